From an optimization exercise on the open Yosys and OpenROAD flow, aimed at small area, a short achievable clock period and few clock cycles per item; shortcuts taken in it are not production practice.
Only simulation tests tie the RTL to the original design; equivalence was not proved.
The runs stand in the order in which they began. Some may have run side by side, so a run need not build on the results above it, and the first need not be the original design.
Not every run is shown, and edits may drop behaviour that the tests do not exercise.
Power figures rest on the tool's default switching activity, not on a simulated workload.

## run.sh

```bash
#!/bin/bash
# synth_recipe.tcl (not shown) runs the flow's synth.tcl, then flattens the netlist and writes it again
# the make line also repeats each setting of config.mk as NAME=value (left out here)
make -C /OpenROAD-flow-scripts/flow DESIGN_CONFIG=/design/flow/config.mk WORK_HOME=/design/flow/orfs CLKGATE_MAP_FILE= SYNTH_SCRIPT=/design/flow/synth_recipe.tcl finish
```

## config.mk

```make
export PLATFORM = sky130hd
export DESIGN_NAME = rram_ternary_cim
export DESIGN_NICKNAME = rram_ternary_cim
export VERILOG_FILES = /design/flow/design.v
export SDC_FILE = /design/flow/constraint.sdc
export NUM_CORES = 4
export LEC_CHECK = 0
export CAP_MARGIN = 20
export CORE_MARGIN = 2
export CORE_UTILIZATION = 40
export SLEW_MARGIN = 20
```

## constraint.sdc

```tcl
create_clock -name core_clock -period 10.0 [get_ports {clk}]
set_input_delay 2.0000 -clock core_clock [delete_from_list [all_inputs] [get_ports {clk}]]
set_output_delay 2.0000 -clock core_clock [all_outputs]
set_load 0.01 [all_outputs]
```

## design.v

```verilog
`timescale 1ns / 1ps
module rram_ternary_cim #(
    parameter ROWS = 16,
    parameter COLS = 16,
    parameter TRIT_WIDTH = 2     
)(
    input  wire                        clk,
    input  wire                        rst_n,
    input  wire [$clog2(ROWS)-1:0]     wr_row,
    input  wire [$clog2(COLS)-1:0]     wr_col,
    input  wire [TRIT_WIDTH-1:0]       wr_data,    
    input  wire                        wr_en,
    input  wire [ROWS*TRIT_WIDTH-1:0]  input_vector,   
    input  wire                        mac_start,
    output reg  [COLS*8-1:0]           mac_result,     
    output reg                         mac_done,
    input  wire [$clog2(ROWS)-1:0]     rd_row,
    input  wire [$clog2(COLS)-1:0]     rd_col,
    output wire [TRIT_WIDTH-1:0]       rd_data
);
    reg [TRIT_WIDTH-1:0] xbar_cell [0:ROWS-1][0:COLS-1];
    always @(posedge clk or negedge rst_n) begin
        if (!rst_n) begin
            integer r, c;
            for (r = 0; r < ROWS; r = r + 1)
                for (c = 0; c < COLS; c = c + 1)
                    xbar_cell[r][c] <= 2'b00;  
        end else if (wr_en) begin
            xbar_cell[wr_row][wr_col] <= wr_data;
        end
    end
    assign rd_data = xbar_cell[rd_row][rd_col];
    function signed [1:0] trit_decode;
        input [1:0] encoded;
        begin
            case (encoded)
                2'b10:   trit_decode = -1;
                2'b00:   trit_decode = 0;
                2'b01:   trit_decode = 1;
                default: trit_decode = 0;  
            endcase
        end
    endfunction
    integer ri, ci;
    reg signed [7:0] col_sum [0:COLS-1];
    reg mac_computing;
    always @(posedge clk or negedge rst_n) begin
        if (!rst_n) begin
            mac_done <= 1'b0;
            mac_computing <= 1'b0;
            mac_result <= {COLS*8{1'b0}};
        end else if (mac_start && !mac_computing) begin
            mac_computing <= 1'b1;
            mac_done <= 1'b0;
            for (ci = 0; ci < COLS; ci = ci + 1) begin
                col_sum[ci] = 0;
                for (ri = 0; ri < ROWS; ri = ri + 1) begin
                    col_sum[ci] = col_sum[ci] +
                        trit_decode(input_vector[ri*TRIT_WIDTH +: TRIT_WIDTH]) *
                        trit_decode(xbar_cell[ri][ci]);
                end
                mac_result[ci*8 +: 8] <= col_sum[ci];
            end
        end else if (mac_computing) begin
            mac_done <= 1'b1;
            mac_computing <= 1'b0;
        end else begin
            mac_done <= 1'b0;
        end
    end
endmodule
```

==> flow_summary.ini, run 1 <==
[run_status]
status = timing/DRC/antenna clean

[critical_path]
cp_slowest_cell = a222oi_1
crit_buf_inv = 3
crit_required_ps = 8000
crit_cells = 11
critical_path_class = in -> out
cp-end-kind = output pin
cp.arrival_ps = 7030
crit_family = simple AND/OR/NAND/NOR gates
rr_worst_depth = 24
slowest_delay_ps = 730
worstPathMaxFanout = 32
cp-start-kind = input port
worstPathCellList = buf_2, and4b_1, buf_4, a222oi_1, nor2_1, a221oi_1, nand4_1, nor4b_1, and4_1, o21ai_1, clkdlybuf4s50_1

[hold_path]
min_path_cells = 0
hp-class = reg -> reg

[synth]
ys_top_cells_by_area = fa_1, dfrtp_1, inv_1, ha_1, mux2_2
async_flop_share_pct = 100
synth.avg_cell_area_um2 = 10.0
synth_top_area_share_pct = 39.9
synth_edf_count = 0
syn_inst = 9187
synthFlopType = dfrtp_1
yosysMostFrequentCell = inv_1
synth.ff_latch_count = 642
syn_area_um2 = 92300
synthDistinctLibCells = 70
synth_common_cells = inv_1, fa_1, nand2_1
synth_top_area_cell = fa_1
seq_area_frac_synth_pct = 17.4
yosysWarnings = 3

[route]
via_count = 66900
wl_per_cell_um = 29.1
detail-route-antenna-nets = 0
vias_per_cell = 5.38
drc = 0
dr.pass1.iters = 6
drt_iter0_markers = 6141
routed_wl_um = 361000

[die]
die-area_um2 = 235000
die_height_um = 484
die-width_um = 484
start_util_pct = 40.2
core-area_um2 = 230000
num_io_pins = 185
rows = 176

[layout]
fin_util_pct = 44.3
fin_area_um2 = 102000
drive_gt1_share_pct = 10.1
layout.nets = 11800
area_delta_synth_final_pct = 10.2

[timing]
worst_slack_ps = 973
min_period_ps = 9030
slew_violations = 0
report.final.setup_viol = 0
rsz0062_at_grt = false
setup_tns_ps = 0
hold_viol_final = 0
fmax_mhz = 111
period_share_pct = 90.3
slew_headroom_pct = 13.9
worstMarginPinSlew_ps = 1280
finClkSkew_ps = 49.0

[global_route]
grt_pass1_wl_um = 525000
grt_antenna_before_repair = 44
first_global_vias = 73200
grt_max_degree = 150
grt_usage_pct = 31.4
grt_overflow = 0

[cts]
clockRootBuffer = clkbuf_16
clkSlewWorstSetupHoldPaths_ps = 60
cts_made_buffers = 83
post-cts-setup-buffer-count = 0
cts_buffer_depth = 3
h-tree-depth = 3
worstSkewPairLatency_ps = 780
cts_resized = 0
clock_sinks = 642
cts_tree = yes
cts_hold_buffers = 0

[placement]
post-place-ws_ps = 560
gp_congestion = 1.09
place_area_um2 = 98700
place_hpwl_um = 298000
port_buffers = 184

[flow_run]
cap_violations = 0

[pwr]
vdd.ir_drop.worst_uv = 292
finalPower_mw = 23.6
p_per_area_nw_per_um2 = 232
leakage_nw = 50.1
metal layers:
| metal | GRT usage, % | wire length (um) | up-vias |
|---|---|---|---|
| met1 | 42.5 | 150000 | 35400 |
| met2 | 48.9 | 165000 | 2859 |
| met3 | 5.66 | 27100 | 669 |
| li1 | - | - | 28000 |
| met5 | 0 | 132 | - |
| met4 | 14.4 | 19500 | 20 |
final timing paths:
check                                             startpoint                           to  slack, ps
worst max-delay path                               rd_row[0]                   rd_data[0]        970
worst min-delay path                 mac_computing$_DFF_PN0_           mac_done$_DFF_PN0_        390
worst max register to register  xbar_cell[33][0]$_DFFE_PN0P_   mac_result[15]$_DFFE_PN0P_       2820
worst min register to register       mac_computing$_DFF_PN0_           mac_done$_DFF_PN0_        390
max in group asynchronous                              rst_n    mac_result[5]$_DFFE_PN0P_       6540
min in group asynchronous                              rst_n  mac_result[109]$_DFFE_PN0P_       1240
placed cells by master, fill, tap and decap left out, types with 171 or more instances in the layout:
| cell | n |
|---|---|
| o21ai_0 | 223 |
| mux2_2 | 483 |
| nor2_1 | 331 |
| inv_1 | 2383 |
| clkdlybuf4s50_1 | 173 |
| fa_1 | 1840 |
| nand2b_1 | 347 |
| nand3_1 | 184 |
| nand2_1 | 719 |
| ha_1 | 603 |
| buf_4 | 171 |
| dfrtp_1 | 642 |
worst reg2reg max path, cell delays in order (launching register included):
cell	delay, ps
dfrtp_1	380
inv_1	60
ha_1	320
nand2b_1	310
inv_1	110
fa_1	600
inv_1	90
fa_1	580
inv_1	60
fa_1	470
fa_1	550
fa_1	530
fa_1	520
fa_1	550
inv_1	50
fa_1	520
inv_1	40
ha_1	320
nor2b_1	140
o21ai_0	160
nand2b_1	110
a21o_1	190
a21oi_1	170
xnor2_1	140
o21ai_0	90
state kept, by name, summed over array words and instances (netlist names):
name,cells
mac_computing,1
xbar_cell,512
mac_result,128
mac_done,1
layout make-up:
type / count / area [um^2]
Antenna cell: 20 / 50.0
Sequential cell: 642 / 16100
Tap cell: 3026 / 3790
Timing Repair Buffer: 387 / 3720
Clock inverter: 38 / 573
Fill cell: 22200 / 128000
Clock buffer: 113 / 2400
Inverter: 2385 / 8950
Multi-Input combinational cell: 5808 / 66200
through the flow:
stage               hold WS [ps]  cells
finish                       386  12400
global route                 402  12400
CTS                          386  12400
detailed placement           367  12200
global placement             381  12200
floorplan                    421   9217
kinds of logic after synthesis:
| family | count (synthesis) | share of synthesized area [%] |
|---|---|---|
| mux | 486 | 5.93 |
| simple gates | 1959 | 10.3 |
| flops | 642 | 17.4 |
| xor+xnor | 198 | 1.88 |
| other cells | 2 | 0.00814 |
| buf+inv | 2767 | 11.4 |
| fa+ha+maj | 2459 | 48.3 |
| compound gates | 674 | 4.78 |
power breakdown:
part / leakage, nW / internal, mW / switching, mW
registers: 8.53 / 3.02 / 0.314
logic: 40.1 / 7.94 / 8.93
clock network: 1.45 / 2.00 / 1.38
total: 50.1 / 13.0 / 10.6
Testbench counts, summed over its fixed seeds: cycles 3,104, macs 1,536.
==> run 2: changes to the inputs <==
==> design.v (replaced) <==
`timescale 1ns / 1ps
module rram_ternary_cim #(
    parameter ROWS = 16,
    parameter COLS = 16,
    parameter TRIT_WIDTH = 2     
)(
    input  wire                        clk,
    input  wire                        rst_n,
    input  wire [$clog2(ROWS)-1:0]     wr_row,
    input  wire [$clog2(COLS)-1:0]     wr_col,
    input  wire [TRIT_WIDTH-1:0]       wr_data,    
    input  wire                        wr_en,
    input  wire [ROWS*TRIT_WIDTH-1:0]  input_vector,   
    input  wire                        mac_start,
    output wire [COLS*8-1:0]           mac_result,     
    output reg                         mac_done,
    input  wire [$clog2(ROWS)-1:0]     rd_row,
    input  wire [$clog2(COLS)-1:0]     rd_col,
    output wire [TRIT_WIDTH-1:0]       rd_data
);
    reg [TRIT_WIDTH-1:0] xbar_cell [0:ROWS-1][0:COLS-1];
    always @(posedge clk or negedge rst_n) begin
        if (!rst_n) begin
            integer r, c;
            for (r = 0; r < ROWS; r = r + 1)
                for (c = 0; c < COLS; c = c + 1)
                    xbar_cell[r][c] <= 2'b00;
        end else if (wr_en) begin
            xbar_cell[wr_row][wr_col] <= wr_data;
        end
    end
    assign rd_data = xbar_cell[rd_row][rd_col];
    wire [ROWS*COLS-1:0] pa, pb;    
    genvar gr, gc;
    generate
        for (gr = 0; gr < ROWS; gr = gr + 1) begin : g_row
            wire xp = input_vector[2*gr] & ~input_vector[2*gr+1];
            wire xn = input_vector[2*gr+1] & ~input_vector[2*gr];
            for (gc = 0; gc < COLS; gc = gc + 1) begin : g_col
                wire c0 = xbar_cell[gr][gc][0];
                wire c1 = xbar_cell[gr][gc][1];
                assign pa[gr*COLS+gc] = (xp & c0) | (xn & c1);
                assign pb[gr*COLS+gc] = ~((xp & c1) | (xn & c0));
            end
        end
    endgenerate
    wire [COLS*6-1:0] pc;           
    generate
        for (gc = 0; gc < COLS; gc = gc + 1) begin : g_res
            reg [5:0] res;          
            always @(posedge clk)
                res <= {pc[gc*6+4 +: 2] - 2'd1, pc[gc*6 +: 4]};
            assign mac_result[gc*8 +: 8] = {{2{res[5]}}, res};
        end
    endgenerate
    always @(posedge clk or negedge rst_n) begin
        if (!rst_n)
            mac_done <= 1'b0;
        else
            mac_done <= mac_start;
    end
    wire c0_s0 = pa[0] ^ pb[0] ^ pa[16];
    wire c0_k0 = (pa[0] & pb[0]) | (pa[0] & pa[16]) | (pb[0] & pa[16]);
    wire c0_s1 = pb[16] ^ pa[32] ^ pb[32];
    wire c0_k1 = (pb[16] & pa[32]) | (pb[16] & pb[32]) | (pa[32] & pb[32]);
    wire c0_s2 = pa[48] ^ pb[48] ^ pa[64];
    wire c0_k2 = (pa[48] & pb[48]) | (pa[48] & pa[64]) | (pb[48] & pa[64]);
    wire c0_s3 = pb[64] ^ pa[80] ^ pb[80];
    wire c0_k3 = (pb[64] & pa[80]) | (pb[64] & pb[80]) | (pa[80] & pb[80]);
    wire c0_s4 = pa[96] ^ pb[96] ^ pa[112];
    wire c0_k4 = (pa[96] & pb[96]) | (pa[96] & pa[112]) | (pb[96] & pa[112]);
    wire c0_s5 = pb[112] ^ pa[128] ^ pb[128];
    wire c0_k5 = (pb[112] & pa[128]) | (pb[112] & pb[128]) | (pa[128] & pb[128]);
    wire c0_s6 = pa[144] ^ pb[144] ^ pa[160];
    wire c0_k6 = (pa[144] & pb[144]) | (pa[144] & pa[160]) | (pb[144] & pa[160]);
    wire c0_s7 = pb[160] ^ pa[176] ^ pb[176];
    wire c0_k7 = (pb[160] & pa[176]) | (pb[160] & pb[176]) | (pa[176] & pb[176]);
    wire c0_s8 = pa[192] ^ pb[192] ^ pa[208];
    wire c0_k8 = (pa[192] & pb[192]) | (pa[192] & pa[208]) | (pb[192] & pa[208]);
    wire c0_s9 = pb[208] ^ pa[224] ^ pb[224];
    wire c0_k9 = (pb[208] & pa[224]) | (pb[208] & pb[224]) | (pa[224] & pb[224]);
    wire c0_s10 = pa[240] ^ pb[240] ^ c0_s0;
    wire c0_k10 = (pa[240] & pb[240]) | (pa[240] & c0_s0) | (pb[240] & c0_s0);
    wire c0_s11 = c0_s1 ^ c0_s2 ^ c0_s3;
    wire c0_k11 = (c0_s1 & c0_s2) | (c0_s1 & c0_s3) | (c0_s2 & c0_s3);
    wire c0_s12 = c0_s4 ^ c0_s5 ^ c0_s6;
    wire c0_k12 = (c0_s4 & c0_s5) | (c0_s4 & c0_s6) | (c0_s5 & c0_s6);
    wire c0_s13 = c0_s7 ^ c0_s8 ^ c0_s9;
    wire c0_k13 = (c0_s7 & c0_s8) | (c0_s7 & c0_s9) | (c0_s8 & c0_s9);
    wire c0_s14 = c0_s10 ^ c0_s11 ^ c0_s12;
    wire c0_k14 = (c0_s10 & c0_s11) | (c0_s10 & c0_s12) | (c0_s11 & c0_s12);
    wire c0_s15 = c0_s13 ^ c0_s14;
    wire c0_k15 = c0_s13 & c0_s14;
    wire c0_s16 = c0_k0 ^ c0_k1 ^ c0_k2;
    wire c0_k16 = (c0_k0 & c0_k1) | (c0_k0 & c0_k2) | (c0_k1 & c0_k2);
    wire c0_s17 = c0_k3 ^ c0_k4 ^ c0_k5;
    wire c0_k17 = (c0_k3 & c0_k4) | (c0_k3 & c0_k5) | (c0_k4 & c0_k5);
    wire c0_s18 = c0_k6 ^ c0_k7 ^ c0_k8;
    wire c0_k18 = (c0_k6 & c0_k7) | (c0_k6 & c0_k8) | (c0_k7 & c0_k8);
    wire c0_s19 = c0_k9 ^ c0_k10 ^ c0_k11;
    wire c0_k19 = (c0_k9 & c0_k10) | (c0_k9 & c0_k11) | (c0_k10 & c0_k11);
    wire c0_s20 = c0_k12 ^ c0_k13 ^ c0_s16;
    wire c0_k20 = (c0_k12 & c0_k13) | (c0_k12 & c0_s16) | (c0_k13 & c0_s16);
    wire c0_s21 = c0_s17 ^ c0_s18 ^ c0_k14;
    wire c0_k21 = (c0_s17 & c0_s18) | (c0_s17 & c0_k14) | (c0_s18 & c0_k14);
    wire c0_s22 = c0_s19 ^ c0_s20 ^ c0_k15;
    wire c0_k22 = (c0_s19 & c0_s20) | (c0_s19 & c0_k15) | (c0_s20 & c0_k15);
    wire c0_s23 = c0_s21 ^ c0_s22;
    wire c0_k23 = c0_s21 & c0_s22;
    wire c0_s24 = c0_k16 ^ c0_k17 ^ c0_k18;
    wire c0_k24 = (c0_k16 & c0_k17) | (c0_k16 & c0_k18) | (c0_k17 & c0_k18);
    wire c0_s25 = c0_k19 ^ c0_k20 ^ c0_s24;
    wire c0_k25 = (c0_k19 & c0_k20) | (c0_k19 & c0_s24) | (c0_k20 & c0_s24);
    wire c0_s26 = c0_k21 ^ c0_s25 ^ c0_k22;
    wire c0_k26 = (c0_k21 & c0_s25) | (c0_k21 & c0_k22) | (c0_s25 & c0_k22);
    wire c0_s27 = c0_k23 ^ c0_s26;
    wire c0_k27 = c0_k23 & c0_s26;
    wire c0_s28 = c0_k24 ^ c0_k25 ^ c0_k26;
    wire c0_k28 = (c0_k24 & c0_k25) | (c0_k24 & c0_k26) | (c0_k25 & c0_k26);
    wire c0_s29 = c0_k27 ^ c0_s28;
    wire c0_k29 = c0_k27 & c0_s28;
    wire c0_s30 = c0_k28 ^ c0_k29;
    wire c0_k30 = c0_k28 & c0_k29;
    assign pc[5:0] = {c0_k30, c0_s30, c0_s29, c0_s27, c0_s23, c0_s15};
    wire c1_s0 = pa[1] ^ pb[1] ^ pa[17];
    wire c1_k0 = (pa[1] & pb[1]) | (pa[1] & pa[17]) | (pb[1] & pa[17]);
    wire c1_s1 = pb[17] ^ pa[33] ^ pb[33];
    wire c1_k1 = (pb[17] & pa[33]) | (pb[17] & pb[33]) | (pa[33] & pb[33]);
    wire c1_s2 = pa[49] ^ pb[49] ^ pa[65];
    wire c1_k2 = (pa[49] & pb[49]) | (pa[49] & pa[65]) | (pb[49] & pa[65]);
    wire c1_s3 = pb[65] ^ pa[81] ^ pb[81];
    wire c1_k3 = (pb[65] & pa[81]) | (pb[65] & pb[81]) | (pa[81] & pb[81]);
    wire c1_s4 = pa[97] ^ pb[97] ^ pa[113];
    wire c1_k4 = (pa[97] & pb[97]) | (pa[97] & pa[113]) | (pb[97] & pa[113]);
    wire c1_s5 = pb[113] ^ pa[129] ^ pb[129];
    wire c1_k5 = (pb[113] & pa[129]) | (pb[113] & pb[129]) | (pa[129] & pb[129]);
    wire c1_s6 = pa[145] ^ pb[145] ^ pa[161];
    wire c1_k6 = (pa[145] & pb[145]) | (pa[145] & pa[161]) | (pb[145] & pa[161]);
    wire c1_s7 = pb[161] ^ pa[177] ^ pb[177];
    wire c1_k7 = (pb[161] & pa[177]) | (pb[161] & pb[177]) | (pa[177] & pb[177]);
    wire c1_s8 = pa[193] ^ pb[193] ^ pa[209];
    wire c1_k8 = (pa[193] & pb[193]) | (pa[193] & pa[209]) | (pb[193] & pa[209]);
    wire c1_s9 = pb[209] ^ pa[225] ^ pb[225];
    wire c1_k9 = (pb[209] & pa[225]) | (pb[209] & pb[225]) | (pa[225] & pb[225]);
    wire c1_s10 = pa[241] ^ pb[241] ^ c1_s0;
    wire c1_k10 = (pa[241] & pb[241]) | (pa[241] & c1_s0) | (pb[241] & c1_s0);
    wire c1_s11 = c1_s1 ^ c1_s2 ^ c1_s3;
    wire c1_k11 = (c1_s1 & c1_s2) | (c1_s1 & c1_s3) | (c1_s2 & c1_s3);
    wire c1_s12 = c1_s4 ^ c1_s5 ^ c1_s6;
    wire c1_k12 = (c1_s4 & c1_s5) | (c1_s4 & c1_s6) | (c1_s5 & c1_s6);
    wire c1_s13 = c1_s7 ^ c1_s8 ^ c1_s9;
    wire c1_k13 = (c1_s7 & c1_s8) | (c1_s7 & c1_s9) | (c1_s8 & c1_s9);
    wire c1_s14 = c1_s10 ^ c1_s11 ^ c1_s12;
    wire c1_k14 = (c1_s10 & c1_s11) | (c1_s10 & c1_s12) | (c1_s11 & c1_s12);
    wire c1_s15 = c1_s13 ^ c1_s14;
    wire c1_k15 = c1_s13 & c1_s14;
    wire c1_s16 = c1_k0 ^ c1_k1 ^ c1_k2;
    wire c1_k16 = (c1_k0 & c1_k1) | (c1_k0 & c1_k2) | (c1_k1 & c1_k2);
    wire c1_s17 = c1_k3 ^ c1_k4 ^ c1_k5;
    wire c1_k17 = (c1_k3 & c1_k4) | (c1_k3 & c1_k5) | (c1_k4 & c1_k5);
    wire c1_s18 = c1_k6 ^ c1_k7 ^ c1_k8;
    wire c1_k18 = (c1_k6 & c1_k7) | (c1_k6 & c1_k8) | (c1_k7 & c1_k8);
    wire c1_s19 = c1_k9 ^ c1_k10 ^ c1_k11;
    wire c1_k19 = (c1_k9 & c1_k10) | (c1_k9 & c1_k11) | (c1_k10 & c1_k11);
    wire c1_s20 = c1_k12 ^ c1_k13 ^ c1_s16;
    wire c1_k20 = (c1_k12 & c1_k13) | (c1_k12 & c1_s16) | (c1_k13 & c1_s16);
    wire c1_s21 = c1_s17 ^ c1_s18 ^ c1_k14;
    wire c1_k21 = (c1_s17 & c1_s18) | (c1_s17 & c1_k14) | (c1_s18 & c1_k14);
    wire c1_s22 = c1_s19 ^ c1_s20 ^ c1_k15;
    wire c1_k22 = (c1_s19 & c1_s20) | (c1_s19 & c1_k15) | (c1_s20 & c1_k15);
    wire c1_s23 = c1_s21 ^ c1_s22;
    wire c1_k23 = c1_s21 & c1_s22;
    wire c1_s24 = c1_k16 ^ c1_k17 ^ c1_k18;
    wire c1_k24 = (c1_k16 & c1_k17) | (c1_k16 & c1_k18) | (c1_k17 & c1_k18);
    wire c1_s25 = c1_k19 ^ c1_k20 ^ c1_s24;
    wire c1_k25 = (c1_k19 & c1_k20) | (c1_k19 & c1_s24) | (c1_k20 & c1_s24);
    wire c1_s26 = c1_k21 ^ c1_s25 ^ c1_k22;
    wire c1_k26 = (c1_k21 & c1_s25) | (c1_k21 & c1_k22) | (c1_s25 & c1_k22);
    wire c1_s27 = c1_k23 ^ c1_s26;
    wire c1_k27 = c1_k23 & c1_s26;
    wire c1_s28 = c1_k24 ^ c1_k25 ^ c1_k26;
    wire c1_k28 = (c1_k24 & c1_k25) | (c1_k24 & c1_k26) | (c1_k25 & c1_k26);
    wire c1_s29 = c1_k27 ^ c1_s28;
    wire c1_k29 = c1_k27 & c1_s28;
    wire c1_s30 = c1_k28 ^ c1_k29;
    wire c1_k30 = c1_k28 & c1_k29;
    assign pc[11:6] = {c1_k30, c1_s30, c1_s29, c1_s27, c1_s23, c1_s15};
    wire c2_s0 = pa[2] ^ pb[2] ^ pa[18];
    wire c2_k0 = (pa[2] & pb[2]) | (pa[2] & pa[18]) | (pb[2] & pa[18]);
    wire c2_s1 = pb[18] ^ pa[34] ^ pb[34];
    wire c2_k1 = (pb[18] & pa[34]) | (pb[18] & pb[34]) | (pa[34] & pb[34]);
    wire c2_s2 = pa[50] ^ pb[50] ^ pa[66];
    wire c2_k2 = (pa[50] & pb[50]) | (pa[50] & pa[66]) | (pb[50] & pa[66]);
    wire c2_s3 = pb[66] ^ pa[82] ^ pb[82];
    wire c2_k3 = (pb[66] & pa[82]) | (pb[66] & pb[82]) | (pa[82] & pb[82]);
    wire c2_s4 = pa[98] ^ pb[98] ^ pa[114];
    wire c2_k4 = (pa[98] & pb[98]) | (pa[98] & pa[114]) | (pb[98] & pa[114]);
    wire c2_s5 = pb[114] ^ pa[130] ^ pb[130];
    wire c2_k5 = (pb[114] & pa[130]) | (pb[114] & pb[130]) | (pa[130] & pb[130]);
    wire c2_s6 = pa[146] ^ pb[146] ^ pa[162];
    wire c2_k6 = (pa[146] & pb[146]) | (pa[146] & pa[162]) | (pb[146] & pa[162]);
    wire c2_s7 = pb[162] ^ pa[178] ^ pb[178];
    wire c2_k7 = (pb[162] & pa[178]) | (pb[162] & pb[178]) | (pa[178] & pb[178]);
    wire c2_s8 = pa[194] ^ pb[194] ^ pa[210];
    wire c2_k8 = (pa[194] & pb[194]) | (pa[194] & pa[210]) | (pb[194] & pa[210]);
    wire c2_s9 = pb[210] ^ pa[226] ^ pb[226];
    wire c2_k9 = (pb[210] & pa[226]) | (pb[210] & pb[226]) | (pa[226] & pb[226]);
    wire c2_s10 = pa[242] ^ pb[242] ^ c2_s0;
    wire c2_k10 = (pa[242] & pb[242]) | (pa[242] & c2_s0) | (pb[242] & c2_s0);
    wire c2_s11 = c2_s1 ^ c2_s2 ^ c2_s3;
    wire c2_k11 = (c2_s1 & c2_s2) | (c2_s1 & c2_s3) | (c2_s2 & c2_s3);
    wire c2_s12 = c2_s4 ^ c2_s5 ^ c2_s6;
    wire c2_k12 = (c2_s4 & c2_s5) | (c2_s4 & c2_s6) | (c2_s5 & c2_s6);
    wire c2_s13 = c2_s7 ^ c2_s8 ^ c2_s9;
    wire c2_k13 = (c2_s7 & c2_s8) | (c2_s7 & c2_s9) | (c2_s8 & c2_s9);
    wire c2_s14 = c2_s10 ^ c2_s11 ^ c2_s12;
    wire c2_k14 = (c2_s10 & c2_s11) | (c2_s10 & c2_s12) | (c2_s11 & c2_s12);
    wire c2_s15 = c2_s13 ^ c2_s14;
    wire c2_k15 = c2_s13 & c2_s14;
    wire c2_s16 = c2_k0 ^ c2_k1 ^ c2_k2;
    wire c2_k16 = (c2_k0 & c2_k1) | (c2_k0 & c2_k2) | (c2_k1 & c2_k2);
    wire c2_s17 = c2_k3 ^ c2_k4 ^ c2_k5;
    wire c2_k17 = (c2_k3 & c2_k4) | (c2_k3 & c2_k5) | (c2_k4 & c2_k5);
    wire c2_s18 = c2_k6 ^ c2_k7 ^ c2_k8;
    wire c2_k18 = (c2_k6 & c2_k7) | (c2_k6 & c2_k8) | (c2_k7 & c2_k8);
    wire c2_s19 = c2_k9 ^ c2_k10 ^ c2_k11;
    wire c2_k19 = (c2_k9 & c2_k10) | (c2_k9 & c2_k11) | (c2_k10 & c2_k11);
    wire c2_s20 = c2_k12 ^ c2_k13 ^ c2_s16;
    wire c2_k20 = (c2_k12 & c2_k13) | (c2_k12 & c2_s16) | (c2_k13 & c2_s16);
    wire c2_s21 = c2_s17 ^ c2_s18 ^ c2_k14;
    wire c2_k21 = (c2_s17 & c2_s18) | (c2_s17 & c2_k14) | (c2_s18 & c2_k14);
    wire c2_s22 = c2_s19 ^ c2_s20 ^ c2_k15;
    wire c2_k22 = (c2_s19 & c2_s20) | (c2_s19 & c2_k15) | (c2_s20 & c2_k15);
    wire c2_s23 = c2_s21 ^ c2_s22;
    wire c2_k23 = c2_s21 & c2_s22;
    wire c2_s24 = c2_k16 ^ c2_k17 ^ c2_k18;
    wire c2_k24 = (c2_k16 & c2_k17) | (c2_k16 & c2_k18) | (c2_k17 & c2_k18);
    wire c2_s25 = c2_k19 ^ c2_k20 ^ c2_s24;
    wire c2_k25 = (c2_k19 & c2_k20) | (c2_k19 & c2_s24) | (c2_k20 & c2_s24);
    wire c2_s26 = c2_k21 ^ c2_s25 ^ c2_k22;
    wire c2_k26 = (c2_k21 & c2_s25) | (c2_k21 & c2_k22) | (c2_s25 & c2_k22);
    wire c2_s27 = c2_k23 ^ c2_s26;
    wire c2_k27 = c2_k23 & c2_s26;
    wire c2_s28 = c2_k24 ^ c2_k25 ^ c2_k26;
    wire c2_k28 = (c2_k24 & c2_k25) | (c2_k24 & c2_k26) | (c2_k25 & c2_k26);
    wire c2_s29 = c2_k27 ^ c2_s28;
    wire c2_k29 = c2_k27 & c2_s28;
    wire c2_s30 = c2_k28 ^ c2_k29;
    wire c2_k30 = c2_k28 & c2_k29;
    assign pc[17:12] = {c2_k30, c2_s30, c2_s29, c2_s27, c2_s23, c2_s15};
    wire c3_s0 = pa[3] ^ pb[3] ^ pa[19];
    wire c3_k0 = (pa[3] & pb[3]) | (pa[3] & pa[19]) | (pb[3] & pa[19]);
    wire c3_s1 = pb[19] ^ pa[35] ^ pb[35];
    wire c3_k1 = (pb[19] & pa[35]) | (pb[19] & pb[35]) | (pa[35] & pb[35]);
    wire c3_s2 = pa[51] ^ pb[51] ^ pa[67];
    wire c3_k2 = (pa[51] & pb[51]) | (pa[51] & pa[67]) | (pb[51] & pa[67]);
    wire c3_s3 = pb[67] ^ pa[83] ^ pb[83];
    wire c3_k3 = (pb[67] & pa[83]) | (pb[67] & pb[83]) | (pa[83] & pb[83]);
    wire c3_s4 = pa[99] ^ pb[99] ^ pa[115];
    wire c3_k4 = (pa[99] & pb[99]) | (pa[99] & pa[115]) | (pb[99] & pa[115]);
    wire c3_s5 = pb[115] ^ pa[131] ^ pb[131];
    wire c3_k5 = (pb[115] & pa[131]) | (pb[115] & pb[131]) | (pa[131] & pb[131]);
    wire c3_s6 = pa[147] ^ pb[147] ^ pa[163];
    wire c3_k6 = (pa[147] & pb[147]) | (pa[147] & pa[163]) | (pb[147] & pa[163]);
    wire c3_s7 = pb[163] ^ pa[179] ^ pb[179];
    wire c3_k7 = (pb[163] & pa[179]) | (pb[163] & pb[179]) | (pa[179] & pb[179]);
    wire c3_s8 = pa[195] ^ pb[195] ^ pa[211];
    wire c3_k8 = (pa[195] & pb[195]) | (pa[195] & pa[211]) | (pb[195] & pa[211]);
    wire c3_s9 = pb[211] ^ pa[227] ^ pb[227];
    wire c3_k9 = (pb[211] & pa[227]) | (pb[211] & pb[227]) | (pa[227] & pb[227]);
    wire c3_s10 = pa[243] ^ pb[243] ^ c3_s0;
    wire c3_k10 = (pa[243] & pb[243]) | (pa[243] & c3_s0) | (pb[243] & c3_s0);
    wire c3_s11 = c3_s1 ^ c3_s2 ^ c3_s3;
    wire c3_k11 = (c3_s1 & c3_s2) | (c3_s1 & c3_s3) | (c3_s2 & c3_s3);
    wire c3_s12 = c3_s4 ^ c3_s5 ^ c3_s6;
    wire c3_k12 = (c3_s4 & c3_s5) | (c3_s4 & c3_s6) | (c3_s5 & c3_s6);
    wire c3_s13 = c3_s7 ^ c3_s8 ^ c3_s9;
    wire c3_k13 = (c3_s7 & c3_s8) | (c3_s7 & c3_s9) | (c3_s8 & c3_s9);
    wire c3_s14 = c3_s10 ^ c3_s11 ^ c3_s12;
    wire c3_k14 = (c3_s10 & c3_s11) | (c3_s10 & c3_s12) | (c3_s11 & c3_s12);
    wire c3_s15 = c3_s13 ^ c3_s14;
    wire c3_k15 = c3_s13 & c3_s14;
    wire c3_s16 = c3_k0 ^ c3_k1 ^ c3_k2;
    wire c3_k16 = (c3_k0 & c3_k1) | (c3_k0 & c3_k2) | (c3_k1 & c3_k2);
    wire c3_s17 = c3_k3 ^ c3_k4 ^ c3_k5;
    wire c3_k17 = (c3_k3 & c3_k4) | (c3_k3 & c3_k5) | (c3_k4 & c3_k5);
    wire c3_s18 = c3_k6 ^ c3_k7 ^ c3_k8;
    wire c3_k18 = (c3_k6 & c3_k7) | (c3_k6 & c3_k8) | (c3_k7 & c3_k8);
    wire c3_s19 = c3_k9 ^ c3_k10 ^ c3_k11;
    wire c3_k19 = (c3_k9 & c3_k10) | (c3_k9 & c3_k11) | (c3_k10 & c3_k11);
    wire c3_s20 = c3_k12 ^ c3_k13 ^ c3_s16;
    wire c3_k20 = (c3_k12 & c3_k13) | (c3_k12 & c3_s16) | (c3_k13 & c3_s16);
    wire c3_s21 = c3_s17 ^ c3_s18 ^ c3_k14;
    wire c3_k21 = (c3_s17 & c3_s18) | (c3_s17 & c3_k14) | (c3_s18 & c3_k14);
    wire c3_s22 = c3_s19 ^ c3_s20 ^ c3_k15;
    wire c3_k22 = (c3_s19 & c3_s20) | (c3_s19 & c3_k15) | (c3_s20 & c3_k15);
    wire c3_s23 = c3_s21 ^ c3_s22;
    wire c3_k23 = c3_s21 & c3_s22;
    wire c3_s24 = c3_k16 ^ c3_k17 ^ c3_k18;
    wire c3_k24 = (c3_k16 & c3_k17) | (c3_k16 & c3_k18) | (c3_k17 & c3_k18);
    wire c3_s25 = c3_k19 ^ c3_k20 ^ c3_s24;
    wire c3_k25 = (c3_k19 & c3_k20) | (c3_k19 & c3_s24) | (c3_k20 & c3_s24);
    wire c3_s26 = c3_k21 ^ c3_s25 ^ c3_k22;
    wire c3_k26 = (c3_k21 & c3_s25) | (c3_k21 & c3_k22) | (c3_s25 & c3_k22);
    wire c3_s27 = c3_k23 ^ c3_s26;
    wire c3_k27 = c3_k23 & c3_s26;
    wire c3_s28 = c3_k24 ^ c3_k25 ^ c3_k26;
    wire c3_k28 = (c3_k24 & c3_k25) | (c3_k24 & c3_k26) | (c3_k25 & c3_k26);
    wire c3_s29 = c3_k27 ^ c3_s28;
    wire c3_k29 = c3_k27 & c3_s28;
    wire c3_s30 = c3_k28 ^ c3_k29;
    wire c3_k30 = c3_k28 & c3_k29;
    assign pc[23:18] = {c3_k30, c3_s30, c3_s29, c3_s27, c3_s23, c3_s15};
    wire c4_s0 = pa[4] ^ pb[4] ^ pa[20];
    wire c4_k0 = (pa[4] & pb[4]) | (pa[4] & pa[20]) | (pb[4] & pa[20]);
    wire c4_s1 = pb[20] ^ pa[36] ^ pb[36];
    wire c4_k1 = (pb[20] & pa[36]) | (pb[20] & pb[36]) | (pa[36] & pb[36]);
    wire c4_s2 = pa[52] ^ pb[52] ^ pa[68];
    wire c4_k2 = (pa[52] & pb[52]) | (pa[52] & pa[68]) | (pb[52] & pa[68]);
    wire c4_s3 = pb[68] ^ pa[84] ^ pb[84];
    wire c4_k3 = (pb[68] & pa[84]) | (pb[68] & pb[84]) | (pa[84] & pb[84]);
    wire c4_s4 = pa[100] ^ pb[100] ^ pa[116];
    wire c4_k4 = (pa[100] & pb[100]) | (pa[100] & pa[116]) | (pb[100] & pa[116]);
    wire c4_s5 = pb[116] ^ pa[132] ^ pb[132];
    wire c4_k5 = (pb[116] & pa[132]) | (pb[116] & pb[132]) | (pa[132] & pb[132]);
    wire c4_s6 = pa[148] ^ pb[148] ^ pa[164];
    wire c4_k6 = (pa[148] & pb[148]) | (pa[148] & pa[164]) | (pb[148] & pa[164]);
    wire c4_s7 = pb[164] ^ pa[180] ^ pb[180];
    wire c4_k7 = (pb[164] & pa[180]) | (pb[164] & pb[180]) | (pa[180] & pb[180]);
    wire c4_s8 = pa[196] ^ pb[196] ^ pa[212];
    wire c4_k8 = (pa[196] & pb[196]) | (pa[196] & pa[212]) | (pb[196] & pa[212]);
    wire c4_s9 = pb[212] ^ pa[228] ^ pb[228];
    wire c4_k9 = (pb[212] & pa[228]) | (pb[212] & pb[228]) | (pa[228] & pb[228]);
    wire c4_s10 = pa[244] ^ pb[244] ^ c4_s0;
    wire c4_k10 = (pa[244] & pb[244]) | (pa[244] & c4_s0) | (pb[244] & c4_s0);
    wire c4_s11 = c4_s1 ^ c4_s2 ^ c4_s3;
    wire c4_k11 = (c4_s1 & c4_s2) | (c4_s1 & c4_s3) | (c4_s2 & c4_s3);
    wire c4_s12 = c4_s4 ^ c4_s5 ^ c4_s6;
    wire c4_k12 = (c4_s4 & c4_s5) | (c4_s4 & c4_s6) | (c4_s5 & c4_s6);
    wire c4_s13 = c4_s7 ^ c4_s8 ^ c4_s9;
    wire c4_k13 = (c4_s7 & c4_s8) | (c4_s7 & c4_s9) | (c4_s8 & c4_s9);
    wire c4_s14 = c4_s10 ^ c4_s11 ^ c4_s12;
    wire c4_k14 = (c4_s10 & c4_s11) | (c4_s10 & c4_s12) | (c4_s11 & c4_s12);
    wire c4_s15 = c4_s13 ^ c4_s14;
    wire c4_k15 = c4_s13 & c4_s14;
    wire c4_s16 = c4_k0 ^ c4_k1 ^ c4_k2;
    wire c4_k16 = (c4_k0 & c4_k1) | (c4_k0 & c4_k2) | (c4_k1 & c4_k2);
    wire c4_s17 = c4_k3 ^ c4_k4 ^ c4_k5;
    wire c4_k17 = (c4_k3 & c4_k4) | (c4_k3 & c4_k5) | (c4_k4 & c4_k5);
    wire c4_s18 = c4_k6 ^ c4_k7 ^ c4_k8;
    wire c4_k18 = (c4_k6 & c4_k7) | (c4_k6 & c4_k8) | (c4_k7 & c4_k8);
    wire c4_s19 = c4_k9 ^ c4_k10 ^ c4_k11;
    wire c4_k19 = (c4_k9 & c4_k10) | (c4_k9 & c4_k11) | (c4_k10 & c4_k11);
    wire c4_s20 = c4_k12 ^ c4_k13 ^ c4_s16;
    wire c4_k20 = (c4_k12 & c4_k13) | (c4_k12 & c4_s16) | (c4_k13 & c4_s16);
    wire c4_s21 = c4_s17 ^ c4_s18 ^ c4_k14;
    wire c4_k21 = (c4_s17 & c4_s18) | (c4_s17 & c4_k14) | (c4_s18 & c4_k14);
    wire c4_s22 = c4_s19 ^ c4_s20 ^ c4_k15;
    wire c4_k22 = (c4_s19 & c4_s20) | (c4_s19 & c4_k15) | (c4_s20 & c4_k15);
    wire c4_s23 = c4_s21 ^ c4_s22;
    wire c4_k23 = c4_s21 & c4_s22;
    wire c4_s24 = c4_k16 ^ c4_k17 ^ c4_k18;
    wire c4_k24 = (c4_k16 & c4_k17) | (c4_k16 & c4_k18) | (c4_k17 & c4_k18);
    wire c4_s25 = c4_k19 ^ c4_k20 ^ c4_s24;
    wire c4_k25 = (c4_k19 & c4_k20) | (c4_k19 & c4_s24) | (c4_k20 & c4_s24);
    wire c4_s26 = c4_k21 ^ c4_s25 ^ c4_k22;
    wire c4_k26 = (c4_k21 & c4_s25) | (c4_k21 & c4_k22) | (c4_s25 & c4_k22);
    wire c4_s27 = c4_k23 ^ c4_s26;
    wire c4_k27 = c4_k23 & c4_s26;
    wire c4_s28 = c4_k24 ^ c4_k25 ^ c4_k26;
    wire c4_k28 = (c4_k24 & c4_k25) | (c4_k24 & c4_k26) | (c4_k25 & c4_k26);
    wire c4_s29 = c4_k27 ^ c4_s28;
    wire c4_k29 = c4_k27 & c4_s28;
    wire c4_s30 = c4_k28 ^ c4_k29;
    wire c4_k30 = c4_k28 & c4_k29;
    assign pc[29:24] = {c4_k30, c4_s30, c4_s29, c4_s27, c4_s23, c4_s15};
    wire c5_s0 = pa[5] ^ pb[5] ^ pa[21];
    wire c5_k0 = (pa[5] & pb[5]) | (pa[5] & pa[21]) | (pb[5] & pa[21]);
    wire c5_s1 = pb[21] ^ pa[37] ^ pb[37];
    wire c5_k1 = (pb[21] & pa[37]) | (pb[21] & pb[37]) | (pa[37] & pb[37]);
    wire c5_s2 = pa[53] ^ pb[53] ^ pa[69];
    wire c5_k2 = (pa[53] & pb[53]) | (pa[53] & pa[69]) | (pb[53] & pa[69]);
    wire c5_s3 = pb[69] ^ pa[85] ^ pb[85];
    wire c5_k3 = (pb[69] & pa[85]) | (pb[69] & pb[85]) | (pa[85] & pb[85]);
    wire c5_s4 = pa[101] ^ pb[101] ^ pa[117];
    wire c5_k4 = (pa[101] & pb[101]) | (pa[101] & pa[117]) | (pb[101] & pa[117]);
    wire c5_s5 = pb[117] ^ pa[133] ^ pb[133];
    wire c5_k5 = (pb[117] & pa[133]) | (pb[117] & pb[133]) | (pa[133] & pb[133]);
    wire c5_s6 = pa[149] ^ pb[149] ^ pa[165];
    wire c5_k6 = (pa[149] & pb[149]) | (pa[149] & pa[165]) | (pb[149] & pa[165]);
    wire c5_s7 = pb[165] ^ pa[181] ^ pb[181];
    wire c5_k7 = (pb[165] & pa[181]) | (pb[165] & pb[181]) | (pa[181] & pb[181]);
    wire c5_s8 = pa[197] ^ pb[197] ^ pa[213];
    wire c5_k8 = (pa[197] & pb[197]) | (pa[197] & pa[213]) | (pb[197] & pa[213]);
    wire c5_s9 = pb[213] ^ pa[229] ^ pb[229];
    wire c5_k9 = (pb[213] & pa[229]) | (pb[213] & pb[229]) | (pa[229] & pb[229]);
    wire c5_s10 = pa[245] ^ pb[245] ^ c5_s0;
    wire c5_k10 = (pa[245] & pb[245]) | (pa[245] & c5_s0) | (pb[245] & c5_s0);
    wire c5_s11 = c5_s1 ^ c5_s2 ^ c5_s3;
    wire c5_k11 = (c5_s1 & c5_s2) | (c5_s1 & c5_s3) | (c5_s2 & c5_s3);
    wire c5_s12 = c5_s4 ^ c5_s5 ^ c5_s6;
    wire c5_k12 = (c5_s4 & c5_s5) | (c5_s4 & c5_s6) | (c5_s5 & c5_s6);
    wire c5_s13 = c5_s7 ^ c5_s8 ^ c5_s9;
    wire c5_k13 = (c5_s7 & c5_s8) | (c5_s7 & c5_s9) | (c5_s8 & c5_s9);
    wire c5_s14 = c5_s10 ^ c5_s11 ^ c5_s12;
    wire c5_k14 = (c5_s10 & c5_s11) | (c5_s10 & c5_s12) | (c5_s11 & c5_s12);
    wire c5_s15 = c5_s13 ^ c5_s14;
    wire c5_k15 = c5_s13 & c5_s14;
    wire c5_s16 = c5_k0 ^ c5_k1 ^ c5_k2;
    wire c5_k16 = (c5_k0 & c5_k1) | (c5_k0 & c5_k2) | (c5_k1 & c5_k2);
    wire c5_s17 = c5_k3 ^ c5_k4 ^ c5_k5;
    wire c5_k17 = (c5_k3 & c5_k4) | (c5_k3 & c5_k5) | (c5_k4 & c5_k5);
    wire c5_s18 = c5_k6 ^ c5_k7 ^ c5_k8;
    wire c5_k18 = (c5_k6 & c5_k7) | (c5_k6 & c5_k8) | (c5_k7 & c5_k8);
    wire c5_s19 = c5_k9 ^ c5_k10 ^ c5_k11;
    wire c5_k19 = (c5_k9 & c5_k10) | (c5_k9 & c5_k11) | (c5_k10 & c5_k11);
    wire c5_s20 = c5_k12 ^ c5_k13 ^ c5_s16;
    wire c5_k20 = (c5_k12 & c5_k13) | (c5_k12 & c5_s16) | (c5_k13 & c5_s16);
    wire c5_s21 = c5_s17 ^ c5_s18 ^ c5_k14;
    wire c5_k21 = (c5_s17 & c5_s18) | (c5_s17 & c5_k14) | (c5_s18 & c5_k14);
    wire c5_s22 = c5_s19 ^ c5_s20 ^ c5_k15;
    wire c5_k22 = (c5_s19 & c5_s20) | (c5_s19 & c5_k15) | (c5_s20 & c5_k15);
    wire c5_s23 = c5_s21 ^ c5_s22;
    wire c5_k23 = c5_s21 & c5_s22;
    wire c5_s24 = c5_k16 ^ c5_k17 ^ c5_k18;
    wire c5_k24 = (c5_k16 & c5_k17) | (c5_k16 & c5_k18) | (c5_k17 & c5_k18);
    wire c5_s25 = c5_k19 ^ c5_k20 ^ c5_s24;
    wire c5_k25 = (c5_k19 & c5_k20) | (c5_k19 & c5_s24) | (c5_k20 & c5_s24);
    wire c5_s26 = c5_k21 ^ c5_s25 ^ c5_k22;
    wire c5_k26 = (c5_k21 & c5_s25) | (c5_k21 & c5_k22) | (c5_s25 & c5_k22);
    wire c5_s27 = c5_k23 ^ c5_s26;
    wire c5_k27 = c5_k23 & c5_s26;
    wire c5_s28 = c5_k24 ^ c5_k25 ^ c5_k26;
    wire c5_k28 = (c5_k24 & c5_k25) | (c5_k24 & c5_k26) | (c5_k25 & c5_k26);
    wire c5_s29 = c5_k27 ^ c5_s28;
    wire c5_k29 = c5_k27 & c5_s28;
    wire c5_s30 = c5_k28 ^ c5_k29;
    wire c5_k30 = c5_k28 & c5_k29;
    assign pc[35:30] = {c5_k30, c5_s30, c5_s29, c5_s27, c5_s23, c5_s15};
    wire c6_s0 = pa[6] ^ pb[6] ^ pa[22];
    wire c6_k0 = (pa[6] & pb[6]) | (pa[6] & pa[22]) | (pb[6] & pa[22]);
    wire c6_s1 = pb[22] ^ pa[38] ^ pb[38];
    wire c6_k1 = (pb[22] & pa[38]) | (pb[22] & pb[38]) | (pa[38] & pb[38]);
    wire c6_s2 = pa[54] ^ pb[54] ^ pa[70];
    wire c6_k2 = (pa[54] & pb[54]) | (pa[54] & pa[70]) | (pb[54] & pa[70]);
    wire c6_s3 = pb[70] ^ pa[86] ^ pb[86];
    wire c6_k3 = (pb[70] & pa[86]) | (pb[70] & pb[86]) | (pa[86] & pb[86]);
    wire c6_s4 = pa[102] ^ pb[102] ^ pa[118];
    wire c6_k4 = (pa[102] & pb[102]) | (pa[102] & pa[118]) | (pb[102] & pa[118]);
    wire c6_s5 = pb[118] ^ pa[134] ^ pb[134];
    wire c6_k5 = (pb[118] & pa[134]) | (pb[118] & pb[134]) | (pa[134] & pb[134]);
    wire c6_s6 = pa[150] ^ pb[150] ^ pa[166];
    wire c6_k6 = (pa[150] & pb[150]) | (pa[150] & pa[166]) | (pb[150] & pa[166]);
    wire c6_s7 = pb[166] ^ pa[182] ^ pb[182];
    wire c6_k7 = (pb[166] & pa[182]) | (pb[166] & pb[182]) | (pa[182] & pb[182]);
    wire c6_s8 = pa[198] ^ pb[198] ^ pa[214];
    wire c6_k8 = (pa[198] & pb[198]) | (pa[198] & pa[214]) | (pb[198] & pa[214]);
    wire c6_s9 = pb[214] ^ pa[230] ^ pb[230];
    wire c6_k9 = (pb[214] & pa[230]) | (pb[214] & pb[230]) | (pa[230] & pb[230]);
    wire c6_s10 = pa[246] ^ pb[246] ^ c6_s0;
    wire c6_k10 = (pa[246] & pb[246]) | (pa[246] & c6_s0) | (pb[246] & c6_s0);
    wire c6_s11 = c6_s1 ^ c6_s2 ^ c6_s3;
    wire c6_k11 = (c6_s1 & c6_s2) | (c6_s1 & c6_s3) | (c6_s2 & c6_s3);
    wire c6_s12 = c6_s4 ^ c6_s5 ^ c6_s6;
    wire c6_k12 = (c6_s4 & c6_s5) | (c6_s4 & c6_s6) | (c6_s5 & c6_s6);
    wire c6_s13 = c6_s7 ^ c6_s8 ^ c6_s9;
    wire c6_k13 = (c6_s7 & c6_s8) | (c6_s7 & c6_s9) | (c6_s8 & c6_s9);
    wire c6_s14 = c6_s10 ^ c6_s11 ^ c6_s12;
    wire c6_k14 = (c6_s10 & c6_s11) | (c6_s10 & c6_s12) | (c6_s11 & c6_s12);
    wire c6_s15 = c6_s13 ^ c6_s14;
    wire c6_k15 = c6_s13 & c6_s14;
    wire c6_s16 = c6_k0 ^ c6_k1 ^ c6_k2;
    wire c6_k16 = (c6_k0 & c6_k1) | (c6_k0 & c6_k2) | (c6_k1 & c6_k2);
    wire c6_s17 = c6_k3 ^ c6_k4 ^ c6_k5;
    wire c6_k17 = (c6_k3 & c6_k4) | (c6_k3 & c6_k5) | (c6_k4 & c6_k5);
    wire c6_s18 = c6_k6 ^ c6_k7 ^ c6_k8;
    wire c6_k18 = (c6_k6 & c6_k7) | (c6_k6 & c6_k8) | (c6_k7 & c6_k8);
    wire c6_s19 = c6_k9 ^ c6_k10 ^ c6_k11;
    wire c6_k19 = (c6_k9 & c6_k10) | (c6_k9 & c6_k11) | (c6_k10 & c6_k11);
    wire c6_s20 = c6_k12 ^ c6_k13 ^ c6_s16;
    wire c6_k20 = (c6_k12 & c6_k13) | (c6_k12 & c6_s16) | (c6_k13 & c6_s16);
    wire c6_s21 = c6_s17 ^ c6_s18 ^ c6_k14;
    wire c6_k21 = (c6_s17 & c6_s18) | (c6_s17 & c6_k14) | (c6_s18 & c6_k14);
    wire c6_s22 = c6_s19 ^ c6_s20 ^ c6_k15;
    wire c6_k22 = (c6_s19 & c6_s20) | (c6_s19 & c6_k15) | (c6_s20 & c6_k15);
    wire c6_s23 = c6_s21 ^ c6_s22;
    wire c6_k23 = c6_s21 & c6_s22;
    wire c6_s24 = c6_k16 ^ c6_k17 ^ c6_k18;
    wire c6_k24 = (c6_k16 & c6_k17) | (c6_k16 & c6_k18) | (c6_k17 & c6_k18);
    wire c6_s25 = c6_k19 ^ c6_k20 ^ c6_s24;
    wire c6_k25 = (c6_k19 & c6_k20) | (c6_k19 & c6_s24) | (c6_k20 & c6_s24);
    wire c6_s26 = c6_k21 ^ c6_s25 ^ c6_k22;
    wire c6_k26 = (c6_k21 & c6_s25) | (c6_k21 & c6_k22) | (c6_s25 & c6_k22);
    wire c6_s27 = c6_k23 ^ c6_s26;
    wire c6_k27 = c6_k23 & c6_s26;
    wire c6_s28 = c6_k24 ^ c6_k25 ^ c6_k26;
    wire c6_k28 = (c6_k24 & c6_k25) | (c6_k24 & c6_k26) | (c6_k25 & c6_k26);
    wire c6_s29 = c6_k27 ^ c6_s28;
    wire c6_k29 = c6_k27 & c6_s28;
    wire c6_s30 = c6_k28 ^ c6_k29;
    wire c6_k30 = c6_k28 & c6_k29;
    assign pc[41:36] = {c6_k30, c6_s30, c6_s29, c6_s27, c6_s23, c6_s15};
    wire c7_s0 = pa[7] ^ pb[7] ^ pa[23];
    wire c7_k0 = (pa[7] & pb[7]) | (pa[7] & pa[23]) | (pb[7] & pa[23]);
    wire c7_s1 = pb[23] ^ pa[39] ^ pb[39];
    wire c7_k1 = (pb[23] & pa[39]) | (pb[23] & pb[39]) | (pa[39] & pb[39]);
    wire c7_s2 = pa[55] ^ pb[55] ^ pa[71];
    wire c7_k2 = (pa[55] & pb[55]) | (pa[55] & pa[71]) | (pb[55] & pa[71]);
    wire c7_s3 = pb[71] ^ pa[87] ^ pb[87];
    wire c7_k3 = (pb[71] & pa[87]) | (pb[71] & pb[87]) | (pa[87] & pb[87]);
    wire c7_s4 = pa[103] ^ pb[103] ^ pa[119];
    wire c7_k4 = (pa[103] & pb[103]) | (pa[103] & pa[119]) | (pb[103] & pa[119]);
    wire c7_s5 = pb[119] ^ pa[135] ^ pb[135];
    wire c7_k5 = (pb[119] & pa[135]) | (pb[119] & pb[135]) | (pa[135] & pb[135]);
    wire c7_s6 = pa[151] ^ pb[151] ^ pa[167];
    wire c7_k6 = (pa[151] & pb[151]) | (pa[151] & pa[167]) | (pb[151] & pa[167]);
    wire c7_s7 = pb[167] ^ pa[183] ^ pb[183];
    wire c7_k7 = (pb[167] & pa[183]) | (pb[167] & pb[183]) | (pa[183] & pb[183]);
    wire c7_s8 = pa[199] ^ pb[199] ^ pa[215];
    wire c7_k8 = (pa[199] & pb[199]) | (pa[199] & pa[215]) | (pb[199] & pa[215]);
    wire c7_s9 = pb[215] ^ pa[231] ^ pb[231];
    wire c7_k9 = (pb[215] & pa[231]) | (pb[215] & pb[231]) | (pa[231] & pb[231]);
    wire c7_s10 = pa[247] ^ pb[247] ^ c7_s0;
    wire c7_k10 = (pa[247] & pb[247]) | (pa[247] & c7_s0) | (pb[247] & c7_s0);
    wire c7_s11 = c7_s1 ^ c7_s2 ^ c7_s3;
    wire c7_k11 = (c7_s1 & c7_s2) | (c7_s1 & c7_s3) | (c7_s2 & c7_s3);
    wire c7_s12 = c7_s4 ^ c7_s5 ^ c7_s6;
    wire c7_k12 = (c7_s4 & c7_s5) | (c7_s4 & c7_s6) | (c7_s5 & c7_s6);
    wire c7_s13 = c7_s7 ^ c7_s8 ^ c7_s9;
    wire c7_k13 = (c7_s7 & c7_s8) | (c7_s7 & c7_s9) | (c7_s8 & c7_s9);
    wire c7_s14 = c7_s10 ^ c7_s11 ^ c7_s12;
    wire c7_k14 = (c7_s10 & c7_s11) | (c7_s10 & c7_s12) | (c7_s11 & c7_s12);
    wire c7_s15 = c7_s13 ^ c7_s14;
    wire c7_k15 = c7_s13 & c7_s14;
    wire c7_s16 = c7_k0 ^ c7_k1 ^ c7_k2;
    wire c7_k16 = (c7_k0 & c7_k1) | (c7_k0 & c7_k2) | (c7_k1 & c7_k2);
    wire c7_s17 = c7_k3 ^ c7_k4 ^ c7_k5;
    wire c7_k17 = (c7_k3 & c7_k4) | (c7_k3 & c7_k5) | (c7_k4 & c7_k5);
    wire c7_s18 = c7_k6 ^ c7_k7 ^ c7_k8;
    wire c7_k18 = (c7_k6 & c7_k7) | (c7_k6 & c7_k8) | (c7_k7 & c7_k8);
    wire c7_s19 = c7_k9 ^ c7_k10 ^ c7_k11;
    wire c7_k19 = (c7_k9 & c7_k10) | (c7_k9 & c7_k11) | (c7_k10 & c7_k11);
    wire c7_s20 = c7_k12 ^ c7_k13 ^ c7_s16;
    wire c7_k20 = (c7_k12 & c7_k13) | (c7_k12 & c7_s16) | (c7_k13 & c7_s16);
    wire c7_s21 = c7_s17 ^ c7_s18 ^ c7_k14;
    wire c7_k21 = (c7_s17 & c7_s18) | (c7_s17 & c7_k14) | (c7_s18 & c7_k14);
    wire c7_s22 = c7_s19 ^ c7_s20 ^ c7_k15;
    wire c7_k22 = (c7_s19 & c7_s20) | (c7_s19 & c7_k15) | (c7_s20 & c7_k15);
    wire c7_s23 = c7_s21 ^ c7_s22;
    wire c7_k23 = c7_s21 & c7_s22;
    wire c7_s24 = c7_k16 ^ c7_k17 ^ c7_k18;
    wire c7_k24 = (c7_k16 & c7_k17) | (c7_k16 & c7_k18) | (c7_k17 & c7_k18);
    wire c7_s25 = c7_k19 ^ c7_k20 ^ c7_s24;
    wire c7_k25 = (c7_k19 & c7_k20) | (c7_k19 & c7_s24) | (c7_k20 & c7_s24);
    wire c7_s26 = c7_k21 ^ c7_s25 ^ c7_k22;
    wire c7_k26 = (c7_k21 & c7_s25) | (c7_k21 & c7_k22) | (c7_s25 & c7_k22);
    wire c7_s27 = c7_k23 ^ c7_s26;
    wire c7_k27 = c7_k23 & c7_s26;
    wire c7_s28 = c7_k24 ^ c7_k25 ^ c7_k26;
    wire c7_k28 = (c7_k24 & c7_k25) | (c7_k24 & c7_k26) | (c7_k25 & c7_k26);
    wire c7_s29 = c7_k27 ^ c7_s28;
    wire c7_k29 = c7_k27 & c7_s28;
    wire c7_s30 = c7_k28 ^ c7_k29;
    wire c7_k30 = c7_k28 & c7_k29;
    assign pc[47:42] = {c7_k30, c7_s30, c7_s29, c7_s27, c7_s23, c7_s15};
    wire c8_s0 = pa[8] ^ pb[8] ^ pa[24];
    wire c8_k0 = (pa[8] & pb[8]) | (pa[8] & pa[24]) | (pb[8] & pa[24]);
    wire c8_s1 = pb[24] ^ pa[40] ^ pb[40];
    wire c8_k1 = (pb[24] & pa[40]) | (pb[24] & pb[40]) | (pa[40] & pb[40]);
    wire c8_s2 = pa[56] ^ pb[56] ^ pa[72];
    wire c8_k2 = (pa[56] & pb[56]) | (pa[56] & pa[72]) | (pb[56] & pa[72]);
    wire c8_s3 = pb[72] ^ pa[88] ^ pb[88];
    wire c8_k3 = (pb[72] & pa[88]) | (pb[72] & pb[88]) | (pa[88] & pb[88]);
    wire c8_s4 = pa[104] ^ pb[104] ^ pa[120];
    wire c8_k4 = (pa[104] & pb[104]) | (pa[104] & pa[120]) | (pb[104] & pa[120]);
    wire c8_s5 = pb[120] ^ pa[136] ^ pb[136];
    wire c8_k5 = (pb[120] & pa[136]) | (pb[120] & pb[136]) | (pa[136] & pb[136]);
    wire c8_s6 = pa[152] ^ pb[152] ^ pa[168];
    wire c8_k6 = (pa[152] & pb[152]) | (pa[152] & pa[168]) | (pb[152] & pa[168]);
    wire c8_s7 = pb[168] ^ pa[184] ^ pb[184];
    wire c8_k7 = (pb[168] & pa[184]) | (pb[168] & pb[184]) | (pa[184] & pb[184]);
    wire c8_s8 = pa[200] ^ pb[200] ^ pa[216];
    wire c8_k8 = (pa[200] & pb[200]) | (pa[200] & pa[216]) | (pb[200] & pa[216]);
    wire c8_s9 = pb[216] ^ pa[232] ^ pb[232];
    wire c8_k9 = (pb[216] & pa[232]) | (pb[216] & pb[232]) | (pa[232] & pb[232]);
    wire c8_s10 = pa[248] ^ pb[248] ^ c8_s0;
    wire c8_k10 = (pa[248] & pb[248]) | (pa[248] & c8_s0) | (pb[248] & c8_s0);
    wire c8_s11 = c8_s1 ^ c8_s2 ^ c8_s3;
    wire c8_k11 = (c8_s1 & c8_s2) | (c8_s1 & c8_s3) | (c8_s2 & c8_s3);
    wire c8_s12 = c8_s4 ^ c8_s5 ^ c8_s6;
    wire c8_k12 = (c8_s4 & c8_s5) | (c8_s4 & c8_s6) | (c8_s5 & c8_s6);
    wire c8_s13 = c8_s7 ^ c8_s8 ^ c8_s9;
    wire c8_k13 = (c8_s7 & c8_s8) | (c8_s7 & c8_s9) | (c8_s8 & c8_s9);
    wire c8_s14 = c8_s10 ^ c8_s11 ^ c8_s12;
    wire c8_k14 = (c8_s10 & c8_s11) | (c8_s10 & c8_s12) | (c8_s11 & c8_s12);
    wire c8_s15 = c8_s13 ^ c8_s14;
    wire c8_k15 = c8_s13 & c8_s14;
    wire c8_s16 = c8_k0 ^ c8_k1 ^ c8_k2;
    wire c8_k16 = (c8_k0 & c8_k1) | (c8_k0 & c8_k2) | (c8_k1 & c8_k2);
    wire c8_s17 = c8_k3 ^ c8_k4 ^ c8_k5;
    wire c8_k17 = (c8_k3 & c8_k4) | (c8_k3 & c8_k5) | (c8_k4 & c8_k5);
    wire c8_s18 = c8_k6 ^ c8_k7 ^ c8_k8;
    wire c8_k18 = (c8_k6 & c8_k7) | (c8_k6 & c8_k8) | (c8_k7 & c8_k8);
    wire c8_s19 = c8_k9 ^ c8_k10 ^ c8_k11;
    wire c8_k19 = (c8_k9 & c8_k10) | (c8_k9 & c8_k11) | (c8_k10 & c8_k11);
    wire c8_s20 = c8_k12 ^ c8_k13 ^ c8_s16;
    wire c8_k20 = (c8_k12 & c8_k13) | (c8_k12 & c8_s16) | (c8_k13 & c8_s16);
    wire c8_s21 = c8_s17 ^ c8_s18 ^ c8_k14;
    wire c8_k21 = (c8_s17 & c8_s18) | (c8_s17 & c8_k14) | (c8_s18 & c8_k14);
    wire c8_s22 = c8_s19 ^ c8_s20 ^ c8_k15;
    wire c8_k22 = (c8_s19 & c8_s20) | (c8_s19 & c8_k15) | (c8_s20 & c8_k15);
    wire c8_s23 = c8_s21 ^ c8_s22;
    wire c8_k23 = c8_s21 & c8_s22;
    wire c8_s24 = c8_k16 ^ c8_k17 ^ c8_k18;
    wire c8_k24 = (c8_k16 & c8_k17) | (c8_k16 & c8_k18) | (c8_k17 & c8_k18);
    wire c8_s25 = c8_k19 ^ c8_k20 ^ c8_s24;
    wire c8_k25 = (c8_k19 & c8_k20) | (c8_k19 & c8_s24) | (c8_k20 & c8_s24);
    wire c8_s26 = c8_k21 ^ c8_s25 ^ c8_k22;
    wire c8_k26 = (c8_k21 & c8_s25) | (c8_k21 & c8_k22) | (c8_s25 & c8_k22);
    wire c8_s27 = c8_k23 ^ c8_s26;
    wire c8_k27 = c8_k23 & c8_s26;
    wire c8_s28 = c8_k24 ^ c8_k25 ^ c8_k26;
    wire c8_k28 = (c8_k24 & c8_k25) | (c8_k24 & c8_k26) | (c8_k25 & c8_k26);
    wire c8_s29 = c8_k27 ^ c8_s28;
    wire c8_k29 = c8_k27 & c8_s28;
    wire c8_s30 = c8_k28 ^ c8_k29;
    wire c8_k30 = c8_k28 & c8_k29;
    assign pc[53:48] = {c8_k30, c8_s30, c8_s29, c8_s27, c8_s23, c8_s15};
    wire c9_s0 = pa[9] ^ pb[9] ^ pa[25];
    wire c9_k0 = (pa[9] & pb[9]) | (pa[9] & pa[25]) | (pb[9] & pa[25]);
    wire c9_s1 = pb[25] ^ pa[41] ^ pb[41];
    wire c9_k1 = (pb[25] & pa[41]) | (pb[25] & pb[41]) | (pa[41] & pb[41]);
    wire c9_s2 = pa[57] ^ pb[57] ^ pa[73];
    wire c9_k2 = (pa[57] & pb[57]) | (pa[57] & pa[73]) | (pb[57] & pa[73]);
    wire c9_s3 = pb[73] ^ pa[89] ^ pb[89];
    wire c9_k3 = (pb[73] & pa[89]) | (pb[73] & pb[89]) | (pa[89] & pb[89]);
    wire c9_s4 = pa[105] ^ pb[105] ^ pa[121];
    wire c9_k4 = (pa[105] & pb[105]) | (pa[105] & pa[121]) | (pb[105] & pa[121]);
    wire c9_s5 = pb[121] ^ pa[137] ^ pb[137];
    wire c9_k5 = (pb[121] & pa[137]) | (pb[121] & pb[137]) | (pa[137] & pb[137]);
    wire c9_s6 = pa[153] ^ pb[153] ^ pa[169];
    wire c9_k6 = (pa[153] & pb[153]) | (pa[153] & pa[169]) | (pb[153] & pa[169]);
    wire c9_s7 = pb[169] ^ pa[185] ^ pb[185];
    wire c9_k7 = (pb[169] & pa[185]) | (pb[169] & pb[185]) | (pa[185] & pb[185]);
    wire c9_s8 = pa[201] ^ pb[201] ^ pa[217];
    wire c9_k8 = (pa[201] & pb[201]) | (pa[201] & pa[217]) | (pb[201] & pa[217]);
    wire c9_s9 = pb[217] ^ pa[233] ^ pb[233];
    wire c9_k9 = (pb[217] & pa[233]) | (pb[217] & pb[233]) | (pa[233] & pb[233]);
    wire c9_s10 = pa[249] ^ pb[249] ^ c9_s0;
    wire c9_k10 = (pa[249] & pb[249]) | (pa[249] & c9_s0) | (pb[249] & c9_s0);
    wire c9_s11 = c9_s1 ^ c9_s2 ^ c9_s3;
    wire c9_k11 = (c9_s1 & c9_s2) | (c9_s1 & c9_s3) | (c9_s2 & c9_s3);
    wire c9_s12 = c9_s4 ^ c9_s5 ^ c9_s6;
    wire c9_k12 = (c9_s4 & c9_s5) | (c9_s4 & c9_s6) | (c9_s5 & c9_s6);
    wire c9_s13 = c9_s7 ^ c9_s8 ^ c9_s9;
    wire c9_k13 = (c9_s7 & c9_s8) | (c9_s7 & c9_s9) | (c9_s8 & c9_s9);
    wire c9_s14 = c9_s10 ^ c9_s11 ^ c9_s12;
    wire c9_k14 = (c9_s10 & c9_s11) | (c9_s10 & c9_s12) | (c9_s11 & c9_s12);
    wire c9_s15 = c9_s13 ^ c9_s14;
    wire c9_k15 = c9_s13 & c9_s14;
    wire c9_s16 = c9_k0 ^ c9_k1 ^ c9_k2;
    wire c9_k16 = (c9_k0 & c9_k1) | (c9_k0 & c9_k2) | (c9_k1 & c9_k2);
    wire c9_s17 = c9_k3 ^ c9_k4 ^ c9_k5;
    wire c9_k17 = (c9_k3 & c9_k4) | (c9_k3 & c9_k5) | (c9_k4 & c9_k5);
    wire c9_s18 = c9_k6 ^ c9_k7 ^ c9_k8;
    wire c9_k18 = (c9_k6 & c9_k7) | (c9_k6 & c9_k8) | (c9_k7 & c9_k8);
    wire c9_s19 = c9_k9 ^ c9_k10 ^ c9_k11;
    wire c9_k19 = (c9_k9 & c9_k10) | (c9_k9 & c9_k11) | (c9_k10 & c9_k11);
    wire c9_s20 = c9_k12 ^ c9_k13 ^ c9_s16;
    wire c9_k20 = (c9_k12 & c9_k13) | (c9_k12 & c9_s16) | (c9_k13 & c9_s16);
    wire c9_s21 = c9_s17 ^ c9_s18 ^ c9_k14;
    wire c9_k21 = (c9_s17 & c9_s18) | (c9_s17 & c9_k14) | (c9_s18 & c9_k14);
    wire c9_s22 = c9_s19 ^ c9_s20 ^ c9_k15;
    wire c9_k22 = (c9_s19 & c9_s20) | (c9_s19 & c9_k15) | (c9_s20 & c9_k15);
    wire c9_s23 = c9_s21 ^ c9_s22;
    wire c9_k23 = c9_s21 & c9_s22;
    wire c9_s24 = c9_k16 ^ c9_k17 ^ c9_k18;
    wire c9_k24 = (c9_k16 & c9_k17) | (c9_k16 & c9_k18) | (c9_k17 & c9_k18);
    wire c9_s25 = c9_k19 ^ c9_k20 ^ c9_s24;
    wire c9_k25 = (c9_k19 & c9_k20) | (c9_k19 & c9_s24) | (c9_k20 & c9_s24);
    wire c9_s26 = c9_k21 ^ c9_s25 ^ c9_k22;
    wire c9_k26 = (c9_k21 & c9_s25) | (c9_k21 & c9_k22) | (c9_s25 & c9_k22);
    wire c9_s27 = c9_k23 ^ c9_s26;
    wire c9_k27 = c9_k23 & c9_s26;
    wire c9_s28 = c9_k24 ^ c9_k25 ^ c9_k26;
    wire c9_k28 = (c9_k24 & c9_k25) | (c9_k24 & c9_k26) | (c9_k25 & c9_k26);
    wire c9_s29 = c9_k27 ^ c9_s28;
    wire c9_k29 = c9_k27 & c9_s28;
    wire c9_s30 = c9_k28 ^ c9_k29;
    wire c9_k30 = c9_k28 & c9_k29;
    assign pc[59:54] = {c9_k30, c9_s30, c9_s29, c9_s27, c9_s23, c9_s15};
    wire c10_s0 = pa[10] ^ pb[10] ^ pa[26];
    wire c10_k0 = (pa[10] & pb[10]) | (pa[10] & pa[26]) | (pb[10] & pa[26]);
    wire c10_s1 = pb[26] ^ pa[42] ^ pb[42];
    wire c10_k1 = (pb[26] & pa[42]) | (pb[26] & pb[42]) | (pa[42] & pb[42]);
    wire c10_s2 = pa[58] ^ pb[58] ^ pa[74];
    wire c10_k2 = (pa[58] & pb[58]) | (pa[58] & pa[74]) | (pb[58] & pa[74]);
    wire c10_s3 = pb[74] ^ pa[90] ^ pb[90];
    wire c10_k3 = (pb[74] & pa[90]) | (pb[74] & pb[90]) | (pa[90] & pb[90]);
    wire c10_s4 = pa[106] ^ pb[106] ^ pa[122];
    wire c10_k4 = (pa[106] & pb[106]) | (pa[106] & pa[122]) | (pb[106] & pa[122]);
    wire c10_s5 = pb[122] ^ pa[138] ^ pb[138];
    wire c10_k5 = (pb[122] & pa[138]) | (pb[122] & pb[138]) | (pa[138] & pb[138]);
    wire c10_s6 = pa[154] ^ pb[154] ^ pa[170];
    wire c10_k6 = (pa[154] & pb[154]) | (pa[154] & pa[170]) | (pb[154] & pa[170]);
    wire c10_s7 = pb[170] ^ pa[186] ^ pb[186];
    wire c10_k7 = (pb[170] & pa[186]) | (pb[170] & pb[186]) | (pa[186] & pb[186]);
    wire c10_s8 = pa[202] ^ pb[202] ^ pa[218];
    wire c10_k8 = (pa[202] & pb[202]) | (pa[202] & pa[218]) | (pb[202] & pa[218]);
    wire c10_s9 = pb[218] ^ pa[234] ^ pb[234];
    wire c10_k9 = (pb[218] & pa[234]) | (pb[218] & pb[234]) | (pa[234] & pb[234]);
    wire c10_s10 = pa[250] ^ pb[250] ^ c10_s0;
    wire c10_k10 = (pa[250] & pb[250]) | (pa[250] & c10_s0) | (pb[250] & c10_s0);
    wire c10_s11 = c10_s1 ^ c10_s2 ^ c10_s3;
    wire c10_k11 = (c10_s1 & c10_s2) | (c10_s1 & c10_s3) | (c10_s2 & c10_s3);
    wire c10_s12 = c10_s4 ^ c10_s5 ^ c10_s6;
    wire c10_k12 = (c10_s4 & c10_s5) | (c10_s4 & c10_s6) | (c10_s5 & c10_s6);
    wire c10_s13 = c10_s7 ^ c10_s8 ^ c10_s9;
    wire c10_k13 = (c10_s7 & c10_s8) | (c10_s7 & c10_s9) | (c10_s8 & c10_s9);
    wire c10_s14 = c10_s10 ^ c10_s11 ^ c10_s12;
    wire c10_k14 = (c10_s10 & c10_s11) | (c10_s10 & c10_s12) | (c10_s11 & c10_s12);
    wire c10_s15 = c10_s13 ^ c10_s14;
    wire c10_k15 = c10_s13 & c10_s14;
    wire c10_s16 = c10_k0 ^ c10_k1 ^ c10_k2;
    wire c10_k16 = (c10_k0 & c10_k1) | (c10_k0 & c10_k2) | (c10_k1 & c10_k2);
    wire c10_s17 = c10_k3 ^ c10_k4 ^ c10_k5;
    wire c10_k17 = (c10_k3 & c10_k4) | (c10_k3 & c10_k5) | (c10_k4 & c10_k5);
    wire c10_s18 = c10_k6 ^ c10_k7 ^ c10_k8;
    wire c10_k18 = (c10_k6 & c10_k7) | (c10_k6 & c10_k8) | (c10_k7 & c10_k8);
    wire c10_s19 = c10_k9 ^ c10_k10 ^ c10_k11;
    wire c10_k19 = (c10_k9 & c10_k10) | (c10_k9 & c10_k11) | (c10_k10 & c10_k11);
    wire c10_s20 = c10_k12 ^ c10_k13 ^ c10_s16;
    wire c10_k20 = (c10_k12 & c10_k13) | (c10_k12 & c10_s16) | (c10_k13 & c10_s16);
    wire c10_s21 = c10_s17 ^ c10_s18 ^ c10_k14;
    wire c10_k21 = (c10_s17 & c10_s18) | (c10_s17 & c10_k14) | (c10_s18 & c10_k14);
    wire c10_s22 = c10_s19 ^ c10_s20 ^ c10_k15;
    wire c10_k22 = (c10_s19 & c10_s20) | (c10_s19 & c10_k15) | (c10_s20 & c10_k15);
    wire c10_s23 = c10_s21 ^ c10_s22;
    wire c10_k23 = c10_s21 & c10_s22;
    wire c10_s24 = c10_k16 ^ c10_k17 ^ c10_k18;
    wire c10_k24 = (c10_k16 & c10_k17) | (c10_k16 & c10_k18) | (c10_k17 & c10_k18);
    wire c10_s25 = c10_k19 ^ c10_k20 ^ c10_s24;
    wire c10_k25 = (c10_k19 & c10_k20) | (c10_k19 & c10_s24) | (c10_k20 & c10_s24);
    wire c10_s26 = c10_k21 ^ c10_s25 ^ c10_k22;
    wire c10_k26 = (c10_k21 & c10_s25) | (c10_k21 & c10_k22) | (c10_s25 & c10_k22);
    wire c10_s27 = c10_k23 ^ c10_s26;
    wire c10_k27 = c10_k23 & c10_s26;
    wire c10_s28 = c10_k24 ^ c10_k25 ^ c10_k26;
    wire c10_k28 = (c10_k24 & c10_k25) | (c10_k24 & c10_k26) | (c10_k25 & c10_k26);
    wire c10_s29 = c10_k27 ^ c10_s28;
    wire c10_k29 = c10_k27 & c10_s28;
    wire c10_s30 = c10_k28 ^ c10_k29;
    wire c10_k30 = c10_k28 & c10_k29;
    assign pc[65:60] = {c10_k30, c10_s30, c10_s29, c10_s27, c10_s23, c10_s15};
    wire c11_s0 = pa[11] ^ pb[11] ^ pa[27];
    wire c11_k0 = (pa[11] & pb[11]) | (pa[11] & pa[27]) | (pb[11] & pa[27]);
    wire c11_s1 = pb[27] ^ pa[43] ^ pb[43];
    wire c11_k1 = (pb[27] & pa[43]) | (pb[27] & pb[43]) | (pa[43] & pb[43]);
    wire c11_s2 = pa[59] ^ pb[59] ^ pa[75];
    wire c11_k2 = (pa[59] & pb[59]) | (pa[59] & pa[75]) | (pb[59] & pa[75]);
    wire c11_s3 = pb[75] ^ pa[91] ^ pb[91];
    wire c11_k3 = (pb[75] & pa[91]) | (pb[75] & pb[91]) | (pa[91] & pb[91]);
    wire c11_s4 = pa[107] ^ pb[107] ^ pa[123];
    wire c11_k4 = (pa[107] & pb[107]) | (pa[107] & pa[123]) | (pb[107] & pa[123]);
    wire c11_s5 = pb[123] ^ pa[139] ^ pb[139];
    wire c11_k5 = (pb[123] & pa[139]) | (pb[123] & pb[139]) | (pa[139] & pb[139]);
    wire c11_s6 = pa[155] ^ pb[155] ^ pa[171];
    wire c11_k6 = (pa[155] & pb[155]) | (pa[155] & pa[171]) | (pb[155] & pa[171]);
    wire c11_s7 = pb[171] ^ pa[187] ^ pb[187];
    wire c11_k7 = (pb[171] & pa[187]) | (pb[171] & pb[187]) | (pa[187] & pb[187]);
    wire c11_s8 = pa[203] ^ pb[203] ^ pa[219];
    wire c11_k8 = (pa[203] & pb[203]) | (pa[203] & pa[219]) | (pb[203] & pa[219]);
    wire c11_s9 = pb[219] ^ pa[235] ^ pb[235];
    wire c11_k9 = (pb[219] & pa[235]) | (pb[219] & pb[235]) | (pa[235] & pb[235]);
    wire c11_s10 = pa[251] ^ pb[251] ^ c11_s0;
    wire c11_k10 = (pa[251] & pb[251]) | (pa[251] & c11_s0) | (pb[251] & c11_s0);
    wire c11_s11 = c11_s1 ^ c11_s2 ^ c11_s3;
    wire c11_k11 = (c11_s1 & c11_s2) | (c11_s1 & c11_s3) | (c11_s2 & c11_s3);
    wire c11_s12 = c11_s4 ^ c11_s5 ^ c11_s6;
    wire c11_k12 = (c11_s4 & c11_s5) | (c11_s4 & c11_s6) | (c11_s5 & c11_s6);
    wire c11_s13 = c11_s7 ^ c11_s8 ^ c11_s9;
    wire c11_k13 = (c11_s7 & c11_s8) | (c11_s7 & c11_s9) | (c11_s8 & c11_s9);
    wire c11_s14 = c11_s10 ^ c11_s11 ^ c11_s12;
    wire c11_k14 = (c11_s10 & c11_s11) | (c11_s10 & c11_s12) | (c11_s11 & c11_s12);
    wire c11_s15 = c11_s13 ^ c11_s14;
    wire c11_k15 = c11_s13 & c11_s14;
    wire c11_s16 = c11_k0 ^ c11_k1 ^ c11_k2;
    wire c11_k16 = (c11_k0 & c11_k1) | (c11_k0 & c11_k2) | (c11_k1 & c11_k2);
    wire c11_s17 = c11_k3 ^ c11_k4 ^ c11_k5;
    wire c11_k17 = (c11_k3 & c11_k4) | (c11_k3 & c11_k5) | (c11_k4 & c11_k5);
    wire c11_s18 = c11_k6 ^ c11_k7 ^ c11_k8;
    wire c11_k18 = (c11_k6 & c11_k7) | (c11_k6 & c11_k8) | (c11_k7 & c11_k8);
    wire c11_s19 = c11_k9 ^ c11_k10 ^ c11_k11;
    wire c11_k19 = (c11_k9 & c11_k10) | (c11_k9 & c11_k11) | (c11_k10 & c11_k11);
    wire c11_s20 = c11_k12 ^ c11_k13 ^ c11_s16;
    wire c11_k20 = (c11_k12 & c11_k13) | (c11_k12 & c11_s16) | (c11_k13 & c11_s16);
    wire c11_s21 = c11_s17 ^ c11_s18 ^ c11_k14;
    wire c11_k21 = (c11_s17 & c11_s18) | (c11_s17 & c11_k14) | (c11_s18 & c11_k14);
    wire c11_s22 = c11_s19 ^ c11_s20 ^ c11_k15;
    wire c11_k22 = (c11_s19 & c11_s20) | (c11_s19 & c11_k15) | (c11_s20 & c11_k15);
    wire c11_s23 = c11_s21 ^ c11_s22;
    wire c11_k23 = c11_s21 & c11_s22;
    wire c11_s24 = c11_k16 ^ c11_k17 ^ c11_k18;
    wire c11_k24 = (c11_k16 & c11_k17) | (c11_k16 & c11_k18) | (c11_k17 & c11_k18);
    wire c11_s25 = c11_k19 ^ c11_k20 ^ c11_s24;
    wire c11_k25 = (c11_k19 & c11_k20) | (c11_k19 & c11_s24) | (c11_k20 & c11_s24);
    wire c11_s26 = c11_k21 ^ c11_s25 ^ c11_k22;
    wire c11_k26 = (c11_k21 & c11_s25) | (c11_k21 & c11_k22) | (c11_s25 & c11_k22);
    wire c11_s27 = c11_k23 ^ c11_s26;
    wire c11_k27 = c11_k23 & c11_s26;
    wire c11_s28 = c11_k24 ^ c11_k25 ^ c11_k26;
    wire c11_k28 = (c11_k24 & c11_k25) | (c11_k24 & c11_k26) | (c11_k25 & c11_k26);
    wire c11_s29 = c11_k27 ^ c11_s28;
    wire c11_k29 = c11_k27 & c11_s28;
    wire c11_s30 = c11_k28 ^ c11_k29;
    wire c11_k30 = c11_k28 & c11_k29;
    assign pc[71:66] = {c11_k30, c11_s30, c11_s29, c11_s27, c11_s23, c11_s15};
    wire c12_s0 = pa[12] ^ pb[12] ^ pa[28];
    wire c12_k0 = (pa[12] & pb[12]) | (pa[12] & pa[28]) | (pb[12] & pa[28]);
    wire c12_s1 = pb[28] ^ pa[44] ^ pb[44];
    wire c12_k1 = (pb[28] & pa[44]) | (pb[28] & pb[44]) | (pa[44] & pb[44]);
    wire c12_s2 = pa[60] ^ pb[60] ^ pa[76];
    wire c12_k2 = (pa[60] & pb[60]) | (pa[60] & pa[76]) | (pb[60] & pa[76]);
    wire c12_s3 = pb[76] ^ pa[92] ^ pb[92];
    wire c12_k3 = (pb[76] & pa[92]) | (pb[76] & pb[92]) | (pa[92] & pb[92]);
    wire c12_s4 = pa[108] ^ pb[108] ^ pa[124];
    wire c12_k4 = (pa[108] & pb[108]) | (pa[108] & pa[124]) | (pb[108] & pa[124]);
    wire c12_s5 = pb[124] ^ pa[140] ^ pb[140];
    wire c12_k5 = (pb[124] & pa[140]) | (pb[124] & pb[140]) | (pa[140] & pb[140]);
    wire c12_s6 = pa[156] ^ pb[156] ^ pa[172];
    wire c12_k6 = (pa[156] & pb[156]) | (pa[156] & pa[172]) | (pb[156] & pa[172]);
    wire c12_s7 = pb[172] ^ pa[188] ^ pb[188];
    wire c12_k7 = (pb[172] & pa[188]) | (pb[172] & pb[188]) | (pa[188] & pb[188]);
    wire c12_s8 = pa[204] ^ pb[204] ^ pa[220];
    wire c12_k8 = (pa[204] & pb[204]) | (pa[204] & pa[220]) | (pb[204] & pa[220]);
    wire c12_s9 = pb[220] ^ pa[236] ^ pb[236];
    wire c12_k9 = (pb[220] & pa[236]) | (pb[220] & pb[236]) | (pa[236] & pb[236]);
    wire c12_s10 = pa[252] ^ pb[252] ^ c12_s0;
    wire c12_k10 = (pa[252] & pb[252]) | (pa[252] & c12_s0) | (pb[252] & c12_s0);
    wire c12_s11 = c12_s1 ^ c12_s2 ^ c12_s3;
    wire c12_k11 = (c12_s1 & c12_s2) | (c12_s1 & c12_s3) | (c12_s2 & c12_s3);
    wire c12_s12 = c12_s4 ^ c12_s5 ^ c12_s6;
    wire c12_k12 = (c12_s4 & c12_s5) | (c12_s4 & c12_s6) | (c12_s5 & c12_s6);
    wire c12_s13 = c12_s7 ^ c12_s8 ^ c12_s9;
    wire c12_k13 = (c12_s7 & c12_s8) | (c12_s7 & c12_s9) | (c12_s8 & c12_s9);
    wire c12_s14 = c12_s10 ^ c12_s11 ^ c12_s12;
    wire c12_k14 = (c12_s10 & c12_s11) | (c12_s10 & c12_s12) | (c12_s11 & c12_s12);
    wire c12_s15 = c12_s13 ^ c12_s14;
    wire c12_k15 = c12_s13 & c12_s14;
    wire c12_s16 = c12_k0 ^ c12_k1 ^ c12_k2;
    wire c12_k16 = (c12_k0 & c12_k1) | (c12_k0 & c12_k2) | (c12_k1 & c12_k2);
    wire c12_s17 = c12_k3 ^ c12_k4 ^ c12_k5;
    wire c12_k17 = (c12_k3 & c12_k4) | (c12_k3 & c12_k5) | (c12_k4 & c12_k5);
    wire c12_s18 = c12_k6 ^ c12_k7 ^ c12_k8;
    wire c12_k18 = (c12_k6 & c12_k7) | (c12_k6 & c12_k8) | (c12_k7 & c12_k8);
    wire c12_s19 = c12_k9 ^ c12_k10 ^ c12_k11;
    wire c12_k19 = (c12_k9 & c12_k10) | (c12_k9 & c12_k11) | (c12_k10 & c12_k11);
    wire c12_s20 = c12_k12 ^ c12_k13 ^ c12_s16;
    wire c12_k20 = (c12_k12 & c12_k13) | (c12_k12 & c12_s16) | (c12_k13 & c12_s16);
    wire c12_s21 = c12_s17 ^ c12_s18 ^ c12_k14;
    wire c12_k21 = (c12_s17 & c12_s18) | (c12_s17 & c12_k14) | (c12_s18 & c12_k14);
    wire c12_s22 = c12_s19 ^ c12_s20 ^ c12_k15;
    wire c12_k22 = (c12_s19 & c12_s20) | (c12_s19 & c12_k15) | (c12_s20 & c12_k15);
    wire c12_s23 = c12_s21 ^ c12_s22;
    wire c12_k23 = c12_s21 & c12_s22;
    wire c12_s24 = c12_k16 ^ c12_k17 ^ c12_k18;
    wire c12_k24 = (c12_k16 & c12_k17) | (c12_k16 & c12_k18) | (c12_k17 & c12_k18);
    wire c12_s25 = c12_k19 ^ c12_k20 ^ c12_s24;
    wire c12_k25 = (c12_k19 & c12_k20) | (c12_k19 & c12_s24) | (c12_k20 & c12_s24);
    wire c12_s26 = c12_k21 ^ c12_s25 ^ c12_k22;
    wire c12_k26 = (c12_k21 & c12_s25) | (c12_k21 & c12_k22) | (c12_s25 & c12_k22);
    wire c12_s27 = c12_k23 ^ c12_s26;
    wire c12_k27 = c12_k23 & c12_s26;
    wire c12_s28 = c12_k24 ^ c12_k25 ^ c12_k26;
    wire c12_k28 = (c12_k24 & c12_k25) | (c12_k24 & c12_k26) | (c12_k25 & c12_k26);
    wire c12_s29 = c12_k27 ^ c12_s28;
    wire c12_k29 = c12_k27 & c12_s28;
    wire c12_s30 = c12_k28 ^ c12_k29;
    wire c12_k30 = c12_k28 & c12_k29;
    assign pc[77:72] = {c12_k30, c12_s30, c12_s29, c12_s27, c12_s23, c12_s15};
    wire c13_s0 = pa[13] ^ pb[13] ^ pa[29];
    wire c13_k0 = (pa[13] & pb[13]) | (pa[13] & pa[29]) | (pb[13] & pa[29]);
    wire c13_s1 = pb[29] ^ pa[45] ^ pb[45];
    wire c13_k1 = (pb[29] & pa[45]) | (pb[29] & pb[45]) | (pa[45] & pb[45]);
    wire c13_s2 = pa[61] ^ pb[61] ^ pa[77];
    wire c13_k2 = (pa[61] & pb[61]) | (pa[61] & pa[77]) | (pb[61] & pa[77]);
    wire c13_s3 = pb[77] ^ pa[93] ^ pb[93];
    wire c13_k3 = (pb[77] & pa[93]) | (pb[77] & pb[93]) | (pa[93] & pb[93]);
    wire c13_s4 = pa[109] ^ pb[109] ^ pa[125];
    wire c13_k4 = (pa[109] & pb[109]) | (pa[109] & pa[125]) | (pb[109] & pa[125]);
    wire c13_s5 = pb[125] ^ pa[141] ^ pb[141];
    wire c13_k5 = (pb[125] & pa[141]) | (pb[125] & pb[141]) | (pa[141] & pb[141]);
    wire c13_s6 = pa[157] ^ pb[157] ^ pa[173];
    wire c13_k6 = (pa[157] & pb[157]) | (pa[157] & pa[173]) | (pb[157] & pa[173]);
    wire c13_s7 = pb[173] ^ pa[189] ^ pb[189];
    wire c13_k7 = (pb[173] & pa[189]) | (pb[173] & pb[189]) | (pa[189] & pb[189]);
    wire c13_s8 = pa[205] ^ pb[205] ^ pa[221];
    wire c13_k8 = (pa[205] & pb[205]) | (pa[205] & pa[221]) | (pb[205] & pa[221]);
    wire c13_s9 = pb[221] ^ pa[237] ^ pb[237];
    wire c13_k9 = (pb[221] & pa[237]) | (pb[221] & pb[237]) | (pa[237] & pb[237]);
    wire c13_s10 = pa[253] ^ pb[253] ^ c13_s0;
    wire c13_k10 = (pa[253] & pb[253]) | (pa[253] & c13_s0) | (pb[253] & c13_s0);
    wire c13_s11 = c13_s1 ^ c13_s2 ^ c13_s3;
    wire c13_k11 = (c13_s1 & c13_s2) | (c13_s1 & c13_s3) | (c13_s2 & c13_s3);
    wire c13_s12 = c13_s4 ^ c13_s5 ^ c13_s6;
    wire c13_k12 = (c13_s4 & c13_s5) | (c13_s4 & c13_s6) | (c13_s5 & c13_s6);
    wire c13_s13 = c13_s7 ^ c13_s8 ^ c13_s9;
    wire c13_k13 = (c13_s7 & c13_s8) | (c13_s7 & c13_s9) | (c13_s8 & c13_s9);
    wire c13_s14 = c13_s10 ^ c13_s11 ^ c13_s12;
    wire c13_k14 = (c13_s10 & c13_s11) | (c13_s10 & c13_s12) | (c13_s11 & c13_s12);
    wire c13_s15 = c13_s13 ^ c13_s14;
    wire c13_k15 = c13_s13 & c13_s14;
    wire c13_s16 = c13_k0 ^ c13_k1 ^ c13_k2;
    wire c13_k16 = (c13_k0 & c13_k1) | (c13_k0 & c13_k2) | (c13_k1 & c13_k2);
    wire c13_s17 = c13_k3 ^ c13_k4 ^ c13_k5;
    wire c13_k17 = (c13_k3 & c13_k4) | (c13_k3 & c13_k5) | (c13_k4 & c13_k5);
    wire c13_s18 = c13_k6 ^ c13_k7 ^ c13_k8;
    wire c13_k18 = (c13_k6 & c13_k7) | (c13_k6 & c13_k8) | (c13_k7 & c13_k8);
    wire c13_s19 = c13_k9 ^ c13_k10 ^ c13_k11;
    wire c13_k19 = (c13_k9 & c13_k10) | (c13_k9 & c13_k11) | (c13_k10 & c13_k11);
    wire c13_s20 = c13_k12 ^ c13_k13 ^ c13_s16;
    wire c13_k20 = (c13_k12 & c13_k13) | (c13_k12 & c13_s16) | (c13_k13 & c13_s16);
    wire c13_s21 = c13_s17 ^ c13_s18 ^ c13_k14;
    wire c13_k21 = (c13_s17 & c13_s18) | (c13_s17 & c13_k14) | (c13_s18 & c13_k14);
    wire c13_s22 = c13_s19 ^ c13_s20 ^ c13_k15;
    wire c13_k22 = (c13_s19 & c13_s20) | (c13_s19 & c13_k15) | (c13_s20 & c13_k15);
    wire c13_s23 = c13_s21 ^ c13_s22;
    wire c13_k23 = c13_s21 & c13_s22;
    wire c13_s24 = c13_k16 ^ c13_k17 ^ c13_k18;
    wire c13_k24 = (c13_k16 & c13_k17) | (c13_k16 & c13_k18) | (c13_k17 & c13_k18);
    wire c13_s25 = c13_k19 ^ c13_k20 ^ c13_s24;
    wire c13_k25 = (c13_k19 & c13_k20) | (c13_k19 & c13_s24) | (c13_k20 & c13_s24);
    wire c13_s26 = c13_k21 ^ c13_s25 ^ c13_k22;
    wire c13_k26 = (c13_k21 & c13_s25) | (c13_k21 & c13_k22) | (c13_s25 & c13_k22);
    wire c13_s27 = c13_k23 ^ c13_s26;
    wire c13_k27 = c13_k23 & c13_s26;
    wire c13_s28 = c13_k24 ^ c13_k25 ^ c13_k26;
    wire c13_k28 = (c13_k24 & c13_k25) | (c13_k24 & c13_k26) | (c13_k25 & c13_k26);
    wire c13_s29 = c13_k27 ^ c13_s28;
    wire c13_k29 = c13_k27 & c13_s28;
    wire c13_s30 = c13_k28 ^ c13_k29;
    wire c13_k30 = c13_k28 & c13_k29;
    assign pc[83:78] = {c13_k30, c13_s30, c13_s29, c13_s27, c13_s23, c13_s15};
    wire c14_s0 = pa[14] ^ pb[14] ^ pa[30];
    wire c14_k0 = (pa[14] & pb[14]) | (pa[14] & pa[30]) | (pb[14] & pa[30]);
    wire c14_s1 = pb[30] ^ pa[46] ^ pb[46];
    wire c14_k1 = (pb[30] & pa[46]) | (pb[30] & pb[46]) | (pa[46] & pb[46]);
    wire c14_s2 = pa[62] ^ pb[62] ^ pa[78];
    wire c14_k2 = (pa[62] & pb[62]) | (pa[62] & pa[78]) | (pb[62] & pa[78]);
    wire c14_s3 = pb[78] ^ pa[94] ^ pb[94];
    wire c14_k3 = (pb[78] & pa[94]) | (pb[78] & pb[94]) | (pa[94] & pb[94]);
    wire c14_s4 = pa[110] ^ pb[110] ^ pa[126];
    wire c14_k4 = (pa[110] & pb[110]) | (pa[110] & pa[126]) | (pb[110] & pa[126]);
    wire c14_s5 = pb[126] ^ pa[142] ^ pb[142];
    wire c14_k5 = (pb[126] & pa[142]) | (pb[126] & pb[142]) | (pa[142] & pb[142]);
    wire c14_s6 = pa[158] ^ pb[158] ^ pa[174];
    wire c14_k6 = (pa[158] & pb[158]) | (pa[158] & pa[174]) | (pb[158] & pa[174]);
    wire c14_s7 = pb[174] ^ pa[190] ^ pb[190];
    wire c14_k7 = (pb[174] & pa[190]) | (pb[174] & pb[190]) | (pa[190] & pb[190]);
    wire c14_s8 = pa[206] ^ pb[206] ^ pa[222];
    wire c14_k8 = (pa[206] & pb[206]) | (pa[206] & pa[222]) | (pb[206] & pa[222]);
    wire c14_s9 = pb[222] ^ pa[238] ^ pb[238];
    wire c14_k9 = (pb[222] & pa[238]) | (pb[222] & pb[238]) | (pa[238] & pb[238]);
    wire c14_s10 = pa[254] ^ pb[254] ^ c14_s0;
    wire c14_k10 = (pa[254] & pb[254]) | (pa[254] & c14_s0) | (pb[254] & c14_s0);
    wire c14_s11 = c14_s1 ^ c14_s2 ^ c14_s3;
    wire c14_k11 = (c14_s1 & c14_s2) | (c14_s1 & c14_s3) | (c14_s2 & c14_s3);
    wire c14_s12 = c14_s4 ^ c14_s5 ^ c14_s6;
    wire c14_k12 = (c14_s4 & c14_s5) | (c14_s4 & c14_s6) | (c14_s5 & c14_s6);
    wire c14_s13 = c14_s7 ^ c14_s8 ^ c14_s9;
    wire c14_k13 = (c14_s7 & c14_s8) | (c14_s7 & c14_s9) | (c14_s8 & c14_s9);
    wire c14_s14 = c14_s10 ^ c14_s11 ^ c14_s12;
    wire c14_k14 = (c14_s10 & c14_s11) | (c14_s10 & c14_s12) | (c14_s11 & c14_s12);
    wire c14_s15 = c14_s13 ^ c14_s14;
    wire c14_k15 = c14_s13 & c14_s14;
    wire c14_s16 = c14_k0 ^ c14_k1 ^ c14_k2;
    wire c14_k16 = (c14_k0 & c14_k1) | (c14_k0 & c14_k2) | (c14_k1 & c14_k2);
    wire c14_s17 = c14_k3 ^ c14_k4 ^ c14_k5;
    wire c14_k17 = (c14_k3 & c14_k4) | (c14_k3 & c14_k5) | (c14_k4 & c14_k5);
    wire c14_s18 = c14_k6 ^ c14_k7 ^ c14_k8;
    wire c14_k18 = (c14_k6 & c14_k7) | (c14_k6 & c14_k8) | (c14_k7 & c14_k8);
    wire c14_s19 = c14_k9 ^ c14_k10 ^ c14_k11;
    wire c14_k19 = (c14_k9 & c14_k10) | (c14_k9 & c14_k11) | (c14_k10 & c14_k11);
    wire c14_s20 = c14_k12 ^ c14_k13 ^ c14_s16;
    wire c14_k20 = (c14_k12 & c14_k13) | (c14_k12 & c14_s16) | (c14_k13 & c14_s16);
    wire c14_s21 = c14_s17 ^ c14_s18 ^ c14_k14;
    wire c14_k21 = (c14_s17 & c14_s18) | (c14_s17 & c14_k14) | (c14_s18 & c14_k14);
    wire c14_s22 = c14_s19 ^ c14_s20 ^ c14_k15;
    wire c14_k22 = (c14_s19 & c14_s20) | (c14_s19 & c14_k15) | (c14_s20 & c14_k15);
    wire c14_s23 = c14_s21 ^ c14_s22;
    wire c14_k23 = c14_s21 & c14_s22;
    wire c14_s24 = c14_k16 ^ c14_k17 ^ c14_k18;
    wire c14_k24 = (c14_k16 & c14_k17) | (c14_k16 & c14_k18) | (c14_k17 & c14_k18);
    wire c14_s25 = c14_k19 ^ c14_k20 ^ c14_s24;
    wire c14_k25 = (c14_k19 & c14_k20) | (c14_k19 & c14_s24) | (c14_k20 & c14_s24);
    wire c14_s26 = c14_k21 ^ c14_s25 ^ c14_k22;
    wire c14_k26 = (c14_k21 & c14_s25) | (c14_k21 & c14_k22) | (c14_s25 & c14_k22);
    wire c14_s27 = c14_k23 ^ c14_s26;
    wire c14_k27 = c14_k23 & c14_s26;
    wire c14_s28 = c14_k24 ^ c14_k25 ^ c14_k26;
    wire c14_k28 = (c14_k24 & c14_k25) | (c14_k24 & c14_k26) | (c14_k25 & c14_k26);
    wire c14_s29 = c14_k27 ^ c14_s28;
    wire c14_k29 = c14_k27 & c14_s28;
    wire c14_s30 = c14_k28 ^ c14_k29;
    wire c14_k30 = c14_k28 & c14_k29;
    assign pc[89:84] = {c14_k30, c14_s30, c14_s29, c14_s27, c14_s23, c14_s15};
    wire c15_s0 = pa[15] ^ pb[15] ^ pa[31];
    wire c15_k0 = (pa[15] & pb[15]) | (pa[15] & pa[31]) | (pb[15] & pa[31]);
    wire c15_s1 = pb[31] ^ pa[47] ^ pb[47];
    wire c15_k1 = (pb[31] & pa[47]) | (pb[31] & pb[47]) | (pa[47] & pb[47]);
    wire c15_s2 = pa[63] ^ pb[63] ^ pa[79];
    wire c15_k2 = (pa[63] & pb[63]) | (pa[63] & pa[79]) | (pb[63] & pa[79]);
    wire c15_s3 = pb[79] ^ pa[95] ^ pb[95];
    wire c15_k3 = (pb[79] & pa[95]) | (pb[79] & pb[95]) | (pa[95] & pb[95]);
    wire c15_s4 = pa[111] ^ pb[111] ^ pa[127];
    wire c15_k4 = (pa[111] & pb[111]) | (pa[111] & pa[127]) | (pb[111] & pa[127]);
    wire c15_s5 = pb[127] ^ pa[143] ^ pb[143];
    wire c15_k5 = (pb[127] & pa[143]) | (pb[127] & pb[143]) | (pa[143] & pb[143]);
    wire c15_s6 = pa[159] ^ pb[159] ^ pa[175];
    wire c15_k6 = (pa[159] & pb[159]) | (pa[159] & pa[175]) | (pb[159] & pa[175]);
    wire c15_s7 = pb[175] ^ pa[191] ^ pb[191];
    wire c15_k7 = (pb[175] & pa[191]) | (pb[175] & pb[191]) | (pa[191] & pb[191]);
    wire c15_s8 = pa[207] ^ pb[207] ^ pa[223];
    wire c15_k8 = (pa[207] & pb[207]) | (pa[207] & pa[223]) | (pb[207] & pa[223]);
    wire c15_s9 = pb[223] ^ pa[239] ^ pb[239];
    wire c15_k9 = (pb[223] & pa[239]) | (pb[223] & pb[239]) | (pa[239] & pb[239]);
    wire c15_s10 = pa[255] ^ pb[255] ^ c15_s0;
    wire c15_k10 = (pa[255] & pb[255]) | (pa[255] & c15_s0) | (pb[255] & c15_s0);
    wire c15_s11 = c15_s1 ^ c15_s2 ^ c15_s3;
    wire c15_k11 = (c15_s1 & c15_s2) | (c15_s1 & c15_s3) | (c15_s2 & c15_s3);
    wire c15_s12 = c15_s4 ^ c15_s5 ^ c15_s6;
    wire c15_k12 = (c15_s4 & c15_s5) | (c15_s4 & c15_s6) | (c15_s5 & c15_s6);
    wire c15_s13 = c15_s7 ^ c15_s8 ^ c15_s9;
    wire c15_k13 = (c15_s7 & c15_s8) | (c15_s7 & c15_s9) | (c15_s8 & c15_s9);
    wire c15_s14 = c15_s10 ^ c15_s11 ^ c15_s12;
    wire c15_k14 = (c15_s10 & c15_s11) | (c15_s10 & c15_s12) | (c15_s11 & c15_s12);
    wire c15_s15 = c15_s13 ^ c15_s14;
    wire c15_k15 = c15_s13 & c15_s14;
    wire c15_s16 = c15_k0 ^ c15_k1 ^ c15_k2;
    wire c15_k16 = (c15_k0 & c15_k1) | (c15_k0 & c15_k2) | (c15_k1 & c15_k2);
    wire c15_s17 = c15_k3 ^ c15_k4 ^ c15_k5;
    wire c15_k17 = (c15_k3 & c15_k4) | (c15_k3 & c15_k5) | (c15_k4 & c15_k5);
    wire c15_s18 = c15_k6 ^ c15_k7 ^ c15_k8;
    wire c15_k18 = (c15_k6 & c15_k7) | (c15_k6 & c15_k8) | (c15_k7 & c15_k8);
    wire c15_s19 = c15_k9 ^ c15_k10 ^ c15_k11;
    wire c15_k19 = (c15_k9 & c15_k10) | (c15_k9 & c15_k11) | (c15_k10 & c15_k11);
    wire c15_s20 = c15_k12 ^ c15_k13 ^ c15_s16;
    wire c15_k20 = (c15_k12 & c15_k13) | (c15_k12 & c15_s16) | (c15_k13 & c15_s16);
    wire c15_s21 = c15_s17 ^ c15_s18 ^ c15_k14;
    wire c15_k21 = (c15_s17 & c15_s18) | (c15_s17 & c15_k14) | (c15_s18 & c15_k14);
    wire c15_s22 = c15_s19 ^ c15_s20 ^ c15_k15;
    wire c15_k22 = (c15_s19 & c15_s20) | (c15_s19 & c15_k15) | (c15_s20 & c15_k15);
    wire c15_s23 = c15_s21 ^ c15_s22;
    wire c15_k23 = c15_s21 & c15_s22;
    wire c15_s24 = c15_k16 ^ c15_k17 ^ c15_k18;
    wire c15_k24 = (c15_k16 & c15_k17) | (c15_k16 & c15_k18) | (c15_k17 & c15_k18);
    wire c15_s25 = c15_k19 ^ c15_k20 ^ c15_s24;
    wire c15_k25 = (c15_k19 & c15_k20) | (c15_k19 & c15_s24) | (c15_k20 & c15_s24);
    wire c15_s26 = c15_k21 ^ c15_s25 ^ c15_k22;
    wire c15_k26 = (c15_k21 & c15_s25) | (c15_k21 & c15_k22) | (c15_s25 & c15_k22);
    wire c15_s27 = c15_k23 ^ c15_s26;
    wire c15_k27 = c15_k23 & c15_s26;
    wire c15_s28 = c15_k24 ^ c15_k25 ^ c15_k26;
    wire c15_k28 = (c15_k24 & c15_k25) | (c15_k24 & c15_k26) | (c15_k25 & c15_k26);
    wire c15_s29 = c15_k27 ^ c15_s28;
    wire c15_k29 = c15_k27 & c15_s28;
    wire c15_s30 = c15_k28 ^ c15_k29;
    wire c15_k30 = c15_k28 & c15_k29;
    assign pc[95:90] = {c15_k30, c15_s30, c15_s29, c15_s27, c15_s23, c15_s15};
endmodule
==> run 2 against run 1 <==
Compared with the run above: hold slack improved by 180 ps; critical path depth unchanged; setup slack better by 240 ps; critical path type unchanged; clock skew is 18 ps lower; largest power group is now registers; sequential cell count shrank 33; die area down 53%; synthesized cell count down 57%.
==> flow_summary.ini, run 2 <==
[route]
drc = 0
detail-route-antenna-nets = 0
routed_wl_um = 205000
top_layer_used = met5
dr_wl_met3_um = 24700
vias_per_cell = 6.64
wl_met1_um = 78700
met2WireLength_um = 86200
dr.pass1.iters = 7
wl_per_cell_um = 37.4
via_count = 36500
drt_iter0_markers = 5336

[critical_path]
worstPathMaxFanout = 18
r2r_start = xbar_cell[95][0]$_DFFE_PN0P_
rr_worst_depth = 17
critical_path_class = in -> out
crit_required_ps = 8000
cp-start-kind = input port
r2r_setup_slack_ps = 5310
r2r-end = g_res[15].res[4]$_DFF_P_
cp-end-kind = output pin
cp.arrival_ps = 6790

[cts]
worstSkewPairLatency_ps = 690
cts_buffer_depth = 3
post-cts-setup-buffer-count = 0
clockRootBuffer = clkbuf_16
cts_made_buffers = 76
cts_resized = 0
cts_tree = yes
h-tree-depth = 3
clkSlewWorstSetupHoldPaths_ps = 50
clock_sinks = 609
cts_hold_buffers = 0

[placement]
place_area_um2 = 47100
dp.cells = 5350
port_buffers = 184
gp_congestion = 1.18
place_hpwl_um = 153000
post-place-ws_ps = 1420

[synth]
ys_top_cells_by_area = dfrtp_1, fa_1, mux2_2, a22oi_1, a22o_1
syn_inst = 3982
syn_area_um2 = 43300
synth_top_area_cell = dfrtp_1
yosysWarnings = 2
synth.ff_latch_count = 609
yosysMostFrequentCell = mux2_2
synth_top_area_share_pct = 29.6
synth_common_cells = mux2_2, dfrtp_1, inv_1
async_flop_share_pct = 84.2
synthDistinctLibCells = 65
synth_edf_count = 0
seq_area_frac_synth_pct = 34.1
synthFlopType = dfrtp_1
synth.avg_cell_area_um2 = 10.9

[die]
core-area_um2 = 107000
die-width_um = 333
die-area_um2 = 111000
die_height_um = 333
num_io_pins = 185
start_util_pct = 40.4
rows = 120

[timing]
slew_headroom_pct = 16.7
period_share_pct = 87.9
hold_viol_final = 0
slew_violations = 0
finClkSkew_ps = 30.7
fin_hold_ws_ps = 562
rsz0062_at_grt = false
fmax_mhz = 114
setup_tns_ps = 0
worst_slack_ps = 1210
report.final.setup_viol = 0
min_period_ps = 8790
worstMarginPinSlew_ps = 1250

[global_route]
grt_overflow = 0
grt_usage_pct = 36.8
grt_antenna_before_repair = 16
grt_max_degree = 173
grt_pass1_wl_um = 285000
first_global_vias = 35900

[layout]
seq_area_um2 = 14800
fillCellCount = 10000
fin_util_pct = 46.4
largest_reg_flops = 512
layout.nets = 4576
fin_area_um2 = 49800
regMostFlops = xbar_cell
multiInputGateArea_um2 = 25900
area_delta_synth_final_pct = 14.9
instances_no_fill = 5498
final_common_cell = mux2_2
reg_top3 = xbar_cell (512), g_res.res (96), mac_done (1)
mostFrequentLayoutCells = mux2_2, dfrtp_1, inv_1, fa_1, a22oi_1
drive_gt1_share_pct = 21.6

[pwr]
clkPwrFrac_pct = 32.0
leakage_nw = 21.8
p_seq_share_pct = 34.1
finalPower_mw = 9.09
p_int_mw = 5.96
p_per_area_nw_per_um2 = 183
p_sw_share_pct = 34.5
vdd.ir_drop.worst_uv = 182
switchingPower_mw = 3.13
power_frac_comb_pct = 33.9

[flow_run]
cap_violations = 0

[hold_path]
hp-class = reg -> reg
hold_start = xbar_cell[193][1]$_DFFE_PN0P_
min_path_cells = 1
min_to = xbar_cell[193][1]$_DFFE_PN0P_

[run_status]
status = timing/DRC/antenna clean
run 2: cell types whose count changed in the layout (fill, tap and decap cells not counted), sizes merged, moves of 141 or more:
cell	before	now
a22o	16	280
a22oi	119	394
fa	1840	416
ha	619	80
inv	2391	457
nand2	719	293
nand2b	348	13
nor2	332	47
o21ai	225	22
xnor2	145	4
run 2: logic make-up after synthesis:
group / share of synthesized area, %
muxes: 13.5
buffers and inverters: 7.47
xor gates and xnor gates: 0.121
AOI/OAI and AO/OA: 15.9
adders and majority gates: 21.5
DFF: 34.1
and+or+nand+nor: 7.42
run 2: final cells by class:
class                   instances  share of cell area, %
diodes                          7                 0.0352
clock buffers                 108                   4.47
clock inverters                32                  0.747
inverters                     452                   3.41
multi-input cells            2557                   52.1
flip-flops and latches        609                   29.7
well taps                    1403                   3.53
repair buffers                330                   6.02
run 2: worst max path at each step:
stage	from	endpoint	slack [ps]
CTS	rd_col[0]	rd_data[1]	1360
finish	rd_col[0]	rd_data[1]	1210
floorplan	rd_row[1]	rd_data[1]	3620
global route	rd_col[0]	rd_data[1]	1140
detailed placement	rd_col[0]	rd_data[1]	1420
global placement	rd_col[0]	rd_data[1]	1440
run 2: layer usage:
metal,track usage [%],up-vias
met5,0,-
met4,22.7,16
met3,11.0,683
met2,53.1,2675
met1,48.5,18900
li1,-,14300
run 2: power by group through the flow:
stage                     registers (mW)  clock network, mW  logic (mW)
final                               3.10               2.91        3.08
after global routing                3.12               3.04        3.59
after CTS                           3.09               2.94        3.17
after detailed placement            3.13                  0        3.12
after global placement              3.13                  0        3.10
after floorplan                     3.12                  0        1.79
run 2: critical path, cell delays in order:
cell and delay, ps:
clkdlybuf4s50_1 860, buf_4 440, and4b_1 510, a22oi_1 400
o22ai_1 140, or4_1 550, nor4_1 300, nand4_1 130
or4_1 570, mux2_2 350, clkdlybuf4s50_1 500
Testbench counts for the RTL of run 2, summed over its fixed seeds: cycles 1,568, macs 1,536.
==> run 3: changes to the inputs <==
==> design.v (replaced) <==
`timescale 1ns / 1ps
module rram_ternary_cim #(
    parameter ROWS = 16,
    parameter COLS = 16,
    parameter TRIT_WIDTH = 2     
)(
    input  wire                        clk,
    input  wire                        rst_n,
    input  wire [$clog2(ROWS)-1:0]     wr_row,
    input  wire [$clog2(COLS)-1:0]     wr_col,
    input  wire [TRIT_WIDTH-1:0]       wr_data,    
    input  wire                        wr_en,
    input  wire [ROWS*TRIT_WIDTH-1:0]  input_vector,   
    input  wire                        mac_start,
    output wire [COLS*8-1:0]           mac_result,     
    output reg                         mac_done,
    input  wire [$clog2(ROWS)-1:0]     rd_row,
    input  wire [$clog2(COLS)-1:0]     rd_col,
    output wire [TRIT_WIDTH-1:0]       rd_data
);
    reg [TRIT_WIDTH-1:0] xbar_cell [0:ROWS-1][0:COLS-1];
    reg [ROWS-1:0] row_vld;
    wire wr_row_inv = ~row_vld[wr_row];      
    wire [COLS-1:0] col_sel, col_en;
    wire [ROWS-1:0] row_sel;
    genvar gr, gc;
    generate
        for (gc = 0; gc < COLS; gc = gc + 1) begin : g_wcol
            assign col_sel[gc] = wr_en & (wr_col == gc);
            assign col_en[gc]  = col_sel[gc] | (wr_en & wr_row_inv);
        end
        for (gr = 0; gr < ROWS; gr = gr + 1) begin : g_wrow
            assign row_sel[gr] = (wr_row == gr);
            for (gc = 0; gc < COLS; gc = gc + 1) begin : g_wcell
                always @(posedge clk)
                    if (row_sel[gr] & col_en[gc])
                        xbar_cell[gr][gc] <= col_sel[gc] ? wr_data : 2'b00;
            end
        end
    endgenerate
    always @(posedge clk or negedge rst_n) begin
        if (!rst_n)
            row_vld <= {ROWS{1'b0}};
        else if (wr_en)
            row_vld[wr_row] <= 1'b1;
    end
    assign rd_data = xbar_cell[rd_row][rd_col] & {TRIT_WIDTH{row_vld[rd_row]}};
    wire [ROWS*COLS-1:0] pa, pb;    
    generate
        for (gr = 0; gr < ROWS; gr = gr + 1) begin : g_row
            wire xp = input_vector[2*gr] & ~input_vector[2*gr+1] & row_vld[gr];
            wire xn = input_vector[2*gr+1] & ~input_vector[2*gr] & row_vld[gr];
            for (gc = 0; gc < COLS; gc = gc + 1) begin : g_col
                wire c0 = xbar_cell[gr][gc][0];
                wire c1 = xbar_cell[gr][gc][1];
                assign pa[gr*COLS+gc] = (xp & c0) | (xn & c1);
                assign pb[gr*COLS+gc] = ~((xp & c1) | (xn & c0));
            end
        end
    endgenerate
    wire [COLS*6-1:0] pc;           
    generate
        for (gc = 0; gc < COLS; gc = gc + 1) begin : g_res
            reg [5:0] res;          
            always @(posedge clk)
                res <= {pc[gc*6+4 +: 2] - 2'd1, pc[gc*6 +: 4]};
            assign mac_result[gc*8 +: 8] = {{2{res[5]}}, res};
        end
    endgenerate
    always @(posedge clk or negedge rst_n) begin
        if (!rst_n)
            mac_done <= 1'b0;
        else
            mac_done <= mac_start;
    end
    wire c0_s0, c0_k0;
    cim_fa u_c0_s0 (.a(pa[0]), .b(pb[0]), .c(pa[16]), .s(c0_s0), .co(c0_k0));
    wire c0_s1, c0_k1;
    cim_fa u_c0_s1 (.a(pb[16]), .b(pa[32]), .c(pb[32]), .s(c0_s1), .co(c0_k1));
    wire c0_s2, c0_k2;
    cim_fa u_c0_s2 (.a(pa[48]), .b(pb[48]), .c(pa[64]), .s(c0_s2), .co(c0_k2));
    wire c0_s3, c0_k3;
    cim_fa u_c0_s3 (.a(pb[64]), .b(pa[80]), .c(pb[80]), .s(c0_s3), .co(c0_k3));
    wire c0_s4, c0_k4;
    cim_fa u_c0_s4 (.a(pa[96]), .b(pb[96]), .c(pa[112]), .s(c0_s4), .co(c0_k4));
    wire c0_s5, c0_k5;
    cim_fa u_c0_s5 (.a(pb[112]), .b(pa[128]), .c(pb[128]), .s(c0_s5), .co(c0_k5));
    wire c0_s6, c0_k6;
    cim_fa u_c0_s6 (.a(pa[144]), .b(pb[144]), .c(pa[160]), .s(c0_s6), .co(c0_k6));
    wire c0_s7, c0_k7;
    cim_fa u_c0_s7 (.a(pb[160]), .b(pa[176]), .c(pb[176]), .s(c0_s7), .co(c0_k7));
    wire c0_s8, c0_k8;
    cim_fa u_c0_s8 (.a(pa[192]), .b(pb[192]), .c(pa[208]), .s(c0_s8), .co(c0_k8));
    wire c0_s9, c0_k9;
    cim_fa u_c0_s9 (.a(pb[208]), .b(pa[224]), .c(pb[224]), .s(c0_s9), .co(c0_k9));
    wire c0_s10, c0_k10;
    cim_fa u_c0_s10 (.a(pa[240]), .b(pb[240]), .c(c0_s0), .s(c0_s10), .co(c0_k10));
    wire c0_s11, c0_k11;
    cim_fa u_c0_s11 (.a(c0_s1), .b(c0_s2), .c(c0_s3), .s(c0_s11), .co(c0_k11));
    wire c0_s12, c0_k12;
    cim_fa u_c0_s12 (.a(c0_s4), .b(c0_s5), .c(c0_s6), .s(c0_s12), .co(c0_k12));
    wire c0_s13, c0_k13;
    cim_fa u_c0_s13 (.a(c0_s7), .b(c0_s8), .c(c0_s9), .s(c0_s13), .co(c0_k13));
    wire c0_s14, c0_k14;
    cim_fa u_c0_s14 (.a(c0_s10), .b(c0_s11), .c(c0_s12), .s(c0_s14), .co(c0_k14));
    wire c0_s15 = c0_s13 ^ c0_s14;
    wire c0_k15 = c0_s13 & c0_s14;
    wire c0_s16, c0_k16;
    cim_fa u_c0_s16 (.a(c0_k0), .b(c0_k1), .c(c0_k2), .s(c0_s16), .co(c0_k16));
    wire c0_s17, c0_k17;
    cim_fa u_c0_s17 (.a(c0_k3), .b(c0_k4), .c(c0_k5), .s(c0_s17), .co(c0_k17));
    wire c0_s18, c0_k18;
    cim_fa u_c0_s18 (.a(c0_k6), .b(c0_k7), .c(c0_k8), .s(c0_s18), .co(c0_k18));
    wire c0_s19, c0_k19;
    cim_fa u_c0_s19 (.a(c0_k9), .b(c0_k10), .c(c0_k11), .s(c0_s19), .co(c0_k19));
    wire c0_s20, c0_k20;
    cim_fa u_c0_s20 (.a(c0_k12), .b(c0_k13), .c(c0_s16), .s(c0_s20), .co(c0_k20));
    wire c0_s21, c0_k21;
    cim_fa u_c0_s21 (.a(c0_s17), .b(c0_s18), .c(c0_k14), .s(c0_s21), .co(c0_k21));
    wire c0_s22, c0_k22;
    cim_fa u_c0_s22 (.a(c0_s19), .b(c0_s20), .c(c0_k15), .s(c0_s22), .co(c0_k22));
    wire c0_s23 = c0_s21 ^ c0_s22;
    wire c0_k23 = c0_s21 & c0_s22;
    wire c0_s24, c0_k24;
    cim_fa u_c0_s24 (.a(c0_k16), .b(c0_k17), .c(c0_k18), .s(c0_s24), .co(c0_k24));
    wire c0_s25, c0_k25;
    cim_fa u_c0_s25 (.a(c0_k19), .b(c0_k20), .c(c0_s24), .s(c0_s25), .co(c0_k25));
    wire c0_s26, c0_k26;
    cim_fa u_c0_s26 (.a(c0_k21), .b(c0_s25), .c(c0_k22), .s(c0_s26), .co(c0_k26));
    wire c0_s27 = c0_k23 ^ c0_s26;
    wire c0_k27 = c0_k23 & c0_s26;
    wire c0_s28, c0_k28;
    cim_fa u_c0_s28 (.a(c0_k24), .b(c0_k25), .c(c0_k26), .s(c0_s28), .co(c0_k28));
    wire c0_s29 = c0_k27 ^ c0_s28;
    wire c0_k29 = c0_k27 & c0_s28;
    wire c0_s30 = c0_k28 ^ c0_k29;
    wire c0_k30 = c0_k28 & c0_k29;
    assign pc[5:0] = {c0_k30, c0_s30, c0_s29, c0_s27, c0_s23, c0_s15};
    wire c1_s0, c1_k0;
    cim_fa u_c1_s0 (.a(pa[1]), .b(pb[1]), .c(pa[17]), .s(c1_s0), .co(c1_k0));
    wire c1_s1, c1_k1;
    cim_fa u_c1_s1 (.a(pb[17]), .b(pa[33]), .c(pb[33]), .s(c1_s1), .co(c1_k1));
    wire c1_s2, c1_k2;
    cim_fa u_c1_s2 (.a(pa[49]), .b(pb[49]), .c(pa[65]), .s(c1_s2), .co(c1_k2));
    wire c1_s3, c1_k3;
    cim_fa u_c1_s3 (.a(pb[65]), .b(pa[81]), .c(pb[81]), .s(c1_s3), .co(c1_k3));
    wire c1_s4, c1_k4;
    cim_fa u_c1_s4 (.a(pa[97]), .b(pb[97]), .c(pa[113]), .s(c1_s4), .co(c1_k4));
    wire c1_s5, c1_k5;
    cim_fa u_c1_s5 (.a(pb[113]), .b(pa[129]), .c(pb[129]), .s(c1_s5), .co(c1_k5));
    wire c1_s6, c1_k6;
    cim_fa u_c1_s6 (.a(pa[145]), .b(pb[145]), .c(pa[161]), .s(c1_s6), .co(c1_k6));
    wire c1_s7, c1_k7;
    cim_fa u_c1_s7 (.a(pb[161]), .b(pa[177]), .c(pb[177]), .s(c1_s7), .co(c1_k7));
    wire c1_s8, c1_k8;
    cim_fa u_c1_s8 (.a(pa[193]), .b(pb[193]), .c(pa[209]), .s(c1_s8), .co(c1_k8));
    wire c1_s9, c1_k9;
    cim_fa u_c1_s9 (.a(pb[209]), .b(pa[225]), .c(pb[225]), .s(c1_s9), .co(c1_k9));
    wire c1_s10, c1_k10;
    cim_fa u_c1_s10 (.a(pa[241]), .b(pb[241]), .c(c1_s0), .s(c1_s10), .co(c1_k10));
    wire c1_s11, c1_k11;
    cim_fa u_c1_s11 (.a(c1_s1), .b(c1_s2), .c(c1_s3), .s(c1_s11), .co(c1_k11));
    wire c1_s12, c1_k12;
    cim_fa u_c1_s12 (.a(c1_s4), .b(c1_s5), .c(c1_s6), .s(c1_s12), .co(c1_k12));
    wire c1_s13, c1_k13;
    cim_fa u_c1_s13 (.a(c1_s7), .b(c1_s8), .c(c1_s9), .s(c1_s13), .co(c1_k13));
    wire c1_s14, c1_k14;
    cim_fa u_c1_s14 (.a(c1_s10), .b(c1_s11), .c(c1_s12), .s(c1_s14), .co(c1_k14));
    wire c1_s15 = c1_s13 ^ c1_s14;
    wire c1_k15 = c1_s13 & c1_s14;
    wire c1_s16, c1_k16;
    cim_fa u_c1_s16 (.a(c1_k0), .b(c1_k1), .c(c1_k2), .s(c1_s16), .co(c1_k16));
    wire c1_s17, c1_k17;
    cim_fa u_c1_s17 (.a(c1_k3), .b(c1_k4), .c(c1_k5), .s(c1_s17), .co(c1_k17));
    wire c1_s18, c1_k18;
    cim_fa u_c1_s18 (.a(c1_k6), .b(c1_k7), .c(c1_k8), .s(c1_s18), .co(c1_k18));
    wire c1_s19, c1_k19;
    cim_fa u_c1_s19 (.a(c1_k9), .b(c1_k10), .c(c1_k11), .s(c1_s19), .co(c1_k19));
    wire c1_s20, c1_k20;
    cim_fa u_c1_s20 (.a(c1_k12), .b(c1_k13), .c(c1_s16), .s(c1_s20), .co(c1_k20));
    wire c1_s21, c1_k21;
    cim_fa u_c1_s21 (.a(c1_s17), .b(c1_s18), .c(c1_k14), .s(c1_s21), .co(c1_k21));
    wire c1_s22, c1_k22;
    cim_fa u_c1_s22 (.a(c1_s19), .b(c1_s20), .c(c1_k15), .s(c1_s22), .co(c1_k22));
    wire c1_s23 = c1_s21 ^ c1_s22;
    wire c1_k23 = c1_s21 & c1_s22;
    wire c1_s24, c1_k24;
    cim_fa u_c1_s24 (.a(c1_k16), .b(c1_k17), .c(c1_k18), .s(c1_s24), .co(c1_k24));
    wire c1_s25, c1_k25;
    cim_fa u_c1_s25 (.a(c1_k19), .b(c1_k20), .c(c1_s24), .s(c1_s25), .co(c1_k25));
    wire c1_s26, c1_k26;
    cim_fa u_c1_s26 (.a(c1_k21), .b(c1_s25), .c(c1_k22), .s(c1_s26), .co(c1_k26));
    wire c1_s27 = c1_k23 ^ c1_s26;
    wire c1_k27 = c1_k23 & c1_s26;
    wire c1_s28, c1_k28;
    cim_fa u_c1_s28 (.a(c1_k24), .b(c1_k25), .c(c1_k26), .s(c1_s28), .co(c1_k28));
    wire c1_s29 = c1_k27 ^ c1_s28;
    wire c1_k29 = c1_k27 & c1_s28;
    wire c1_s30 = c1_k28 ^ c1_k29;
    wire c1_k30 = c1_k28 & c1_k29;
    assign pc[11:6] = {c1_k30, c1_s30, c1_s29, c1_s27, c1_s23, c1_s15};
    wire c2_s0, c2_k0;
    cim_fa u_c2_s0 (.a(pa[2]), .b(pb[2]), .c(pa[18]), .s(c2_s0), .co(c2_k0));
    wire c2_s1, c2_k1;
    cim_fa u_c2_s1 (.a(pb[18]), .b(pa[34]), .c(pb[34]), .s(c2_s1), .co(c2_k1));
    wire c2_s2, c2_k2;
    cim_fa u_c2_s2 (.a(pa[50]), .b(pb[50]), .c(pa[66]), .s(c2_s2), .co(c2_k2));
    wire c2_s3, c2_k3;
    cim_fa u_c2_s3 (.a(pb[66]), .b(pa[82]), .c(pb[82]), .s(c2_s3), .co(c2_k3));
    wire c2_s4, c2_k4;
    cim_fa u_c2_s4 (.a(pa[98]), .b(pb[98]), .c(pa[114]), .s(c2_s4), .co(c2_k4));
    wire c2_s5, c2_k5;
    cim_fa u_c2_s5 (.a(pb[114]), .b(pa[130]), .c(pb[130]), .s(c2_s5), .co(c2_k5));
    wire c2_s6, c2_k6;
    cim_fa u_c2_s6 (.a(pa[146]), .b(pb[146]), .c(pa[162]), .s(c2_s6), .co(c2_k6));
    wire c2_s7, c2_k7;
    cim_fa u_c2_s7 (.a(pb[162]), .b(pa[178]), .c(pb[178]), .s(c2_s7), .co(c2_k7));
    wire c2_s8, c2_k8;
    cim_fa u_c2_s8 (.a(pa[194]), .b(pb[194]), .c(pa[210]), .s(c2_s8), .co(c2_k8));
    wire c2_s9, c2_k9;
    cim_fa u_c2_s9 (.a(pb[210]), .b(pa[226]), .c(pb[226]), .s(c2_s9), .co(c2_k9));
    wire c2_s10, c2_k10;
    cim_fa u_c2_s10 (.a(pa[242]), .b(pb[242]), .c(c2_s0), .s(c2_s10), .co(c2_k10));
    wire c2_s11, c2_k11;
    cim_fa u_c2_s11 (.a(c2_s1), .b(c2_s2), .c(c2_s3), .s(c2_s11), .co(c2_k11));
    wire c2_s12, c2_k12;
    cim_fa u_c2_s12 (.a(c2_s4), .b(c2_s5), .c(c2_s6), .s(c2_s12), .co(c2_k12));
    wire c2_s13, c2_k13;
    cim_fa u_c2_s13 (.a(c2_s7), .b(c2_s8), .c(c2_s9), .s(c2_s13), .co(c2_k13));
    wire c2_s14, c2_k14;
    cim_fa u_c2_s14 (.a(c2_s10), .b(c2_s11), .c(c2_s12), .s(c2_s14), .co(c2_k14));
    wire c2_s15 = c2_s13 ^ c2_s14;
    wire c2_k15 = c2_s13 & c2_s14;
    wire c2_s16, c2_k16;
    cim_fa u_c2_s16 (.a(c2_k0), .b(c2_k1), .c(c2_k2), .s(c2_s16), .co(c2_k16));
    wire c2_s17, c2_k17;
    cim_fa u_c2_s17 (.a(c2_k3), .b(c2_k4), .c(c2_k5), .s(c2_s17), .co(c2_k17));
    wire c2_s18, c2_k18;
    cim_fa u_c2_s18 (.a(c2_k6), .b(c2_k7), .c(c2_k8), .s(c2_s18), .co(c2_k18));
    wire c2_s19, c2_k19;
    cim_fa u_c2_s19 (.a(c2_k9), .b(c2_k10), .c(c2_k11), .s(c2_s19), .co(c2_k19));
    wire c2_s20, c2_k20;
    cim_fa u_c2_s20 (.a(c2_k12), .b(c2_k13), .c(c2_s16), .s(c2_s20), .co(c2_k20));
    wire c2_s21, c2_k21;
    cim_fa u_c2_s21 (.a(c2_s17), .b(c2_s18), .c(c2_k14), .s(c2_s21), .co(c2_k21));
    wire c2_s22, c2_k22;
    cim_fa u_c2_s22 (.a(c2_s19), .b(c2_s20), .c(c2_k15), .s(c2_s22), .co(c2_k22));
    wire c2_s23 = c2_s21 ^ c2_s22;
    wire c2_k23 = c2_s21 & c2_s22;
    wire c2_s24, c2_k24;
    cim_fa u_c2_s24 (.a(c2_k16), .b(c2_k17), .c(c2_k18), .s(c2_s24), .co(c2_k24));
    wire c2_s25, c2_k25;
    cim_fa u_c2_s25 (.a(c2_k19), .b(c2_k20), .c(c2_s24), .s(c2_s25), .co(c2_k25));
    wire c2_s26, c2_k26;
    cim_fa u_c2_s26 (.a(c2_k21), .b(c2_s25), .c(c2_k22), .s(c2_s26), .co(c2_k26));
    wire c2_s27 = c2_k23 ^ c2_s26;
    wire c2_k27 = c2_k23 & c2_s26;
    wire c2_s28, c2_k28;
    cim_fa u_c2_s28 (.a(c2_k24), .b(c2_k25), .c(c2_k26), .s(c2_s28), .co(c2_k28));
    wire c2_s29 = c2_k27 ^ c2_s28;
    wire c2_k29 = c2_k27 & c2_s28;
    wire c2_s30 = c2_k28 ^ c2_k29;
    wire c2_k30 = c2_k28 & c2_k29;
    assign pc[17:12] = {c2_k30, c2_s30, c2_s29, c2_s27, c2_s23, c2_s15};
    wire c3_s0, c3_k0;
    cim_fa u_c3_s0 (.a(pa[3]), .b(pb[3]), .c(pa[19]), .s(c3_s0), .co(c3_k0));
    wire c3_s1, c3_k1;
    cim_fa u_c3_s1 (.a(pb[19]), .b(pa[35]), .c(pb[35]), .s(c3_s1), .co(c3_k1));
    wire c3_s2, c3_k2;
    cim_fa u_c3_s2 (.a(pa[51]), .b(pb[51]), .c(pa[67]), .s(c3_s2), .co(c3_k2));
    wire c3_s3, c3_k3;
    cim_fa u_c3_s3 (.a(pb[67]), .b(pa[83]), .c(pb[83]), .s(c3_s3), .co(c3_k3));
    wire c3_s4, c3_k4;
    cim_fa u_c3_s4 (.a(pa[99]), .b(pb[99]), .c(pa[115]), .s(c3_s4), .co(c3_k4));
    wire c3_s5, c3_k5;
    cim_fa u_c3_s5 (.a(pb[115]), .b(pa[131]), .c(pb[131]), .s(c3_s5), .co(c3_k5));
    wire c3_s6, c3_k6;
    cim_fa u_c3_s6 (.a(pa[147]), .b(pb[147]), .c(pa[163]), .s(c3_s6), .co(c3_k6));
    wire c3_s7, c3_k7;
    cim_fa u_c3_s7 (.a(pb[163]), .b(pa[179]), .c(pb[179]), .s(c3_s7), .co(c3_k7));
    wire c3_s8, c3_k8;
    cim_fa u_c3_s8 (.a(pa[195]), .b(pb[195]), .c(pa[211]), .s(c3_s8), .co(c3_k8));
    wire c3_s9, c3_k9;
    cim_fa u_c3_s9 (.a(pb[211]), .b(pa[227]), .c(pb[227]), .s(c3_s9), .co(c3_k9));
    wire c3_s10, c3_k10;
    cim_fa u_c3_s10 (.a(pa[243]), .b(pb[243]), .c(c3_s0), .s(c3_s10), .co(c3_k10));
    wire c3_s11, c3_k11;
    cim_fa u_c3_s11 (.a(c3_s1), .b(c3_s2), .c(c3_s3), .s(c3_s11), .co(c3_k11));
    wire c3_s12, c3_k12;
    cim_fa u_c3_s12 (.a(c3_s4), .b(c3_s5), .c(c3_s6), .s(c3_s12), .co(c3_k12));
    wire c3_s13, c3_k13;
    cim_fa u_c3_s13 (.a(c3_s7), .b(c3_s8), .c(c3_s9), .s(c3_s13), .co(c3_k13));
    wire c3_s14, c3_k14;
    cim_fa u_c3_s14 (.a(c3_s10), .b(c3_s11), .c(c3_s12), .s(c3_s14), .co(c3_k14));
    wire c3_s15 = c3_s13 ^ c3_s14;
    wire c3_k15 = c3_s13 & c3_s14;
    wire c3_s16, c3_k16;
    cim_fa u_c3_s16 (.a(c3_k0), .b(c3_k1), .c(c3_k2), .s(c3_s16), .co(c3_k16));
    wire c3_s17, c3_k17;
    cim_fa u_c3_s17 (.a(c3_k3), .b(c3_k4), .c(c3_k5), .s(c3_s17), .co(c3_k17));
    wire c3_s18, c3_k18;
    cim_fa u_c3_s18 (.a(c3_k6), .b(c3_k7), .c(c3_k8), .s(c3_s18), .co(c3_k18));
    wire c3_s19, c3_k19;
    cim_fa u_c3_s19 (.a(c3_k9), .b(c3_k10), .c(c3_k11), .s(c3_s19), .co(c3_k19));
    wire c3_s20, c3_k20;
    cim_fa u_c3_s20 (.a(c3_k12), .b(c3_k13), .c(c3_s16), .s(c3_s20), .co(c3_k20));
    wire c3_s21, c3_k21;
    cim_fa u_c3_s21 (.a(c3_s17), .b(c3_s18), .c(c3_k14), .s(c3_s21), .co(c3_k21));
    wire c3_s22, c3_k22;
    cim_fa u_c3_s22 (.a(c3_s19), .b(c3_s20), .c(c3_k15), .s(c3_s22), .co(c3_k22));
    wire c3_s23 = c3_s21 ^ c3_s22;
    wire c3_k23 = c3_s21 & c3_s22;
    wire c3_s24, c3_k24;
    cim_fa u_c3_s24 (.a(c3_k16), .b(c3_k17), .c(c3_k18), .s(c3_s24), .co(c3_k24));
    wire c3_s25, c3_k25;
    cim_fa u_c3_s25 (.a(c3_k19), .b(c3_k20), .c(c3_s24), .s(c3_s25), .co(c3_k25));
    wire c3_s26, c3_k26;
    cim_fa u_c3_s26 (.a(c3_k21), .b(c3_s25), .c(c3_k22), .s(c3_s26), .co(c3_k26));
    wire c3_s27 = c3_k23 ^ c3_s26;
    wire c3_k27 = c3_k23 & c3_s26;
    wire c3_s28, c3_k28;
    cim_fa u_c3_s28 (.a(c3_k24), .b(c3_k25), .c(c3_k26), .s(c3_s28), .co(c3_k28));
    wire c3_s29 = c3_k27 ^ c3_s28;
    wire c3_k29 = c3_k27 & c3_s28;
    wire c3_s30 = c3_k28 ^ c3_k29;
    wire c3_k30 = c3_k28 & c3_k29;
    assign pc[23:18] = {c3_k30, c3_s30, c3_s29, c3_s27, c3_s23, c3_s15};
    wire c4_s0, c4_k0;
    cim_fa u_c4_s0 (.a(pa[4]), .b(pb[4]), .c(pa[20]), .s(c4_s0), .co(c4_k0));
    wire c4_s1, c4_k1;
    cim_fa u_c4_s1 (.a(pb[20]), .b(pa[36]), .c(pb[36]), .s(c4_s1), .co(c4_k1));
    wire c4_s2, c4_k2;
    cim_fa u_c4_s2 (.a(pa[52]), .b(pb[52]), .c(pa[68]), .s(c4_s2), .co(c4_k2));
    wire c4_s3, c4_k3;
    cim_fa u_c4_s3 (.a(pb[68]), .b(pa[84]), .c(pb[84]), .s(c4_s3), .co(c4_k3));
    wire c4_s4, c4_k4;
    cim_fa u_c4_s4 (.a(pa[100]), .b(pb[100]), .c(pa[116]), .s(c4_s4), .co(c4_k4));
    wire c4_s5, c4_k5;
    cim_fa u_c4_s5 (.a(pb[116]), .b(pa[132]), .c(pb[132]), .s(c4_s5), .co(c4_k5));
    wire c4_s6, c4_k6;
    cim_fa u_c4_s6 (.a(pa[148]), .b(pb[148]), .c(pa[164]), .s(c4_s6), .co(c4_k6));
    wire c4_s7, c4_k7;
    cim_fa u_c4_s7 (.a(pb[164]), .b(pa[180]), .c(pb[180]), .s(c4_s7), .co(c4_k7));
    wire c4_s8, c4_k8;
    cim_fa u_c4_s8 (.a(pa[196]), .b(pb[196]), .c(pa[212]), .s(c4_s8), .co(c4_k8));
    wire c4_s9, c4_k9;
    cim_fa u_c4_s9 (.a(pb[212]), .b(pa[228]), .c(pb[228]), .s(c4_s9), .co(c4_k9));
    wire c4_s10, c4_k10;
    cim_fa u_c4_s10 (.a(pa[244]), .b(pb[244]), .c(c4_s0), .s(c4_s10), .co(c4_k10));
    wire c4_s11, c4_k11;
    cim_fa u_c4_s11 (.a(c4_s1), .b(c4_s2), .c(c4_s3), .s(c4_s11), .co(c4_k11));
    wire c4_s12, c4_k12;
    cim_fa u_c4_s12 (.a(c4_s4), .b(c4_s5), .c(c4_s6), .s(c4_s12), .co(c4_k12));
    wire c4_s13, c4_k13;
    cim_fa u_c4_s13 (.a(c4_s7), .b(c4_s8), .c(c4_s9), .s(c4_s13), .co(c4_k13));
    wire c4_s14, c4_k14;
    cim_fa u_c4_s14 (.a(c4_s10), .b(c4_s11), .c(c4_s12), .s(c4_s14), .co(c4_k14));
    wire c4_s15 = c4_s13 ^ c4_s14;
    wire c4_k15 = c4_s13 & c4_s14;
    wire c4_s16, c4_k16;
    cim_fa u_c4_s16 (.a(c4_k0), .b(c4_k1), .c(c4_k2), .s(c4_s16), .co(c4_k16));
    wire c4_s17, c4_k17;
    cim_fa u_c4_s17 (.a(c4_k3), .b(c4_k4), .c(c4_k5), .s(c4_s17), .co(c4_k17));
    wire c4_s18, c4_k18;
    cim_fa u_c4_s18 (.a(c4_k6), .b(c4_k7), .c(c4_k8), .s(c4_s18), .co(c4_k18));
    wire c4_s19, c4_k19;
    cim_fa u_c4_s19 (.a(c4_k9), .b(c4_k10), .c(c4_k11), .s(c4_s19), .co(c4_k19));
    wire c4_s20, c4_k20;
    cim_fa u_c4_s20 (.a(c4_k12), .b(c4_k13), .c(c4_s16), .s(c4_s20), .co(c4_k20));
    wire c4_s21, c4_k21;
    cim_fa u_c4_s21 (.a(c4_s17), .b(c4_s18), .c(c4_k14), .s(c4_s21), .co(c4_k21));
    wire c4_s22, c4_k22;
    cim_fa u_c4_s22 (.a(c4_s19), .b(c4_s20), .c(c4_k15), .s(c4_s22), .co(c4_k22));
    wire c4_s23 = c4_s21 ^ c4_s22;
    wire c4_k23 = c4_s21 & c4_s22;
    wire c4_s24, c4_k24;
    cim_fa u_c4_s24 (.a(c4_k16), .b(c4_k17), .c(c4_k18), .s(c4_s24), .co(c4_k24));
    wire c4_s25, c4_k25;
    cim_fa u_c4_s25 (.a(c4_k19), .b(c4_k20), .c(c4_s24), .s(c4_s25), .co(c4_k25));
    wire c4_s26, c4_k26;
    cim_fa u_c4_s26 (.a(c4_k21), .b(c4_s25), .c(c4_k22), .s(c4_s26), .co(c4_k26));
    wire c4_s27 = c4_k23 ^ c4_s26;
    wire c4_k27 = c4_k23 & c4_s26;
    wire c4_s28, c4_k28;
    cim_fa u_c4_s28 (.a(c4_k24), .b(c4_k25), .c(c4_k26), .s(c4_s28), .co(c4_k28));
    wire c4_s29 = c4_k27 ^ c4_s28;
    wire c4_k29 = c4_k27 & c4_s28;
    wire c4_s30 = c4_k28 ^ c4_k29;
    wire c4_k30 = c4_k28 & c4_k29;
    assign pc[29:24] = {c4_k30, c4_s30, c4_s29, c4_s27, c4_s23, c4_s15};
    wire c5_s0, c5_k0;
    cim_fa u_c5_s0 (.a(pa[5]), .b(pb[5]), .c(pa[21]), .s(c5_s0), .co(c5_k0));
    wire c5_s1, c5_k1;
    cim_fa u_c5_s1 (.a(pb[21]), .b(pa[37]), .c(pb[37]), .s(c5_s1), .co(c5_k1));
    wire c5_s2, c5_k2;
    cim_fa u_c5_s2 (.a(pa[53]), .b(pb[53]), .c(pa[69]), .s(c5_s2), .co(c5_k2));
    wire c5_s3, c5_k3;
    cim_fa u_c5_s3 (.a(pb[69]), .b(pa[85]), .c(pb[85]), .s(c5_s3), .co(c5_k3));
    wire c5_s4, c5_k4;
    cim_fa u_c5_s4 (.a(pa[101]), .b(pb[101]), .c(pa[117]), .s(c5_s4), .co(c5_k4));
    wire c5_s5, c5_k5;
    cim_fa u_c5_s5 (.a(pb[117]), .b(pa[133]), .c(pb[133]), .s(c5_s5), .co(c5_k5));
    wire c5_s6, c5_k6;
    cim_fa u_c5_s6 (.a(pa[149]), .b(pb[149]), .c(pa[165]), .s(c5_s6), .co(c5_k6));
    wire c5_s7, c5_k7;
    cim_fa u_c5_s7 (.a(pb[165]), .b(pa[181]), .c(pb[181]), .s(c5_s7), .co(c5_k7));
    wire c5_s8, c5_k8;
    cim_fa u_c5_s8 (.a(pa[197]), .b(pb[197]), .c(pa[213]), .s(c5_s8), .co(c5_k8));
    wire c5_s9, c5_k9;
    cim_fa u_c5_s9 (.a(pb[213]), .b(pa[229]), .c(pb[229]), .s(c5_s9), .co(c5_k9));
    wire c5_s10, c5_k10;
    cim_fa u_c5_s10 (.a(pa[245]), .b(pb[245]), .c(c5_s0), .s(c5_s10), .co(c5_k10));
    wire c5_s11, c5_k11;
    cim_fa u_c5_s11 (.a(c5_s1), .b(c5_s2), .c(c5_s3), .s(c5_s11), .co(c5_k11));
    wire c5_s12, c5_k12;
    cim_fa u_c5_s12 (.a(c5_s4), .b(c5_s5), .c(c5_s6), .s(c5_s12), .co(c5_k12));
    wire c5_s13, c5_k13;
    cim_fa u_c5_s13 (.a(c5_s7), .b(c5_s8), .c(c5_s9), .s(c5_s13), .co(c5_k13));
    wire c5_s14, c5_k14;
    cim_fa u_c5_s14 (.a(c5_s10), .b(c5_s11), .c(c5_s12), .s(c5_s14), .co(c5_k14));
    wire c5_s15 = c5_s13 ^ c5_s14;
    wire c5_k15 = c5_s13 & c5_s14;
    wire c5_s16, c5_k16;
    cim_fa u_c5_s16 (.a(c5_k0), .b(c5_k1), .c(c5_k2), .s(c5_s16), .co(c5_k16));
    wire c5_s17, c5_k17;
    cim_fa u_c5_s17 (.a(c5_k3), .b(c5_k4), .c(c5_k5), .s(c5_s17), .co(c5_k17));
    wire c5_s18, c5_k18;
    cim_fa u_c5_s18 (.a(c5_k6), .b(c5_k7), .c(c5_k8), .s(c5_s18), .co(c5_k18));
    wire c5_s19, c5_k19;
    cim_fa u_c5_s19 (.a(c5_k9), .b(c5_k10), .c(c5_k11), .s(c5_s19), .co(c5_k19));
    wire c5_s20, c5_k20;
    cim_fa u_c5_s20 (.a(c5_k12), .b(c5_k13), .c(c5_s16), .s(c5_s20), .co(c5_k20));
    wire c5_s21, c5_k21;
    cim_fa u_c5_s21 (.a(c5_s17), .b(c5_s18), .c(c5_k14), .s(c5_s21), .co(c5_k21));
    wire c5_s22, c5_k22;
    cim_fa u_c5_s22 (.a(c5_s19), .b(c5_s20), .c(c5_k15), .s(c5_s22), .co(c5_k22));
    wire c5_s23 = c5_s21 ^ c5_s22;
    wire c5_k23 = c5_s21 & c5_s22;
    wire c5_s24, c5_k24;
    cim_fa u_c5_s24 (.a(c5_k16), .b(c5_k17), .c(c5_k18), .s(c5_s24), .co(c5_k24));
    wire c5_s25, c5_k25;
    cim_fa u_c5_s25 (.a(c5_k19), .b(c5_k20), .c(c5_s24), .s(c5_s25), .co(c5_k25));
    wire c5_s26, c5_k26;
    cim_fa u_c5_s26 (.a(c5_k21), .b(c5_s25), .c(c5_k22), .s(c5_s26), .co(c5_k26));
    wire c5_s27 = c5_k23 ^ c5_s26;
    wire c5_k27 = c5_k23 & c5_s26;
    wire c5_s28, c5_k28;
    cim_fa u_c5_s28 (.a(c5_k24), .b(c5_k25), .c(c5_k26), .s(c5_s28), .co(c5_k28));
    wire c5_s29 = c5_k27 ^ c5_s28;
    wire c5_k29 = c5_k27 & c5_s28;
    wire c5_s30 = c5_k28 ^ c5_k29;
    wire c5_k30 = c5_k28 & c5_k29;
    assign pc[35:30] = {c5_k30, c5_s30, c5_s29, c5_s27, c5_s23, c5_s15};
    wire c6_s0, c6_k0;
    cim_fa u_c6_s0 (.a(pa[6]), .b(pb[6]), .c(pa[22]), .s(c6_s0), .co(c6_k0));
    wire c6_s1, c6_k1;
    cim_fa u_c6_s1 (.a(pb[22]), .b(pa[38]), .c(pb[38]), .s(c6_s1), .co(c6_k1));
    wire c6_s2, c6_k2;
    cim_fa u_c6_s2 (.a(pa[54]), .b(pb[54]), .c(pa[70]), .s(c6_s2), .co(c6_k2));
    wire c6_s3, c6_k3;
    cim_fa u_c6_s3 (.a(pb[70]), .b(pa[86]), .c(pb[86]), .s(c6_s3), .co(c6_k3));
    wire c6_s4, c6_k4;
    cim_fa u_c6_s4 (.a(pa[102]), .b(pb[102]), .c(pa[118]), .s(c6_s4), .co(c6_k4));
    wire c6_s5, c6_k5;
    cim_fa u_c6_s5 (.a(pb[118]), .b(pa[134]), .c(pb[134]), .s(c6_s5), .co(c6_k5));
    wire c6_s6, c6_k6;
    cim_fa u_c6_s6 (.a(pa[150]), .b(pb[150]), .c(pa[166]), .s(c6_s6), .co(c6_k6));
    wire c6_s7, c6_k7;
    cim_fa u_c6_s7 (.a(pb[166]), .b(pa[182]), .c(pb[182]), .s(c6_s7), .co(c6_k7));
    wire c6_s8, c6_k8;
    cim_fa u_c6_s8 (.a(pa[198]), .b(pb[198]), .c(pa[214]), .s(c6_s8), .co(c6_k8));
    wire c6_s9, c6_k9;
    cim_fa u_c6_s9 (.a(pb[214]), .b(pa[230]), .c(pb[230]), .s(c6_s9), .co(c6_k9));
    wire c6_s10, c6_k10;
    cim_fa u_c6_s10 (.a(pa[246]), .b(pb[246]), .c(c6_s0), .s(c6_s10), .co(c6_k10));
    wire c6_s11, c6_k11;
    cim_fa u_c6_s11 (.a(c6_s1), .b(c6_s2), .c(c6_s3), .s(c6_s11), .co(c6_k11));
    wire c6_s12, c6_k12;
    cim_fa u_c6_s12 (.a(c6_s4), .b(c6_s5), .c(c6_s6), .s(c6_s12), .co(c6_k12));
    wire c6_s13, c6_k13;
    cim_fa u_c6_s13 (.a(c6_s7), .b(c6_s8), .c(c6_s9), .s(c6_s13), .co(c6_k13));
    wire c6_s14, c6_k14;
    cim_fa u_c6_s14 (.a(c6_s10), .b(c6_s11), .c(c6_s12), .s(c6_s14), .co(c6_k14));
    wire c6_s15 = c6_s13 ^ c6_s14;
    wire c6_k15 = c6_s13 & c6_s14;
    wire c6_s16, c6_k16;
    cim_fa u_c6_s16 (.a(c6_k0), .b(c6_k1), .c(c6_k2), .s(c6_s16), .co(c6_k16));
    wire c6_s17, c6_k17;
    cim_fa u_c6_s17 (.a(c6_k3), .b(c6_k4), .c(c6_k5), .s(c6_s17), .co(c6_k17));
    wire c6_s18, c6_k18;
    cim_fa u_c6_s18 (.a(c6_k6), .b(c6_k7), .c(c6_k8), .s(c6_s18), .co(c6_k18));
    wire c6_s19, c6_k19;
    cim_fa u_c6_s19 (.a(c6_k9), .b(c6_k10), .c(c6_k11), .s(c6_s19), .co(c6_k19));
    wire c6_s20, c6_k20;
    cim_fa u_c6_s20 (.a(c6_k12), .b(c6_k13), .c(c6_s16), .s(c6_s20), .co(c6_k20));
    wire c6_s21, c6_k21;
    cim_fa u_c6_s21 (.a(c6_s17), .b(c6_s18), .c(c6_k14), .s(c6_s21), .co(c6_k21));
    wire c6_s22, c6_k22;
    cim_fa u_c6_s22 (.a(c6_s19), .b(c6_s20), .c(c6_k15), .s(c6_s22), .co(c6_k22));
    wire c6_s23 = c6_s21 ^ c6_s22;
    wire c6_k23 = c6_s21 & c6_s22;
    wire c6_s24, c6_k24;
    cim_fa u_c6_s24 (.a(c6_k16), .b(c6_k17), .c(c6_k18), .s(c6_s24), .co(c6_k24));
    wire c6_s25, c6_k25;
    cim_fa u_c6_s25 (.a(c6_k19), .b(c6_k20), .c(c6_s24), .s(c6_s25), .co(c6_k25));
    wire c6_s26, c6_k26;
    cim_fa u_c6_s26 (.a(c6_k21), .b(c6_s25), .c(c6_k22), .s(c6_s26), .co(c6_k26));
    wire c6_s27 = c6_k23 ^ c6_s26;
    wire c6_k27 = c6_k23 & c6_s26;
    wire c6_s28, c6_k28;
    cim_fa u_c6_s28 (.a(c6_k24), .b(c6_k25), .c(c6_k26), .s(c6_s28), .co(c6_k28));
    wire c6_s29 = c6_k27 ^ c6_s28;
    wire c6_k29 = c6_k27 & c6_s28;
    wire c6_s30 = c6_k28 ^ c6_k29;
    wire c6_k30 = c6_k28 & c6_k29;
    assign pc[41:36] = {c6_k30, c6_s30, c6_s29, c6_s27, c6_s23, c6_s15};
    wire c7_s0, c7_k0;
    cim_fa u_c7_s0 (.a(pa[7]), .b(pb[7]), .c(pa[23]), .s(c7_s0), .co(c7_k0));
    wire c7_s1, c7_k1;
    cim_fa u_c7_s1 (.a(pb[23]), .b(pa[39]), .c(pb[39]), .s(c7_s1), .co(c7_k1));
    wire c7_s2, c7_k2;
    cim_fa u_c7_s2 (.a(pa[55]), .b(pb[55]), .c(pa[71]), .s(c7_s2), .co(c7_k2));
    wire c7_s3, c7_k3;
    cim_fa u_c7_s3 (.a(pb[71]), .b(pa[87]), .c(pb[87]), .s(c7_s3), .co(c7_k3));
    wire c7_s4, c7_k4;
    cim_fa u_c7_s4 (.a(pa[103]), .b(pb[103]), .c(pa[119]), .s(c7_s4), .co(c7_k4));
    wire c7_s5, c7_k5;
    cim_fa u_c7_s5 (.a(pb[119]), .b(pa[135]), .c(pb[135]), .s(c7_s5), .co(c7_k5));
    wire c7_s6, c7_k6;
    cim_fa u_c7_s6 (.a(pa[151]), .b(pb[151]), .c(pa[167]), .s(c7_s6), .co(c7_k6));
    wire c7_s7, c7_k7;
    cim_fa u_c7_s7 (.a(pb[167]), .b(pa[183]), .c(pb[183]), .s(c7_s7), .co(c7_k7));
    wire c7_s8, c7_k8;
    cim_fa u_c7_s8 (.a(pa[199]), .b(pb[199]), .c(pa[215]), .s(c7_s8), .co(c7_k8));
    wire c7_s9, c7_k9;
    cim_fa u_c7_s9 (.a(pb[215]), .b(pa[231]), .c(pb[231]), .s(c7_s9), .co(c7_k9));
    wire c7_s10, c7_k10;
    cim_fa u_c7_s10 (.a(pa[247]), .b(pb[247]), .c(c7_s0), .s(c7_s10), .co(c7_k10));
    wire c7_s11, c7_k11;
    cim_fa u_c7_s11 (.a(c7_s1), .b(c7_s2), .c(c7_s3), .s(c7_s11), .co(c7_k11));
    wire c7_s12, c7_k12;
    cim_fa u_c7_s12 (.a(c7_s4), .b(c7_s5), .c(c7_s6), .s(c7_s12), .co(c7_k12));
    wire c7_s13, c7_k13;
    cim_fa u_c7_s13 (.a(c7_s7), .b(c7_s8), .c(c7_s9), .s(c7_s13), .co(c7_k13));
    wire c7_s14, c7_k14;
    cim_fa u_c7_s14 (.a(c7_s10), .b(c7_s11), .c(c7_s12), .s(c7_s14), .co(c7_k14));
    wire c7_s15 = c7_s13 ^ c7_s14;
    wire c7_k15 = c7_s13 & c7_s14;
    wire c7_s16, c7_k16;
    cim_fa u_c7_s16 (.a(c7_k0), .b(c7_k1), .c(c7_k2), .s(c7_s16), .co(c7_k16));
    wire c7_s17, c7_k17;
    cim_fa u_c7_s17 (.a(c7_k3), .b(c7_k4), .c(c7_k5), .s(c7_s17), .co(c7_k17));
    wire c7_s18, c7_k18;
    cim_fa u_c7_s18 (.a(c7_k6), .b(c7_k7), .c(c7_k8), .s(c7_s18), .co(c7_k18));
    wire c7_s19, c7_k19;
    cim_fa u_c7_s19 (.a(c7_k9), .b(c7_k10), .c(c7_k11), .s(c7_s19), .co(c7_k19));
    wire c7_s20, c7_k20;
    cim_fa u_c7_s20 (.a(c7_k12), .b(c7_k13), .c(c7_s16), .s(c7_s20), .co(c7_k20));
    wire c7_s21, c7_k21;
    cim_fa u_c7_s21 (.a(c7_s17), .b(c7_s18), .c(c7_k14), .s(c7_s21), .co(c7_k21));
    wire c7_s22, c7_k22;
    cim_fa u_c7_s22 (.a(c7_s19), .b(c7_s20), .c(c7_k15), .s(c7_s22), .co(c7_k22));
    wire c7_s23 = c7_s21 ^ c7_s22;
    wire c7_k23 = c7_s21 & c7_s22;
    wire c7_s24, c7_k24;
    cim_fa u_c7_s24 (.a(c7_k16), .b(c7_k17), .c(c7_k18), .s(c7_s24), .co(c7_k24));
    wire c7_s25, c7_k25;
    cim_fa u_c7_s25 (.a(c7_k19), .b(c7_k20), .c(c7_s24), .s(c7_s25), .co(c7_k25));
    wire c7_s26, c7_k26;
    cim_fa u_c7_s26 (.a(c7_k21), .b(c7_s25), .c(c7_k22), .s(c7_s26), .co(c7_k26));
    wire c7_s27 = c7_k23 ^ c7_s26;
    wire c7_k27 = c7_k23 & c7_s26;
    wire c7_s28, c7_k28;
    cim_fa u_c7_s28 (.a(c7_k24), .b(c7_k25), .c(c7_k26), .s(c7_s28), .co(c7_k28));
    wire c7_s29 = c7_k27 ^ c7_s28;
    wire c7_k29 = c7_k27 & c7_s28;
    wire c7_s30 = c7_k28 ^ c7_k29;
    wire c7_k30 = c7_k28 & c7_k29;
    assign pc[47:42] = {c7_k30, c7_s30, c7_s29, c7_s27, c7_s23, c7_s15};
    wire c8_s0, c8_k0;
    cim_fa u_c8_s0 (.a(pa[8]), .b(pb[8]), .c(pa[24]), .s(c8_s0), .co(c8_k0));
    wire c8_s1, c8_k1;
    cim_fa u_c8_s1 (.a(pb[24]), .b(pa[40]), .c(pb[40]), .s(c8_s1), .co(c8_k1));
    wire c8_s2, c8_k2;
    cim_fa u_c8_s2 (.a(pa[56]), .b(pb[56]), .c(pa[72]), .s(c8_s2), .co(c8_k2));
    wire c8_s3, c8_k3;
    cim_fa u_c8_s3 (.a(pb[72]), .b(pa[88]), .c(pb[88]), .s(c8_s3), .co(c8_k3));
    wire c8_s4, c8_k4;
    cim_fa u_c8_s4 (.a(pa[104]), .b(pb[104]), .c(pa[120]), .s(c8_s4), .co(c8_k4));
    wire c8_s5, c8_k5;
    cim_fa u_c8_s5 (.a(pb[120]), .b(pa[136]), .c(pb[136]), .s(c8_s5), .co(c8_k5));
    wire c8_s6, c8_k6;
    cim_fa u_c8_s6 (.a(pa[152]), .b(pb[152]), .c(pa[168]), .s(c8_s6), .co(c8_k6));
    wire c8_s7, c8_k7;
    cim_fa u_c8_s7 (.a(pb[168]), .b(pa[184]), .c(pb[184]), .s(c8_s7), .co(c8_k7));
    wire c8_s8, c8_k8;
    cim_fa u_c8_s8 (.a(pa[200]), .b(pb[200]), .c(pa[216]), .s(c8_s8), .co(c8_k8));
    wire c8_s9, c8_k9;
    cim_fa u_c8_s9 (.a(pb[216]), .b(pa[232]), .c(pb[232]), .s(c8_s9), .co(c8_k9));
    wire c8_s10, c8_k10;
    cim_fa u_c8_s10 (.a(pa[248]), .b(pb[248]), .c(c8_s0), .s(c8_s10), .co(c8_k10));
    wire c8_s11, c8_k11;
    cim_fa u_c8_s11 (.a(c8_s1), .b(c8_s2), .c(c8_s3), .s(c8_s11), .co(c8_k11));
    wire c8_s12, c8_k12;
    cim_fa u_c8_s12 (.a(c8_s4), .b(c8_s5), .c(c8_s6), .s(c8_s12), .co(c8_k12));
    wire c8_s13, c8_k13;
    cim_fa u_c8_s13 (.a(c8_s7), .b(c8_s8), .c(c8_s9), .s(c8_s13), .co(c8_k13));
    wire c8_s14, c8_k14;
    cim_fa u_c8_s14 (.a(c8_s10), .b(c8_s11), .c(c8_s12), .s(c8_s14), .co(c8_k14));
    wire c8_s15 = c8_s13 ^ c8_s14;
    wire c8_k15 = c8_s13 & c8_s14;
    wire c8_s16, c8_k16;
    cim_fa u_c8_s16 (.a(c8_k0), .b(c8_k1), .c(c8_k2), .s(c8_s16), .co(c8_k16));
    wire c8_s17, c8_k17;
    cim_fa u_c8_s17 (.a(c8_k3), .b(c8_k4), .c(c8_k5), .s(c8_s17), .co(c8_k17));
    wire c8_s18, c8_k18;
    cim_fa u_c8_s18 (.a(c8_k6), .b(c8_k7), .c(c8_k8), .s(c8_s18), .co(c8_k18));
    wire c8_s19, c8_k19;
    cim_fa u_c8_s19 (.a(c8_k9), .b(c8_k10), .c(c8_k11), .s(c8_s19), .co(c8_k19));
    wire c8_s20, c8_k20;
    cim_fa u_c8_s20 (.a(c8_k12), .b(c8_k13), .c(c8_s16), .s(c8_s20), .co(c8_k20));
    wire c8_s21, c8_k21;
    cim_fa u_c8_s21 (.a(c8_s17), .b(c8_s18), .c(c8_k14), .s(c8_s21), .co(c8_k21));
    wire c8_s22, c8_k22;
    cim_fa u_c8_s22 (.a(c8_s19), .b(c8_s20), .c(c8_k15), .s(c8_s22), .co(c8_k22));
    wire c8_s23 = c8_s21 ^ c8_s22;
    wire c8_k23 = c8_s21 & c8_s22;
    wire c8_s24, c8_k24;
    cim_fa u_c8_s24 (.a(c8_k16), .b(c8_k17), .c(c8_k18), .s(c8_s24), .co(c8_k24));
    wire c8_s25, c8_k25;
    cim_fa u_c8_s25 (.a(c8_k19), .b(c8_k20), .c(c8_s24), .s(c8_s25), .co(c8_k25));
    wire c8_s26, c8_k26;
    cim_fa u_c8_s26 (.a(c8_k21), .b(c8_s25), .c(c8_k22), .s(c8_s26), .co(c8_k26));
    wire c8_s27 = c8_k23 ^ c8_s26;
    wire c8_k27 = c8_k23 & c8_s26;
    wire c8_s28, c8_k28;
    cim_fa u_c8_s28 (.a(c8_k24), .b(c8_k25), .c(c8_k26), .s(c8_s28), .co(c8_k28));
    wire c8_s29 = c8_k27 ^ c8_s28;
    wire c8_k29 = c8_k27 & c8_s28;
    wire c8_s30 = c8_k28 ^ c8_k29;
    wire c8_k30 = c8_k28 & c8_k29;
    assign pc[53:48] = {c8_k30, c8_s30, c8_s29, c8_s27, c8_s23, c8_s15};
    wire c9_s0, c9_k0;
    cim_fa u_c9_s0 (.a(pa[9]), .b(pb[9]), .c(pa[25]), .s(c9_s0), .co(c9_k0));
    wire c9_s1, c9_k1;
    cim_fa u_c9_s1 (.a(pb[25]), .b(pa[41]), .c(pb[41]), .s(c9_s1), .co(c9_k1));
    wire c9_s2, c9_k2;
    cim_fa u_c9_s2 (.a(pa[57]), .b(pb[57]), .c(pa[73]), .s(c9_s2), .co(c9_k2));
    wire c9_s3, c9_k3;
    cim_fa u_c9_s3 (.a(pb[73]), .b(pa[89]), .c(pb[89]), .s(c9_s3), .co(c9_k3));
    wire c9_s4, c9_k4;
    cim_fa u_c9_s4 (.a(pa[105]), .b(pb[105]), .c(pa[121]), .s(c9_s4), .co(c9_k4));
    wire c9_s5, c9_k5;
    cim_fa u_c9_s5 (.a(pb[121]), .b(pa[137]), .c(pb[137]), .s(c9_s5), .co(c9_k5));
    wire c9_s6, c9_k6;
    cim_fa u_c9_s6 (.a(pa[153]), .b(pb[153]), .c(pa[169]), .s(c9_s6), .co(c9_k6));
    wire c9_s7, c9_k7;
    cim_fa u_c9_s7 (.a(pb[169]), .b(pa[185]), .c(pb[185]), .s(c9_s7), .co(c9_k7));
    wire c9_s8, c9_k8;
    cim_fa u_c9_s8 (.a(pa[201]), .b(pb[201]), .c(pa[217]), .s(c9_s8), .co(c9_k8));
    wire c9_s9, c9_k9;
    cim_fa u_c9_s9 (.a(pb[217]), .b(pa[233]), .c(pb[233]), .s(c9_s9), .co(c9_k9));
    wire c9_s10, c9_k10;
    cim_fa u_c9_s10 (.a(pa[249]), .b(pb[249]), .c(c9_s0), .s(c9_s10), .co(c9_k10));
    wire c9_s11, c9_k11;
    cim_fa u_c9_s11 (.a(c9_s1), .b(c9_s2), .c(c9_s3), .s(c9_s11), .co(c9_k11));
    wire c9_s12, c9_k12;
    cim_fa u_c9_s12 (.a(c9_s4), .b(c9_s5), .c(c9_s6), .s(c9_s12), .co(c9_k12));
    wire c9_s13, c9_k13;
    cim_fa u_c9_s13 (.a(c9_s7), .b(c9_s8), .c(c9_s9), .s(c9_s13), .co(c9_k13));
    wire c9_s14, c9_k14;
    cim_fa u_c9_s14 (.a(c9_s10), .b(c9_s11), .c(c9_s12), .s(c9_s14), .co(c9_k14));
    wire c9_s15 = c9_s13 ^ c9_s14;
    wire c9_k15 = c9_s13 & c9_s14;
    wire c9_s16, c9_k16;
    cim_fa u_c9_s16 (.a(c9_k0), .b(c9_k1), .c(c9_k2), .s(c9_s16), .co(c9_k16));
    wire c9_s17, c9_k17;
    cim_fa u_c9_s17 (.a(c9_k3), .b(c9_k4), .c(c9_k5), .s(c9_s17), .co(c9_k17));
    wire c9_s18, c9_k18;
    cim_fa u_c9_s18 (.a(c9_k6), .b(c9_k7), .c(c9_k8), .s(c9_s18), .co(c9_k18));
    wire c9_s19, c9_k19;
    cim_fa u_c9_s19 (.a(c9_k9), .b(c9_k10), .c(c9_k11), .s(c9_s19), .co(c9_k19));
    wire c9_s20, c9_k20;
    cim_fa u_c9_s20 (.a(c9_k12), .b(c9_k13), .c(c9_s16), .s(c9_s20), .co(c9_k20));
    wire c9_s21, c9_k21;
    cim_fa u_c9_s21 (.a(c9_s17), .b(c9_s18), .c(c9_k14), .s(c9_s21), .co(c9_k21));
    wire c9_s22, c9_k22;
    cim_fa u_c9_s22 (.a(c9_s19), .b(c9_s20), .c(c9_k15), .s(c9_s22), .co(c9_k22));
    wire c9_s23 = c9_s21 ^ c9_s22;
    wire c9_k23 = c9_s21 & c9_s22;
    wire c9_s24, c9_k24;
    cim_fa u_c9_s24 (.a(c9_k16), .b(c9_k17), .c(c9_k18), .s(c9_s24), .co(c9_k24));
    wire c9_s25, c9_k25;
    cim_fa u_c9_s25 (.a(c9_k19), .b(c9_k20), .c(c9_s24), .s(c9_s25), .co(c9_k25));
    wire c9_s26, c9_k26;
    cim_fa u_c9_s26 (.a(c9_k21), .b(c9_s25), .c(c9_k22), .s(c9_s26), .co(c9_k26));
    wire c9_s27 = c9_k23 ^ c9_s26;
    wire c9_k27 = c9_k23 & c9_s26;
    wire c9_s28, c9_k28;
    cim_fa u_c9_s28 (.a(c9_k24), .b(c9_k25), .c(c9_k26), .s(c9_s28), .co(c9_k28));
    wire c9_s29 = c9_k27 ^ c9_s28;
    wire c9_k29 = c9_k27 & c9_s28;
    wire c9_s30 = c9_k28 ^ c9_k29;
    wire c9_k30 = c9_k28 & c9_k29;
    assign pc[59:54] = {c9_k30, c9_s30, c9_s29, c9_s27, c9_s23, c9_s15};
    wire c10_s0, c10_k0;
    cim_fa u_c10_s0 (.a(pa[10]), .b(pb[10]), .c(pa[26]), .s(c10_s0), .co(c10_k0));
    wire c10_s1, c10_k1;
    cim_fa u_c10_s1 (.a(pb[26]), .b(pa[42]), .c(pb[42]), .s(c10_s1), .co(c10_k1));
    wire c10_s2, c10_k2;
    cim_fa u_c10_s2 (.a(pa[58]), .b(pb[58]), .c(pa[74]), .s(c10_s2), .co(c10_k2));
    wire c10_s3, c10_k3;
    cim_fa u_c10_s3 (.a(pb[74]), .b(pa[90]), .c(pb[90]), .s(c10_s3), .co(c10_k3));
    wire c10_s4, c10_k4;
    cim_fa u_c10_s4 (.a(pa[106]), .b(pb[106]), .c(pa[122]), .s(c10_s4), .co(c10_k4));
    wire c10_s5, c10_k5;
    cim_fa u_c10_s5 (.a(pb[122]), .b(pa[138]), .c(pb[138]), .s(c10_s5), .co(c10_k5));
    wire c10_s6, c10_k6;
    cim_fa u_c10_s6 (.a(pa[154]), .b(pb[154]), .c(pa[170]), .s(c10_s6), .co(c10_k6));
    wire c10_s7, c10_k7;
    cim_fa u_c10_s7 (.a(pb[170]), .b(pa[186]), .c(pb[186]), .s(c10_s7), .co(c10_k7));
    wire c10_s8, c10_k8;
    cim_fa u_c10_s8 (.a(pa[202]), .b(pb[202]), .c(pa[218]), .s(c10_s8), .co(c10_k8));
    wire c10_s9, c10_k9;
    cim_fa u_c10_s9 (.a(pb[218]), .b(pa[234]), .c(pb[234]), .s(c10_s9), .co(c10_k9));
    wire c10_s10, c10_k10;
    cim_fa u_c10_s10 (.a(pa[250]), .b(pb[250]), .c(c10_s0), .s(c10_s10), .co(c10_k10));
    wire c10_s11, c10_k11;
    cim_fa u_c10_s11 (.a(c10_s1), .b(c10_s2), .c(c10_s3), .s(c10_s11), .co(c10_k11));
    wire c10_s12, c10_k12;
    cim_fa u_c10_s12 (.a(c10_s4), .b(c10_s5), .c(c10_s6), .s(c10_s12), .co(c10_k12));
    wire c10_s13, c10_k13;
    cim_fa u_c10_s13 (.a(c10_s7), .b(c10_s8), .c(c10_s9), .s(c10_s13), .co(c10_k13));
    wire c10_s14, c10_k14;
    cim_fa u_c10_s14 (.a(c10_s10), .b(c10_s11), .c(c10_s12), .s(c10_s14), .co(c10_k14));
    wire c10_s15 = c10_s13 ^ c10_s14;
    wire c10_k15 = c10_s13 & c10_s14;
    wire c10_s16, c10_k16;
    cim_fa u_c10_s16 (.a(c10_k0), .b(c10_k1), .c(c10_k2), .s(c10_s16), .co(c10_k16));
    wire c10_s17, c10_k17;
    cim_fa u_c10_s17 (.a(c10_k3), .b(c10_k4), .c(c10_k5), .s(c10_s17), .co(c10_k17));
    wire c10_s18, c10_k18;
    cim_fa u_c10_s18 (.a(c10_k6), .b(c10_k7), .c(c10_k8), .s(c10_s18), .co(c10_k18));
    wire c10_s19, c10_k19;
    cim_fa u_c10_s19 (.a(c10_k9), .b(c10_k10), .c(c10_k11), .s(c10_s19), .co(c10_k19));
    wire c10_s20, c10_k20;
    cim_fa u_c10_s20 (.a(c10_k12), .b(c10_k13), .c(c10_s16), .s(c10_s20), .co(c10_k20));
    wire c10_s21, c10_k21;
    cim_fa u_c10_s21 (.a(c10_s17), .b(c10_s18), .c(c10_k14), .s(c10_s21), .co(c10_k21));
    wire c10_s22, c10_k22;
    cim_fa u_c10_s22 (.a(c10_s19), .b(c10_s20), .c(c10_k15), .s(c10_s22), .co(c10_k22));
    wire c10_s23 = c10_s21 ^ c10_s22;
    wire c10_k23 = c10_s21 & c10_s22;
    wire c10_s24, c10_k24;
    cim_fa u_c10_s24 (.a(c10_k16), .b(c10_k17), .c(c10_k18), .s(c10_s24), .co(c10_k24));
    wire c10_s25, c10_k25;
    cim_fa u_c10_s25 (.a(c10_k19), .b(c10_k20), .c(c10_s24), .s(c10_s25), .co(c10_k25));
    wire c10_s26, c10_k26;
    cim_fa u_c10_s26 (.a(c10_k21), .b(c10_s25), .c(c10_k22), .s(c10_s26), .co(c10_k26));
    wire c10_s27 = c10_k23 ^ c10_s26;
    wire c10_k27 = c10_k23 & c10_s26;
    wire c10_s28, c10_k28;
    cim_fa u_c10_s28 (.a(c10_k24), .b(c10_k25), .c(c10_k26), .s(c10_s28), .co(c10_k28));
    wire c10_s29 = c10_k27 ^ c10_s28;
    wire c10_k29 = c10_k27 & c10_s28;
    wire c10_s30 = c10_k28 ^ c10_k29;
    wire c10_k30 = c10_k28 & c10_k29;
    assign pc[65:60] = {c10_k30, c10_s30, c10_s29, c10_s27, c10_s23, c10_s15};
    wire c11_s0, c11_k0;
    cim_fa u_c11_s0 (.a(pa[11]), .b(pb[11]), .c(pa[27]), .s(c11_s0), .co(c11_k0));
    wire c11_s1, c11_k1;
    cim_fa u_c11_s1 (.a(pb[27]), .b(pa[43]), .c(pb[43]), .s(c11_s1), .co(c11_k1));
    wire c11_s2, c11_k2;
    cim_fa u_c11_s2 (.a(pa[59]), .b(pb[59]), .c(pa[75]), .s(c11_s2), .co(c11_k2));
    wire c11_s3, c11_k3;
    cim_fa u_c11_s3 (.a(pb[75]), .b(pa[91]), .c(pb[91]), .s(c11_s3), .co(c11_k3));
    wire c11_s4, c11_k4;
    cim_fa u_c11_s4 (.a(pa[107]), .b(pb[107]), .c(pa[123]), .s(c11_s4), .co(c11_k4));
    wire c11_s5, c11_k5;
    cim_fa u_c11_s5 (.a(pb[123]), .b(pa[139]), .c(pb[139]), .s(c11_s5), .co(c11_k5));
    wire c11_s6, c11_k6;
    cim_fa u_c11_s6 (.a(pa[155]), .b(pb[155]), .c(pa[171]), .s(c11_s6), .co(c11_k6));
    wire c11_s7, c11_k7;
    cim_fa u_c11_s7 (.a(pb[171]), .b(pa[187]), .c(pb[187]), .s(c11_s7), .co(c11_k7));
    wire c11_s8, c11_k8;
    cim_fa u_c11_s8 (.a(pa[203]), .b(pb[203]), .c(pa[219]), .s(c11_s8), .co(c11_k8));
    wire c11_s9, c11_k9;
    cim_fa u_c11_s9 (.a(pb[219]), .b(pa[235]), .c(pb[235]), .s(c11_s9), .co(c11_k9));
    wire c11_s10, c11_k10;
    cim_fa u_c11_s10 (.a(pa[251]), .b(pb[251]), .c(c11_s0), .s(c11_s10), .co(c11_k10));
    wire c11_s11, c11_k11;
    cim_fa u_c11_s11 (.a(c11_s1), .b(c11_s2), .c(c11_s3), .s(c11_s11), .co(c11_k11));
    wire c11_s12, c11_k12;
    cim_fa u_c11_s12 (.a(c11_s4), .b(c11_s5), .c(c11_s6), .s(c11_s12), .co(c11_k12));
    wire c11_s13, c11_k13;
    cim_fa u_c11_s13 (.a(c11_s7), .b(c11_s8), .c(c11_s9), .s(c11_s13), .co(c11_k13));
    wire c11_s14, c11_k14;
    cim_fa u_c11_s14 (.a(c11_s10), .b(c11_s11), .c(c11_s12), .s(c11_s14), .co(c11_k14));
    wire c11_s15 = c11_s13 ^ c11_s14;
    wire c11_k15 = c11_s13 & c11_s14;
    wire c11_s16, c11_k16;
    cim_fa u_c11_s16 (.a(c11_k0), .b(c11_k1), .c(c11_k2), .s(c11_s16), .co(c11_k16));
    wire c11_s17, c11_k17;
    cim_fa u_c11_s17 (.a(c11_k3), .b(c11_k4), .c(c11_k5), .s(c11_s17), .co(c11_k17));
    wire c11_s18, c11_k18;
    cim_fa u_c11_s18 (.a(c11_k6), .b(c11_k7), .c(c11_k8), .s(c11_s18), .co(c11_k18));
    wire c11_s19, c11_k19;
    cim_fa u_c11_s19 (.a(c11_k9), .b(c11_k10), .c(c11_k11), .s(c11_s19), .co(c11_k19));
    wire c11_s20, c11_k20;
    cim_fa u_c11_s20 (.a(c11_k12), .b(c11_k13), .c(c11_s16), .s(c11_s20), .co(c11_k20));
    wire c11_s21, c11_k21;
    cim_fa u_c11_s21 (.a(c11_s17), .b(c11_s18), .c(c11_k14), .s(c11_s21), .co(c11_k21));
    wire c11_s22, c11_k22;
    cim_fa u_c11_s22 (.a(c11_s19), .b(c11_s20), .c(c11_k15), .s(c11_s22), .co(c11_k22));
    wire c11_s23 = c11_s21 ^ c11_s22;
    wire c11_k23 = c11_s21 & c11_s22;
    wire c11_s24, c11_k24;
    cim_fa u_c11_s24 (.a(c11_k16), .b(c11_k17), .c(c11_k18), .s(c11_s24), .co(c11_k24));
    wire c11_s25, c11_k25;
    cim_fa u_c11_s25 (.a(c11_k19), .b(c11_k20), .c(c11_s24), .s(c11_s25), .co(c11_k25));
    wire c11_s26, c11_k26;
    cim_fa u_c11_s26 (.a(c11_k21), .b(c11_s25), .c(c11_k22), .s(c11_s26), .co(c11_k26));
    wire c11_s27 = c11_k23 ^ c11_s26;
    wire c11_k27 = c11_k23 & c11_s26;
    wire c11_s28, c11_k28;
    cim_fa u_c11_s28 (.a(c11_k24), .b(c11_k25), .c(c11_k26), .s(c11_s28), .co(c11_k28));
    wire c11_s29 = c11_k27 ^ c11_s28;
    wire c11_k29 = c11_k27 & c11_s28;
    wire c11_s30 = c11_k28 ^ c11_k29;
    wire c11_k30 = c11_k28 & c11_k29;
    assign pc[71:66] = {c11_k30, c11_s30, c11_s29, c11_s27, c11_s23, c11_s15};
    wire c12_s0, c12_k0;
    cim_fa u_c12_s0 (.a(pa[12]), .b(pb[12]), .c(pa[28]), .s(c12_s0), .co(c12_k0));
    wire c12_s1, c12_k1;
    cim_fa u_c12_s1 (.a(pb[28]), .b(pa[44]), .c(pb[44]), .s(c12_s1), .co(c12_k1));
    wire c12_s2, c12_k2;
    cim_fa u_c12_s2 (.a(pa[60]), .b(pb[60]), .c(pa[76]), .s(c12_s2), .co(c12_k2));
    wire c12_s3, c12_k3;
    cim_fa u_c12_s3 (.a(pb[76]), .b(pa[92]), .c(pb[92]), .s(c12_s3), .co(c12_k3));
    wire c12_s4, c12_k4;
    cim_fa u_c12_s4 (.a(pa[108]), .b(pb[108]), .c(pa[124]), .s(c12_s4), .co(c12_k4));
    wire c12_s5, c12_k5;
    cim_fa u_c12_s5 (.a(pb[124]), .b(pa[140]), .c(pb[140]), .s(c12_s5), .co(c12_k5));
    wire c12_s6, c12_k6;
    cim_fa u_c12_s6 (.a(pa[156]), .b(pb[156]), .c(pa[172]), .s(c12_s6), .co(c12_k6));
    wire c12_s7, c12_k7;
    cim_fa u_c12_s7 (.a(pb[172]), .b(pa[188]), .c(pb[188]), .s(c12_s7), .co(c12_k7));
    wire c12_s8, c12_k8;
    cim_fa u_c12_s8 (.a(pa[204]), .b(pb[204]), .c(pa[220]), .s(c12_s8), .co(c12_k8));
    wire c12_s9, c12_k9;
    cim_fa u_c12_s9 (.a(pb[220]), .b(pa[236]), .c(pb[236]), .s(c12_s9), .co(c12_k9));
    wire c12_s10, c12_k10;
    cim_fa u_c12_s10 (.a(pa[252]), .b(pb[252]), .c(c12_s0), .s(c12_s10), .co(c12_k10));
    wire c12_s11, c12_k11;
    cim_fa u_c12_s11 (.a(c12_s1), .b(c12_s2), .c(c12_s3), .s(c12_s11), .co(c12_k11));
    wire c12_s12, c12_k12;
    cim_fa u_c12_s12 (.a(c12_s4), .b(c12_s5), .c(c12_s6), .s(c12_s12), .co(c12_k12));
    wire c12_s13, c12_k13;
    cim_fa u_c12_s13 (.a(c12_s7), .b(c12_s8), .c(c12_s9), .s(c12_s13), .co(c12_k13));
    wire c12_s14, c12_k14;
    cim_fa u_c12_s14 (.a(c12_s10), .b(c12_s11), .c(c12_s12), .s(c12_s14), .co(c12_k14));
    wire c12_s15 = c12_s13 ^ c12_s14;
    wire c12_k15 = c12_s13 & c12_s14;
    wire c12_s16, c12_k16;
    cim_fa u_c12_s16 (.a(c12_k0), .b(c12_k1), .c(c12_k2), .s(c12_s16), .co(c12_k16));
    wire c12_s17, c12_k17;
    cim_fa u_c12_s17 (.a(c12_k3), .b(c12_k4), .c(c12_k5), .s(c12_s17), .co(c12_k17));
    wire c12_s18, c12_k18;
    cim_fa u_c12_s18 (.a(c12_k6), .b(c12_k7), .c(c12_k8), .s(c12_s18), .co(c12_k18));
    wire c12_s19, c12_k19;
    cim_fa u_c12_s19 (.a(c12_k9), .b(c12_k10), .c(c12_k11), .s(c12_s19), .co(c12_k19));
    wire c12_s20, c12_k20;
    cim_fa u_c12_s20 (.a(c12_k12), .b(c12_k13), .c(c12_s16), .s(c12_s20), .co(c12_k20));
    wire c12_s21, c12_k21;
    cim_fa u_c12_s21 (.a(c12_s17), .b(c12_s18), .c(c12_k14), .s(c12_s21), .co(c12_k21));
    wire c12_s22, c12_k22;
    cim_fa u_c12_s22 (.a(c12_s19), .b(c12_s20), .c(c12_k15), .s(c12_s22), .co(c12_k22));
    wire c12_s23 = c12_s21 ^ c12_s22;
    wire c12_k23 = c12_s21 & c12_s22;
    wire c12_s24, c12_k24;
    cim_fa u_c12_s24 (.a(c12_k16), .b(c12_k17), .c(c12_k18), .s(c12_s24), .co(c12_k24));
    wire c12_s25, c12_k25;
    cim_fa u_c12_s25 (.a(c12_k19), .b(c12_k20), .c(c12_s24), .s(c12_s25), .co(c12_k25));
    wire c12_s26, c12_k26;
    cim_fa u_c12_s26 (.a(c12_k21), .b(c12_s25), .c(c12_k22), .s(c12_s26), .co(c12_k26));
    wire c12_s27 = c12_k23 ^ c12_s26;
    wire c12_k27 = c12_k23 & c12_s26;
    wire c12_s28, c12_k28;
    cim_fa u_c12_s28 (.a(c12_k24), .b(c12_k25), .c(c12_k26), .s(c12_s28), .co(c12_k28));
    wire c12_s29 = c12_k27 ^ c12_s28;
    wire c12_k29 = c12_k27 & c12_s28;
    wire c12_s30 = c12_k28 ^ c12_k29;
    wire c12_k30 = c12_k28 & c12_k29;
    assign pc[77:72] = {c12_k30, c12_s30, c12_s29, c12_s27, c12_s23, c12_s15};
    wire c13_s0, c13_k0;
    cim_fa u_c13_s0 (.a(pa[13]), .b(pb[13]), .c(pa[29]), .s(c13_s0), .co(c13_k0));
    wire c13_s1, c13_k1;
    cim_fa u_c13_s1 (.a(pb[29]), .b(pa[45]), .c(pb[45]), .s(c13_s1), .co(c13_k1));
    wire c13_s2, c13_k2;
    cim_fa u_c13_s2 (.a(pa[61]), .b(pb[61]), .c(pa[77]), .s(c13_s2), .co(c13_k2));
    wire c13_s3, c13_k3;
    cim_fa u_c13_s3 (.a(pb[77]), .b(pa[93]), .c(pb[93]), .s(c13_s3), .co(c13_k3));
    wire c13_s4, c13_k4;
    cim_fa u_c13_s4 (.a(pa[109]), .b(pb[109]), .c(pa[125]), .s(c13_s4), .co(c13_k4));
    wire c13_s5, c13_k5;
    cim_fa u_c13_s5 (.a(pb[125]), .b(pa[141]), .c(pb[141]), .s(c13_s5), .co(c13_k5));
    wire c13_s6, c13_k6;
    cim_fa u_c13_s6 (.a(pa[157]), .b(pb[157]), .c(pa[173]), .s(c13_s6), .co(c13_k6));
    wire c13_s7, c13_k7;
    cim_fa u_c13_s7 (.a(pb[173]), .b(pa[189]), .c(pb[189]), .s(c13_s7), .co(c13_k7));
    wire c13_s8, c13_k8;
    cim_fa u_c13_s8 (.a(pa[205]), .b(pb[205]), .c(pa[221]), .s(c13_s8), .co(c13_k8));
    wire c13_s9, c13_k9;
    cim_fa u_c13_s9 (.a(pb[221]), .b(pa[237]), .c(pb[237]), .s(c13_s9), .co(c13_k9));
    wire c13_s10, c13_k10;
    cim_fa u_c13_s10 (.a(pa[253]), .b(pb[253]), .c(c13_s0), .s(c13_s10), .co(c13_k10));
    wire c13_s11, c13_k11;
    cim_fa u_c13_s11 (.a(c13_s1), .b(c13_s2), .c(c13_s3), .s(c13_s11), .co(c13_k11));
    wire c13_s12, c13_k12;
    cim_fa u_c13_s12 (.a(c13_s4), .b(c13_s5), .c(c13_s6), .s(c13_s12), .co(c13_k12));
    wire c13_s13, c13_k13;
    cim_fa u_c13_s13 (.a(c13_s7), .b(c13_s8), .c(c13_s9), .s(c13_s13), .co(c13_k13));
    wire c13_s14, c13_k14;
    cim_fa u_c13_s14 (.a(c13_s10), .b(c13_s11), .c(c13_s12), .s(c13_s14), .co(c13_k14));
    wire c13_s15 = c13_s13 ^ c13_s14;
    wire c13_k15 = c13_s13 & c13_s14;
    wire c13_s16, c13_k16;
    cim_fa u_c13_s16 (.a(c13_k0), .b(c13_k1), .c(c13_k2), .s(c13_s16), .co(c13_k16));
    wire c13_s17, c13_k17;
    cim_fa u_c13_s17 (.a(c13_k3), .b(c13_k4), .c(c13_k5), .s(c13_s17), .co(c13_k17));
    wire c13_s18, c13_k18;
    cim_fa u_c13_s18 (.a(c13_k6), .b(c13_k7), .c(c13_k8), .s(c13_s18), .co(c13_k18));
    wire c13_s19, c13_k19;
    cim_fa u_c13_s19 (.a(c13_k9), .b(c13_k10), .c(c13_k11), .s(c13_s19), .co(c13_k19));
    wire c13_s20, c13_k20;
    cim_fa u_c13_s20 (.a(c13_k12), .b(c13_k13), .c(c13_s16), .s(c13_s20), .co(c13_k20));
    wire c13_s21, c13_k21;
    cim_fa u_c13_s21 (.a(c13_s17), .b(c13_s18), .c(c13_k14), .s(c13_s21), .co(c13_k21));
    wire c13_s22, c13_k22;
    cim_fa u_c13_s22 (.a(c13_s19), .b(c13_s20), .c(c13_k15), .s(c13_s22), .co(c13_k22));
    wire c13_s23 = c13_s21 ^ c13_s22;
    wire c13_k23 = c13_s21 & c13_s22;
    wire c13_s24, c13_k24;
    cim_fa u_c13_s24 (.a(c13_k16), .b(c13_k17), .c(c13_k18), .s(c13_s24), .co(c13_k24));
    wire c13_s25, c13_k25;
    cim_fa u_c13_s25 (.a(c13_k19), .b(c13_k20), .c(c13_s24), .s(c13_s25), .co(c13_k25));
    wire c13_s26, c13_k26;
    cim_fa u_c13_s26 (.a(c13_k21), .b(c13_s25), .c(c13_k22), .s(c13_s26), .co(c13_k26));
    wire c13_s27 = c13_k23 ^ c13_s26;
    wire c13_k27 = c13_k23 & c13_s26;
    wire c13_s28, c13_k28;
    cim_fa u_c13_s28 (.a(c13_k24), .b(c13_k25), .c(c13_k26), .s(c13_s28), .co(c13_k28));
    wire c13_s29 = c13_k27 ^ c13_s28;
    wire c13_k29 = c13_k27 & c13_s28;
    wire c13_s30 = c13_k28 ^ c13_k29;
    wire c13_k30 = c13_k28 & c13_k29;
    assign pc[83:78] = {c13_k30, c13_s30, c13_s29, c13_s27, c13_s23, c13_s15};
    wire c14_s0, c14_k0;
    cim_fa u_c14_s0 (.a(pa[14]), .b(pb[14]), .c(pa[30]), .s(c14_s0), .co(c14_k0));
    wire c14_s1, c14_k1;
    cim_fa u_c14_s1 (.a(pb[30]), .b(pa[46]), .c(pb[46]), .s(c14_s1), .co(c14_k1));
    wire c14_s2, c14_k2;
    cim_fa u_c14_s2 (.a(pa[62]), .b(pb[62]), .c(pa[78]), .s(c14_s2), .co(c14_k2));
    wire c14_s3, c14_k3;
    cim_fa u_c14_s3 (.a(pb[78]), .b(pa[94]), .c(pb[94]), .s(c14_s3), .co(c14_k3));
    wire c14_s4, c14_k4;
    cim_fa u_c14_s4 (.a(pa[110]), .b(pb[110]), .c(pa[126]), .s(c14_s4), .co(c14_k4));
    wire c14_s5, c14_k5;
    cim_fa u_c14_s5 (.a(pb[126]), .b(pa[142]), .c(pb[142]), .s(c14_s5), .co(c14_k5));
    wire c14_s6, c14_k6;
    cim_fa u_c14_s6 (.a(pa[158]), .b(pb[158]), .c(pa[174]), .s(c14_s6), .co(c14_k6));
    wire c14_s7, c14_k7;
    cim_fa u_c14_s7 (.a(pb[174]), .b(pa[190]), .c(pb[190]), .s(c14_s7), .co(c14_k7));
    wire c14_s8, c14_k8;
    cim_fa u_c14_s8 (.a(pa[206]), .b(pb[206]), .c(pa[222]), .s(c14_s8), .co(c14_k8));
    wire c14_s9, c14_k9;
    cim_fa u_c14_s9 (.a(pb[222]), .b(pa[238]), .c(pb[238]), .s(c14_s9), .co(c14_k9));
    wire c14_s10, c14_k10;
    cim_fa u_c14_s10 (.a(pa[254]), .b(pb[254]), .c(c14_s0), .s(c14_s10), .co(c14_k10));
    wire c14_s11, c14_k11;
    cim_fa u_c14_s11 (.a(c14_s1), .b(c14_s2), .c(c14_s3), .s(c14_s11), .co(c14_k11));
    wire c14_s12, c14_k12;
    cim_fa u_c14_s12 (.a(c14_s4), .b(c14_s5), .c(c14_s6), .s(c14_s12), .co(c14_k12));
    wire c14_s13, c14_k13;
    cim_fa u_c14_s13 (.a(c14_s7), .b(c14_s8), .c(c14_s9), .s(c14_s13), .co(c14_k13));
    wire c14_s14, c14_k14;
    cim_fa u_c14_s14 (.a(c14_s10), .b(c14_s11), .c(c14_s12), .s(c14_s14), .co(c14_k14));
    wire c14_s15 = c14_s13 ^ c14_s14;
    wire c14_k15 = c14_s13 & c14_s14;
    wire c14_s16, c14_k16;
    cim_fa u_c14_s16 (.a(c14_k0), .b(c14_k1), .c(c14_k2), .s(c14_s16), .co(c14_k16));
    wire c14_s17, c14_k17;
    cim_fa u_c14_s17 (.a(c14_k3), .b(c14_k4), .c(c14_k5), .s(c14_s17), .co(c14_k17));
    wire c14_s18, c14_k18;
    cim_fa u_c14_s18 (.a(c14_k6), .b(c14_k7), .c(c14_k8), .s(c14_s18), .co(c14_k18));
    wire c14_s19, c14_k19;
    cim_fa u_c14_s19 (.a(c14_k9), .b(c14_k10), .c(c14_k11), .s(c14_s19), .co(c14_k19));
    wire c14_s20, c14_k20;
    cim_fa u_c14_s20 (.a(c14_k12), .b(c14_k13), .c(c14_s16), .s(c14_s20), .co(c14_k20));
    wire c14_s21, c14_k21;
    cim_fa u_c14_s21 (.a(c14_s17), .b(c14_s18), .c(c14_k14), .s(c14_s21), .co(c14_k21));
    wire c14_s22, c14_k22;
    cim_fa u_c14_s22 (.a(c14_s19), .b(c14_s20), .c(c14_k15), .s(c14_s22), .co(c14_k22));
    wire c14_s23 = c14_s21 ^ c14_s22;
    wire c14_k23 = c14_s21 & c14_s22;
    wire c14_s24, c14_k24;
    cim_fa u_c14_s24 (.a(c14_k16), .b(c14_k17), .c(c14_k18), .s(c14_s24), .co(c14_k24));
    wire c14_s25, c14_k25;
    cim_fa u_c14_s25 (.a(c14_k19), .b(c14_k20), .c(c14_s24), .s(c14_s25), .co(c14_k25));
    wire c14_s26, c14_k26;
    cim_fa u_c14_s26 (.a(c14_k21), .b(c14_s25), .c(c14_k22), .s(c14_s26), .co(c14_k26));
    wire c14_s27 = c14_k23 ^ c14_s26;
    wire c14_k27 = c14_k23 & c14_s26;
    wire c14_s28, c14_k28;
    cim_fa u_c14_s28 (.a(c14_k24), .b(c14_k25), .c(c14_k26), .s(c14_s28), .co(c14_k28));
    wire c14_s29 = c14_k27 ^ c14_s28;
    wire c14_k29 = c14_k27 & c14_s28;
    wire c14_s30 = c14_k28 ^ c14_k29;
    wire c14_k30 = c14_k28 & c14_k29;
    assign pc[89:84] = {c14_k30, c14_s30, c14_s29, c14_s27, c14_s23, c14_s15};
    wire c15_s0, c15_k0;
    cim_fa u_c15_s0 (.a(pa[15]), .b(pb[15]), .c(pa[31]), .s(c15_s0), .co(c15_k0));
    wire c15_s1, c15_k1;
    cim_fa u_c15_s1 (.a(pb[31]), .b(pa[47]), .c(pb[47]), .s(c15_s1), .co(c15_k1));
    wire c15_s2, c15_k2;
    cim_fa u_c15_s2 (.a(pa[63]), .b(pb[63]), .c(pa[79]), .s(c15_s2), .co(c15_k2));
    wire c15_s3, c15_k3;
    cim_fa u_c15_s3 (.a(pb[79]), .b(pa[95]), .c(pb[95]), .s(c15_s3), .co(c15_k3));
    wire c15_s4, c15_k4;
    cim_fa u_c15_s4 (.a(pa[111]), .b(pb[111]), .c(pa[127]), .s(c15_s4), .co(c15_k4));
    wire c15_s5, c15_k5;
    cim_fa u_c15_s5 (.a(pb[127]), .b(pa[143]), .c(pb[143]), .s(c15_s5), .co(c15_k5));
    wire c15_s6, c15_k6;
    cim_fa u_c15_s6 (.a(pa[159]), .b(pb[159]), .c(pa[175]), .s(c15_s6), .co(c15_k6));
    wire c15_s7, c15_k7;
    cim_fa u_c15_s7 (.a(pb[175]), .b(pa[191]), .c(pb[191]), .s(c15_s7), .co(c15_k7));
    wire c15_s8, c15_k8;
    cim_fa u_c15_s8 (.a(pa[207]), .b(pb[207]), .c(pa[223]), .s(c15_s8), .co(c15_k8));
    wire c15_s9, c15_k9;
    cim_fa u_c15_s9 (.a(pb[223]), .b(pa[239]), .c(pb[239]), .s(c15_s9), .co(c15_k9));
    wire c15_s10, c15_k10;
    cim_fa u_c15_s10 (.a(pa[255]), .b(pb[255]), .c(c15_s0), .s(c15_s10), .co(c15_k10));
    wire c15_s11, c15_k11;
    cim_fa u_c15_s11 (.a(c15_s1), .b(c15_s2), .c(c15_s3), .s(c15_s11), .co(c15_k11));
    wire c15_s12, c15_k12;
    cim_fa u_c15_s12 (.a(c15_s4), .b(c15_s5), .c(c15_s6), .s(c15_s12), .co(c15_k12));
    wire c15_s13, c15_k13;
    cim_fa u_c15_s13 (.a(c15_s7), .b(c15_s8), .c(c15_s9), .s(c15_s13), .co(c15_k13));
    wire c15_s14, c15_k14;
    cim_fa u_c15_s14 (.a(c15_s10), .b(c15_s11), .c(c15_s12), .s(c15_s14), .co(c15_k14));
    wire c15_s15 = c15_s13 ^ c15_s14;
    wire c15_k15 = c15_s13 & c15_s14;
    wire c15_s16, c15_k16;
    cim_fa u_c15_s16 (.a(c15_k0), .b(c15_k1), .c(c15_k2), .s(c15_s16), .co(c15_k16));
    wire c15_s17, c15_k17;
    cim_fa u_c15_s17 (.a(c15_k3), .b(c15_k4), .c(c15_k5), .s(c15_s17), .co(c15_k17));
    wire c15_s18, c15_k18;
    cim_fa u_c15_s18 (.a(c15_k6), .b(c15_k7), .c(c15_k8), .s(c15_s18), .co(c15_k18));
    wire c15_s19, c15_k19;
    cim_fa u_c15_s19 (.a(c15_k9), .b(c15_k10), .c(c15_k11), .s(c15_s19), .co(c15_k19));
    wire c15_s20, c15_k20;
    cim_fa u_c15_s20 (.a(c15_k12), .b(c15_k13), .c(c15_s16), .s(c15_s20), .co(c15_k20));
    wire c15_s21, c15_k21;
    cim_fa u_c15_s21 (.a(c15_s17), .b(c15_s18), .c(c15_k14), .s(c15_s21), .co(c15_k21));
    wire c15_s22, c15_k22;
    cim_fa u_c15_s22 (.a(c15_s19), .b(c15_s20), .c(c15_k15), .s(c15_s22), .co(c15_k22));
    wire c15_s23 = c15_s21 ^ c15_s22;
    wire c15_k23 = c15_s21 & c15_s22;
    wire c15_s24, c15_k24;
    cim_fa u_c15_s24 (.a(c15_k16), .b(c15_k17), .c(c15_k18), .s(c15_s24), .co(c15_k24));
    wire c15_s25, c15_k25;
    cim_fa u_c15_s25 (.a(c15_k19), .b(c15_k20), .c(c15_s24), .s(c15_s25), .co(c15_k25));
    wire c15_s26, c15_k26;
    cim_fa u_c15_s26 (.a(c15_k21), .b(c15_s25), .c(c15_k22), .s(c15_s26), .co(c15_k26));
    wire c15_s27 = c15_k23 ^ c15_s26;
    wire c15_k27 = c15_k23 & c15_s26;
    wire c15_s28, c15_k28;
    cim_fa u_c15_s28 (.a(c15_k24), .b(c15_k25), .c(c15_k26), .s(c15_s28), .co(c15_k28));
    wire c15_s29 = c15_k27 ^ c15_s28;
    wire c15_k29 = c15_k27 & c15_s28;
    wire c15_s30 = c15_k28 ^ c15_k29;
    wire c15_k30 = c15_k28 & c15_k29;
    assign pc[95:90] = {c15_k30, c15_s30, c15_s29, c15_s27, c15_s23, c15_s15};
endmodule
module cim_fa (input wire a, input wire b, input wire c, output wire s, output wire co);
    assign s = a ^ b ^ c;
    assign co = (a & b) | (a & c) | (b & c);
endmodule
--- a/config.mk
+++ b/config.mk
@@ -10,2 +10,5 @@
 export CORE_UTILIZATION = 40
+export SETUP_SLACK_MARGIN = 4
 export SLEW_MARGIN = 20
+export SYNTH_HIERARCHICAL = 1
+export SYNTH_MINIMUM_KEEP_SIZE = 0
==> run 3 against run 2 <==
Compared with the run above: sequential power increased by about 10%; total power increased by 48%; via count decreased by 3.2%; clock power increased by 4%; area after synthesis decreased by 7.7%; fmax increased by 24%; critical path depth unchanged; clock-buffer cell count decreased by 7; non-clock buffer count increased by 141; still clean; combinational power increased by 130%; final cell count decreased by 13%; global-route usage increased by 6.3 points.
==> flow_summary.ini, run 3 <==
[route]
detail-route-antenna-nets = 0
drt_iter0_markers = 6768
via_count = 35300
routed_wl_um = 232000
dr.pass1.iters = 9
wl_met1_um = 81300
top_layer_used = met5
dr_wl_met3_um = 36600
vias_per_cell = 7.37
drc = 0
wl_per_cell_um = 48.3
met2WireLength_um = 91300

[synth]
yosysWarnings = 8
syn_inst = 3186
syn_area_um2 = 40000
synth_edf_count = 512
yosys.area_share.adder_pct = 23.5
synthFlopType = edfxtp_1
synth.avg_cell_area_um2 = 12.6
synthSimpleGateAreaFrac_pct = 9.29
async_flop_share_pct = 2.72
synth-xor-area-share_pct = 0.153
ys_top_cells_by_area = edfxtp_1, fa_1, a22oi_1, a22o_1, dfxtp_1
synth_top_family_by_area = adder cells
synth_common_cells = edfxtp_1, fa_1, a22oi_1
seq_area_frac_synth_pct = 44.3
yosysMostFrequentCell = edfxtp_1
synth_top_area_cell = edfxtp_1
synth.ff_latch_count = 625
synthDistinctLibCells = 80
synth_mux_area_share_pct = 0.560
synth_compound_area_share_pct = 18.0
synth_top_area_share_pct = 38.4

[die]
die-area_um2 = 103000
num_io_pins = 185
start_util_pct = 40.5
die_height_um = 320
rows = 115
die-width_um = 320
core-area_um2 = 98700

[layout]
fin_area_um2 = 50400
regMostFlops = xbar_cell
area_delta_synth_final_pct = 26.0
drive_gt1_share_pct = 20.6
mostFrequentLayoutCells = edfxtp_1, a22oi_1, fa_1, nor2_1, a22o_1
reg_top3 = xbar_cell (512), g_res.res (96), row_vld (16)
final_common_cell = edfxtp_1
layout.nets = 3978
largest_reg_flops = 512
fillCellCount = 8520

[timing]
min_period_ps = 7110
worst_slack_ps = 2890
hold_viol_final = 0
fmax_mhz = 141
rsz0062_at_grt = true
slew_headroom_pct = 20.1
report.final.setup_viol = 0
finClkSkew_ps = 24.8
period_share_pct = 71.1
worstMarginPinSlew_ps = 1200
slew_violations = 0
setup_tns_ps = 0

[flow_run]
cap_violations = 0

[pwr]
p_per_area_nw_per_um2 = 266
leakage_nw = 17.1
finalPower_mw = 13.4
vdd.ir_drop.worst_uv = 323

[placement]
port_buffers = 184
post-place-ws_ps = 1380
place_area_um2 = 43300
gp_congestion = 1.12
place_hpwl_um = 149000

[global_route]
first_global_vias = 32600
grt_usage_pct = 43.1
grt_pass1_wl_um = 293000
grt_overflow = 0
grt_max_degree = 52
grt_antenna_before_repair = 33

[critical_path]
critical_path_class = in -> out
worstPathMaxFanout = 17
crit_required_ps = 8000
cp-end-kind = output pin
cp.arrival_ps = 5110
rr_worst_depth = 16
cp-start-kind = input port

[cts]
h-tree-depth = 3
clockRootBuffer = clkbuf_16
worstSkewPairLatency_ps = 680
clkSlewWorstSetupHoldPaths_ps = 60
cts_made_buffers = 75
cts_tree = yes
cts_buffer_depth = 3
clock_sinks = 625

[hold_path]
min_path_cells = 1
hp-class = reg -> reg

[run_status]
status = timing/DRC/antenna clean
-- run 3: cell types whose count changed after synthesis, moves of 15 or more --
cell and change:
a21o_1 +16, a22oi_1 +19, and2_1 +34, and3b_1 +15
buf_2 +26, clkbuf_1 -85, dfrtp_1 -496, edfxtp_1 +512
inv_1 -397, mux2_2 -514, nand2_1 -216, nor2_1 +279
nor2b_1 -28, o22ai_1 +21
-- run 3: final timing paths --
kind | startpoint | to | slack [ps]
worst max-delay path | rd_row[0] | rd_data[0] | 2890
worst min-delay path | row_vld[2]$_DFFE_PN0P_ | row_vld[2]$_DFFE_PN0P_ | 590
worst max register to register | row_vld[3]$_DFFE_PN0P_ | g_res[9].res[4]$_DFF_P_ | 4840
worst min register to register | row_vld[2]$_DFFE_PN0P_ | row_vld[2]$_DFFE_PN0P_ | 590
max in group asynchronous | rst_n | row_vld[8]$_DFFE_PN0P_ | 7730
min in group asynchronous | rst_n | row_vld[11]$_DFFE_PN0P_ | 1780
-- run 3: critical path: stages --
cell,delay (ps)
buf_16,130
buf_12,140
nor4bb_4,170
buf_6,190
a222oi_1,480
o22ai_1,220
or4_1,590
or4_4,450
nor4_4,310
a311oi_2,180
buf_2,210
-- run 3: cell type report --
class,instances,area (um^2),area share (%)
Clock buffer,101,2190,4.35
Sequential cell,625,17700,35.2
Antenna cell,22,55.1,0.109
Tap cell,1287,1610,3.19
Timing Repair Buffer,471,6200,12.3
Inverter,55,210,0.417
Clock inverter,38,537,1.06
Multi-Input combinational cell,2195,21900,43.4
-- run 3: cell families after synthesis --
kind of cell               after synthesis
DFF                                    625
buffers and inverters                  370
muxes                                   11
xor gates and xnor gates                 7
adders and majority gates              502
AOI/OAI and AO/OA                      934
and+or+nand+nor                        737
-- run 3: power breakdown --
part,total (mW),internal [mW],leakage (nW),switching [mW]
Combinational,6.96,3.35,10.4,3.61
Clock,3.04,1.84,1.32,1.20
Sequential,3.42,3.25,5.41,0.164
-- run 3: routing by layer --
metal / track usage, % / vias up
met1: 55.2 / 17800
met3: 17.1 / 1019
met5: 0 / -
li1: - / 12800
met2: 58.8 / 3691
met4: 31.6 / 28
-- run 3: what timing repair did --
action,in CTS,in global routing
endpoints found under the setup margin,71,33
gates cloned,36,15
resized for setup,286,194
pin swaps,86,130
hold buffers,0,0
setup buffers,80,59
-- run 3: per-stage QoR --
| step | std cells | hold slack, ps | util (%) |
|---|---|---|---|
| after floorplan | 3186 | 474 | - |
| after global placement | 4440 | 563 | 43.8 |
| after detailed placement | 4443 | 563 | 43.8 |
| after CTS | 4698 | 580 | 49.5 |
| after global routing | 4774 | 613 | 51.0 |
| final | 4794 | 588 | 51.1 |
-- run 3: Yosys stat by module (local to each module, per instance) --
| module | flip-flops and latches | copies in the design |
|---|---|---|
| rram_ternary_cim | 625 | 1 |
| cim_fa | 0 | 416 |
Testbench counts for the RTL of run 3, summed over its fixed seeds: cycles 1,568, macs 1,536.
==> run 4: changes to the inputs <==
--- a/design.v
+++ b/design.v
@@ -46,3 +46,18 @@
     end
-    assign rd_data = xbar_cell[rd_row][rd_col] & {TRIT_WIDTH{row_vld[rd_row]}};
+    wire [ROWS-1:0] rd_rh = ({{(ROWS-1){1'b0}}, 1'b1} << rd_row) & row_vld;
+    wire [COLS-1:0] rd_ch = {{(COLS-1){1'b0}}, 1'b1} << rd_col;
+    reg [TRIT_WIDTH*COLS-1:0] rd_colv;
+    reg [TRIT_WIDTH-1:0] rd_v;
+    integer rr, rc;
+    always @* begin
+        rd_colv = {TRIT_WIDTH*COLS{1'b0}};
+        for (rc = 0; rc < COLS; rc = rc + 1)
+            for (rr = 0; rr < ROWS; rr = rr + 1)
+                rd_colv[rc*TRIT_WIDTH +: TRIT_WIDTH] = rd_colv[rc*TRIT_WIDTH +: TRIT_WIDTH]
+                    | (xbar_cell[rr][rc] & {TRIT_WIDTH{rd_rh[rr]}});
+        rd_v = {TRIT_WIDTH{1'b0}};
+        for (rc = 0; rc < COLS; rc = rc + 1)
+            rd_v = rd_v | (rd_colv[rc*TRIT_WIDTH +: TRIT_WIDTH] & {TRIT_WIDTH{rd_ch[rc]}});
+    end
+    assign rd_data = rd_v;
     wire [ROWS*COLS-1:0] pa, pb;    
@@ -65,3 +80,3 @@
             always @(posedge clk)
-                res <= {pc[gc*6+4 +: 2] - 2'd1, pc[gc*6 +: 4]};
+                res <= {~(pc[gc*6+5] | pc[gc*6+4]), ~pc[gc*6+4], pc[gc*6 +: 4]};
             assign mac_result[gc*8 +: 8] = {{2{res[5]}}, res};
==> run 4 against run 3 <==
Compared with the run above: still clean; wire length decreased by 27%; sequential share of layout area increased by 1.8 points; hold slack improved by 50 ps; clock-buffer cell count decreased by 13; highest routed layer unchanged.
==> flow_summary.ini, run 4 <==
[run_status]
status = timing/DRC/antenna clean

[route]
vias_per_cell = 6.93
wl_per_cell_um = 38.6
via_count = 30400
detail-route-antenna-nets = 0
drc = 0
drt_iter0_markers = 5574
dr.pass1.iters = 7
routed_wl_um = 169000

[timing]
setup_tns_ps = 0
min_period_ps = 6670
report.final.setup_viol = 0
fmax_mhz = 150
rsz0062_at_grt = true
finClkSkew_ps = 43.9
fin_hold_ws_ps = 639
worstMarginPinSlew_ps = 1330
hold_viol_final = 0
period_share_pct = 66.7
slew_headroom_pct = 10.9
slew_violations = 0

[cts]
cts_tree = yes
clkSlewWorstSetupHoldPaths_ps = 60
cts_made_buffers = 74
clock_sinks = 625
h-tree-depth = 3
worstSkewPairLatency_ps = 670
cts_buffer_depth = 3
clockRootBuffer = clkbuf_16

[critical_path]
crit_required_ps = 8000
r2r_start = row_vld[4]$_DFFE_PN0P_
cp.arrival_ps = 4670
cp-end-kind = output pin
rr_worst_depth = 16
worstPathMaxFanout = 9
r2r-end = g_res[15].res[4]$_DFF_P_
critical_path_class = in -> out
r2r_setup_slack_ps = 4840
cp-start-kind = input port

[die]
die-area_um2 = 96700
start_util_pct = 40.4
rows = 112
num_io_pins = 185
die_height_um = 311
die-width_um = 311
core-area_um2 = 93300

[synth]
ys_top_cells_by_area = edfxtp_1, fa_1, a22o_1, a22oi_1, dfxtp_1
synth_common_cells = edfxtp_1, fa_1, a22o_1, a22oi_1, nor2_1
synth_edf_count = 512
syn_inst = 2775
seq_area_frac_synth_pct = 47.0
yosysMostFrequentCell = edfxtp_1
synthFlopType = edfxtp_1
synthDistinctLibCells = 53
async_flop_share_pct = 2.72
synth_top_area_share_pct = 40.8
yosysWarnings = 8
synth.avg_cell_area_um2 = 13.6
synth.ff_latch_count = 625
synth_top_area_cell = edfxtp_1
syn_area_um2 = 37700

[pwr]
vdd.ir_drop.worst_uv = 290
p_sw_share_pct = 37.9
p_per_area_nw_per_um2 = 285
switchingPower_mw = 5.18
leakage_nw = 16.6
p_int_mw = 8.49
power_frac_comb_pct = 53.9
p_seq_share_pct = 25.0
clkPwrFrac_pct = 21.1

[layout]
largest_reg_flops = 512
reg_top3 = xbar_cell (512), g_res.res (96), row_vld (16)
fillCellCount = 7807
area_delta_synth_final_pct = 27.4
mostFrequentLayoutCells = edfxtp_1, fa_1, a22o_1, nor2_1, a22oi_1
final_common_cell = edfxtp_1
layout.nets = 3616
drive_gt1_share_pct = 22.8
regMostFlops = xbar_cell
instances_no_fill = 4381

[flow_run]
cap_violations = 0

[hold_path]
min_to = row_vld[12]$_DFFE_PN0P_
hp-class = reg -> reg
min_path_cells = 1
hold_start = row_vld[12]$_DFFE_PN0P_

[placement]
gp_congestion = 0.958
dp.cells = 4037
place_hpwl_um = 97800
port_buffers = 184

[global_route]
grt_pass1_wl_um = 228000
first_global_vias = 30100
grt_usage_pct = 33.7
grt_max_degree = 33
grt_overflow = 0
grt_antenna_before_repair = 9
==> run 4: cell count changes after synthesis, moves of 22 or more <==
| cell | before | now |
|---|---|---|
| o21ai_0 | 24 | 0 |
| clkbuf_1 | 211 | 175 |
| and3_1 | 5 | 37 |
| nand3_1 | 97 | 23 |
| a22oi_1 | 413 | 338 |
| a21oi_1 | 40 | 3 |
| o22ai_1 | 79 | 2 |
| nand2_1 | 77 | 50 |
| a221oi_1 | 9 | 81 |
| buf_2 | 50 | 23 |
| nor4_1 | 30 | 4 |
| nor2_1 | 326 | 304 |
| a22o_1 | 269 | 338 |
==> run 4: worst max-delay path, stage by stage <==
cell and delay [ps]:
clkdlybuf4s50_1 770, nand4_1 700, a31oi_2 700, nor4b_2 110
nand4_1 180, buf_2 190
==> run 4: worst max path at each step <==
| stage | start | to | slack (ps) |
|---|---|---|---|
| 2_1_floorplan | input_vector[21] | g_res[10].res[4]$_DFF_P_ | 3960 |
| 3_3_place_gp | rd_row[1] | rd_data[1] | 1930 |
| 3_5_place_dp | rd_row[0] | rd_data[1] | 1880 |
| 4_1_cts | rd_row[2] | rd_data[0] | 3520 |
| 5_1_grt | rd_row[3] | rd_data[0] | 3400 |
| 6_report | rd_col[0] | rd_data[0] | 3330 |
==> run 4: area by class of cell <==
cell class / instances / area [um^2] / area share (%)
multi-input cells: 1855 / 20000 / 41.6
inverters: 51 / 191 / 0.399
well taps: 1254 / 1570 / 3.27
diodes: 6 / 15.0 / 0.0313
clock buffers: 88 / 1980 / 4.14
flip-flops and latches: 625 / 17700 / 36.9
repair buffers: 454 / 5950 / 12.4
clock inverters: 48 / 572 / 1.19
==> run 4: repair_timing <==
| action | 4_1_cts | 5_1_grt |
|---|---|---|
| cloned | 31 | 8 |
| hold buffers | 0 | 0 |
| resized for setup | 371 | 168 |
| pin swaps | 142 | 137 |
| endpoints found under the setup margin | 74 | 35 |
| buffers inserted | 126 | 37 |
==> run 4: stage by stage <==
step | total power, mW | area (um^2) | utilization, % | worst slack [ps]
final | 13.7 | 48000 | 51.4 | 3330
after global routing | 14.8 | 48000 | 51.4 | 3400
after CTS | 13.6 | 46800 | 50.2 | 3520
after detailed placement | 10.2 | 40900 | 43.8 | 1880
after global placement | 10.1 | 40800 | 43.8 | 1930
after floorplan | 7.62 | 38100 | - | 3960
==> run 4: power by group through the flow <==
stage,sequential (mW),combinational [mW],clock [mW]
6_report,3.41,7.37,2.89
5_1_grt,3.43,8.36,3.01
4_1_cts,3.40,7.31,2.89
3_5_place_dp,3.45,6.80,0
3_3_place_gp,3.45,6.68,0
2_1_floorplan,3.51,4.11,0
==> run 4: routing by layer <==
| layer | global-route usage, % | vias to the layer above | wire length [um] |
|---|---|---|---|
| met5 | 0.395 | - | 320 |
| met3 | 14.1 | 789 | 28300 |
| met4 | 21.0 | 18 | 13700 |
| met2 | 48.1 | 3003 | 69200 |
| li1 | - | 11200 | - |
| met1 | 42.2 | 15300 | 57400 |
==> run 4: Yosys stat by module, one instance, submodules excluded <==
module            cells inside  times used
rram_ternary_cim          2359           1
cim_fa                       1         416
==> run 4: kinds of logic after synthesis <==
group                    Yosys count  synth area share [%]
AO/OA/AOI/OAI                    809                  17.6
flip-flops                       625                  47.0
AND/OR/NAND/NOR                  535                  6.64
adder cells (fa/ha/maj)          501                  24.9
buffers and inverters            298                  3.42
multiplexers                       5                 0.299
XOR/XNOR                           2                0.0465
Testbench counts for the RTL of run 4, summed over its fixed seeds: cycles 1,568, macs 1,536.
==> run 5: changes to the inputs <==
==> design.v (replaced) <==
`timescale 1ns / 1ps
module rram_ternary_cim #(
    parameter ROWS = 16,
    parameter COLS = 16,
    parameter TRIT_WIDTH = 2     
)(
    input  wire                        clk,
    input  wire                        rst_n,
    input  wire [$clog2(ROWS)-1:0]     wr_row,
    input  wire [$clog2(COLS)-1:0]     wr_col,
    input  wire [TRIT_WIDTH-1:0]       wr_data,    
    input  wire                        wr_en,
    input  wire [ROWS*TRIT_WIDTH-1:0]  input_vector,   
    input  wire                        mac_start,
    output wire [COLS*8-1:0]           mac_result,     
    output reg                         mac_done,
    input  wire [$clog2(ROWS)-1:0]     rd_row,
    input  wire [$clog2(COLS)-1:0]     rd_col,
    output wire [TRIT_WIDTH-1:0]       rd_data
);
    reg  [ROWS*COLS*TRIT_WIDTH-1:0] xbar;
    reg  [ROWS-1:0] row_vld;
    wire [ROWS-1:0] row_n;      
    wire [COLS-1:0] col_n;      
    wire [COLS*TRIT_WIDTH-1:0] col_wd;
    cim_wdec u_wdec (.wr_en(wr_en), .wr_row(wr_row), .wr_col(wr_col), .wr_data(wr_data),
                     .row_vld(row_vld), .row_n(row_n), .col_n(col_n), .col_wd(col_wd));
    genvar gr, gc;
    generate
        for (gr = 0; gr < ROWS; gr = gr + 1) begin : g_wrow
            for (gc = 0; gc < COLS; gc = gc + 1) begin : g_wcell
                always @(posedge clk)
                    if (~(row_n[gr] | col_n[gc]))
                        xbar[(gr*COLS+gc)*2 +: 2] <= col_wd[gc*2 +: 2];
            end
        end
    endgenerate
    always @(posedge clk or negedge rst_n) begin
        if (!rst_n)
            row_vld <= {ROWS{1'b0}};
        else if (wr_en)
            row_vld[wr_row] <= 1'b1;
    end
    cim_rmux u_rmux (.xbar(xbar), .row_vld(row_vld), .rd_row(rd_row), .rd_col(rd_col),
                     .rd_data(rd_data));
    wire [ROWS-1:0] xp, xn;
    generate
        for (gr = 0; gr < ROWS; gr = gr + 1) begin : g_x
            assign xp[gr] = input_vector[2*gr] & ~input_vector[2*gr+1] & row_vld[gr];
            assign xn[gr] = input_vector[2*gr+1] & ~input_vector[2*gr] & row_vld[gr];
        end
        for (gc = 0; gc < COLS; gc = gc + 1) begin : g_res
            wire [ROWS*2-1:0] cv;
            wire [5:0] sum;
            for (gr = 0; gr < ROWS; gr = gr + 1) begin : g_cv
                assign cv[gr*2 +: 2] = xbar[(gr*COLS+gc)*2 +: 2];
            end
            cim_col u_col (.xp(xp), .xn(xn), .cv(cv), .sum(sum));
            reg [5:0] res;
            always @(posedge clk)
                res <= sum;
            assign mac_result[gc*8 +: 8] = {{2{res[5]}}, res};
        end
    endgenerate
    always @(posedge clk or negedge rst_n) begin
        if (!rst_n)
            mac_done <= 1'b0;
        else
            mac_done <= mac_start;
    end
endmodule
module cim_wdec (
    input  wire         wr_en,
    input  wire [3:0]   wr_row,
    input  wire [3:0]   wr_col,
    input  wire [1:0]   wr_data,
    input  wire [15:0]  row_vld,
    output wire [15:0]  row_n,
    output wire [15:0]  col_n,
    output wire [31:0]  col_wd
);
    wire row_first = ~row_vld[wr_row];
    wire [15:0] col_sel, col_en, row_sel;
    genvar i;
    generate
        for (i = 0; i < 16; i = i + 1) begin : g_dec
            assign col_sel[i] = wr_en & (wr_col == i);
            assign col_en[i]  = col_sel[i] | (wr_en & row_first);
            assign row_sel[i] = (wr_row == i);
            assign col_wd[i*2 +: 2] = wr_data & {2{col_sel[i]}};
            assign row_n[i] = ~row_sel[i];
            assign col_n[i] = ~col_en[i];
        end
    endgenerate
endmodule
module cim_rmux (
    input  wire [511:0] xbar,
    input  wire [15:0]  row_vld,
    input  wire [3:0]   rd_row,
    input  wire [3:0]   rd_col,
    output wire [1:0]   rd_data
);
    wire [15:0] rh = (16'd1 << rd_row) & row_vld;
    wire [15:0] ch = 16'd1 << rd_col;
    reg [31:0] colv;
    reg [1:0]  v;
    integer r, c;
    always @* begin
        colv = 32'd0;
        for (c = 0; c < 16; c = c + 1)
            for (r = 0; r < 16; r = r + 1)
                colv[c*2 +: 2] = colv[c*2 +: 2] | (xbar[(r*16+c)*2 +: 2] & {2{rh[r]}});
        v = 2'd0;
        for (c = 0; c < 16; c = c + 1)
            v = v | (colv[c*2 +: 2] & {2{ch[c]}});
    end
    assign rd_data = v;
endmodule
module cim_col (
    input  wire [15:0] xp,
    input  wire [15:0] xn,
    input  wire [31:0] cv,
    output wire [5:0]  sum
);
    wire [15:0] pa, pb;    
    genvar r;
    generate
        for (r = 0; r < 16; r = r + 1) begin : g_p
            assign pa[r] = (xp[r] & cv[2*r]) | (xn[r] & cv[2*r+1]);
            assign pb[r] = ~((xp[r] & cv[2*r+1]) | (xn[r] & cv[2*r]));
        end
    endgenerate
    wire [5:0] pc;
    assign sum = {~(pc[5] | pc[4]), ~pc[4], pc[3:0]};
    wire s0 = pa[0] ^ pb[0];
    wire k0 = pa[0] & pb[0];
    wire s1, k1;
    cim_fa u_s1 (.a(pa[1]), .b(pb[1]), .c(pa[2]), .s(s1), .co(k1));
    wire s2, k2;
    cim_fa u_s2 (.a(pb[2]), .b(pa[3]), .c(pb[3]), .s(s2), .co(k2));
    wire s3, k3;
    cim_fa u_s3 (.a(pa[4]), .b(pb[4]), .c(pa[5]), .s(s3), .co(k3));
    wire s4, k4;
    cim_fa u_s4 (.a(pb[5]), .b(pa[6]), .c(pb[6]), .s(s4), .co(k4));
    wire s5, k5;
    cim_fa u_s5 (.a(pa[7]), .b(pb[7]), .c(pa[8]), .s(s5), .co(k5));
    wire s6, k6;
    cim_fa u_s6 (.a(pb[8]), .b(pa[9]), .c(pb[9]), .s(s6), .co(k6));
    wire s7, k7;
    cim_fa u_s7 (.a(pa[10]), .b(pb[10]), .c(pa[11]), .s(s7), .co(k7));
    wire s8, k8;
    cim_fa u_s8 (.a(pb[11]), .b(pa[12]), .c(pb[12]), .s(s8), .co(k8));
    wire s9, k9;
    cim_fa u_s9 (.a(pa[13]), .b(pb[13]), .c(pa[14]), .s(s9), .co(k9));
    wire s10, k10;
    cim_fa u_s10 (.a(pb[14]), .b(pa[15]), .c(pb[15]), .s(s10), .co(k10));
    wire s11, k11;
    cim_fa u_s11 (.a(s0), .b(s1), .c(s2), .s(s11), .co(k11));
    wire s12, k12;
    cim_fa u_s12 (.a(s3), .b(s4), .c(s5), .s(s12), .co(k12));
    wire s13, k13;
    cim_fa u_s13 (.a(s6), .b(s7), .c(s8), .s(s13), .co(k13));
    wire s14, k14;
    cim_fa u_s14 (.a(s9), .b(s10), .c(s11), .s(s14), .co(k14));
    wire s15, k15;
    cim_fa u_s15 (.a(s12), .b(s13), .c(s14), .s(s15), .co(k15));
    wire s16 = k0 ^ k1;
    wire k16 = k0 & k1;
    wire s17, k17;
    cim_fa u_s17 (.a(k2), .b(k3), .c(k4), .s(s17), .co(k17));
    wire s18, k18;
    cim_fa u_s18 (.a(k5), .b(k6), .c(k7), .s(s18), .co(k18));
    wire s19, k19;
    cim_fa u_s19 (.a(k8), .b(k9), .c(k10), .s(s19), .co(k19));
    wire s20, k20;
    cim_fa u_s20 (.a(s16), .b(k11), .c(k12), .s(s20), .co(k20));
    wire s21, k21;
    cim_fa u_s21 (.a(k13), .b(s17), .c(s18), .s(s21), .co(k21));
    wire s22, k22;
    cim_fa u_s22 (.a(s19), .b(k14), .c(s20), .s(s22), .co(k22));
    wire s23, k23;
    cim_fa u_s23 (.a(s21), .b(k15), .c(s22), .s(s23), .co(k23));
    wire s24 = k16 ^ k17;
    wire k24 = k16 & k17;
    wire s25, k25;
    cim_fa u_s25 (.a(k18), .b(k19), .c(s24), .s(s25), .co(k25));
    wire s26, k26;
    cim_fa u_s26 (.a(k20), .b(k21), .c(s25), .s(s26), .co(k26));
    wire s27, k27;
    cim_fa u_s27 (.a(k22), .b(s26), .c(k23), .s(s27), .co(k27));
    wire s28, k28;
    cim_fa u_s28 (.a(k24), .b(k25), .c(k26), .s(s28), .co(k28));
    wire s29 = s28 ^ k27;
    wire k29 = s28 & k27;
    wire s30 = k28 ^ k29;
    wire k30 = k28 & k29;
    assign pc = {k30, s30, s29, s27, s23, s15};
endmodule
module cim_fa (input wire a, input wire b, input wire c, output wire s, output wire co);
    assign s = a ^ b ^ c;
    assign co = (a & b) | (a & c) | (b & c);
endmodule
==> run 5 against run 4 <==
Compared with the run above: first-iteration DRC count decreased by 26%; wire length is 5.9% lower; global-route usage down 2.0 points.
==> flow_summary.ini, run 5 <==
[cts]
cts_made_buffers = 76
h-tree-depth = 3
clock_sinks = 625
worstSkewPairLatency_ps = 660
clockRootBuffer = clkbuf_16
clkSlewWorstSetupHoldPaths_ps = 60
cts_tree = yes
cts_hold_buffers = 0
cts_buffer_depth = 3

[die]
die-area_um2 = 97600
num_io_pins = 185
die_height_um = 312
die-width_um = 312
start_util_pct = 40.2
rows = 113
core-area_um2 = 94600

[hold_path]
hp-class = reg -> reg

[timing]
hold_viol_final = 0
rsz0062_at_grt = true
period_share_pct = 65.9
slew_violations = 0
fmax_mhz = 152
worstMarginPinSlew_ps = 1240
slew_headroom_pct = 17.5
report.final.setup_viol = 0
min_period_ps = 6590
finClkSkew_ps = 37.2
setup_tns_ps = 0

[pwr]
vdd.ir_drop.worst_uv = 190
leakage_nw = 15.6
finalPower_mw = 11.7
p_per_area_nw_per_um2 = 255

[layout]
final_common_cell = edfxtp_1
regMostFlops = xbar
layout.nets = 3524
drive_gt1_share_pct = 16.3
reg_top3 = xbar (512), g_res.res (96), row_vld (16)
mostFrequentLayoutCells = edfxtp_1, fa_1, a22o_1, a22oi_1, nor2_1
largest_reg_flops = 512
area_delta_synth_final_pct = 20.4

[route]
dr.pass1.iters = 9
drt_iter0_markers = 4101
drc = 0
wl_per_cell_um = 37.0
via_count = 29200
vias_per_cell = 6.79
detail-route-antenna-nets = 0
routed_wl_um = 159000

[critical_path]
r2r_setup_slack_ps = 4970
cp-end-kind = output pin
cp_slowest_cell = or4_4
critical_path_class = in -> out
crit_required_ps = 8000
worstPathCellList = buf_8, and2_4, and3_4, buf_12, buf_16, a22o_1, a221oi_2, nand4_1, a22oi_2, o211ai_1, or4_4, buf_6
worstPathMaxFanout = 5
slowest_delay_ps = 490
cp.arrival_ps = 4590
cp-start-kind = input port

[synth]
synthFlopType = edfxtp_1
synth_top_area_share_pct = 40.4
async_flop_share_pct = 2.72
seq_area_frac_synth_pct = 46.6
synth_edf_count = 512
synth_common_cells = edfxtp_1, fa_1, a22o_1
ys_top_cells_by_area = edfxtp_1, fa_1, a22o_1, a22oi_1, dfxtp_1
yosysMostFrequentCell = edfxtp_1
syn_area_um2 = 38000
synth_top_area_cell = edfxtp_1
synthDistinctLibCells = 58
synth.avg_cell_area_um2 = 13.7
syn_inst = 2773
yosysWarnings = 8
synth.ff_latch_count = 625

[global_route]
first_global_vias = 29200
grt_overflow = 0
grt_pass1_wl_um = 217000
grt_antenna_before_repair = 12
grt_max_degree = 33
grt_usage_pct = 31.7

[placement]
port_buffers = 184
place_hpwl_um = 93200
gp_congestion = 0.944

[run_status]
status = timing/DRC/antenna clean

[flow_run]
cap_violations = 0
==> run 5: final timing paths <==
| path | from | end | cells after the start |
|---|---|---|---|
| min in group asynchronous | rst_n | row_vld[10]$_DFFE_PN0P_ | 1 |
| max in group asynchronous | rst_n | row_vld[7]$_DFFE_PN0P_ | 1 |
| setup reg to reg | row_vld[6]$_DFFE_PN0P_ | g_res[10].res[4]$_DFF_P_ | 14 |
| hold / removal | row_vld[5]$_DFFE_PN0P_ | row_vld[5]$_DFFE_PN0P_ | 2 |
| hold reg to reg | row_vld[5]$_DFFE_PN0P_ | row_vld[5]$_DFFE_PN0P_ | 2 |
| setup / recovery | rd_row[3] | rd_data[1] | 12 |
==> run 5: stage by stage <==
step,hold WS (ps),std cells,setup WS [ps],instance area [um^2],util [%]
floorplan,485,2773,3900,38100,-
global placement,588,4055,2030,40900,43.2
detailed placement,583,4057,1990,40900,43.3
CTS,608,4281,3490,45100,47.7
global route,631,4297,3370,45800,48.4
finish,614,4302,3410,45800,48.4
==> run 5: kinds of logic after synthesis <==
family                     share of synthesized area, %
AOI/OAI and AO/OA                                  18.0
DFF                                                46.6
and+or+nand+nor                                    6.39
adders and majority gates                          24.7
buffers and inverters                              4.09
muxes                                             0.240
==> run 5: modules after synthesis (local to each module, per instance) <==
module | copies in the design | cells inside
cim_col | 16 | 44
cim_fa | 416 | 1
cim_rmux | 1 | 448
cim_wdec | 1 | 112
rram_ternary_cim | 1 | 1093
==> run 5: cell type report <==
type	count	area, um^2
well taps	1265	1580
diodes	5	12.5
clock inverters	43	432
fillers	8131	48800
repair buffers	344	4050
multi-input cells	1866	19700
inverters	57	214
clock buffers	97	2040
flip-flops and latches	625	17700
==> run 5: power by group <==
group	internal [mW]	total (mW)	switching, mW	leakage [nW]
Clock	1.63	2.80	1.17	1.20
Combinational	2.59	5.57	2.98	9.11
Sequential	3.18	3.31	0.131	5.25
==> run 5: critical path, delay by kind of cell <==
kind / cells / cell delay [ps]
and+or+nand+nor: 4 / 1230
AOI/OAI and AO/OA: 4 / 800
buffers and inverters: 4 / 550
==> run 5: repair_timing <==
item                                    CTS  global route
pin swaps                                42            52
setup buffers                            69            10
gates resized for setup                 197           114
cloned                                   15             6
endpoints found under the setup margin   75            27
==> run 5: metal layers <==
layer | GRT usage (%) | wire length, um | vias to the layer above
met5 | 0 | 117 | -
met4 | 18.4 | 11300 | 16
met3 | 9.86 | 22100 | 639
met2 | 48.2 | 69800 | 2592
met1 | 40.0 | 55700 | 14900
li1 | - | - | 11100
Testbench counts for the RTL of run 5, summed over its fixed seeds: cycles 1,568, macs 1,536.
==> run 6: changes to the inputs <==
--- a/design.v
+++ b/design.v
@@ -104,15 +104,38 @@
     wire [15:0] ch = 16'd1 << rd_col;
-    reg [31:0] colv;
-    reg [1:0]  v;
-    integer r, c;
-    always @* begin
-        colv = 32'd0;
-        for (c = 0; c < 16; c = c + 1)
-            for (r = 0; r < 16; r = r + 1)
-                colv[c*2 +: 2] = colv[c*2 +: 2] | (xbar[(r*16+c)*2 +: 2] & {2{rh[r]}});
-        v = 2'd0;
-        for (c = 0; c < 16; c = c + 1)
-            v = v | (colv[c*2 +: 2] & {2{ch[c]}});
-    end
-    assign rd_data = v;
+    genvar c, b, r, h;
+    generate
+        for (b = 0; b < 2; b = b + 1) begin : g_b
+            wire [31:0] hv;                  
+            for (c = 0; c < 16; c = c + 1) begin : g_c
+                wire [15:0] d;
+                for (r = 0; r < 16; r = r + 1) begin : g_r
+                    assign d[r] = xbar[(r*16+c)*2+b];
+                end
+                cim_ao8 u_lo (.s(rh[7:0]), .d(d[7:0]), .y(hv[2*c]));
+                cim_ao8 u_hi (.s(rh[15:8]), .d(d[15:8]), .y(hv[2*c+1]));
+            end
+            wire [3:0] qv;                   
+            for (h = 0; h < 4; h = h + 1) begin : g_q
+                cim_ao8 u_q (.s({ch[4*h+3], ch[4*h+3], ch[4*h+2], ch[4*h+2],
+                                 ch[4*h+1], ch[4*h+1], ch[4*h], ch[4*h]}),
+                             .d(hv[8*h +: 8]), .y(qv[h]));
+            end
+            cim_or4 u_o (.a(qv), .y(rd_data[b]));
+        end
+    endgenerate
+endmodule
+module cim_ao8 (input wire [7:0] s, input wire [7:0] d, output wire y);
+    assign y = |(s & d);
+endmodule
+module cim_or4 (input wire [3:0] a, output wire y);
+    wire n0, n1;
+    cim_nor2 u_n0 (.a(a[0]), .b(a[1]), .y(n0));
+    cim_nor2 u_n1 (.a(a[2]), .b(a[3]), .y(n1));
+    cim_nand2 u_y (.a(n0), .b(n1), .y(y));
+endmodule
+module cim_nor2 (input wire a, input wire b, output wire y);
+    assign y = ~(a | b);
+endmodule
+module cim_nand2 (input wire a, input wire b, output wire y);
+    assign y = ~(a & b);
 endmodule
@@ -132,4 +155,2 @@
     endgenerate
-    wire [5:0] pc;
-    assign sum = {~(pc[5] | pc[4]), ~pc[4], pc[3:0]};
     wire s0 = pa[0] ^ pb[0];
@@ -194,5 +215,5 @@
     wire k29 = s28 & k27;
-    wire s30 = k28 ^ k29;
-    wire k30 = k28 & k29;
-    assign pc = {k30, s30, s29, s27, s23, s15};
+    assign sum[3:0] = {s29, s27, s23, s15};
+    assign sum[4] = ~(k28 ^ k29);
+    assign sum[5] = ~(k28 | k29);
 endmodule
--- a/config.mk
+++ b/config.mk
@@ -10,3 +10,3 @@
 export CORE_UTILIZATION = 40
-export SETUP_SLACK_MARGIN = 4
+export SETUP_SLACK_MARGIN = 3.8
 export SLEW_MARGIN = 20
==> run 6 against run 5 <==
Compared with the run above: wire length decreased by 9.5%; via count decreased by 3.7%; still clean; total power decreased by 3.3%; sequential power about the same; fmax increased by 4.7%; global-route usage decreased by 2.5 points; utilization decreased by 0.77 points; largest power group unchanged; final cell count decreased by 1.2%; area after synthesis decreased by 1.0%; highest routed layer is now met4; clock-buffer cell count decreased by 5; hold slack got worse by 16 ps; setup slack improved by 300 ps.
==> flow_summary.ini, run 6 <==
[critical_path]
crit_cells = 11
endpoint = rd_data[1]
r2r_start = row_vld[13]$_DFFE_PN0P_
crit_family = simple AND/OR/NAND/NOR gates
cp-start-kind = input port
r2r_setup_slack_ps = 5060
worstPathMaxFanout = 7
worstPathCellList = buf_8, and2b_4, and3_4, buf_12, a22oi_2, nand4_1, a22oi_2, nand4_1, nor2_4, nand2_4, buf_6
slowest_delay_ps = 440
cp.arrival_ps = 4290
crit_buf_inv = 3
critical_path_class = in -> out
cp_slowest_cell = a22oi_2
cp-end-kind = output pin
r2r-end = g_res[0].res[4]$_DFF_P_
crit_required_ps = 8000
cp-startpoint = rd_row[3]
rr_worst_depth = 13

[global_route]
grt_overflow = 0
grt_max_degree = 33
first_global_vias = 28700
grt_usage_pct = 29.2
grt_antenna_before_repair = 1
grt_pass1_wl_um = 202000

[layout]
drive_gt1_share_pct = 11.6
area_delta_synth_final_pct = 18.2
fin_area_um2 = 44500
largest_reg_flops = 512
regMostFlops = xbar
mostFrequentLayoutCells = a22oi_1, edfxtp_1, fa_1, nor2_1, a22o_1
multiInputGateArea_um2 = 19300
layout.nets = 3491
reg_top3 = xbar (512), g_res.res (96), row_vld (16)
fillCellCount = 8108
seq_area_um2 = 17700

[placement]
place_hpwl_um = 89300
place_area_um2 = 40800
gp_congestion = 0.937
port_buffers = 184

[synth]
async_flop_share_pct = 2.72
seq_area_frac_synth_pct = 47.1
synth_common_cells = a22oi_1, edfxtp_1, fa_1
synth_top_area_cell = edfxtp_1
syn_inst = 2737
yosysWarnings = 7
synthDistinctLibCells = 47
synth.ff_latch_count = 625
ys_top_cells_by_area = edfxtp_1, fa_1, a22oi_1, a22o_1, dfxtp_1
syn_area_um2 = 37600
synth_top_area_share_pct = 40.8
synth.avg_cell_area_um2 = 13.8
yosysMostFrequentCell = a22oi_1
synthFlopType = edfxtp_1
synth_edf_count = 512

[cts]
cts_tree = yes
h-tree-depth = 3
clkSlewWorstSetupHoldPaths_ps = 60
cts_buffer_depth = 3
worstSkewPairLatency_ps = 650
clock_sinks = 625
clockRootBuffer = clkbuf_16
cts_made_buffers = 75
cts_hold_buffers = 0

[die]
die-area_um2 = 96600
num_io_pins = 185
start_util_pct = 40.3
die-width_um = 311
core-area_um2 = 93300
die_height_um = 311
rows = 112

[pwr]
vdd.ir_drop.worst_uv = 186
p_per_area_nw_per_um2 = 254
leakage_nw = 14.8
finalPower_mw = 11.3

[route]
via_count = 28100
vias_per_cell = 6.62
detail-route-antenna-nets = 0
drt_iter0_markers = 4336
wl_per_cell_um = 33.8
drc = 0
dr.pass1.iters = 7
routed_wl_um = 144000

[timing]
worstMarginPinSlew_ps = 1190
rsz0062_at_grt = true
fmax_mhz = 159
finClkSkew_ps = 31.4
min_period_ps = 6290
setup_tns_ps = 0
period_share_pct = 62.9
report.final.setup_viol = 0
hold_viol_final = 0
slew_headroom_pct = 20.2
slew_violations = 0

[flow_run]
cap_violations = 0

[hold_path]
hp-class = reg -> reg

[run_status]
status = timing/DRC/antenna clean
[run 6: Yosys stat by module, one instance, submodules excluded, excerpt]
| module | cells | area (um^2) | times used | flops+latches |
|---|---|---|---|---|
| cim_ao8 | 5 | 36.3 | 72 | 0 |
| cim_wdec | 112 | 723 | 1 | 0 |
| cim_fa | 1 | 20.0 | 416 | 0 |
| rram_ternary_cim | 1093 | 19900 | 1 | 625 |
| cim_col | 44 | 364 | 16 | 0 |
| cim_nor2 | 1 | 3.75 | 4 | 0 |
| cim_nand2 | 1 | 3.75 | 2 | 0 |
| cim_rmux | 46 | 273 | 1 | 0 |
[run 6: cells by family (layout without fill, tap and decap cells)]
family / count (synthesis) / in the layout / share of synthesized area [%]
AOI/OAI and AO/OA: 846 / 846 / 17.7
DFF: 625 / 625 / 47.1
and+or+nand+nor: 536 / 543 / 6.81
adders and majority gates: 500 / 500 / 24.9
buffers and inverters: 225 / 477 / 3.25
muxes: 5 / 5 / 0.243
other: 0 / 2 / 0
[run 6: worst min path at each step]
stage,from,endpoint,slack [ps],cells after the start
global placement,row_vld[0]$_DFFE_PN0P_,row_vld[0]$_DFFE_PN0P_,560,1
floorplan,row_vld[0]$_DFFE_PN0P_,row_vld[0]$_DFFE_PN0P_,490,1
CTS,row_vld[0]$_DFFE_PN0P_,row_vld[0]$_DFFE_PN0P_,600,1
global route,row_vld[0]$_DFFE_PN0P_,row_vld[0]$_DFFE_PN0P_,610,1
finish,row_vld[0]$_DFFE_PN0P_,row_vld[0]$_DFFE_PN0P_,600,1
detailed placement,row_vld[0]$_DFFE_PN0P_,row_vld[0]$_DFFE_PN0P_,570,1
[run 6: report_power, final]
| part | switching [mW] | total (mW) | internal (mW) |
|---|---|---|---|
| registers | 0.127 | 3.31 | 3.18 |
| logic | 2.73 | 5.17 | 2.43 |
| clock network | 1.13 | 2.81 | 1.68 |
[run 6: repair_timing]
action,CTS,global route
pin swaps,45,15
setup buffers,23,4
endpoints found under the setup margin,63,17
cloned,12,1
resized for setup,147,34
[run 6: metal layers]
metal	vias up	global-route usage [%]	part of all wire [%]	wire length, um
met4	0	17.6	7.3	10500
met1	14400	35.7	35	50900
met5	-	0	0	0
li1	11000	-	-	-
met2	2154	46.3	46	65600
met3	547	7.92	12	16900
[run 6: cell type report]
| type | instances | area share (%) |
|---|---|---|
| tap | 1254 | 3.53 |
| antenna | 2 | 0.0113 |
| sequential | 625 | 39.8 |
| clock buffer | 92 | 4.58 |
| clock inverter | 44 | 1.05 |
| timing repair buffer | 285 | 7.06 |
| inverter | 56 | 0.473 |
| multi-input combinational | 1894 | 43.5 |
[run 6: per-stage QoR]
step	hold WS [ps]	std cells	setup WS, ps	utilization [%]
final	599	4252	3710	47.7
after floorplan	487	2737	3840	-
after global placement	563	4070	2480	43.7
after CTS	595	4244	3810	47.4
after detailed placement	570	4073	2420	43.7
after global routing	605	4250	3790	47.7
Testbench counts for the RTL of run 6, summed over its fixed seeds: cycles 1,568, macs 1,536.
==> run 7: changes to the inputs <==
==> flow/run.sh (new file) <==
#!/bin/bash
# Layout flow: the standard ORFS flow (standard.sh, all steps), except
# that the port buffers are sky130_fd_sc_hd__buf_2 instead of the buffer
# that buffer_ports picks on its own (a slow delay buffer).
set -e
cp standard.sh standard.sh.txt
export BUFFER_PORTS_ARGS="-buffer_cell sky130_fd_sc_hd__buf_2"
bash standard.sh > standard.log 2>&1
==> standard.sh (new file) <==
#!/bin/bash
# synth_recipe.tcl (not shown) runs the flow's synth.tcl, then flattens the netlist and writes it again
# the make line also repeats each setting of config.mk as NAME=value (left out here)
make -C /OpenROAD-flow-scripts/flow DESIGN_CONFIG=/design/flow/config.mk WORK_HOME=/design/flow/orfs CLKGATE_MAP_FILE= SYNTH_SCRIPT=/design/flow/synth_recipe.tcl "${@:-finish}"
removed: run.sh
==> run 7 against run 6 <==
Compared with the run above: design area is 3.1% lower; non-clock buffer count is 10 lower; sequential share of layout area is 1.3 points higher; fmax is 0.63% lower; critical path type unchanged; register-to-register slack hardly changed; setup slack worse by 40 ps; combinational power is 2% lower.
==> flow_summary.ini, run 7 <==
[run_status]
status = timing/DRC/antenna clean

[synth]
syn_area_um2 = 37600
synthDistinctLibCells = 47
synth_top_family_by_area = adder cells
synth_common_cells = a22oi_1, edfxtp_1, fa_1
yosysMostFrequentCell = a22oi_1
synthSimpleGateAreaFrac_pct = 6.81
synthFlopType = edfxtp_1
syn_inst = 2737
synth.avg_cell_area_um2 = 13.8
synth-xor-area-share_pct = 0
synth_mux_area_share_pct = 0.243
yosysWarnings = 7
synth.ff_latch_count = 625
synth_compound_area_share_pct = 17.7
synth_edf_count = 512
synth_top_area_cell = edfxtp_1
yosys.area_share.adder_pct = 24.9
ys_top_cells_by_area = edfxtp_1, fa_1, a22oi_1, a22o_1, dfxtp_1
async_flop_share_pct = 2.72
synth_top_area_share_pct = 40.8
seq_area_frac_synth_pct = 47.1

[placement]
port_buffers = 184
place_hpwl_um = 85400
gp_congestion = 0.914

[die]
core-area_um2 = 93300
start_util_pct = 40.3
num_io_pins = 185
die-width_um = 311
die-area_um2 = 96600
die_height_um = 311
rows = 112

[timing]
report.final.setup_viol = 0
fmax_mhz = 158
setup_tns_ps = 0
fin_hold_ws_ps = 590
slew_headroom_pct = 18.1
worstMarginPinSlew_ps = 1230
rsz0062_at_grt = true
period_share_pct = 63.3
hold_viol_final = 0
slew_violations = 0
finClkSkew_ps = 19.0
min_period_ps = 6330

[global_route]
grt_usage_pct = 27.7
grt_pass1_wl_um = 194000
grt_max_degree = 33
first_global_vias = 28700
grt_antenna_before_repair = 9
grt_overflow = 0

[route]
vias_per_cell = 6.52
detail-route-antenna-nets = 0
drt_iter0_markers = 3923
routed_wl_um = 136000
dr.pass1.iters = 9
wl_per_cell_um = 32.1
drc = 0
via_count = 27600

[cts]
clockRootBuffer = clkbuf_16
clock_sinks = 625
worstSkewPairLatency_ps = 640
cts_tree = yes
cts_buffer_depth = 3
clkSlewWorstSetupHoldPaths_ps = 60
h-tree-depth = 3
cts_made_buffers = 74
cts_hold_buffers = 0

[critical_path]
critical_path_class = in -> out
worstPathMaxFanout = 7
crit_buf_inv = 4
cp_slowest_cell = a22oi_2
cp-start-kind = input port
worstPathCellList = buf_8, and2b_2, and3_4, buf_12, buf_16, a22oi_2, nand4_1, a22oi_2, nand4_1, nor2_2, nand2_4, buf_6
slowest_delay_ps = 410
crit_required_ps = 8000
cp-end-kind = output pin
cp.arrival_ps = 4330
crit_family = simple AND/OR/NAND/NOR gates

[layout]
mostFrequentLayoutCells = a22oi_1, edfxtp_1, fa_1, nor2_1, a22o_1
layout.nets = 3473
largest_reg_flops = 512
regMostFlops = xbar
area_delta_synth_final_pct = 14.5
fillCellCount = 8346
drive_gt1_share_pct = 16.2
final_common_cell = a22oi_1
reg_top3 = xbar (512), g_res.res (96), row_vld (16)

[pwr]
p_seq_share_pct = 29.6
power_frac_comb_pct = 45.6
vdd.ir_drop.worst_uv = 194
clkPwrFrac_pct = 24.8
switchingPower_mw = 4.08
p_per_area_nw_per_um2 = 258
leakage_nw = 14.7
p_sw_share_pct = 36.7
p_int_mw = 7.05

[flow_run]
cap_violations = 0

[hold_path]
hp-class = reg -> reg
-- run 7: cell counts after synthesis --
No cell type changed its count.
-- run 7: routing by layer --
layer	wire length, um	GRT usage, %
met1	48500	34.7
met2	61800	43.8
met3	16600	6.82
met4	8930	16.1
met5	13	0
-- run 7: metrics by stage --
step / utilization (%) / instance area (um^2) / power, mW / setup WS, ps / cells
finish: 46.2 / 43100 / 11.1 / 3670 / 4235
floorplan: - / 37700 / 8.11 / 3840 / 2737
global placement: 42.7 / 39900 / 8.36 / 3120 / 4075
global route: 46.2 / 43100 / 12.0 / 3680 / 4235
detailed placement: 42.7 / 39900 / 8.43 / 3120 / 4076
CTS: 46.0 / 42900 / 11.3 / 3810 / 4224
-- run 7: timing repair --
action / 4_1_cts / 5_1_grt
cloned: 6 / 0
gates resized for setup: 74 / 12
setup endpoints to repair: 2 / 3
pin swaps: 27 / 10
buffers inserted: 6 / 9
-- run 7: final timing paths --
| kind | from | end | cells past startpoint | slack (ps) |
|---|---|---|---|---|
| setup / recovery | rd_row[2] | rd_data[0] | 12 | 3670 |
| hold / removal | row_vld[0]$_DFFE_PN0P_ | row_vld[0]$_DFFE_PN0P_ | 1 | 590 |
| setup reg to reg | row_vld[4]$_DFFE_PN0P_ | g_res[0].res[4]$_DFF_P_ | 14 | 5060 |
| hold reg to reg | row_vld[0]$_DFFE_PN0P_ | row_vld[0]$_DFFE_PN0P_ | 1 | 590 |
| max in group asynchronous | rst_n | row_vld[2]$_DFFE_PN0P_ | 1 | 8440 |
| min in group asynchronous | rst_n | row_vld[1]$_DFFE_PN0P_ | 1 | 1280 |
-- run 7: modules after synthesis, one instance, submodules excluded, excerpt --
module            cell area (um^2)  times used
cim_col                        364          16
cim_nand2                     3.75           2
cim_ao8                       36.3          72
rram_ternary_cim             19900           1
cim_fa                        20.0         416
cim_wdec                       723           1
cim_rmux                       273           1
cim_nor2                      3.75           4
-- run 7: layout make-up --
class,count,area [um^2],area share [%]
Clock buffer,108,2160,5.02
Clock inverter,28,330,0.766
Tap cell,1254,1570,3.64
Antenna cell,2,5.00,0.0116
Multi-Input combinational cell,1887,19100,44.4
Inverter,56,210,0.488
Timing Repair Buffer,275,1960,4.55
Sequential cell,625,17700,41.1
-- run 7: cells by family (layout without fill, tap and decap cells) --
family                   Yosys count  count (layout)
AO/OA/AOI/OAI                    846             846
adder cells (fa/ha/maj)          500             500
buffers and inverters            225             467
flip-flops                       625             625
multiplexers                       5               5
other                              0               2
AND/OR/NAND/NOR                  536             536
-- run 7: power by group through the flow --
| stage | clock network, mW | registers (mW) | logic (mW) |
|---|---|---|---|
| CTS | 2.80 | 3.29 | 5.17 |
| finish | 2.76 | 3.29 | 5.07 |
| global placement | 0 | 3.34 | 5.02 |
| detailed placement | 0 | 3.34 | 5.09 |
| global route | 2.90 | 3.32 | 5.78 |
| floorplan | 0 | 3.43 | 4.67 |
==> run 8: changes to the inputs <==
--- a/design.v
+++ b/design.v
@@ -102,4 +102,5 @@
 );
-    wire [15:0] rh = (16'd1 << rd_row) & row_vld;
-    wire [15:0] ch = 16'd1 << rd_col;
+    wire [15:0] rh = 16'd1 << rd_row;
+    wire vsel = |(rh & row_vld);
+    wire [15:0] ch = (16'd1 << rd_col) & {16{vsel}};
     genvar c, b, r, h;
@@ -158,3 +159,4 @@
     wire s1, k1;
-    cim_fa u_s1 (.a(pa[1]), .b(pb[1]), .c(pa[2]), .s(s1), .co(k1));
+    cim_fsum u_s1 (.a(pa[1]), .b(pb[1]), .c(pa[2]), .s(s1));
+    cim_maj u_k1 (.a(pa[1]), .b(pb[1]), .c(pa[2]), .y(k1));
     wire s2, k2;
@@ -178,3 +180,4 @@
     wire s11, k11;
-    cim_fa u_s11 (.a(s0), .b(s1), .c(s2), .s(s11), .co(k11));
+    cim_fsum u_s11 (.a(s0), .b(s1), .c(s2), .s(s11));
+    cim_maj u_k11 (.a(s0), .b(s1), .c(s2), .y(k11));
     wire s12, k12;
@@ -200,3 +203,4 @@
     wire s22, k22;
-    cim_fa u_s22 (.a(s19), .b(k14), .c(s20), .s(s22), .co(k22));
+    cim_fsum u_s22 (.a(s19), .b(k14), .c(s20), .s(s22));
+    cim_maj u_k22 (.a(s19), .b(k14), .c(s20), .y(k22));
     wire s23, k23;
@@ -206,5 +210,6 @@
     wire s25, k25;
-    cim_fa u_s25 (.a(k18), .b(k19), .c(s24), .s(s25), .co(k25));
+    cim_fsum u_s25 (.a(k18), .b(k19), .c(s24), .s(s25));
+    cim_maj u_k25 (.a(k18), .b(k19), .c(s24), .y(k25));
     wire s26, k26;
-    cim_fa u_s26 (.a(k20), .b(k21), .c(s25), .s(s26), .co(k26));
+    cim_fa u_s26 (.a(s25), .b(k20), .c(k21), .s(s26), .co(k26));
     wire s27, k27;
@@ -219,2 +224,9 @@
 endmodule
+module cim_fsum (input wire a, input wire b, input wire c, output wire s);
+    wire p = a ^ b;
+    assign s = p ^ c;
+endmodule
+module cim_maj (input wire a, input wire b, input wire c, output wire y);
+    assign y = (a & b) | (a & c) | (b & c);
+endmodule
 module cim_fa (input wire a, input wire b, input wire c, output wire s, output wire co);
--- a/flow/run.sh
+++ b/flow/run.sh
@@ -5,3 +5,2 @@
 set -e
-cp standard.sh standard.sh.txt
 export BUFFER_PORTS_ARGS="-buffer_cell sky130_fd_sc_hd__buf_2"
==> run 8 against run 7 <==
Compared with the run above: clock power about the same; critical path depth unchanged; utilization down 0.28 points; final cell count up 3.2%; total power is 4.3% higher; die area increased by 3.2%; combinational power up 9.3%; first-iteration DRC count grew 1.4%; register-to-register slack improved by 60 ps; wire length grew 2.5%; critical path type unchanged.
==> flow_summary.ini, run 8 <==
[cts]
cts_tree = yes
h-tree-depth = 3
cts_made_buffers = 75
clock_sinks = 625
clockRootBuffer = clkbuf_16
cts_buffer_depth = 3
clkSlewWorstSetupHoldPaths_ps = 50
worstSkewPairLatency_ps = 640
cts_hold_buffers = 0

[critical_path]
cp-start-kind = input port
r2r_start = row_vld[1]$_DFFE_PN0P_
worstPathMaxFanout = 8
cp-startpoint = rd_row[3]
critical_path_class = in -> out
cp-end-kind = output pin
crit_required_ps = 8000
cp.arrival_ps = 4390

[route]
dr.pass1.iters = 7
wl_per_cell_um = 31.9
routed_wl_um = 139000
detail-route-antenna-nets = 0
drc = 0
via_count = 29000
drt_iter0_markers = 3976
vias_per_cell = 6.63

[timing]
fmax_mhz = 157
slew_violations = 0
rsz0062_at_grt = true
worstMarginPinSlew_ps = 1130
period_share_pct = 63.9
report.final.setup_viol = 0
hold_viol_final = 0
slew_headroom_pct = 24.7
min_period_ps = 6390
setup_tns_ps = 0
finClkSkew_ps = 45.4

[placement]
port_buffers = 184
place_hpwl_um = 91500
gp_congestion = 0.972

[die]
die-width_um = 316
num_io_pins = 185
core-area_um2 = 96400
rows = 114
die-area_um2 = 99700
die_height_um = 316
start_util_pct = 40.3

[layout]
largest_reg_flops = 512
area_delta_synth_final_pct = 13.9
fin_util_pct = 45.9
final_common_cell = a22oi_1
mostFrequentLayoutCells = a22oi_1, edfxtp_1, fa_1, nor2_1, a22o_1
reg_top3 = xbar (512), g_res.res (96), row_vld (16)
drive_gt1_share_pct = 18.1
layout.nets = 3513
regMostFlops = xbar

[global_route]
first_global_vias = 29300
grt_antenna_before_repair = 12
grt_usage_pct = 27.8
grt_max_degree = 33
grt_pass1_wl_um = 200000
grt_overflow = 0

[hold_path]
hold_start = row_vld[8]$_DFFE_PN0P_
hp-class = reg -> reg

[synth]
yosysWarnings = 7
synth_top_area_share_pct = 39.6
synthFlopType = edfxtp_1
async_flop_share_pct = 2.72
synth_common_cells = a22oi_1, edfxtp_1, fa_1
yosysMostFrequentCell = a22oi_1
synth_top_area_cell = edfxtp_1
syn_area_um2 = 38900
ys_top_cells_by_area = edfxtp_1, fa_1, a22oi_1, a22o_1, dfxtp_1
syn_inst = 2844
synth.ff_latch_count = 625
synth.avg_cell_area_um2 = 13.7
seq_area_frac_synth_pct = 45.6
synthDistinctLibCells = 56
synth_edf_count = 512

[run_status]
status = timing/DRC/antenna clean

[flow_run]
cap_violations = 0

[pwr]
p_per_area_nw_per_um2 = 262
vdd.ir_drop.worst_uv = 236
leakage_nw = 15.4
-- run 8: area by class of cell --
type / count / area, um^2
flip-flops and latches: 625 / 17700
multi-input cells: 1986 / 20400
inverters: 57 / 214
well taps: 1276 / 1600
clock inverters: 38 / 372
diodes: 9 / 22.5
clock buffers: 100 / 2110
fillers: 8619 / 52200
repair buffers: 278 / 1820
-- run 8: final timing paths --
check                                          end  slack [ps]  depth (start not counted)
min in group asynchronous   row_vld[9]$_DFFE_PN0P_        1280                          1
hold / removal              row_vld[8]$_DFFE_PN0P_         600                          1
setup / recovery                        rd_data[1]        3610                         12
max in group asynchronous   row_vld[2]$_DFFE_PN0P_        8410                          1
setup reg to reg           g_res[1].res[4]$_DFF_P_        5120                         14
hold reg to reg             row_vld[8]$_DFFE_PN0P_         600                          1
-- run 8: power breakdown --
| group | switching [mW] | leakage [nW] | internal [mW] |
|---|---|---|---|
| registers | 0.111 | 5.25 | 3.18 |
| logic | 2.98 | 8.95 | 2.56 |
| clock network | 1.13 | 1.21 | 1.64 |
| total | 4.22 | 15.4 | 7.38 |
-- run 8: metrics by stage --
stage | hold slack [ps] | instances | total power, mW | setup WS, ps | area [um^2]
after global routing | 635 | 4361 | 12.4 | 3630 | 44200
after CTS | 597 | 4360 | 11.8 | 3750 | 44200
after detailed placement | 581 | 4202 | 8.92 | 2780 | 41200
after global placement | 591 | 4200 | 8.83 | 2460 | 41200
after floorplan | 491 | 2844 | 8.48 | 3810 | 39000
final | 603 | 4369 | 11.6 | 3610 | 44300
-- run 8: cell families (layout without fill, tap and decap cells) --
family	Yosys count	in the layout	share of synthesized area, %
buffers and inverters	233	473	3.28
adders and majority gates	500	500	22.7
DFF	625	625	45.6
muxes	8	8	0.325
and+or+nand+nor	543	543	6.66
xor gates and xnor gates	64	64	3.91
other	0	9	0
AOI/OAI and AO/OA	871	871	17.5
-- run 8: Yosys stat by module (local to each module, per instance), excerpt --
module,cells,copies in the design,area [um^2],flip-flops and latches
cim_col,44,16,364,0
cim_fa,1,352,20.0,0
cim_fsum,1,64,23.8,0
cim_nor2,1,4,3.75,0
cim_wdec,112,1,723,0
rram_ternary_cim,1093,1,19900,625
-- run 8: timing repair --
action                                 in CTS  in global routing
pin swaps                                  45                  5
setup buffers                              18                  0
resized for setup                          68                  5
setup endpoints to repair                   2                  2
endpoints found under the hold margin       0                  0
cloned                                      2                  0
-- run 8: routing by layer --
layer  vias to the layer above  GRT usage [%]  part of all wire, %
met2                      2309           43.0                   44
li1                      11500              -                    -
met3                       453           6.93                   13
met1                     14700           37.2                   37
met4                         2           12.3                  5.1
met5                         -          0.426                0.042
-- run 8: worst max-delay path, stage by stage --
cell and delay, ps:
buf_16 110, mux2_4 290, a32o_2 280, nor4b_4 250
buf_6 270, buf_16 160, a21oi_2 90, a22oi_1 230
nand4_1 180, nor2_2 200, nand2_2 150, buf_6 150
Testbench counts for the RTL of run 8, summed over its fixed seeds: cycles 1,568, macs 1,536.
==> run 9: changes to the inputs <==
--- a/config.mk
+++ b/config.mk
@@ -10,2 +10,3 @@
 export CORE_UTILIZATION = 40
+export CTS_BUF_LIST = sky130_fd_sc_hd__clkbuf_8
 export SETUP_SLACK_MARGIN = 3.8
==> run 9 against run 8 <==
Compared with the run above: largest cell class unchanged; critical endpoint unchanged; design area stayed put; critical path depth is 1 lower; non-clock buffer count stayed put; register-to-register slack hardly changed; die area stayed put; largest power group unchanged; hold slack better by 4.2 ps; sequential share of layout area stayed put.
==> flow_summary.ini, run 9 <==
[synth]
ys_top_cells_by_area = edfxtp_1, fa_1, a22oi_1, a22o_1, dfxtp_1
yosysWarnings = 7
syn_area_um2 = 38900
seq_area_frac_synth_pct = 45.6
synth.ff_latch_count = 625
synth.avg_cell_area_um2 = 13.7
yosysMostFrequentCell = a22oi_1
async_flop_share_pct = 2.72
synth_common_cells = a22oi_1, edfxtp_1, fa_1
synth_top_area_cell = edfxtp_1
synth_edf_count = 512
syn_inst = 2844
synthDistinctLibCells = 56
synthFlopType = edfxtp_1
synth_top_area_share_pct = 39.6

[layout]
fin_util_pct = 45.9
layout.nets = 3545
mostFrequentLayoutCells = a22oi_1, edfxtp_1, fa_1, nor2_1, a22o_1
largest_reg_flops = 512
drive_gt1_share_pct = 19.5
regMostFlops = xbar
instances_no_fill = 4433
reg_top3 = xbar (512), g_res.res (96), row_vld (16)
area_delta_synth_final_pct = 13.9
final_common_cell = a22oi_1

[global_route]
grt_max_degree = 33
first_global_vias = 29700
grt_antenna_before_repair = 13
grt_overflow = 0
grt_usage_pct = 27.8
grt_pass1_wl_um = 200000

[cts]
cts_tree = yes
clkSlewWorstSetupHoldPaths_ps = 60
clockRootBuffer = clkbuf_8
clock_sinks = 625
worstSkewPairLatency_ps = 790
cts_buffer_depth = 3
h-tree-depth = 3
cts_made_buffers = 107

[route]
dr.pass1.iters = 6
routed_wl_um = 140000
detail-route-antenna-nets = 0
wl_per_cell_um = 31.5
drc = 0
drt_iter0_markers = 4181
vias_per_cell = 6.54
via_count = 29000

[placement]
post-place-ws_ps = 2780
place_hpwl_um = 91500
gp_congestion = 0.972
dp.cells = 4202
port_buffers = 184

[timing]
fmax_mhz = 158
worst_slack_ps = 3680
setup_tns_ps = 0
report.final.setup_viol = 0
rsz0062_at_grt = true
period_share_pct = 63.2
hold_viol_final = 0
min_period_ps = 6320
slew_violations = 0
finClkSkew_ps = 71.7
worstMarginPinSlew_ps = 1090
slew_headroom_pct = 27.1

[die]
start_util_pct = 40.3
core-area_um2 = 96400
num_io_pins = 185
rows = 114
die-area_um2 = 99700
die_height_um = 316
die-width_um = 316

[critical_path]
crit_required_ps = 8000
cp-end-kind = output pin
cp-start-kind = input port
r2r-end = g_res[1].res[4]$_DFF_P_
cp.arrival_ps = 4320
r2r_setup_slack_ps = 5110
worstPathMaxFanout = 8
cp_slowest_cell = mux2_4
rr_worst_depth = 13
r2r_start = row_vld[5]$_DFFE_PN0P_
slowest_delay_ps = 290
critical_path.most_common_cell = buf_6
worstPathCellList = buf_16, mux2_4, a32o_2, nor4b_4, buf_6, a21oi_4, a22oi_2, nand4_1, nor2_2, nand2_4, buf_6
critical_path_class = in -> out

[pwr]
switchingPower_mw = 4.22
finalPower_mw = 11.5
power_frac_comb_pct = 48.3
p_per_area_nw_per_um2 = 259
p_seq_share_pct = 28.7
leakage_nw = 15.5
p_sw_share_pct = 36.9
vdd.ir_drop.worst_uv = 238
clkPwrFrac_pct = 22.9
p_int_mw = 7.23

[hold_path]
hold_start = row_vld[8]$_DFFE_PN0P_
min_path_cells = 1
hp-class = reg -> reg
min_to = row_vld[8]$_DFFE_PN0P_

[flow_run]
cap_violations = 0

[run_status]
status = timing/DRC/antenna clean
run 9: cell count changes in the layout (fill, tap and decap cells not counted), moves of 5 or more:
cell        change
clkinv_1        +9
inv_1          +19
a22oi_1         -5
bufinv_16       +9
clkinvlp_4      +8
clkbuf_16      -80
clkbuf_1       -17
inv_6           -6
clkbuf_8      +116
a22oi_2         +5
run 9: critical path, delay by kind of cell:
family | cells | cell delay (ps)
muxes | 1 | 290
AOI/OAI and AO/OA | 3 | 590
buffers and inverters | 3 | 500
and+or+nand+nor | 4 | 910
run 9: Yosys stat by module, one instance, submodules excluded, excerpt:
module | cells inside | flops+latches | copies in the design | cell area [um^2]
cim_ao8 | 5 | 0 | 72 | 36.3
cim_nor2 | 1 | 0 | 4 | 3.75
rram_ternary_cim | 1093 | 625 | 1 | 19900
cim_fsum | 1 | 0 | 64 | 23.8
cim_fa | 1 | 0 | 352 | 20.0
cim_rmux | 89 | 0 | 1 | 533
cim_wdec | 112 | 0 | 1 | 723
cim_col | 44 | 0 | 16 | 364
run 9: kinds of logic (layout without fill, tap and decap cells):
family,after synthesis,in the layout,share of synthesized area (%)
AOI/OAI and AO/OA,871,871,17.5
xor gates and xnor gates,64,64,3.91
adders and majority gates,500,500,22.7
buffers and inverters,233,534,3.28
DFF,625,625,45.6
muxes,8,8,0.325
other,0,12,0
and+or+nand+nor,543,543,6.66
run 9: layout make-up:
| cell class | count | area (um^2) |
|---|---|---|
| multi-input cells | 1986 | 20400 |
| fillers | 8659 | 52200 |
| clock buffers | 119 | 1640 |
| repair buffers | 278 | 1840 |
| inverters | 57 | 214 |
| diodes | 12 | 30.0 |
| well taps | 1276 | 1600 |
| clock inverters | 80 | 773 |
| flip-flops and latches | 625 | 17700 |
run 9: metal layers:
metal,track usage (%),up-vias,wire [um]
met5,0.616,-,92
met4,14.0,2,7250
met3,7.34,464,18700
met1,36.6,14600,51800
met2,42.6,2339,62000
li1,-,11600,-
run 9: worst max-delay path by stage:
stage / start / end / slack [ps] / cells past startpoint
6_report: rd_row[3] / rd_data[1] / 3680 / 11
4_1_cts: rd_row[3] / rd_data[1] / 3750 / 11
3_3_place_gp: rd_row[3] / rd_data[0] / 2460 / 10
2_1_floorplan: rd_row[3] / rd_data[0] / 3810 / 10
5_1_grt: rd_row[3] / rd_data[1] / 3620 / 12
3_5_place_dp: rd_row[3] / rd_data[0] / 2780 / 11
run 9: per-stage QoR:
stage	hold WS (ps)	area (um^2)
after floorplan	491	39000
after global placement	591	41200
after detailed placement	581	41200
after CTS	598	44100
after global routing	631	44200
final	607	44300
run 9: repair_timing:
action                     in CTS  in global routing
resized for setup              68                 15
setup endpoints to repair       2                  2
cloned                          2                  0
pin swaps                      46                 15
hold buffers                    0                  0
buffers inserted               16                  2
run 9: power by group through the flow:
stage	Combinational (mW)	Sequential, mW	Clock, mW
after global routing	6.22	3.32	2.77
after global placement	5.49	3.34	0
after detailed placement	5.57	3.35	0
final	5.54	3.29	2.63
after floorplan	5.05	3.43	0
after CTS	5.66	3.30	2.67
==> run 10: changes to the inputs <==
--- a/design.v
+++ b/design.v
@@ -103,4 +103,8 @@
     wire [15:0] rh = 16'd1 << rd_row;
-    wire vsel = |(rh & row_vld);
-    wire [15:0] ch = (16'd1 << rd_col) & {16{vsel}};
+    wire [15:0] ch = 16'd1 << rd_col;
+    wire [1:0] vh;
+    wire vsel_n;
+    cim_ao8 u_v0 (.s(rh[7:0]), .d(row_vld[7:0]), .y(vh[0]));
+    cim_ao8 u_v1 (.s(rh[15:8]), .d(row_vld[15:8]), .y(vh[1]));
+    cim_nor2 u_vn (.a(vh[0]), .b(vh[1]), .y(vsel_n));
     genvar c, b, r, h;
@@ -123,3 +127,6 @@
             end
-            cim_or4 u_o (.a(qv), .y(rd_data[b]));
+            wire [1:0] on;
+            cim_nor2 u_n0 (.a(qv[0]), .b(qv[1]), .y(on[0]));
+            cim_nor2 u_n1 (.a(qv[2]), .b(qv[3]), .y(on[1]));
+            cim_a21oi u_o (.a1(on[0]), .a2(on[1]), .b1(vsel_n), .y(rd_data[b]));
         end
@@ -130,7 +137,4 @@
 endmodule
-module cim_or4 (input wire [3:0] a, output wire y);
-    wire n0, n1;
-    cim_nor2 u_n0 (.a(a[0]), .b(a[1]), .y(n0));
-    cim_nor2 u_n1 (.a(a[2]), .b(a[3]), .y(n1));
-    cim_nand2 u_y (.a(n0), .b(n1), .y(y));
+module cim_a21oi (input wire a1, input wire a2, input wire b1, output wire y);
+    assign y = ~((a1 & a2) | b1);
 endmodule
@@ -138,5 +142,2 @@
     assign y = ~(a | b);
-endmodule
-module cim_nand2 (input wire a, input wire b, output wire y);
-    assign y = ~(a & b);
 endmodule
--- a/config.mk
+++ b/config.mk
@@ -9,3 +9,3 @@
 export CORE_MARGIN = 2
-export CORE_UTILIZATION = 40
+export CORE_UTILIZATION = 55
 export CTS_BUF_LIST = sky130_fd_sc_hd__clkbuf_8
==> run 10 against run 9 <==
Compared with the run above: sequential share of layout area grew 1.1 points; wire length down 1.8%; total power is 5.2% lower; design area down 2.6%; global-route usage rose by 9.7 points; critical path depth down 1; die area decreased by 27%; combinational power is 4.5% lower; area after synthesis hardly changed; clock power decreased by 13%; utilization up 16 points; sequential cell count is the same; largest cell class unchanged.
==> flow_summary.ini, run 10 <==
[die]
die_height_um = 270
die-width_um = 270
num_io_pins = 185
die-area_um2 = 72800
rows = 97
start_util_pct = 55.5
core-area_um2 = 70000

[critical_path]
worstPathMaxFanout = 19
crit_buf_inv = 3
cp-end-kind = output pin
crit_required_ps = 8000
slowest_delay_ps = 430
critical_path_class = in -> out
crit_family = simple AND/OR/NAND/NOR gates
cp.arrival_ps = 4250
cp-start-kind = input port
worstPathCellList = buf_8, and4bb_4, buf_6, a22oi_1, nand4_1, a22oi_1, nand4_1, nor2_2, a21oi_2, buf_2
cp_slowest_cell = and4bb_4

[layout]
final_common_cell = a22oi_1
regMostFlops = xbar
mostFrequentLayoutCells = a22oi_1, edfxtp_1, fa_1, nor2_1, a22o_1
largest_reg_flops = 512
instances_no_fill = 4019
multiInputGateArea_um2 = 20400
fillCellCount = 5477
fin_area_um2 = 43100
layout.nets = 3474
fin_util_pct = 61.6
reg_top3 = xbar (512), g_res.res (96), row_vld (16)
drive_gt1_share_pct = 18.5
seq_area_um2 = 17700
area_delta_synth_final_pct = 10.9

[global_route]
grt_pass1_wl_um = 196000
grt_antenna_before_repair = 5
grt_usage_pct = 37.5
grt_max_degree = 34
first_global_vias = 28900
grt_overflow = 0

[synth]
syn_inst = 2806
yosysWarnings = 7
synth.ff_latch_count = 625
synth_edf_count = 512
synth_common_cells = a22oi_1, edfxtp_1, fa_1
syn_area_um2 = 38900
synth_top_area_share_pct = 39.6
synthDistinctLibCells = 50
seq_area_frac_synth_pct = 45.6
synth_top_area_cell = edfxtp_1
async_flop_share_pct = 2.72
synthFlopType = edfxtp_1
ys_top_cells_by_area = edfxtp_1, fa_1, a22oi_1, a22o_1, dfxtp_1
synth.avg_cell_area_um2 = 13.9
yosysMostFrequentCell = a22oi_1

[route]
wl_per_cell_um = 34.2
detail-route-antenna-nets = 0
dr.pass1.iters = 10
via_count = 28700
routed_wl_um = 137000
drt_iter0_markers = 3786
vias_per_cell = 7.15
drc = 0

[timing]
fin_hold_ws_ps = 613
worstMarginPinSlew_ps = 1260
rsz0062_at_grt = true
finClkSkew_ps = 34.0
report.final.setup_viol = 0
hold_viol_final = 0
period_share_pct = 62.5
min_period_ps = 6250
fmax_mhz = 160
worst_slack_ps = 3750
slew_violations = 0
slew_headroom_pct = 15.7
setup_tns_ps = 0

[cts]
cts_tree = yes
cts_made_buffers = 107
h-tree-depth = 3
cts_buffer_depth = 3
worstSkewPairLatency_ps = 740
clock_sinks = 625
clockRootBuffer = clkbuf_8
clkSlewWorstSetupHoldPaths_ps = 60

[placement]
place_area_um2 = 40600
post-place-ws_ps = 3280
port_buffers = 184
place_hpwl_um = 86100
gp_congestion = 0.943
dp.cells = 3807

[pwr]
finalPower_mw = 10.9
vdd.ir_drop.worst_uv = 265
p_per_area_nw_per_um2 = 252
leakage_nw = 15.1

[run_status]
status = timing/DRC/antenna clean

[hold_path]
hp-class = reg -> reg

[flow_run]
cap_violations = 0
==> run 10: cell count changes after synthesis, sizes merged, moves of 6 or more <==
cell / delta
nand2: -14
nor2: -10
nor3: -6
and4bb: +12
a21oi: -16
nor4b: +7
nand3: -6
and4b: +7
a22oi: +8
==> run 10: cells by family after synthesis <==
kind of cell | synth area share, %
AND/OR/NAND/NOR | 6.92
AO/OA/AOI/OAI | 17.3
XOR/XNOR | 3.91
multiplexers | 0.235
buffers and inverters | 3.30
flip-flops | 45.6
adder cells (fa/ha/maj) | 22.7
==> run 10: worst paths after layout <==
check                                  startpoint  depth (start not counted)                      end  slack (ps)
max                                     rd_row[2]                         10               rd_data[1]        3750
min                        row_vld[5]$_DFFE_PN0P_                          2   row_vld[5]$_DFFE_PN0P_         610
max reg2reg                row_vld[1]$_DFFE_PN0P_                         12  g_res[8].res[4]$_DFF_P_        4880
min reg2reg                row_vld[5]$_DFFE_PN0P_                          2   row_vld[5]$_DFFE_PN0P_         610
max in group asynchronous                   rst_n                          1  row_vld[15]$_DFFE_PN0P_        8510
min in group asynchronous                   rst_n                          1       mac_done$_DFF_PN0_        1190
==> run 10: what timing repair did <==
action / in CTS / in global routing
cloned: 2 / 1
setup buffers: 3 / 2
setup endpoints to repair: 2 / 2
gates resized for setup: 39 / 32
hold buffers: 0 / 0
pin swaps: 7 / 22
hold endpoints to repair: 0 / 0
==> run 10: layout make-up <==
class,count,area share [%]
Sequential cell,625,41.1
Timing Repair Buffer,243,3.51
Inverter,56,0.488
Antenna cell,3,0.0174
Tap cell,940,2.73
Clock buffer,115,3.67
Clock inverter,86,1.20
Multi-Input combinational cell,1951,47.3
==> run 10: power breakdown <==
| group | total [mW] | switching, mW | leakage (nW) | internal, mW |
|---|---|---|---|---|
| Sequential | 3.28 | 0.100 | 5.25 | 3.18 |
| Clock | 2.29 | 1.09 | 1.18 | 1.19 |
| Combinational | 5.29 | 2.83 | 8.70 | 2.46 |
==> run 10: Yosys stat by module, one instance, submodules excluded <==
module / copies in the design / cells / flops+latches / cell area (um^2)
rram_ternary_cim: 1 / 1093 / 625 / 19900
cim_wdec: 1 / 112 / 0 / 723
cim_rmux: 1 / 40 / 0 / 453
cim_col: 16 / 44 / 0 / 364
cim_ao8: 74 / 5 / 0 / 36.3
cim_fsum: 64 / 1 / 0 / 23.8
cim_fa: 352 / 1 / 0 / 20.0
cim_maj: 64 / 1 / 0 / 11.3
cim_a21oi: 2 / 1 / 0 / 8.76
cim_nor2: 5 / 1 / 0 / 3.75
==> run 10: layer usage <==
| metal | global-route usage, % | wire [um] | vias up |
|---|---|---|---|
| met5 | 0 | 35 | - |
| met4 | 17.8 | 7370 | 6 |
| met3 | 11.2 | 19700 | 463 |
| met2 | 55.5 | 59700 | 2353 |
| met1 | 51.1 | 50500 | 14500 |
| li1 | - | - | 11400 |
==> run 10: tightest hold or removal path: cells and delay by family, from the launching register on <==
| family | cells | cell delay (ps) |
|---|---|---|
| AO/OA/AOI/OAI | 2 | 140 |
| flip-flops | 1 | 430 |
Testbench counts for the RTL of run 10, summed over its fixed seeds: cycles 1,568, macs 1,536.
==> run 11: changes to the inputs <==
--- a/config.mk
+++ b/config.mk
@@ -9,3 +9,3 @@
 export CORE_MARGIN = 2
-export CORE_UTILIZATION = 55
+export CORE_UTILIZATION = 40
 export CTS_BUF_LIST = sky130_fd_sc_hd__clkbuf_8
==> run 11 against run 10 <==
Compared with the run above: sequential power hardly changed; non-clock buffer count is 16 higher; still clean on timing, DRC and antenna; hold slack worse by 1.0 ps; largest cell class unchanged; sequential cell count stayed put; utilization is 16 points lower; area after synthesis stayed put.
==> flow_summary.ini, run 11 <==
[synth]
syn_inst = 2806
seq_area_frac_synth_pct = 45.6
synth_top_area_cell = edfxtp_1
syn_area_um2 = 38900
synth_edf_count = 512
synth_common_cells = a22oi_1, edfxtp_1, fa_1
synthFlopType = edfxtp_1
synthDistinctLibCells = 50
async_flop_share_pct = 2.72
synth.avg_cell_area_um2 = 13.9
yosysMostFrequentCell = a22oi_1
yosysWarnings = 7
synth_top_area_share_pct = 39.6
ys_top_cells_by_area = edfxtp_1, fa_1, a22oi_1, a22o_1, dfxtp_1
synth.ff_latch_count = 625

[critical_path]
crit_required_ps = 8000
rr_worst_depth = 14
r2r-end = g_res[10].res[4]$_DFF_P_
r2r_setup_slack_ps = 5110
cp-end-kind = output pin
worstPathMaxFanout = 33
worstPathCellList = buf_12, and4_1, buf_12, a22oi_2, nand4_1, a22oi_2, nand4_1, nor2_4, a21oi_4, buf_6
r2r_start = row_vld[4]$_DFFE_PN0P_
slowest_delay_ps = 300
cp-start-kind = input port
cp_slowest_cell = a22oi_2
critical_path_class = in -> out
cp.arrival_ps = 4290

[layout]
largest_reg_flops = 512
area_delta_synth_final_pct = 12.9
final_common_cell = a22oi_1
fillCellCount = 8524
mostFrequentLayoutCells = a22oi_1, edfxtp_1, fa_1, nor2_1, a22o_1
layout.nets = 3490
reg_top3 = xbar (512), g_res.res (96), row_vld (16)
regMostFlops = xbar
drive_gt1_share_pct = 19.2

[route]
dr.pass1.iters = 7
drt_iter0_markers = 4072
wl_per_cell_um = 32.5
vias_per_cell = 6.53
detail-route-antenna-nets = 0
drc = 0
via_count = 28600
routed_wl_um = 142000

[timing]
finClkSkew_ps = 30.8
slew_violations = 0
rsz0062_at_grt = false
slew_headroom_pct = 20.9
report.final.setup_viol = 0
period_share_pct = 62.9
min_period_ps = 6290
worstMarginPinSlew_ps = 1180
fmax_mhz = 159
hold_viol_final = 0
setup_tns_ps = 0

[cts]
clockRootBuffer = clkbuf_8
clock_sinks = 625
h-tree-depth = 3
cts_hold_buffers = 0
clkSlewWorstSetupHoldPaths_ps = 60
cts_made_buffers = 107
cts_buffer_depth = 3
worstSkewPairLatency_ps = 750
cts_tree = yes

[placement]
gp_congestion = 0.938
port_buffers = 184
place_hpwl_um = 87800

[global_route]
grt_max_degree = 34
grt_pass1_wl_um = 198000
grt_usage_pct = 27.9
first_global_vias = 29000
grt_overflow = 0
grt_antenna_before_repair = 10

[pwr]
vdd.ir_drop.worst_uv = 175
leakage_nw = 15.3
p_per_area_nw_per_um2 = 254
finalPower_mw = 11.1

[hold_path]
min_path_cells = 2
hold_start = row_vld[3]$_DFFE_PN0P_
min_to = row_vld[3]$_DFFE_PN0P_
hp-class = reg -> reg

[die]
die-area_um2 = 99700
rows = 114
num_io_pins = 185
start_util_pct = 40.3
core-area_um2 = 96600
die-width_um = 316
die_height_um = 316

[run_status]
status = timing/DRC/antenna clean

[flow_run]
cap_violations = 0
-- run 11: where the power goes --
part / switching [mW] / internal [mW]
clock: 1.10 / 1.21
sequential: 0.109 / 3.18
combinational: 2.98 / 2.56
-- run 11: logic make-up after synthesis --
kind of cell / Yosys count / synth area share (%)
fa+ha+maj: 500 / 22.7
xor+xnor: 64 / 3.91
flops: 625 / 45.6
mux: 5 / 0.235
simple gates: 523 / 6.92
buf+inv: 233 / 3.30
compound gates: 856 / 17.3
-- run 11: worst max path at each step --
stage,start,endpoint,slack (ps),cells after the start
after CTS,rd_row[3],rd_data[1],3790,9
after global placement,rd_row[1],rd_data[1],3170,10
after global routing,rd_row[2],rd_data[0],3750,8
after floorplan,input_vector[1],g_res[0].res[4]$_DFF_P_,3850,13
final,rd_row[3],rd_data[1],3710,10
after detailed placement,rd_row[3],rd_data[0],3130,10
-- run 11: metrics by stage --
step	hold slack [ps]	area (um^2)	cells	worst slack (ps)	utilization (%)
after floorplan	496	39000	2806	3850	-
after global placement	580	41100	4154	3170	42.5
after detailed placement	577	41100	4156	3130	42.6
after CTS	593	43500	4357	3790	45.0
after global routing	646	43900	4367	3750	45.4
final	612	43900	4371	3710	45.4
-- run 11: cell type report --
cell class              count  area, um^2  share of cell area, %
diodes                      5        12.5                 0.0285
clock inverters            85         531                   1.21
clock buffers             114        1570                   3.58
repair buffers            259        1790                   4.08
well taps                1276        1600                   3.64
inverters                  56         210                  0.479
multi-input cells        1951       20400                   46.6
flip-flops and latches    625       17700                   40.4
-- run 11: per-layer routing --
metal	GRT usage [%]	share of wire (%)	vias up
met5	0	0.034	-
met4	13.4	5.4	8
met3	7.68	14	451
met2	41.5	43	2207
met1	37.8	37	14500
li1	-	-	11400
-- run 11: per-module statistics from Yosys (local to each module, per instance) --
module / times used / flip-flops and latches
cim_rmux: 1 / 0
cim_nor2: 5 / 0
cim_col: 16 / 0
rram_ternary_cim: 1 / 625
cim_fa: 352 / 0
cim_maj: 64 / 0
cim_wdec: 1 / 0
cim_ao8: 74 / 0
cim_fsum: 64 / 0
cim_a21oi: 2 / 0
-- run 11: what timing repair did --
item                       CTS  global route
gates cloned                 1             6
setup buffers                1             1
setup endpoints to repair    2             2
resized for setup           56            60
pin swaps                   11            23
-- run 11: critical path, delay by kind of cell --
family	cells	cell delay (ps)
AND/OR/NAND/NOR	4	980
buffers and inverters	3	510
AO/OA/AOI/OAI	3	650
==> run 12: changes to the inputs <==
--- a/design.v
+++ b/design.v
@@ -105,6 +105,4 @@
     wire [1:0] vh;
-    wire vsel_n;
     cim_ao8 u_v0 (.s(rh[7:0]), .d(row_vld[7:0]), .y(vh[0]));
     cim_ao8 u_v1 (.s(rh[15:8]), .d(row_vld[15:8]), .y(vh[1]));
-    cim_nor2 u_vn (.a(vh[0]), .b(vh[1]), .y(vsel_n));
     genvar c, b, r, h;
@@ -127,2 +125,4 @@
             end
+            wire vsel_n;                     
+            cim_nor2 u_vn (.a(vh[0]), .b(vh[1]), .y(vsel_n));
             wire [1:0] on;
@@ -160,4 +160,3 @@
     wire s1, k1;
-    cim_fsum u_s1 (.a(pa[1]), .b(pb[1]), .c(pa[2]), .s(s1));
-    cim_maj u_k1 (.a(pa[1]), .b(pb[1]), .c(pa[2]), .y(k1));
+    cim_fa u_s1 (.a(pa[1]), .b(pb[1]), .c(pa[2]), .s(s1), .co(k1));
     wire s2, k2;
@@ -181,4 +180,3 @@
     wire s11, k11;
-    cim_fsum u_s11 (.a(s0), .b(s1), .c(s2), .s(s11));
-    cim_maj u_k11 (.a(s0), .b(s1), .c(s2), .y(k11));
+    cim_fa u_s11 (.a(s0), .b(s1), .c(s2), .s(s11), .co(k11));
     wire s12, k12;
@@ -204,4 +202,3 @@
     wire s22, k22;
-    cim_fsum u_s22 (.a(s19), .b(k14), .c(s20), .s(s22));
-    cim_maj u_k22 (.a(s19), .b(k14), .c(s20), .y(k22));
+    cim_fa u_s22 (.a(s19), .b(k14), .c(s20), .s(s22), .co(k22));
     wire s23, k23;
@@ -211,6 +208,5 @@
     wire s25, k25;
-    cim_fsum u_s25 (.a(k18), .b(k19), .c(s24), .s(s25));
-    cim_maj u_k25 (.a(k18), .b(k19), .c(s24), .y(k25));
+    cim_fa u_s25 (.a(k18), .b(k19), .c(s24), .s(s25), .co(k25));
     wire s26, k26;
-    cim_fa u_s26 (.a(s25), .b(k20), .c(k21), .s(s26), .co(k26));
+    cim_fa u_s26 (.a(k20), .b(k21), .c(s25), .s(s26), .co(k26));
     wire s27, k27;
--- a/config.mk
+++ b/config.mk
@@ -9,3 +9,3 @@
 export CORE_MARGIN = 2
-export CORE_UTILIZATION = 40
+export CORE_UTILIZATION = 55
 export CTS_BUF_LIST = sky130_fd_sc_hd__clkbuf_8
@@ -15 +15,2 @@
 export SYNTH_MINIMUM_KEEP_SIZE = 0
+export TNS_END_PERCENT = 0
==> run 12 against run 11 <==
Compared with the run above: still clean on timing, DRC and antenna; sequential power about the same; clock power is 2% higher; wire length is 8.5% lower; setup slack improved by 110 ps; register-to-register slack got worse by 340 ps; design area decreased by 4.0%; sequential share of layout area increased by 1.7 points; via count is 4.6% lower; largest cell class unchanged; largest power group unchanged.
==> flow_summary.ini, run 12 <==
[synth]
synthDistinctLibCells = 48
synth.ff_latch_count = 625
syn_inst = 2743
syn_area_um2 = 37900
synth.avg_cell_area_um2 = 13.8
synth_edf_count = 512
seq_area_frac_synth_pct = 46.7
async_flop_share_pct = 2.72
yosysMostFrequentCell = a22oi_1
ys_top_cells_by_area = edfxtp_1, fa_1, a22oi_1, a22o_1, dfxtp_1
yosysWarnings = 7
synthFlopType = edfxtp_1
synth_top_area_share_pct = 40.6
synth_top_area_cell = edfxtp_1
synth_common_cells = a22oi_1, edfxtp_1, fa_1

[cts]
clock_sinks = 625
clockRootBuffer = clkbuf_8
h-tree-depth = 3
cts_buffer_depth = 3
post-cts-setup-buffer-count = 0
worstSkewPairLatency_ps = 720
clkSlewWorstSetupHoldPaths_ps = 60
cts_tree = yes
cts_made_buffers = 106

[timing]
setup_tns_ps = 0
fmax_mhz = 162
rsz0062_at_grt = false
report.final.setup_viol = 0
worstMarginPinSlew_ps = 1250
finClkSkew_ps = 30.3
slew_violations = 0
hold_viol_final = 0
slew_headroom_pct = 16.8
min_period_ps = 6180
period_share_pct = 61.8

[layout]
drive_gt1_share_pct = 16.6
reg_top3 = xbar (512), g_res.res (96), row_vld (16)
largest_reg_flops = 512
mostFrequentLayoutCells = a22oi_1, edfxtp_1, fa_1, nor2_1, a22o_1
fillCellCount = 5345
area_delta_synth_final_pct = 11.0
final_common_cell = a22oi_1
fin_util_pct = 61.5
regMostFlops = xbar
layout.nets = 3465

[pwr]
p_sw_share_pct = 37.5
clkPwrFrac_pct = 22.1
power_frac_comb_pct = 47.0
p_seq_share_pct = 30.9
switchingPower_mw = 3.98
vdd.ir_drop.worst_uv = 174
p_per_area_nw_per_um2 = 252
leakage_nw = 14.5
p_int_mw = 6.65

[route]
drt_iter0_markers = 3207
via_count = 27200
drc = 0
wl_per_cell_um = 33.4
routed_wl_um = 130000
detail-route-antenna-nets = 0
vias_per_cell = 7.00
dr.pass1.iters = 6

[die]
num_io_pins = 185
rows = 96
die-area_um2 = 71100
die-width_um = 267
die_height_um = 267
core-area_um2 = 68500
start_util_pct = 55.4

[run_status]
status = timing/DRC/antenna clean

[flow_run]
cap_violations = 0

[placement]
place_hpwl_um = 80800
gp_congestion = 0.895
port_buffers = 184

[critical_path]
cp.arrival_ps = 4180
crit_required_ps = 8000
r2r_setup_slack_ps = 4770
cp-end-kind = output pin
critical_path_class = in -> out
worstPathMaxFanout = 33
cp-startpoint = rd_row[0]
cp-start-kind = input port
r2r-end = g_res[11].res[4]$_DFF_P_
r2r_start = row_vld[2]$_DFFE_PN0P_
rr_worst_depth = 13

[global_route]
top_usage_layer = met2
grt_antenna_before_repair = 5
grt_util_met1_pct = 48.4
grt_usage_pct = 36.7
first_global_vias = 27900
grt_overflow = 0
grt_max_degree = 34
grt_pass1_wl_um = 184000
grtUsageMet2_pct = 57.5
grt_util_met3_pct = 9.66

[hold_path]
min_to = row_vld[0]$_DFFE_PN0P_
min_path_cells = 1
hp-class = reg -> reg
hold_start = row_vld[0]$_DFFE_PN0P_
==> run 12: what timing repair did <==
action,CTS,global route
gates resized for setup,29,36
pin swaps,6,11
setup endpoints to repair,2,2
hold buffers,0,0
endpoints found under the hold margin,0,0
gates cloned,0,1
==> run 12: per-layer routing <==
metal / up-vias / share of wire [%]
met1: 13900 / 37
li1: 11000 / -
met3: 419 / 12
met2: 1848 / 45
met4: 4 / 5.2
met5: - / 0.015
==> run 12: worst max path at each step <==
stage	end	slack (ps)
finish	rd_data[0]	3820
detailed placement	g_res[11].res[4]$_DFF_P_	3240
CTS	rd_data[1]	3800
global route	rd_data[1]	3800
floorplan	g_res[0].res[4]$_DFF_P_	3630
global placement	g_res[14].res[4]$_DFF_P_	3340
==> run 12: power by group through the flow <==
stage / Combinational, mW / Clock, mW / Sequential (mW)
after detailed placement: 5.03 / 0 / 3.33
final: 4.99 / 2.35 / 3.28
after CTS: 5.07 / 2.38 / 3.28
after global placement: 4.87 / 0 / 3.33
after floorplan: 4.68 / 0 / 3.43
after global routing: 5.60 / 2.50 / 3.31
==> run 12: layout make-up <==
| type | count | area (um^2) | area share (%) |
|---|---|---|---|
| antenna | 4 | 10.0 | 0.0238 |
| clock buffer | 127 | 1750 | 4.15 |
| clock inverter | 73 | 434 | 1.03 |
| inverter | 56 | 210 | 0.499 |
| multi-input combinational | 1885 | 19400 | 46.0 |
| sequential | 625 | 17700 | 42.1 |
| tap | 882 | 1100 | 2.62 |
| timing repair buffer | 237 | 1520 | 3.61 |
==> run 12: cell families after synthesis <==
family / synth area share [%]
buf+inv: 3.39
flops: 46.7
fa+ha+maj: 24.7
mux: 0.241
compound gates: 17.8
simple gates: 7.11
==> run 12: per-module statistics from Yosys (local to each module, per instance) <==
module            times used  cells inside
cim_rmux                   1            40
cim_a21oi                  2             1
cim_ao8                   74             5
cim_nor2                   6             1
cim_wdec                   1           112
cim_fa                   416             1
rram_ternary_cim           1          1093
cim_col                   16            44
==> run 12: critical path: stages <==
cell      delay [ps]
buf_6            160
and4bb_2         280
buf_12           210
a22oi_1          220
nand4_1          310
a22oi_1          250
nand4_1          230
nor2_4           250
a21oi_2          100
buf_2            140
==> run 12: metrics by stage <==
stage	power (mW)	setup slack (ps)	instance area [um^2]	hold slack, ps	cells
5_1_grt	11.4	3800	42100	608	3887
3_3_place_gp	8.20	3340	39500	570	3680
6_report	10.6	3820	42100	584	3889
3_5_place_dp	8.36	3240	39600	561	3682
4_1_cts	10.7	3800	41900	577	3882
2_1_floorplan	8.11	3630	38000	496	2743
Testbench counts for the RTL of run 12, summed over its fixed seeds: cycles 1,568, macs 1,536.
==> run 13: changes to the inputs <==
--- a/config.mk
+++ b/config.mk
@@ -15,2 +15 @@
 export SYNTH_MINIMUM_KEEP_SIZE = 0
-export TNS_END_PERCENT = 0
==> run 13 against run 12 <==
Compared with the run above: fmax down 1.8%; global-route usage rose by 1.6 points; sequential cell count did not move; register-to-register slack worse by 70 ps; total power decreased by 2.8%; still clean on timing, DRC and antenna; largest cell class unchanged.
==> flow_summary.ini, run 13 <==
[timing]
hold_viol_final = 0
min_period_ps = 6290
report.final.setup_viol = 0
finClkSkew_ps = 45.1
slew_headroom_pct = 15.0
worstMarginPinSlew_ps = 1270
rsz0062_at_grt = true
setup_tns_ps = 0
slew_violations = 0
fmax_mhz = 159
period_share_pct = 62.9

[pwr]
finalPower_mw = 10.3
vdd.ir_drop.worst_uv = 251
leakage_nw = 14.7
p_per_area_nw_per_um2 = 243

[route]
dr.pass1.iters = 8
via_count = 28100
detail-route-antenna-nets = 0
vias_per_cell = 7.19
drc = 0
drt_iter0_markers = 3966
routed_wl_um = 137000
wl_per_cell_um = 35.0

[layout]
reg_top3 = xbar (512), g_res.res (96), row_vld (16)
mostFrequentLayoutCells = a22oi_1, edfxtp_1, fa_1, nor2_1, a22o_1
area_delta_synth_final_pct = 12.2
regMostFlops = xbar
final_common_cell = a22oi_1
largest_reg_flops = 512
drive_gt1_share_pct = 17.2
layout.nets = 3488
fin_util_pct = 62.1

[die]
die_height_um = 267
rows = 96
die-area_um2 = 71100
num_io_pins = 185
start_util_pct = 55.4
core-area_um2 = 68500
die-width_um = 267

[synth]
seq_area_frac_synth_pct = 46.7
synth_common_cells = a22oi_1, edfxtp_1, fa_1
synthDistinctLibCells = 48
synth_edf_count = 512
synth_top_area_share_pct = 40.6
synth.ff_latch_count = 625
syn_area_um2 = 37900
synth.avg_cell_area_um2 = 13.8
async_flop_share_pct = 2.72
synthFlopType = edfxtp_1
yosysMostFrequentCell = a22oi_1
syn_inst = 2743
ys_top_cells_by_area = edfxtp_1, fa_1, a22oi_1, a22o_1, dfxtp_1
yosysWarnings = 7
synth_top_area_cell = edfxtp_1

[critical_path]
r2r_setup_slack_ps = 4700
r2r_start = row_vld[5]$_DFFE_PN0P_
cp-end-kind = output pin
crit_required_ps = 8000
worstPathCellList = buf_12, nor4b_4, buf_4, buf_6, a22oi_1, nand4_1, a22oi_2, nand4_1, nor2_4, a21oi_4, buf_2
r2r-end = g_res[1].res[4]$_DFF_P_
critical_path_class = in -> out
slowest_delay_ps = 410
endpoint = rd_data[0]
cp.arrival_ps = 4290
cp-startpoint = rd_row[3]
cp-start-kind = input port
worstPathMaxFanout = 19
critical_path.most_common_cell = nand4_1
rr_worst_depth = 13
cp_slowest_cell = a22oi_2

[cts]
cts_buffer_depth = 3
clock_sinks = 625
clkSlewWorstSetupHoldPaths_ps = 60
h-tree-depth = 3
cts_tree = yes
cts_made_buffers = 111
clockRootBuffer = clkbuf_8
cts_hold_buffers = 0
worstSkewPairLatency_ps = 750

[hold_path]
hp-class = reg -> reg

[global_route]
grt_overflow = 0
grt_pass1_wl_um = 191000
grt_antenna_before_repair = 4
grt_usage_pct = 38.2
first_global_vias = 28300
grt_max_degree = 34

[flow_run]
cap_violations = 0

[placement]
gp_congestion = 0.915
port_buffers = 184
place_hpwl_um = 82200

[run_status]
status = timing/DRC/antenna clean
==> run 13: cell counts after synthesis <==
Identical to the previous run, type by type.
==> run 13: layout make-up <==
cell class	count	area [um^2]
sequential	625	17700
clock inverter	79	393
timing repair buffer	252	1940
tap	882	1100
antenna	7	17.5
clock buffer	125	1720
inverter	56	210
fill	5274	25900
multi-input combinational	1888	19400
==> run 13: power by group <==
group          internal, mW  switching (mW)  total (mW)
sequential             3.18           0.109        3.29
combinational          2.12            2.65        4.77
clock                  1.19            1.09        2.28
==> run 13: worst max-delay path, delay by kind of cell <==
kind | cells | cell delay (ps)
buffers and inverters | 4 | 640
and+or+nand+nor | 4 | 900
AOI/OAI and AO/OA | 3 | 720
==> run 13: what timing repair did <==
action                                  in CTS  in global routing
pin swaps                                    9                 24
cloned                                       7                  4
setup buffers                                6                  3
resized for setup                           52                 35
endpoints found under the setup margin       2                  2
==> run 13: metrics by stage <==
| stage | cell area [um^2] | setup WS, ps | hold WS, ps | instances |
|---|---|---|---|---|
| floorplan | 38000 | 3840 | 496 | 2743 |
| CTS | 42100 | 3770 | 583 | 3895 |
| detailed placement | 39500 | 3170 | 569 | 3678 |
| finish | 42500 | 3710 | 584 | 3914 |
| global route | 42500 | 3790 | 619 | 3909 |
| global placement | 39500 | 3040 | 562 | 3677 |
==> run 13: cell families (layout without fill, tap and decap cells) <==
group | count (synthesis) | in the layout | synth area share (%)
buf+inv | 233 | 512 | 3.39
fa+ha+maj | 500 | 500 | 24.7
other cells | 0 | 7 | 0
simple gates | 524 | 527 | 7.11
mux | 5 | 5 | 0.241
compound gates | 856 | 856 | 17.8
flops | 625 | 625 | 46.7
==> run 13: worst min path at each step <==
| stage | start | end | slack [ps] | depth (start not counted) |
|---|---|---|---|---|
| 5_1_grt | row_vld[11]$_DFFE_PN0P_ | row_vld[11]$_DFFE_PN0P_ | 620 | 2 |
| 6_report | row_vld[11]$_DFFE_PN0P_ | row_vld[11]$_DFFE_PN0P_ | 580 | 2 |
| 3_3_place_gp | row_vld[5]$_DFFE_PN0P_ | row_vld[5]$_DFFE_PN0P_ | 560 | 2 |
| 2_1_floorplan | row_vld[0]$_DFFE_PN0P_ | row_vld[0]$_DFFE_PN0P_ | 500 | 1 |
| 4_1_cts | row_vld[1]$_DFFE_PN0P_ | row_vld[1]$_DFFE_PN0P_ | 580 | 2 |
| 3_5_place_dp | row_vld[1]$_DFFE_PN0P_ | row_vld[1]$_DFFE_PN0P_ | 570 | 2 |
==> run 13: modules after synthesis (local to each module, per instance), a selection <==
module            area [um^2]  flip-flops and latches
cim_a21oi                8.76                       0
cim_fa                   20.0                       0
cim_wdec                  723                       0
rram_ternary_cim        19900                     625
cim_rmux                  453                       0
cim_col                   364                       0
==> run 13: metal layers <==
layer / wire (um) / GRT usage, %
met1: 49800 / 52.1
met5: 94 / 0
met3: 20700 / 12.8
met4: 5890 / 14.9
met2: 60400 / 57.0
==> run 14: changes to the inputs <==
--- a/design.v
+++ b/design.v
@@ -218,4 +218,7 @@
     assign sum[3:0] = {s29, s27, s23, s15};
-    assign sum[4] = ~(k28 ^ k29);
-    assign sum[5] = ~(k28 | k29);
+    cim_xnor2 u_top4 (.a(k28), .b(k29), .y(sum[4]));
+    cim_nor2 u_top5 (.a(k28), .b(k29), .y(sum[5]));
+endmodule
+module cim_xnor2 (input wire a, input wire b, output wire y);
+    assign y = ~(a ^ b);
 endmodule
--- a/config.mk
+++ b/config.mk
@@ -15 +15,2 @@
 export SYNTH_MINIMUM_KEEP_SIZE = 0
+export TNS_END_PERCENT = 0
==> run 14 against run 13 <==
Compared with the run above: synthesized cell count is 1.2% lower; fmax hardly changed; first-iteration DRC count up 0.68%; clock skew down 9.3 ps; combinational power grew 3%; die area shrank 0.47%; sequential share of layout area grew 0.51 points; design area fell by 1.2%; via count fell by 2.5%; register-to-register slack better by 80 ps; wire length shrank 5.3%; sequential cell count did not move; critical endpoint is now rd_data[1]; largest power group unchanged.
==> flow_summary.ini, run 14 <==
[synth]
yosysMostFrequentCell = a22oi_1
synth_edf_count = 512
synthFlopType = edfxtp_1
seq_area_frac_synth_pct = 47.0
synth.ff_latch_count = 625
async_flop_share_pct = 2.72
yosysWarnings = 7
synth_common_cells = a22oi_1, edfxtp_1, fa_1
syn_inst = 2711
synth.avg_cell_area_um2 = 13.9
synth_top_area_cell = edfxtp_1
synth_top_area_share_pct = 40.7
syn_area_um2 = 37700
ys_top_cells_by_area = edfxtp_1, fa_1, a22oi_1, a22o_1, dfxtp_1
synthDistinctLibCells = 49

[layout]
fin_area_um2 = 42000
mostFrequentLayoutCells = a22oi_1, edfxtp_1, fa_1, nor2_1, a22o_1
reg_top3 = xbar (512), g_res.res (96), row_vld (16)
largest_reg_flops = 512
drive_gt1_share_pct = 17.3
multiInputGateArea_um2 = 19300
fin_util_pct = 61.6
area_delta_synth_final_pct = 11.4
instances_no_fill = 3860
final_common_cell = a22oi_1
seq_area_um2 = 17700
regMostFlops = xbar
fillCellCount = 5293
layout.nets = 3417

[placement]
place_hpwl_um = 80800
gp_congestion = 0.927
port_buffers = 184
dp.cells = 3645
place_area_um2 = 39400
post-place-ws_ps = 3200

[timing]
min_period_ps = 6290
worst_slack_ps = 3710
period_share_pct = 62.9
finClkSkew_ps = 35.9
fmax_mhz = 159
worstMarginPinSlew_ps = 1290
slew_headroom_pct = 14.1
report.final.setup_viol = 0
rsz0062_at_grt = true
hold_viol_final = 0
slew_violations = 0
setup_tns_ps = 0

[die]
start_util_pct = 55.3
rows = 96
die_height_um = 266
die-area_um2 = 70700
die-width_um = 266
core-area_um2 = 68200
num_io_pins = 185

[route]
via_count = 27500
drc = 0
vias_per_cell = 7.11
routed_wl_um = 130000
drt_iter0_markers = 3993
wl_per_cell_um = 33.6
detail-route-antenna-nets = 0
dr.pass1.iters = 6

[critical_path]
cp-end-kind = output pin
crit_required_ps = 8000
worstPathCellList = buf_4, and4bb_4, a22oi_1, nand4_1, a22oi_1, nand4_1, nor2_4, a21oi_2, buf_2
crit_family = simple AND/OR/NAND/NOR gates
crit_buf_inv = 2
critical_path_class = in -> out
cp.arrival_ps = 4290
cp_slowest_cell = and4bb_4
worstPathMaxFanout = 33
slowest_delay_ps = 820
cp-start-kind = input port

[cts]
cts_buffer_depth = 3
cts_hold_buffers = 0
h-tree-depth = 3
clockRootBuffer = clkbuf_8
cts_made_buffers = 110
cts_tree = yes
clkSlewWorstSetupHoldPaths_ps = 60
clock_sinks = 625
worstSkewPairLatency_ps = 740

[global_route]
first_global_vias = 27800
grt_usage_pct = 36.9
grt_antenna_before_repair = 3
grt_max_degree = 34
grt_pass1_wl_um = 185000
grt_overflow = 0

[run_status]
status = timing/DRC/antenna clean

[pwr]
p_per_area_nw_per_um2 = 256
leakage_nw = 14.3
vdd.ir_drop.worst_uv = 261

[flow_run]
cap_violations = 0

[hold_path]
hp-class = reg -> reg
==> run 14: changes by cell type in the layout (fill, tap and decap cells not counted), sizes merged, moves of 8 or more <==
cell | previous run | this run
xnor2 | 0 | 16
clkinv | 29 | 37
ha | 84 | 68
inv | 97 | 30
nor2 | 296 | 312
buf | 243 | 232
clkbuf | 129 | 140
==> run 14: timing repair <==
| action | CTS | global route |
|---|---|---|
| cloned | 1 | 0 |
| pin swaps | 6 | 6 |
| buffers inserted | 1 | 0 |
| setup endpoints to repair | 2 | 3 |
| gates resized for setup | 30 | 6 |
==> run 14: tightest hold or removal path: cells and delay by family (launching register included) <==
kind            cells  cell delay (ps)
flops               1              420
compound gates      2              130
==> run 14: routing by layer <==
metal	routed length [um]	part of all wire (%)	vias up	global-route usage [%]
li1	-	-	11000	-
met1	47000	36	14000	49.3
met2	59200	46	2077	57.0
met3	17300	13	402	9.43
met4	6220	4.8	2	17.0
met5	14	0.011	-	0
==> run 14: final timing paths <==
check                                        from                       to  slack, ps  cells past startpoint
max in group asynchronous                   rst_n   row_vld[8]$_DFFE_PN0P_       8500                      1
min                        row_vld[2]$_DFFE_PN0P_   row_vld[2]$_DFFE_PN0P_        590                      2
max reg2reg                row_vld[5]$_DFFE_PN0P_  g_res[8].res[5]$_DFF_P_       4780                     11
min reg2reg                row_vld[2]$_DFFE_PN0P_   row_vld[2]$_DFFE_PN0P_        590                      2
min in group asynchronous                   rst_n   row_vld[7]$_DFFE_PN0P_       1200                      1
max                                     rd_row[3]               rd_data[1]       3710                      9
==> run 14: layout make-up <==
| cell class | count | share of cell area [%] |
|---|---|---|
| Multi-Input combinational cell | 1902 | 46.0 |
| Sequential cell | 625 | 42.2 |
| Clock buffer | 140 | 4.59 |
| Clock inverter | 69 | 1.19 |
| Inverter | 8 | 0.0715 |
| Timing Repair Buffer | 232 | 3.36 |
| Antenna cell | 2 | 0.0119 |
| Tap cell | 882 | 2.63 |
==> run 14: cell families after synthesis <==
family,count (synthesis),share of synthesized area [%]
and+or+nand+nor,540,7.30
AOI/OAI and AO/OA,856,17.9
buffers and inverters,185,2.92
DFF,625,47.0
muxes,5,0.242
xor gates and xnor gates,16,0.371
adders and majority gates,484,24.3
==> run 14: stage by stage <==
stage | power, mW | hold slack, ps
3_5_place_dp | 8.22 | 560
2_1_floorplan | 8.18 | 496
3_3_place_gp | 8.11 | 532
5_1_grt | 11.6 | 594
6_report | 10.7 | 588
4_1_cts | 10.8 | 575
==> run 14: Yosys stat by module (local to each module, per instance), excerpt <==
module / area, um^2 / copies in the design
cim_a21oi: 8.76 / 2
cim_ao8: 36.3 / 74
cim_fa: 20.0 / 416
cim_nor2: 3.75 / 22
cim_rmux: 453 / 1
cim_wdec: 723 / 1
cim_xnor2: 8.76 / 16
==> run 14: report_power, final <==
part / leakage (nW) / total [mW] / internal [mW] / switching, mW
logic: 7.71 / 4.89 / 2.19 / 2.70
registers: 5.25 / 3.28 / 3.18 / 0.0977
clock network: 1.35 / 2.57 / 1.44 / 1.13
Testbench counts for the RTL of run 14, summed over its fixed seeds: cycles 1,568, macs 1,536.
==> run 15: changes to the inputs <==
--- a/design.v
+++ b/design.v
@@ -45,9 +45,13 @@
                      .rd_data(rd_data));
-    wire [ROWS-1:0] xp, xn;
-    generate
-        for (gr = 0; gr < ROWS; gr = gr + 1) begin : g_x
-            assign xp[gr] = input_vector[2*gr] & ~input_vector[2*gr+1] & row_vld[gr];
-            assign xn[gr] = input_vector[2*gr+1] & ~input_vector[2*gr] & row_vld[gr];
-        end
+    generate
         for (gc = 0; gc < COLS; gc = gc + 1) begin : g_res
+            wire [ROWS-1:0] xp, xn;
+            if (gc % (COLS/2) == 0) begin : g_x
+                for (gr = 0; gr < ROWS; gr = gr + 1) begin : g_xr
+                    cim_xdec u_xd (.x(input_vector[2*gr +: 2]), .v(row_vld[gr]), .p(xp[gr]), .n(xn[gr]));
+                end
+            end else begin : g_xc
+                assign xp = g_res[gc - gc % (COLS/2)].xp;
+                assign xn = g_res[gc - gc % (COLS/2)].xn;
+            end
             wire [ROWS*2-1:0] cv;
@@ -70,2 +74,6 @@
     end
+endmodule
+module cim_xdec (input wire [1:0] x, input wire v, output wire p, output wire n);
+    assign p = x[0] & ~x[1] & v;
+    assign n = x[1] & ~x[0] & v;
 endmodule
@@ -102,3 +110,5 @@
 );
-    wire [15:0] rh = 16'd1 << rd_row;
+    wire [15:0] rh, rh1;
+    cim_dec16 u_rh0 (.a(rd_row), .y(rh));
+    cim_dec16 u_rh1 (.a(rd_row), .y(rh1));
     wire [15:0] ch = 16'd1 << rd_col;
@@ -116,4 +126,5 @@
                 end
-                cim_ao8 u_lo (.s(rh[7:0]), .d(d[7:0]), .y(hv[2*c]));
-                cim_ao8 u_hi (.s(rh[15:8]), .d(d[15:8]), .y(hv[2*c+1]));
+                wire [15:0] rs = (c < 8) ? rh : rh1;
+                cim_ao8 u_lo (.s(rs[7:0]), .d(d[7:0]), .y(hv[2*c]));
+                cim_ao8 u_hi (.s(rs[15:8]), .d(d[15:8]), .y(hv[2*c+1]));
             end
@@ -133,2 +144,5 @@
     endgenerate
+endmodule
+module cim_dec16 (input wire [3:0] a, output wire [15:0] y);
+    assign y = 16'd1 << a;
 endmodule
==> run 15 against run 14 <==
Compared with the run above: total power down 3.3%; global-route usage is 0.39 points higher; setup slack improved by 41 ps; utilization is 0.22 points lower; design area increased by 0.51%; critical path depth grew 1; synthesized cell count grew 1.3%; area after synthesis is 1.8% higher; clock power decreased by 8.2%; largest power group unchanged.
==> flow_summary.ini, run 15 <==
[cts]
clkSlewWorstSetupHoldPaths_ps = 60
clockRootBuffer = clkbuf_8
h-tree-depth = 3
cts_made_buffers = 105
clock_sinks = 625
worstSkewPairLatency_ps = 740
cts_buffer_depth = 3
cts_tree = yes

[layout]
mostFrequentLayoutCells = a22oi_1, edfxtp_1, fa_1, nor2_1, a22o_1
largest_reg_flops = 512
area_delta_synth_final_pct = 9.94
layout.nets = 3438
reg_top3 = xbar (512), g_res.res (96), row_vld (16)
final_common_cell = a22oi_1
drive_gt1_share_pct = 15.7
regMostFlops = xbar
fillCellCount = 5421

[synth]
synthDistinctLibCells = 51
ys_top_cells_by_area = edfxtp_1, fa_1, a22oi_1, a22o_1, dfxtp_1
synth_top_area_share_pct = 40.0
async_flop_share_pct = 2.72
syn_area_um2 = 38400
synth.ff_latch_count = 625
synth_common_cells = a22oi_1, edfxtp_1, fa_1
synth_top_area_cell = edfxtp_1
yosysMostFrequentCell = a22oi_1
seq_area_frac_synth_pct = 46.1
synth_edf_count = 512
syn_inst = 2747
synth.avg_cell_area_um2 = 14.0
synthFlopType = edfxtp_1
yosysWarnings = 7

[critical_path]
cp.arrival_ps = 4250
worstPathMaxFanout = 32
rr_worst_depth = 10
crit_required_ps = 8000
cp-end-kind = output pin
cp-start-kind = input port
critical_path_class = in -> out

[flow_run]
cap_violations = 0

[route]
met2WireLength_um = 60100
drt_iter0_markers = 3591
wl_per_cell_um = 33.8
vias_per_cell = 7.06
top_layer_used = met4
via_count = 27800
wl_met1_um = 46800
drc = 0
routed_wl_um = 133000
detail-route-antenna-nets = 0
dr_wl_met3_um = 16700
dr.pass1.iters = 7

[global_route]
grt_overflow = 0
grt_max_degree = 33
first_global_vias = 28200
grt_pass1_wl_um = 188000
grt_usage_pct = 37.2
grt_antenna_before_repair = 5

[timing]
fin_hold_ws_ps = 609
slew_headroom_pct = 16.2
report.final.setup_viol = 0
min_period_ps = 6250
finClkSkew_ps = 34.8
fmax_mhz = 160
period_share_pct = 62.5
worst_slack_ps = 3750
rsz0062_at_grt = false
worstMarginPinSlew_ps = 1260
hold_viol_final = 0
slew_violations = 0
setup_tns_ps = 0

[die]
die_height_um = 268
rows = 96
start_util_pct = 55.8
die-area_um2 = 72000
num_io_pins = 185
core-area_um2 = 68800
die-width_um = 268

[placement]
place_hpwl_um = 91400
port_buffers = 184
gp_congestion = 0.957
post-place-ws_ps = 3050

[pwr]
finalPower_mw = 10.4
p_per_area_nw_per_um2 = 246
leakage_nw = 14.6
vdd.ir_drop.worst_uv = 264

[hold_path]
hp-class = reg -> reg
min_path_cells = 1

[run_status]
status = timing/DRC/antenna clean
run 15: changes by cell type after synthesis, moves of 9 or more:
cell      previous run  this run
and3b_1             12        65
nand2_1             36        20
nor2_1             312       296
and4bb_1             0        15
buf_6                1        13
nor4b_4              0        12
and4bb_2            12         3
buf_1                0         9
clkbuf_1            67        58
run 15: metal layers:
metal	track usage, %	vias to the layer above
li1	-	11100
met5	0.608	-
met1	47.1	14100
met4	23.5	0
met2	57.3	2045
met3	9.87	455
run 15: per-stage QoR:
stage | utilization, % | instances | cell area, um^2
2_1_floorplan | - | 2747 | 38400
6_report | 61.4 | 3931 | 42200
5_1_grt | 61.3 | 3925 | 42200
3_3_place_gp | 57.7 | 3712 | 39700
4_1_cts | 61.2 | 3920 | 42100
3_5_place_dp | 57.8 | 3716 | 39800
run 15: path summary, 6_finish.rpt:
kind                                         from                       to  slack (ps)
max                                     rd_row[0]               rd_data[1]        3750
min                        row_vld[8]$_DFFE_PN0P_   row_vld[8]$_DFFE_PN0P_         610
max reg2reg                row_vld[1]$_DFFE_PN0P_  g_res[9].res[4]$_DFF_P_        4940
min reg2reg                row_vld[8]$_DFFE_PN0P_   row_vld[8]$_DFFE_PN0P_         610
max in group asynchronous                   rst_n   row_vld[3]$_DFFE_PN0P_        8490
min in group asynchronous                   rst_n  row_vld[13]$_DFFE_PN0P_        1210
run 15: worst max-delay path, cell delays in order:
cell and delay, ps:
buf_12 180, and4bb_1 240, buf_4 260, a22oi_1 330
nand4_1 210, a22oi_1 290, nand4_1 200, nor2_2 200
a21oi_2 120, buf_2 160
run 15: final cells by class:
class                   instances  area [um^2]  area share (%)
multi-input cells            1933        19800            46.8
inverters                       8         30.0          0.0711
flip-flops and latches        625        17700            42.0
diodes                          8         20.0          0.0474
clock buffers                 125         1720            4.07
clock inverters                74          474            1.12
well taps                     931         1160            2.76
repair buffers                227         1340            3.16
run 15: power breakdown:
part | switching (mW) | total, mW | leakage [nW] | internal [mW]
sequential | 0.0955 | 3.27 | 5.25 | 3.18
combinational | 2.60 | 4.76 | 8.06 | 2.16
clock | 1.08 | 2.36 | 1.28 | 1.27
run 15: cells by family after synthesis:
| family | share of synthesized area (%) |
|---|---|
| and+or+nand+nor | 8.75 |
| AOI/OAI and AO/OA | 17.6 |
| xor gates and xnor gates | 0.365 |
| DFF | 46.1 |
| muxes | 0.238 |
| buffers and inverters | 3.07 |
| adders and majority gates | 23.9 |
run 15: modules after synthesis, one instance, submodules excluded:
| module | flops+latches | cells | area, um^2 |
|---|---|---|---|
| cim_a21oi | 0 | 1 | 8.76 |
| cim_ao8 | 0 | 5 | 36.3 |
| cim_col | 0 | 40 | 340 |
| cim_dec16 | 0 | 20 | 277 |
| cim_fa | 0 | 1 | 20.0 |
| cim_nor2 | 0 | 1 | 3.75 |
| cim_rmux | 0 | 20 | 277 |
| cim_wdec | 0 | 112 | 723 |
| cim_xdec | 0 | 2 | 17.5 |
| cim_xnor2 | 0 | 1 | 8.76 |
| rram_ternary_cim | 625 | 1045 | 19600 |
run 15: repair_timing:
| item | 4_1_cts | 5_1_grt |
|---|---|---|
| buffers inserted | 5 | 2 |
| setup endpoints to repair | 2 | 2 |
| pin swaps | 2 | 3 |
| hold buffers | 0 | 0 |
| resized for setup | 46 | 18 |
Testbench counts for the RTL of run 15, summed over its fixed seeds: cycles 1,568, macs 1,536.
==> run 16: changes to the inputs <==
--- a/config.mk
+++ b/config.mk
@@ -9,3 +9,3 @@
 export CORE_MARGIN = 2
-export CORE_UTILIZATION = 55
+export CORE_UTILIZATION = 70
 export CTS_BUF_LIST = sky130_fd_sc_hd__clkbuf_8
==> run 16 against run 15 <==
Compared with the run above: critical path type unchanged; largest cell class unchanged; sequential share of layout area grew 0.69 points; synthesized cell count is the same; combinational power is essentially flat; critical endpoint unchanged; total power shrank 1.5%; still clean on timing, DRC and antenna; design area shrank 1.6%.
==> flow_summary.ini, run 16 <==
[run_status]
status = timing/DRC/antenna clean

[synth]
synth.avg_cell_area_um2 = 14.0
synthDistinctLibCells = 51
synthFlopType = edfxtp_1
yosysMostFrequentCell = a22oi_1
synth_common_cells = a22oi_1, edfxtp_1, fa_1
syn_inst = 2747
synth.ff_latch_count = 625
syn_area_um2 = 38400
seq_area_frac_synth_pct = 46.1
synth_top_area_cell = edfxtp_1
yosysWarnings = 7
ys_top_cells_by_area = edfxtp_1, fa_1, a22oi_1, a22o_1, dfxtp_1
synth_edf_count = 512
synth_top_area_share_pct = 40.0
async_flop_share_pct = 2.72

[route]
via_count = 28500
detail-route-antenna-nets = 0
dr.pass1.iters = 7
routed_wl_um = 129000
wl_per_cell_um = 35.1
vias_per_cell = 7.76
drt_iter0_markers = 4855
drc = 0

[global_route]
grt_antenna_before_repair = 6
grt_max_degree = 33
grt_usage_pct = 45.5
first_global_vias = 28800
grt_overflow = 0
grt_pass1_wl_um = 182000

[cts]
cts_buffer_depth = 3
clockRootBuffer = clkbuf_8
worstSkewPairLatency_ps = 720
cts_tree = yes
h-tree-depth = 3
cts_made_buffers = 99
clkSlewWorstSetupHoldPaths_ps = 60
clock_sinks = 625

[timing]
slew_headroom_pct = 12.4
setup_tns_ps = 0
worst_slack_ps = 3730
period_share_pct = 62.7
min_period_ps = 6270
report.final.setup_viol = 0
worstMarginPinSlew_ps = 1310
hold_viol_final = 0
fmax_mhz = 160
slew_violations = 0
finClkSkew_ps = 30.1
rsz0062_at_grt = true

[layout]
fin_util_pct = 76.9
mostFrequentLayoutCells = a22oi_1, edfxtp_1, fa_1, nor2_1, a22o_1
area_delta_synth_final_pct = 8.17
reg_top3 = xbar (512), g_res.res (96), row_vld (16)
multiInputGateArea_um2 = 19700
seq_area_um2 = 17700
layout.nets = 3422
final_common_cell = a22oi_1
largest_reg_flops = 512
instances_no_fill = 3668
drive_gt1_share_pct = 14.7
regMostFlops = xbar
fillCellCount = 3374

[critical_path]
cp-startpoint = rd_row[1]
critical_path_class = in -> out
worstPathMaxFanout = 32
r2r_start = row_vld[1]$_DFFE_PN0P_
cp_slowest_cell = and4bb_4
cp.arrival_ps = 4270
crit_required_ps = 8000
slowest_delay_ps = 420
endpoint = rd_data[1]
r2r_setup_slack_ps = 4860
worstPathCellList = buf_8, and4bb_4, a22oi_1, nand4_1, a22oi_1, nand4_1, nor2_2, a21oi_2, buf_2
rr_worst_depth = 10
cp-start-kind = input port
cp-end-kind = output pin
r2r-end = g_res[5].res[4]$_DFF_P_

[die]
core-area_um2 = 54000
num_io_pins = 185
die_height_um = 238
die-width_um = 238
start_util_pct = 71.1
die-area_um2 = 56800
rows = 85

[pwr]
finalPower_mw = 10.2
leakage_nw = 14.4
vdd.ir_drop.worst_uv = 305
p_per_area_nw_per_um2 = 246

[hold_path]
hp-class = reg -> reg

[placement]
port_buffers = 184
dp.cells = 3476
post-place-ws_ps = 3010
place_hpwl_um = 85500
gp_congestion = 0.999

[flow_run]
cap_violations = 0
run 16: cell counts after synthesis:
No cell type changed its count.
run 16: timing repair:
item	4_1_cts	5_1_grt
endpoints found under the hold margin	0	0
pin swaps	0	3
buffers inserted	2	0
hold buffers	0	0
gates resized for setup	46	16
setup endpoints to repair	2	2
run 16: worst min-delay path by stage:
| stage | from | end | cells after the start |
|---|---|---|---|
| floorplan | row_vld[13]$_DFFE_PN0P_ | row_vld[13]$_DFFE_PN0P_ | 2 |
| detailed placement | row_vld[9]$_DFFE_PN0P_ | row_vld[9]$_DFFE_PN0P_ | 2 |
| global placement | row_vld[9]$_DFFE_PN0P_ | row_vld[9]$_DFFE_PN0P_ | 2 |
| finish | row_vld[9]$_DFFE_PN0P_ | row_vld[9]$_DFFE_PN0P_ | 2 |
| global route | row_vld[2]$_DFFE_PN0P_ | row_vld[2]$_DFFE_PN0P_ | 2 |
| CTS | row_vld[9]$_DFFE_PN0P_ | row_vld[9]$_DFFE_PN0P_ | 2 |
run 16: per-module statistics from Yosys, one instance, submodules excluded:
module            flip-flops and latches  cell area, um^2  copies in the design
cim_a21oi                              0             8.76                     2
cim_ao8                                0             36.3                    74
cim_col                                0              340                    16
cim_dec16                              0              277                     2
cim_fa                                 0             20.0                   416
cim_nor2                               0             3.75                    22
cim_rmux                               0              277                     1
cim_wdec                               0              723                     1
cim_xdec                               0             17.5                    32
cim_xnor2                              0             8.76                    16
rram_ternary_cim                     625            19600                     1
run 16: cells by family (layout without fill, tap and decap cells):
group                    after synthesis  in the layout  share of synthesized area, %
AO/OA/AOI/OAI                        856            856                          17.6
adder cells (fa/ha/maj)              484            484                          23.9
multiplexers                           5              5                         0.238
AND/OR/NAND/NOR                      572            572                          8.75
flip-flops                           625            625                          46.1
buffers and inverters                189            408                          3.07
other                                  0              6                             0
XOR/XNOR                              16             16                         0.365
run 16: worst max-delay path, delay by kind of cell:
family / cells / cell delay (ps)
AND/OR/NAND/NOR: 4 / 1070
buffers and inverters: 2 / 410
AO/OA/AOI/OAI: 3 / 770
run 16: final cells by class:
type	instances	share of cell area, %
timing repair buffer	217	2.97
antenna	6	0.0361
tap	696	2.10
inverter	8	0.0723
sequential	625	42.6
clock buffer	112	3.71
clock inverter	71	1.02
multi-input combinational	1933	47.5
run 16: routing by layer:
metal / routed length [um] / vias to the layer above / GRT usage [%]
li1: - / 11100 / -
met1: 40100 / 13900 / 57.3
met2: 55300 / 2775 / 67.0
met3: 21500 / 713 / 15.2
met4: 11700 / 6 / 32.3
met5: 41 / - / 0
run 16: where the power goes:
group	switching [mW]	internal [mW]	leakage, nW	total (mW)
Sequential	0.109	3.18	5.25	3.29
Combinational	2.61	2.16	7.99	4.77
Clock	1.04	1.13	1.14	2.17
run 16: metrics by stage:
step           instance area (um^2)  hold slack, ps
2_1_floorplan                 38400             514
3_3_place_gp                  39400             585
3_5_place_dp                  39400             588
4_1_cts                       41500             600
5_1_grt                       41500             640
6_report                      41600             612
==> run 17: changes to the inputs <==
==> flow/run.sh (replaced) <==
#!/bin/bash
# Layout flow: the standard ORFS flow (standard.sh, all steps), except
# that the port buffers are sky130_fd_sc_hd__buf_1 (the repair steps upsize those on critical paths) instead of the buffer
# that buffer_ports picks on its own (a slow delay buffer).
set -e
export BUFFER_PORTS_ARGS="-buffer_cell sky130_fd_sc_hd__buf_1"
bash standard.sh > standard.log 2>&1
--- a/config.mk
+++ b/config.mk
@@ -9,3 +9,3 @@
 export CORE_MARGIN = 2
-export CORE_UTILIZATION = 70
+export CORE_UTILIZATION = 55
 export CTS_BUF_LIST = sky130_fd_sc_hd__clkbuf_8
==> run 17 against run 16 <==
Compared with the run above: largest power group unchanged; sequential cell count is the same; first-iteration DRC count is 27% lower; critical endpoint is now rd_data[0]; fmax shrank 0.40%.
==> flow_summary.ini, run 17 <==
[route]
routed_wl_um = 130000
dr.pass1.iters = 6
drt_iter0_markers = 3538
vias_per_cell = 6.98
drc = 0
detail-route-antenna-nets = 0
via_count = 27600
wl_per_cell_um = 32.9

[synth]
synth_top_area_share_pct = 40.0
synth.avg_cell_area_um2 = 14.0
ys_top_cells_by_area = edfxtp_1, fa_1, a22oi_1, a22o_1, dfxtp_1
synth_top_area_cell = edfxtp_1
syn_inst = 2747
synth_common_cells = a22oi_1, edfxtp_1, fa_1
seq_area_frac_synth_pct = 46.1
synth_edf_count = 512
yosysMostFrequentCell = a22oi_1
synthFlopType = edfxtp_1
syn_area_um2 = 38400
async_flop_share_pct = 2.72
synthDistinctLibCells = 51
yosysWarnings = 7
synth.ff_latch_count = 625

[critical_path]
worstPathMaxFanout = 32
critical_path_class = in -> out
slowest_delay_ps = 330
cp.arrival_ps = 4290
cp-start-kind = input port
critical_path.most_common_cell = nand4_1
crit_required_ps = 8000
worstPathCellList = clkbuf_8, and4bb_1, buf_4, a22oi_2, nand4_1, a22oi_1, nand4_1, nor2_4, a21oi_2, buf_1
cp_slowest_cell = nand4_1
cp-end-kind = output pin

[pwr]
vdd.ir_drop.worst_uv = 250
leakage_nw = 14.1
p_per_area_nw_per_um2 = 242

[hold_path]
hp-class = reg -> reg

[layout]
instances_no_fill = 3949
regMostFlops = xbar
largest_reg_flops = 512
area_delta_synth_final_pct = 9.27
drive_gt1_share_pct = 9.46
final_common_cell = a22oi_1
mostFrequentLayoutCells = a22oi_1, edfxtp_1, fa_1, nor2_1, a22o_1
layout.nets = 3446
reg_top3 = xbar (512), g_res.res (96), row_vld (16)
fin_util_pct = 61.0

[global_route]
grt_max_degree = 33
grt_pass1_wl_um = 185000
grt_usage_pct = 36.4
grt_antenna_before_repair = 15
first_global_vias = 28100
grt_overflow = 0

[timing]
fin_hold_ws_ps = 613
slew_headroom_pct = 15.8
slew_violations = 0
worstMarginPinSlew_ps = 1260
period_share_pct = 62.9
setup_tns_ps = 0
report.final.setup_viol = 0
fmax_mhz = 159
worst_slack_ps = 3710
min_period_ps = 6290
hold_viol_final = 0
finClkSkew_ps = 24.4
rsz0062_at_grt = true

[die]
die-width_um = 268
die-area_um2 = 72000
core-area_um2 = 68800
num_io_pins = 185
die_height_um = 268
start_util_pct = 55.8
rows = 96

[cts]
h-tree-depth = 3
cts_buffer_depth = 3
cts_made_buffers = 109
clock_sinks = 625
cts_hold_buffers = 0
cts_tree = yes
clockRootBuffer = clkbuf_8
clkSlewWorstSetupHoldPaths_ps = 60
worstSkewPairLatency_ps = 740

[placement]
post-place-ws_ps = 3020
dp.cells = 3713
place_hpwl_um = 91300
port_buffers = 184
gp_congestion = 0.982

[run_status]
status = timing/DRC/antenna clean

[flow_run]
cap_violations = 0
run 17: cell counts after synthesis:
No cell type changed its count.
run 17: routing by layer:
layer / share of wire, % / GRT usage, % / up-vias
met1: 36 / 45.7 / 14200
met2: 47 / 58.9 / 1854
met3: 11 / 6.80 / 397
met5: 0.011 / 0.338 / -
li1: - / - / 11200
met4: 6.2 / 22.0 / 4
run 17: path summary, 6_finish.rpt:
path	to	start	slack [ps]	cells after the start
setup reg to reg	g_res[6].res[4]$_DFF_P_	row_vld[4]$_DFFE_PN0P_	4960	10
hold / removal	row_vld[4]$_DFFE_PN0P_	row_vld[4]$_DFFE_PN0P_	610	2
hold reg to reg	row_vld[4]$_DFFE_PN0P_	row_vld[4]$_DFFE_PN0P_	610	2
min in group asynchronous	row_vld[15]$_DFFE_PN0P_	rst_n	1220	1
setup / recovery	rd_data[0]	rd_row[3]	3710	10
max in group asynchronous	row_vld[7]$_DFFE_PN0P_	rst_n	8470	1
run 17: area by class of cell:
class                           count  area (um^2)
Timing Repair Buffer              231         1180
Multi-Input combinational cell   1933        19800
Fill cell                        5461        26800
Inverter                            8         30.0
Clock inverter                     83          385
Sequential cell                   625        17700
Tap cell                          931         1160
Clock buffer                      123         1690
Antenna cell                       15         37.5
run 17: timing repair:
item                                    4_1_cts  5_1_grt
gates resized for setup                      44       19
endpoints found under the setup margin        2        2
setup buffers                                11        3
pin swaps                                     3        8
cloned                                        0        0
run 17: worst max-delay path, delay by kind of cell:
| kind | cells | cell delay, ps |
|---|---|---|
| AOI/OAI and AO/OA | 3 | 610 |
| buffers and inverters | 3 | 610 |
| and+or+nand+nor | 4 | 1030 |
run 17: cells by family (layout without fill, tap and decap cells):
logic type / after synthesis / count (layout) / share of synthesized area, %
AND/OR/NAND/NOR: 572 / 572 / 8.75
XOR/XNOR: 16 / 16 / 0.365
flip-flops: 625 / 625 / 46.1
other: 0 / 15 / 0
AO/OA/AOI/OAI: 856 / 856 / 17.6
adder cells (fa/ha/maj): 484 / 484 / 23.9
multiplexers: 5 / 5 / 0.238
buffers and inverters: 189 / 445 / 3.07
run 17: per-module statistics from Yosys (local to each module, per instance), a selection:
module | cells | flops+latches | times used | area, um^2
cim_xnor2 | 1 | 0 | 16 | 8.76
cim_dec16 | 20 | 0 | 2 | 277
cim_col | 40 | 0 | 16 | 340
cim_fa | 1 | 0 | 416 | 20.0
rram_ternary_cim | 1045 | 625 | 1 | 19600
cim_wdec | 112 | 0 | 1 | 723
cim_ao8 | 5 | 0 | 74 | 36.3
cim_rmux | 20 | 0 | 1 | 277
cim_xdec | 2 | 0 | 32 | 17.5
cim_nor2 | 1 | 0 | 22 | 3.75
run 17: stage by stage:
stage	total power, mW	cell area [um^2]
4_1_cts	10.3	41800
6_report	10.2	42000
3_5_place_dp	8.06	39500
5_1_grt	11.0	42000
3_3_place_gp	7.87	39400
2_1_floorplan	8.25	38400
run 17: power by group:
group | switching, mW | total [mW] | internal, mW
Clock | 1.08 | 2.23 | 1.15
Sequential | 0.102 | 3.28 | 3.18
Combinational | 2.57 | 4.64 | 2.07
==> run 18: changes to the inputs <==
==> flow/run.sh (replaced) <==
#!/bin/bash
# Layout flow: the standard ORFS flow (standard.sh, all steps), except
# that the port buffers are sky130_fd_sc_hd__buf_2 instead of the buffer
# that buffer_ports picks on its own (a slow delay buffer).
set -e
export BUFFER_PORTS_ARGS="-buffer_cell sky130_fd_sc_hd__buf_2"
bash standard.sh > standard.log 2>&1
--- a/config.mk
+++ b/config.mk
@@ -9,5 +9,5 @@
 export CORE_MARGIN = 2
-export CORE_UTILIZATION = 55
+export CORE_UTILIZATION = 70
 export CTS_BUF_LIST = sky130_fd_sc_hd__clkbuf_8
-export SETUP_SLACK_MARGIN = 3.8
+export SETUP_SLACK_MARGIN = 4.1
 export SLEW_MARGIN = 20
==> run 18 against run 17 <==
Compared with the run above: sequential share of layout area shrank 0.51 points; critical path depth is the same; wire length grew 3.6%; non-clock buffer count increased by 29; fmax up 3.3%; hold slack better by 8.0 ps; global-route usage is 9.4 points higher; critical endpoint unchanged.
==> flow_summary.ini, run 18 <==
[cts]
cts_tree = yes
cts_buffer_depth = 3
cts_hold_buffers = 0
clock_sinks = 625
clkSlewWorstSetupHoldPaths_ps = 60
worstSkewPairLatency_ps = 720
h-tree-depth = 3
clockRootBuffer = clkbuf_8
cts_made_buffers = 99

[pwr]
p_per_area_nw_per_um2 = 243
finalPower_mw = 10.3
leakage_nw = 14.7
vdd.ir_drop.worst_uv = 306

[route]
routed_wl_um = 135000
detail-route-antenna-nets = 0
via_count = 29400
vias_per_cell = 7.92
dr.pass1.iters = 10
drt_iter0_markers = 5352
drc = 0
wl_per_cell_um = 36.2

[die]
start_util_pct = 71.1
die-width_um = 238
die-area_um2 = 56800
die_height_um = 238
num_io_pins = 185
rows = 85
core-area_um2 = 54000

[timing]
min_period_ps = 6090
finClkSkew_ps = 32.7
hold_viol_final = 0
fmax_mhz = 164
report.final.setup_viol = 0
slew_headroom_pct = 13.9
period_share_pct = 60.9
setup_tns_ps = 0
worstMarginPinSlew_ps = 1290
rsz0062_at_grt = true
slew_violations = 0

[layout]
area_delta_synth_final_pct = 10.6
largest_reg_flops = 512
mostFrequentLayoutCells = a22oi_1, edfxtp_1, fa_1, nor2_1, a22o_1
regMostFlops = xbar
fin_util_pct = 78.6
layout.nets = 3473
final_common_cell = a22oi_1
reg_top3 = xbar (512), g_res.res (96), row_vld (16)
drive_gt1_share_pct = 17.2

[synth]
async_flop_share_pct = 2.72
syn_inst = 2747
synthDistinctLibCells = 51
seq_area_frac_synth_pct = 46.1
synth_common_cells = a22oi_1, edfxtp_1, fa_1
synth_top_area_share_pct = 40.0
yosysMostFrequentCell = a22oi_1
synth.ff_latch_count = 625
synth_edf_count = 512
yosysWarnings = 7
synth.avg_cell_area_um2 = 14.0
synth_top_area_cell = edfxtp_1
synthFlopType = edfxtp_1
ys_top_cells_by_area = edfxtp_1, fa_1, a22oi_1, a22o_1, dfxtp_1
syn_area_um2 = 38400

[critical_path]
cp.arrival_ps = 4090
slowest_delay_ps = 320
critical_path_class = in -> out
crit_required_ps = 8000
cp_slowest_cell = a22oi_1
worstPathMaxFanout = 11
worstPathCellList = clkbuf_16, buf_12, and4bb_4, a22oi_1, nand4_1, a22oi_1, nand4_1, nor2_4, a21oi_4, buf_2
cp-end-kind = output pin
cp-start-kind = input port

[global_route]
grt_max_degree = 35
grt_antenna_before_repair = 6
grt_pass1_wl_um = 184000
first_global_vias = 29000
grt_overflow = 0
grt_usage_pct = 45.8

[run_status]
status = timing/DRC/antenna clean

[placement]
gp_congestion = 0.999
place_hpwl_um = 85500
port_buffers = 184

[hold_path]
hp-class = reg -> reg

[flow_run]
cap_violations = 0
run 18: cell counts after synthesis:
No cell type changed its count.
run 18: worst paths after layout:
check,start,to,cells after the start,slack [ps]
setup reg to reg,row_vld[5]$_DFFE_PN0P_,g_res[8].res[4]$_DFF_P_,10,4870
hold / removal,row_vld[9]$_DFFE_PN0P_,row_vld[9]$_DFFE_PN0P_,2,620
max in group asynchronous,rst_n,row_vld[9]$_DFFE_PN0P_,1,8530
hold reg to reg,row_vld[9]$_DFFE_PN0P_,row_vld[9]$_DFFE_PN0P_,2,620
setup / recovery,rd_row[2],rd_data[0],10,3910
min in group asynchronous,rst_n,row_vld[0]$_DFFE_PN0P_,1,1190
run 18: per-layer routing:
metal | track usage (%) | routed length [um]
met1 | 56.8 | 41500
met2 | 67.2 | 57000
met3 | 16.1 | 22600
met4 | 33.2 | 13600
met5 | 0 | 34
run 18: worst max-delay path: cells and delay by family:
kind / cells / cell delay [ps]
and+or+nand+nor: 4 / 950
AOI/OAI and AO/OA: 3 / 670
buffers and inverters: 3 / 470
run 18: cell type report:
cell class / instances / area (um^2)
flip-flops and latches: 625 / 17700
fillers: 3238 / 11500
inverters: 8 / 30.0
well taps: 696 / 871
clock inverters: 71 / 424
repair buffers: 260 / 1880
clock buffers: 112 / 1540
diodes: 4 / 10.0
multi-input cells: 1941 / 20000
run 18: logic make-up after synthesis:
group	Yosys count	share of synthesized area, %
AO/OA/AOI/OAI	856	17.6
adder cells (fa/ha/maj)	484	23.9
flip-flops	625	46.1
AND/OR/NAND/NOR	572	8.75
XOR/XNOR	16	0.365
multiplexers	5	0.238
buffers and inverters	189	3.07
run 18: modules after synthesis, one instance, submodules excluded, a selection:
module / flip-flops and latches / copies in the design / cells inside
cim_col: 0 / 16 / 40
cim_fa: 0 / 416 / 1
cim_wdec: 0 / 1 / 112
cim_ao8: 0 / 74 / 5
cim_a21oi: 0 / 2 / 1
rram_ternary_cim: 625 / 1 / 1045
cim_nor2: 0 / 22 / 1
cim_rmux: 0 / 1 / 20
cim_xnor2: 0 / 16 / 1
cim_xdec: 0 / 32 / 2
run 18: metrics by stage:
stage	hold slack [ps]	area, um^2	setup WS, ps	instances
2_1_floorplan	514	38400	4260	2747
3_3_place_gp	585	39400	3090	3476
3_5_place_dp	588	39400	3010	3476
4_1_cts	600	41600	4030	3668
5_1_grt	636	42500	3940	3715
6_report	621	42500	3910	3717
run 18: repair_timing:
item,in CTS,in global routing
cloned,2,14
endpoints found under the hold margin,0,0
gates resized for setup,77,56
setup endpoints to repair,5,48
buffers inserted,7,31
pin swaps,15,38
run 18: power by group:
| group | leakage [nW] | switching [mW] | total [mW] | internal (mW) |
|---|---|---|---|---|
| clock | 1.14 | 1.04 | 2.18 | 1.13 |
| sequential | 5.25 | 0.110 | 3.29 | 3.18 |
| combinational | 8.36 | 2.65 | 4.85 | 2.20 |
==> run 19: changes to the inputs <==
--- a/config.mk
+++ b/config.mk
@@ -9,5 +9,7 @@
 export CORE_MARGIN = 2
-export CORE_UTILIZATION = 70
+export CORE_UTILIZATION = 55
 export CTS_BUF_LIST = sky130_fd_sc_hd__clkbuf_8
-export SETUP_SLACK_MARGIN = 4.1
+export CTS_CLUSTER_DIAMETER = 80
+export CTS_CLUSTER_SIZE = 16
+export SETUP_SLACK_MARGIN = 3.8
 export SLEW_MARGIN = 20
==> run 19 against run 18 <==
Compared with the run above: still clean; total power shrank 8.6%; clock-buffer cell count shrank 62; utilization shrank 19 points; register-to-register slack gained 50 ps; area after synthesis is the same; critical path type unchanged; largest cell class unchanged.
==> flow_summary.ini, run 19 <==
[run_status]
status = timing/DRC/antenna clean

[layout]
drive_gt1_share_pct = 13.2
regMostFlops = xbar
fin_util_pct = 59.6
area_delta_synth_final_pct = 6.73
instances_no_fill = 3818
fin_area_um2 = 41000
mostFrequentLayoutCells = a22oi_1, edfxtp_1, fa_1, nor2_1, a22o_1
final_common_cell = a22oi_1
layout.nets = 3381
fillCellCount = 5504
reg_top3 = xbar (512), g_res.res (96), row_vld (16)
largest_reg_flops = 512

[critical_path]
cp-start-kind = input port
critical_path_class = in -> out
cp-end-kind = output pin
crit_required_ps = 8000
worstPathMaxFanout = 32
cp.arrival_ps = 4240

[pwr]
leakage_nw = 13.9
p_int_mw = 5.86
p_per_area_nw_per_um2 = 230
p_sw_share_pct = 37.9
clkPwrFrac_pct = 14.8
finalPower_mw = 9.43
p_seq_share_pct = 34.7
switchingPower_mw = 3.57
vdd.ir_drop.worst_uv = 262
power_frac_comb_pct = 50.5

[placement]
place_hpwl_um = 91400
gp_congestion = 0.957
dp.cells = 3716
place_area_um2 = 39800
port_buffers = 184

[die]
num_io_pins = 185
start_util_pct = 55.8
die-area_um2 = 72000
core-area_um2 = 68800
rows = 96
die_height_um = 268
die-width_um = 268

[synth]
synth_top_area_cell = edfxtp_1
yosysWarnings = 7
ys_top_cells_by_area = edfxtp_1, fa_1, a22oi_1, a22o_1, dfxtp_1
synth_edf_count = 512
synth.ff_latch_count = 625
syn_area_um2 = 38400
synthFlopType = edfxtp_1
synth_top_area_share_pct = 40.0
synth_common_cells = a22oi_1, edfxtp_1, fa_1
synthDistinctLibCells = 51
async_flop_share_pct = 2.72
syn_inst = 2747
synth.avg_cell_area_um2 = 14.0
seq_area_frac_synth_pct = 46.1
yosysMostFrequentCell = a22oi_1

[route]
drc = 0
drt_iter0_markers = 3544
vias_per_cell = 7.16
detail-route-antenna-nets = 0
dr.pass1.iters = 7
wl_per_cell_um = 34.6
routed_wl_um = 132000
via_count = 27300

[timing]
slew_headroom_pct = 17.6
min_period_ps = 6240
hold_viol_final = 0
fmax_mhz = 160
period_share_pct = 62.4
slew_violations = 0
worstMarginPinSlew_ps = 1240
setup_tns_ps = 0
rsz0062_at_grt = false
report.final.setup_viol = 0
finClkSkew_ps = 29.5

[global_route]
first_global_vias = 27700
grt_antenna_before_repair = 5
grt_max_degree = 33
grt_overflow = 0
grt_pass1_wl_um = 187000
grt_usage_pct = 36.9

[cts]
clock_sinks = 625
cts_buffer_depth = 3
clockRootBuffer = clkbuf_8
cts_made_buffers = 47
worstSkewPairLatency_ps = 700
h-tree-depth = 2
clkSlewWorstSetupHoldPaths_ps = 100
cts_tree = yes

[flow_run]
cap_violations = 0

[hold_path]
hp-class = reg -> reg
==> run 19: cell counts after synthesis <==
Identical to the previous run, type by type.
==> run 19: worst paths after layout <==
| kind | start | cells after the start | endpoint | slack [ps] |
|---|---|---|---|---|
| max in group asynchronous | rst_n | 1 | row_vld[10]$_DFFE_PN0P_ | 8470 |
| max reg2reg | row_vld[4]$_DFFE_PN0P_ | 10 | g_res[10].res[4]$_DFF_P_ | 4920 |
| min in group asynchronous | rst_n | 1 | mac_done$_DFF_PN0_ | 1220 |
| min | row_vld[12]$_DFFE_PN0P_ | 2 | row_vld[12]$_DFFE_PN0P_ | 610 |
| max | rd_row[1] | 9 | rd_data[1] | 3760 |
| min reg2reg | row_vld[12]$_DFFE_PN0P_ | 2 | row_vld[12]$_DFFE_PN0P_ | 610 |
==> run 19: area by class of cell <==
type                    count  area (um^2)  share of cell area, %
well taps                 931         1160                   2.84
diodes                      5         12.5                 0.0305
repair buffers            228         1390                   3.40
multi-input cells        1933        19800                   48.2
clock buffers              50          688                   1.68
flip-flops and latches    625        17700                   43.2
clock inverters            38          229                  0.558
inverters                   8         30.0                 0.0732
==> run 19: what timing repair did <==
item	CTS	global route
gates resized for setup	46	18
hold buffers	0	0
endpoints found under the setup margin	2	2
pin swaps	2	4
buffers inserted	5	2
endpoints found under the hold margin	0	0
gates cloned	0	0
==> run 19: cells by family (layout without fill, tap and decap cells) <==
logic type,after synthesis,after routing,share of synthesized area (%)
compound gates,856,856,17.6
xor+xnor,16,16,0.365
buf+inv,189,324,3.07
simple gates,572,572,8.75
mux,5,5,0.238
fa+ha+maj,484,484,23.9
other cells,0,5,0
flops,625,625,46.1
==> run 19: per-stage QoR <==
| stage | hold slack (ps) | worst slack [ps] |
|---|---|---|
| after floorplan | 514 | 4260 |
| after global placement | 575 | 3100 |
| after detailed placement | 586 | 3050 |
| after CTS | 612 | 3800 |
| after global routing | 630 | 3810 |
| final | 607 | 3760 |
==> run 19: worst max-delay path, stage by stage <==
cell and delay (ps):
buf_8 230, and4bb_4 390, a22oi_1 250, nand4_1 150, a22oi_1 290, nand4_1 300, nor2_2 300, a21oi_2 150
buf_2 160
==> run 19: routing by layer <==
layer | global-route usage, % | vias up | wire (um)
met5 | 0.405 | - | 0
met2 | 57.3 | 1939 | 59900
met4 | 21.3 | 0 | 8760
li1 | - | 11000 | -
met1 | 47.4 | 14000 | 47600
met3 | 9.48 | 408 | 15900
==> run 19: power groups by stage <==
stage	clock network [mW]	logic (mW)	registers [mW]
2_1_floorplan	0	4.82	3.44
3_3_place_gp	0	4.69	3.32
3_5_place_dp	0	4.83	3.33
4_1_cts	1.42	4.87	3.27
5_1_grt	1.51	5.45	3.30
6_report	1.40	4.76	3.27
==> run 19: per-module statistics from Yosys (local to each module, per instance), a selection <==
module,flip-flops and latches,area [um^2],times used
cim_nor2,0,3.75,22
cim_dec16,0,277,2
cim_col,0,340,16
cim_fa,0,20.0,416
cim_a21oi,0,8.76,2
cim_xnor2,0,8.76,16
cim_xdec,0,17.5,32
rram_ternary_cim,625,19600,1
cim_wdec,0,723,1
cim_rmux,0,277,1
==> run 20: changes to the inputs <==
--- a/config.mk
+++ b/config.mk
@@ -9,3 +9,3 @@
 export CORE_MARGIN = 2
-export CORE_UTILIZATION = 55
+export CORE_UTILIZATION = 70
 export CTS_BUF_LIST = sky130_fd_sc_hd__clkbuf_8
@@ -13,3 +13,3 @@
 export CTS_CLUSTER_SIZE = 16
-export SETUP_SLACK_MARGIN = 3.8
+export SETUP_SLACK_MARGIN = 4.0
 export SLEW_MARGIN = 20
==> run 20 against run 19 <==
Compared with the run above: final cell count fell by 6.1%; design area fell by 0.31%; highest routed layer is now met5; critical path depth is 1 higher; non-clock buffer count is 1 higher; synthesized cell count is the same; combinational power grew 1%; clock-buffer cell count shrank 3; sequential cell count unchanged; wire length fell by 0.35%; critical path type unchanged; via count increased by 4.6%; clock power shrank 6%; critical endpoint is now rd_data[0]; area after synthesis unchanged.
==> flow_summary.ini, run 20 <==
[layout]
mostFrequentLayoutCells = a22oi_1, edfxtp_1, fa_1, nor2_1, a22o_1
largest_reg_flops = 512
drive_gt1_share_pct = 13.4
fin_util_pct = 75.7
final_common_cell = a22oi_1
regMostFlops = xbar
reg_top3 = xbar (512), g_res.res (96), row_vld (16)
area_delta_synth_final_pct = 6.39
layout.nets = 3388

[placement]
port_buffers = 184
place_hpwl_um = 85500
gp_congestion = 0.999

[synth]
yosysMostFrequentCell = a22oi_1
ys_top_cells_by_area = edfxtp_1, fa_1, a22oi_1, a22o_1, dfxtp_1
async_flop_share_pct = 2.72
syn_inst = 2747
synth_common_cells = a22oi_1, edfxtp_1, fa_1
synth_edf_count = 512
seq_area_frac_synth_pct = 46.1
synthFlopType = edfxtp_1
synth_top_area_cell = edfxtp_1
synth_top_area_share_pct = 40.0
synth.ff_latch_count = 625
synthDistinctLibCells = 51
syn_area_um2 = 38400
yosysWarnings = 7
synth.avg_cell_area_um2 = 14.0

[critical_path]
crit_required_ps = 8000
r2r_start = row_vld[6]$_DFFE_PN0P_
cp-start-kind = input port
worstPathMaxFanout = 20
r2r_setup_slack_ps = 4900
cp.arrival_ps = 4110
cp-end-kind = output pin
critical_path_class = in -> out
r2r-end = g_res[5].res[4]$_DFF_P_
rr_worst_depth = 10

[hold_path]
min_to = row_vld[9]$_DFFE_PN0P_
hold_start = row_vld[9]$_DFFE_PN0P_
min_path_cells = 2
hp-class = reg -> reg

[cts]
cts_tree = yes
clkSlewWorstSetupHoldPaths_ps = 110
worstSkewPairLatency_ps = 730
cts_buffer_depth = 3
clock_sinks = 625
h-tree-depth = 2
cts_hold_buffers = 0
clockRootBuffer = clkbuf_8
cts_made_buffers = 46

[die]
die-width_um = 238
core-area_um2 = 54000
die_height_um = 238
num_io_pins = 185
rows = 85
start_util_pct = 71.1
die-area_um2 = 56800

[global_route]
grt_pass1_wl_um = 181000
grt_antenna_before_repair = 7
first_global_vias = 28300
grt_overflow = 0
grt_usage_pct = 45.2
grt_max_degree = 33

[timing]
period_share_pct = 61.1
fmax_mhz = 164
finClkSkew_ps = 37.8
rsz0062_at_grt = true
min_period_ps = 6110
slew_violations = 0
worstMarginPinSlew_ps = 1300
report.final.setup_viol = 0
setup_tns_ps = 0
slew_headroom_pct = 13.6
hold_viol_final = 0

[pwr]
leakage_nw = 13.9
switchingPower_mw = 3.61
clkPwrFrac_pct = 14.0
p_per_area_nw_per_um2 = 230
p_sw_share_pct = 38.4
power_frac_comb_pct = 51.1
p_int_mw = 5.80
p_seq_share_pct = 34.9
vdd.ir_drop.worst_uv = 339

[route]
via_count = 28600
detail-route-antenna-nets = 0
wl_per_cell_um = 36.7
routed_wl_um = 132000
drc = 0
drt_iter0_markers = 4989
dr.pass1.iters = 9
vias_per_cell = 7.97

[run_status]
status = timing/DRC/antenna clean

[flow_run]
cap_violations = 0
## run 20: cells by family after synthesis
kind of cell    count (synthesis)  share of synthesized area (%)
compound gates                856                           17.6
xor+xnor                       16                          0.365
fa+ha+maj                     484                           23.9
buf+inv                       189                           3.07
flops                         625                           46.1
mux                             5                          0.238
simple gates                  572                           8.75
## run 20: layout make-up
| cell class | count | area (um^2) |
|---|---|---|
| diodes | 3 | 7.51 |
| clock buffers | 47 | 647 |
| clock inverters | 38 | 173 |
| fillers | 3446 | 13200 |
| inverters | 8 | 30.0 |
| multi-input cells | 1940 | 19900 |
| flip-flops and latches | 625 | 17700 |
| well taps | 696 | 871 |
| repair buffers | 229 | 1510 |
## run 20: stage by stage
step / cells / area (um^2) / setup slack (ps) / total power [mW] / hold slack (ps)
2_1_floorplan: 2747 / 38400 / 4260 / 8.25 / 514
3_3_place_gp: 3476 / 39400 / 3090 / 7.82 / 585
3_5_place_dp: 3476 / 39400 / 3010 / 8.09 / 588
4_1_cts: 3565 / 40400 / 4000 / 9.41 / 612
5_1_grt: 3585 / 40900 / 3980 / 10.0 / 649
6_report: 3586 / 40900 / 3890 / 9.41 / 625
## run 20: per-module statistics from Yosys, one instance, submodules excluded
module	cells	copies in the design	flip-flops and latches	area, um^2
cim_col	40	16	0	340
cim_ao8	5	74	0	36.3
cim_rmux	20	1	0	277
cim_nor2	1	22	0	3.75
cim_fa	1	416	0	20.0
cim_dec16	20	2	0	277
cim_xnor2	1	16	0	8.76
cim_xdec	2	32	0	17.5
rram_ternary_cim	1045	1	625	19600
cim_a21oi	1	2	0	8.76
cim_wdec	112	1	0	723
## run 20: worst max-delay path by stage
stage | cells after the start | endpoint | startpoint | slack (ps)
after global routing | 10 | rd_data[1] | rd_row[3] | 3980
after global placement | 9 | rd_data[0] | rd_row[1] | 3090
after CTS | 10 | rd_data[0] | rd_row[1] | 4000
final | 10 | rd_data[0] | rd_row[0] | 3890
after floorplan | 10 | g_res[0].res[3]$_DFF_P_ | input_vector[3] | 4260
after detailed placement | 9 | rd_data[1] | rd_row[1] | 3010
## run 20: critical path: stages
cell,delay (ps)
buf_16,170
and4bb_4,350
buf_6,190
a22oi_1,170
nand4_1,150
a22oi_2,200
nand4_1,280
nor2_4,280
a21oi_4,120
buf_2,160
## run 20: repair_timing
action                                  4_1_cts  5_1_grt
buffers inserted                              4        5
endpoints found under the setup margin        2       15
pin swaps                                    11       21
hold endpoints to repair                      0        0
gates cloned                                  0       11
gates resized for setup                      70       38
## run 20: per-layer routing
layer | GRT usage [%] | vias up | routed length (um)
li1 | - | 11000 | -
met5 | 0 | - | 98
met2 | 67.0 | 2912 | 56600
met4 | 31.4 | 10 | 12100
met3 | 13.2 | 736 | 21800
met1 | 58.0 | 13900 | 41100
## run 20: power groups by stage
stage	Sequential (mW)	Combinational [mW]	Clock, mW
floorplan	3.44	4.82	0
global placement	3.32	4.49	0
detailed placement	3.34	4.76	0
CTS	3.28	4.81	1.32
global route	3.30	5.32	1.40
finish	3.28	4.81	1.32
==> run 21: changes to the inputs <==
--- a/config.mk
+++ b/config.mk
@@ -9,3 +9,3 @@
 export CORE_MARGIN = 2
-export CORE_UTILIZATION = 70
+export CORE_UTILIZATION = 55
 export CTS_BUF_LIST = sky130_fd_sc_hd__clkbuf_8
@@ -13,3 +13,3 @@
 export CTS_CLUSTER_SIZE = 16
-export SETUP_SLACK_MARGIN = 4.0
+export SETUP_SLACK_MARGIN = 4.1
 export SLEW_MARGIN = 20
==> run 21 against run 20 <==
Compared with the run above: largest power group unchanged; sequential share of layout area shrank 0.64 points; clock skew shrank 3.6 ps; global-route usage shrank 8.0 points; synthesized cell count is the same; still clean; area after synthesis is the same; register-to-register slack gained 80 ps; sequential cell count is the same; clock power grew 6%; critical path type unchanged; setup slack gained 33 ps; hold slack lost 9.9 ps.
==> flow_summary.ini, run 21 <==
[run_status]
status = timing/DRC/antenna clean

[timing]
rsz0062_at_grt = true
fin_hold_ws_ps = 615
finClkSkew_ps = 34.2
fmax_mhz = 165
period_share_pct = 60.7
hold_viol_final = 0
slew_headroom_pct = 19.1
min_period_ps = 6070
slew_violations = 0
setup_tns_ps = 0
worstMarginPinSlew_ps = 1210
worst_slack_ps = 3930
report.final.setup_viol = 0

[layout]
area_delta_synth_final_pct = 7.99
drive_gt1_share_pct = 15.0
largest_reg_flops = 512
fin_util_pct = 60.3
regMostFlops = xbar
layout.nets = 3402
multiInputGateArea_um2 = 20000
instances_no_fill = 3839
final_common_cell = a22oi_1
seq_area_um2 = 17700
mostFrequentLayoutCells = a22oi_1, edfxtp_1, fa_1, nor2_1, a22o_1
fillCellCount = 5489
reg_top3 = xbar (512), g_res.res (96), row_vld (16)
fin_area_um2 = 41500

[synth]
yosysMostFrequentCell = a22oi_1
synth_top_area_cell = edfxtp_1
synthDistinctLibCells = 51
async_flop_share_pct = 2.72
synth.ff_latch_count = 625
ys_top_cells_by_area = edfxtp_1, fa_1, a22oi_1, a22o_1, dfxtp_1
synthFlopType = edfxtp_1
synth_edf_count = 512
yosysWarnings = 7
seq_area_frac_synth_pct = 46.1
synth_top_area_share_pct = 40.0
synth.avg_cell_area_um2 = 14.0
syn_inst = 2747
syn_area_um2 = 38400
synth_common_cells = a22oi_1, edfxtp_1, fa_1

[die]
start_util_pct = 55.8
die-area_um2 = 72000
die-width_um = 268
num_io_pins = 185
rows = 96
die_height_um = 268
core-area_um2 = 68800

[route]
dr.pass1.iters = 8
wl_per_cell_um = 35.1
via_count = 27700
drt_iter0_markers = 3693
routed_wl_um = 135000
detail-route-antenna-nets = 0
vias_per_cell = 7.21
drc = 0

[critical_path]
worstPathCellList = bufbuf_16, and4b_4, a22oi_1, nand4_1, a22oi_1, nand4_1, nor2_4, a21oi_2, buf_2
critical_path_class = in -> out
cp-start-kind = input port
crit_cells = 9
slowest_delay_ps = 330
r2r_start = row_vld[2]$_DFFE_PN0P_
endpoint = rd_data[1]
worstPathMaxFanout = 18
rr_worst_depth = 10
cp-startpoint = rd_row[0]
crit_required_ps = 8000
crit_family = simple AND/OR/NAND/NOR gates
r2r-end = g_res[0].res[4]$_DFF_P_
r2r_setup_slack_ps = 4980
cp_slowest_cell = nand4_1
cp-end-kind = output pin
cp.arrival_ps = 4070
crit_buf_inv = 2

[global_route]
grt_usage_pct = 37.2
grt_pass1_wl_um = 188000
grt_max_degree = 34
grt_antenna_before_repair = 6
grt_overflow = 0
first_global_vias = 27900

[cts]
h-tree-depth = 2
clockRootBuffer = clkbuf_8
cts_tree = yes
cts_made_buffers = 47
cts_hold_buffers = 0
clock_sinks = 625
worstSkewPairLatency_ps = 700
cts_buffer_depth = 3
clkSlewWorstSetupHoldPaths_ps = 100

[pwr]
p_seq_share_pct = 34.6
vdd.ir_drop.worst_uv = 262
leakage_nw = 14.1
finalPower_mw = 9.46
p_per_area_nw_per_um2 = 228
clkPwrFrac_pct = 14.8
power_frac_comb_pct = 50.6
p_sw_share_pct = 37.9
switchingPower_mw = 3.58
p_int_mw = 5.87

[flow_run]
cap_violations = 0

[placement]
place_area_um2 = 39800
dp.cells = 3716
place_hpwl_um = 91400
post-place-ws_ps = 3050
gp_congestion = 0.957
port_buffers = 184

[hold_path]
min_path_cells = 1
hp-class = reg -> reg
## run 21: area by class of cell
type / count / share of cell area [%]
antenna: 5 / 0.0302
clock buffer: 50 / 1.66
clock inverter: 38 / 0.552
inverter: 8 / 0.0724
multi-input combinational: 1937 / 48.1
sequential: 625 / 42.7
tap: 931 / 2.81
timing repair buffer: 245 / 4.06
## run 21: how the worst min path moves through the flow
| stage | from | endpoint | slack, ps |
|---|---|---|---|
| floorplan | row_vld[13]$_DFFE_PN0P_ | row_vld[13]$_DFFE_PN0P_ | 510 |
| global placement | row_vld[8]$_DFFE_PN0P_ | row_vld[8]$_DFFE_PN0P_ | 580 |
| detailed placement | row_vld[12]$_DFFE_PN0P_ | row_vld[12]$_DFFE_PN0P_ | 590 |
| CTS | row_vld[12]$_DFFE_PN0P_ | row_vld[12]$_DFFE_PN0P_ | 610 |
| global route | row_vld[8]$_DFFE_PN0P_ | row_vld[8]$_DFFE_PN0P_ | 630 |
| finish | row_vld[8]$_DFFE_PN0P_ | row_vld[8]$_DFFE_PN0P_ | 620 |
## run 21: power by group through the flow
stage                     logic, mW  registers, mW  clock network (mW)
final                          4.79           3.27                1.40
after global routing           5.47           3.30                1.51
after CTS                      4.88           3.27                1.42
after detailed placement       4.83           3.33                   0
after global placement         4.69           3.32                   0
after floorplan                4.82           3.44                   0
## run 21: cells by family after synthesis
logic type,Yosys count,synth area share [%]
AOI/OAI and AO/OA,856,17.6
xor gates and xnor gates,16,0.365
adders and majority gates,484,23.9
buffers and inverters,189,3.07
DFF,625,46.1
muxes,5,0.238
and+or+nand+nor,572,8.75
## run 21: repair_timing
action | CTS | global route
resized for setup | 86 | 34
endpoints found under the hold margin | 0 | 0
setup endpoints to repair | 6 | 49
setup buffers | 15 | 5
gates cloned | 2 | 6
pin swaps | 17 | 23
## run 21: metal layers
layer | global-route usage (%) | up-vias | part of all wire [%]
met1 | 47.4 | 14100 | 35
met4 | 21.9 | 4 | 6.9
met5 | 0.473 | - | 0.022
met3 | 9.91 | 425 | 13
met2 | 57.7 | 2090 | 45
li1 | - | 11000 | -
## run 21: worst register-to-register path, stage by stage (launching register included)
cell	delay, ps
dfrtp_1	490
and3b_1	920
a22oi_1	310
fa_1	640
fa_1	460
fa_1	460
fa_1	420
fa_1	440
fa_1	420
ha_1	250
xnor2_1	120
## run 21: per-module statistics from Yosys, one instance, submodules excluded
module            cells  area [um^2]  copies in the design
cim_a21oi             1         8.76                     2
cim_ao8               5         36.3                    74
cim_col              40          340                    16
cim_dec16            20          277                     2
cim_fa                1         20.0                   416
cim_nor2              1         3.75                    22
cim_rmux             20          277                     1
cim_wdec            112          723                     1
cim_xdec              2         17.5                    32
cim_xnor2             1         8.76                    16
rram_ternary_cim   1045        19600                     1
==> run 22: changes to the inputs <==
--- a/config.mk
+++ b/config.mk
@@ -9,3 +9,3 @@
 export CORE_MARGIN = 2
-export CORE_UTILIZATION = 55
+export CORE_UTILIZATION = 70
 export CTS_BUF_LIST = sky130_fd_sc_hd__clkbuf_8
@@ -13,3 +13,3 @@
 export CTS_CLUSTER_SIZE = 16
-export SETUP_SLACK_MARGIN = 4.1
+export SETUP_SLACK_MARGIN = 4.2
 export SLEW_MARGIN = 20
==> run 22 against run 21 <==
Compared with the run above: clock power is 6% lower; sequential power hardly changed; area after synthesis stayed put; total power is 0.21% lower; critical endpoint is now rd_data[0].
==> flow_summary.ini, run 22 <==
[hold_path]
hp-class = reg -> reg
min_path_cells = 2

[timing]
min_period_ps = 6190
rsz0062_at_grt = true
worstMarginPinSlew_ps = 1310
setup_tns_ps = 0
report.final.setup_viol = 0
slew_headroom_pct = 12.4
period_share_pct = 61.9
hold_viol_final = 0
slew_violations = 0
fin_hold_ws_ps = 622
fmax_mhz = 161
finClkSkew_ps = 58.7

[route]
detail-route-antenna-nets = 0
drc = 0
drt_iter0_markers = 5047
via_count = 29100
dr.pass1.iters = 8
vias_per_cell = 8.06
routed_wl_um = 135000
wl_per_cell_um = 37.3

[placement]
gp_congestion = 0.999
dp.cells = 3476
place_hpwl_um = 85500
port_buffers = 184

[pwr]
p_per_area_nw_per_um2 = 228
vdd.ir_drop.worst_uv = 339
leakage_nw = 14.1
finalPower_mw = 9.44

[cts]
cts_buffer_depth = 3
h-tree-depth = 2
clkSlewWorstSetupHoldPaths_ps = 110
clock_sinks = 625
cts_tree = yes
clockRootBuffer = clkbuf_8
cts_made_buffers = 46
worstSkewPairLatency_ps = 740
cts_hold_buffers = 0

[layout]
instances_no_fill = 3617
reg_top3 = xbar (512), g_res.res (96), row_vld (16)
final_common_cell = a22oi_1
layout.nets = 3418
area_delta_synth_final_pct = 7.60
regMostFlops = xbar
mostFrequentLayoutCells = a22oi_1, edfxtp_1, fa_1, nor2_1, a22o_1
largest_reg_flops = 512
drive_gt1_share_pct = 15.0
fin_util_pct = 76.5

[synth]
synth_top_area_cell = edfxtp_1
syn_area_um2 = 38400
syn_inst = 2747
synthDistinctLibCells = 51
synth.ff_latch_count = 625
synth.avg_cell_area_um2 = 14.0
synth_edf_count = 512
seq_area_frac_synth_pct = 46.1
ys_top_cells_by_area = edfxtp_1, fa_1, a22oi_1, a22o_1, dfxtp_1
yosysWarnings = 7
yosysMostFrequentCell = a22oi_1
async_flop_share_pct = 2.72
synth_top_area_share_pct = 40.0
synth_common_cells = a22oi_1, edfxtp_1, fa_1
synthFlopType = edfxtp_1

[die]
die_height_um = 238
start_util_pct = 71.1
core-area_um2 = 54000
rows = 85
die-area_um2 = 56800
num_io_pins = 185
die-width_um = 238

[critical_path]
r2r-end = g_res[5].res[4]$_DFF_P_
r2r_setup_slack_ps = 4910
cp-start-kind = input port
cp_slowest_cell = a22oi_2
crit_family = simple AND/OR/NAND/NOR gates
rr_worst_depth = 10
crit_cells = 10
crit_required_ps = 8000
slowest_delay_ps = 310
critical_path.most_common_cell = nand4_1
r2r_start = row_vld[6]$_DFFE_PN0P_
critical_path_class = in -> out
cp.arrival_ps = 4190
cp-startpoint = rd_row[3]
endpoint = rd_data[0]
cp-end-kind = output pin
worstPathMaxFanout = 13
worstPathCellList = clkbuf_16, buf_12, and4b_4, a22oi_1, nand4_1, a22oi_2, nand4_1, nor2_4, a21oi_4, buf_2
crit_buf_inv = 3

[global_route]
grt_pass1_wl_um = 182000
grt_usage_pct = 45.5
grt_overflow = 0
grt_max_degree = 35
grt_antenna_before_repair = 6
first_global_vias = 28400

[flow_run]
cap_violations = 0

[run_status]
status = timing/DRC/antenna clean
==> run 22: metrics by stage <==
step	instance area [um^2]	setup slack [ps]
finish	41300	3810
global route	41300	3910
detailed placement	39400	3010
CTS	40500	4040
global placement	39400	3090
floorplan	38400	4260
==> run 22: worst min-delay path: stages (launching register included) <==
cell,delay (ps)
dfrtp_1,460
a31oi_1,60
o21ai_0,70
==> run 22: where the power goes <==
group / switching (mW) / internal (mW) / total (mW)
logic: 2.64 / 2.19 / 4.83
clock network: 0.874 / 0.447 / 1.32
registers: 0.111 / 3.17 / 3.28
total: 3.63 / 5.81 / 9.44
==> run 22: cell type report <==
cell class              instances  area [um^2]
clock inverters                38          173
repair buffers                252         1780
multi-input cells            1947        20100
fillers                      3373        12700
diodes                          4         10.0
inverters                       8         30.0
well taps                     696          871
clock buffers                  47          647
flip-flops and latches        625        17700
==> run 22: Yosys stat by module (local to each module, per instance) <==
| module | flip-flops and latches | cells |
|---|---|---|
| cim_col | 0 | 40 |
| cim_ao8 | 0 | 5 |
| cim_fa | 0 | 1 |
| cim_nor2 | 0 | 1 |
| cim_xnor2 | 0 | 1 |
| cim_rmux | 0 | 20 |
| cim_a21oi | 0 | 1 |
| rram_ternary_cim | 625 | 1045 |
| cim_dec16 | 0 | 20 |
| cim_wdec | 0 | 112 |
| cim_xdec | 0 | 2 |
==> run 22: cell families (layout without fill, tap and decap cells) <==
family / after synthesis / in the layout / synth area share, %
other: 0 / 4 / 0
AOI/OAI and AO/OA: 856 / 856 / 17.6
buffers and inverters: 189 / 345 / 3.07
adders and majority gates: 484 / 484 / 23.9
muxes: 5 / 5 / 0.238
and+or+nand+nor: 572 / 586 / 8.75
xor gates and xnor gates: 16 / 16 / 0.365
DFF: 625 / 625 / 46.1
==> run 22: timing repair <==
| action | CTS | global route |
|---|---|---|
| gates resized for setup | 78 | 64 |
| setup buffers | 10 | 17 |
| pin swaps | 18 | 42 |
| endpoints found under the setup margin | 27 | 50 |
| endpoints found under the hold margin | 0 | 0 |
| cloned | 2 | 21 |
==> run 22: worst min path at each step <==
stage | startpoint | end
after global placement | row_vld[9]$_DFFE_PN0P_ | row_vld[9]$_DFFE_PN0P_
after detailed placement | row_vld[9]$_DFFE_PN0P_ | row_vld[9]$_DFFE_PN0P_
after global routing | row_vld[2]$_DFFE_PN0P_ | row_vld[2]$_DFFE_PN0P_
final | row_vld[9]$_DFFE_PN0P_ | row_vld[9]$_DFFE_PN0P_
after CTS | row_vld[9]$_DFFE_PN0P_ | row_vld[9]$_DFFE_PN0P_
after floorplan | row_vld[13]$_DFFE_PN0P_ | row_vld[13]$_DFFE_PN0P_
==> run 22: layer usage <==
layer | vias to the layer above | routed length (um) | global-route usage (%)
met4 | 6 | 13100 | 31.7
li1 | 11100 | - | -
met2 | 3011 | 57400 | 67.2
met5 | - | 41 | 0
met1 | 14200 | 41300 | 57.8
met3 | 828 | 22900 | 14.2

static timing again, ports no longer ideal:
How much do the figures lean on ideal ports? The routed layouts below were timed once more, with nothing changed but the port constraints.
Step 1: set_driving_cell puts a clkbuf_16 on clk and a buf_2 on each other input, an assumption about the parent block.
Step 2 also shifts input and output timing later by t, the mid clock arrival at the registers, as if the neighbouring blocks saw the same clock.
a / b / c = ideal ports / drivers / drivers and shift; a / b = the first two.
run	t, ns	setup slack, ns	worst data-port slew with drivers (ns)	pins driven straight from the clock port
run 1	0.838	0.973 / 0.809 / 0.478	0.16	1
run 2	0.746	1.210 / 1.154 / 1.154	0.10	1
run 3	0.745	2.891 / 2.718 / 2.718	0.22	1
run 4	0.730	3.329 / 3.244 / 3.244	0.19	1
run 5	0.710	3.409 / 3.329 / 3.268	0.08	1
run 6	0.698	3.705 / 3.644 / 3.184	0.07	1
run 7	0.697	3.665 / 3.615 / 3.429	0.13	1
run 8	0.700	3.614 / 3.465 / 3.465	0.17	1
run 9	0.828	3.682 / 3.540 / 3.515	0.16	1
run 10	0.790	3.750 / 3.701 / 3.241	0.11	1
run 11	0.794	3.710 / 3.660 / 3.547	0.12	1
run 12	0.770	3.819 / 3.759 / 3.154	0.13	1
run 13	0.785	3.707 / 3.637 / 3.082	0.15	1
run 14	0.790	3.712 / 3.689 / 3.136	0.11	1
run 15	0.786	3.753 / 3.617 / 3.208	0.14	1
run 16	0.764	3.734 / 3.648 / 3.174	0.14	1
run 17	0.787	3.709 / 3.646 / 3.216	0.13	1
run 18	0.773	3.908 / 3.696 / 3.221	0.23	1
run 19	0.753	3.762 / 3.635 / 3.245	0.14	1
run 20	0.764	3.895 / 3.713 / 3.235	0.19	1
run 21	0.758	3.928 / 3.736 / 3.278	0.25	1
run 22	0.762	3.806 / 3.624 / 3.237	0.26	1
After both steps every run listed still meets setup and hold. For run 18, which loses most, drivers alone change the setup slack by -0.212 ns; drivers and shift together by -0.687 ns.
